This is an optimization exercise on Yosys and OpenROAD, whose aim is small area and a short achievable clock period, not a production implementation.
Where RTL was checked, it was by simulation tests only, not by an equivalence proof against the original.
Order is by start time. A run may have started before the one above it ended, and the first run may already hold edits.
Some runs may be left out. An edit can pass the tests and still lose a function that they never use.
Only the layout flow was run in runs 3 to 6, 8 to 13, 15, 18, 19, 24 and 29; the RTL was not checked for function there.
Power is estimated from default activity; no workload was simulated.

[flow/config.mk]
export PLATFORM = sky130hd
export DESIGN_NAME = s_axi_template
export DESIGN_NICKNAME = s_axi_template
export VERILOG_FILES = /design/flow/design.v
export SDC_FILE = /design/flow/constraint.sdc
export NUM_CORES = 4
export LEC_CHECK = 0
export CAP_MARGIN = 20
export CORE_MARGIN = 2
export CORE_UTILIZATION = 40
export SLEW_MARGIN = 20
[flow/constraint.sdc]
create_clock -name core_clock -period 10.0 [get_ports {S_AXI_ACLK}]
set_input_delay 2.0000 -clock core_clock [delete_from_list [all_inputs] [get_ports {S_AXI_ACLK}]]
set_output_delay 2.0000 -clock core_clock [all_outputs]
set_load 0.01 [all_outputs]
[flow/run.sh]
#!/bin/bash
# synth_recipe.tcl (not shown) runs the flow's synth.tcl, then flattens the netlist and writes it again
# the make line also repeats each setting of config.mk as NAME=value (left out here)
make -C /OpenROAD-flow-scripts/flow DESIGN_CONFIG=/design/flow/config.mk WORK_HOME=/design/flow/orfs CLKGATE_MAP_FILE= SYNTH_SCRIPT=/design/flow/synth_recipe.tcl finish
[flow/design.v]
module xbip_multadd_0 (
  input  wire [15:0] A,
  input  wire [15:0] B,
  input  wire [15:0] C,
  input  wire        SUBTRACT,
  output wire [15:0] P,
  output wire [47:0] PCOUT
);
  wire [47:0] ab = A * B;
  wire [47:0] full = SUBTRACT ? (ab - {32'h0, C}) : (ab + {32'h0, C});
  assign P = full[15:0];
  assign PCOUT = full;
endmodule
`timescale 1ns / 1ps
module s_axi_template #(
		parameter integer C_S_AXI_ID_WIDTH	= 1,
		parameter integer C_S_AXI_DATA_WIDTH	= 64,
		parameter integer C_S_AXI_ADDR_WIDTH	= 32,
		parameter integer C_S_AXI_AWUSER_WIDTH	= 1,
		parameter integer C_S_AXI_ARUSER_WIDTH	= 1,
		parameter integer C_S_AXI_WUSER_WIDTH	= 1,
		parameter integer C_S_AXI_RUSER_WIDTH	= 1,
		parameter integer C_S_AXI_BUSER_WIDTH	= 1
	)
	(
		(* DONT_TOUCH = "TRUE" *) output wire [15:0] P_buf,  
		(* DONT_TOUCH = "TRUE" *) output wire [15:0] A_dbg,
		(* DONT_TOUCH = "TRUE" *) output wire [15:0] B_dbg,
		(* DONT_TOUCH = "TRUE" *) output wire [15:0] C_dbg,
		(* DONT_TOUCH = "TRUE" *) output wire [ 3:0] mode_sel_dbg,
		(* DONT_TOUCH = "TRUE" *) input wire  S_AXI_ACLK,
		(* DONT_TOUCH = "TRUE" *) input wire  S_AXI_ARESETN,
		(* DONT_TOUCH = "TRUE" *) input wire [C_S_AXI_ID_WIDTH-1 : 0] S_AXI_AWID,
		(* DONT_TOUCH = "TRUE" *) input wire [C_S_AXI_ADDR_WIDTH-1 : 0] S_AXI_AWADDR,
		(* DONT_TOUCH = "TRUE" *) input wire [7 : 0] S_AXI_AWLEN,
		(* DONT_TOUCH = "TRUE" *) input wire [2 : 0] S_AXI_AWSIZE,
		(* DONT_TOUCH = "TRUE" *) input wire [1 : 0] S_AXI_AWBURST,
		(* DONT_TOUCH = "TRUE" *) input wire  S_AXI_AWLOCK,
		(* DONT_TOUCH = "TRUE" *) input wire [3 : 0] S_AXI_AWCACHE,
		(* DONT_TOUCH = "TRUE" *) input wire [2 : 0] S_AXI_AWPROT,
		(* DONT_TOUCH = "TRUE" *) input wire [3 : 0] S_AXI_AWQOS,
		(* DONT_TOUCH = "TRUE" *) input wire [3 : 0] S_AXI_AWREGION,
		(* DONT_TOUCH = "TRUE" *) input wire [C_S_AXI_AWUSER_WIDTH-1 : 0] S_AXI_AWUSER,
		(* DONT_TOUCH = "TRUE" *) input wire  S_AXI_AWVALID,
		(* DONT_TOUCH = "TRUE" *) output wire  S_AXI_AWREADY,
		(* DONT_TOUCH = "TRUE" *) input wire [C_S_AXI_DATA_WIDTH-1 : 0] S_AXI_WDATA,
		(* DONT_TOUCH = "TRUE" *) input wire [(C_S_AXI_DATA_WIDTH/8)-1 : 0] S_AXI_WSTRB,
		(* DONT_TOUCH = "TRUE" *) input wire  S_AXI_WLAST,
		(* DONT_TOUCH = "TRUE" *) input wire [C_S_AXI_WUSER_WIDTH-1 : 0] S_AXI_WUSER,
		(* DONT_TOUCH = "TRUE" *) input wire  S_AXI_WVALID,
		(* DONT_TOUCH = "TRUE" *) output wire  S_AXI_WREADY,
		(* DONT_TOUCH = "TRUE" *) output wire [C_S_AXI_ID_WIDTH-1 : 0] S_AXI_BID,
		(* DONT_TOUCH = "TRUE" *) output wire [1 : 0] S_AXI_BRESP,
		(* DONT_TOUCH = "TRUE" *) output wire [C_S_AXI_BUSER_WIDTH-1 : 0] S_AXI_BUSER,
		(* DONT_TOUCH = "TRUE" *) output wire  S_AXI_BVALID,
		(* DONT_TOUCH = "TRUE" *) input wire  S_AXI_BREADY,
		(* DONT_TOUCH = "TRUE" *) input wire [C_S_AXI_ID_WIDTH-1 : 0] S_AXI_ARID,
		(* DONT_TOUCH = "TRUE" *) input wire [C_S_AXI_ADDR_WIDTH-1 : 0] S_AXI_ARADDR,
		(* DONT_TOUCH = "TRUE" *) input wire [7 : 0] S_AXI_ARLEN,
		(* DONT_TOUCH = "TRUE" *) input wire [2 : 0] S_AXI_ARSIZE,
		(* DONT_TOUCH = "TRUE" *) input wire [1 : 0] S_AXI_ARBURST,
		(* DONT_TOUCH = "TRUE" *) input wire  S_AXI_ARLOCK,
		(* DONT_TOUCH = "TRUE" *) input wire [3 : 0] S_AXI_ARCACHE,
		(* DONT_TOUCH = "TRUE" *) input wire [2 : 0] S_AXI_ARPROT,
		(* DONT_TOUCH = "TRUE" *) input wire [3 : 0] S_AXI_ARQOS,
		(* DONT_TOUCH = "TRUE" *) input wire [3 : 0] S_AXI_ARREGION,
		(* DONT_TOUCH = "TRUE" *) input wire [C_S_AXI_ARUSER_WIDTH-1 : 0] S_AXI_ARUSER,
		(* DONT_TOUCH = "TRUE" *) input wire  S_AXI_ARVALID,
		(* DONT_TOUCH = "TRUE" *) output wire  S_AXI_ARREADY,
		(* DONT_TOUCH = "TRUE" *) output wire [C_S_AXI_ID_WIDTH-1 : 0] S_AXI_RID,
		(* DONT_TOUCH = "TRUE" *) output wire [C_S_AXI_DATA_WIDTH-1 : 0] S_AXI_RDATA,
		(* DONT_TOUCH = "TRUE" *) output wire [1 : 0] S_AXI_RRESP,
		(* DONT_TOUCH = "TRUE" *) output wire  S_AXI_RLAST,
		(* DONT_TOUCH = "TRUE" *) output wire [C_S_AXI_RUSER_WIDTH-1 : 0] S_AXI_RUSER,
		(* DONT_TOUCH = "TRUE" *) output wire  S_AXI_RVALID,
		(* DONT_TOUCH = "TRUE" *) input wire  S_AXI_RREADY
	);
	(* DONT_TOUCH = "TRUE" *) reg [C_S_AXI_ADDR_WIDTH-1 : 0] 	axi_awaddr;
	reg  	axi_awready;
	reg  	axi_wready;
	reg [1 : 0] 	axi_bresp;
	reg [C_S_AXI_BUSER_WIDTH-1 : 0] 	axi_buser;
	reg  	axi_bvalid;
	(* DONT_TOUCH = "TRUE" *) reg [C_S_AXI_ADDR_WIDTH-1 : 0] 	axi_araddr;
	reg  	axi_arready;
	reg [C_S_AXI_DATA_WIDTH-1 : 0] 	axi_rdata;
	reg [1 : 0] 	axi_rresp;
	reg  	axi_rlast;
	reg [C_S_AXI_RUSER_WIDTH-1 : 0] 	axi_ruser;
	reg  	axi_rvalid;
	wire aw_wrap_en;
	wire ar_wrap_en;
	wire [31:0]  aw_wrap_size ; 
	wire [31:0]  ar_wrap_size ; 
	(* DONT_TOUCH = "TRUE" *) reg axi_awv_awr_flag;
	(* DONT_TOUCH = "TRUE" *) reg axi_arv_arr_flag; 
	reg [7:0] axi_awlen_cntr;
	reg [7:0] axi_arlen_cntr;
	reg [1:0] axi_arburst;
	reg [1:0] axi_awburst;
	reg [7:0] axi_arlen;
	reg [7:0] axi_awlen;
	localparam integer ADDR_LSB = (C_S_AXI_DATA_WIDTH/64)+ 1;
	localparam integer OPT_MEM_ADDR_BITS = 7;
	localparam integer USER_NUM_MEM = 1;
	(* DONT_TOUCH = "TRUE" *) wire [C_S_AXI_ADDR_WIDTH-1:0] mem_address;
	(* DONT_TOUCH = "TRUE" *) wire [USER_NUM_MEM-1:0] mem_select;
	(* DONT_TOUCH = "TRUE" *) wire [C_S_AXI_DATA_WIDTH-1:0] mem_data_out;
	(* DONT_TOUCH = "TRUE" *) wire [C_S_AXI_DATA_WIDTH-1:0] S_AXI_WDATA_mux;
	(* DONT_TOUCH = "TRUE" *) reg [15:0] A;
	(* DONT_TOUCH = "TRUE" *) reg [15:0] B;
	(* DONT_TOUCH = "TRUE" *) reg [15:0] C;
	(* DONT_TOUCH = "TRUE" *) reg [15:0] B_in;
	(* DONT_TOUCH = "TRUE" *) reg [15:0] C_in;
	(* DONT_TOUCH = "TRUE" *) wire [15:0] P_out; 
	(* DONT_TOUCH = "TRUE" *) reg SUBTRACT;
	(* DONT_TOUCH = "TRUE" *) reg [ 7:0] mode_sel;
	(* DONT_TOUCH = "TRUE" *) reg ABC_in_flag_n;
	(* DONT_TOUCH = "TRUE" *) reg [C_S_AXI_DATA_WIDTH-1:0] ABC_in_buf;
	(* DONT_TOUCH = "TRUE" *) reg [C_S_AXI_ADDR_WIDTH-1:0] mem_address_buf;
	(* DONT_TOUCH = "TRUE" *) reg [ 3:0] mem_wren_buf;
	assign S_AXI_AWREADY	= axi_awready;
	assign S_AXI_WREADY	= axi_wready;
	assign S_AXI_BRESP	= axi_bresp;
	assign S_AXI_BUSER	= axi_buser;
	assign S_AXI_BVALID	= axi_bvalid;
	assign S_AXI_ARREADY	= axi_arready;
	assign S_AXI_RDATA	= axi_rdata;
	assign S_AXI_RRESP	= axi_rresp;
	assign S_AXI_RLAST	= axi_rlast;
	assign S_AXI_RUSER	= axi_ruser;
	assign S_AXI_RVALID	= axi_rvalid;
	assign S_AXI_BID = S_AXI_AWID;
	assign S_AXI_RID = S_AXI_ARID;
	assign  aw_wrap_size = (C_S_AXI_DATA_WIDTH/8 * (axi_awlen)); 
	assign  ar_wrap_size = (C_S_AXI_DATA_WIDTH/8 * (axi_arlen)); 
	assign  aw_wrap_en = ((axi_awaddr & aw_wrap_size) == aw_wrap_size)? 1'b1: 1'b0;
	assign  ar_wrap_en = ((axi_araddr & ar_wrap_size) == ar_wrap_size)? 1'b1: 1'b0;
	always @( posedge S_AXI_ACLK )
	begin
	  if ( S_AXI_ARESETN == 1'b0 )
	    begin
	      axi_awready <= 1'b0;
	      axi_awv_awr_flag <= 1'b0;
	    end 
	  else
	    begin    
	      if (~axi_awready && S_AXI_AWVALID && ~axi_awv_awr_flag && ~axi_arv_arr_flag)
	        begin
	          axi_awready <= 1'b1;
	          axi_awv_awr_flag  <= 1'b1; 
	        end
	      else if (S_AXI_WLAST && axi_wready)          
	        begin
	          axi_awv_awr_flag  <= 1'b0;
	        end
	      else        
	        begin
	          axi_awready <= 1'b0;
	        end
	    end 
	end       
	always @( posedge S_AXI_ACLK )
	begin
	  if ( S_AXI_ARESETN == 1'b0 )
	    begin
	      axi_awaddr <= 0;
	      axi_awlen_cntr <= 0;
	      axi_awburst <= 0;
	      axi_awlen <= 0;
	    end 
	  else
	    begin    
	      if (~axi_awready && S_AXI_AWVALID && ~axi_awv_awr_flag)
	        begin
	          axi_awaddr <= S_AXI_AWADDR[C_S_AXI_ADDR_WIDTH - 1:0];  
	           axi_awburst <= S_AXI_AWBURST; 
	           axi_awlen <= S_AXI_AWLEN;     
	          axi_awlen_cntr <= 0;
	        end   
	      else if((axi_awlen_cntr <= axi_awlen) && axi_wready && S_AXI_WVALID)        
	        begin
	          axi_awlen_cntr <= axi_awlen_cntr + 1;
	          case (axi_awburst)
	            2'b00:  
	              begin
	                axi_awaddr <= axi_awaddr;          
	              end   
	            2'b01:  
	              begin
	                axi_awaddr[C_S_AXI_ADDR_WIDTH - 1:ADDR_LSB] <= axi_awaddr[C_S_AXI_ADDR_WIDTH - 1:ADDR_LSB] + 1;
	                axi_awaddr[ADDR_LSB-1:0]  <= {ADDR_LSB{1'b0}};   
	              end   
	            2'b10:  
	              if (aw_wrap_en)
	                begin
	                  axi_awaddr <= (axi_awaddr - aw_wrap_size); 
	                end
	              else 
	                begin
	                  axi_awaddr[C_S_AXI_ADDR_WIDTH - 1:ADDR_LSB] <= axi_awaddr[C_S_AXI_ADDR_WIDTH - 1:ADDR_LSB] + 1;
	                  axi_awaddr[ADDR_LSB-1:0]  <= {ADDR_LSB{1'b0}}; 
	                end                      
	            default:  
	              begin
	                axi_awaddr <= axi_awaddr[C_S_AXI_ADDR_WIDTH - 1:ADDR_LSB] + 1;
	              end
	          endcase              
	        end
	    end 
	end       
	always @( posedge S_AXI_ACLK )
	begin
	  if ( S_AXI_ARESETN == 1'b0 )
	    begin
	      axi_wready <= 1'b0;
	    end 
	  else
	    begin    
	      if ( ~axi_wready && S_AXI_WVALID && axi_awv_awr_flag)
	        begin
	          axi_wready <= 1'b1;
	        end
	      else if (S_AXI_WLAST && axi_wready)
	        begin
	          axi_wready <= 1'b0;
	        end
	    end 
	end       
	always @( posedge S_AXI_ACLK )
	begin
	  if ( S_AXI_ARESETN == 1'b0 )
	    begin
	      axi_bvalid <= 0;
	      axi_bresp <= 2'b0;
	      axi_buser <= 0;
	    end 
	  else
	    begin    
	      if (axi_awv_awr_flag && axi_wready && S_AXI_WVALID && ~axi_bvalid && S_AXI_WLAST )
	        begin
	          axi_bvalid <= 1'b1;
	          axi_bresp  <= 2'b0; 
	        end                   
	      else
	        begin
	          if (S_AXI_BREADY && axi_bvalid) 
	            begin
	              axi_bvalid <= 1'b0; 
	            end  
	        end
	    end
	 end   
	always @( posedge S_AXI_ACLK )
	begin
	  if ( S_AXI_ARESETN == 1'b0 )
	    begin
	      axi_arready <= 1'b0;
	      axi_arv_arr_flag <= 1'b0;
	    end 
	  else
	    begin    
	      if (~axi_arready && S_AXI_ARVALID && ~axi_awv_awr_flag && ~axi_arv_arr_flag)
	        begin
	          axi_arready <= 1'b1;
	          axi_arv_arr_flag <= 1'b1;
	        end
	      else if (axi_rvalid && S_AXI_RREADY && axi_arlen_cntr == axi_arlen)
	        begin
	          axi_arv_arr_flag  <= 1'b0;
	        end
	      else        
	        begin
	          axi_arready <= 1'b0;
	        end
	    end 
	end       
	always @( posedge S_AXI_ACLK )
	begin
	  if ( S_AXI_ARESETN == 1'b0 )
	    begin
	      axi_araddr <= 0;
	      axi_arlen_cntr <= 0;
	      axi_arburst <= 0;
	      axi_arlen <= 0;
	      axi_rlast <= 1'b0;
	      axi_ruser <= 0;
	    end 
	  else
	    begin    
	      if (~axi_arready && S_AXI_ARVALID && ~axi_arv_arr_flag)
	        begin
	          axi_araddr <= S_AXI_ARADDR[C_S_AXI_ADDR_WIDTH - 1:0]; 
	          axi_arburst <= S_AXI_ARBURST; 
	          axi_arlen <= S_AXI_ARLEN;     
	          axi_arlen_cntr <= 0;
	          axi_rlast <= 1'b0;
	        end   
	      else if((axi_arlen_cntr <= axi_arlen) && axi_rvalid && S_AXI_RREADY)        
	        begin
	          axi_arlen_cntr <= axi_arlen_cntr + 1;
	          axi_rlast <= 1'b0;
	          case (axi_arburst)
	            2'b00:  
	              begin
	                axi_araddr       <= axi_araddr;        
	              end   
	            2'b01:  
	              begin
	                axi_araddr[C_S_AXI_ADDR_WIDTH - 1:ADDR_LSB] <= axi_araddr[C_S_AXI_ADDR_WIDTH - 1:ADDR_LSB] + 1; 
	                axi_araddr[ADDR_LSB-1:0]  <= {ADDR_LSB{1'b0}};   
	              end   
	            2'b10:  
	              if (ar_wrap_en) 
	                begin
	                  axi_araddr <= (axi_araddr - ar_wrap_size); 
	                end
	              else 
	                begin
	                axi_araddr[C_S_AXI_ADDR_WIDTH - 1:ADDR_LSB] <= axi_araddr[C_S_AXI_ADDR_WIDTH - 1:ADDR_LSB] + 1; 
	                axi_araddr[ADDR_LSB-1:0]  <= {ADDR_LSB{1'b0}};   
	                end                      
	            default:  
	              begin
	                axi_araddr <= axi_araddr[C_S_AXI_ADDR_WIDTH - 1:ADDR_LSB]+1;
	              end
	          endcase              
	        end
	      else if((axi_arlen_cntr == axi_arlen) && ~axi_rlast && axi_arv_arr_flag )   
	        begin
	          axi_rlast <= 1'b1;
	        end          
	      else if (S_AXI_RREADY)   
	        begin
	          axi_rlast <= 1'b0;
	        end          
	    end 
	end       
	always @( posedge S_AXI_ACLK )
	begin
	  if ( S_AXI_ARESETN == 1'b0 )
	    begin
	      axi_rvalid <= 0;
	      axi_rresp  <= 0;
	    end 
	  else
	    begin    
	      if (axi_arv_arr_flag && ~axi_rvalid)
	        begin
	          axi_rvalid <= 1'b1;
	          axi_rresp  <= 2'b0; 
	        end   
	      else if (axi_rvalid && S_AXI_RREADY)
	        begin
	          axi_rvalid <= 1'b0;
	        end            
	    end
	end    
assign mem_address = (axi_arv_arr_flag? axi_araddr:(axi_awv_awr_flag? axi_awaddr:0));
wire [3:0] mem_rden;
wire [3:0] mem_wren;
assign mem_wren = (axi_wready && S_AXI_WVALID) ? 4'b1101 : 4'b0;
always @(posedge S_AXI_ACLK) begin
	if (S_AXI_ARESETN == 1'b0) begin
		A <= 'd0;
		B <= 'd0;
		C <= 'd0;
		mode_sel <= 'd0;
		ABC_in_flag_n <= 'b1;
		ABC_in_buf <= 'h0;
	end
	else if (mem_wren[0]) begin  
	case (mem_address[19:16])  
		4'h1 : begin 
			A <= S_AXI_WDATA[15:0];
			B <= B;
			C <= C;
			mode_sel <= mode_sel;
			ABC_in_flag_n <= 'b0;
			ABC_in_buf<= {32'h0, S_AXI_WDATA[31:0]};
		end
		4'h2 : begin 
			A <= A;
			B <= S_AXI_WDATA[15:0];
			C <= C;
			mode_sel <= mode_sel;
			ABC_in_flag_n <= 1'b0;
			ABC_in_buf <= {32'h0, S_AXI_WDATA[31:0]};
		end
		4'h3 : begin
			A <= A;
			B <= B;
			C <= S_AXI_WDATA[15:0];
			mode_sel <= mode_sel;
			ABC_in_flag_n <= 'b0;
			ABC_in_buf <= {32'h0, S_AXI_WDATA[31:0]};
		end
		4'h4 : begin
			A <= A;
			B <= B;
			C <= C;
			mode_sel <= S_AXI_WDATA[7:0];
			ABC_in_flag_n <= 'b0;
			ABC_in_buf <= ABC_in_buf;
		end
		4'h5 : begin
			A <= A;
			B <= B;
			C <= C;
			mode_sel <= mode_sel;
			ABC_in_flag_n <= 1'b1;
			ABC_in_buf <= ABC_in_buf;
		end
		default : begin
			A <= A;
			B <= B;
			C <= C;
			mode_sel <= mode_sel;
			ABC_in_flag_n <= 1'b1;
			ABC_in_buf <= ABC_in_buf;
		end
	endcase
	end
end
	always @( mem_data_out, axi_rvalid)
	begin
	  if (axi_rvalid) 
	    begin
	      axi_rdata <= mem_data_out;
		end
	   else 
	    begin
	      axi_rdata <= 64'h00000000;
	    end       
	end    
assign mode_sel_dbg = mode_sel;
assign A_dbg = A;
assign B_dbg = B_in;
assign C_dbg = C_in;
always @(posedge S_AXI_ACLK) begin
	if (S_AXI_ARESETN == 1'b0) begin 
		B_in		<= 'd0;
		C_in		<= 'd0;
	end
	else 	begin 
	case (mode_sel[2:0]) 
	3'b000 : begin
		B_in <= 'h0;
		C_in <= 'h0;
		SUBTRACT <= 1'b0;
	end
	3'b001 : begin
		B_in <= B;
		C_in <= 'd0;
		SUBTRACT <= 1'b1;
	end
	3'b010 : begin
		B_in <= B;
		C_in <= 'h0;
		SUBTRACT <= 1'b0;
	end
	3'b011 : begin
		B_in <= B;
		C_in <= C;
		SUBTRACT <= 1'b1;
	end
	3'b100 : begin
		B_in <= 'd1;
		C_in <= C;
		SUBTRACT <= 1'b0;
	end
	3'b101 : begin
		B_in <= 'd1;
		C_in <= C;
		SUBTRACT <= 1'b1;
	end
	3'b110 : begin
		B_in <= B;
		C_in <= C;
		SUBTRACT <= 1'b0;
	end
	3'b111 : begin
		B_in <= B;
		C_in <= C;
		SUBTRACT <= 1'b1;
	end
	endcase
	end
end
always @(posedge S_AXI_ACLK) begin
	if (S_AXI_ARESETN == 1'b0) begin
		mem_address_buf <=  'd0;
		mem_wren_buf <= 'b0;
	end
	else begin
		mem_address_buf <= mem_address;
		mem_wren_buf <= mem_wren;
	end
end
assign S_AXI_WDATA_mux = !ABC_in_flag_n ? ABC_in_buf : S_AXI_WDATA;
assign P_buf = (mode_sel[2:0] == 3'b000) ? P_out :           
               (mode_sel[2:0] == 3'b010) ? P_out :       
               (mode_sel[2:0] == 3'b011) ? P_out :       
               (mode_sel[2:0] == 3'b111) ? P_out :       
               16'b0;
wire [31:0] reg_data_out;
assign mem_data_out = {{(C_S_AXI_DATA_WIDTH-32){1'b0}}, reg_data_out};
registerx32  #(
	.C_REG_DATA_WIDTH(32),
	.C_ADDR_WIDTH(16)
)
registerx32_1(
    .clk(S_AXI_ACLK),
    .rstn(S_AXI_ARESETN),
    .address(mem_address[19:16]),  
    .data_in(S_AXI_WDATA),
    .write_enable(mem_wren[0]),
    .data_out(reg_data_out),
	.MultAdder_data_in(P_buf)
);
xbip_multadd_0 MultAdd (
  .A(A),                 
  .B(B_in),                 
  .C(C_in),                 
  .SUBTRACT(SUBTRACT),   
  .P(P_out),                 
  .PCOUT()         
);
endmodule
module registerx32
	#(
		parameter integer C_REG_DATA_WIDTH	= 32,
		parameter integer C_ADDR_WIDTH	= 16
	)
(
    input wire clk,
    input wire rstn,
    input wire [C_ADDR_WIDTH-1:0] address,
    input wire [C_REG_DATA_WIDTH-1:0] data_in,
    input wire write_enable,
	input wire [C_REG_DATA_WIDTH-1:0] MultAdder_data_in,
    output reg [C_REG_DATA_WIDTH-1:0] data_out
);
    reg [C_REG_DATA_WIDTH-1:0] mem [0:C_ADDR_WIDTH-1];
    localparam READ_ONLY_ADDR1 = 'h5;
    localparam READ_ONLY_ADDR2 = 'h6;
    reg [C_REG_DATA_WIDTH-1:0] MultAdder_only_reg1;
    reg [C_REG_DATA_WIDTH-1:0] MultAdder_only_reg2;
 	integer i;
    always @(posedge clk) begin
        if (!rstn) begin
            for (i = 0; i < C_ADDR_WIDTH; i = i + 1) begin
                mem[i] <= 'b0;
            end
            MultAdder_only_reg1 <= 'h0;  
            MultAdder_only_reg2 <= 'h0;  
            data_out <= 'h0;
        end 
		else if ((address != READ_ONLY_ADDR1) && (address != READ_ONLY_ADDR2)) 
		begin
			MultAdder_only_reg1 <= MultAdder_data_in;
			MultAdder_only_reg2 <= MultAdder_data_in;
        end 
		else if (write_enable && (address != READ_ONLY_ADDR1) && (address != READ_ONLY_ADDR2)) 
		begin
            mem[address] <= data_in;
			MultAdder_only_reg1 <= MultAdder_data_in;
			MultAdder_only_reg2 <= MultAdder_data_in;
        end 
		else
		begin
            if (address == READ_ONLY_ADDR1) 
			begin
                data_out <= MultAdder_only_reg1;
            end 
			else if (address == READ_ONLY_ADDR2) 
			begin
                data_out <= MultAdder_only_reg2;
            end 
			else 
			begin
                data_out <= mem[address];
            end
        end
    end
endmodule
==> metrics.yaml, run 1 <==
synth:
  synthCells: 2363
  yosys_warnings: 5
  synth-seq-area-share_pct: 25.4
  yosys.cell_types.count: 78
  syn_area_sq_um: 18700
  syn_avg_cell_area_sq_um: 7.93
  synth_edf_count: 1
  ys_ff_latch: 237
  synth-async-reset-ratio_pct: 0
  synth_ff_type: "dfxtp_1"
detailed_routing:
  via_count: 16869
  drt_wl_total_um: 57000
  vias_per_cell: 5.44
  dr.pass1.iters: 6
  drc: 0
  drt_iter0_drc: 1162
  wl_per_cell_um: 18.4
  ant_nets: 0
critical_path:
  rrSetupSlack_ns: 3.29
  crit_path_start_kind: "flip-flop"
  critPathArrivalTime_ns: 7.42
  crit_type: "reg -> out"
  crit_path_end_kind: "output pin"
  crit_required_ns: 8.00
  cp_max_fo: 15
clocking:
  ctsResizeCount: 0
  cts_made_buffers: 29
  cts.sink_count: 237
  clockRootBuffer: "clkbuf_16"
  htreeDepth: 1
  clock_path_buffers: 3
  cts.clk_slew.worst_paths_ns: 0.06
  cts_tree: "done"
  postCtsSetupBuffers: 0
  worstSkewPairLatency_ns: 0.58
  cts_hold_buf: 0
cells_and_area:
  drive_gt1_share_pct: 3.73
  final_nets: 2887
  fill_cells: 4626
  final_common_cell: "dfxtp_1"
  final_util_pct: 47.5
  antenna_cells: 0
  syn_to_final_growth_pct: 17.4
  mostFrequentLayoutCells: "dfxtp_1 (236), nand2_1 (234), clkdlybuf4s50_1 (208)"
sta:
  tightest_slew_ns: 1.08
  tns_ns: 0
  rsz0062_at_grt: "false"
  fmax_ghz: 0.106
  clock_skew_ns: 0.0257
  min_period_ns: 9.42
  setup_viol: 0
  min_period_over_period_pct: 94.2
  slew-limit-headroom_pct: 28.0
  slew_viol_final: 0
  hold_viol: 0
floorplan:
  core_sq_um: 46400
  fp.dieW_um: 220
  die-area_sq_um: 48600
  die_h_um: 220
  ioPinCount: 353
  fp-row-count: 79
  start_util_pct: 40.4
placed_design:
  hpwl_um: 41000
  place_congestion: 0.892
  io_buffers: 209
power:
  ir_drop_mv: 0.130
  power_per_cell_area_nw_per_um2: 121
  leakage_uw: 0.00860
run:
  cap_violations: 0
outcome:
  status: "complete, no violations"
worst_hold_path:
  hold_class: "reg -> reg"
global_routing:
  grt_usage_pct: 23.4
  grt_pass1_wl_um: 90900
  overflow: 0
  antenna_found_initial: 0
  grt_pass1_vias: 16795
  grt_max_degree: 86
kinds of logic (layout without fill, tap and decap cells):
| kind of cell | after synthesis | in the layout | synth area share (%) |
|---|---|---|---|
| compound gates | 456 | 456 | 15.5 |
| xor+xnor | 158 | 158 | 7.53 |
| fa+ha+maj | 206 | 206 | 17.1 |
| buf+inv | 373 | 468 | 8.37 |
| flops | 237 | 237 | 25.4 |
| mux | 62 | 62 | 3.32 |
| other cells | 1 | 38 | 0.0200 |
| simple gates | 870 | 870 | 22.8 |
state kept, by name (all words and copies together) (netlist names), 2 cells and up:
signal	cells
axi_awaddr	30
registerx32_1.data_out	32
axi_awlen	8
B_in	16
B	16
axi_awlen_cntr	8
registerx32_1.MultAdder_only_reg2	16
axi_awburst	2
axi_arburst	2
A	16
axi_araddr	30
mode_sel	4
axi_arlen	8
axi_arlen_cntr	8
C	16
C_in	16
path summary, 6_finish.rpt:
check                                                        endpoint  depth (start not counted)                        from
worst max-delay path                                        P_buf[15]                         21                     B_in[2]
worst min-delay path                       registerx32_1.data_out[13]                          2  registerx32_1.data_out[13]
worst max register to register  registerx32_1.MultAdder_only_reg2[15]                         21                     B_in[2]
worst min register to register             registerx32_1.data_out[13]                          2  registerx32_1.data_out[13]
area by class of cell:
type	instances	area, sq um	area share, %
Multi-Input combinational cell	1790	12600	57.2
Sequential cell	237	4750	21.6
Timing Repair Buffer	231	2260	10.3
Clock buffer	38	779	3.54
Tap cell	607	759	3.45
Inverter	185	697	3.17
Clock inverter	14	175	0.796
per-layer routing:
metal,vias to the layer above,part of all wire (%),GRT usage [%]
li1,8150,-,-
met1,8146,45,30.7
met2,479,47,39.6
met3,94,5.4,3.46
met4,0,2.9,7.20
met5,-,0,0
power by group:
part / total, uW / leakage, uW / switching (uW) / internal [uW]
clock network: 1060 / 0.000460 / 433 / 628
registers: 1050 / 0.00193 / 69.7 / 980
logic: 553 / 0.00621 / 337 / 216
cells in the mapped netlist, drive strengths merged, types with 4 or more instances:
cell type  instances  share of area, %
a2111oi            6              0.31
a211o              7              0.33
a211oi            23              0.92
a21o              16              0.64
a21oi            161               4.3
a221oi            17              0.79
a22oi              6              0.24
a2bb2oi            4              0.19
a311oi             7              0.33
a31oi             17              0.57
and2             162               5.4
and3              40               1.3
buf               54               2.0
clkbuf           134               2.7
dfxtp            236                25
fa                83               8.9
ha               123               8.2
inv              185               3.7
mux2i             60               3.2
nand2            234               4.7
nand2b            10              0.33
nand3             66               1.8
nand4             17              0.57
nor2             200               4.0
nor2b             16              0.53
nor3              57               1.6
nor4              18              0.60
o2111ai            4              0.19
o211ai            14              0.56
o21a              15              0.60
o21ai             85               2.3
o21bai             4              0.16
o221ai            12              0.56
o22ai             13              0.43
o31ai              9              0.36
o32ai              4              0.19
or2                7              0.25
or3               14              0.47
or4               18              0.76
xnor2            108               5.0
xor2              48               2.2
metrics by stage:
step,area [sq um],instances,hold WS (ns),total power [uW],setup WS (ns)
finish,22000,3102,0.453,2660,0.577
global route,22000,3102,0.464,2800,0.155
CTS,22000,3101,0.452,2680,0.546
detailed placement,21000,3049,0.438,1610,1.16
global placement,21000,3049,0.433,1610,1.18
floorplan,18900,2400,0.429,1450,2.18
worst max-delay path, cell delays in order (launching register included):
cell	delay, ns
dfxtp_1	0.79
nand2_1	0.17
fa_1	0.55
fa_1	0.44
fa_1	0.48
fa_1	0.49
inv_1	0.05
fa_1	0.54
inv_1	0.06
fa_1	0.53
inv_1	0.05
ha_1	0.37
o2111ai_1	0.18
nand4_1	0.12
o311ai_0	0.16
xnor2_1	0.17
ha_1	0.42
a21oi_1	0.17
o21ai_0	0.12
xnor2_1	0.43
nor2_1	0.07
clkdlybuf4s50_1	0.49
==> inputs of run 2 (changes only) <==
==> flow/design.v (replaced) <==
module xbip_multadd_0 (
  input  wire [15:0] A,
  input  wire [15:0] B,
  input  wire [15:0] X,
  input  wire        CI,
  output wire [15:0] S,
  output wire [15:0] Y
);
  wire one0 = B[0] ^ 1'b0;
  wire two0 = (B[1] & ~B[0] & ~1'b0) | (~B[1] & B[0] & 1'b0);
  wire neg0 = B[1];
  wire pp0_0 = (one0 & A[0]) ^ neg0;
  wire pp0_1 = ((one0 & A[1]) | (two0 & A[0])) ^ neg0;
  wire pp0_2 = ((one0 & A[2]) | (two0 & A[1])) ^ neg0;
  wire pp0_3 = ((one0 & A[3]) | (two0 & A[2])) ^ neg0;
  wire pp0_4 = ((one0 & A[4]) | (two0 & A[3])) ^ neg0;
  wire pp0_5 = ((one0 & A[5]) | (two0 & A[4])) ^ neg0;
  wire pp0_6 = ((one0 & A[6]) | (two0 & A[5])) ^ neg0;
  wire pp0_7 = ((one0 & A[7]) | (two0 & A[6])) ^ neg0;
  wire pp0_8 = ((one0 & A[8]) | (two0 & A[7])) ^ neg0;
  wire pp0_9 = ((one0 & A[9]) | (two0 & A[8])) ^ neg0;
  wire pp0_10 = ((one0 & A[10]) | (two0 & A[9])) ^ neg0;
  wire pp0_11 = ((one0 & A[11]) | (two0 & A[10])) ^ neg0;
  wire pp0_12 = ((one0 & A[12]) | (two0 & A[11])) ^ neg0;
  wire pp0_13 = ((one0 & A[13]) | (two0 & A[12])) ^ neg0;
  wire pp0_14 = ((one0 & A[14]) | (two0 & A[13])) ^ neg0;
  wire pp0_15 = ((one0 & A[15]) | (two0 & A[14])) ^ neg0;
  wire one1 = B[2] ^ B[1];
  wire two1 = (B[3] & ~B[2] & ~B[1]) | (~B[3] & B[2] & B[1]);
  wire neg1 = B[3];
  wire pp1_0 = (one1 & A[0]) ^ neg1;
  wire pp1_1 = ((one1 & A[1]) | (two1 & A[0])) ^ neg1;
  wire pp1_2 = ((one1 & A[2]) | (two1 & A[1])) ^ neg1;
  wire pp1_3 = ((one1 & A[3]) | (two1 & A[2])) ^ neg1;
  wire pp1_4 = ((one1 & A[4]) | (two1 & A[3])) ^ neg1;
  wire pp1_5 = ((one1 & A[5]) | (two1 & A[4])) ^ neg1;
  wire pp1_6 = ((one1 & A[6]) | (two1 & A[5])) ^ neg1;
  wire pp1_7 = ((one1 & A[7]) | (two1 & A[6])) ^ neg1;
  wire pp1_8 = ((one1 & A[8]) | (two1 & A[7])) ^ neg1;
  wire pp1_9 = ((one1 & A[9]) | (two1 & A[8])) ^ neg1;
  wire pp1_10 = ((one1 & A[10]) | (two1 & A[9])) ^ neg1;
  wire pp1_11 = ((one1 & A[11]) | (two1 & A[10])) ^ neg1;
  wire pp1_12 = ((one1 & A[12]) | (two1 & A[11])) ^ neg1;
  wire pp1_13 = ((one1 & A[13]) | (two1 & A[12])) ^ neg1;
  wire one2 = B[4] ^ B[3];
  wire two2 = (B[5] & ~B[4] & ~B[3]) | (~B[5] & B[4] & B[3]);
  wire neg2 = B[5];
  wire pp2_0 = (one2 & A[0]) ^ neg2;
  wire pp2_1 = ((one2 & A[1]) | (two2 & A[0])) ^ neg2;
  wire pp2_2 = ((one2 & A[2]) | (two2 & A[1])) ^ neg2;
  wire pp2_3 = ((one2 & A[3]) | (two2 & A[2])) ^ neg2;
  wire pp2_4 = ((one2 & A[4]) | (two2 & A[3])) ^ neg2;
  wire pp2_5 = ((one2 & A[5]) | (two2 & A[4])) ^ neg2;
  wire pp2_6 = ((one2 & A[6]) | (two2 & A[5])) ^ neg2;
  wire pp2_7 = ((one2 & A[7]) | (two2 & A[6])) ^ neg2;
  wire pp2_8 = ((one2 & A[8]) | (two2 & A[7])) ^ neg2;
  wire pp2_9 = ((one2 & A[9]) | (two2 & A[8])) ^ neg2;
  wire pp2_10 = ((one2 & A[10]) | (two2 & A[9])) ^ neg2;
  wire pp2_11 = ((one2 & A[11]) | (two2 & A[10])) ^ neg2;
  wire one3 = B[6] ^ B[5];
  wire two3 = (B[7] & ~B[6] & ~B[5]) | (~B[7] & B[6] & B[5]);
  wire neg3 = B[7];
  wire pp3_0 = (one3 & A[0]) ^ neg3;
  wire pp3_1 = ((one3 & A[1]) | (two3 & A[0])) ^ neg3;
  wire pp3_2 = ((one3 & A[2]) | (two3 & A[1])) ^ neg3;
  wire pp3_3 = ((one3 & A[3]) | (two3 & A[2])) ^ neg3;
  wire pp3_4 = ((one3 & A[4]) | (two3 & A[3])) ^ neg3;
  wire pp3_5 = ((one3 & A[5]) | (two3 & A[4])) ^ neg3;
  wire pp3_6 = ((one3 & A[6]) | (two3 & A[5])) ^ neg3;
  wire pp3_7 = ((one3 & A[7]) | (two3 & A[6])) ^ neg3;
  wire pp3_8 = ((one3 & A[8]) | (two3 & A[7])) ^ neg3;
  wire pp3_9 = ((one3 & A[9]) | (two3 & A[8])) ^ neg3;
  wire one4 = B[8] ^ B[7];
  wire two4 = (B[9] & ~B[8] & ~B[7]) | (~B[9] & B[8] & B[7]);
  wire neg4 = B[9];
  wire pp4_0 = (one4 & A[0]) ^ neg4;
  wire pp4_1 = ((one4 & A[1]) | (two4 & A[0])) ^ neg4;
  wire pp4_2 = ((one4 & A[2]) | (two4 & A[1])) ^ neg4;
  wire pp4_3 = ((one4 & A[3]) | (two4 & A[2])) ^ neg4;
  wire pp4_4 = ((one4 & A[4]) | (two4 & A[3])) ^ neg4;
  wire pp4_5 = ((one4 & A[5]) | (two4 & A[4])) ^ neg4;
  wire pp4_6 = ((one4 & A[6]) | (two4 & A[5])) ^ neg4;
  wire pp4_7 = ((one4 & A[7]) | (two4 & A[6])) ^ neg4;
  wire one5 = B[10] ^ B[9];
  wire two5 = (B[11] & ~B[10] & ~B[9]) | (~B[11] & B[10] & B[9]);
  wire neg5 = B[11];
  wire pp5_0 = (one5 & A[0]) ^ neg5;
  wire pp5_1 = ((one5 & A[1]) | (two5 & A[0])) ^ neg5;
  wire pp5_2 = ((one5 & A[2]) | (two5 & A[1])) ^ neg5;
  wire pp5_3 = ((one5 & A[3]) | (two5 & A[2])) ^ neg5;
  wire pp5_4 = ((one5 & A[4]) | (two5 & A[3])) ^ neg5;
  wire pp5_5 = ((one5 & A[5]) | (two5 & A[4])) ^ neg5;
  wire one6 = B[12] ^ B[11];
  wire two6 = (B[13] & ~B[12] & ~B[11]) | (~B[13] & B[12] & B[11]);
  wire neg6 = B[13];
  wire pp6_0 = (one6 & A[0]) ^ neg6;
  wire pp6_1 = ((one6 & A[1]) | (two6 & A[0])) ^ neg6;
  wire pp6_2 = ((one6 & A[2]) | (two6 & A[1])) ^ neg6;
  wire pp6_3 = ((one6 & A[3]) | (two6 & A[2])) ^ neg6;
  wire one7 = B[14] ^ B[13];
  wire two7 = (B[15] & ~B[14] & ~B[13]) | (~B[15] & B[14] & B[13]);
  wire neg7 = B[15];
  wire pp7_0 = (one7 & A[0]) ^ neg7;
  wire pp7_1 = ((one7 & A[1]) | (two7 & A[0])) ^ neg7;
  wire s0 = X[14] ^ neg7;
  wire c0 = X[14] & neg7;
  wire s1 = X[15] ^ pp0_15;
  wire s2 = X[8] ^ neg4;
  wire c2 = X[8] & neg4;
  wire s3 = X[9] ^ pp0_9;
  wire c3 = X[9] & pp0_9;
  wire s4 = X[10] ^ neg5 ^ pp0_10;
  wire c4 = (X[10] & neg5) | (X[10] & pp0_10) | (neg5 & pp0_10);
  wire s5 = pp1_8 ^ pp2_6;
  wire c5 = pp1_8 & pp2_6;
  wire s6 = X[11] ^ pp0_11 ^ pp1_9;
  wire c6 = (X[11] & pp0_11) | (X[11] & pp1_9) | (pp0_11 & pp1_9);
  wire s7 = pp2_7 ^ pp3_5;
  wire c7 = pp2_7 & pp3_5;
  wire s8 = X[12] ^ neg6 ^ pp0_12;
  wire c8 = (X[12] & neg6) | (X[12] & pp0_12) | (neg6 & pp0_12);
  wire s9 = pp1_10 ^ pp2_8 ^ pp3_6;
  wire c9 = (pp1_10 & pp2_8) | (pp1_10 & pp3_6) | (pp2_8 & pp3_6);
  wire s10 = pp4_4 ^ pp5_2;
  wire c10 = pp4_4 & pp5_2;
  wire s11 = X[13] ^ pp0_13 ^ pp1_11;
  wire c11 = (X[13] & pp0_13) | (X[13] & pp1_11) | (pp0_13 & pp1_11);
  wire s12 = pp2_9 ^ pp3_7 ^ pp4_5;
  wire c12 = (pp2_9 & pp3_7) | (pp2_9 & pp4_5) | (pp3_7 & pp4_5);
  wire s13 = pp5_3 ^ pp6_1;
  wire c13 = pp5_3 & pp6_1;
  wire s14 = pp0_14 ^ pp1_12 ^ pp2_10;
  wire c14 = (pp0_14 & pp1_12) | (pp0_14 & pp2_10) | (pp1_12 & pp2_10);
  wire s15 = pp3_8 ^ pp4_6 ^ pp5_4;
  wire c15 = (pp3_8 & pp4_6) | (pp3_8 & pp5_4) | (pp4_6 & pp5_4);
  wire s16 = pp6_2 ^ pp7_0 ^ s0;
  wire c16 = (pp6_2 & pp7_0) | (pp6_2 & s0) | (pp7_0 & s0);
  wire s17 = c0 ^ pp1_13 ^ pp2_11;
  wire s18 = pp3_9 ^ pp4_7 ^ pp5_5;
  wire s19 = pp6_3 ^ pp7_1 ^ s1;
  wire s20 = X[4] ^ neg2;
  wire c20 = X[4] & neg2;
  wire s21 = X[5] ^ pp0_5;
  wire c21 = X[5] & pp0_5;
  wire s22 = X[6] ^ neg3 ^ pp0_6;
  wire c22 = (X[6] & neg3) | (X[6] & pp0_6) | (neg3 & pp0_6);
  wire s23 = pp1_4 ^ pp2_2;
  wire c23 = pp1_4 & pp2_2;
  wire s24 = X[7] ^ pp0_7 ^ pp1_5;
  wire c24 = (X[7] & pp0_7) | (X[7] & pp1_5) | (pp0_7 & pp1_5);
  wire s25 = pp2_3 ^ pp3_1;
  wire c25 = pp2_3 & pp3_1;
  wire s26 = pp0_8 ^ pp1_6 ^ pp2_4;
  wire c26 = (pp0_8 & pp1_6) | (pp0_8 & pp2_4) | (pp1_6 & pp2_4);
  wire s27 = pp3_2 ^ pp4_0 ^ s2;
  wire c27 = (pp3_2 & pp4_0) | (pp3_2 & s2) | (pp4_0 & s2);
  wire s28 = c2 ^ pp1_7 ^ pp2_5;
  wire c28 = (c2 & pp1_7) | (c2 & pp2_5) | (pp1_7 & pp2_5);
  wire s29 = pp3_3 ^ pp4_1 ^ s3;
  wire c29 = (pp3_3 & pp4_1) | (pp3_3 & s3) | (pp4_1 & s3);
  wire s30 = pp3_4 ^ pp4_2 ^ pp5_0;
  wire c30 = (pp3_4 & pp4_2) | (pp3_4 & pp5_0) | (pp4_2 & pp5_0);
  wire s31 = c3 ^ s4 ^ s5;
  wire c31 = (c3 & s4) | (c3 & s5) | (s4 & s5);
  wire s32 = pp4_3 ^ pp5_1 ^ c4;
  wire c32 = (pp4_3 & pp5_1) | (pp4_3 & c4) | (pp5_1 & c4);
  wire s33 = c5 ^ s6 ^ s7;
  wire c33 = (c5 & s6) | (c5 & s7) | (s6 & s7);
  wire s34 = pp6_0 ^ c6 ^ c7;
  wire c34 = (pp6_0 & c6) | (pp6_0 & c7) | (c6 & c7);
  wire s35 = s10 ^ s8 ^ s9;
  wire c35 = (s10 & s8) | (s10 & s9) | (s8 & s9);
  wire s36 = c10 ^ c8 ^ c9;
  wire c36 = (c10 & c8) | (c10 & c9) | (c8 & c9);
  wire s37 = s11 ^ s12 ^ s13;
  wire c37 = (s11 & s12) | (s11 & s13) | (s12 & s13);
  wire s38 = c11 ^ c12 ^ c13;
  wire c38 = (c11 & c12) | (c11 & c13) | (c12 & c13);
  wire s39 = s14 ^ s15 ^ s16;
  wire c39 = (s14 & s15) | (s14 & s16) | (s15 & s16);
  wire s40 = c14 ^ c15 ^ c16;
  wire s41 = s17 ^ s18 ^ s19;
  wire s42 = CI ^ X[0];
  wire c42 = CI & X[0];
  wire s43 = X[2] ^ neg1;
  wire c43 = X[2] & neg1;
  wire s44 = X[3] ^ pp0_3;
  wire c44 = X[3] & pp0_3;
  wire s45 = pp0_4 ^ pp1_2 ^ pp2_0;
  wire c45 = (pp0_4 & pp1_2) | (pp0_4 & pp2_0) | (pp1_2 & pp2_0);
  wire s46 = c20 ^ pp1_3 ^ pp2_1;
  wire c46 = (c20 & pp1_3) | (c20 & pp2_1) | (pp1_3 & pp2_1);
  wire s47 = pp3_0 ^ c21 ^ s22;
  wire c47 = (pp3_0 & c21) | (pp3_0 & s22) | (c21 & s22);
  wire s48 = c22 ^ c23 ^ s24;
  wire c48 = (c22 & c23) | (c22 & s24) | (c23 & s24);
  wire s49 = c24 ^ c25 ^ s26;
  wire c49 = (c24 & c25) | (c24 & s26) | (c25 & s26);
  wire s50 = c26 ^ c27 ^ s28;
  wire c50 = (c26 & c27) | (c26 & s28) | (c27 & s28);
  wire s51 = c28 ^ s30 ^ c29;
  wire c51 = (c28 & s30) | (c28 & c29) | (s30 & c29);
  wire s52 = c30 ^ c31 ^ s32;
  wire c52 = (c30 & c31) | (c30 & s32) | (c31 & s32);
  wire s53 = c32 ^ c33 ^ s34;
  wire c53 = (c32 & c33) | (c32 & s34) | (c33 & s34);
  wire s54 = c34 ^ c35 ^ s36;
  wire c54 = (c34 & c35) | (c34 & s36) | (c35 & s36);
  wire s55 = c36 ^ c37 ^ s38;
  wire c55 = (c36 & c37) | (c36 & s38) | (c37 & s38);
  wire s56 = c38 ^ c39 ^ s40;
  wire s57 = neg0 ^ s42;
  wire c57 = neg0 & s42;
  wire s58 = X[1] ^ c42 ^ pp0_1;
  wire c58 = (X[1] & c42) | (X[1] & pp0_1) | (c42 & pp0_1);
  wire s59 = pp0_2 ^ pp1_0 ^ s43;
  wire c59 = (pp0_2 & pp1_0) | (pp0_2 & s43) | (pp1_0 & s43);
  wire s60 = c43 ^ pp1_1 ^ s44;
  wire c60 = (c43 & pp1_1) | (c43 & s44) | (pp1_1 & s44);
  wire s61 = s20 ^ c44 ^ s45;
  wire c61 = (s20 & c44) | (s20 & s45) | (c44 & s45);
  wire s62 = c45 ^ s21 ^ s46;
  wire c62 = (c45 & s21) | (c45 & s46) | (s21 & s46);
  wire s63 = c46 ^ s23 ^ s47;
  wire c63 = (c46 & s23) | (c46 & s47) | (s23 & s47);
  wire s64 = s25 ^ c47 ^ s48;
  wire c64 = (s25 & c47) | (s25 & s48) | (c47 & s48);
  wire s65 = s27 ^ c48 ^ s49;
  wire c65 = (s27 & c48) | (s27 & s49) | (c48 & s49);
  wire s66 = c49 ^ s29 ^ s50;
  wire c66 = (c49 & s29) | (c49 & s50) | (s29 & s50);
  wire s67 = c50 ^ s31 ^ s51;
  wire c67 = (c50 & s31) | (c50 & s51) | (s31 & s51);
  wire s68 = s33 ^ c51 ^ s52;
  wire c68 = (s33 & c51) | (s33 & s52) | (c51 & s52);
  wire s69 = s35 ^ c52 ^ s53;
  wire c69 = (s35 & c52) | (s35 & s53) | (c52 & s53);
  wire s70 = s37 ^ c53 ^ s54;
  wire c70 = (s37 & c53) | (s37 & s54) | (c53 & s54);
  wire s71 = s39 ^ c54 ^ s55;
  wire c71 = (s39 & c54) | (s39 & s55) | (c54 & s55);
  wire s72 = c55 ^ s56 ^ s41;
  assign S[0] = pp0_0;
  assign Y[0] = s57;
  assign S[1] = c57;
  assign Y[1] = s58;
  assign S[2] = c58;
  assign Y[2] = s59;
  assign S[3] = c59;
  assign Y[3] = s60;
  assign S[4] = c60;
  assign Y[4] = s61;
  assign S[5] = c61;
  assign Y[5] = s62;
  assign S[6] = c62;
  assign Y[6] = s63;
  assign S[7] = c63;
  assign Y[7] = s64;
  assign S[8] = c64;
  assign Y[8] = s65;
  assign S[9] = c65;
  assign Y[9] = s66;
  assign S[10] = c66;
  assign Y[10] = s67;
  assign S[11] = c67;
  assign Y[11] = s68;
  assign S[12] = c68;
  assign Y[12] = s69;
  assign S[13] = c69;
  assign Y[13] = s70;
  assign S[14] = c70;
  assign Y[14] = s71;
  assign S[15] = c71;
  assign Y[15] = s72;
endmodule
`timescale 1ns / 1ps
module s_axi_template #(
		parameter integer C_S_AXI_ID_WIDTH	= 1,
		parameter integer C_S_AXI_DATA_WIDTH	= 64,
		parameter integer C_S_AXI_ADDR_WIDTH	= 32,
		parameter integer C_S_AXI_AWUSER_WIDTH	= 1,
		parameter integer C_S_AXI_ARUSER_WIDTH	= 1,
		parameter integer C_S_AXI_WUSER_WIDTH	= 1,
		parameter integer C_S_AXI_RUSER_WIDTH	= 1,
		parameter integer C_S_AXI_BUSER_WIDTH	= 1
	)
	(
		output wire [15:0] P_buf,  
		output wire [15:0] A_dbg,
		output wire [15:0] B_dbg,
		output wire [15:0] C_dbg,
		output wire [ 3:0] mode_sel_dbg,
		input wire  S_AXI_ACLK,
		input wire  S_AXI_ARESETN,
		input wire [C_S_AXI_ID_WIDTH-1 : 0] S_AXI_AWID,
		input wire [C_S_AXI_ADDR_WIDTH-1 : 0] S_AXI_AWADDR,
		input wire [7 : 0] S_AXI_AWLEN,
		input wire [2 : 0] S_AXI_AWSIZE,
		input wire [1 : 0] S_AXI_AWBURST,
		input wire  S_AXI_AWLOCK,
		input wire [3 : 0] S_AXI_AWCACHE,
		input wire [2 : 0] S_AXI_AWPROT,
		input wire [3 : 0] S_AXI_AWQOS,
		input wire [3 : 0] S_AXI_AWREGION,
		input wire [C_S_AXI_AWUSER_WIDTH-1 : 0] S_AXI_AWUSER,
		input wire  S_AXI_AWVALID,
		output wire  S_AXI_AWREADY,
		input wire [C_S_AXI_DATA_WIDTH-1 : 0] S_AXI_WDATA,
		input wire [(C_S_AXI_DATA_WIDTH/8)-1 : 0] S_AXI_WSTRB,
		input wire  S_AXI_WLAST,
		input wire [C_S_AXI_WUSER_WIDTH-1 : 0] S_AXI_WUSER,
		input wire  S_AXI_WVALID,
		output wire  S_AXI_WREADY,
		output wire [C_S_AXI_ID_WIDTH-1 : 0] S_AXI_BID,
		output wire [1 : 0] S_AXI_BRESP,
		output wire [C_S_AXI_BUSER_WIDTH-1 : 0] S_AXI_BUSER,
		output wire  S_AXI_BVALID,
		input wire  S_AXI_BREADY,
		input wire [C_S_AXI_ID_WIDTH-1 : 0] S_AXI_ARID,
		input wire [C_S_AXI_ADDR_WIDTH-1 : 0] S_AXI_ARADDR,
		input wire [7 : 0] S_AXI_ARLEN,
		input wire [2 : 0] S_AXI_ARSIZE,
		input wire [1 : 0] S_AXI_ARBURST,
		input wire  S_AXI_ARLOCK,
		input wire [3 : 0] S_AXI_ARCACHE,
		input wire [2 : 0] S_AXI_ARPROT,
		input wire [3 : 0] S_AXI_ARQOS,
		input wire [3 : 0] S_AXI_ARREGION,
		input wire [C_S_AXI_ARUSER_WIDTH-1 : 0] S_AXI_ARUSER,
		input wire  S_AXI_ARVALID,
		output wire  S_AXI_ARREADY,
		output wire [C_S_AXI_ID_WIDTH-1 : 0] S_AXI_RID,
		output wire [C_S_AXI_DATA_WIDTH-1 : 0] S_AXI_RDATA,
		output wire [1 : 0] S_AXI_RRESP,
		output wire  S_AXI_RLAST,
		output wire [C_S_AXI_RUSER_WIDTH-1 : 0] S_AXI_RUSER,
		output wire  S_AXI_RVALID,
		input wire  S_AXI_RREADY
	);
	reg        axi_awready, axi_awv_awr_flag, axi_wready, axi_bvalid;
	reg        axi_arready, axi_arv_arr_flag, axi_rvalid, axi_rlast;
	reg  [7:0] axi_arlen_rem;      
	reg  [3:0] wsel;               
	wire idle   = ~axi_awv_awr_flag & ~axi_arv_arr_flag;
	wire aw_set = S_AXI_AWVALID & idle;
	wire ar_set = S_AXI_ARVALID & idle;
	wire wbeat  = axi_wready & S_AXI_WVALID;
	wire wdone  = S_AXI_WLAST & axi_wready;
	wire rhs    = axi_rvalid & S_AXI_RREADY;
	wire rzero  = (axi_arlen_rem == 8'd0);
	always @(posedge S_AXI_ACLK) begin
		if (S_AXI_ARESETN == 1'b0) begin
			axi_awready      <= 1'b0;
			axi_awv_awr_flag <= 1'b0;
			axi_wready       <= 1'b0;
			axi_bvalid       <= 1'b0;
			axi_arready      <= 1'b0;
			axi_arv_arr_flag <= 1'b0;
			axi_rvalid       <= 1'b0;
			axi_rlast        <= 1'b0;
			axi_arlen_rem    <= 8'd0;
		end else begin
			axi_awready <= aw_set;
			if (aw_set)
				axi_awv_awr_flag <= 1'b1;
			else if (wdone)
				axi_awv_awr_flag <= 1'b0;
			if (~axi_wready & S_AXI_WVALID & axi_awv_awr_flag)
				axi_wready <= 1'b1;
			else if (wdone)
				axi_wready <= 1'b0;
			if (wbeat & S_AXI_WLAST)
				axi_bvalid <= 1'b1;
			else if (S_AXI_BREADY & axi_bvalid)
				axi_bvalid <= 1'b0;
			axi_arready <= ar_set;
			if (ar_set)
				axi_arv_arr_flag <= 1'b1;
			else if (rhs & rzero)
				axi_arv_arr_flag <= 1'b0;
			if (axi_arv_arr_flag & ~axi_rvalid)
				axi_rvalid <= 1'b1;
			else if (rhs)
				axi_rvalid <= 1'b0;
			if (S_AXI_ARVALID & ~axi_arv_arr_flag) begin
				axi_arlen_rem <= S_AXI_ARLEN;
				axi_rlast     <= 1'b0;
			end else if (rhs) begin
				axi_arlen_rem <= axi_arlen_rem - 8'd1;
				axi_rlast     <= 1'b0;
			end else if (rzero & ~axi_rlast & axi_arv_arr_flag)
				axi_rlast <= 1'b1;
			else if (S_AXI_RREADY)
				axi_rlast <= 1'b0;
		end
	end
	always @(posedge S_AXI_ACLK)
		if (S_AXI_AWVALID & ~axi_awv_awr_flag)
			wsel <= {S_AXI_AWADDR[19:16] == 4'h4, S_AXI_AWADDR[19:16] == 4'h3,
			         S_AXI_AWADDR[19:16] == 4'h2, S_AXI_AWADDR[19:16] == 4'h1};
	assign S_AXI_AWREADY = axi_awready;
	assign S_AXI_WREADY  = axi_wready;
	assign S_AXI_BVALID  = axi_bvalid;
	assign S_AXI_BRESP   = 2'b00;
	assign S_AXI_BUSER   = {C_S_AXI_BUSER_WIDTH{1'b0}};
	assign S_AXI_BID     = S_AXI_AWID;
	assign S_AXI_ARREADY = axi_arready;
	assign S_AXI_RVALID  = axi_rvalid;
	assign S_AXI_RLAST   = axi_rlast;
	assign S_AXI_RRESP   = 2'b00;
	assign S_AXI_RUSER   = {C_S_AXI_RUSER_WIDTH{1'b0}};
	assign S_AXI_RID     = S_AXI_ARID;
	reg [15:0] A, B, C, B_in, C_in;
	reg [ 3:0] mode_sel;
	wire rst = ~S_AXI_ARESETN;
	wire [15:0] W = S_AXI_WDATA[15:0];
	wire [15:0] A_nx = rst ? 16'd0 : (wbeat & wsel[0]) ? W : A;
	wire [15:0] B_nx = rst ? 16'd0 : (wbeat & wsel[1]) ? W : B;
	wire [15:0] C_nx = rst ? 16'd0 : (wbeat & wsel[2]) ? W : C;
	wire [ 3:0] M_nx = rst ? 4'd0  : (wbeat & wsel[3]) ? W[3:0] : mode_sel;
	wire [15:0] Bi_nx = rst ? 16'd0 :
	                    (mode_sel[2:0] == 3'b000) ? 16'd0 :
	                    (mode_sel[2:1] == 2'b10)  ? 16'd1 : B;
	wire [15:0] Ci_nx = (~rst & (mode_sel[2] | (mode_sel[1] & mode_sel[0]))) ? C : 16'd0;
	wire        Sub_nx = mode_sel[0];
	always @(posedge S_AXI_ACLK) begin
		A        <= A_nx;
		B        <= B_nx;
		C        <= C_nx;
		mode_sel <= M_nx;
		B_in     <= Bi_nx;
		C_in     <= Ci_nx;
	end
	assign A_dbg        = A;
	assign B_dbg        = B_in;
	assign C_dbg        = C_in;
	assign mode_sel_dbg = mode_sel;
	wire [15:0] cs_s, cs_y;
	reg  [15:0] P_s, P_y;
	xbip_multadd_0 MultAdd (
		.A (A_nx),
		.B (Bi_nx),
		.X (Ci_nx ^ {16{Sub_nx}}),
		.CI(Sub_nx),
		.S (cs_s),
		.Y (cs_y)
	);
	always @(posedge S_AXI_ACLK) begin
		P_s <= cs_s;
		P_y <= cs_y;
	end
	wire P_en = (~mode_sel[2] & ~mode_sel[0]) | (mode_sel[1] & mode_sel[0]);
	assign P_buf = (P_s + P_y) & {16{P_en}};
	reg [15:0] rd_data;
	wire aw56 = (S_AXI_AWADDR[19:16] == 4'h5) | (S_AXI_AWADDR[19:16] == 4'h6);
	wire ar56 = (S_AXI_ARADDR[19:16] == 4'h5) | (S_AXI_ARADDR[19:16] == 4'h6);
	wire rd_load = (aw_set & aw56) | (ar_set & ar56);
	always @(posedge S_AXI_ACLK)
		if (rst)
			rd_data <= 16'd0;
		else if (rd_load)
			rd_data <= P_buf;
	assign S_AXI_RDATA = {{(C_S_AXI_DATA_WIDTH-16){1'b0}}, rd_data & {16{axi_rvalid}}};
endmodule
==> metrics.yaml, run 2 <==
detailed_routing:
  drt_iter0_drc: 846  # -27%
  wl_per_cell_um: 17.3  # -6.0%
  dr.pass1.iters: 5  # -1
  drt_wl_total_um: 29400  # -48%
  vias_per_cell: 5.28  # -3.0%
  drc: 0  # unchanged
  ant_nets: 0  # unchanged
  via_count: 8981  # -47%
synth:
  synth_ff_type: "dfxtp_1"
  synth_mux_area_share_pct: 2.63  # -0.69 points
  synth-async-reset-ratio_pct: 0  # unchanged
  yosys_warnings: 1  # -4
  yosys.cell_types.count: 67  # -14%
  syn_avg_cell_area_sq_um: 8.17  # +2.9%
  synth.area.top_cells: "dfxtp_1 (28%), fa_1 (9.6%), a21oi_1 (5.8%), nand2_1 (5.8%), xnor2_1 (4.4%)"
  synth_compound_area_share_pct: 17.6  # +2.1 points
  synth-seq-area-share_pct: 29.0  # +3.6 points
  syn_area_sq_um: 10600  # -43%
  ys_ff_latch: 152  # -36%
  synth_xor_area_share_pct: 6.95  # -0.58 points
  yosysMostFrequentCell: "nand2_1"
  yosysTopAreaCell: "dfxtp_1"
  synth-simple-area-share_pct: 17.8  # -5.0 points
  synth_common_cells: "nand2_1 (164), dfxtp_1 (148), a21oi_1 (123)"
  netlist.area_leader.share_pct: 27.8  # +2.6 points
  synthCells: 1303  # -45%
  yosys.area_share.adder_pct: 15.2  # -1.8 points
  synth_top_family_by_area: "simple AND/OR/NAND/NOR gates"
  synth_edf_count: 4  # +3
sta:
  fmax_ghz: 0.149  # +40%
  slew_viol_final: 0  # unchanged
  tightest_slew_ns: 0.966  # -0.114 ns
  hold_viol: 0  # unchanged
  setup_viol: 0  # unchanged
  tns_ns: 0  # unchanged
  min_period_ns: 6.72  # -2.70 ns
  rsz0062_at_grt: "false"
  clock_skew_ns: 0.0125  # -0.0132 ns
  min_period_over_period_pct: 67.2  # -27 points
  slew-limit-headroom_pct: 35.5  # +7.5 points
critical_path:
  rrSetupSlack_ns: 4.98  # +1.69 ns
  critPathArrivalTime_ns: 7.08  # -0.34 ns
  crit_chain: "clkdlybuf4s50_1 > nand3_4 > mux2i_1 > nand2b_1 > inv_1 > nand2_1 > o311ai_1 > a22oi_1 > nor2_1 > ha_1 > fa_1 > fa_1 > xnor2_1 > xnor2_1 > xnor2_1 > xnor2_1 > xnor2_1 > xnor2_1 > xnor2_1"
  crit_type: "in -> reg"
  crit_path_start_kind: "input pin"
  worst_path_max_delay_cell: "clkdlybuf4s50_1"
  crit_path_end_kind: "flip-flop"
  crit_top_cell: "xnor2_1"
  r2r_start: "axi_wready"
  critPathMaxStageDelay_ns: 0.73  # -0.06 ns
  crit_required_ns: 10.36  # +2.36 ns
  r2r_end: "P_y[15]"
  reg2regPathDepth: 18  # -14%
  cp_max_fo: 16  # +1
placed_design:
  io_buffers: 129  # -38%
  hpwl_um: 21100  # -49%
  place_congestion: 0.881  # -1.2%
outcome:
  status: "complete, no violations"
global_routing:
  grt_usage_pct: 20.8  # -2.6 points
  grt_max_degree: 62  # -28%
  overflow: 0  # unchanged
  grt_pass1_wl_um: 46000  # -49%
  grt_pass1_vias: 8293  # -51%
  antenna_found_initial: 0  # unchanged
clocking:
  clock_path_buffers: 2  # -1
  cts_made_buffers: 17  # -41%
  ctsResizeCount: 0  # unchanged
  htreeDepth: 4  # +3
  postCtsSetupBuffers: 0  # unchanged
  cts_tree: "done"
  cts.sink_count: 152  # -36%
  cts.clk_slew.worst_paths_ns: 0.07  # about the same
  clockRootBuffer: "clkbuf_16"
  cts_hold_buf: 0  # unchanged
  worstSkewPairLatency_ns: 0.44  # -0.14 ns
floorplan:
  ioPinCount: 353  # unchanged
  start_util_pct: 40.8  # +0.39 points
  fp-row-count: 59  # -25%
  core_sq_um: 26100  # -44%
  die-area_sq_um: 27900  # -43%
  fp.dieW_um: 167  # -24%
  die_h_um: 167  # -24%
power:
  leakage_uw: 0.00503  # -41%
  ir_drop_mv: 0.0884  # -32%
  power_per_cell_area_nw_per_um2: 114  # -5.6%
worst_hold_path:
  hold_end: "rd_data[9]"
  holdPathStages: 2  # unchanged
  worstHoldStart: "rd_data[9]"
  hold_class: "reg -> reg"
cells_and_area:
  drive_gt1_share_pct: 6.00  # +2.3 points
  multi_input_area_sq_um: 6620  # -47%
  final_util_pct: 47.7  # +0.23 points
  fill_cells: 2568  # -44%
  mostFrequentLayoutCells: "nand2_1 (164), dfxtp_1 (147), clkdlybuf4s50_1 (129)"
  final_nets: 1644  # -43%
  register_area_sq_um: 3080  # -35%
  antenna_cells: 0  # unchanged
  syn_to_final_growth_pct: 16.8
  final_common_cell: "nand2_1"
run:
  cap_violations: 0  # unchanged
## run 2: per-layer routing
metal,track usage (%),vias up,share of wire (%)
met2,33.5,331,46
met5,0,-,0
met3,3.31,32,6.2
met4,6.18,0,1.9
li1,-,4384,-
met1,28.7,4234,45
## run 2: area by class of cell
| class | instances | share of cell area [%] |
|---|---|---|
| Clock inverter | 14 | 1.45 |
| Inverter | 67 | 2.02 |
| Timing Repair Buffer | 147 | 11.5 |
| Sequential cell | 152 | 24.8 |
| Multi-Input combinational cell | 969 | 53.2 |
| Tap cell | 335 | 3.37 |
| Clock buffer | 18 | 3.62 |
## run 2: worst max-delay path by stage
stage                       from      end  slack [ns]  cells after the start
floorplan           S_AXI_WVALID  P_y[15]        3.96                     21
global placement    S_AXI_WVALID  P_y[15]        2.89                     21
detailed placement  S_AXI_WVALID  P_y[15]        2.80                     21
CTS                 S_AXI_WVALID  P_y[15]        3.23                     21
global route        S_AXI_WVALID  P_y[15]        3.02                     19
finish              S_AXI_WVALID  P_y[15]        3.28                     19
## run 2: cells by family after synthesis
logic type,count (synthesis)
and+or+nand+nor,412
AOI/OAI and AO/OA,294
buffers and inverters,235
DFF,152
adders and majority gates,103
xor gates and xnor gates,82
muxes,24
other,1
## run 2: critical path, delay by kind of cell
kind / cells / cell delay (ns)
adder cells (fa/ha/maj): 3 / 1.10
buffers and inverters: 2 / 1.11
multiplexers: 1 / 0.25
XOR/XNOR: 7 / 1.15
AND/OR/NAND/NOR: 4 / 1.16
AO/OA/AOI/OAI: 2 / 0.31
## run 2: stage by stage
step / setup slack (ns) / cell area, sq um / hold slack [ns] / cells / power (uW)
floorplan: 3.96 / 10800 / 0.427 / 1356 / 714
global placement: 2.89 / 11800 / 0.435 / 1670 / 736
detailed placement: 2.80 / 11800 / 0.441 / 1670 / 737
CTS: 3.23 / 12400 / 0.450 / 1702 / 1430
global route: 3.02 / 12400 / 0.458 / 1702 / 1470
finish: 3.28 / 12400 / 0.447 / 1702 / 1420
## run 2: report_power, final
part           switching [uW]  total (uW)  leakage (uW)  internal (uW)
combinational            59.0        97.7       0.00349           38.6
sequential               9.59         626       0.00124            617
clock                     302         696      0.000307            394
total                     371        1420       0.00503           1050
==> inputs of run 3 (changes only) <==
--- a/flow/design.v
+++ b/flow/design.v
@@ -414,7 +414,8 @@
 	reg [ 3:0] mode_sel;
 	wire rst = ~S_AXI_ARESETN;
 	wire [15:0] W = S_AXI_WDATA[15:0];
-	wire [15:0] A_nx = rst ? 16'd0 : (wbeat & wsel[0]) ? W : A;
+	wire [15:0] A_wr = (wbeat & wsel[0]) ? W : A;
+	wire [15:0] A_nx = rst ? 16'd0 : A_wr;
 	wire [15:0] B_nx = rst ? 16'd0 : (wbeat & wsel[1]) ? W : B;
 	wire [15:0] C_nx = rst ? 16'd0 : (wbeat & wsel[2]) ? W : C;
 	wire [ 3:0] M_nx = rst ? 4'd0  : (wbeat & wsel[3]) ? W[3:0] : mode_sel;
@@ -438,7 +439,7 @@
 	wire [15:0] cs_s, cs_y;
 	reg  [15:0] P_s, P_y;
 	xbip_multadd_0 MultAdd (
-		.A (A_nx),
+		.A (A_wr),
 		.B (Bi_nx),
 		.X (Ci_nx ^ {16{Sub_nx}}),
 		.CI(Sub_nx),
--- a/flow/config.mk
+++ b/flow/config.mk
@@ -5,7 +5,11 @@
 export SDC_FILE = /design/flow/constraint.sdc
 export NUM_CORES = 4
 export LEC_CHECK = 0
+export ABC_CLOCK_PERIOD_IN_PS = 4000
 export CAP_MARGIN = 20
 export CORE_MARGIN = 2
 export CORE_UTILIZATION = 40
+export CTS_BUF_LIST = sky130_fd_sc_hd__clkbuf_8
+export CTS_CLUSTER_SIZE = 30
+export SETUP_SLACK_MARGIN = 3.5
 export SLEW_MARGIN = 20
==> metrics.yaml, run 3 <==
global_routing:
  grt_usage_pct: 21.0  # +0.28 points
  antenna_found_initial: 0  # unchanged
  grt_max_degree: 57  # -8.1%
  overflow: 0  # unchanged
  grt_pass1_wl_um: 43500  # -5.4%
  grt_pass1_vias: 7811  # -5.8%
outcome:
  status: "complete, no violations"
critical_path:
  path_delay_family: "adder cells"
  crit_required_ns: 10.40  # +0.04 ns
  crit_type: "in -> reg"
  startpoint: "S_AXI_ARESETN"
  critPathArrivalTime_ns: 6.54  # -0.54 ns
  crit_top_cell: "xnor2_1"
  rrSetupSlack_ns: 5.04  # +0.06 ns
  cp_max_fo: 56  # +40
  crit_chain: "buf_2 > buf_4 > o21ai_1 > buf_4 > a21o_1 > o22ai_1 > xnor2_1 > fa_1 > fa_1 > fa_1 > xnor2_1 > xnor2_1 > xnor2_1 > xnor2_1 > xnor2_1 > xnor2_1"
  critPathMaxStageDelay_ns: 0.53  # -0.20 ns
  crit_path_start_kind: "input pin"
  crit_buf_inv: 3  # +1
  crit_path_end_kind: "flip-flop"
  r2r_start: "mode_sel[0]"
  worst_path_max_delay_cell: "buf_4"
power:
  pwr-share-clk_pct: 42.2  # -6.8 points
  power_per_cell_area_nw_per_um2: 104  # -8.8%
  power_switching_uw: 338  # -8.9%
  seqPwrFrac_pct: 49.9  # +5.8 points
  p_sw_share_pct: 26.9  # +0.82 points
  leakage_uw: 0.00482  # -4.3%
  comb_power_share_pct: 7.8  # +0.9 points
  ir_drop_mv: 0.0815  # -7.8%
  power.internal_uw: 917  # -13%
synth:
  syn_area_sq_um: 10200  # -4.0%
  netlist.area_leader.share_pct: 29.0  # +1.2 points
  synth_top_family_by_area: "compound AO/OA/AOI/OAI gates"
  yosysMostFrequentCell: "dfxtp_1"
  synth.area.top_cells: "dfxtp_1 (29%), fa_1 (10%), xnor2_1 (5.8%), nand2_1 (4.9%), buf_4 (4.2%)"
  ys_ff_latch: 152  # unchanged
  synth_mux_area_share_pct: 3.30  # +0.66 points
  synth-async-reset-ratio_pct: 0  # unchanged
  synth_xor_area_share_pct: 7.63  # +0.69 points
  yosys.area_share.adder_pct: 14.8  # -0.44 points
  yosysTopAreaCell: "dfxtp_1"
  yosys.cell_types.count: 68  # +1.5%
  yosys_warnings: 1  # unchanged
  synth-simple-area-share_pct: 16.6  # -1.2 points
  synth_common_cells: "dfxtp_1 (148), nand2_1 (134), clkbuf_1 (77)"
  synth_edf_count: 4  # unchanged
  synth_compound_area_share_pct: 17.6  # about the same
  syn_avg_cell_area_sq_um: 8.60  # +5.2%
  synth_ff_type: "dfxtp_1"
  synthCells: 1188  # -8.8%
  synth-seq-area-share_pct: 30.2  # +1.2 points
floorplan:
  ioPinCount: 353  # unchanged
  fp.dieW_um: 164  # -2.0%
  die_h_um: 164  # -2.0%
  core_sq_um: 25100  # -3.6%
  start_util_pct: 40.7  # -0.17 points
  fp-row-count: 58  # -1.7%
  die-area_sq_um: 26800  # -3.9%
cells_and_area:
  mostFrequentLayoutCells: "dfxtp_1 (148), nand2_1 (134), clkdlybuf4s50_1 (128)"
  final_nets: 1568  # -4.6%
  stdcell_area_sq_um: 12000  # -3.1%
  fill_cells: 2501  # -2.6%
  syn_to_final_growth_pct: 18.0
  final_common_cell: "dfxtp_1"
  antenna_cells: 0  # unchanged
  drive_gt1_share_pct: 6.43  # +0.43 points
clocking:
  clockRootBuffer: "clkbuf_8"
  worstSkewPairLatency_ns: 0.48  # +0.04 ns
  cts.sink_count: 152  # unchanged
  cts_tree: "done"
  cts_hold_buf: 0  # unchanged
  clock_path_buffers: 2  # unchanged
  htreeDepth: 4  # unchanged
  cts_made_buffers: 17  # unchanged
  cts.clk_slew.worst_paths_ns: 0.10  # +0.03 ns
detailed_routing:
  drc: 0  # unchanged
  vias_per_cell: 5.12  # -3.0%
  wl_per_cell_um: 17.1  # -1.0%
  drt_iter0_drc: 530  # -37%
  ant_nets: 0  # unchanged
  drt_wl_total_um: 27700  # -5.7%
  via_count: 8300  # -7.6%
  dr.pass1.iters: 6  # +1
worst_hold_path:
  worstHoldStart: "rd_data[12]"
  hold_class: "reg -> reg"
sta:
  min_period_ns: 6.14  # -0.583 ns
  slew_viol_final: 0  # unchanged
  clock_skew_ns: 0.0237  # +0.0112 ns
  slew-limit-headroom_pct: 37.7  # +2.2 points
  rsz0062_at_grt: "false"
  tns_ns: 0  # unchanged
  fmax_ghz: 0.163  # +9.5%
  tightest_slew_ns: 0.933  # -0.0324 ns
  hold_viol: 0  # unchanged
  min_period_over_period_pct: 61.4  # -5.8 points
  setup_viol: 0  # unchanged
placed_design:
  place_area_sq_um: 11500  # -2.6%
  hpwl_um: 20400  # -3.4%
  io_buffers: 129  # unchanged
  place_congestion: 0.839  # -4.8%
run:
  cap_violations: 0  # unchanged
## run 3: what timing repair did
action / in CTS / in global routing
pin swaps: 0 / 1
gates resized for setup: 2 / 2
hold endpoints to repair: 0 / 0
buffers inserted: 2 / 8
endpoints found under the setup margin: 2 / 1
cloned: 0 / 0
## run 3: final cells by class
class	count	area, sq um	area share, %
multi-input combinational	886	6350	52.7
sequential	152	3080	25.6
timing repair buffer	160	1530	12.7
tap	330	413	3.43
clock buffer	17	234	1.94
inverter	61	229	1.90
clock inverter	15	206	1.71
## run 3: cells by family (layout without fill, tap and decap cells)
group | after synthesis | in the layout
and+or+nand+nor | 350 | 350
AOI/OAI and AO/OA | 272 | 272
buffers and inverters | 203 | 253
DFF | 152 | 152
adders and majority gates | 92 | 92
xor gates and xnor gates | 89 | 89
muxes | 29 | 29
other | 1 | 54
## run 3: tightest hold or removal path, stage by stage, from the launching register on
cell     delay (ns)
dfxtp_1        0.32
nand3_1        0.06
nand2_1        0.04
## run 3: metrics by stage
stage               worst slack (ns)  std cells  power, uW  hold WS [ns]  util [%]
floorplan                       4.40       1241        712         0.425         -
global placement                2.57       1578        736         0.435      45.8
detailed placement              2.56       1579        737         0.441      45.8
CTS                             3.58       1613       1270         0.455      47.7
global route                    3.53       1621       1300         0.470      48.0
finish                          3.86       1621       1260         0.453      48.0
## run 3: metal layers
metal	part of all wire, %	vias up	global-route usage, %
li1	-	4089	-
met5	0	-	0
met3	5.9	29	3.48
met4	1.9	0	6.22
met2	47	269	34.5
met1	45	3913	28.6
## run 3: power by group through the flow
stage | Sequential [uW] | Clock, uW | Combinational, uW
3_5_place_dp | 641 | 0 | 96.2
5_1_grt | 629 | 567 | 108
6_report | 627 | 530 | 98.4
4_1_cts | 627 | 544 | 97.1
3_3_place_gp | 641 | 0 | 95.5
2_1_floorplan | 637 | 0 | 75.5
## run 3: worst paths after layout
check / cells past startpoint / end
min reg2reg: 2 / rd_data[12]
min: 2 / rd_data[12]
max reg2reg: 17 / P_y[15]
max: 16 / P_y[15]
==> inputs of run 4 (changes only) <==
--- a/flow/config.mk
+++ b/flow/config.mk
@@ -9,7 +9,5 @@
 export CAP_MARGIN = 20
 export CORE_MARGIN = 2
 export CORE_UTILIZATION = 40
-export CTS_BUF_LIST = sky130_fd_sc_hd__clkbuf_8
-export CTS_CLUSTER_SIZE = 30
 export SETUP_SLACK_MARGIN = 3.5
 export SLEW_MARGIN = 20
==> metrics.yaml, run 4 <==
floorplan:
  start_util_pct: 40.7  # unchanged
  fp-row-count: 58  # unchanged
  ioPinCount: 353  # unchanged
  core_sq_um: 25100  # unchanged
  die_h_um: 164  # unchanged
  fp.dieW_um: 164  # unchanged
  die-area_sq_um: 26800  # unchanged
sta:
  fmax_ghz: 0.165  # +1.2%
  tns_ns: 0  # unchanged
  slew-limit-headroom_pct: 36.3  # -1.4 points
  clock_skew_ns: 0.0146  # -0.00904 ns
  slew_viol_final: 0  # unchanged
  hold_viol: 0  # unchanged
  setup_viol: 0  # unchanged
  min_period_ns: 6.07  # -0.0717 ns
  rsz0062_at_grt: "false"
  min_period_over_period_pct: 60.7  # -0.72 points
  tightest_slew_ns: 0.954  # +0.0206 ns
synth:
  yosysMostFrequentCell: "dfxtp_1"
  synth_edf_count: 4  # unchanged
  yosys.cell_types.count: 68  # unchanged
  syn_avg_cell_area_sq_um: 8.60  # unchanged
  synth-seq-area-share_pct: 30.2  # unchanged
  synthCells: 1188  # unchanged
  synth-async-reset-ratio_pct: 0  # unchanged
  yosysTopAreaCell: "dfxtp_1"
  ys_ff_latch: 152  # unchanged
  synth_ff_type: "dfxtp_1"
  synth.area.top_cells: "dfxtp_1 (29%), fa_1 (10%), xnor2_1 (5.8%), nand2_1 (4.9%), buf_4 (4.2%)"
  syn_area_sq_um: 10200  # unchanged
  yosys_warnings: 1  # unchanged
  synth_common_cells: "dfxtp_1 (148), nand2_1 (134), clkbuf_1 (77)"
  netlist.area_leader.share_pct: 29.0  # unchanged
global_routing:
  antenna_found_initial: 0  # unchanged
  grt_max_degree: 57  # unchanged
  grt_pass1_vias: 7822  # +0.14%
  grt_pass1_wl_um: 43600  # +0.40%
  grt_usage_pct: 21.2  # +0.12 points
  overflow: 0  # unchanged
detailed_routing:
  drt_iter0_drc: 608  # +15%
  wl_met1_um: 12700  # +1.1%
  drt_wl_total_um: 27800  # +0.36%
  wl_met2_um: 13000  # +0.11%
  vias_per_cell: 5.12  # about the same
  wl_met3_um: 1640  # +0.43%
  drc: 0  # unchanged
  top_layer_used: "met4"
  ant_nets: 0  # unchanged
  wl_per_cell_um: 17.2  # +0.36%
  dr.pass1.iters: 6  # unchanged
  via_count: 8292  # -0.096%
outcome:
  status: "complete, no violations"
clocking:
  worstSkewPairLatency_ns: 0.43  # -0.05 ns
  clock_path_buffers: 2  # unchanged
  htreeDepth: 4  # unchanged
  cts_hold_buf: 0  # unchanged
  clockRootBuffer: "clkbuf_16"
  cts.sink_count: 152  # unchanged
  cts.clk_slew.worst_paths_ns: 0.07  # -0.03 ns
  cts_tree: "done"
  cts_made_buffers: 17  # unchanged
critical_path:
  crit_required_ns: 10.32  # -0.08 ns
  crit_path_start_kind: "input pin"
  crit_path_end_kind: "flip-flop"
  crit_type: "in -> reg"
  critPathArrivalTime_ns: 6.39  # -0.15 ns
  cp_max_fo: 19  # -66%
cells_and_area:
  multi_input_area_sq_um: 6350  # unchanged
  syn_to_final_growth_pct: 19.8
  fill_cells: 2477  # -0.96%
  final_nets: 1568  # unchanged
  stdcell_area_sq_um: 12200  # +1.6%
  final_common_cell: "dfxtp_1"
  register_area_sq_um: 3080  # unchanged
  final_util_pct: 48.7  # +0.75 points
  antenna_cells: 0  # unchanged
  drive_gt1_share_pct: 6.43  # unchanged
  mostFrequentLayoutCells: "dfxtp_1 (148), nand2_1 (134), clkdlybuf4s50_1 (128)"
power:
  leakage_uw: 0.00490  # +1.8%
  power_per_cell_area_nw_per_um2: 115  # +11%
  ir_drop_mv: 0.118  # +45%
placed_design:
  hpwl_um: 20400  # unchanged
  place_area_sq_um: 11500  # unchanged
  place_congestion: 0.839  # unchanged
  io_buffers: 129  # unchanged
worst_hold_path:
  hold_class: "reg -> reg"
run:
  cap_violations: 0  # unchanged
[run 4: cell counts after synthesis]
Identical to the previous run, type by type.
[run 4: per-stage QoR]
stage	hold WS, ns	power [uW]	instances	setup WS (ns)
after floorplan	0.425	712	1241	4.40
after CTS	0.451	1420	1613	3.53
after global routing	0.465	1460	1621	3.64
after detailed placement	0.441	737	1579	2.56
after global placement	0.435	736	1578	2.57
final	0.449	1410	1621	3.93
[run 4: final timing paths]
kind / startpoint / endpoint / slack [ns] / depth (start not counted)
setup / recovery: S_AXI_WVALID / P_y[15] / 3.93 / 16
setup reg to reg: mode_sel[0] / P_y[15] / 5.04 / 17
hold / removal: rd_data[12] / rd_data[12] / 0.45 / 2
hold reg to reg: rd_data[12] / rd_data[12] / 0.45 / 2
[run 4: area by class of cell]
class	count	share of cell area [%]
clock buffers	18	3.68
clock inverters	14	1.44
inverters	61	1.87
multi-input cells	886	51.9
flip-flops and latches	152	25.2
well taps	330	3.37
repair buffers	160	12.5
[run 4: critical path: stages]
cell and delay, ns:
clkdlybuf4s50_1 0.63, nand3_4 0.20, buf_12 0.20, buf_4 0.14, mux2i_1 0.51, o221ai_1 0.18, o31ai_1 0.15, fa_1 0.51
fa_1 0.46, fa_1 0.41, xnor2_1 0.16, xnor2_1 0.23, xnor2_1 0.16, xnor2_1 0.10, xnor2_1 0.22, xnor2_1 0.10
[run 4: repair_timing]
action                                  CTS  global route
pin swaps                                 0             1
gates cloned                              0             0
gates resized for setup                   2             3
setup buffers                             2             8
endpoints found under the setup margin    3             1
[run 4: kinds of logic after synthesis]
logic type                 Yosys count  share of synthesized area, %
muxes                               29                          3.30
DFF                                152                          30.2
other                                1                        0.0367
buffers and inverters              203                          9.84
adders and majority gates           92                          14.8
xor gates and xnor gates            89                          7.63
and+or+nand+nor                    350                          16.6
AOI/OAI and AO/OA                  272                          17.6
[run 4: routing by layer]
layer,vias to the layer above,global-route usage (%)
met5,-,0
met4,0,5.90
met3,27,3.99
met2,278,34.6
met1,3892,28.6
li1,4095,-
[run 4: power by group]
group	switching (uW)	internal (uW)
sequential	10.1	617
clock	291	394
combinational	55.7	42.7
==> inputs of run 5 (changes only) <==
--- a/flow/config.mk
+++ b/flow/config.mk
@@ -9,5 +9,7 @@
 export CAP_MARGIN = 20
 export CORE_MARGIN = 2
 export CORE_UTILIZATION = 40
-export SETUP_SLACK_MARGIN = 3.5
+export CTS_BUF_LIST = sky130_fd_sc_hd__clkbuf_8
+export CTS_CLUSTER_SIZE = 30
+export SETUP_SLACK_MARGIN = 5
 export SLEW_MARGIN = 20
==> metrics.yaml, run 5 <==
global_routing:
  grt_max_degree: 52  # -8.8%
  overflow: 0  # unchanged
  antenna_found_initial: 0  # unchanged
  grt_pass1_wl_um: 45600  # +4.4%
  grt_pass1_vias: 8184  # +4.6%
  grt_usage_pct: 22.2  # +1.0 points
clocking:
  cts.sink_count: 152  # unchanged
  htreeDepth: 4  # unchanged
  worstSkewPairLatency_ns: 0.48  # +0.05 ns
  cts_made_buffers: 17  # unchanged
  clock_path_buffers: 2  # unchanged
  cts.clk_slew.worst_paths_ns: 0.10  # +0.03 ns
  cts_hold_buf: 0  # unchanged
  clockRootBuffer: "clkbuf_8"
  cts_tree: "done"
synth:
  yosysMostFrequentCell: "dfxtp_1"
  syn_avg_cell_area_sq_um: 8.60  # unchanged
  yosys.cell_types.count: 68  # unchanged
  synthCells: 1188  # unchanged
  yosysTopAreaCell: "dfxtp_1"
  netlist.area_leader.share_pct: 29.0  # unchanged
  synth-seq-area-share_pct: 30.2  # unchanged
  yosys_warnings: 1  # unchanged
  synth.area.top_cells: "dfxtp_1 (29%), fa_1 (10%), xnor2_1 (5.8%), nand2_1 (4.9%), buf_4 (4.2%)"
  synth_common_cells: "dfxtp_1 (148), nand2_1 (134), clkbuf_1 (77)"
  syn_area_sq_um: 10200  # unchanged
  synth_edf_count: 4  # unchanged
  synth-async-reset-ratio_pct: 0  # unchanged
  synth_ff_type: "dfxtp_1"
  ys_ff_latch: 152  # unchanged
placed_design:
  hpwl_um: 20400  # +0.18%
  io_buffers: 129  # unchanged
  place_congestion: 0.852  # +1.5%
detailed_routing:
  top_layer_used: "met4"
  wl_per_cell_um: 18.1  # +5.6%
  dr.pass1.iters: 5  # -1
  drt_wl_total_um: 30000  # +7.7%
  via_count: 8728  # +5.3%
  drt_iter0_drc: 726  # +19%
  ant_nets: 0  # unchanged
  wl_met1_um: 13400  # +5.5%
  drc: 0  # unchanged
  wl_met3_um: 1970  # +20%
  vias_per_cell: 5.28  # +3.2%
  wl_met2_um: 13800  # +6.6%
sta:
  min_period_over_period_pct: 50.9  # -9.7 points
  min_period_ns: 5.09  # -0.974 ns
  setup_viol: 0  # unchanged
  tightest_slew_ns: 1.03  # +0.0792 ns
  fmax_ghz: 0.196  # +19%
  slew_viol_final: 0  # unchanged
  slew-limit-headroom_pct: 29.8  # -6.6 points
  clock_skew_ns: 0.0245  # +0.00986 ns
  rsz0062_at_grt: "true"
  hold_viol: 0  # unchanged
  tns_ns: 0  # unchanged
cells_and_area:
  final_common_cell: "dfxtp_1"
  drive_gt1_share_pct: 12.6  # +6.2 points
  final_nets: 1600  # +2.0%
  antenna_cells: 0  # unchanged
  syn_to_final_growth_pct: 25.1
  final_util_pct: 50.9  # +2.1 points
  mostFrequentLayoutCells: "dfxtp_1 (148), nand2_1 (131), clkdlybuf4s50_1 (109)"
power:
  p_sw_share_pct: 27.8  # +2.5 points
  comb_power_share_pct: 9.1  # +2.1 points
  power.internal_uw: 896  # -15%
  power_switching_uw: 345  # -3.3%
  pwr-share-clk_pct: 40.3  # -8.3 points
  power_per_cell_area_nw_per_um2: 97.1  # -16%
  seqPwrFrac_pct: 50.6  # +6.1 points
  leakage_uw: 0.00518  # +5.8%
  ir_drop_mv: 0.0663  # -44%
run:
  cap_violations: 0  # unchanged
critical_path:
  rrSetupSlack_ns: 5.54  # +0.50 ns
  crit_buf_inv: 4  # +1
  path_delay_family: "adder cells"
  crit_path_start_kind: "input pin"
  critPathMaxStageDelay_ns: 0.49  # -0.14 ns
  crit_chain: "buf_12 > nand3_4 > buf_12 > buf_16 > mux2i_4 > a21oi_1 > o211ai_1 > nand2_1 > fa_2 > fa_1 > inv_1 > fa_2 > xnor2_2 > xnor2_1 > xnor2_1 > xnor2_1 > xnor2_1 > xnor2_1"
  crit_required_ns: 10.41  # +0.09 ns
  crit_top_cell: "xnor2_1"
  crit_path_end_kind: "flip-flop"
  critPathArrivalTime_ns: 5.51  # -0.88 ns
  crit_type: "in -> reg"
  cp_max_fo: 5  # -14
  worst_path_max_delay_cell: "fa_1"
floorplan:
  core_sq_um: 25100  # unchanged
  ioPinCount: 353  # unchanged
  fp.dieW_um: 164  # unchanged
  die_h_um: 164  # unchanged
  start_util_pct: 40.7  # unchanged
  fp-row-count: 58  # unchanged
  die-area_sq_um: 26800  # unchanged
outcome:
  status: "complete, no violations"
worst_hold_path:
  hold_class: "reg -> reg"
[run 5: cell types whose count changed in the layout (fill, tap and decap cells not counted), moves of 8 or more]
cell             previous run  this run
clkdlybuf4s50_1           128       109
clkbuf_16                  18         0
clkbuf_8                    0        17
buf_4                      29        40
dlygate4sd2_1               0        10
buf_12                      1         9
buf_6                       0         8
[run 5: timing repair]
item                                    in CTS  in global routing
cloned                                       6                  0
resized for setup                           71                 36
setup buffers                               21                 20
endpoints found under the setup margin      30                 13
endpoints found under the hold margin        0                  0
pin swaps                                   18                 26
[run 5: per-layer routing]
metal | vias to the layer above | track usage [%]
met5 | - | 0
met4 | 0 | 7.02
met3 | 46 | 3.89
met2 | 342 | 36.4
met1 | 4178 | 29.8
li1 | 4162 | -
[run 5: power groups by stage]
stage	clock (uW)	sequential (uW)	combinational (uW)
after floorplan	0	637	76.7
after global placement	0	641	96.6
after detailed placement	0	641	97.8
after CTS	507	628	108
after global routing	529	630	123
final	499	628	113
[run 5: logic make-up after synthesis]
group / count (synthesis) / share of synthesized area [%]
buf+inv: 203 / 9.84
simple gates: 350 / 16.6
mux: 29 / 3.30
flops: 152 / 30.2
other cells: 1 / 0.0367
compound gates: 272 / 17.6
fa+ha+maj: 92 / 14.8
xor+xnor: 89 / 7.63
[run 5: path summary, 6_finish.rpt]
kind	from	to	cells after the start
max	S_AXI_WVALID	P_y[15]	18
min reg2reg	rd_data[10]	rd_data[10]	2
max reg2reg	mode_sel[0]	P_y[15]	18
min	rd_data[10]	rd_data[10]	2
[run 5: layout make-up]
| type | instances | area (sq um) |
|---|---|---|
| multi-input cells | 888 | 6650 |
| clock inverters | 15 | 163 |
| repair buffers | 190 | 1990 |
| fillers | 2403 | 12300 |
| clock buffers | 17 | 234 |
| inverters | 61 | 235 |
| flip-flops and latches | 152 | 3080 |
| well taps | 330 | 413 |
[run 5: worst reg2reg max path: stages, from the launching register on]
cell     delay (ns)
dfxtp_1        0.32
buf_4          0.36
nor2b_1        0.42
o21a_4         0.20
buf_12         0.19
o21ai_0        0.13
buf_4          0.20
o22ai_2        0.21
xnor2_2        0.10
fa_2           0.36
fa_1           0.49
inv_1          0.06
fa_2           0.37
xnor2_2        0.18
xnor2_1        0.16
xnor2_1        0.17
xnor2_1        0.11
xnor2_1        0.21
xnor2_1        0.15
[run 5: through the flow]
| step | total power (uW) | worst slack, ns | instance area [sq um] | instances | hold slack (ns) |
|---|---|---|---|---|---|
| floorplan | 714 | 4.72 | 10500 | 1241 | 0.425 |
| global placement | 737 | 3.02 | 11500 | 1574 | 0.432 |
| detailed placement | 739 | 2.97 | 11500 | 1574 | 0.440 |
| CTS | 1240 | 4.87 | 12400 | 1633 | 0.452 |
| global route | 1280 | 4.73 | 12800 | 1653 | 0.483 |
| finish | 1240 | 4.91 | 12800 | 1653 | 0.449 |
==> inputs of run 6 (changes only) <==
--- a/flow/config.mk
+++ b/flow/config.mk
@@ -8,7 +8,7 @@
 export ABC_CLOCK_PERIOD_IN_PS = 4000
 export CAP_MARGIN = 20
 export CORE_MARGIN = 2
-export CORE_UTILIZATION = 40
+export CORE_UTILIZATION = 60
 export CTS_BUF_LIST = sky130_fd_sc_hd__clkbuf_8
 export CTS_CLUSTER_SIZE = 30
 export SETUP_SLACK_MARGIN = 5
==> metrics.yaml, run 6 <==
outcome:
  status: "complete, no violations"
floorplan:
  start_util_pct: 61.6  # +21 points
  die-area_sq_um: 18100  # -33%
  fp.dieW_um: 134  # -18%
  core_sq_um: 16600  # -34%
  fp-row-count: 47  # -19%
  die_h_um: 134  # -18%
  ioPinCount: 353  # unchanged
power:
  leakage_uw: 0.00515  # -0.58%
  power_uw: 1240  # -0.37%
  power_per_cell_area_nw_per_um2: 98.2  # +1.1%
  ir_drop_mv: 0.0746  # +13%
detailed_routing:
  via_count: 8834  # +1.2%
  drc: 0  # unchanged
  dr.pass1.iters: 5  # unchanged
  wl_per_cell_um: 18.7  # +3.4%
  vias_per_cell: 5.74  # +8.8%
  drt_iter0_drc: 743  # +2.3%
  ant_nets: 0  # unchanged
  drt_wl_total_um: 28800  # -3.8%
global_routing:
  overflow: 0  # unchanged
  grt_use_met2_pct: 50.9  # +15 points
  antenna_found_initial: 0  # unchanged
  grtUsageMet3_pct: 7.09  # +3.2 points
  grt_usage_pct: 32.0  # +9.8 points
  grt_pass1_wl_um: 44700  # -1.8%
  busiest_layer: "met2"
  use_met1_pct: 41.4  # +12 points
  grt_pass1_vias: 8280  # +1.2%
  grt_max_degree: 52  # unchanged
placed_design:
  io_buffers: 129  # unchanged
  place_inst: 1465  # -6.9%
  place_congestion: 0.895  # +5.1%
  hpwl_um: 19400  # -5.2%
synth:
  synth_top_family_by_area: "compound AO/OA/AOI/OAI gates"
  synthCells: 1188  # unchanged
  synth_ff_type: "dfxtp_1"
  synth.area.top_cells: "dfxtp_1 (29%), fa_1 (10%), xnor2_1 (5.8%), nand2_1 (4.9%), buf_4 (4.2%)"
  synth_mux_area_share_pct: 3.30  # unchanged
  synth_xor_area_share_pct: 7.63  # unchanged
  synth-async-reset-ratio_pct: 0  # unchanged
  syn_avg_cell_area_sq_um: 8.60  # unchanged
  synth_edf_count: 4  # unchanged
  yosysMostFrequentCell: "dfxtp_1"
  synth-seq-area-share_pct: 30.2  # unchanged
  yosys.area_share.adder_pct: 14.8  # unchanged
  netlist.area_leader.share_pct: 29.0  # unchanged
  syn_area_sq_um: 10200  # unchanged
  yosysTopAreaCell: "dfxtp_1"
  synth_common_cells: "dfxtp_1 (148), nand2_1 (134), clkbuf_1 (77)"
  ys_ff_latch: 152  # unchanged
  yosys_warnings: 1  # unchanged
  synth_compound_area_share_pct: 17.6  # unchanged
  synth-simple-area-share_pct: 16.6  # unchanged
  yosys.cell_types.count: 68  # unchanged
cells_and_area:
  syn_to_final_growth_pct: 23.3
  fin_cells: 1538  # -7.0%
  mostFrequentLayoutCells: "dfxtp_1 (148), nand2_1 (130), clkdlybuf4s50_1 (110)"
  fill_cells: 1268  # -47%
  drive_gt1_share_pct: 13.1  # +0.43 points
  register_area_sq_um: 3080  # unchanged
  antenna_cells: 0  # unchanged
  final_common_cell: "dfxtp_1"
  multi_input_area_sq_um: 6690  # +0.51%
  final_nets: 1595  # -0.31%
clocking:
  clockRootBuffer: "clkbuf_8"
  clock_path_buffers: 2  # unchanged
  cts.clk_slew.worst_paths_ns: 0.08  # -0.02 ns
  worstSkewPairLatency_ns: 0.48  # about the same
  cts_tree: "done"
  cts.sink_count: 152  # unchanged
  htreeDepth: 4  # unchanged
  cts_made_buffers: 17  # unchanged
critical_path:
  crit_buf_inv: 3  # -1
  critPathArrivalTime_ns: 5.64  # +0.13 ns
  cp_max_fo: 6  # +1
  crit_chain: "buf_12 > nand3_4 > buf_12 > mux2i_4 > maj3_2 > nand2_1 > o211ai_1 > nand2_1 > fa_2 > inv_2 > fa_2 > fa_2 > xnor2_2 > xnor2_2 > xnor2_1 > xnor2_1 > xnor2_1 > xnor2_2"
  worst_path_max_delay_cell: "fa_2"
  crit_type: "in -> reg"
  crit_required_ns: 10.37  # -0.04 ns
  crit_path_end_kind: "flip-flop"
  path_delay_family: "adder cells"
  crit_path_start_kind: "input pin"
  critPathMaxStageDelay_ns: 0.55  # +0.06 ns
sta:
  setup_viol: 0  # unchanged
  fmax_ghz: 0.190  # -3.2%
  slew_viol_final: 0  # unchanged
  hold_viol: 0  # unchanged
  min_period_ns: 5.26  # +0.168 ns
  slew-limit-headroom_pct: 46.9  # +17 points
  tns_ns: 0  # unchanged
  clock_skew_ns: 0.0209  # -0.00360 ns
  min_period_over_period_pct: 52.6  # +1.7 points
  tightest_slew_ns: 0.795  # -0.238 ns
  rsz0062_at_grt: "true"
  fin_hold_ws_ns: 0.450  # +0.000840 ns
worst_hold_path:
  hold_class: "reg -> reg"
run:
  cap_violations: 0  # unchanged
-- run 6: final timing paths --
path | cells after the start | to | start | slack (ns)
max | 18 | P_y[15] | S_AXI_WVALID | 4.74
min | 2 | rd_data[12] | rd_data[12] | 0.45
max reg2reg | 15 | P_y[15] | B[8] | 5.51
min reg2reg | 2 | rd_data[12] | rd_data[12] | 0.45
-- run 6: final cells by class --
type / instances / area share, %
clock buffer: 20 / 2.19
clock inverter: 12 / 1.12
inverter: 61 / 1.86
multi-input combinational: 886 / 53.1
sequential: 152 / 24.5
tap: 220 / 2.19
timing repair buffer: 187 / 15.0
-- run 6: per-stage QoR --
step	utilization [%]	cell area (sq um)	setup slack, ns
after detailed placement	68.7	11400	2.96
after CTS	74.4	12300	4.75
after floorplan	-	10500	4.72
final	75.9	12600	4.74
after global placement	68.7	11400	2.99
after global routing	75.9	12600	4.66
-- run 6: what timing repair did --
item	4_1_cts	5_1_grt
hold buffers	0	0
pin swaps	18	19
setup buffers	27	9
gates cloned	5	0
setup endpoints to repair	30	16
resized for setup	68	44
-- run 6: layer usage --
layer | share of wire (%) | up-vias
met2 | 46 | 455
met3 | 8.4 | 90
li1 | - | 4152
met1 | 41 | 4137
met4 | 4.6 | 0
met5 | 0 | -
-- run 6: power breakdown --
| part | leakage (uW) | switching (uW) | internal, uW |
|---|---|---|---|
| combinational | 0.00371 | 61.6 | 50.5 |
| sequential | 0.00124 | 10.6 | 616 |
| clock | 0.000211 | 251 | 245 |
-- run 6: worst register-to-register path, cell delays in order (launching register included) --
cell	delay, ns
dfxtp_1	0.85
clkinv_1	0.52
nor3_1	0.28
a211oi_1	0.07
a21oi_1	0.14
o21ai_1	0.15
fa_2	0.57
inv_2	0.04
fa_2	0.34
fa_2	0.39
xnor2_2	0.20
xnor2_2	0.15
xnor2_1	0.16
xnor2_1	0.11
xnor2_1	0.26
xnor2_2	0.18
-- run 6: cells by family after synthesis --
group / after synthesis
adder cells (fa/ha/maj): 92
AO/OA/AOI/OAI: 272
flip-flops: 152
XOR/XNOR: 89
other: 1
AND/OR/NAND/NOR: 350
buffers and inverters: 203
multiplexers: 29
==> inputs of run 7 (changes only) <==
--- a/flow/design.v
+++ b/flow/design.v
@@ -4,7 +4,8 @@
   input  wire [15:0] X,
   input  wire        CI,
   output wire [15:0] S,
-  output wire [15:0] Y
+  output wire [15:0] Y,
+  output wire        Z
 );
   wire one0 = B[0] ^ 1'b0;
   wire two0 = (B[1] & ~B[0] & ~1'b0) | (~B[1] & B[0] & 1'b0);
@@ -104,174 +105,167 @@
   wire pp7_1 = ((one7 & A[1]) | (two7 & A[0])) ^ neg7;
   wire s0 = X[14] ^ neg7;
   wire c0 = X[14] & neg7;
-  wire s1 = X[15] ^ pp0_15;
-  wire s2 = X[8] ^ neg4;
-  wire c2 = X[8] & neg4;
-  wire s3 = X[9] ^ pp0_9;
-  wire c3 = X[9] & pp0_9;
-  wire s4 = X[10] ^ neg5 ^ pp0_10;
-  wire c4 = (X[10] & neg5) | (X[10] & pp0_10) | (neg5 & pp0_10);
-  wire s5 = pp1_8 ^ pp2_6;
-  wire c5 = pp1_8 & pp2_6;
-  wire s6 = X[11] ^ pp0_11 ^ pp1_9;
-  wire c6 = (X[11] & pp0_11) | (X[11] & pp1_9) | (pp0_11 & pp1_9);
-  wire s7 = pp2_7 ^ pp3_5;
-  wire c7 = pp2_7 & pp3_5;
-  wire s8 = X[12] ^ neg6 ^ pp0_12;
-  wire c8 = (X[12] & neg6) | (X[12] & pp0_12) | (neg6 & pp0_12);
-  wire s9 = pp1_10 ^ pp2_8 ^ pp3_6;
-  wire c9 = (pp1_10 & pp2_8) | (pp1_10 & pp3_6) | (pp2_8 & pp3_6);
-  wire s10 = pp4_4 ^ pp5_2;
-  wire c10 = pp4_4 & pp5_2;
-  wire s11 = X[13] ^ pp0_13 ^ pp1_11;
-  wire c11 = (X[13] & pp0_13) | (X[13] & pp1_11) | (pp0_13 & pp1_11);
-  wire s12 = pp2_9 ^ pp3_7 ^ pp4_5;
-  wire c12 = (pp2_9 & pp3_7) | (pp2_9 & pp4_5) | (pp3_7 & pp4_5);
-  wire s13 = pp5_3 ^ pp6_1;
-  wire c13 = pp5_3 & pp6_1;
-  wire s14 = pp0_14 ^ pp1_12 ^ pp2_10;
-  wire c14 = (pp0_14 & pp1_12) | (pp0_14 & pp2_10) | (pp1_12 & pp2_10);
-  wire s15 = pp3_8 ^ pp4_6 ^ pp5_4;
-  wire c15 = (pp3_8 & pp4_6) | (pp3_8 & pp5_4) | (pp4_6 & pp5_4);
-  wire s16 = pp6_2 ^ pp7_0 ^ s0;
-  wire c16 = (pp6_2 & pp7_0) | (pp6_2 & s0) | (pp7_0 & s0);
-  wire s17 = c0 ^ pp1_13 ^ pp2_11;
-  wire s18 = pp3_9 ^ pp4_7 ^ pp5_5;
-  wire s19 = pp6_3 ^ pp7_1 ^ s1;
-  wire s20 = X[4] ^ neg2;
-  wire c20 = X[4] & neg2;
-  wire s21 = X[5] ^ pp0_5;
-  wire c21 = X[5] & pp0_5;
-  wire s22 = X[6] ^ neg3 ^ pp0_6;
-  wire c22 = (X[6] & neg3) | (X[6] & pp0_6) | (neg3 & pp0_6);
-  wire s23 = pp1_4 ^ pp2_2;
-  wire c23 = pp1_4 & pp2_2;
-  wire s24 = X[7] ^ pp0_7 ^ pp1_5;
-  wire c24 = (X[7] & pp0_7) | (X[7] & pp1_5) | (pp0_7 & pp1_5);
-  wire s25 = pp2_3 ^ pp3_1;
-  wire c25 = pp2_3 & pp3_1;
-  wire s26 = pp0_8 ^ pp1_6 ^ pp2_4;
-  wire c26 = (pp0_8 & pp1_6) | (pp0_8 & pp2_4) | (pp1_6 & pp2_4);
-  wire s27 = pp3_2 ^ pp4_0 ^ s2;
-  wire c27 = (pp3_2 & pp4_0) | (pp3_2 & s2) | (pp4_0 & s2);
-  wire s28 = c2 ^ pp1_7 ^ pp2_5;
-  wire c28 = (c2 & pp1_7) | (c2 & pp2_5) | (pp1_7 & pp2_5);
-  wire s29 = pp3_3 ^ pp4_1 ^ s3;
-  wire c29 = (pp3_3 & pp4_1) | (pp3_3 & s3) | (pp4_1 & s3);
-  wire s30 = pp3_4 ^ pp4_2 ^ pp5_0;
-  wire c30 = (pp3_4 & pp4_2) | (pp3_4 & pp5_0) | (pp4_2 & pp5_0);
-  wire s31 = c3 ^ s4 ^ s5;
-  wire c31 = (c3 & s4) | (c3 & s5) | (s4 & s5);
-  wire s32 = pp4_3 ^ pp5_1 ^ c4;
-  wire c32 = (pp4_3 & pp5_1) | (pp4_3 & c4) | (pp5_1 & c4);
-  wire s33 = c5 ^ s6 ^ s7;
-  wire c33 = (c5 & s6) | (c5 & s7) | (s6 & s7);
-  wire s34 = pp6_0 ^ c6 ^ c7;
-  wire c34 = (pp6_0 & c6) | (pp6_0 & c7) | (c6 & c7);
-  wire s35 = s10 ^ s8 ^ s9;
-  wire c35 = (s10 & s8) | (s10 & s9) | (s8 & s9);
-  wire s36 = c10 ^ c8 ^ c9;
-  wire c36 = (c10 & c8) | (c10 & c9) | (c8 & c9);
-  wire s37 = s11 ^ s12 ^ s13;
-  wire c37 = (s11 & s12) | (s11 & s13) | (s12 & s13);
-  wire s38 = c11 ^ c12 ^ c13;
-  wire c38 = (c11 & c12) | (c11 & c13) | (c12 & c13);
-  wire s39 = s14 ^ s15 ^ s16;
-  wire c39 = (s14 & s15) | (s14 & s16) | (s15 & s16);
-  wire s40 = c14 ^ c15 ^ c16;
-  wire s41 = s17 ^ s18 ^ s19;
-  wire s42 = CI ^ X[0];
-  wire c42 = CI & X[0];
-  wire s43 = X[2] ^ neg1;
-  wire c43 = X[2] & neg1;
-  wire s44 = X[3] ^ pp0_3;
-  wire c44 = X[3] & pp0_3;
-  wire s45 = pp0_4 ^ pp1_2 ^ pp2_0;
-  wire c45 = (pp0_4 & pp1_2) | (pp0_4 & pp2_0) | (pp1_2 & pp2_0);
-  wire s46 = c20 ^ pp1_3 ^ pp2_1;
-  wire c46 = (c20 & pp1_3) | (c20 & pp2_1) | (pp1_3 & pp2_1);
-  wire s47 = pp3_0 ^ c21 ^ s22;
-  wire c47 = (pp3_0 & c21) | (pp3_0 & s22) | (c21 & s22);
-  wire s48 = c22 ^ c23 ^ s24;
-  wire c48 = (c22 & c23) | (c22 & s24) | (c23 & s24);
-  wire s49 = c24 ^ c25 ^ s26;
-  wire c49 = (c24 & c25) | (c24 & s26) | (c25 & s26);
-  wire s50 = c26 ^ c27 ^ s28;
-  wire c50 = (c26 & c27) | (c26 & s28) | (c27 & s28);
-  wire s51 = c28 ^ s30 ^ c29;
-  wire c51 = (c28 & s30) | (c28 & c29) | (s30 & c29);
-  wire s52 = c30 ^ c31 ^ s32;
-  wire c52 = (c30 & c31) | (c30 & s32) | (c31 & s32);
-  wire s53 = c32 ^ c33 ^ s34;
-  wire c53 = (c32 & c33) | (c32 & s34) | (c33 & s34);
-  wire s54 = c34 ^ c35 ^ s36;
-  wire c54 = (c34 & c35) | (c34 & s36) | (c35 & s36);
-  wire s55 = c36 ^ c37 ^ s38;
-  wire c55 = (c36 & c37) | (c36 & s38) | (c37 & s38);
-  wire s56 = c38 ^ c39 ^ s40;
-  wire s57 = neg0 ^ s42;
-  wire c57 = neg0 & s42;
-  wire s58 = X[1] ^ c42 ^ pp0_1;
-  wire c58 = (X[1] & c42) | (X[1] & pp0_1) | (c42 & pp0_1);
-  wire s59 = pp0_2 ^ pp1_0 ^ s43;
-  wire c59 = (pp0_2 & pp1_0) | (pp0_2 & s43) | (pp1_0 & s43);
-  wire s60 = c43 ^ pp1_1 ^ s44;
-  wire c60 = (c43 & pp1_1) | (c43 & s44) | (pp1_1 & s44);
-  wire s61 = s20 ^ c44 ^ s45;
-  wire c61 = (s20 & c44) | (s20 & s45) | (c44 & s45);
-  wire s62 = c45 ^ s21 ^ s46;
-  wire c62 = (c45 & s21) | (c45 & s46) | (s21 & s46);
-  wire s63 = c46 ^ s23 ^ s47;
-  wire c63 = (c46 & s23) | (c46 & s47) | (s23 & s47);
-  wire s64 = s25 ^ c47 ^ s48;
-  wire c64 = (s25 & c47) | (s25 & s48) | (c47 & s48);
-  wire s65 = s27 ^ c48 ^ s49;
-  wire c65 = (s27 & c48) | (s27 & s49) | (c48 & s49);
-  wire s66 = c49 ^ s29 ^ s50;
-  wire c66 = (c49 & s29) | (c49 & s50) | (s29 & s50);
-  wire s67 = c50 ^ s31 ^ s51;
-  wire c67 = (c50 & s31) | (c50 & s51) | (s31 & s51);
-  wire s68 = s33 ^ c51 ^ s52;
-  wire c68 = (s33 & c51) | (s33 & s52) | (c51 & s52);
-  wire s69 = s35 ^ c52 ^ s53;
-  wire c69 = (s35 & c52) | (s35 & s53) | (c52 & s53);
-  wire s70 = s37 ^ c53 ^ s54;
-  wire c70 = (s37 & c53) | (s37 & s54) | (c53 & s54);
-  wire s71 = s39 ^ c54 ^ s55;
-  wire c71 = (s39 & c54) | (s39 & s55) | (c54 & s55);
-  wire s72 = c55 ^ s56 ^ s41;
+  wire s1 = X[8] ^ neg4;
+  wire c1 = X[8] & neg4;
+  wire s2 = X[9] ^ pp0_9;
+  wire c2 = X[9] & pp0_9;
+  wire s3 = X[10] ^ neg5 ^ pp0_10;
+  wire c3 = (X[10] & neg5) | (X[10] & pp0_10) | (neg5 & pp0_10);
+  wire s4 = pp1_8 ^ pp2_6;
+  wire c4 = pp1_8 & pp2_6;
+  wire s5 = X[11] ^ pp0_11 ^ pp1_9;
+  wire c5 = (X[11] & pp0_11) | (X[11] & pp1_9) | (pp0_11 & pp1_9);
+  wire s6 = pp2_7 ^ pp3_5;
+  wire c6 = pp2_7 & pp3_5;
+  wire s7 = X[12] ^ neg6 ^ pp0_12;
+  wire c7 = (X[12] & neg6) | (X[12] & pp0_12) | (neg6 & pp0_12);
+  wire s8 = pp1_10 ^ pp2_8 ^ pp3_6;
+  wire c8 = (pp1_10 & pp2_8) | (pp1_10 & pp3_6) | (pp2_8 & pp3_6);
+  wire s9 = pp4_4 ^ pp5_2;
+  wire c9 = pp4_4 & pp5_2;
+  wire s10 = X[13] ^ pp0_13 ^ pp1_11;
+  wire c10 = (X[13] & pp0_13) | (X[13] & pp1_11) | (pp0_13 & pp1_11);
+  wire s11 = pp2_9 ^ pp3_7 ^ pp4_5;
+  wire c11 = (pp2_9 & pp3_7) | (pp2_9 & pp4_5) | (pp3_7 & pp4_5);
+  wire s12 = pp5_3 ^ pp6_1;
+  wire c12 = pp5_3 & pp6_1;
+  wire s13 = pp0_14 ^ pp1_12 ^ pp2_10;
+  wire c13 = (pp0_14 & pp1_12) | (pp0_14 & pp2_10) | (pp1_12 & pp2_10);
+  wire s14 = pp3_8 ^ pp4_6 ^ pp5_4;
+  wire c14 = (pp3_8 & pp4_6) | (pp3_8 & pp5_4) | (pp4_6 & pp5_4);
+  wire s15 = pp6_2 ^ pp7_0 ^ s0;
+  wire c15 = (pp6_2 & pp7_0) | (pp6_2 & s0) | (pp7_0 & s0);
+  wire s16 = X[4] ^ neg2;
+  wire c16 = X[4] & neg2;
+  wire s17 = X[5] ^ pp0_5;
+  wire c17 = X[5] & pp0_5;
+  wire s18 = X[6] ^ neg3 ^ pp0_6;
+  wire c18 = (X[6] & neg3) | (X[6] & pp0_6) | (neg3 & pp0_6);
+  wire s19 = pp1_4 ^ pp2_2;
+  wire c19 = pp1_4 & pp2_2;
+  wire s20 = X[7] ^ pp0_7 ^ pp1_5;
+  wire c20 = (X[7] & pp0_7) | (X[7] & pp1_5) | (pp0_7 & pp1_5);
+  wire s21 = pp2_3 ^ pp3_1;
+  wire c21 = pp2_3 & pp3_1;
+  wire s22 = pp0_8 ^ pp1_6 ^ pp2_4;
+  wire c22 = (pp0_8 & pp1_6) | (pp0_8 & pp2_4) | (pp1_6 & pp2_4);
+  wire s23 = pp3_2 ^ pp4_0 ^ s1;
+  wire c23 = (pp3_2 & pp4_0) | (pp3_2 & s1) | (pp4_0 & s1);
+  wire s24 = c1 ^ pp1_7 ^ pp2_5;
+  wire c24 = (c1 & pp1_7) | (c1 & pp2_5) | (pp1_7 & pp2_5);
+  wire s25 = pp3_3 ^ pp4_1 ^ s2;
+  wire c25 = (pp3_3 & pp4_1) | (pp3_3 & s2) | (pp4_1 & s2);
+  wire s26 = pp3_4 ^ pp4_2 ^ pp5_0;
+  wire c26 = (pp3_4 & pp4_2) | (pp3_4 & pp5_0) | (pp4_2 & pp5_0);
+  wire s27 = c2 ^ s3 ^ s4;
+  wire c27 = (c2 & s3) | (c2 & s4) | (s3 & s4);
+  wire s28 = pp4_3 ^ pp5_1 ^ c3;
+  wire c28 = (pp4_3 & pp5_1) | (pp4_3 & c3) | (pp5_1 & c3);
+  wire s29 = c4 ^ s5 ^ s6;
+  wire c29 = (c4 & s5) | (c4 & s6) | (s5 & s6);
+  wire s30 = pp6_0 ^ c5 ^ c6;
+  wire c30 = (pp6_0 & c5) | (pp6_0 & c6) | (c5 & c6);
+  wire s31 = s7 ^ s8 ^ s9;
+  wire c31 = (s7 & s8) | (s7 & s9) | (s8 & s9);
+  wire s32 = c7 ^ c8 ^ c9;
+  wire c32 = (c7 & c8) | (c7 & c9) | (c8 & c9);
+  wire s33 = s10 ^ s11 ^ s12;
+  wire c33 = (s10 & s11) | (s10 & s12) | (s11 & s12);
+  wire s34 = c10 ^ c11 ^ c12;
+  wire c34 = (c10 & c11) | (c10 & c12) | (c11 & c12);
+  wire s35 = s13 ^ s14 ^ s15;
+  wire c35 = (s13 & s14) | (s13 & s15) | (s14 & s15);
+  wire s36 = CI ^ X[0];
+  wire c36 = CI & X[0];
+  wire s37 = X[2] ^ neg1;
+  wire c37 = X[2] & neg1;
+  wire s38 = X[3] ^ pp0_3;
+  wire c38 = X[3] & pp0_3;
+  wire s39 = pp0_4 ^ pp1_2 ^ pp2_0;
+  wire c39 = (pp0_4 & pp1_2) | (pp0_4 & pp2_0) | (pp1_2 & pp2_0);
+  wire s40 = c16 ^ pp1_3 ^ pp2_1;
+  wire c40 = (c16 & pp1_3) | (c16 & pp2_1) | (pp1_3 & pp2_1);
+  wire s41 = pp3_0 ^ c17 ^ s18;
+  wire c41 = (pp3_0 & c17) | (pp3_0 & s18) | (c17 & s18);
+  wire s42 = c18 ^ c19 ^ s20;
+  wire c42 = (c18 & c19) | (c18 & s20) | (c19 & s20);
+  wire s43 = c20 ^ c21 ^ s22;
+  wire c43 = (c20 & c21) | (c20 & s22) | (c21 & s22);
+  wire s44 = c22 ^ c23 ^ s24;
+  wire c44 = (c22 & c23) | (c22 & s24) | (c23 & s24);
+  wire s45 = c24 ^ s26 ^ c25;
+  wire c45 = (c24 & s26) | (c24 & c25) | (s26 & c25);
+  wire s46 = c26 ^ c27 ^ s28;
+  wire c46 = (c26 & c27) | (c26 & s28) | (c27 & s28);
+  wire s47 = c28 ^ c29 ^ s30;
+  wire c47 = (c28 & c29) | (c28 & s30) | (c29 & s30);
+  wire s48 = c30 ^ c31 ^ s32;
+  wire c48 = (c30 & c31) | (c30 & s32) | (c31 & s32);
+  wire s49 = c32 ^ c33 ^ s34;
+  wire c49 = (c32 & c33) | (c32 & s34) | (c33 & s34);
+  wire s50 = neg0 ^ s36;
+  wire c50 = neg0 & s36;
+  wire s51 = X[1] ^ c36 ^ pp0_1;
+  wire c51 = (X[1] & c36) | (X[1] & pp0_1) | (c36 & pp0_1);
+  wire s52 = pp0_2 ^ pp1_0 ^ s37;
+  wire c52 = (pp0_2 & pp1_0) | (pp0_2 & s37) | (pp1_0 & s37);
+  wire s53 = c37 ^ pp1_1 ^ s38;
+  wire c53 = (c37 & pp1_1) | (c37 & s38) | (pp1_1 & s38);
+  wire s54 = s16 ^ c38 ^ s39;
+  wire c54 = (s16 & c38) | (s16 & s39) | (c38 & s39);
+  wire s55 = c39 ^ s17 ^ s40;
+  wire c55 = (c39 & s17) | (c39 & s40) | (s17 & s40);
+  wire s56 = c40 ^ s19 ^ s41;
+  wire c56 = (c40 & s19) | (c40 & s41) | (s19 & s41);
+  wire s57 = s21 ^ c41 ^ s42;
+  wire c57 = (s21 & c41) | (s21 & s42) | (c41 & s42);
+  wire s58 = s23 ^ c42 ^ s43;
+  wire c58 = (s23 & c42) | (s23 & s43) | (c42 & s43);
+  wire s59 = c43 ^ s25 ^ s44;
+  wire c59 = (c43 & s25) | (c43 & s44) | (s25 & s44);
+  wire s60 = c44 ^ s27 ^ s45;
+  wire c60 = (c44 & s27) | (c44 & s45) | (s27 & s45);
+  wire s61 = s29 ^ c45 ^ s46;
+  wire c61 = (s29 & c45) | (s29 & s46) | (c45 & s46);
+  wire s62 = s31 ^ c46 ^ s47;
+  wire c62 = (s31 & c46) | (s31 & s47) | (c46 & s47);
+  wire s63 = s33 ^ c47 ^ s48;
+  wire c63 = (s33 & c47) | (s33 & s48) | (c47 & s48);
+  wire s64 = s35 ^ c48 ^ s49;
+  wire c64 = (s35 & c48) | (s35 & s49) | (c48 & s49);
+  assign S[15] = X[15] ^ c0 ^ pp0_15 ^ pp1_13 ^ pp2_11 ^ pp3_9 ^ pp4_7 ^ pp5_5 ^ pp6_3 ^ pp7_1 ^ c13 ^ c14 ^ c15 ^ c34 ^ c35;
+  assign Y[15] = c64;
+  assign Z = c49;
   assign S[0] = pp0_0;
-  assign Y[0] = s57;
-  assign S[1] = c57;
-  assign Y[1] = s58;
-  assign S[2] = c58;
-  assign Y[2] = s59;
-  assign S[3] = c59;
-  assign Y[3] = s60;
-  assign S[4] = c60;
-  assign Y[4] = s61;
-  assign S[5] = c61;
-  assign Y[5] = s62;
-  assign S[6] = c62;
-  assign Y[6] = s63;
-  assign S[7] = c63;
-  assign Y[7] = s64;
-  assign S[8] = c64;
-  assign Y[8] = s65;
-  assign S[9] = c65;
-  assign Y[9] = s66;
-  assign S[10] = c66;
-  assign Y[10] = s67;
-  assign S[11] = c67;
-  assign Y[11] = s68;
-  assign S[12] = c68;
-  assign Y[12] = s69;
-  assign S[13] = c69;
-  assign Y[13] = s70;
-  assign S[14] = c70;
-  assign Y[14] = s71;
-  assign S[15] = c71;
-  assign Y[15] = s72;
+  assign Y[0] = s50;
+  assign S[1] = c50;
+  assign Y[1] = s51;
+  assign S[2] = c51;
+  assign Y[2] = s52;
+  assign S[3] = c52;
+  assign Y[3] = s53;
+  assign S[4] = c53;
+  assign Y[4] = s54;
+  assign S[5] = c54;
+  assign Y[5] = s55;
+  assign S[6] = c55;
+  assign Y[6] = s56;
+  assign S[7] = c56;
+  assign Y[7] = s57;
+  assign S[8] = c57;
+  assign Y[8] = s58;
+  assign S[9] = c58;
+  assign Y[9] = s59;
+  assign S[10] = c59;
+  assign Y[10] = s60;
+  assign S[11] = c60;
+  assign Y[11] = s61;
+  assign S[12] = c61;
+  assign Y[12] = s62;
+  assign S[13] = c62;
+  assign Y[13] = s63;
+  assign S[14] = c63;
+  assign Y[14] = s64;
 endmodule
 `timescale 1ns / 1ps
 module s_axi_template #(
@@ -437,21 +431,25 @@
 	assign C_dbg        = C_in;
 	assign mode_sel_dbg = mode_sel;
 	wire [15:0] cs_s, cs_y;
+	wire        cs_z;
 	reg  [15:0] P_s, P_y;
+	reg         P_z;
 	xbip_multadd_0 MultAdd (
 		.A (A_wr),
 		.B (Bi_nx),
 		.X (Ci_nx ^ {16{Sub_nx}}),
 		.CI(Sub_nx),
 		.S (cs_s),
-		.Y (cs_y)
+		.Y (cs_y),
+		.Z (cs_z)
 	);
 	always @(posedge S_AXI_ACLK) begin
 		P_s <= cs_s;
 		P_y <= cs_y;
+		P_z <= cs_z;
 	end
 	wire P_en = (~mode_sel[2] & ~mode_sel[0]) | (mode_sel[1] & mode_sel[0]);
-	assign P_buf = (P_s + P_y) & {16{P_en}};
+	assign P_buf = ((P_s + P_y) ^ {P_z, 15'd0}) & {16{P_en}};
 	reg [15:0] rd_data;
 	wire aw56 = (S_AXI_AWADDR[19:16] == 4'h5) | (S_AXI_AWADDR[19:16] == 4'h6);
 	wire ar56 = (S_AXI_ARADDR[19:16] == 4'h5) | (S_AXI_ARADDR[19:16] == 4'h6);
--- a/flow/config.mk
+++ b/flow/config.mk
@@ -8,7 +8,7 @@
 export ABC_CLOCK_PERIOD_IN_PS = 4000
 export CAP_MARGIN = 20
 export CORE_MARGIN = 2
-export CORE_UTILIZATION = 60
+export CORE_UTILIZATION = 40
 export CTS_BUF_LIST = sky130_fd_sc_hd__clkbuf_8
 export CTS_CLUSTER_SIZE = 30
 export SETUP_SLACK_MARGIN = 5
==> metrics.yaml, run 7 <==
floorplan:
  die_h_um: 162  # +21%
  fp.dieW_um: 162  # +21%
  core_sq_um: 24500  # +48%
  ioPinCount: 353  # unchanged
  start_util_pct: 41.0  # -21 points
  die-area_sq_um: 26400  # +46%
  fp-row-count: 57  # +21%
detailed_routing:
  wl_per_cell_um: 18.0  # -3.8%
  ant_nets: 0  # unchanged
  drt_wl_total_um: 30000  # +4.2%
  via_count: 8727  # -1.2%
  dr.pass1.iters: 5  # unchanged
  drt_iter0_drc: 705  # -5.1%
  vias_per_cell: 5.24  # -8.9%
  drc: 0  # unchanged
clocking:
  clock_path_buffers: 2  # unchanged
  cts_made_buffers: 17  # unchanged
  clockRootBuffer: "clkbuf_8"
  htreeDepth: 4  # unchanged
  cts.sink_count: 153  # +0.66%
  worstSkewPairLatency_ns: 0.48  # about the same
  cts.clk_slew.worst_paths_ns: 0.10  # +0.02 ns
  cts_hold_buf: 0  # unchanged
  cts_tree: "done"
sta:
  setup_slack_ns: 4.75  # +0.0139 ns
  setup_viol: 0  # unchanged
  min_period_over_period_pct: 52.5  # -0.14 points
  slew_viol_final: 0  # unchanged
  clock_skew_ns: 0.0259  # +0.00504 ns
  tightest_slew_ns: 0.926  # +0.131 ns
  tns_ns: 0  # unchanged
  slew-limit-headroom_pct: 37.0  # -9.9 points
  rsz0062_at_grt: "true"
  fmax_ghz: 0.191  # +0.26%
  hold_viol: 0  # unchanged
  min_period_ns: 5.25  # -0.0139 ns
synth:
  synth_compound_area_share_pct: 15.8  # -1.8 points
  syn_avg_cell_area_sq_um: 8.57  # -0.25%
  syn_area_sq_um: 10000  # -1.7%
  synthCells: 1171  # -1.4%
  yosysMostFrequentCell: "dfxtp_1"
  synth_common_cells: "dfxtp_1 (149), nand2_1 (130), a21oi_1 (89)"
  yosysTopAreaCell: "dfxtp_1"
  yosys_warnings: 1  # unchanged
  yosys.cell_types.count: 64  # -5.9%
  synth-seq-area-share_pct: 30.9  # +0.71 points
  synth_ff_type: "dfxtp_1"
  synth_xor_area_share_pct: 8.51  # +0.88 points
  synth.area.top_cells: "dfxtp_1 (30%), fa_1 (10%), xnor2_1 (5.8%), nand2_1 (4.9%), a21oi_1 (4.4%)"
  ys_ff_latch: 153  # +0.66%
  netlist.area_leader.share_pct: 29.7  # +0.69 points
  synth-simple-area-share_pct: 16.0  # -0.61 points
  synth_edf_count: 4  # unchanged
  yosys.area_share.adder_pct: 15.0  # +0.15 points
  synth_mux_area_share_pct: 3.83  # +0.53 points
  synth_top_family_by_area: "simple AND/OR/NAND/NOR gates"
  synth-async-reset-ratio_pct: 0  # unchanged
placed_design:
  io_buffers: 129  # unchanged
  pre_cts_ws_ns: 2.76  # -0.196 ns
  place_congestion: 0.898  # +0.29%
  hpwl_um: 20100  # +3.6%
cells_and_area:
  drive_gt1_share_pct: 18.1  # +5.0 points
  syn_to_final_growth_pct: 28.6
  register_area_sq_um: 3110  # +0.73%
  fill_cells: 2292  # +81%
  final_nets: 1620  # +1.6%
  mostFrequentLayoutCells: "dfxtp_1 (147), nand2_1 (123), clkdlybuf4s50_1 (109)"
  final_common_cell: "dfxtp_1"
  multi_input_area_sq_um: 6570  # -1.7%
  antenna_cells: 0  # unchanged
critical_path:
  rrSetupSlack_ns: 5.59  # +0.08 ns
  crit_path_start_kind: "input pin"
  reg2regPathDepth: 19  # +4
  critPathArrivalTime_ns: 5.65  # about the same
  crit_path_end_kind: "flip-flop"
  r2r_end: "P_s[15]"
  cp_max_fo: 20  # +14
  crit_required_ns: 10.40  # +0.03 ns
  r2r_start: "axi_wready"
  crit_type: "in -> reg"
global_routing:
  grt_max_degree: 44  # -15%
  antenna_found_initial: 0  # unchanged
  grt_pass1_wl_um: 46000  # +2.9%
  overflow: 0  # unchanged
  grt_usage_pct: 22.5  # -9.4 points
  grt_pass1_vias: 8220  # -0.72%
power:
  pwr-share-clk_pct: 39.5  # -0.7 points
  power_per_cell_area_nw_per_um2: 94.7  # -3.5%
  leakage_uw: 0.00530  # +2.9%
  power.internal_uw: 879  # -3.6%
  power_switching_uw: 344  # +6.2%
  seqPwrFrac_pct: 51.6  # +0.9 points
  ir_drop_mv: 0.0868  # +16%
  comb_power_share_pct: 8.9  # -0.2 points
  p_sw_share_pct: 28.1  # +1.9 points
run:
  cap_violations: 0  # unchanged
outcome:
  status: "complete, no violations"
worst_hold_path:
  hold_end: "rd_data[8]"
  hold_class: "reg -> reg"
  worstHoldStart: "rd_data[8]"
  holdPathStages: 2  # unchanged
[run 7: changes by cell type after synthesis, moves of 7 or more]
| cell | previous run | this run |
|---|---|---|
| o21ai_0 | 45 | 38 |
| mux2i_1 | 21 | 14 |
| o221ai_1 | 10 | 18 |
| a21boi_0 | 47 | 0 |
| a21oi_1 | 58 | 89 |
| buf_2 | 4 | 11 |
| inv_1 | 57 | 64 |
| o211a_1 | 8 | 1 |
| a211oi_1 | 7 | 16 |
| nor2b_1 | 27 | 7 |
| nor2_1 | 51 | 85 |
| xor2_1 | 21 | 29 |
| clkbuf_1 | 77 | 61 |
| o22ai_1 | 36 | 28 |
[run 7: cell families (layout without fill, tap and decap cells)]
group                      count (synthesis)  count (layout)
AOI/OAI and AO/OA                        250             250
and+or+nand+nor                          348             349
adders and majority gates                 91              91
muxes                                     29              30
other                                      1              54
buffers and inverters                    203             320
xor gates and xnor gates                  96              96
DFF                                      153             153
[run 7: repair_timing]
action | 4_1_cts | 5_1_grt
cloned | 4 | 3
pin swaps | 18 | 50
gates resized for setup | 75 | 105
setup endpoints to repair | 32 | 21
setup buffers | 46 | 25
[run 7: cell type report]
class | count | area share (%)
inverters | 66 | 1.94
flip-flops and latches | 153 | 24.1
multi-input cells | 870 | 50.9
clock buffers | 18 | 1.92
well taps | 324 | 3.14
clock inverters | 14 | 1.18
repair buffers | 222 | 16.9
[run 7: how the worst max path moves through the flow]
stage / startpoint / end / cells past startpoint
final: S_AXI_ARESETN / P_s[15] / 16
after floorplan: S_AXI_WVALID / P_s[15] / 19
after global routing: S_AXI_ARESETN / P_s[15] / 16
after global placement: S_AXI_ARESETN / P_s[15] / 18
after CTS: S_AXI_WVALID / P_s[15] / 20
after detailed placement: S_AXI_ARESETN / P_s[15] / 18
[run 7: worst max-delay path: stages]
cell and delay, ns:
buf_4 0.21, o21a_4 0.26, buf_6 0.25, nand2_1 0.22, o22ai_1 0.29, xnor2_1 0.15
fa_1 0.53, inv_2 0.05, fa_2 0.35, xor2_2 0.16, xnor2_1 0.18, xnor2_1 0.16
xnor2_1 0.11, xnor2_1 0.22, xnor3_1 0.29, xnor2_2 0.21
[run 7: through the flow]
| step | area [sq um] | std cells | hold WS [ns] | util (%) | total power, uW |
|---|---|---|---|---|---|
| floorplan | 10300 | 1224 | 0.427 | - | 712 |
| global placement | 11300 | 1557 | 0.434 | 46.4 | 736 |
| detailed placement | 11300 | 1557 | 0.440 | 46.4 | 737 |
| CTS | 12300 | 1639 | 0.451 | 50.5 | 1230 |
| global route | 12900 | 1667 | 0.469 | 52.8 | 1270 |
| finish | 12900 | 1667 | 0.450 | 52.8 | 1220 |
[run 7: routing by layer]
metal / share of wire [%] / vias up / global-route usage (%) / wire (um)
met5: 0 / - / 0 / 0
met4: 3.5 / 0 / 8.13 / 1040
met3: 6.5 / 66 / 3.64 / 1950
met2: 46 / 379 / 36.5 / 13800
met1: 44 / 4119 / 30.5 / 13300
li1: - / 4163 / - / -
[run 7: power by group through the flow]
stage | clock network (uW) | registers, uW | logic [uW]
after floorplan | 0 | 641 | 71.1
after detailed placement | 0 | 644 | 92.2
after global placement | 0 | 644 | 91.7
after global routing | 519 | 633 | 117
final | 483 | 631 | 109
after CTS | 493 | 631 | 101
==> inputs of run 8 (changes only) <==
--- a/flow/design.v
+++ b/flow/design.v
@@ -233,7 +233,21 @@
   wire c63 = (s33 & c47) | (s33 & s48) | (c47 & s48);
   wire s64 = s35 ^ c48 ^ s49;
   wire c64 = (s35 & c48) | (s35 & s49) | (c48 & s49);
-  assign S[15] = X[15] ^ c0 ^ pp0_15 ^ pp1_13 ^ pp2_11 ^ pp3_9 ^ pp4_7 ^ pp5_5 ^ pp6_3 ^ pp7_1 ^ c13 ^ c14 ^ c15 ^ c34 ^ c35;
+  wire x65 = X[15] ^ c0;
+  wire x66 = pp0_15 ^ pp1_13;
+  wire x67 = pp2_11 ^ pp3_9;
+  wire x68 = pp4_7 ^ pp5_5;
+  wire x69 = pp6_3 ^ pp7_1;
+  wire x70 = x65 ^ x66;
+  wire x71 = x67 ^ x68;
+  wire x72 = x69 ^ c13;
+  wire x73 = c14 ^ c15;
+  wire x74 = x70 ^ x71;
+  wire x75 = x72 ^ x73;
+  wire x76 = x74 ^ c34;
+  wire x77 = c35 ^ x75;
+  wire x78 = x76 ^ x77;
+  assign S[15] = x78;
   assign Y[15] = c64;
   assign Z = c49;
   assign S[0] = pp0_0;
@@ -408,7 +422,8 @@
 	reg [ 3:0] mode_sel;
 	wire rst = ~S_AXI_ARESETN;
 	wire [15:0] W = S_AXI_WDATA[15:0];
-	wire [15:0] A_wr = (wbeat & wsel[0]) ? W : A;
+	wire        armA = axi_wready & wsel[0];
+	wire [15:0] A_wr = S_AXI_WVALID ? (armA ? W : A) : A;
 	wire [15:0] A_nx = rst ? 16'd0 : A_wr;
 	wire [15:0] B_nx = rst ? 16'd0 : (wbeat & wsel[1]) ? W : B;
 	wire [15:0] C_nx = rst ? 16'd0 : (wbeat & wsel[2]) ? W : C;
==> flow/flow/run.sh (new file) <==
#!/bin/bash
# The standard layout (standard.sh), with the port buffers made from
# sky130_fd_sc_hd__buf_2 instead of the cell buffer_ports picks by itself.
set -euo pipefail
bash standard.sh BUFFER_PORTS_ARGS="-buffer_cell sky130_fd_sc_hd__buf_2" MATCH_CELL_FOOTPRINT=0 finish > standard.log 2>&1
==> flow/standard.sh (new file) <==
#!/bin/bash
# synth_recipe.tcl (not shown) runs the flow's synth.tcl, then flattens the netlist and writes it again
# the make line also repeats each setting of config.mk as NAME=value (left out here)
make -C /OpenROAD-flow-scripts/flow DESIGN_CONFIG=/design/flow/config.mk WORK_HOME=/design/flow/orfs CLKGATE_MAP_FILE= SYNTH_SCRIPT=/design/flow/synth_recipe.tcl "${@:-finish}"
removed: flow/run.sh
==> metrics.yaml, run 8 <==
detailed_routing:
  drt_wl_total_um: 30300  # +1.0%
  dr.pass1.iters: 5  # unchanged
  drc: 0  # unchanged
  drt_iter0_drc: 740  # +5.0%
  vias_per_cell: 5.28  # +0.89%
  via_count: 8789  # +0.71%
  wl_per_cell_um: 18.2  # +1.2%
  ant_nets: 0  # unchanged
power:
  ir_drop_mv: 0.0765  # -12%
  leakage_uw: 0.00555  # +4.6%
  power_per_cell_area_nw_per_um2: 101  # +6.6%
sta:
  setup_viol: 0  # unchanged
  fin_hold_ws_ns: 0.462  # +0.0125 ns
  rsz0062_at_grt: "true"
  slew-limit-headroom_pct: 49.9  # +13 points
  min_period_over_period_pct: 51.8  # -0.72 points
  clock_skew_ns: 0.0222  # -0.00379 ns
  tns_ns: 0  # unchanged
  fmax_ghz: 0.193  # +1.4%
  tightest_slew_ns: 0.749  # -0.177 ns
  min_period_ns: 5.18  # -0.0722 ns
  slew_viol_final: 0  # unchanged
  hold_viol: 0  # unchanged
clocking:
  cts.clk_slew.worst_paths_ns: 0.10  # about the same
  clockRootBuffer: "clkbuf_8"
  clock_path_buffers: 2  # unchanged
  cts.sink_count: 153  # unchanged
  cts_hold_buf: 0  # unchanged
  cts_tree: "done"
  htreeDepth: 4  # unchanged
  worstSkewPairLatency_ns: 0.47  # about the same
  cts_made_buffers: 17  # unchanged
placed_design:
  hpwl_um: 19800  # -1.5%
  io_buffers: 129  # unchanged
  place_congestion: 0.846  # -5.8%
  place_area_sq_um: 11000  # -2.7%
synth:
  synthCells: 1201  # +2.6%
  yosys.cell_types.count: 63  # -1.6%
  synth_ff_type: "dfxtp_1"
  yosys_warnings: 1  # unchanged
  ys_ff_latch: 153  # unchanged
  syn_area_sq_um: 10300  # +3.0%
  netlist.area_leader.share_pct: 28.8  # -0.87 points
  synth-seq-area-share_pct: 30.0  # -0.90 points
  synth_edf_count: 4  # unchanged
  synth.area.top_cells: "dfxtp_1 (29%), fa_1 (9.9%), xnor2_1 (5.2%), nand2_1 (4.2%), buf_4 (4.1%)"
  yosysTopAreaCell: "dfxtp_1"
  syn_avg_cell_area_sq_um: 8.61  # +0.44%
  yosysMostFrequentCell: "dfxtp_1"
  synth-async-reset-ratio_pct: 0  # unchanged
  synth_common_cells: "dfxtp_1 (149), nand2_1 (117), a21oi_1 (81)"
floorplan:
  fp-row-count: 58  # +1.8%
  die_h_um: 165  # +1.5%
  start_util_pct: 41.0  # -0.088 points
  die-area_sq_um: 27200  # +2.9%
  ioPinCount: 353  # unchanged
  fp.dieW_um: 165  # +1.5%
  core_sq_um: 25300  # +3.2%
global_routing:
  grt_pass1_vias: 8107  # -1.4%
  grt_max_degree: 62  # +41%
  overflow: 0  # unchanged
  grt_usage_pct: 22.0  # -0.50 points
  grt_pass1_wl_um: 45800  # -0.39%
  antenna_found_initial: 2  # +2
cells_and_area:
  mostFrequentLayoutCells: "dfxtp_1 (147), buf_2 (129), nand2_1 (111)"
  stdcell_area_sq_um: 12300  # -4.9%
  drive_gt1_share_pct: 22.7  # +4.6 points
  final_nets: 1610  # -0.62%
  fill_cells: 2428  # +5.9%
  syn_to_final_growth_pct: 18.8
  final_common_cell: "dfxtp_1"
critical_path:
  crit_type: "in -> reg"
  critPathArrivalTime_ns: 5.55  # -0.10 ns
  crit_path_start_kind: "input pin"
  crit_path_end_kind: "flip-flop"
  crit_required_ns: 10.37  # -0.03 ns
  cp_max_fo: 7  # -65%
outcome:
  status: "complete, no violations"
worst_hold_path:
  hold_class: "reg -> reg"
run:
  cap_violations: 0  # unchanged
## run 8: changes by cell type in the layout (fill, tap and decap cells not counted), sizes merged, moves of 19 or more
cell,delta
o22ai,+19
a21boi,+38
clkdlybuf4s50,-109
nor2b,+29
o221ai,-19
a221oi,+22
buf,+89
## run 8: power breakdown
group	internal (uW)	switching, uW	total, uW
clock network	232	272	504
registers	620	10.5	631
logic	42.6	64.1	107
## run 8: per-layer routing
layer	share of wire [%]	track usage [%]
met1	45	30.1
met3	7.1	3.79
met5	0	0
met4	1.9	6.17
met2	46	35.9
## run 8: stage by stage
stage / utilization, % / power, uW / cells / setup WS, ns
finish: 48.6 / 1240 / 1664 / 4.82
global route: 48.6 / 1290 / 1663 / 4.72
CTS: 47.2 / 1250 / 1646 / 4.90
detailed placement: 43.7 / 734 / 1588 / 3.14
global placement: 43.7 / 732 / 1588 / 3.24
floorplan: - / 720 / 1254 / 4.77
## run 8: timing repair
action	CTS	global route
cloned	6	1
endpoints found under the setup margin	27	19
pin swaps	7	25
hold endpoints to repair	0	0
buffers inserted	20	15
gates resized for setup	40	45
## run 8: final timing paths
path | start | endpoint | slack (ns) | depth (start not counted)
max reg2reg | B[0] | P_s[15] | 5.78 | 15
min reg2reg | C[12] | C[12] | 0.46 | 2
min | C[12] | C[12] | 0.46 | 2
max | S_AXI_WVALID | P_s[15] | 4.82 | 16
## run 8: cells by family after synthesis
kind of cell    share of synthesized area, %
compound gates                          16.6
xor+xnor                                7.50
fa+ha+maj                               15.3
buf+inv                                 9.65
flops                                   30.0
mux                                     4.00
other cells                           0.0363
simple gates                            16.9
## run 8: cell type report
class | instances | area, sq um | share of cell area [%]
Antenna cell | 1 | 2.50 | 0.0204
Clock buffer | 17 | 234 | 1.90
Clock inverter | 15 | 181 | 1.48
Inverter | 57 | 218 | 1.77
Multi-Input combinational cell | 901 | 6840 | 55.7
Sequential cell | 153 | 3110 | 25.3
Tap cell | 330 | 413 | 3.36
Timing Repair Buffer | 190 | 1290 | 10.5
## run 8: critical path, stage by stage
cell     delay [ns]
buf_12         0.12
nand3_4        0.08
buf_12         0.16
buf_4          0.14
mux2i_2        0.40
o22ai_1        0.16
o22a_1         0.25
fa_1           0.43
fa_1           0.51
xnor2_2        0.22
xnor2_2        0.14
xnor2_1        0.15
xnor2_1        0.16
xnor2_1        0.10
xnor2_1        0.28
xnor2_1        0.21
==> inputs of run 9 (changes only) <==
==> flow/flow/run.sh (replaced) <==
#!/bin/bash
# The standard layout (standard.sh), with the port buffers made from
# sky130_fd_sc_hd__buf_2 instead of the cell buffer_ports picks by itself.
set -euo pipefail
bash standard.sh BUFFER_PORTS_ARGS="-buffer_cell sky130_fd_sc_hd__buf_2" finish > standard.log 2>&1
==> metrics.yaml, run 9 <==
critical_path:
  critPathArrivalTime_ns: 5.63  # +0.08 ns
  worst_path_max_delay_cell: "fa_1"
  crit_chain: "buf_12 > nand3_4 > buf_12 > buf_12 > mux2i_4 > buf_6 > nor2_2 > a221oi_2 > a21oi_1 > a21oi_1 > nor2_1 > fa_2 > inv_2 > fa_1 > fa_1 > inv_1 > fa_2"
  crit_required_ns: 10.40  # +0.03 ns
  critPathMaxStageDelay_ns: 0.52  # about the same
  rrSetupSlack_ns: 5.62  # -0.16 ns
  cp_max_fo: 6  # -1
  crit_path_end_kind: "flip-flop"
  crit_type: "in -> reg"
  crit_top_cell: "buf_12"
  crit_path_start_kind: "input pin"
sta:
  clock_skew_ns: 0.0280  # +0.00588 ns
  hold_viol: 0  # unchanged
  fmax_ghz: 0.191  # -1.2%
  tns_ns: 0  # unchanged
  min_period_ns: 5.24  # +0.0604 ns
  slew-limit-headroom_pct: 29.1  # -21 points
  rsz0062_at_grt: "true"
  min_period_over_period_pct: 52.4  # +0.60 points
  slew_viol_final: 0  # unchanged
  tightest_slew_ns: 1.03  # +0.285 ns
  setup_viol: 0  # unchanged
global_routing:
  antenna_found_initial: 1  # -1
  grt_max_degree: 61  # -1.6%
  grt_usage_pct: 22.1  # +0.083 points
  grt_pass1_vias: 8048  # -0.73%
  overflow: 0  # unchanged
  grt_pass1_wl_um: 45700  # -0.18%
cells_and_area:
  syn_to_final_growth_pct: 18.1
  fin_cells: 1661  # -0.18%
  mostFrequentLayoutCells: "dfxtp_1 (146), buf_2 (129), nand2_1 (111)"
  final_nets: 1607  # -0.19%
  final_util_pct: 48.4  # -0.29 points
  final_common_cell: "dfxtp_1"
  drive_gt1_share_pct: 22.3  # -0.40 points
detailed_routing:
  via_count: 8782  # -0.080%
  drt_wl_total_um: 29900  # -1.5%
  drc: 0  # unchanged
  wl_met2_um: 13600  # -3.2%
  drt_iter0_drc: 818  # +11%
  top_layer_used: "met4"
  wl_met3_um: 2290  # +6.6%
  dr.pass1.iters: 5  # unchanged
  wl_per_cell_um: 18.0  # -1.3%
  vias_per_cell: 5.29  # +0.10%
  wl_met1_um: 13300  # -1.8%
  ant_nets: 0  # unchanged
placed_design:
  io_buffers: 129  # unchanged
  hpwl_um: 19700  # -0.28%
  place_congestion: 0.891  # +5.3%
  place_inst: 1587  # -0.063%
clocking:
  clock_path_buffers: 2  # unchanged
  cts.clk_slew.worst_paths_ns: 0.10  # about the same
  clockRootBuffer: "clkbuf_8"
  htreeDepth: 4  # unchanged
  cts_tree: "done"
  cts_made_buffers: 17  # unchanged
  cts_hold_buf: 0  # unchanged
  worstSkewPairLatency_ns: 0.47  # about the same
  cts.sink_count: 153  # unchanged
power:
  ir_drop_mv: 0.0707  # -7.5%
  leakage_uw: 0.00557  # +0.48%
  power_per_cell_area_nw_per_um2: 98.3  # -2.7%
run:
  cap_violations: 0  # unchanged
synth:
  synth.area.top_cells: "dfxtp_1 (29%), fa_1 (9.9%), xnor2_1 (5.2%), nand2_1 (4.2%), buf_4 (4.1%)"
  synthCells: 1201  # unchanged
  yosysTopAreaCell: "dfxtp_1"
  synth_ff_type: "dfxtp_1"
  syn_area_sq_um: 10300  # unchanged
  synth-seq-area-share_pct: 30.0  # unchanged
  yosys.cell_types.count: 63  # unchanged
  synth-async-reset-ratio_pct: 0  # unchanged
  yosys_warnings: 1  # unchanged
  yosysMostFrequentCell: "dfxtp_1"
  netlist.area_leader.share_pct: 28.8  # unchanged
  synth_edf_count: 4  # unchanged
  syn_avg_cell_area_sq_um: 8.61  # unchanged
  synth_common_cells: "dfxtp_1 (149), nand2_1 (117), a21oi_1 (81)"
  ys_ff_latch: 153  # unchanged
floorplan:
  die_h_um: 165  # unchanged
  fp.dieW_um: 165  # unchanged
  core_sq_um: 25300  # unchanged
  start_util_pct: 41.0  # unchanged
  ioPinCount: 353  # unchanged
  die-area_sq_um: 27200  # unchanged
  fp-row-count: 58  # unchanged
worst_hold_path:
  hold_class: "reg -> reg"
outcome:
  status: "complete, no violations"
run 9: cells by family after synthesis:
group	after synthesis	synth area share, %
simple gates	356	16.9
compound gates	268	16.6
buf+inv	202	9.65
flops	153	30.0
fa+ha+maj	99	15.3
xor+xnor	87	7.50
mux	35	4.00
other cells	1	0.0363
run 9: repair_timing:
action	CTS	global route
pin swaps	18	27
setup buffers	22	12
endpoints found under the setup margin	26	12
cloned	7	0
gates resized for setup	46	27
run 9: worst paths after layout:
check,startpoint,end,depth (start not counted)
hold reg to reg,rd_data[9],rd_data[9],2
hold / removal,rd_data[9],rd_data[9],2
setup / recovery,S_AXI_WVALID,P_y[14],17
setup reg to reg,axi_wready,P_y[14],16
run 9: worst max-delay path, delay by kind of cell:
family | cells | cell delay (ns)
compound gates | 3 | 0.47
buf+inv | 6 | 0.72
simple gates | 3 | 0.26
fa+ha+maj | 4 | 1.88
mux | 1 | 0.29
run 9: final cells by class:
cell class,count,area [sq um]
diodes,1,2.50
multi-input cells,900,6760
inverters,57,218
fillers,2430,13000
clock buffers,18,248
clock inverters,14,128
well taps,330,413
repair buffers,188,1340
flip-flops and latches,153,3110
run 9: metal layers:
metal  GRT usage, %  vias to the layer above
li1               -                     4194
met1           30.1                     4170
met2           35.2                      369
met3           4.42                       49
met4           7.27                        0
met5              0                        -
run 9: where the power goes:
part | switching [uW] | total (uW) | internal (uW)
sequential | 10.6 | 631 | 620
clock | 274 | 462 | 188
combinational | 63.3 | 108 | 44.7
run 9: stage by stage:
stage	power, uW	instance area, sq um	hold WS, ns	setup slack, ns
finish	1200	12200	0.458	4.76
global route	1250	12200	0.483	4.69
CTS	1210	12000	0.459	4.88
detailed placement	734	11000	0.444	3.18
global placement	733	11000	0.440	3.19
floorplan	720	10600	0.429	4.76
==> inputs of run 10 (changes only) <==
==> flow/design.v (replaced) <==
module mul_front (
  input  wire        WV,
  input  wire        ARM,
  input  wire [15:0] W,
  input  wire [15:0] AQ,
  input  wire [15:0] B,
  output wire [15:0] AW,
  output wire [71:0] PP,
  output wire [7:0]  NEG
);
  assign AW = WV ? (ARM ? W : AQ) : AQ;
  wire one0 = B[0] ^ 1'b0;
  wire two0 = (B[1] & ~B[0] & ~1'b0) | (~B[1] & B[0] & 1'b0);
  assign NEG[0] = B[1];
  assign PP[0] = (one0 & AW[0]) ^ B[1];
  assign PP[1] = ((one0 & AW[1]) | (two0 & AW[0])) ^ B[1];
  assign PP[2] = ((one0 & AW[2]) | (two0 & AW[1])) ^ B[1];
  assign PP[3] = ((one0 & AW[3]) | (two0 & AW[2])) ^ B[1];
  assign PP[4] = ((one0 & AW[4]) | (two0 & AW[3])) ^ B[1];
  assign PP[5] = ((one0 & AW[5]) | (two0 & AW[4])) ^ B[1];
  assign PP[6] = ((one0 & AW[6]) | (two0 & AW[5])) ^ B[1];
  assign PP[7] = ((one0 & AW[7]) | (two0 & AW[6])) ^ B[1];
  assign PP[8] = ((one0 & AW[8]) | (two0 & AW[7])) ^ B[1];
  assign PP[9] = ((one0 & AW[9]) | (two0 & AW[8])) ^ B[1];
  assign PP[10] = ((one0 & AW[10]) | (two0 & AW[9])) ^ B[1];
  assign PP[11] = ((one0 & AW[11]) | (two0 & AW[10])) ^ B[1];
  assign PP[12] = ((one0 & AW[12]) | (two0 & AW[11])) ^ B[1];
  assign PP[13] = ((one0 & AW[13]) | (two0 & AW[12])) ^ B[1];
  assign PP[14] = ((one0 & AW[14]) | (two0 & AW[13])) ^ B[1];
  assign PP[15] = ((one0 & AW[15]) | (two0 & AW[14])) ^ B[1];
  wire one1 = B[2] ^ B[1];
  wire two1 = (B[3] & ~B[2] & ~B[1]) | (~B[3] & B[2] & B[1]);
  assign NEG[1] = B[3];
  assign PP[16] = (one1 & AW[0]) ^ B[3];
  assign PP[17] = ((one1 & AW[1]) | (two1 & AW[0])) ^ B[3];
  assign PP[18] = ((one1 & AW[2]) | (two1 & AW[1])) ^ B[3];
  assign PP[19] = ((one1 & AW[3]) | (two1 & AW[2])) ^ B[3];
  assign PP[20] = ((one1 & AW[4]) | (two1 & AW[3])) ^ B[3];
  assign PP[21] = ((one1 & AW[5]) | (two1 & AW[4])) ^ B[3];
  assign PP[22] = ((one1 & AW[6]) | (two1 & AW[5])) ^ B[3];
  assign PP[23] = ((one1 & AW[7]) | (two1 & AW[6])) ^ B[3];
  assign PP[24] = ((one1 & AW[8]) | (two1 & AW[7])) ^ B[3];
  assign PP[25] = ((one1 & AW[9]) | (two1 & AW[8])) ^ B[3];
  assign PP[26] = ((one1 & AW[10]) | (two1 & AW[9])) ^ B[3];
  assign PP[27] = ((one1 & AW[11]) | (two1 & AW[10])) ^ B[3];
  assign PP[28] = ((one1 & AW[12]) | (two1 & AW[11])) ^ B[3];
  assign PP[29] = ((one1 & AW[13]) | (two1 & AW[12])) ^ B[3];
  wire one2 = B[4] ^ B[3];
  wire two2 = (B[5] & ~B[4] & ~B[3]) | (~B[5] & B[4] & B[3]);
  assign NEG[2] = B[5];
  assign PP[30] = (one2 & AW[0]) ^ B[5];
  assign PP[31] = ((one2 & AW[1]) | (two2 & AW[0])) ^ B[5];
  assign PP[32] = ((one2 & AW[2]) | (two2 & AW[1])) ^ B[5];
  assign PP[33] = ((one2 & AW[3]) | (two2 & AW[2])) ^ B[5];
  assign PP[34] = ((one2 & AW[4]) | (two2 & AW[3])) ^ B[5];
  assign PP[35] = ((one2 & AW[5]) | (two2 & AW[4])) ^ B[5];
  assign PP[36] = ((one2 & AW[6]) | (two2 & AW[5])) ^ B[5];
  assign PP[37] = ((one2 & AW[7]) | (two2 & AW[6])) ^ B[5];
  assign PP[38] = ((one2 & AW[8]) | (two2 & AW[7])) ^ B[5];
  assign PP[39] = ((one2 & AW[9]) | (two2 & AW[8])) ^ B[5];
  assign PP[40] = ((one2 & AW[10]) | (two2 & AW[9])) ^ B[5];
  assign PP[41] = ((one2 & AW[11]) | (two2 & AW[10])) ^ B[5];
  wire one3 = B[6] ^ B[5];
  wire two3 = (B[7] & ~B[6] & ~B[5]) | (~B[7] & B[6] & B[5]);
  assign NEG[3] = B[7];
  assign PP[42] = (one3 & AW[0]) ^ B[7];
  assign PP[43] = ((one3 & AW[1]) | (two3 & AW[0])) ^ B[7];
  assign PP[44] = ((one3 & AW[2]) | (two3 & AW[1])) ^ B[7];
  assign PP[45] = ((one3 & AW[3]) | (two3 & AW[2])) ^ B[7];
  assign PP[46] = ((one3 & AW[4]) | (two3 & AW[3])) ^ B[7];
  assign PP[47] = ((one3 & AW[5]) | (two3 & AW[4])) ^ B[7];
  assign PP[48] = ((one3 & AW[6]) | (two3 & AW[5])) ^ B[7];
  assign PP[49] = ((one3 & AW[7]) | (two3 & AW[6])) ^ B[7];
  assign PP[50] = ((one3 & AW[8]) | (two3 & AW[7])) ^ B[7];
  assign PP[51] = ((one3 & AW[9]) | (two3 & AW[8])) ^ B[7];
  wire one4 = B[8] ^ B[7];
  wire two4 = (B[9] & ~B[8] & ~B[7]) | (~B[9] & B[8] & B[7]);
  assign NEG[4] = B[9];
  assign PP[52] = (one4 & AW[0]) ^ B[9];
  assign PP[53] = ((one4 & AW[1]) | (two4 & AW[0])) ^ B[9];
  assign PP[54] = ((one4 & AW[2]) | (two4 & AW[1])) ^ B[9];
  assign PP[55] = ((one4 & AW[3]) | (two4 & AW[2])) ^ B[9];
  assign PP[56] = ((one4 & AW[4]) | (two4 & AW[3])) ^ B[9];
  assign PP[57] = ((one4 & AW[5]) | (two4 & AW[4])) ^ B[9];
  assign PP[58] = ((one4 & AW[6]) | (two4 & AW[5])) ^ B[9];
  assign PP[59] = ((one4 & AW[7]) | (two4 & AW[6])) ^ B[9];
  wire one5 = B[10] ^ B[9];
  wire two5 = (B[11] & ~B[10] & ~B[9]) | (~B[11] & B[10] & B[9]);
  assign NEG[5] = B[11];
  assign PP[60] = (one5 & AW[0]) ^ B[11];
  assign PP[61] = ((one5 & AW[1]) | (two5 & AW[0])) ^ B[11];
  assign PP[62] = ((one5 & AW[2]) | (two5 & AW[1])) ^ B[11];
  assign PP[63] = ((one5 & AW[3]) | (two5 & AW[2])) ^ B[11];
  assign PP[64] = ((one5 & AW[4]) | (two5 & AW[3])) ^ B[11];
  assign PP[65] = ((one5 & AW[5]) | (two5 & AW[4])) ^ B[11];
  wire one6 = B[12] ^ B[11];
  wire two6 = (B[13] & ~B[12] & ~B[11]) | (~B[13] & B[12] & B[11]);
  assign NEG[6] = B[13];
  assign PP[66] = (one6 & AW[0]) ^ B[13];
  assign PP[67] = ((one6 & AW[1]) | (two6 & AW[0])) ^ B[13];
  assign PP[68] = ((one6 & AW[2]) | (two6 & AW[1])) ^ B[13];
  assign PP[69] = ((one6 & AW[3]) | (two6 & AW[2])) ^ B[13];
  wire one7 = B[14] ^ B[13];
  wire two7 = (B[15] & ~B[14] & ~B[13]) | (~B[15] & B[14] & B[13]);
  assign NEG[7] = B[15];
  assign PP[70] = (one7 & AW[0]) ^ B[15];
  assign PP[71] = ((one7 & AW[1]) | (two7 & AW[0])) ^ B[15];
endmodule
module xbip_multadd_0 (
  input  wire        WV,
  input  wire        ARM,
  input  wire [15:0] W,
  input  wire [15:0] AQ,
  input  wire [15:0] B,
  input  wire [15:0] X,
  input  wire        CI,
  output wire [15:0] AW,
  output wire [15:0] S,
  output wire [15:0] Y,
  output wire [15:0] Z,
  output wire        E
);
  wire [71:0] PP;
  wire [7:0] NEG;
  mul_front front (.WV(WV), .ARM(ARM), .W(W), .AQ(AQ), .B(B), .AW(AW), .PP(PP), .NEG(NEG));
  wire s0 = NEG[0] ^ X[0];
  wire c0 = NEG[0] & X[0];
  wire s1 = NEG[1] ^ X[2];
  wire c1 = NEG[1] & X[2];
  wire s2 = NEG[2] ^ X[4];
  wire c2 = NEG[2] & X[4];
  wire s3 = NEG[3] ^ X[6];
  wire c3 = NEG[3] & X[6];
  wire s4 = NEG[4] ^ X[8];
  wire c4 = NEG[4] & X[8];
  wire s5 = NEG[5] ^ X[10];
  wire c5 = NEG[5] & X[10];
  wire s6 = NEG[6] ^ X[12];
  wire c6 = NEG[6] & X[12];
  wire s7 = NEG[7] ^ X[14];
  wire c7 = NEG[7] & X[14];
  wire s8 = X[9] ^ c4;
  wire c8 = X[9] & c4;
  wire s9 = PP[10] ^ PP[24] ^ PP[36];
  wire c9 = (PP[10] & PP[24]) | (PP[10] & PP[36]) | (PP[24] & PP[36]);
  wire s10 = X[11] ^ c5 ^ PP[11];
  wire c10 = (X[11] & c5) | (X[11] & PP[11]) | (c5 & PP[11]);
  wire s11 = PP[25] ^ PP[37];
  wire c11 = PP[25] & PP[37];
  wire s12 = PP[12] ^ PP[26] ^ PP[38];
  wire c12 = (PP[12] & PP[26]) | (PP[12] & PP[38]) | (PP[26] & PP[38]);
  wire s13 = PP[48] ^ PP[56] ^ PP[62];
  wire c13 = (PP[48] & PP[56]) | (PP[48] & PP[62]) | (PP[56] & PP[62]);
  wire s14 = X[13] ^ c6 ^ PP[13];
  wire c14 = (X[13] & c6) | (X[13] & PP[13]) | (c6 & PP[13]);
  wire s15 = PP[27] ^ PP[39] ^ PP[49];
  wire c15 = (PP[27] & PP[39]) | (PP[27] & PP[49]) | (PP[39] & PP[49]);
  wire s16 = PP[57] ^ PP[63];
  wire c16 = PP[57] & PP[63];
  wire s17 = PP[14] ^ PP[28] ^ PP[40];
  wire c17 = (PP[14] & PP[28]) | (PP[14] & PP[40]) | (PP[28] & PP[40]);
  wire s18 = PP[50] ^ PP[58] ^ PP[64];
  wire c18 = (PP[50] & PP[58]) | (PP[50] & PP[64]) | (PP[58] & PP[64]);
  wire s19 = PP[68] ^ PP[70] ^ s7;
  wire c19 = (PP[68] & PP[70]) | (PP[68] & s7) | (PP[70] & s7);
  wire s20 = X[5] ^ c2;
  wire c20 = X[5] & c2;
  wire s21 = PP[20] ^ PP[32] ^ PP[42];
  wire c21 = (PP[20] & PP[32]) | (PP[20] & PP[42]) | (PP[32] & PP[42]);
  wire s22 = X[7] ^ c3 ^ PP[21];
  wire c22 = (X[7] & c3) | (X[7] & PP[21]) | (c3 & PP[21]);
  wire s23 = PP[33] ^ PP[43];
  wire c23 = PP[33] & PP[43];
  wire s24 = PP[22] ^ PP[34] ^ PP[44];
  wire c24 = (PP[22] & PP[34]) | (PP[22] & PP[44]) | (PP[34] & PP[44]);
  wire s25 = PP[52] ^ PP[8] ^ s4;
  wire c25 = (PP[52] & PP[8]) | (PP[52] & s4) | (PP[8] & s4);
  wire s26 = PP[23] ^ PP[35] ^ PP[45];
  wire c26 = (PP[23] & PP[35]) | (PP[23] & PP[45]) | (PP[35] & PP[45]);
  wire s27 = PP[53] ^ PP[9] ^ s8;
  wire c27 = (PP[53] & PP[9]) | (PP[53] & s8) | (PP[9] & s8);
  wire s28 = PP[46] ^ PP[54] ^ PP[60];
  wire c28 = (PP[46] & PP[54]) | (PP[46] & PP[60]) | (PP[54] & PP[60]);
  wire s29 = s5 ^ c8 ^ s9;
  wire c29 = (s5 & c8) | (s5 & s9) | (c8 & s9);
  wire s30 = PP[47] ^ PP[55] ^ PP[61];
  wire c30 = (PP[47] & PP[55]) | (PP[47] & PP[61]) | (PP[55] & PP[61]);
  wire s31 = c9 ^ s10 ^ s11;
  wire c31 = (c9 & s10) | (c9 & s11) | (s10 & s11);
  wire s32 = PP[66] ^ s6 ^ c10;
  wire c32 = (PP[66] & s6) | (PP[66] & c10) | (s6 & c10);
  wire s33 = c11 ^ s12 ^ s13;
  wire c33 = (c11 & s12) | (c11 & s13) | (s12 & s13);
  wire s34 = PP[67] ^ c12 ^ c13;
  wire c34 = (PP[67] & c12) | (PP[67] & c13) | (c12 & c13);
  wire s35 = s14 ^ s15 ^ s16;
  wire c35 = (s14 & s15) | (s14 & s16) | (s15 & s16);
  wire s36 = c14 ^ c15 ^ c16;
  wire c36 = (c14 & c15) | (c14 & c16) | (c15 & c16);
  wire s37 = s17 ^ s18 ^ s19;
  wire c37 = (s17 & s18) | (s17 & s19) | (s18 & s19);
  wire s38 = X[3] ^ c1;
  wire c38 = X[3] & c1;
  wire s39 = PP[18] ^ PP[30] ^ PP[4];
  wire c39 = (PP[18] & PP[30]) | (PP[18] & PP[4]) | (PP[30] & PP[4]);
  wire s40 = PP[19] ^ PP[31] ^ PP[5];
  wire c40 = (PP[19] & PP[31]) | (PP[19] & PP[5]) | (PP[31] & PP[5]);
  wire s41 = PP[6] ^ s3 ^ c20;
  wire c41 = (PP[6] & s3) | (PP[6] & c20) | (s3 & c20);
  wire s42 = PP[7] ^ c21 ^ s22;
  wire c42 = (PP[7] & c21) | (PP[7] & s22) | (c21 & s22);
  wire s43 = c22 ^ c23 ^ s24;
  wire c43 = (c22 & c23) | (c22 & s24) | (c23 & s24);
  wire s44 = c24 ^ c25 ^ s26;
  wire c44 = (c24 & c25) | (c24 & s26) | (c25 & s26);
  wire s45 = c26 ^ s28 ^ c27;
  wire c45 = (c26 & s28) | (c26 & c27) | (s28 & c27);
  wire s46 = c28 ^ s30 ^ c29;
  wire c46 = (c28 & s30) | (c28 & c29) | (s30 & c29);
  wire s47 = c30 ^ c31 ^ s32;
  wire c47 = (c30 & c31) | (c30 & s32) | (c31 & s32);
  wire s48 = c32 ^ c33 ^ s34;
  wire c48 = (c32 & c33) | (c32 & s34) | (c33 & s34);
  wire s49 = c34 ^ c35 ^ s36;
  wire c49 = (c34 & c35) | (c34 & s36) | (c35 & s36);
  wire s50 = CI ^ PP[0];
  wire c50 = CI & PP[0];
  wire s51 = X[1] ^ c0 ^ PP[1];
  wire c51 = (X[1] & c0) | (X[1] & PP[1]) | (c0 & PP[1]);
  wire s52 = PP[16] ^ PP[2] ^ s1;
  wire c52 = (PP[16] & PP[2]) | (PP[16] & s1) | (PP[2] & s1);
  wire s53 = PP[17] ^ PP[3] ^ s38;
  wire c53 = (PP[17] & PP[3]) | (PP[17] & s38) | (PP[3] & s38);
  wire s54 = s2 ^ c38 ^ s39;
  wire c54 = (s2 & c38) | (s2 & s39) | (c38 & s39);
  wire s55 = c39 ^ s20 ^ s40;
  wire c55 = (c39 & s20) | (c39 & s40) | (s20 & s40);
  wire s56 = c40 ^ s21 ^ s41;
  wire c56 = (c40 & s21) | (c40 & s41) | (s21 & s41);
  wire s57 = s23 ^ c41 ^ s42;
  wire c57 = (s23 & c41) | (s23 & s42) | (c41 & s42);
  wire s58 = s25 ^ c42 ^ s43;
  wire c58 = (s25 & c42) | (s25 & s43) | (c42 & s43);
  wire s59 = c43 ^ s27 ^ s44;
  wire c59 = (c43 & s27) | (c43 & s44) | (s27 & s44);
  wire x60 = X[15] ^ c7;
  wire x61 = PP[15] ^ PP[29];
  wire x62 = PP[41] ^ PP[51];
  wire x63 = PP[59] ^ PP[65];
  wire x64 = PP[69] ^ PP[71];
  wire x65 = x60 ^ x61;
  wire x66 = x62 ^ x63;
  wire x67 = x64 ^ c17;
  wire x68 = c18 ^ c19;
  wire x69 = x65 ^ x66;
  wire x70 = x67 ^ x68;
  wire x71 = x69 ^ c36;
  wire x72 = x70 ^ x71;
  assign S[0] = s0;
  assign Y[0] = s50;
  assign Z[0] = 1'b0;
  assign S[1] = c50;
  assign Y[1] = s51;
  assign Z[1] = 1'b0;
  assign S[2] = c51;
  assign Y[2] = s52;
  assign Z[2] = 1'b0;
  assign S[3] = c52;
  assign Y[3] = s53;
  assign Z[3] = 1'b0;
  assign S[4] = c53;
  assign Y[4] = s54;
  assign Z[4] = 1'b0;
  assign S[5] = c54;
  assign Y[5] = s55;
  assign Z[5] = 1'b0;
  assign S[6] = c55;
  assign Y[6] = s56;
  assign Z[6] = 1'b0;
  assign S[7] = c56;
  assign Y[7] = s57;
  assign Z[7] = 1'b0;
  assign S[8] = c57;
  assign Y[8] = s58;
  assign Z[8] = 1'b0;
  assign S[9] = c58;
  assign Y[9] = s59;
  assign Z[9] = 1'b0;
  assign E = c59;
  assign S[10] = c44;
  assign Y[10] = s29;
  assign Z[10] = s45;
  assign S[11] = s31;
  assign Y[11] = c45;
  assign Z[11] = s46;
  assign S[12] = s33;
  assign Y[12] = c46;
  assign Z[12] = s47;
  assign S[13] = s35;
  assign Y[13] = c47;
  assign Z[13] = s48;
  assign S[14] = s37;
  assign Y[14] = c48;
  assign Z[14] = s49;
  assign S[15] = c37;
  assign Y[15] = c49;
  assign Z[15] = x72;
endmodule
module mul_final (
  input  wire [15:0] S,
  input  wire [15:0] Y,
  input  wire [15:0] Z,
  input  wire        E,
  input  wire        EN,
  output wire [15:0] P
);
  wire [15:0] r1, r2;
  assign r1[0] = S[0];
  assign r2[0] = Y[0];
  assign r1[1] = S[1];
  assign r2[1] = Y[1];
  assign r1[2] = S[2];
  assign r2[2] = Y[2];
  assign r1[3] = S[3];
  assign r2[3] = Y[3];
  assign r1[4] = S[4];
  assign r2[4] = Y[4];
  assign r1[5] = S[5];
  assign r2[5] = Y[5];
  assign r1[6] = S[6];
  assign r2[6] = Y[6];
  assign r1[7] = S[7];
  assign r2[7] = Y[7];
  assign r1[8] = S[8];
  assign r2[8] = Y[8];
  assign r1[9] = S[9];
  assign r2[9] = Y[9];
  assign r1[10] = S[10] ^ Y[10] ^ Z[10];
  assign r2[10] = E;
  assign r1[11] = S[11] ^ Y[11] ^ Z[11];
  assign r2[11] = (S[10] & Y[10]) | (S[10] & Z[10]) | (Y[10] & Z[10]);
  assign r1[12] = S[12] ^ Y[12] ^ Z[12];
  assign r2[12] = (S[11] & Y[11]) | (S[11] & Z[11]) | (Y[11] & Z[11]);
  assign r1[13] = S[13] ^ Y[13] ^ Z[13];
  assign r2[13] = (S[12] & Y[12]) | (S[12] & Z[12]) | (Y[12] & Z[12]);
  assign r1[14] = S[14] ^ Y[14] ^ Z[14];
  assign r2[14] = (S[13] & Y[13]) | (S[13] & Z[13]) | (Y[13] & Z[13]);
  assign r1[15] = S[15] ^ Y[15] ^ Z[15];
  assign r2[15] = (S[14] & Y[14]) | (S[14] & Z[14]) | (Y[14] & Z[14]);
  assign P = (r1 + r2) & {16{EN}};
endmodule
`timescale 1ns / 1ps
module s_axi_template #(
		parameter integer C_S_AXI_ID_WIDTH	= 1,
		parameter integer C_S_AXI_DATA_WIDTH	= 64,
		parameter integer C_S_AXI_ADDR_WIDTH	= 32,
		parameter integer C_S_AXI_AWUSER_WIDTH	= 1,
		parameter integer C_S_AXI_ARUSER_WIDTH	= 1,
		parameter integer C_S_AXI_WUSER_WIDTH	= 1,
		parameter integer C_S_AXI_RUSER_WIDTH	= 1,
		parameter integer C_S_AXI_BUSER_WIDTH	= 1
	)
	(
		output wire [15:0] P_buf,  
		output wire [15:0] A_dbg,
		output wire [15:0] B_dbg,
		output wire [15:0] C_dbg,
		output wire [ 3:0] mode_sel_dbg,
		input wire  S_AXI_ACLK,
		input wire  S_AXI_ARESETN,
		input wire [C_S_AXI_ID_WIDTH-1 : 0] S_AXI_AWID,
		input wire [C_S_AXI_ADDR_WIDTH-1 : 0] S_AXI_AWADDR,
		input wire [7 : 0] S_AXI_AWLEN,
		input wire [2 : 0] S_AXI_AWSIZE,
		input wire [1 : 0] S_AXI_AWBURST,
		input wire  S_AXI_AWLOCK,
		input wire [3 : 0] S_AXI_AWCACHE,
		input wire [2 : 0] S_AXI_AWPROT,
		input wire [3 : 0] S_AXI_AWQOS,
		input wire [3 : 0] S_AXI_AWREGION,
		input wire [C_S_AXI_AWUSER_WIDTH-1 : 0] S_AXI_AWUSER,
		input wire  S_AXI_AWVALID,
		output wire  S_AXI_AWREADY,
		input wire [C_S_AXI_DATA_WIDTH-1 : 0] S_AXI_WDATA,
		input wire [(C_S_AXI_DATA_WIDTH/8)-1 : 0] S_AXI_WSTRB,
		input wire  S_AXI_WLAST,
		input wire [C_S_AXI_WUSER_WIDTH-1 : 0] S_AXI_WUSER,
		input wire  S_AXI_WVALID,
		output wire  S_AXI_WREADY,
		output wire [C_S_AXI_ID_WIDTH-1 : 0] S_AXI_BID,
		output wire [1 : 0] S_AXI_BRESP,
		output wire [C_S_AXI_BUSER_WIDTH-1 : 0] S_AXI_BUSER,
		output wire  S_AXI_BVALID,
		input wire  S_AXI_BREADY,
		input wire [C_S_AXI_ID_WIDTH-1 : 0] S_AXI_ARID,
		input wire [C_S_AXI_ADDR_WIDTH-1 : 0] S_AXI_ARADDR,
		input wire [7 : 0] S_AXI_ARLEN,
		input wire [2 : 0] S_AXI_ARSIZE,
		input wire [1 : 0] S_AXI_ARBURST,
		input wire  S_AXI_ARLOCK,
		input wire [3 : 0] S_AXI_ARCACHE,
		input wire [2 : 0] S_AXI_ARPROT,
		input wire [3 : 0] S_AXI_ARQOS,
		input wire [3 : 0] S_AXI_ARREGION,
		input wire [C_S_AXI_ARUSER_WIDTH-1 : 0] S_AXI_ARUSER,
		input wire  S_AXI_ARVALID,
		output wire  S_AXI_ARREADY,
		output wire [C_S_AXI_ID_WIDTH-1 : 0] S_AXI_RID,
		output wire [C_S_AXI_DATA_WIDTH-1 : 0] S_AXI_RDATA,
		output wire [1 : 0] S_AXI_RRESP,
		output wire  S_AXI_RLAST,
		output wire [C_S_AXI_RUSER_WIDTH-1 : 0] S_AXI_RUSER,
		output wire  S_AXI_RVALID,
		input wire  S_AXI_RREADY
	);
	reg        axi_awready, axi_awv_awr_flag, axi_wready, axi_bvalid;
	reg        axi_arready, axi_arv_arr_flag, axi_rvalid, axi_rlast;
	reg  [7:0] axi_arlen_rem;      
	reg  [3:0] wsel;               
	wire idle   = ~axi_awv_awr_flag & ~axi_arv_arr_flag;
	wire aw_set = S_AXI_AWVALID & idle;
	wire ar_set = S_AXI_ARVALID & idle;
	wire wbeat  = axi_wready & S_AXI_WVALID;
	wire wdone  = S_AXI_WLAST & axi_wready;
	wire rhs    = axi_rvalid & S_AXI_RREADY;
	wire rzero  = (axi_arlen_rem == 8'd0);
	always @(posedge S_AXI_ACLK) begin
		if (S_AXI_ARESETN == 1'b0) begin
			axi_awready      <= 1'b0;
			axi_awv_awr_flag <= 1'b0;
			axi_wready       <= 1'b0;
			axi_bvalid       <= 1'b0;
			axi_arready      <= 1'b0;
			axi_arv_arr_flag <= 1'b0;
			axi_rvalid       <= 1'b0;
			axi_rlast        <= 1'b0;
			axi_arlen_rem    <= 8'd0;
		end else begin
			axi_awready <= aw_set;
			if (aw_set)
				axi_awv_awr_flag <= 1'b1;
			else if (wdone)
				axi_awv_awr_flag <= 1'b0;
			if (~axi_wready & S_AXI_WVALID & axi_awv_awr_flag)
				axi_wready <= 1'b1;
			else if (wdone)
				axi_wready <= 1'b0;
			if (wbeat & S_AXI_WLAST)
				axi_bvalid <= 1'b1;
			else if (S_AXI_BREADY & axi_bvalid)
				axi_bvalid <= 1'b0;
			axi_arready <= ar_set;
			if (ar_set)
				axi_arv_arr_flag <= 1'b1;
			else if (rhs & rzero)
				axi_arv_arr_flag <= 1'b0;
			if (axi_arv_arr_flag & ~axi_rvalid)
				axi_rvalid <= 1'b1;
			else if (rhs)
				axi_rvalid <= 1'b0;
			if (S_AXI_ARVALID & ~axi_arv_arr_flag) begin
				axi_arlen_rem <= S_AXI_ARLEN;
				axi_rlast     <= 1'b0;
			end else if (rhs) begin
				axi_arlen_rem <= axi_arlen_rem - 8'd1;
				axi_rlast     <= 1'b0;
			end else if (rzero & ~axi_rlast & axi_arv_arr_flag)
				axi_rlast <= 1'b1;
			else if (S_AXI_RREADY)
				axi_rlast <= 1'b0;
		end
	end
	always @(posedge S_AXI_ACLK)
		if (S_AXI_AWVALID & ~axi_awv_awr_flag)
			wsel <= {S_AXI_AWADDR[19:16] == 4'h4, S_AXI_AWADDR[19:16] == 4'h3,
			         S_AXI_AWADDR[19:16] == 4'h2, S_AXI_AWADDR[19:16] == 4'h1};
	assign S_AXI_AWREADY = axi_awready;
	assign S_AXI_WREADY  = axi_wready;
	assign S_AXI_BVALID  = axi_bvalid;
	assign S_AXI_BRESP   = 2'b00;
	assign S_AXI_BUSER   = {C_S_AXI_BUSER_WIDTH{1'b0}};
	assign S_AXI_BID     = S_AXI_AWID;
	assign S_AXI_ARREADY = axi_arready;
	assign S_AXI_RVALID  = axi_rvalid;
	assign S_AXI_RLAST   = axi_rlast;
	assign S_AXI_RRESP   = 2'b00;
	assign S_AXI_RUSER   = {C_S_AXI_RUSER_WIDTH{1'b0}};
	assign S_AXI_RID     = S_AXI_ARID;
	reg [15:0] A, B, C, B_in, C_in;
	reg [ 3:0] mode_sel;
	wire rst = ~S_AXI_ARESETN;
	wire [15:0] W = S_AXI_WDATA[15:0];
	wire [15:0] A_wr;
	wire [15:0] A_nx = rst ? 16'd0 : A_wr;
	wire [15:0] B_nx = rst ? 16'd0 : (wbeat & wsel[1]) ? W : B;
	wire [15:0] C_nx = rst ? 16'd0 : (wbeat & wsel[2]) ? W : C;
	wire [ 3:0] M_nx = rst ? 4'd0  : (wbeat & wsel[3]) ? W[3:0] : mode_sel;
	wire [15:0] Bi_nx = rst ? 16'd0 :
	                    (mode_sel[2:0] == 3'b000) ? 16'd0 :
	                    (mode_sel[2:1] == 2'b10)  ? 16'd1 : B;
	wire [15:0] Ci_nx = (~rst & (mode_sel[2] | (mode_sel[1] & mode_sel[0]))) ? C : 16'd0;
	wire        Sub_nx = mode_sel[0];
	always @(posedge S_AXI_ACLK) begin
		A        <= A_nx;
		B        <= B_nx;
		C        <= C_nx;
		mode_sel <= M_nx;
		B_in     <= Bi_nx;
		C_in     <= Ci_nx;
	end
	assign A_dbg        = A;
	assign B_dbg        = B_in;
	assign C_dbg        = C_in;
	assign mode_sel_dbg = mode_sel;
	wire [15:0] cs_s, cs_y, cs_z;
	wire        cs_e;
	reg  [15:0] P_s, P_y, P_z;
	reg         P_e;
	xbip_multadd_0 MultAdd (
		.WV (S_AXI_WVALID),
		.ARM(axi_wready & wsel[0]),
		.W  (W),
		.AQ (A),
		.B  (Bi_nx),
		.X  (Ci_nx ^ {16{Sub_nx}}),
		.CI (Sub_nx),
		.AW (A_wr),
		.S  (cs_s),
		.Y  (cs_y),
		.Z  (cs_z),
		.E  (cs_e)
	);
	always @(posedge S_AXI_ACLK) begin
		P_s <= cs_s;
		P_y <= cs_y;
		P_z <= cs_z;
		P_e <= cs_e;
	end
	wire P_en = (~mode_sel[2] & ~mode_sel[0]) | (mode_sel[1] & mode_sel[0]);
	mul_final MultFinal (
		.S (P_s),
		.Y (P_y),
		.Z (P_z),
		.E (P_e),
		.EN(P_en),
		.P (P_buf)
	);
	reg [15:0] rd_data;
	wire aw56 = (S_AXI_AWADDR[19:16] == 4'h5) | (S_AXI_AWADDR[19:16] == 4'h6);
	wire ar56 = (S_AXI_ARADDR[19:16] == 4'h5) | (S_AXI_ARADDR[19:16] == 4'h6);
	wire rd_load = (aw_set & aw56) | (ar_set & ar56);
	always @(posedge S_AXI_ACLK)
		if (rst)
			rd_data <= 16'd0;
		else if (rd_load)
			rd_data <= P_buf;
	assign S_AXI_RDATA = {{(C_S_AXI_DATA_WIDTH-16){1'b0}}, rd_data & {16{axi_rvalid}}};
endmodule
==> flow/flow/run.sh (replaced) <==
#!/bin/bash
# The standard layout (standard.sh), with the port buffers made from
# sky130_fd_sc_hd__buf_2 instead of the cell buffer_ports picks by itself.
set -euo pipefail
bash standard.sh BUFFER_PORTS_ARGS="-buffer_cell sky130_fd_sc_hd__buf_2" MATCH_CELL_FOOTPRINT=0 finish > standard.log 2>&1
==> metrics.yaml, run 10 <==
placed_design:
  io_buffers: 129  # unchanged
  place_congestion: 0.894  # +0.35%
  place_area_sq_um: 11400  # +3.4%
  hpwl_um: 21900  # +11%
sta:
  min_period_ns: 4.96  # -0.280 ns
  min_period_over_period_pct: 49.6  # -2.8 points
  slew-limit-headroom_pct: 20.0  # -9.1 points
  fmax_ghz: 0.202  # +5.6%
  slew_viol_final: 0  # unchanged
  setup_viol: 0  # unchanged
  hold_viol: 0  # unchanged
  fin_hold_ws_ns: 0.455  # -0.00270 ns
  tightest_slew_ns: 1.20  # +0.164 ns
  clock_skew_ns: 0.0218  # -0.00627 ns
  rsz0062_at_grt: "true"
  tns_ns: 0  # unchanged
cells_and_area:
  stdcell_area_sq_um: 12600  # +3.5%
  antenna_cells: 0  # -1
  register_area_sq_um: 3230  # +3.8%
  multi_input_area_sq_um: 6950  # +2.9%
  final_common_cell: "dfxtp_1"
  fill_cells: 2576  # +6.0%
  mostFrequentLayoutCells: "dfxtp_1 (153), a21oi_1 (137), buf_2 (128)"
  drive_gt1_share_pct: 20.6  # -1.6 points
  syn_to_final_growth_pct: 17.7
  final_nets: 1718  # +6.9%
detailed_routing:
  drc: 0  # unchanged
  ant_nets: 0  # unchanged
  vias_per_cell: 5.40  # +2.1%
  wl_per_cell_um: 18.8  # +4.5%
  drt_wl_total_um: 33400  # +12%
  via_count: 9582  # +9.1%
  drt_iter0_drc: 956  # +17%
  dr.pass1.iters: 5  # unchanged
synth:
  synth_ff_type: "dfxtp_1"
  syn_avg_cell_area_sq_um: 8.17  # -5.1%
  synth-seq-area-share_pct: 30.0  # +0.035 points
  yosys.cell_types.count: 59  # -6.3%
  syn_area_sq_um: 10700  # +3.8%
  yosysTopAreaCell: "dfxtp_1"
  yosys_warnings: 1  # unchanged
  yosysMostFrequentCell: "dfxtp_1"
  synth_edf_count: 4  # unchanged
  synthCells: 1313  # +9.3%
  ys_ff_latch: 159  # +3.9%
  synth_common_cells: "dfxtp_1 (155), a21oi_1 (140), nor2_1 (121)"
  netlist.area_leader.share_pct: 28.9  # +0.077 points
  synth.area.top_cells: "dfxtp_1 (29%), fa_1 (9.5%), a21oi_1 (6.5%), nor2_1 (4.2%), buf_4 (4.2%)"
  synth-async-reset-ratio_pct: 0  # unchanged
power:
  power_per_cell_area_nw_per_um2: 101  # +2.8%
  seqPwrFrac_pct: 51.3  # -1.2 points
  ir_drop_mv: 0.0782  # +11%
  power_uw: 1280  # +6.3%
  pwr-share-clk_pct: 40.2  # +1.7 points
  power_switching_uw: 363  # +4.4%
  power.internal_uw: 914  # +7.1%
  comb_power_share_pct: 8.5  # -0.5 points
  leakage_uw: 0.00558  # about the same
  p_sw_share_pct: 28.4  # -0.53 points
global_routing:
  grt_max_degree: 62  # +1.6%
  grt_usage_pct: 23.1  # +1.0 points
  overflow: 0  # unchanged
  grt_pass1_vias: 8861  # +10%
  antenna_found_initial: 0  # -1
  grt_pass1_wl_um: 50300  # +9.9%
worst_hold_path:
  holdPathStages: 2  # unchanged
  hold_end: "rd_data[9]"
  worstHoldStart: "rd_data[9]"
  hold_class: "reg -> reg"
clocking:
  htreeDepth: 4  # unchanged
  cts_tree: "done"
  clock_path_buffers: 2  # unchanged
  cts_hold_buf: 0  # unchanged
  cts_made_buffers: 17  # unchanged
  cts.sink_count: 159  # +3.9%
  worstSkewPairLatency_ns: 0.47  # about the same
  clockRootBuffer: "clkbuf_8"
  cts.clk_slew.worst_paths_ns: 0.09  # about the same
critical_path:
  rrSetupSlack_ns: 5.51  # -0.11 ns
  path_delay_family: "adder cells"
  crit_required_ns: 10.33  # -0.07 ns
  cp_max_fo: 9  # +3
  crit_chain: "buf_12 > nand3_4 > clkbuf_16 > mux2i_4 > buf_4 > nor2_1 > a221oi_1 > a21oi_1 > a21oi_1 > nor2_1 > fa_1 > inv_1 > fa_1 > inv_1 > fa_1"
  crit_top_cell: "fa_1"
  critPathMaxStageDelay_ns: 0.58  # +0.06 ns
  crit_buf_inv: 5  # -1
  critPathArrivalTime_ns: 5.29  # -0.34 ns
  r2r_end: "P_z[15]"
  reg2regPathDepth: 16  # unchanged
  crit_path_start_kind: "input pin"
  r2r_start: "B[5]"
  worst_path_max_delay_cell: "fa_1"
  crit_type: "in -> reg"
  crit_path_end_kind: "flip-flop"
floorplan:
  ioPinCount: 353  # unchanged
  die_h_um: 168  # +1.8%
  core_sq_um: 26200  # +3.8%
  die-area_sq_um: 28200  # +3.7%
  start_util_pct: 40.9  # about the same
  fp-row-count: 59  # +1.7%
  fp.dieW_um: 168  # +1.8%
outcome:
  status: "complete, no violations"
run:
  cap_violations: 0  # unchanged
## run 10: changes by cell type in the layout (fill, tap and decap cells not counted), moves of 21 or more
cell / change
a21boi_0: -33
a211oi_1: +24
nor3_1: +30
nor2_1: +53
nor2b_1: -25
a21oi_1: +63
buf_4: +21
## run 10: power groups by stage
stage,Sequential [uW],Clock [uW],Combinational [uW]
3_3_place_gp,668,0,91.5
6_report,655,513,109
3_5_place_dp,669,0,93.0
4_1_cts,655,519,102
2_1_floorplan,665,0,80.9
5_1_grt,657,547,118
## run 10: cell type report
class                           instances  share of cell area [%]
Clock buffer                           17                    1.85
Clock inverter                         14                    1.36
Inverter                               55                    1.73
Multi-Input combinational cell        990                    55.0
Sequential cell                       159                    25.5
Tap cell                              335                    3.32
Timing Repair Buffer                  204                    11.1
Timing Repair inverter                  1                  0.0693
## run 10: routing by layer
metal / vias to the layer above / wire, um / global-route usage [%]
met5: - / 0 / 0
met4: 0 / 773 / 6.88
met3: 52 / 2990 / 5.62
met2: 460 / 15000 / 36.3
met1: 4482 / 14600 / 31.6
li1: 4588 / - / -
## run 10: worst reg2reg max path, delay by kind of cell (launching register included)
kind,cells,cell delay [ns]
AND/OR/NAND/NOR,2,1.19
buffers and inverters,2,0.52
adder cells (fa/ha/maj),2,0.61
flip-flops,1,0.33
XOR/XNOR,7,1.24
AO/OA/AOI/OAI,3,0.49
## run 10: what timing repair did
item / in CTS / in global routing
gates resized for setup: 33 / 33
endpoints found under the hold margin: 0 / 0
setup buffers: 17 / 30
endpoints found under the setup margin: 32 / 12
pin swaps: 5 / 23
cloned: 5 / 2
## run 10: logic make-up after synthesis
family | count (synthesis) | synth area share (%)
XOR/XNOR | 78 | 6.62
AO/OA/AOI/OAI | 326 | 18.0
multiplexers | 42 | 4.22
AND/OR/NAND/NOR | 389 | 16.5
adder cells (fa/ha/maj) | 99 | 14.7
buffers and inverters | 219 | 9.83
other | 1 | 0.0349
flip-flops | 159 | 30.0
## run 10: how the worst max path moves through the flow
stage                  start  endpoint  slack (ns)  depth (start not counted)
6_report        S_AXI_WVALID    P_y[9]        5.04                         15
5_1_grt         S_AXI_WVALID   P_z[15]        4.90                         19
4_1_cts         S_AXI_WVALID   P_z[15]        4.95                         19
3_5_place_dp   S_AXI_ARESETN   P_z[15]        3.28                         17
3_3_place_gp   S_AXI_ARESETN   P_z[15]        3.30                         17
2_1_floorplan   S_AXI_WVALID   P_z[15]        4.84                         20
## run 10: per-stage QoR
| step | setup WS, ns | std cells | util (%) |
|---|---|---|---|
| finish | 5.04 | 1775 | 48.2 |
| global route | 4.90 | 1775 | 48.2 |
| CTS | 4.95 | 1743 | 46.6 |
| detailed placement | 3.28 | 1690 | 43.5 |
| global placement | 3.30 | 1690 | 43.5 |
| floorplan | 4.84 | 1366 | - |
==> inputs of run 11 (changes only) <==
--- a/flow/config.mk
+++ b/flow/config.mk
@@ -13,3 +13,5 @@
 export CTS_CLUSTER_SIZE = 30
 export SETUP_SLACK_MARGIN = 5
 export SLEW_MARGIN = 20
+export SYNTH_HIERARCHICAL = 1
+export SYNTH_MINIMUM_KEEP_SIZE = 0
==> metrics.yaml, run 11 <==
clocking:
  cts_hold_buf: 0  # unchanged
  clockRootBuffer: "clkbuf_8"
  cts_tree: "done"
  cts_made_buffers: 17  # unchanged
  worstSkewPairLatency_ns: 0.47  # about the same
  cts.sink_count: 159  # unchanged
  cts.clk_slew.worst_paths_ns: 0.09  # about the same
  htreeDepth: 4  # unchanged
  clock_path_buffers: 2  # unchanged
critical_path:
  crit_type: "in -> reg"
  cp_max_fo: 22  # +13
  crit_chain: "buf_6 > buf_12 > clkinv_16 > a21oi_4 > buf_6 > and2_4 > nor2_1 > nand2_2 > mux2i_1 > or3_4 > fa_1 > fa_1 > fa_1"
  r2r_start: "axi_wready"
  startpoint: "S_AXI_ARESETN"
  critPathArrivalTime_ns: 5.28  # about the same
  crit_path_end_kind: "flip-flop"
  endpoint: "P_y[9]"
  cp.depth: 13  # -2
  crit_buf_inv: 4  # -1
  r2r_end: "P_y[9]"
  reg2regPathDepth: 9  # -7
  path_delay_family: "adder cells"
  crit_top_cell: "fa_1"
  critPathMaxStageDelay_ns: 0.61  # +0.03 ns
  worst_path_max_delay_cell: "fa_1"
  rrSetupSlack_ns: 5.85  # +0.34 ns
  crit_path_start_kind: "input pin"
  crit_required_ns: 10.33  # about the same
synth:
  yosys_warnings: 7  # +6
  synthCells: 1384  # +5.4%
  syn_avg_cell_area_sq_um: 8.50  # +4.1%
  syn_area_sq_um: 11800  # +9.7%
global_routing:
  grt_max_degree: 45  # -27%
  grt_pass1_vias: 9022  # +1.8%
  grt_usage_pct: 21.8  # -1.3 points
  antenna_found_initial: 2  # +2
  grt_pass1_wl_um: 52400  # +4.2%
  overflow: 0  # unchanged
power:
  power_switching_uw: 352  # -2.9%
  power_per_cell_area_nw_per_um2: 95.9  # -5.1%
  p_sw_share_pct: 28.5  # +0.093 points
  ir_drop_mv: 0.0722  # -7.7%
  seqPwrFrac_pct: 53.1  # +1.8 points
  power.internal_uw: 883  # -3.4%
  comb_power_share_pct: 8.3  # -0.2 points
  pwr-share-clk_pct: 38.6  # -1.6 points
  leakage_uw: 0.00623  # +12%
floorplan:
  fp-row-count: 62  # +5.1%
  fp.dieW_um: 176  # +4.6%
  start_util_pct: 40.8  # -0.16 points
  core_sq_um: 28900  # +10%
  die_h_um: 176  # +4.6%
  ioPinCount: 353  # unchanged
  die-area_sq_um: 30800  # +9.5%
detailed_routing:
  ant_nets: 0  # unchanged
  via_count: 9861  # +2.9%
  drt_wl_total_um: 34500  # +3.2%
  wl_per_cell_um: 18.7  # -0.35%
  drc: 0  # unchanged
  dr.pass1.iters: 5  # unchanged
  drt_iter0_drc: 968  # +1.3%
  vias_per_cell: 5.36  # -0.67%
sta:
  hold_viol: 0  # unchanged
  tightest_slew_ns: 0.713  # -0.485 ns
  slew_viol_final: 0  # unchanged
  fmax_ghz: 0.202  # +0.15%
  clock_skew_ns: 0.0335  # +0.0118 ns
  rsz0062_at_grt: "true"
  slew-limit-headroom_pct: 52.4  # +32 points
  setup_viol: 0  # unchanged
  min_period_ns: 4.95  # -0.00747 ns
  min_period_over_period_pct: 49.5  # -0.075 points
  tns_ns: 0  # unchanged
outcome:
  status: "complete, no violations"
cells_and_area:
  final_common_cell: "dfxtp_1"
  mostFrequentLayoutCells: "dfxtp_1 (155), a21oi_1 (130), buf_2 (127)"
  final_nets: 1731  # +0.76%
  fill_cells: 2877  # +12%
  register_area_sq_um: 3220  # about the same
  syn_to_final_growth_pct: 9.43
  drive_gt1_share_pct: 21.3  # +0.63 points
  stdcell_area_sq_um: 12900  # +1.9%
  multi_input_area_sq_um: 7310  # +5.1%
placed_design:
  io_buffers: 129  # unchanged
  hpwl_um: 23300  # +6.5%
  place_congestion: 0.895  # about the same
  place_area_sq_um: 11900  # +4.5%
worst_hold_path:
  hold_class: "reg -> reg"
run:
  cap_violations: 0  # unchanged
==> run 11: power groups by stage <==
stage	Combinational, uW	Sequential (uW)	Clock (uW)
after floorplan	84.8	667	0
after global placement	91.3	670	0
after detailed placement	92.6	671	0
after CTS	98.5	656	488
after global routing	111	658	512
final	102	656	477
==> run 11: worst min path at each step <==
stage                    start    endpoint  depth (start not counted)
global placement         B[14]       B[14]                          2
global route        rd_data[4]  rd_data[4]                          2
floorplan           rd_data[0]  rd_data[0]                          2
CTS                      B[14]       B[14]                          2
detailed placement       B[14]       B[14]                          2
finish                   C[15]       C[15]                          2
==> run 11: final cells by class <==
cell class	count	area share, %
clock buffers	17	1.82
repair inverters	1	0.0874
diodes	1	0.0194
inverters	90	2.83
multi-input cells	993	56.7
clock inverters	15	1.05
well taps	384	3.73
flip-flops and latches	159	25.0
repair buffers	179	8.70
==> run 11: tightest hold or removal path, cell delays in order, from the launching register on <==
cell,delay [ns]
dfxtp_1,0.32
nand2_1,0.05
a21oi_1,0.05
==> run 11: repair_timing <==
item                                    in CTS  in global routing
endpoints found under the setup margin      33                 18
cloned                                      11                  2
buffers inserted                            29                  7
endpoints found under the hold margin        0                  0
pin swaps                                   10                  4
resized for setup                           31                 23
==> run 11: layer usage <==
metal	share of wire, %	GRT usage (%)	vias to the layer above
met3	7.8	3.79	40
met2	45	34.2	461
met1	45	31.2	4712
met4	1.2	5.06	2
met5	0.038	0	-
li1	-	-	4646
==> run 11: per-stage QoR <==
stage | total power, uW | utilization [%] | hold slack (ns) | std cells | worst slack (ns)
global placement | 762 | 41.3 | 0.437 | 1757 | 3.54
CTS | 1240 | 44.1 | 0.455 | 1829 | 5.01
finish | 1240 | 44.6 | 0.455 | 1839 | 5.05
floorplan | 752 | - | 0.430 | 1437 | 4.99
detailed placement | 763 | 41.3 | 0.442 | 1757 | 3.45
global route | 1280 | 44.6 | 0.471 | 1838 | 4.92
==> inputs of run 12 (changes only) <==
==> flow/flow/run.sh (replaced) <==
#!/bin/bash
# The standard layout (standard.sh), with the port buffers made from
# sky130_fd_sc_hd__buf_2 instead of the cell buffer_ports picks by itself,
# resizing free to change a cell's footprint, and timing repair aiming for
# 5.5 ns of setup slack.
set -euo pipefail
bash standard.sh BUFFER_PORTS_ARGS="-buffer_cell sky130_fd_sc_hd__buf_2" MATCH_CELL_FOOTPRINT=0 SETUP_SLACK_MARGIN=5.5 finish > standard.log 2>&1
--- a/flow/config.mk
+++ b/flow/config.mk
@@ -11,7 +11,4 @@
 export CORE_UTILIZATION = 40
 export CTS_BUF_LIST = sky130_fd_sc_hd__clkbuf_8
 export CTS_CLUSTER_SIZE = 30
-export SETUP_SLACK_MARGIN = 5
 export SLEW_MARGIN = 20
-export SYNTH_HIERARCHICAL = 1
-export SYNTH_MINIMUM_KEEP_SIZE = 0
==> metrics.yaml, run 12 <==
outcome:
  status: "complete, no violations"
critical_path:
  crit_type: "in -> reg"
  r2r_start: "B[2]"
  crit_path_start_kind: "input pin"
  r2r_end: "P_z[15]"
  crit_required_ns: 10.42  # +0.09 ns
  critPathArrivalTime_ns: 5.40  # +0.12 ns
  reg2regPathDepth: 17  # +8
  cp_max_fo: 8  # -64%
  crit_path_end_kind: "flip-flop"
  rrSetupSlack_ns: 5.62  # -0.23 ns
cells_and_area:
  drive_gt1_share_pct: 28.0  # +6.7 points
  final_nets: 1752  # +1.2%
  antenna_cells: 0  # -1
  mostFrequentLayoutCells: "dfxtp_1 (146), a21oi_1 (132), buf_2 (128)"
  final_common_cell: "dfxtp_1"
  syn_to_final_growth_pct: 24.5
  stdcell_area_sq_um: 13400  # +3.7%
global_routing:
  overflow: 0  # unchanged
  grt_usage_pct: 24.2  # +2.4 points
  grt_pass1_vias: 9352  # +3.7%
  grt_pass1_wl_um: 53000  # +1.1%
  grt_max_degree: 73  # +62%
  antenna_found_initial: 0  # -2
worst_hold_path:
  hold_end: "rd_data[9]"
  holdPathStages: 2  # unchanged
  worstHoldStart: "rd_data[9]"
  hold_class: "reg -> reg"
sta:
  rsz0062_at_grt: "true"
  fmax_ghz: 0.201  # -0.66%
  min_period_over_period_pct: 49.8  # +0.33 points
  tightest_slew_ns: 1.01  # +0.300 ns
  clock_skew_ns: 0.0282  # -0.00529 ns
  slew_viol_final: 0  # unchanged
  tns_ns: 0  # unchanged
  min_period_ns: 4.98  # +0.0327 ns
  setup_viol: 0  # unchanged
  hold_viol: 0  # unchanged
  slew-limit-headroom_pct: 32.3  # -20 points
floorplan:
  fp.dieW_um: 168  # -4.4%
  die_h_um: 168  # -4.4%
  start_util_pct: 40.9  # +0.16 points
  fp-row-count: 59  # -4.8%
  die-area_sq_um: 28200  # -8.6%
  core_sq_um: 26200  # -9.2%
  ioPinCount: 353  # unchanged
placed_design:
  place_area_sq_um: 11400  # -4.1%
  io_buffers: 129  # unchanged
  place_congestion: 0.895  # about the same
  hpwl_um: 21600  # -7.6%
clocking:
  htreeDepth: 4  # unchanged
  clockRootBuffer: "clkbuf_8"
  clock_path_buffers: 2  # unchanged
  cts_made_buffers: 17  # unchanged
  cts_tree: "done"
  cts.sink_count: 159  # unchanged
  cts.clk_slew.worst_paths_ns: 0.10  # about the same
  worstSkewPairLatency_ns: 0.48  # about the same
power:
  leakage_uw: 0.00580  # -6.9%
  ir_drop_mv: 0.0708  # -1.9%
  power_per_cell_area_nw_per_um2: 95.4  # -0.56%
synth:
  synth.area.top_cells: "dfxtp_1 (29%), fa_1 (9.5%), a21oi_1 (6.5%), nor2_1 (4.2%), buf_4 (4.2%)"
  syn_avg_cell_area_sq_um: 8.17  # -3.9%
  synth_ff_type: "dfxtp_1"
  synth-seq-area-share_pct: 30.0
  yosys.cell_types.count: 59
  netlist.area_leader.share_pct: 28.9
  syn_area_sq_um: 10700  # -8.8%
  yosysMostFrequentCell: "dfxtp_1"
  synth-async-reset-ratio_pct: 0
  ys_ff_latch: 159
  synth_common_cells: "dfxtp_1 (155), a21oi_1 (140), nor2_1 (121)"
  yosys_warnings: 1  # -6
  synthCells: 1313  # -5.1%
  yosysTopAreaCell: "dfxtp_1"
  synth_edf_count: 4
detailed_routing:
  via_count: 9998  # +1.4%
  drt_wl_total_um: 34700  # +0.79%
  drt_iter0_drc: 847  # -13%
  wl_per_cell_um: 19.2  # +2.4%
  dr.pass1.iters: 5  # unchanged
  ant_nets: 0  # unchanged
  drc: 0  # unchanged
  vias_per_cell: 5.52  # +3.0%
run:
  cap_violations: 0  # unchanged
## run 12: cell families after synthesis
family / count (synthesis) / synth area share [%]
other: 1 / 0.0349
XOR/XNOR: 78 / 6.62
multiplexers: 42 / 4.22
flip-flops: 159 / 30.0
adder cells (fa/ha/maj): 99 / 14.7
buffers and inverters: 219 / 9.83
AND/OR/NAND/NOR: 389 / 16.5
AO/OA/AOI/OAI: 326 / 18.0
## run 12: repair_timing
action                                  CTS  global route
pin swaps                                53            49
setup buffers                            60            22
gates resized for setup                  94            71
endpoints found under the setup margin   39            32
hold buffers                              0             0
gates cloned                              8             0
## run 12: worst max-delay path by stage
stage	start	end	slack [ns]
6_report	S_AXI_WVALID	P_y[7]	5.02
5_1_grt	S_AXI_WVALID	P_z[15]	4.92
4_1_cts	S_AXI_WVALID	P_z[15]	5.14
3_5_place_dp	S_AXI_WVALID	P_z[15]	3.77
3_3_place_gp	S_AXI_ARESETN	P_z[15]	3.84
2_1_floorplan	S_AXI_WVALID	P_z[15]	4.84
## run 12: per-stage QoR
step | setup WS (ns) | total power [uW] | hold slack, ns | cells | utilization, %
after floorplan | 4.84 | 747 | 0.417 | 1366 | -
after global placement | 3.84 | 760 | 0.430 | 1688 | 43.6
after detailed placement | 3.77 | 761 | 0.439 | 1688 | 43.6
after CTS | 5.14 | 1280 | 0.454 | 1788 | 49.2
after global routing | 4.92 | 1320 | 0.473 | 1810 | 51.0
final | 5.02 | 1270 | 0.450 | 1810 | 51.0
## run 12: final cells by class
class | count | area, sq um
clock inverters | 15 | 176
repair buffers | 238 | 1770
fillers | 2461 | 12800
clock buffers | 17 | 234
inverters | 55 | 216
well taps | 335 | 419
multi-input cells | 991 | 7310
flip-flops and latches | 159 | 3240
## run 12: routing by layer
layer | global-route usage, % | wire length (um) | up-vias
li1 | - | - | 4673
met1 | 33.0 | 15000 | 4825
met2 | 38.2 | 15900 | 434
met3 | 4.65 | 2740 | 66
met4 | 9.38 | 1090 | 0
met5 | 0 | 0 | -
## run 12: power by group
part           internal, uW  switching [uW]
registers               644            10.2
logic                  43.7            71.9
clock network           212             293
total                   899             375
## run 12: worst max-delay path, cell delays in order
cell and delay [ns]:
buf_12 0.11, nand3_4 0.12, clkbuf_16 0.19, mux2i_4 0.40, buf_6 0.15, buf_6 0.08
buf_6 0.12, nor3_4 0.05, a211oi_2 0.21, a21oi_1 0.05, a21oi_1 0.17, nor2_1 0.09
fa_1 0.54, inv_2 0.04, fa_1 0.51, inv_2 0.04, fa_2 0.52
==> inputs of run 13 (changes only) <==
==> flow/flow/run.sh (replaced) <==
#!/bin/bash
# The standard layout (standard.sh), with the port buffers made from
# sky130_fd_sc_hd__buf_2 instead of the cell buffer_ports picks by itself,
# resizing free to change a cell's footprint, and timing repair aiming for
# 6.0 ns of setup slack.
set -euo pipefail
bash standard.sh BUFFER_PORTS_ARGS="-buffer_cell sky130_fd_sc_hd__buf_2" MATCH_CELL_FOOTPRINT=0 SETUP_SLACK_MARGIN=6.0 finish > standard.log 2>&1
==> metrics.yaml, run 13 <==
sta:
  hold_viol: 0  # unchanged
  tns_ns: 0  # unchanged
  slew-limit-headroom_pct: 36.3  # +4.0 points
  setup_viol: 0  # unchanged
  setup_slack_ns: 5.04  # +0.0258 ns
  slew_viol_final: 0  # unchanged
  clock_skew_ns: 0.0246  # -0.00359 ns
  rsz0062_at_grt: "true"
  fmax_ghz: 0.202  # +0.52%
  min_period_over_period_pct: 49.6  # -0.26 points
  tightest_slew_ns: 0.953  # -0.0595 ns
  min_period_ns: 4.96  # -0.0258 ns
critical_path:
  crit_buf_inv: 4  # -3
  worst_path_max_delay_cell: "fa_2"
  cp_max_fo: 6  # -2
  crit_type: "in -> reg"
  rrSetupSlack_ns: 5.74  # +0.12 ns
  crit_top_cell: "xnor2_1"
  crit_path_start_kind: "input pin"
  critPathMaxStageDelay_ns: 0.43  # -0.11 ns
  critPathArrivalTime_ns: 5.32  # -0.08 ns
  path_delay_family: "XOR/XNOR gates"
  crit_path_end_kind: "flip-flop"
  crit_required_ns: 10.37  # -0.05 ns
  crit_chain: "buf_12 > nand3_4 > buf_12 > clkbuf_16 > buf_4 > mux2i_4 > o22ai_1 > o22a_1 > fa_2 > fa_2 > xnor2_2 > xnor2_1 > xnor2_1 > xnor2_1 > xnor2_1 > xnor2_1 > xnor3_1"
global_routing:
  grt_max_degree: 73  # unchanged
  grt_usage_pct: 24.4  # +0.18 points
  overflow: 0  # unchanged
  antenna_found_initial: 1  # +1
  grt_pass1_vias: 9202  # -1.6%
  grt_pass1_wl_um: 52800  # -0.30%
cells_and_area:
  syn_to_final_growth_pct: 25.7
  fill_cells: 2465  # +0.16%
  mostFrequentLayoutCells: "dfxtp_1 (146), a21oi_1 (128), buf_2 (127)"
  final_common_cell: "dfxtp_1"
  fin_cells: 1813  # +0.17%
  drive_gt1_share_pct: 28.9  # +0.89 points
  final_nets: 1755  # +0.17%
  stdcell_area_sq_um: 13500  # +0.94%
  antenna_cells: 0  # unchanged
synth:
  ys_ff_latch: 159  # unchanged
  synthCells: 1313  # unchanged
  yosysTopAreaCell: "dfxtp_1"
  synth_top_family_by_area: "compound AO/OA/AOI/OAI gates"
  synth_edf_count: 4  # unchanged
  synth_xor_area_share_pct: 6.62  # unchanged
  yosys.cell_types.count: 59  # unchanged
  synth_compound_area_share_pct: 18.0  # unchanged
  synth_ff_type: "dfxtp_1"
  synth.area.top_cells: "dfxtp_1 (29%), fa_1 (9.5%), a21oi_1 (6.5%), nor2_1 (4.2%), buf_4 (4.2%)"
  yosysMostFrequentCell: "dfxtp_1"
  synth_mux_area_share_pct: 4.22  # unchanged
  netlist.area_leader.share_pct: 28.9  # unchanged
  yosys.area_share.adder_pct: 14.7  # unchanged
  synth-simple-area-share_pct: 16.5  # unchanged
  synth-async-reset-ratio_pct: 0  # unchanged
  syn_avg_cell_area_sq_um: 8.17  # unchanged
  synth_common_cells: "dfxtp_1 (155), a21oi_1 (140), nor2_1 (121)"
  synth-seq-area-share_pct: 30.0  # unchanged
  yosys_warnings: 1  # unchanged
  syn_area_sq_um: 10700  # unchanged
detailed_routing:
  drc: 0  # unchanged
  via_count: 9957  # -0.41%
  drt_iter0_drc: 928  # +9.6%
  vias_per_cell: 5.49  # -0.57%
  ant_nets: 0  # unchanged
  drt_wl_total_um: 35200  # +1.3%
  dr.pass1.iters: 7  # +2
  wl_per_cell_um: 19.4  # +1.1%
power:
  leakage_uw: 0.00581  # +0.16%
  power_per_cell_area_nw_per_um2: 92.1  # -3.4%
  ir_drop_mv: 0.0580  # -18%
clocking:
  cts_tree: "done"
  clockRootBuffer: "clkbuf_8"
  cts.sink_count: 159  # unchanged
  cts_hold_buf: 0  # unchanged
  cts_made_buffers: 17  # unchanged
  clock_path_buffers: 2  # unchanged
  htreeDepth: 4  # unchanged
  cts.clk_slew.worst_paths_ns: 0.10  # about the same
  worstSkewPairLatency_ns: 0.48  # about the same
floorplan:
  start_util_pct: 40.9  # unchanged
  fp.dieW_um: 168  # unchanged
  die-area_sq_um: 28200  # unchanged
  ioPinCount: 353  # unchanged
  core_sq_um: 26200  # unchanged
  fp-row-count: 59  # unchanged
  die_h_um: 168  # unchanged
placed_design:
  pre_cts_ws_ns: 3.13  # -0.649 ns
  place_area_sq_um: 11500  # +0.49%
  place_inst: 1690  # +0.12%
  io_buffers: 129  # unchanged
  hpwl_um: 21700  # +0.68%
  place_congestion: 0.879  # -1.8%
outcome:
  status: "complete, no violations"
worst_hold_path:
  hold_class: "reg -> reg"
run:
  cap_violations: 0  # unchanged
[run 13: cell types whose count changed in the layout (fill, tap and decap cells not counted), sizes merged]
cell,previous run,this run
clkbuf,21,23
bufinv,1,0
buf,234,235
inv,61,60
clkinvlp,0,2
[run 13: metal layers]
layer	track usage (%)	wire, um	up-vias	share of wire (%)
met4	8.81	998	0	2.8
met1	33.0	15600	4756	44
li1	-	-	4667	-
met5	0	0	-	0
met3	4.68	2810	68	8.0
met2	39.1	15800	466	45
[run 13: area by class of cell]
| class | instances | area (sq um) | area share [%] |
|---|---|---|---|
| flip-flops and latches | 159 | 3240 | 24.0 |
| well taps | 335 | 419 | 3.11 |
| repair inverters | 1 | 8.76 | 0.0650 |
| repair buffers | 240 | 1850 | 13.7 |
| multi-input cells | 991 | 7370 | 54.7 |
| clock buffers | 18 | 248 | 1.84 |
| inverters | 55 | 219 | 1.62 |
| clock inverters | 14 | 125 | 0.928 |
[run 13: power by group]
group	leakage (uW)	switching, uW	internal [uW]
Sequential	0.00130	10.0	644
Combinational	0.00433	74.0	45.1
Clock	0.000187	282	187
Total	0.00581	366	876
[run 13: what timing repair did]
action,in CTS,in global routing
gates resized for setup,117,73
cloned,10,0
pin swaps,66,58
buffers inserted,64,17
hold endpoints to repair,0,0
endpoints found under the setup margin,56,48
[run 13: worst min-delay path: stages (launching register included)]
cell and delay (ns):
dfxtp_1 0.32, nand2_1 0.05, o21ai_1 0.05
[run 13: final timing paths]
path / start / endpoint / cells after the start
max: S_AXI_WVALID / P_z[15] / 17
min: rd_data[15] / rd_data[15] / 2
max reg2reg: B[2] / P_z[15] / 17
min reg2reg: rd_data[15] / rd_data[15] / 2
[run 13: through the flow]
| stage | total power (uW) | utilization (%) | hold WS [ns] |
|---|---|---|---|
| after global placement | 760 | 43.9 | 0.432 |
| after floorplan | 747 | - | 0.417 |
| after CTS | 1250 | 49.8 | 0.454 |
| final | 1240 | 51.4 | 0.456 |
| after global routing | 1290 | 51.4 | 0.473 |
| after detailed placement | 762 | 43.9 | 0.439 |
[run 13: cells by family (layout without fill, tap and decap cells)]
| group | Yosys count | after routing |
|---|---|---|
| and+or+nand+nor | 389 | 390 |
| AOI/OAI and AO/OA | 326 | 326 |
| DFF | 159 | 159 |
| adders and majority gates | 99 | 99 |
| buffers and inverters | 219 | 328 |
| muxes | 42 | 44 |
| other | 1 | 54 |
| xor gates and xnor gates | 78 | 78 |
==> inputs of run 14 (changes only) <==
==> flow/design.v: back to that of run 7 <==
==> flow/flow/run.sh (replaced) <==
#!/bin/bash
# The standard layout (standard.sh), with the port buffers made from
# sky130_fd_sc_hd__buf_2 instead of the cell buffer_ports picks by itself.
set -euo pipefail
bash standard.sh BUFFER_PORTS_ARGS="-buffer_cell sky130_fd_sc_hd__buf_2" finish > standard.log 2>&1
--- a/flow/config.mk
+++ b/flow/config.mk
@@ -11,4 +11,5 @@
 export CORE_UTILIZATION = 40
 export CTS_BUF_LIST = sky130_fd_sc_hd__clkbuf_8
 export CTS_CLUSTER_SIZE = 30
+export SETUP_SLACK_MARGIN = 5
 export SLEW_MARGIN = 20
==> metrics.yaml, run 14 <==
critical_path:
  r2r_end: "P_s[15]"
  r2r_start: "axi_wready"
  endpoint: "P_s[15]"
  worst_path_max_delay_cell: "fa_1"
  crit_type: "in -> reg"
  cp_max_fo: 8  # +2
  crit_top_cell: "xnor2_1"
  reg2regPathDepth: 17  # unchanged
  crit_path_end_kind: "flip-flop"
  crit_required_ns: 10.35  # -0.02 ns
  crit_chain: "buf_12 > nand3_4 > buf_4 > mux2_2 > o21ai_0 > a22oi_1 > o21ai_1 > nand2_1 > fa_1 > inv_1 > fa_2 > xor2_1 > xnor2_1 > xnor2_1 > xnor2_1 > xnor2_1 > xnor3_1 > xnor2_2"
  rrSetupSlack_ns: 5.53  # -0.21 ns
  critPathArrivalTime_ns: 5.63  # +0.31 ns
  critPathMaxStageDelay_ns: 0.50  # +0.07 ns
  crit_path_start_kind: "input pin"
  startpoint: "S_AXI_WVALID"
global_routing:
  grt_usage_pct: 21.7  # -2.8 points
  grt_pass1_vias: 7758  # -16%
  grt_pass1_wl_um: 43900  # -17%
  grt_max_degree: 78  # +6.8%
  antenna_found_initial: 0  # -1
  overflow: 0  # unchanged
cells_and_area:
  antenna_cells: 0  # unchanged
  mostFrequentLayoutCells: "dfxtp_1 (149), buf_2 (127), nand2_1 (123)"
  fill_cells: 2429  # -1.5%
  final_nets: 1592  # -9.3%
  syn_to_final_growth_pct: 16.8
  drive_gt1_share_pct: 22.5  # -6.4 points
  final_common_cell: "dfxtp_1"
clocking:
  cts.clk_slew.worst_paths_ns: 0.09  # about the same
  clock_path_buffers: 2  # unchanged
  cts_hold_buf: 0  # unchanged
  worstSkewPairLatency_ns: 0.48  # about the same
  clockRootBuffer: "clkbuf_8"
  cts.sink_count: 153  # -3.8%
  cts_tree: "done"
  htreeDepth: 4  # unchanged
  cts_made_buffers: 17  # unchanged
floorplan:
  die_h_um: 162  # -3.2%
  fp.dieW_um: 162  # -3.2%
  core_sq_um: 24500  # -6.7%
  ioPinCount: 353  # unchanged
  die-area_sq_um: 26400  # -6.3%
  start_util_pct: 41.0  # +0.096 points
  fp-row-count: 57  # -3.4%
detailed_routing:
  vias_per_cell: 5.26  # -4.2%
  dr.pass1.iters: 5  # -2
  wl_per_cell_um: 17.7  # -8.7%
  via_count: 8626  # -13%
  ant_nets: 0  # unchanged
  drt_iter0_drc: 808  # -13%
  drt_wl_total_um: 29000  # -17%
  drc: 0  # unchanged
synth:
  yosys_warnings: 1  # unchanged
  syn_area_sq_um: 10000  # -6.4%
  syn_avg_cell_area_sq_um: 8.57  # +4.9%
  synth_ff_type: "dfxtp_1"
  synth-async-reset-ratio_pct: 0  # unchanged
  synth.area.top_cells: "dfxtp_1 (30%), fa_1 (10%), xnor2_1 (5.8%), nand2_1 (4.9%), a21oi_1 (4.4%)"
  netlist.area_leader.share_pct: 29.7  # +0.79 points
  synth_common_cells: "dfxtp_1 (149), nand2_1 (130), a21oi_1 (89)"
  ys_ff_latch: 153  # -3.8%
  synth-seq-area-share_pct: 30.9  # +0.87 points
  yosysTopAreaCell: "dfxtp_1"
  synthCells: 1171  # -11%
  yosys.cell_types.count: 64  # +8.5%
  synth_edf_count: 4  # unchanged
  yosysMostFrequentCell: "dfxtp_1"
power:
  power_per_cell_area_nw_per_um2: 101  # +9.6%
  pwr-share-clk_pct: 38.9  # +1.1 points
  comb_power_share_pct: 7.8  # -1.8 points
  ir_drop_mv: 0.0702  # +21%
  leakage_uw: 0.00510  # -12%
  seqPwrFrac_pct: 53.3  # +0.6 points
  power.internal_uw: 846  # -3.5%
  power_switching_uw: 338  # -7.5%
  p_sw_share_pct: 28.6  # -0.89 points
sta:
  min_period_over_period_pct: 52.8  # +3.2 points
  clock_skew_ns: 0.0245  # -0.000166 ns
  setup_slack_ns: 4.72  # -0.324 ns
  fmax_ghz: 0.189  # -6.1%
  slew_viol_final: 0  # unchanged
  hold_viol: 0  # unchanged
  rsz0062_at_grt: "true"
  min_period_ns: 5.28  # +0.324 ns
  tns_ns: 0  # unchanged
  slew-limit-headroom_pct: 38.4  # +2.1 points
  setup_viol: 0  # unchanged
  tightest_slew_ns: 0.906  # -0.0476 ns
outcome:
  status: "complete, no violations"
placed_design:
  io_buffers: 129  # unchanged
  pre_cts_ws_ns: 3.46  # +0.333 ns
  hpwl_um: 19800  # -8.9%
  place_congestion: 0.887  # +0.89%
worst_hold_path:
  hold_class: "reg -> reg"
run:
  cap_violations: 0  # unchanged
==> run 14: changes by cell type after synthesis, sizes merged, moves of 10 or more <==
| cell | previous run | this run |
|---|---|---|
| a21oi | 140 | 89 |
| o31ai | 1 | 13 |
| nor3 | 57 | 35 |
| nor2 | 121 | 85 |
| nand2 | 118 | 130 |
| o221ai | 2 | 19 |
| inv | 53 | 65 |
| a211oi | 26 | 16 |
| o21ai | 71 | 43 |
| clkbuf | 89 | 61 |
| xnor2 | 47 | 66 |
| a221oi | 15 | 2 |
==> run 14: final cells by class <==
type / count / area, sq um / share of cell area (%)
clock buffers: 19 / 262 / 2.23
clock inverters: 13 / 110 / 0.939
inverters: 66 / 251 / 2.14
multi-input cells: 870 / 6400 / 54.5
flip-flops and latches: 153 / 3100 / 26.5
well taps: 324 / 405 / 3.46
repair buffers: 194 / 1200 / 10.2
==> run 14: per-stage QoR <==
stage	power (uW)	instance area, sq um	cells	hold WS, ns	utilization (%)
after floorplan	712	10300	1224	0.427	-
after global placement	725	10700	1557	0.433	43.8
after detailed placement	726	10700	1557	0.440	43.8
after CTS	1190	11400	1621	0.452	46.7
after global routing	1230	11700	1639	0.472	48.0
final	1180	11700	1639	0.450	48.0
==> run 14: cells by family (layout without fill, tap and decap cells) <==
logic type | Yosys count | in the layout | synth area share, %
buffers and inverters | 203 | 292 | 10.0
DFF | 153 | 153 | 30.9
muxes | 29 | 30 | 3.83
and+or+nand+nor | 348 | 349 | 16.0
adders and majority gates | 91 | 91 | 15.0
xor gates and xnor gates | 96 | 96 | 8.51
AOI/OAI and AO/OA | 250 | 250 | 15.8
other | 1 | 54 | 0.0374
==> run 14: metal layers <==
metal  wire (um)  vias to the layer above  global-route usage [%]
met5           0                        -                       0
met4        1010                        0                    8.45
met3        2190                       65                    3.90
met2       13000                      361                    33.8
met1       12800                     4087                    29.9
li1            -                     4113                       -
==> run 14: how the worst min path moves through the flow <==
stage                     slack, ns          end  cells past startpoint   startpoint
after global placement         0.43   rd_data[0]                      2   rd_data[0]
after CTS                      0.45   rd_data[0]                      2   rd_data[0]
after global routing           0.47   rd_data[0]                      2   rd_data[0]
final                          0.45   rd_data[3]                      2   rd_data[3]
after floorplan                0.43  rd_data[11]                      2  rd_data[11]
after detailed placement       0.44   rd_data[6]                      2   rd_data[6]
==> run 14: power groups by stage <==
| stage | clock, uW | combinational, uW | sequential [uW] |
|---|---|---|---|
| after global routing | 499 | 100 | 633 |
| after detailed placement | 0 | 81.6 | 644 |
| after floorplan | 0 | 71.1 | 641 |
| after CTS | 474 | 87.1 | 631 |
| final | 460 | 92.2 | 631 |
| after global placement | 0 | 81.1 | 644 |
==> run 14: what timing repair did <==
action,CTS,global route
setup buffers,30,17
cloned,2,1
endpoints found under the setup margin,19,9
gates resized for setup,28,47
pin swaps,10,17
==> run 14: worst max-delay path, delay by kind of cell <==
kind	cells	cell delay, ns
xor gates and xnor gates	7	1.26
AOI/OAI and AO/OA	3	0.48
muxes	1	0.33
buffers and inverters	3	0.40
and+or+nand+nor	2	0.28
adders and majority gates	2	0.86
==> inputs of run 15 (changes only) <==
==> flow/design.v: back to that of run 10 <==
==> flow/flow/run.sh (replaced) <==
#!/bin/bash
# The standard layout (standard.sh), with the port buffers made from
# sky130_fd_sc_hd__buf_1 instead of the cell buffer_ports picks by itself.
set -euo pipefail
bash standard.sh BUFFER_PORTS_ARGS="-buffer_cell sky130_fd_sc_hd__buf_1" MATCH_CELL_FOOTPRINT=0 finish > standard.log 2>&1
--- a/flow/config.mk
+++ b/flow/config.mk
@@ -9,7 +9,7 @@
 export CAP_MARGIN = 20
 export CORE_MARGIN = 2
 export CORE_UTILIZATION = 40
-export CTS_BUF_LIST = sky130_fd_sc_hd__clkbuf_8
-export CTS_CLUSTER_SIZE = 30
+export CTS_BUF_LIST = sky130_fd_sc_hd__clkbuf_4 sky130_fd_sc_hd__clkbuf_8
+export CTS_CLUSTER_SIZE = 40
 export SETUP_SLACK_MARGIN = 5
 export SLEW_MARGIN = 20
==> metrics.yaml, run 15 <==
sta:
  rsz0062_at_grt: "true"
  min_period_ns: 5.03  # -0.250 ns
  tightest_slew_ns: 1.30  # +0.390 ns
  clock_skew_ns: 0.0202  # -0.00422 ns
  min_period_over_period_pct: 50.3  # -2.5 points
  setup_viol: 0  # unchanged
  tns_ns: 0  # unchanged
  slew-limit-headroom_pct: 13.4  # -25 points
  hold_viol: 0  # unchanged
  slew_viol_final: 0  # unchanged
  fmax_ghz: 0.199  # +5.0%
synth:
  synth_common_cells: "dfxtp_1 (155), a21oi_1 (140), nor2_1 (121)"
  synth_ff_type: "dfxtp_1"
  synth_edf_count: 4  # unchanged
  netlist.area_leader.share_pct: 28.9  # -0.79 points
  synth-async-reset-ratio_pct: 0  # unchanged
  syn_avg_cell_area_sq_um: 8.17  # -4.7%
  ys_ff_latch: 159  # +3.9%
  synthCells: 1313  # +12%
  synth-seq-area-share_pct: 30.0  # -0.87 points
  yosysTopAreaCell: "dfxtp_1"
  synth.area.top_cells: "dfxtp_1 (29%), fa_1 (9.5%), a21oi_1 (6.5%), nor2_1 (4.2%), buf_4 (4.2%)"
  syn_area_sq_um: 10700  # +6.9%
  yosysMostFrequentCell: "dfxtp_1"
  yosys.cell_types.count: 59  # -7.8%
  yosys_warnings: 1  # unchanged
placed_design:
  hpwl_um: 21500  # +8.6%
  place_area_sq_um: 11200  # +4.9%
  place_congestion: 0.879  # -0.88%
  io_buffers: 129  # unchanged
clocking:
  htreeDepth: 4  # unchanged
  clock_path_buffers: 2  # unchanged
  cts.clk_slew.worst_paths_ns: 0.09  # about the same
  worstSkewPairLatency_ns: 0.47  # about the same
  clockRootBuffer: "clkbuf_8"
  cts_tree: "done"
  cts.sink_count: 159  # +3.9%
  cts_made_buffers: 17  # unchanged
critical_path:
  crit_top_cell: "xnor2_1"
  crit_chain: "buf_12 > nand3_4 > buf_12 > buf_4 > mux2i_2 > o22ai_1 > o22a_1 > fa_1 > fa_2 > xnor2_2 > xnor2_1 > xnor2_1 > xnor2_1 > xnor2_1 > xnor2_1 > xnor3_1"
  critPathMaxStageDelay_ns: 0.43  # -0.07 ns
  cp_max_fo: 8  # unchanged
  critPathArrivalTime_ns: 5.37  # -0.26 ns
  crit_path_start_kind: "input pin"
  crit_required_ns: 10.34  # about the same
  worst_path_max_delay_cell: "fa_2"
  crit_type: "in -> reg"
  crit_path_end_kind: "flip-flop"
  reg2regPathDepth: 16  # -1
global_routing:
  grt_max_degree: 73  # -6.4%
  antenna_found_initial: 1  # +1
  grt_usage_pct: 23.1  # +1.5 points
  grt_pass1_vias: 8736  # +13%
  overflow: 0  # unchanged
  grt_pass1_wl_um: 50400  # +15%
power:
  power_per_cell_area_nw_per_um2: 101  # +0.45%
  leakage_uw: 0.00504  # -1.2%
  ir_drop_mv: 0.0722  # +2.9%
  power_uw: 1260  # +6.2%
cells_and_area:
  final_common_cell: "dfxtp_1"
  antenna_cells: 0  # unchanged
  syn_to_final_growth_pct: 15.6
  mostFrequentLayoutCells: "dfxtp_1 (153), a21oi_1 (137), buf_1 (126)"
  multi_input_area_sq_um: 6990  # +9.3%
  fill_cells: 2558  # +5.3%
  drive_gt1_share_pct: 11.5  # -11 points
  final_nets: 1712  # +7.5%
  stdcell_area_sq_um: 12400  # +5.7%
  register_area_sq_um: 3230  # +4.0%
floorplan:
  core_sq_um: 26200  # +7.1%
  die_h_um: 168  # +3.3%
  fp.dieW_um: 168  # +3.3%
  start_util_pct: 40.9  # -0.096 points
  die-area_sq_um: 28200  # +6.7%
  ioPinCount: 353  # unchanged
  fp-row-count: 59  # +3.5%
detailed_routing:
  wl_per_cell_um: 18.9  # +6.6%
  drt_iter0_drc: 865  # +7.1%
  drc: 0  # unchanged
  drt_wl_total_um: 33400  # +15%
  via_count: 9705  # +13%
  vias_per_cell: 5.49  # +4.3%
  dr.pass1.iters: 6  # +1
  ant_nets: 0  # unchanged
outcome:
  status: "complete, no violations"
run:
  cap_violations: 0  # unchanged
worst_hold_path:
  hold_class: "reg -> reg"
  holdPathStages: 2  # unchanged
run 15: worst paths after layout:
kind | to | from | slack, ns
worst max register to register | P_z[15] | B[5] | 5.41
worst max-delay path | P_z[15] | S_AXI_WVALID | 4.97
worst min register to register | rd_data[12] | rd_data[12] | 0.45
worst min-delay path | rd_data[12] | rd_data[12] | 0.45
run 15: kinds of logic after synthesis:
| family | share of synthesized area [%] |
|---|---|
| flip-flops | 30.0 |
| other | 0.0349 |
| multiplexers | 4.22 |
| AND/OR/NAND/NOR | 16.5 |
| adder cells (fa/ha/maj) | 14.7 |
| XOR/XNOR | 6.62 |
| AO/OA/AOI/OAI | 18.0 |
| buffers and inverters | 9.83 |
run 15: what timing repair did:
item                                    4_1_cts  5_1_grt
setup buffers                                19       23
gates cloned                                  8        1
hold buffers                                  0        0
endpoints found under the setup margin       29        9
gates resized for setup                      43       26
pin swaps                                     5       25
run 15: final cells by class:
class,count,area share [%]
Multi-Input combinational cell,993,56.4
Sequential cell,159,26.0
Timing Repair Buffer,196,9.34
Tap cell,335,3.38
Clock buffer,17,1.89
Inverter,55,1.73
Clock inverter,13,1.26
run 15: per-stage QoR:
step	utilization, %	setup slack [ns]	std cells	hold WS (ns)
final	47.3	4.97	1768	0.451
after global placement	42.8	3.39	1687	0.429
after global routing	47.3	4.85	1768	0.473
after floorplan	-	4.84	1366	0.417
after detailed placement	42.8	3.26	1687	0.435
after CTS	46.1	4.92	1744	0.455
run 15: worst max-delay path, delay by kind of cell:
family | cells | cell delay [ns]
buf+inv | 3 | 0.38
compound gates | 2 | 0.37
xor+xnor | 7 | 1.26
simple gates | 1 | 0.08
mux | 1 | 0.40
fa+ha+maj | 2 | 0.84
run 15: power breakdown:
part           leakage, uW  internal, uW  switching (uW)
clock             0.000191           226             269
sequential         0.00129           644            10.5
combinational      0.00356          37.0            70.0
run 15: routing by layer:
metal / share of wire [%] / global-route usage, % / up-vias
met1: 45 / 32.9 / 4573
met5: 0.033 / 0 / -
met4: 3.1 / 8.54 / 2
li1: - / - / 4592
met2: 43 / 35.2 / 476
met3: 8.4 / 4.00 / 62
==> inputs of run 16 (changes only) <==
--- a/flow/design.v
+++ b/flow/design.v
@@ -118,7 +118,8 @@
   output wire [15:0] S,
   output wire [15:0] Y,
   output wire [15:0] Z,
-  output wire        E
+  output wire        E,
+  output wire [1:0]  F
 );
   wire [71:0] PP;
   wire [7:0] NEG;
@@ -243,19 +244,18 @@
   wire c58 = (s25 & c42) | (s25 & s43) | (c42 & s43);
   wire s59 = c43 ^ s27 ^ s44;
   wire c59 = (c43 & s27) | (c43 & s44) | (s27 & s44);
-  wire x60 = X[15] ^ c7;
-  wire x61 = PP[15] ^ PP[29];
-  wire x62 = PP[41] ^ PP[51];
-  wire x63 = PP[59] ^ PP[65];
-  wire x64 = PP[69] ^ PP[71];
-  wire x65 = x60 ^ x61;
-  wire x66 = x62 ^ x63;
-  wire x67 = x64 ^ c17;
-  wire x68 = c18 ^ c19;
-  wire x69 = x65 ^ x66;
-  wire x70 = x67 ^ x68;
-  wire x71 = x69 ^ c36;
-  wire x72 = x70 ^ x71;
+  wire x60 = c7 ^ c17;
+  wire x61 = c18 ^ c19;
+  wire x62 = x60 ^ x61;
+  wire x63 = X[15] ^ PP[15];
+  wire x64 = PP[29] ^ PP[41];
+  wire x65 = PP[51] ^ PP[59];
+  wire x66 = PP[65] ^ PP[69];
+  wire x67 = PP[71] ^ x63;
+  wire x68 = x64 ^ x65;
+  wire x69 = x66 ^ x67;
+  wire x70 = x68 ^ x69;
+  assign F = {x62, x70};
   assign S[0] = s0;
   assign Y[0] = s50;
   assign Z[0] = 1'b0;
@@ -302,15 +302,16 @@
   assign S[14] = s37;
   assign Y[14] = c48;
   assign Z[14] = s49;
-  assign S[15] = c37;
-  assign Y[15] = c49;
-  assign Z[15] = x72;
+  assign S[15] = c36;
+  assign Y[15] = c37;
+  assign Z[15] = c49;
 endmodule
 module mul_final (
   input  wire [15:0] S,
   input  wire [15:0] Y,
   input  wire [15:0] Z,
   input  wire        E,
+  input  wire [1:0]  F,
   input  wire        EN,
   output wire [15:0] P
 );
@@ -345,7 +346,7 @@
   assign r2[13] = (S[12] & Y[12]) | (S[12] & Z[12]) | (Y[12] & Z[12]);
   assign r1[14] = S[14] ^ Y[14] ^ Z[14];
   assign r2[14] = (S[13] & Y[13]) | (S[13] & Z[13]) | (Y[13] & Z[13]);
-  assign r1[15] = S[15] ^ Y[15] ^ Z[15];
+  assign r1[15] = S[15] ^ Y[15] ^ Z[15] ^ F[0] ^ F[1];
   assign r2[15] = (S[14] & Y[14]) | (S[14] & Z[14]) | (Y[14] & Z[14]);
   assign P = (r1 + r2) & {16{EN}};
 endmodule
@@ -514,8 +515,10 @@
 	assign mode_sel_dbg = mode_sel;
 	wire [15:0] cs_s, cs_y, cs_z;
 	wire        cs_e;
+	wire [ 1:0] cs_f;
 	reg  [15:0] P_s, P_y, P_z;
 	reg         P_e;
+	reg  [ 1:0] P_f;
 	xbip_multadd_0 MultAdd (
 		.WV (S_AXI_WVALID),
 		.ARM(axi_wready & wsel[0]),
@@ -528,13 +531,15 @@
 		.S  (cs_s),
 		.Y  (cs_y),
 		.Z  (cs_z),
-		.E  (cs_e)
+		.E  (cs_e),
+		.F  (cs_f)
 	);
 	always @(posedge S_AXI_ACLK) begin
 		P_s <= cs_s;
 		P_y <= cs_y;
 		P_z <= cs_z;
 		P_e <= cs_e;
+		P_f <= cs_f;
 	end
 	wire P_en = (~mode_sel[2] & ~mode_sel[0]) | (mode_sel[1] & mode_sel[0]);
 	mul_final MultFinal (
@@ -542,6 +547,7 @@
 		.Y (P_y),
 		.Z (P_z),
 		.E (P_e),
+		.F (P_f),
 		.EN(P_en),
 		.P (P_buf)
 	);
==> metrics.yaml, run 16 <==
synth:
  synth.area.top_cells: "dfxtp_1 (30%), fa_1 (9.9%), xnor2_1 (6.7%), nand2_1 (4.7%), buf_4 (4.2%)"
  synth_common_cells: "dfxtp_1 (157), nand2_1 (129), xnor2_1 (79)"
  synth-seq-area-share_pct: 31.7  # +1.6 points
  yosys_warnings: 1  # unchanged
  ys_ff_latch: 161  # +1.3%
  syn_avg_cell_area_sq_um: 8.75  # +7.1%
  synth-async-reset-ratio_pct: 0  # unchanged
  synth_edf_count: 4  # unchanged
  yosys.cell_types.count: 68  # +15%
  yosysTopAreaCell: "dfxtp_1"
  yosysMostFrequentCell: "dfxtp_1"
  netlist.area_leader.share_pct: 30.5  # +1.6 points
  syn_area_sq_um: 10300  # -3.9%
  synth_ff_type: "dfxtp_1"
  synthCells: 1178  # -10%
floorplan:
  fp.dieW_um: 165  # -1.9%
  die-area_sq_um: 27100  # -3.8%
  die_h_um: 165  # -1.9%
  start_util_pct: 40.8  # -0.12 points
  fp-row-count: 58  # -1.7%
  core_sq_um: 25300  # -3.6%
  ioPinCount: 353  # unchanged
clocking:
  cts_tree: "done"
  cts.sink_count: 161  # +1.3%
  cts_made_buffers: 17  # unchanged
  cts_hold_buf: 0  # unchanged
  clockRootBuffer: "clkbuf_8"
  worstSkewPairLatency_ns: 0.47  # about the same
  htreeDepth: 4  # unchanged
  clock_path_buffers: 2  # unchanged
  cts.clk_slew.worst_paths_ns: 0.10  # about the same
global_routing:
  grt_max_degree: 71  # -2.7%
  grt_pass1_wl_um: 42200  # -16%
  antenna_found_initial: 0  # -1
  overflow: 0  # unchanged
  grt_usage_pct: 20.3  # -2.9 points
  grt_pass1_vias: 7646  # -12%
placed_design:
  hpwl_um: 19900  # -7.2%
  io_buffers: 129  # unchanged
  place_area_sq_um: 10800  # -4.1%
  pre_cts_ws_ns: 3.77  # +0.516 ns
  place_congestion: 0.935  # +6.4%
detailed_routing:
  vias_per_cell: 5.26  # -4.2%
  drt_wl_total_um: 27200  # -18%
  drt_iter0_drc: 606  # -30%
  dr.pass1.iters: 5  # -1
  ant_nets: 0  # unchanged
  wl_per_cell_um: 16.9  # -10%
  drc: 0  # unchanged
  via_count: 8453  # -13%
sta:
  rsz0062_at_grt: "true"
  hold_viol: 0  # unchanged
  setup_slack_ns: 5.10  # +0.130 ns
  min_period_over_period_pct: 49.0  # -1.3 points
  min_period_ns: 4.90  # -0.130 ns
  slew_viol_final: 0  # unchanged
  clock_skew_ns: 0.0149  # -0.00530 ns
  setup_viol: 0  # unchanged
  tns_ns: 0  # unchanged
  tightest_slew_ns: 0.882  # -0.414 ns
  fmax_ghz: 0.204  # +2.7%
  fin_hold_ws_ns: 0.464  # +0.0127 ns
  slew-limit-headroom_pct: 41.1  # +28 points
cells_and_area:
  mostFrequentLayoutCells: "dfxtp_1 (157), nand2_1 (126), buf_1 (126)"
  drive_gt1_share_pct: 7.67  # -3.8 points
  final_nets: 1555  # -9.2%
  final_common_cell: "dfxtp_1"
  stdcell_area_sq_um: 11400  # -7.9%
  antenna_cells: 0  # unchanged
  syn_to_final_growth_pct: 10.8
critical_path:
  r2r_end: "P_y[7]"
  crit_required_ns: 8.00  # -2.34 ns
  cp_max_fo: 6  # -2
  crit_path_start_kind: "flip-flop"
  critPathArrivalTime_ns: 2.90  # -2.47 ns
  crit_path_end_kind: "output pin"
  r2r_start: "mode_sel[2]"
  rrSetupSlack_ns: 6.17  # +0.76 ns
  reg2regPathDepth: 11  # -5
  crit_type: "reg -> out"
worst_hold_path:
  holdPathStages: 2  # unchanged
  worstHoldStart: "C[0]"
  hold_class: "reg -> reg"
  hold_end: "C[0]"
power:
  ir_drop_mv: 0.0682  # -5.6%
  power_per_cell_area_nw_per_um2: 116  # +14%
  leakage_uw: 0.00460  # -8.7%
run:
  cap_violations: 0  # unchanged
outcome:
  status: "complete, no violations"
[run 16: cell count changes in the layout (fill, tap and decap cells not counted), sizes merged, moves of 16 or more]
cell | previous run | this run
o22ai | 33 | 55
a21oi | 140 | 64
nor2b | 11 | 27
a21boi | 5 | 46
xnor2 | 47 | 79
nor3 | 57 | 23
o21ai | 71 | 43
nor2 | 121 | 66
buf | 192 | 152
a211oi | 26 | 7
[run 16: what timing repair did]
action | CTS | global route
buffers inserted | 6 | 3
setup endpoints to repair | 29 | 21
pin swaps | 2 | 3
resized for setup | 13 | 15
[run 16: cells by family after synthesis]
family | count (synthesis) | synth area share (%)
compound gates | 271 | 17.0
xor+xnor | 95 | 8.35
fa+ha+maj | 88 | 14.3
buf+inv | 196 | 9.54
flops | 161 | 31.7
mux | 24 | 3.17
other cells | 1 | 0.0364
simple gates | 342 | 16.0
[run 16: how the worst max path moves through the flow]
stage,start,endpoint,slack (ns),depth (start not counted)
finish,P_z[10],P_buf[14],5.10,11
global route,mode_sel[0],P_buf[6],4.95,5
CTS,S_AXI_ARESETN,P_y[7],5.01,12
detailed placement,S_AXI_WVALID,P_z[11],3.77,13
global placement,S_AXI_WVALID,P_z[11],3.81,13
floorplan,S_AXI_WVALID,P_y[8],5.06,13
[run 16: power by group]
part,switching (uW),internal (uW),leakage [uW]
logic,61.2,33.8,0.00306
registers,11.6,653,0.00131
clock network,274,285,0.000231
total,347,972,0.00460
[run 16: cell type report]
class | instances | area [sq um]
clock buffer | 18 | 241
timing repair buffer | 155 | 706
multi-input combinational | 874 | 6360
sequential | 161 | 3260
fill | 2549 | 13800
clock inverter | 14 | 218
tap | 330 | 413
inverter | 56 | 214
[run 16: through the flow]
stage          util [%]  total power (uW)  std cells
5_1_grt            45.2              1370       1608
4_1_cts            44.9              1330       1605
2_1_floorplan         -               758       1231
6_report           45.2              1320       1608
3_5_place_dp       42.6               771       1567
3_3_place_gp       42.6               770       1567
[run 16: critical path, stage by stage (launching register included)]
cell      delay (ns)
dfxtp_1         0.32
fa_1            0.59
ha_4            0.24
inv_1           0.07
o21bai_1        0.09
a21o_1          0.21
a21o_1          0.19
a21oi_2         0.17
o31a_1          0.19
xor2_1          0.17
nor2_1          0.06
buf_1           0.15
[run 16: routing by layer]
metal | global-route usage [%] | part of all wire (%)
met1 | 29.1 | 46
met2 | 30.9 | 45
met3 | 3.19 | 6.9
met4 | 7.19 | 2.4
met5 | 0 | 0
==> inputs of run 17 (changes only) <==
==> flow/flow/run.sh (replaced) <==
#!/bin/bash
# The standard layout (standard.sh), with the port buffers made from
# sky130_fd_sc_hd__buf_1 instead of the cell buffer_ports picks by itself.
set -euo pipefail
bash standard.sh BUFFER_PORTS_ARGS="-buffer_cell sky130_fd_sc_hd__buf_1" MATCH_CELL_FOOTPRINT=0 SKIP_REPAIR_TIE_FANOUT=1 finish > standard.log 2>&1
==> metrics.yaml, run 17 <==
synth:
  synthCells: 1178  # unchanged
  ys_ff_latch: 161  # unchanged
  synth-async-reset-ratio_pct: 0  # unchanged
  synth.area.top_cells: "dfxtp_1 (30%), fa_1 (9.9%), xnor2_1 (6.7%), nand2_1 (4.7%), buf_4 (4.2%)"
  synth_common_cells: "dfxtp_1 (157), nand2_1 (129), xnor2_1 (79)"
  synth-seq-area-share_pct: 31.7  # unchanged
  yosysMostFrequentCell: "dfxtp_1"
  netlist.area_leader.share_pct: 30.5  # unchanged
  syn_avg_cell_area_sq_um: 8.75  # unchanged
  syn_area_sq_um: 10300  # unchanged
  yosysTopAreaCell: "dfxtp_1"
  yosys_warnings: 1  # unchanged
  synth_ff_type: "dfxtp_1"
  synth_edf_count: 4  # unchanged
  yosys.cell_types.count: 68  # unchanged
sta:
  tightest_slew_ns: 0.983  # +0.100 ns
  setup_viol: 0  # unchanged
  tns_ns: 0  # unchanged
  slew_viol_final: 0  # unchanged
  clock_skew_ns: 0.0284  # +0.0134 ns
  min_period_ns: 4.89  # -0.00552 ns
  min_period_over_period_pct: 48.9  # -0.055 points
  fmax_ghz: 0.204  # +0.11%
  hold_viol: 0  # unchanged
  rsz0062_at_grt: "true"
  slew-limit-headroom_pct: 34.0  # -7.0 points
global_routing:
  grt_max_degree: 63  # -11%
  grt_usage_pct: 20.0  # -0.21 points
  antenna_found_initial: 1  # +1
  overflow: 0  # unchanged
  grt_pass1_vias: 7596  # -0.65%
  grt_pass1_wl_um: 42100  # -0.21%
floorplan:
  ioPinCount: 353  # unchanged
  start_util_pct: 40.8  # unchanged
  die-area_sq_um: 27100  # unchanged
  die_h_um: 165  # unchanged
  fp-row-count: 58  # unchanged
  fp.dieW_um: 165  # unchanged
  core_sq_um: 25300  # unchanged
clocking:
  cts.sink_count: 161  # unchanged
  worstSkewPairLatency_ns: 0.47  # about the same
  clock_path_buffers: 2  # unchanged
  cts_hold_buf: 0  # unchanged
  clockRootBuffer: "clkbuf_8"
  cts.clk_slew.worst_paths_ns: 0.09  # about the same
  cts_tree: "done"
  cts_made_buffers: 17  # unchanged
  htreeDepth: 4  # unchanged
detailed_routing:
  drt_wl_total_um: 26600  # -2.1%
  drt_iter0_drc: 640  # +5.6%
  vias_per_cell: 5.23  # -0.42%
  wl_per_cell_um: 17.1  # +1.3%
  ant_nets: 0  # unchanged
  dr.pass1.iters: 5  # unchanged
  drc: 0  # unchanged
  via_count: 8135  # -3.8%
power:
  p_sw_share_pct: 26.6  # +0.23 points
  power_switching_uw: 331  # -4.6%
  power_per_cell_area_nw_per_um2: 112  # -3.3%
  ir_drop_mv: 0.0792  # +16%
  power_uw: 1250  # -5.4%
  seqPwrFrac_pct: 53.3  # +2.9 points
  comb_power_share_pct: 7.6  # +0.4 points
  power.internal_uw: 916  # -5.7%
  pwr-share-clk_pct: 39.1  # -3.3 points
  leakage_uw: 0.00439  # -4.5%
cells_and_area:
  drive_gt1_share_pct: 7.77  # +0.10 points
  mostFrequentLayoutCells: "dfxtp_1 (156), nand2_1 (128), buf_1 (126)"
  final_common_cell: "dfxtp_1"
  syn_to_final_growth_pct: 8.33
  final_nets: 1500  # -3.5%
  fin_cells: 1554  # -3.4%
critical_path:
  critPathArrivalTime_ns: 5.22  # +2.32 ns
  crit_chain: "clkbuf_4 > o21a_1 > nand2_1 > nand2_2 > o22a_1 > fa_1 > inv_1 > fa_1 > fa_1"
  crit_buf_inv: 2  # unchanged
  crit_path_end_kind: "flip-flop"
  crit_path_start_kind: "input pin"
  path_delay_family: "adder cells"
  crit_top_cell: "fa_1"
  critPathMaxStageDelay_ns: 0.56  # -0.03 ns
  worst_path_max_delay_cell: "fa_1"
  crit_required_ns: 10.33  # +2.33 ns
  cp_max_fo: 36  # +30
  crit_type: "in -> reg"
outcome:
  status: "complete, no violations"
placed_design:
  place_inst: 1512  # -3.5%
  io_buffers: 129  # unchanged
  hpwl_um: 19600  # -2.0%
  place_congestion: 0.910  # -2.7%
run:
  cap_violations: 0  # unchanged
worst_hold_path:
  hold_class: "reg -> reg"
==> run 17: cell counts after synthesis <==
Identical to the previous run, type by type.
==> run 17: what timing repair did <==
action	in CTS	in global routing
gates resized for setup	14	16
hold endpoints to repair	0	0
pin swaps	3	4
cloned	0	1
setup endpoints to repair	38	24
buffers inserted	5	3
==> run 17: layout make-up <==
| type | instances | area [sq um] |
|---|---|---|
| antenna | 1 | 2.50 |
| clock buffer | 21 | 289 |
| clock inverter | 11 | 115 |
| fill | 2567 | 14100 |
| inverter | 56 | 218 |
| multi-input combinational | 821 | 6160 |
| sequential | 161 | 3260 |
| tap | 330 | 413 |
| timing repair buffer | 152 | 701 |
| timing repair inverter | 1 | 5.00 |
==> run 17: worst reg2reg max path: stages (launching register included) <==
cell and delay, ns:
dfxtp_1 0.64, nand2b_4 0.18, and4b_1 0.22, o21ai_1 0.76, o22ai_1 0.24, xnor2_1 0.19
fa_1 0.55, inv_1 0.05, fa_1 0.47, inv_1 0.05, fa_1 0.42
==> run 17: layer usage <==
metal  up-vias  wire, um  track usage, %
li1       3976         -               -
met1      3807     12900            29.4
met2       319     11600            29.7
met3        33      1810            4.24
met4         0       368            5.53
met5         -         0               0
==> run 17: worst paths after layout <==
check                startpoint       to  slack, ns  cells past startpoint
setup / recovery  S_AXI_ARESETN  P_z[13]       5.11                      9
hold / removal            C[14]    C[14]       0.46                      2
setup reg to reg    mode_sel[2]   P_y[9]       6.11                     10
hold reg to reg           C[14]    C[14]       0.46                      2
==> run 17: power by group through the flow <==
stage          sequential [uW]  combinational [uW]  clock (uW)
3_5_place_dp               680                91.6           0
5_1_grt                    667                 106         533
3_3_place_gp               680                90.7           0
4_1_cts                    665                94.0         505
2_1_floorplan              676                82.2           0
6_report                   665                95.0         487
==> run 17: cells by family after synthesis <==
| family | synth area share (%) |
|---|---|
| xor+xnor | 8.35 |
| flops | 31.7 |
| other cells | 0.0364 |
| simple gates | 16.0 |
| buf+inv | 9.54 |
| compound gates | 17.0 |
| fa+ha+maj | 14.3 |
| mux | 3.17 |
==> run 17: metrics by stage <==
step           cell area (sq um)  hold slack (ns)  setup WS [ns]  utilization [%]
6_report                   11200            0.462           5.11             44.2
4_1_cts                    11100            0.466           5.01             43.9
2_1_floorplan              10300            0.436           5.06                -
5_1_grt                    11200            0.478           4.97             44.2
3_5_place_dp               10600            0.454           3.69             41.8
3_3_place_gp               10600            0.446           3.72             41.8
==> inputs of run 18 (changes only) <==
--- a/flow/design.v
+++ b/flow/design.v
@@ -496,11 +496,13 @@
 	wire [15:0] B_nx = rst ? 16'd0 : (wbeat & wsel[1]) ? W : B;
 	wire [15:0] C_nx = rst ? 16'd0 : (wbeat & wsel[2]) ? W : C;
 	wire [ 3:0] M_nx = rst ? 4'd0  : (wbeat & wsel[3]) ? W[3:0] : mode_sel;
-	wire [15:0] Bi_nx = rst ? 16'd0 :
-	                    (mode_sel[2:0] == 3'b000) ? 16'd0 :
+	wire [15:0] Bi_m  = (mode_sel[2:0] == 3'b000) ? 16'd0 :
 	                    (mode_sel[2:1] == 2'b10)  ? 16'd1 : B;
-	wire [15:0] Ci_nx = (~rst & (mode_sel[2] | (mode_sel[1] & mode_sel[0]))) ? C : 16'd0;
+	wire [15:0] Ci_m  = (mode_sel[2] | (mode_sel[1] & mode_sel[0])) ? C : 16'd0;
+	wire [15:0] Bi_nx = rst ? 16'd0 : Bi_m;
+	wire [15:0] Ci_nx = rst ? 16'd0 : Ci_m;
 	wire        Sub_nx = mode_sel[0];
+	reg         rst_d;
 	always @(posedge S_AXI_ACLK) begin
 		A        <= A_nx;
 		B        <= B_nx;
@@ -508,6 +510,7 @@
 		mode_sel <= M_nx;
 		B_in     <= Bi_nx;
 		C_in     <= Ci_nx;
+		rst_d    <= rst;
 	end
 	assign A_dbg        = A;
 	assign B_dbg        = B_in;
@@ -524,8 +527,8 @@
 		.ARM(axi_wready & wsel[0]),
 		.W  (W),
 		.AQ (A),
-		.B  (Bi_nx),
-		.X  (Ci_nx ^ {16{Sub_nx}}),
+		.B  (Bi_m),
+		.X  (Ci_m ^ {16{Sub_nx}}),
 		.CI (Sub_nx),
 		.AW (A_wr),
 		.S  (cs_s),
@@ -541,7 +544,7 @@
 		P_e <= cs_e;
 		P_f <= cs_f;
 	end
-	wire P_en = (~mode_sel[2] & ~mode_sel[0]) | (mode_sel[1] & mode_sel[0]);
+	wire P_en = ~rst_d & ((~mode_sel[2] & ~mode_sel[0]) | (mode_sel[1] & mode_sel[0]));
 	mul_final MultFinal (
 		.S (P_s),
 		.Y (P_y),
==> flow/flow/run.sh (replaced) <==
#!/bin/bash
# The standard layout (standard.sh), with the port buffers made from
# sky130_fd_sc_hd__buf_1 instead of the cell buffer_ports picks by itself.
set -euo pipefail
bash standard.sh BUFFER_PORTS_ARGS="-buffer_cell sky130_fd_sc_hd__buf_1" MATCH_CELL_FOOTPRINT=0 finish > standard.log 2>&1
==> metrics.yaml, run 18 <==
outcome:
  status: "complete, no violations"
cells_and_area:
  antenna_cells: 0  # -1
  drive_gt1_share_pct: 7.75  # -0.013 points
  final_nets: 1759  # +17%
  fill_cells: 2798  # +9.0%
  syn_to_final_growth_pct: 10.0
  register_area_sq_um: 3290  # +0.65%
  multi_input_area_sq_um: 7240  # +17%
  final_common_cell: "a21oi_1"
  fin_cells: 1861  # +20%
  stdcell_area_sq_um: 12400  # +11%
  mostFrequentLayoutCells: "a21oi_1 (170), dfxtp_1 (156), nand2_1 (140)"
global_routing:
  overflow: 0  # unchanged
  grt_usage_pct: 22.8  # +2.8 points
  antenna_found_initial: 0  # -1
  grt_pass1_vias: 9117  # +20%
  grt_pass1_wl_um: 51700  # +23%
  grt_max_degree: 77  # +22%
synth:
  yosys.cell_types.count: 59  # -13%
  synth-async-reset-ratio_pct: 0  # unchanged
  synth_compound_area_share_pct: 19.7  # +2.7 points
  ys_ff_latch: 162  # +0.62%
  yosysTopAreaCell: "dfxtp_1"
  synthCells: 1415  # +20%
  synth.area.top_cells: "dfxtp_1 (28%), fa_1 (9.1%), a21oi_1 (7.7%), nand2_1 (4.7%), nor2_1 (4.0%)"
  synth_mux_area_share_pct: 3.01  # -0.15 points
  synth_common_cells: "a21oi_1 (173), dfxtp_1 (158), nand2_1 (140)"
  synth_top_family_by_area: "compound AO/OA/AOI/OAI gates"
  yosys_warnings: 1  # unchanged
  synth-seq-area-share_pct: 29.2  # -2.5 points
  synth_ff_type: "dfxtp_1"
  synth-simple-area-share_pct: 18.4  # +2.4 points
  syn_area_sq_um: 11300  # +9.2%
  yosysMostFrequentCell: "a21oi_1"
  yosys.area_share.adder_pct: 14.1  # -0.15 points
  synth_xor_area_share_pct: 5.61  # -2.7 points
  netlist.area_leader.share_pct: 28.1  # -2.4 points
  synth_edf_count: 4  # unchanged
  syn_avg_cell_area_sq_um: 7.95  # -9.1%
critical_path:
  critPathArrivalTime_ns: 5.26  # +0.04 ns
  rrSetupSlack_ns: 5.62  # -0.49 ns
  crit_type: "in -> reg"
  cp_max_fo: 30  # -17%
  crit_path_start_kind: "input pin"
  crit_required_ns: 10.34  # about the same
  startpoint: "S_AXI_WVALID"
  crit_path_end_kind: "flip-flop"
  r2r_start: "mode_sel[0]"
floorplan:
  core_sq_um: 27700  # +9.7%
  start_util_pct: 40.6  # -0.21 points
  ioPinCount: 353  # unchanged
  fp-row-count: 61  # +5.2%
  die-area_sq_um: 29500  # +8.9%
  die_h_um: 172  # +4.4%
  fp.dieW_um: 172  # +4.4%
power:
  ir_drop_mv: 0.0607  # -23%
  leakage_uw: 0.00494  # +12%
  p_sw_share_pct: 28.9  # +2.4 points
  seqPwrFrac_pct: 52.7  # -0.6 points
  power.internal_uw: 900  # -1.8%
  comb_power_share_pct: 8.3  # +0.7 points
  pwr-share-clk_pct: 39.0  # about the same
  power_per_cell_area_nw_per_um2: 102  # -8.4%
  power_switching_uw: 366  # +10%
  power_uw: 1270  # +1.5%
clocking:
  clockRootBuffer: "clkbuf_8"
  clock_path_buffers: 2  # unchanged
  worstSkewPairLatency_ns: 0.49  # +0.02 ns
  cts.clk_slew.worst_paths_ns: 0.09  # about the same
  cts_tree: "done"
  cts.sink_count: 162  # +0.62%
  cts_made_buffers: 17  # unchanged
  htreeDepth: 4  # unchanged
sta:
  fmax_ghz: 0.204  # -0.34%
  min_period_over_period_pct: 49.1  # +0.17 points
  min_period_ns: 4.91  # +0.0166 ns
  hold_viol: 0  # unchanged
  tightest_slew_ns: 1.18  # +0.197 ns
  tns_ns: 0  # unchanged
  rsz0062_at_grt: "true"
  setup_viol: 0  # unchanged
  clock_skew_ns: 0.0276  # -0.000825 ns
  slew-limit-headroom_pct: 21.2  # -13 points
  slew_viol_final: 0  # unchanged
worst_hold_path:
  worstHoldStart: "rd_data[5]"
  hold_class: "reg -> reg"
detailed_routing:
  ant_nets: 0  # unchanged
  drt_iter0_drc: 1062  # +66%
  vias_per_cell: 5.44  # +3.9%
  dr.pass1.iters: 6  # +1
  via_count: 10124  # +24%
  drt_wl_total_um: 33900  # +27%
  wl_per_cell_um: 18.2  # +6.3%
  drc: 0  # unchanged
placed_design:
  place_congestion: 0.908  # -0.20%
  place_inst: 1809  # +20%
  place_area_sq_um: 11700  # +11%
  hpwl_um: 22400  # +15%
  io_buffers: 129  # unchanged
run:
  cap_violations: 0  # unchanged
[run 18: per-layer routing]
metal,part of all wire [%],track usage (%),up-vias
met5,0,0,-
met4,4.1,11.3,0
met3,7.6,3.18,73
li1,-,-,4851
met1,45,31.4,4787
met2,44,35.2,413
[run 18: what timing repair did]
action,CTS,global route
gates cloned,3,1
setup endpoints to repair,25,19
buffers inserted,5,11
pin swaps,3,7
gates resized for setup,11,22
endpoints found under the hold margin,0,0
hold buffers,0,0
[run 18: cells by family after synthesis]
family	after synthesis
buffers and inverters	235
AO/OA/AOI/OAI	372
adder cells (fa/ha/maj)	100
flip-flops	162
other	1
AND/OR/NAND/NOR	444
XOR/XNOR	69
multiplexers	32
[run 18: path summary, 6_finish.rpt]
kind / to / depth (start not counted)
max: P_y[8] / 13
min: rd_data[5] / 2
max reg2reg: P_z[14] / 8
min reg2reg: rd_data[5] / 2
[run 18: metrics by stage]
stage	utilization (%)	setup slack, ns	hold slack, ns
after floorplan	-	4.99	0.432
after global placement	42.1	3.95	0.438
after detailed placement	42.2	3.89	0.445
after CTS	44.0	5.01	0.458
after global routing	44.7	4.99	0.473
final	44.7	5.09	0.456
[run 18: final cells by class]
type | instances | area share (%)
clock buffers | 19 | 2.06
inverters | 46 | 1.39
clock inverters | 13 | 1.01
flip-flops and latches | 162 | 26.5
multi-input cells | 1074 | 58.4
repair buffers | 169 | 6.73
well taps | 378 | 3.82
[run 18: critical path, cell delays in order]
cell and delay [ns]:
clkbuf_4 0.20, nand3_4 0.12, buf_12 0.20, mux2i_2 0.34, buf_12 0.23, nor2_1 0.06
a221oi_1 0.26, a21oi_1 0.06, o21ai_0 0.25, fa_1 0.46, inv_1 0.12, fa_1 0.45
fa_1 0.44
[run 18: power by group through the flow]
stage	combinational, uW	clock (uW)	sequential [uW]
6_report	105	494	668
5_1_grt	115	529	669
4_1_cts	101	504	668
3_5_place_dp	97.6	0	682
3_3_place_gp	96.5	0	681
2_1_floorplan	87.5	0	678
==> inputs of run 19 (changes only) <==
--- a/flow/config.mk
+++ b/flow/config.mk
@@ -5,6 +5,7 @@
 export SDC_FILE = /design/flow/constraint.sdc
 export NUM_CORES = 4
 export LEC_CHECK = 0
+export ABC_AREA = 1
 export ABC_CLOCK_PERIOD_IN_PS = 4000
 export CAP_MARGIN = 20
 export CORE_MARGIN = 2
==> metrics.yaml, run 19 <==
synth:
  syn_avg_cell_area_sq_um: 7.84  # -1.4%
  synth_compound_area_share_pct: 12.1  # -7.6 points
  synthCells: 1300  # -8.1%
  synth_top_family_by_area: "simple AND/OR/NAND/NOR gates"
  synth-simple-area-share_pct: 21.0  # +2.6 points
  synth_xor_area_share_pct: 7.90  # +2.3 points
  synth_edf_count: 4  # unchanged
  syn_area_sq_um: 10200  # -9.4%
  yosys.cell_types.count: 49  # -17%
  netlist.area_leader.share_pct: 31.0  # +2.9 points
  yosysMostFrequentCell: "nand2_1"
  synth_mux_area_share_pct: 0  # -3.0 points
  synth_ff_type: "dfxtp_1"
  yosys_warnings: 1  # unchanged
  synth-async-reset-ratio_pct: 0  # unchanged
  synth-seq-area-share_pct: 32.2  # +3.0 points
  yosysTopAreaCell: "dfxtp_1"
  ys_ff_latch: 162  # unchanged
  synth.area.top_cells: "dfxtp_1 (31%), fa_1 (10%), nand2_1 (8.4%), xor2_1 (7.4%), inv_1 (5.4%)"
  synth_common_cells: "nand2_1 (229), dfxtp_1 (158), inv_1 (148)"
  yosys.area_share.adder_pct: 13.8  # -0.30 points
critical_path:
  crit_type: "in -> reg"
  critPathMaxStageDelay_ns: 0.86  # +0.40 ns
  crit_top_cell: "fa_1"
  critPathArrivalTime_ns: 5.30  # +0.04 ns
  crit_required_ns: 10.36  # +0.02 ns
  crit_chain: "buf_1 > nand3_1 > buf_4 > o21ai_0 > o22ai_1 > xor2_1 > fa_1 > inv_1 > fa_1 > fa_1"
  startpoint: "S_AXI_WVALID"
  crit_path_end_kind: "flip-flop"
  crit_buf_inv: 3  # -1
  cp_max_fo: 31  # +3.3%
  crit_path_start_kind: "input pin"
  r2r_start: "mode_sel[1]"
  worst_path_max_delay_cell: "o21ai_0"
  path_delay_family: "adder cells"
global_routing:
  grt_pass1_vias: 8084  # -11%
  antenna_found_initial: 0  # unchanged
  grt_max_degree: 79  # +2.6%
  overflow: 0  # unchanged
  grt_usage_pct: 20.9  # -1.9 points
  grt_pass1_wl_um: 43200  # -16%
placed_design:
  pre_cts_ws_ns: 4.66  # +0.766 ns
  io_buffers: 129  # unchanged
  hpwl_um: 21000  # -6.3%
  place_inst: 1707  # -5.6%
  place_area_sq_um: 10600  # -9.1%
  place_congestion: 0.888  # -2.2%
floorplan:
  core_sq_um: 25100  # -9.4%
  die-area_sq_um: 26800  # -9.2%
  ioPinCount: 353  # unchanged
  start_util_pct: 40.6  # about the same
  fp-row-count: 58  # -4.9%
  fp.dieW_um: 164  # -4.7%
  die_h_um: 164  # -4.7%
sta:
  hold_viol: 0  # unchanged
  slew_viol_final: 0  # unchanged
  tns_ns: 0  # unchanged
  tightest_slew_ns: 1.05  # -0.128 ns
  min_period_over_period_pct: 49.4  # +0.25 points
  clock_skew_ns: 0.0195  # -0.00810 ns
  rsz0062_at_grt: "false"
  min_period_ns: 4.94  # +0.0251 ns
  slew-limit-headroom_pct: 29.1  # +7.9 points
  fmax_ghz: 0.203  # -0.51%
  setup_slack_ns: 5.06  # -0.0251 ns
  setup_viol: 0  # unchanged
detailed_routing:
  ant_nets: 0  # unchanged
  vias_per_cell: 4.98  # -8.5%
  drt_wl_total_um: 27700  # -18%
  dr.pass1.iters: 5  # -1
  wl_per_cell_um: 15.9  # -12%
  drt_iter0_drc: 568  # -47%
  via_count: 8655  # -15%
  drc: 0  # unchanged
worst_hold_path:
  hold_class: "reg -> reg"
  worstHoldStart: "axi_bvalid"
power:
  power_switching_uw: 395  # +7.9%
  leakage_uw: 0.00519  # +5.2%
  seqPwrFrac_pct: 52.1  # -0.6 points
  p_sw_share_pct: 30.0  # +1.1 points
  power.internal_uw: 920  # +2.2%
  comb_power_share_pct: 11.3  # +3.0 points
  ir_drop_mv: 0.0604  # -0.54%
  power_per_cell_area_nw_per_um2: 119  # +17%
  pwr-share-clk_pct: 36.7  # -2.3 points
clocking:
  cts_tree: "done"
  worstSkewPairLatency_ns: 0.48  # about the same
  clockRootBuffer: "clkbuf_8"
  postCtsSetupBuffers: 0  # -5
  clock_path_buffers: 2  # unchanged
  cts_hold_buf: 0  # unchanged
  ctsResizeCount: 0  # -11
  cts.clk_slew.worst_paths_ns: 0.10  # about the same
  cts_made_buffers: 17  # unchanged
  htreeDepth: 4  # unchanged
  cts.sink_count: 162  # unchanged
run:
  cap_violations: 0  # unchanged
outcome:
  status: "complete, no violations"
cells_and_area:
  mostFrequentLayoutCells: "nand2_1 (229), dfxtp_1 (158), inv_1 (147)"
  syn_to_final_growth_pct: 8.15
  fill_cells: 2601  # -7.0%
  final_nets: 1685  # -4.2%
  final_common_cell: "nand2_1"
  drive_gt1_share_pct: 6.03  # -1.7 points
  stdcell_area_sq_um: 11000  # -11%
  fin_cells: 1739  # -6.6%
  antenna_cells: 0  # unchanged
run 19: stage by stage:
| stage | hold WS [ns] | utilization [%] | total power (uW) |
|---|---|---|---|
| 3_5_place_dp | 0.454 | 42.3 | 845 |
| 5_1_grt | 0.491 | 43.9 | 1370 |
| 2_1_floorplan | 0.441 | - | 815 |
| 3_3_place_gp | 0.449 | 42.3 | 845 |
| 4_1_cts | 0.466 | 43.8 | 1320 |
| 6_report | 0.466 | 43.9 | 1310 |
run 19: final cells by class:
cell class / count / area [sq um] / area share [%]
inverters: 166 / 626 / 5.67
multi-input cells: 916 / 5810 / 52.7
clock inverters: 12 / 121 / 1.10
flip-flops and latches: 162 / 3280 / 29.8
repair buffers: 133 / 514 / 4.66
well taps: 330 / 413 / 3.74
clock buffers: 20 / 263 / 2.38
run 19: power by group through the flow:
stage	Sequential (uW)	Combinational [uW]	Clock (uW)
after global routing	687	166	521
after detailed placement	699	146	0
after CTS	684	146	494
final	685	148	482
after floorplan	693	121	0
after global placement	699	145	0
run 19: final timing paths:
path	end	slack, ns	depth (start not counted)
max	P_z[13]	5.06	10
min	axi_bvalid	0.47	2
max reg2reg	P_y[9]	5.30	13
min reg2reg	axi_bvalid	0.47	2
run 19: cells by family (layout without fill, tap and decap cells):
| logic type | count (synthesis) | in the layout |
|---|---|---|
| AND/OR/NAND/NOR | 472 | 472 |
| adder cells (fa/ha/maj) | 82 | 82 |
| buffers and inverters | 275 | 331 |
| flip-flops | 162 | 162 |
| AO/OA/AOI/OAI | 216 | 216 |
| other | 1 | 54 |
| XOR/XNOR | 92 | 92 |
run 19: worst min-delay path, stage by stage, from the launching register on:
cell and delay [ns]:
dfxtp_1 0.32, nand2_1 0.06, a21oi_1 0.05
run 19: per-layer routing:
metal | routed length, um | global-route usage (%)
met1 | 13000 | 29.1
met2 | 12500 | 33.0
met3 | 1670 | 3.78
met4 | 492 | 6.50
met5 | 0 | 0
==> inputs of run 20 (changes only) <==
--- a/flow/design.v
+++ b/flow/design.v
@@ -496,13 +496,11 @@
 	wire [15:0] B_nx = rst ? 16'd0 : (wbeat & wsel[1]) ? W : B;
 	wire [15:0] C_nx = rst ? 16'd0 : (wbeat & wsel[2]) ? W : C;
 	wire [ 3:0] M_nx = rst ? 4'd0  : (wbeat & wsel[3]) ? W[3:0] : mode_sel;
-	wire [15:0] Bi_m  = (mode_sel[2:0] == 3'b000) ? 16'd0 :
+	wire [15:0] Bi_nx = rst ? 16'd0 :
+	                    (mode_sel[2:0] == 3'b000) ? 16'd0 :
 	                    (mode_sel[2:1] == 2'b10)  ? 16'd1 : B;
-	wire [15:0] Ci_m  = (mode_sel[2] | (mode_sel[1] & mode_sel[0])) ? C : 16'd0;
-	wire [15:0] Bi_nx = rst ? 16'd0 : Bi_m;
-	wire [15:0] Ci_nx = rst ? 16'd0 : Ci_m;
+	wire [15:0] Ci_nx = (~rst & (mode_sel[2] | (mode_sel[1] & mode_sel[0]))) ? C : 16'd0;
 	wire        Sub_nx = mode_sel[0];
-	reg         rst_d;
 	always @(posedge S_AXI_ACLK) begin
 		A        <= A_nx;
 		B        <= B_nx;
@@ -510,7 +508,6 @@
 		mode_sel <= M_nx;
 		B_in     <= Bi_nx;
 		C_in     <= Ci_nx;
-		rst_d    <= rst;
 	end
 	assign A_dbg        = A;
 	assign B_dbg        = B_in;
@@ -527,8 +524,8 @@
 		.ARM(axi_wready & wsel[0]),
 		.W  (W),
 		.AQ (A),
-		.B  (Bi_m),
-		.X  (Ci_m ^ {16{Sub_nx}}),
+		.B  (Bi_nx),
+		.X  (Ci_nx ^ {16{Sub_nx}}),
 		.CI (Sub_nx),
 		.AW (A_wr),
 		.S  (cs_s),
@@ -544,7 +541,7 @@
 		P_e <= cs_e;
 		P_f <= cs_f;
 	end
-	wire P_en = ~rst_d & ((~mode_sel[2] & ~mode_sel[0]) | (mode_sel[1] & mode_sel[0]));
+	wire P_en = (~mode_sel[2] & ~mode_sel[0]) | (mode_sel[1] & mode_sel[0]);
 	mul_final MultFinal (
 		.S (P_s),
 		.Y (P_y),
==> metrics.yaml, run 20 <==
outcome:
  status: "complete, no violations"
cells_and_area:
  final_nets: 1638  # -2.8%
  syn_to_final_growth_pct: 11.1
  fill_cells: 2529  # -2.8%
  antenna_cells: 0  # unchanged
  drive_gt1_share_pct: 7.57  # +1.5 points
  mostFrequentLayoutCells: "nand2_1 (210), inv_1 (158), dfxtp_1 (157)"
  final_common_cell: "nand2_1"
clocking:
  worstSkewPairLatency_ns: 0.49  # about the same
  clock_path_buffers: 2  # unchanged
  clockRootBuffer: "clkbuf_8"
  cts.clk_slew.worst_paths_ns: 0.09  # about the same
  cts.sink_count: 161  # -0.62%
  htreeDepth: 4  # unchanged
  cts_tree: "done"
  cts_made_buffers: 17  # unchanged
floorplan:
  fp.dieW_um: 160  # -2.1%
  ioPinCount: 353  # unchanged
  die-area_sq_um: 25700  # -4.2%
  start_util_pct: 40.5  # -0.11 points
  fp-row-count: 57  # -1.7%
  core_sq_um: 24100  # -4.0%
  die_h_um: 160  # -2.1%
detailed_routing:
  wl_per_cell_um: 15.9  # about the same
  via_count: 8267  # -4.5%
  dr.pass1.iters: 6  # +1
  drc: 0  # unchanged
  drt_wl_total_um: 26800  # -3.2%
  vias_per_cell: 4.91  # -1.4%
  ant_nets: 0  # unchanged
  drt_iter0_drc: 513  # -9.7%
power:
  pwr-share-clk_pct: 39.0  # +2.3 points
  comb_power_share_pct: 10.4  # -0.9 points
  power.internal_uw: 935  # +1.6%
  power_per_cell_area_nw_per_um2: 123  # +3.3%
  ir_drop_mv: 0.0789  # +31%
  power_switching_uw: 401  # +1.5%
  power_uw: 1340  # +1.6%
  leakage_uw: 0.00513  # -1.3%
  p_sw_share_pct: 30.0  # -0.039 points
  seqPwrFrac_pct: 50.6  # -1.5 points
sta:
  min_period_ns: 4.83  # -0.106 ns
  slew-limit-headroom_pct: 33.3  # +4.2 points
  rsz0062_at_grt: "false"
  fmax_ghz: 0.207  # +2.2%
  setup_viol: 0  # unchanged
  clock_skew_ns: 0.0208  # +0.00135 ns
  hold_viol: 0  # unchanged
  tns_ns: 0  # unchanged
  slew_viol_final: 0  # unchanged
  tightest_slew_ns: 0.998  # -0.0543 ns
  min_period_over_period_pct: 48.3  # -1.1 points
critical_path:
  path_delay_family: "adder cells"
  crit_type: "in -> reg"
  critPathArrivalTime_ns: 5.19  # -0.11 ns
  crit_path_end_kind: "flip-flop"
  crit_required_ns: 10.35  # about the same
  crit_buf_inv: 4  # +1
  crit_path_start_kind: "input pin"
  critPathMaxStageDelay_ns: 0.50  # -0.36 ns
  worst_path_max_delay_cell: "fa_1"
  cp_max_fo: 17  # -45%
  crit_chain: "buf_1 > nand2_1 > inv_2 > nand2_4 > nand2_1 > nand2_1 > inv_1 > o22ai_1 > xor2_1 > fa_1 > inv_1 > fa_1 > fa_1"
global_routing:
  grt_usage_pct: 21.1  # +0.18 points
  antenna_found_initial: 0  # unchanged
  grt_pass1_vias: 7869  # -2.7%
  grt_max_degree: 32  # -59%
  overflow: 0  # unchanged
  grt_pass1_wl_um: 42700  # -1.4%
synth:
  syn_area_sq_um: 9760  # -4.3%
  synthCells: 1234  # -5.1%
  ys_ff_latch: 161  # -0.62%
  synth-seq-area-share_pct: 33.4  # +1.2 points
  synth_ff_type: "dfxtp_1"
  synth_edf_count: 4  # unchanged
  synth.area.top_cells: "dfxtp_1 (32%), fa_1 (10%), nand2_1 (8.2%), xor2_1 (6.3%), inv_1 (6.1%)"
  netlist.area_leader.share_pct: 32.2  # +1.2 points
  yosys.cell_types.count: 45  # -8.2%
  synth-async-reset-ratio_pct: 0  # unchanged
  synth_common_cells: "nand2_1 (212), inv_1 (159), dfxtp_1 (157)"
  yosysMostFrequentCell: "nand2_1"
  syn_avg_cell_area_sq_um: 7.91  # +0.86%
  yosysTopAreaCell: "dfxtp_1"
  yosys_warnings: 1  # unchanged
placed_design:
  hpwl_um: 20500  # -2.2%
  place_congestion: 0.927  # +4.4%
  io_buffers: 129  # unchanged
worst_hold_path:
  hold_class: "reg -> reg"
run:
  cap_violations: 0  # unchanged
==> run 20: cell types whose count changed after synthesis, moves of 12 or more <==
cell and change:
xor2_1 -16, nor2_1 -17, nand2_1 -17, o211ai_1 +12, nand3_1 -21, o22ai_1 -15
o21ai_0 +28
==> run 20: kinds of logic (layout without fill, tap and decap cells) <==
| family | count (synthesis) | count (layout) | share of synthesized area (%) |
|---|---|---|---|
| adder cells (fa/ha/maj) | 83 | 83 | 14.6 |
| XOR/XNOR | 79 | 79 | 7.09 |
| AO/OA/AOI/OAI | 239 | 239 | 13.8 |
| flip-flops | 161 | 161 | 33.4 |
| other | 1 | 54 | 0.0384 |
| buffers and inverters | 273 | 347 | 13.1 |
| AND/OR/NAND/NOR | 398 | 398 | 18.0 |
==> run 20: worst min-delay path, cell delays in order (launching register included) <==
cell and delay, ns:
dfxtp_1 0.31, inv_1 0.06, a21oi_1 0.05
==> run 20: worst paths after layout <==
| kind | depth (start not counted) | end | from | slack (ns) |
|---|---|---|---|---|
| setup / recovery | 13 | P_y[8] | S_AXI_WVALID | 5.17 |
| hold / removal | 2 | C[7] | C[7] | 0.46 |
| setup reg to reg | 14 | P_y[8] | mode_sel[1] | 6.29 |
| hold reg to reg | 2 | C[7] | C[7] | 0.46 |
==> run 20: stage by stage <==
step / hold WS, ns / instance area, sq um / util (%) / instances / setup WS, ns
final: 0.456 / 10800 / 45.0 / 1685 / 5.17
after global routing: 0.479 / 10800 / 45.0 / 1685 / 5.00
after CTS: 0.456 / 10800 / 44.6 / 1681 / 5.02
after detailed placement: 0.444 / 10300 / 42.5 / 1644 / 3.90
after global placement: 0.440 / 10300 / 42.5 / 1644 / 3.95
after floorplan: 0.430 / 9960 / - / 1287 / 5.19
==> run 20: layer usage <==
metal | vias up | global-route usage (%) | share of wire, % | wire [um]
met2 | 310 | 33.0 | 44 | 11900
met1 | 3848 | 29.1 | 46 | 12300
met3 | 50 | 4.00 | 6.9 | 1860
li1 | 4059 | - | - | -
met5 | - | 0 | 0 | 0
met4 | 0 | 7.82 | 2.8 | 744
==> run 20: cell type report <==
type	count	area (sq um)	area share, %
clock buffer	18	241	2.23
clock inverter	14	173	1.59
inverter	172	649	5.99
multi-input combinational	853	5480	50.6
sequential	161	3260	30.1
tap	324	405	3.74
timing repair buffer	143	629	5.80
==> run 20: what timing repair did <==
action,4_1_cts,5_1_grt
pin swaps,1,1
setup endpoints to repair,26,16
buffers inserted,5,4
cloned,0,0
hold buffers,0,0
gates resized for setup,12,15
==> run 20: power groups by stage <==
| stage | combinational [uW] | sequential, uW | clock (uW) |
|---|---|---|---|
| 6_report | 139 | 676 | 520 |
| 5_1_grt | 155 | 680 | 549 |
| 4_1_cts | 136 | 677 | 526 |
| 3_5_place_dp | 133 | 691 | 0 |
| 3_3_place_gp | 132 | 691 | 0 |
| 2_1_floorplan | 110 | 687 | 0 |
==> inputs of run 21 (changes only) <==
==> flow/flow/run.sh (replaced) <==
#!/bin/bash
# The standard layout (standard.sh), with the port buffers made from
# sky130_fd_sc_hd__buf_1 instead of the cell buffer_ports picks by itself.
set -euo pipefail
bash standard.sh BUFFER_PORTS_ARGS="-buffer_cell sky130_fd_sc_hd__buf_1" MATCH_CELL_FOOTPRINT=0 SKIP_REPAIR_TIE_FANOUT=1 finish > standard.log 2>&1
--- a/flow/config.mk
+++ b/flow/config.mk
@@ -9,7 +9,7 @@
 export ABC_CLOCK_PERIOD_IN_PS = 4000
 export CAP_MARGIN = 20
 export CORE_MARGIN = 2
-export CORE_UTILIZATION = 40
+export CORE_UTILIZATION = 50
 export CTS_BUF_LIST = sky130_fd_sc_hd__clkbuf_4 sky130_fd_sc_hd__clkbuf_8
 export CTS_CLUSTER_SIZE = 40
 export SETUP_SLACK_MARGIN = 5
==> metrics.yaml, run 21 <==
clocking:
  clockRootBuffer: "clkbuf_8"
  cts_tree: "done"
  htreeDepth: 4  # unchanged
  cts.clk_slew.worst_paths_ns: 0.09  # about the same
  cts_hold_buf: 0  # unchanged
  worstSkewPairLatency_ns: 0.47  # -0.02 ns
  cts_made_buffers: 17  # unchanged
  cts.sink_count: 161  # unchanged
  clock_path_buffers: 2  # unchanged
detailed_routing:
  drc: 0  # unchanged
  dr.pass1.iters: 5  # -1
  drt_wl_total_um: 24900  # -7.4%
  drt_iter0_drc: 419  # -18%
  ant_nets: 0  # unchanged
  vias_per_cell: 5.14  # +4.7%
  wl_per_cell_um: 15.8  # -0.89%
  via_count: 8083  # -2.2%
sta:
  setup_slack_ns: 5.13  # -0.0373 ns
  fmax_ghz: 0.205  # -0.77%
  tns_ns: 0  # unchanged
  hold_viol: 0  # unchanged
  rsz0062_at_grt: "true"
  min_period_over_period_pct: 48.7  # +0.37 points
  slew-limit-headroom_pct: 43.1  # +9.8 points
  tightest_slew_ns: 0.851  # -0.147 ns
  clock_skew_ns: 0.0166  # -0.00425 ns
  slew_viol_final: 0  # unchanged
  min_period_ns: 4.87  # +0.0373 ns
  setup_viol: 0  # unchanged
floorplan:
  ioPinCount: 353  # unchanged
  core_sq_um: 19300  # -20%
  fp-row-count: 51  # -11%
  die-area_sq_um: 20700  # -20%
  fp.dieW_um: 144  # -10%
  start_util_pct: 50.5  # +10 points
  die_h_um: 144  # -10%
cells_and_area:
  final_nets: 1586  # -3.2%
  fill_cells: 1921  # -24%
  syn_to_final_growth_pct: 7.97
  final_common_cell: "nand2_1"
  antenna_cells: 0  # unchanged
  multi_input_area_sq_um: 5260  # -4.0%
  register_area_sq_um: 3260  # unchanged
  fin_cells: 1574  # -6.6%
  drive_gt1_share_pct: 7.94  # +0.38 points
  mostFrequentLayoutCells: "nand2_1 (211), dfxtp_1 (157), inv_1 (156)"
critical_path:
  worst_path_max_delay_cell: "xor2_1"
  crit_required_ns: 10.35  # about the same
  critPathArrivalTime_ns: 5.22  # +0.03 ns
  crit_top_cell: "fa_1"
  startpoint: "S_AXI_ARESETN"
  crit_path_end_kind: "flip-flop"
  path_delay_family: "adder cells"
  crit_type: "in -> reg"
  crit_buf_inv: 6  # +2
  cp_max_fo: 42  # +25
  crit_path_start_kind: "input pin"
  r2r_start: "mode_sel[1]"
  critPathMaxStageDelay_ns: 0.43  # -0.07 ns
  crit_chain: "buf_6 > inv_2 > buf_6 > a21oi_1 > inv_2 > nor2_1 > xor2_1 > ha_1 > fa_1 > inv_1 > fa_1 > inv_1 > fa_1"
global_routing:
  grt_usage_pct: 24.6  # +3.5 points
  grt_max_degree: 55  # +72%
  grt_pass1_wl_um: 39000  # -8.5%
  antenna_found_initial: 0  # unchanged
  busiest_layer: "met2"
  grt_pass1_vias: 7538  # -4.2%
  grt_use_met2_pct: 38.8  # +5.8 points
  use_met1_pct: 33.5  # +4.4 points
  overflow: 0  # unchanged
  grtUsageMet3_pct: 5.40  # +1.4 points
synth:
  synth_xor_area_share_pct: 7.09  # unchanged
  synth-simple-area-share_pct: 18.0  # unchanged
  synth_common_cells: "nand2_1 (212), inv_1 (159), dfxtp_1 (157)"
  synth-async-reset-ratio_pct: 0  # unchanged
  syn_area_sq_um: 9760  # unchanged
  synth-seq-area-share_pct: 33.4  # unchanged
  yosys_warnings: 1  # unchanged
  synth_compound_area_share_pct: 13.8  # unchanged
  synthCells: 1234  # unchanged
  netlist.area_leader.share_pct: 32.2  # unchanged
  synth.area.top_cells: "dfxtp_1 (32%), fa_1 (10%), nand2_1 (8.2%), xor2_1 (6.3%), inv_1 (6.1%)"
  syn_avg_cell_area_sq_um: 7.91  # unchanged
  synth_top_family_by_area: "simple AND/OR/NAND/NOR gates"
  synth_mux_area_share_pct: 0  # unchanged
  synth_ff_type: "dfxtp_1"
  ys_ff_latch: 161  # unchanged
  yosys.area_share.adder_pct: 14.6  # unchanged
  yosysTopAreaCell: "dfxtp_1"
  yosysMostFrequentCell: "nand2_1"
  yosys.cell_types.count: 45  # unchanged
  synth_edf_count: 4  # unchanged
placed_design:
  pre_cts_ws_ns: 3.74  # -0.164 ns
  hpwl_um: 18900  # -7.9%
  io_buffers: 129  # unchanged
  place_congestion: 0.894  # -3.5%
  place_inst: 1532  # -6.8%
power:
  power.internal_uw: 909  # -2.8%
  power_switching_uw: 376  # -6.1%
  seqPwrFrac_pct: 52.6  # +2.0 points
  comb_power_share_pct: 10.5  # about the same
  p_sw_share_pct: 29.3  # -0.73 points
  pwr-share-clk_pct: 36.9  # -2.1 points
  ir_drop_mv: 0.0919  # +16%
  power_per_cell_area_nw_per_um2: 122  # -1.0%
  leakage_uw: 0.00493  # -3.7%
outcome:
  status: "complete, no violations"
run:
  cap_violations: 0  # unchanged
worst_hold_path:
  worstHoldStart: "C[5]"
  hold_class: "reg -> reg"
-- run 21: final cells by class --
| type | count | share of cell area [%] |
|---|---|---|
| inverters | 172 | 6.23 |
| clock inverters | 13 | 1.21 |
| flip-flops and latches | 161 | 31.0 |
| well taps | 265 | 3.15 |
| multi-input cells | 800 | 49.9 |
| clock buffers | 19 | 2.36 |
| repair buffers | 144 | 6.15 |
-- run 21: logic make-up after synthesis --
logic type,after synthesis
AND/OR/NAND/NOR,398
buffers and inverters,273
AO/OA/AOI/OAI,239
flip-flops,161
adder cells (fa/ha/maj),83
XOR/XNOR,79
other,1
-- run 21: timing repair --
| item | CTS | global route |
|---|---|---|
| pin swaps | 2 | 1 |
| resized for setup | 7 | 19 |
| endpoints found under the setup margin | 29 | 16 |
| cloned | 0 | 1 |
| setup buffers | 5 | 4 |
-- run 21: per-layer routing --
metal  up-vias  routed length, um
li1       4019                  -
met1      3751              11500
met2       275              11200
met3        38               1620
met4         0                605
met5         -                  0
-- run 21: final timing paths --
path / to / slack [ns] / depth (start not counted)
min: C[5] / 0.45 / 2
min reg2reg: C[5] / 0.45 / 2
max: P_y[9] / 5.13 / 13
max reg2reg: P_y[9] / 6.27 / 16
-- run 21: through the flow --
stage	cell area, sq um	hold WS, ns	utilization, %	total power (uW)
after floorplan	9760	0.430	-	797
after global routing	10500	0.475	54.5	1340
after detailed placement	9980	0.444	51.6	821
after global placement	9980	0.439	51.6	820
after CTS	10400	0.458	53.9	1290
final	10500	0.453	54.5	1280
-- run 21: power groups by stage --
| stage | Clock, uW | Combinational [uW] | Sequential (uW) |
|---|---|---|---|
| 6_report | 474 | 135 | 676 |
| 5_1_grt | 512 | 152 | 679 |
| 4_1_cts | 485 | 131 | 676 |
| 3_5_place_dp | 0 | 130 | 691 |
| 3_3_place_gp | 0 | 129 | 691 |
| 2_1_floorplan | 0 | 110 | 687 |
-- run 21: worst reg2reg max path, delay by kind of cell, from the launching register on --
family | cells | cell delay [ns]
xor+xnor | 1 | 0.12
fa+ha+maj | 3 | 1.42
buf+inv | 6 | 0.71
flops | 1 | 0.44
compound gates | 1 | 0.15
simple gates | 5 | 0.77
==> inputs of run 22 (changes only) <==
--- a/flow/config.mk
+++ b/flow/config.mk
@@ -9,7 +9,7 @@
 export ABC_CLOCK_PERIOD_IN_PS = 4000
 export CAP_MARGIN = 20
 export CORE_MARGIN = 2
-export CORE_UTILIZATION = 50
+export CORE_UTILIZATION = 40
 export CTS_BUF_LIST = sky130_fd_sc_hd__clkbuf_4 sky130_fd_sc_hd__clkbuf_8
 export CTS_CLUSTER_SIZE = 40
 export SETUP_SLACK_MARGIN = 5
==> metrics.yaml, run 22 <==
power:
  leakage_uw: 0.00496  # +0.42%
  power_switching_uw: 365  # -2.8%
  comb_power_share_pct: 9.6  # -0.9 points
  power.internal_uw: 1010  # +11%
  pwr-share-clk_pct: 41.2  # +4.3 points
  seqPwrFrac_pct: 49.1  # -3.5 points
  ir_drop_mv: 0.0824  # -10%
  power_per_cell_area_nw_per_um2: 129  # +6.2%
  power_uw: 1380  # +7.2%
  p_sw_share_pct: 26.5  # -2.7 points
synth:
  ys_ff_latch: 161  # unchanged
  syn_avg_cell_area_sq_um: 7.91  # unchanged
  synth-seq-area-share_pct: 33.4  # unchanged
  synth_edf_count: 4  # unchanged
  yosys_warnings: 1  # unchanged
  yosys.area_share.adder_pct: 14.6  # unchanged
  netlist.area_leader.share_pct: 32.2  # unchanged
  yosys.cell_types.count: 45  # unchanged
  synth_compound_area_share_pct: 13.8  # unchanged
  synth-simple-area-share_pct: 18.0  # unchanged
  synth_xor_area_share_pct: 7.09  # unchanged
  yosysTopAreaCell: "dfxtp_1"
  synth.area.top_cells: "dfxtp_1 (32%), fa_1 (10%), nand2_1 (8.2%), xor2_1 (6.3%), inv_1 (6.1%)"
  yosysMostFrequentCell: "nand2_1"
  synth_mux_area_share_pct: 0  # unchanged
  synth_ff_type: "dfxtp_1"
  synth_common_cells: "nand2_1 (212), inv_1 (159), dfxtp_1 (157)"
  synth-async-reset-ratio_pct: 0  # unchanged
  synthCells: 1234  # unchanged
  synth_top_family_by_area: "simple AND/OR/NAND/NOR gates"
  syn_area_sq_um: 9760  # unchanged
sta:
  tns_ns: 0  # unchanged
  clock_skew_ns: 0.0189  # +0.00231 ns
  min_period_ns: 4.82  # -0.0442 ns
  setup_slack_ns: 5.18  # +0.0442 ns
  hold_viol: 0  # unchanged
  rsz0062_at_grt: "false"
  setup_viol: 0  # unchanged
  slew-limit-headroom_pct: 42.1  # -0.96 points
  min_period_over_period_pct: 48.2  # -0.44 points
  fmax_ghz: 0.207  # +0.92%
  tightest_slew_ns: 0.866  # +0.0144 ns
  slew_viol_final: 0  # unchanged
global_routing:
  grt_pass1_vias: 7672  # +1.8%
  overflow: 0  # unchanged
  antenna_found_initial: 0  # unchanged
  grt_usage_pct: 20.0  # -4.6 points
  use_met1_pct: 27.9  # -5.6 points
  grt_max_degree: 55  # unchanged
  busiest_layer: "met2"
  grt_pass1_wl_um: 40600  # +4.0%
  grtUsageMet3_pct: 3.84  # -1.6 points
  grt_use_met2_pct: 31.7  # -7.1 points
floorplan:
  core_sq_um: 24100  # +25%
  fp-row-count: 57  # +12%
  die-area_sq_um: 25700  # +24%
  die_h_um: 160  # +11%
  start_util_pct: 40.5  # -10 points
  fp.dieW_um: 160  # +11%
  ioPinCount: 353  # unchanged
critical_path:
  crit_required_ns: 10.32  # -0.03 ns
  critPathMaxStageDelay_ns: 0.54  # +0.11 ns
  worst_path_max_delay_cell: "fa_1"
  cp_max_fo: 15  # -64%
  crit_type: "in -> reg"
  path_delay_family: "adder cells"
  crit_path_end_kind: "flip-flop"
  crit_path_start_kind: "input pin"
  crit_top_cell: "fa_1"
  crit_buf_inv: 4  # -2
  crit_chain: "buf_1 > nand2_1 > nor2_1 > buf_4 > or2_2 > o21a_1 > inv_1 > o22ai_1 > xor2_1 > fa_1 > inv_1 > fa_1 > fa_1"
  critPathArrivalTime_ns: 5.15  # -0.07 ns
clocking:
  clockRootBuffer: "clkbuf_8"
  cts_made_buffers: 17  # unchanged
  cts.clk_slew.worst_paths_ns: 0.09  # about the same
  cts_tree: "done"
  worstSkewPairLatency_ns: 0.46  # about the same
  htreeDepth: 4  # unchanged
  cts.sink_count: 161  # unchanged
  clock_path_buffers: 2  # unchanged
  cts_hold_buf: 0  # unchanged
cells_and_area:
  drive_gt1_share_pct: 7.67  # -0.27 points
  final_nets: 1580  # -0.38%
  antenna_cells: 0  # unchanged
  final_common_cell: "nand2_1"
  mostFrequentLayoutCells: "nand2_1 (209), inv_1 (158), dfxtp_1 (157)"
  syn_to_final_growth_pct: 8.96
run:
  cap_violations: 0  # unchanged
worst_hold_path:
  hold_class: "reg -> reg"
detailed_routing:
  drt_iter0_drc: 597  # +42%
  wl_per_cell_um: 15.6  # -1.3%
  ant_nets: 0  # unchanged
  drc: 0  # unchanged
  drt_wl_total_um: 25400  # +2.0%
  vias_per_cell: 4.94  # -3.8%
  via_count: 8036  # -0.58%
  dr.pass1.iters: 5  # unchanged
outcome:
  status: "complete, no violations"
placed_design:
  io_buffers: 129  # unchanged
  hpwl_um: 19500  # +2.9%
  place_congestion: 0.910  # +1.8%
  pre_cts_ws_ns: 4.13  # +0.386 ns
-- run 22: worst paths after layout --
kind                            endpoint  slack, ns  depth (start not counted)          from
worst max-delay path              P_y[8]       5.18                         13  S_AXI_WVALID
worst min-delay path                C[1]       0.46                          2          C[1]
worst min register to register      C[1]       0.46                          2          C[1]
worst max register to register    P_y[8]       6.17                         14   mode_sel[1]
-- run 22: metrics by stage --
step                      cell area, sq um  hold slack [ns]  util [%]  cells
after floorplan                       9760            0.430         -   1234
after global placement               10100            0.439      41.7   1592
after detailed placement             10100            0.447      41.7   1592
after CTS                            10600            0.460      43.8   1625
after global routing                 10600            0.473      44.1   1627
final                                10600            0.456      44.1   1627
-- run 22: power groups by stage --
stage | clock (uW) | combinational (uW) | sequential, uW
final | 567 | 133 | 677
after global routing | 606 | 149 | 680
after CTS | 580 | 132 | 677
after detailed placement | 0 | 130 | 692
after global placement | 0 | 130 | 691
after floorplan | 0 | 110 | 687
-- run 22: layer usage --
layer / routed length [um] / part of all wire (%)
met1: 12100 / 48
met3: 1410 / 5.6
met4: 361 / 1.4
met2: 11500 / 45
met5: 0 / 0
-- run 22: final cells by class --
cell class | count | area [sq um]
fill | 2522 | 13500
multi-input combinational | 800 | 5280
sequential | 161 | 3260
inverter | 172 | 646
timing repair buffer | 138 | 576
tap | 324 | 405
clock buffer | 19 | 262
clock inverter | 13 | 208
-- run 22: what timing repair did --
item,in CTS,in global routing
setup buffers,1,2
endpoints found under the setup margin,16,14
pin swaps,1,1
resized for setup,8,18
-- run 22: kinds of logic after synthesis --
kind of cell | Yosys count
fa+ha+maj | 83
buf+inv | 273
simple gates | 398
other cells | 1
compound gates | 239
xor+xnor | 79
flops | 161
-- run 22: worst min-delay path: stages, from the launching register on --
cell and delay [ns]:
dfxtp_1 0.30, inv_1 0.06, a21oi_1 0.05
==> inputs of run 23 (changes only) <==
==> flow/flow/run.sh (replaced) <==
#!/bin/bash
# The standard layout (standard.sh) with these changes:
#  - the port buffers are sky130_fd_sc_hd__buf_1 instead of the cell that
#    buffer_ports picks by itself;
#  - resizing may change a cell's footprint (MATCH_CELL_FOOTPRINT=0);
#  - the constant outputs share one tie cell (SKIP_REPAIR_TIE_FANOUT=1).
# ORFS writes each step's log under orfs/logs; make's own output goes to standard.log.
set -euo pipefail
bash standard.sh BUFFER_PORTS_ARGS="-buffer_cell sky130_fd_sc_hd__buf_1" MATCH_CELL_FOOTPRINT=0 SKIP_REPAIR_TIE_FANOUT=1 finish > standard.log 2>&1
==> metrics.yaml, run 23 <==
outcome:
  status: "complete, no violations"
detailed_routing:
  vias_per_cell: 4.94  # unchanged
  ant_nets: 0  # unchanged
  dr.pass1.iters: 5  # unchanged
  via_count: 8036  # unchanged
  wl_per_cell_um: 15.6  # unchanged
  drc: 0  # unchanged
  drt_iter0_drc: 597  # unchanged
  drt_wl_total_um: 25400  # unchanged
sta:
  setup_slack_ns: 5.18  # unchanged
  hold_viol: 0  # unchanged
  tightest_slew_ns: 0.866  # unchanged
  tns_ns: 0  # unchanged
  fin_hold_ws_ns: 0.456  # unchanged
  clock_skew_ns: 0.0189  # unchanged
  min_period_ns: 4.82  # unchanged
  rsz0062_at_grt: "false"
  slew-limit-headroom_pct: 42.1  # unchanged
  fmax_ghz: 0.207  # unchanged
  min_period_over_period_pct: 48.2  # unchanged
  setup_viol: 0  # unchanged
  slew_viol_final: 0  # unchanged
clocking:
  cts_made_buffers: 17  # unchanged
  cts.sink_count: 161  # unchanged
  cts_tree: "done"
  worstSkewPairLatency_ns: 0.46  # about the same
  cts.clk_slew.worst_paths_ns: 0.09  # about the same
  clockRootBuffer: "clkbuf_8"
  cts_hold_buf: 0  # unchanged
  htreeDepth: 4  # unchanged
  clock_path_buffers: 2  # unchanged
synth:
  synth_xor_area_share_pct: 7.09  # unchanged
  synth_mux_area_share_pct: 0  # unchanged
  synth-async-reset-ratio_pct: 0  # unchanged
  yosys.area_share.adder_pct: 14.6  # unchanged
  ys_ff_latch: 161  # unchanged
  synth_ff_type: "dfxtp_1"
  yosysTopAreaCell: "dfxtp_1"
  synth_top_family_by_area: "simple AND/OR/NAND/NOR gates"
  syn_area_sq_um: 9760  # unchanged
  yosysMostFrequentCell: "nand2_1"
  yosys_warnings: 1  # unchanged
  synthCells: 1234  # unchanged
  syn_avg_cell_area_sq_um: 7.91  # unchanged
  netlist.area_leader.share_pct: 32.2  # unchanged
  synth_edf_count: 4  # unchanged
  synth-simple-area-share_pct: 18.0  # unchanged
  synth.area.top_cells: "dfxtp_1 (32%), fa_1 (10%), nand2_1 (8.2%), xor2_1 (6.3%), inv_1 (6.1%)"
  synth_common_cells: "nand2_1 (212), inv_1 (159), dfxtp_1 (157)"
  synth-seq-area-share_pct: 33.4  # unchanged
  yosys.cell_types.count: 45  # unchanged
  synth_compound_area_share_pct: 13.8  # unchanged
critical_path:
  crit_required_ns: 10.32  # about the same
  crit_path_end_kind: "flip-flop"
  cp_max_fo: 15  # unchanged
  crit_type: "in -> reg"
  crit_path_start_kind: "input pin"
  critPathArrivalTime_ns: 5.15  # about the same
placed_design:
  place_congestion: 0.910  # unchanged
  hpwl_um: 19500  # unchanged
  place_inst: 1592  # unchanged
  pre_cts_ws_ns: 4.13  # unchanged
  io_buffers: 129  # unchanged
cells_and_area:
  syn_to_final_growth_pct: 8.96  # unchanged
  mostFrequentLayoutCells: "nand2_1 (209), inv_1 (158), dfxtp_1 (157)"
  drive_gt1_share_pct: 7.67  # unchanged
  fin_cells: 1627  # unchanged
  antenna_cells: 0  # unchanged
  final_nets: 1580  # unchanged
  final_common_cell: "nand2_1"
floorplan:
  ioPinCount: 353  # unchanged
  start_util_pct: 40.5  # unchanged
  die_h_um: 160  # unchanged
  fp.dieW_um: 160  # unchanged
  core_sq_um: 24100  # unchanged
  die-area_sq_um: 25700  # unchanged
  fp-row-count: 57  # unchanged
global_routing:
  overflow: 0  # unchanged
  grt_pass1_vias: 7672  # unchanged
  grt_usage_pct: 20.0  # unchanged
  grt_pass1_wl_um: 40600  # unchanged
  antenna_found_initial: 0  # unchanged
  grt_max_degree: 55  # unchanged
run:
  cap_violations: 0  # unchanged
power:
  leakage_uw: 0.00496  # unchanged
  ir_drop_mv: 0.0824  # unchanged
  power_per_cell_area_nw_per_um2: 129  # unchanged
worst_hold_path:
  hold_class: "reg -> reg"
## run 23: cell type report
type	instances	area, sq um
Clock buffer	19	262
Clock inverter	13	208
Fill cell	2522	13500
Inverter	172	646
Multi-Input combinational cell	800	5280
Sequential cell	161	3260
Tap cell	324	405
Timing Repair Buffer	138	576
## run 23: cells by family (layout without fill, tap and decap cells)
kind of cell             Yosys count  in the layout
other                              1              1
AO/OA/AOI/OAI                    239            239
AND/OR/NAND/NOR                  398            398
adder cells (fa/ha/maj)           83             83
flip-flops                       161            161
buffers and inverters            273            342
XOR/XNOR                          79             79
## run 23: critical path, stage by stage
cell and delay, ns:
buf_1 0.10, nand2_1 0.10, nor2_1 0.05, buf_4 0.19, or2_2 0.28, o21a_1 0.16, inv_1 0.39, o22ai_1 0.18
xor2_1 0.18, fa_1 0.54, inv_1 0.06, fa_1 0.50, fa_1 0.41
## run 23: power breakdown
part           switching, uW  leakage [uW]  total, uW  internal [uW]
clock network            256      0.000236        567            311
registers               14.6       0.00131        677            662
logic                   94.9       0.00341        133           38.0
## run 23: worst paths after layout
check	depth (start not counted)	slack [ns]	start	end
setup / recovery	13	5.18	S_AXI_WVALID	P_y[8]
hold / removal	2	0.46	C[1]	C[1]
setup reg to reg	14	6.17	mode_sel[1]	P_y[8]
hold reg to reg	2	0.46	C[1]	C[1]
## run 23: per-stage QoR
stage	area, sq um	util (%)	total power (uW)
2_1_floorplan	9760	-	797
3_3_place_gp	10100	41.7	821
3_5_place_dp	10100	41.7	822
4_1_cts	10600	43.8	1390
5_1_grt	10600	44.1	1430
6_report	10600	44.1	1380
## run 23: layer usage
| metal | vias up | global-route usage (%) | share of wire [%] |
|---|---|---|---|
| met5 | - | 0 | 0 |
| met4 | 0 | 5.28 | 1.4 |
| met3 | 25 | 3.84 | 5.6 |
| met2 | 245 | 31.7 | 45 |
| met1 | 3760 | 27.9 | 48 |
| li1 | 4006 | - | - |
## run 23: timing repair
item | in CTS | in global routing
setup endpoints to repair | 16 | 14
gates resized for setup | 8 | 18
gates cloned | 0 | 0
setup buffers | 1 | 2
pin swaps | 1 | 1
==> inputs of run 24 (changes only) <==
--- a/flow/design.v
+++ b/flow/design.v
@@ -238,24 +238,18 @@
   wire c55 = (c39 & s20) | (c39 & s40) | (s20 & s40);
   wire s56 = c40 ^ s21 ^ s41;
   wire c56 = (c40 & s21) | (c40 & s41) | (s21 & s41);
-  wire s57 = s23 ^ c41 ^ s42;
-  wire c57 = (s23 & c41) | (s23 & s42) | (c41 & s42);
-  wire s58 = s25 ^ c42 ^ s43;
-  wire c58 = (s25 & c42) | (s25 & s43) | (c42 & s43);
-  wire s59 = c43 ^ s27 ^ s44;
-  wire c59 = (c43 & s27) | (c43 & s44) | (s27 & s44);
-  wire x60 = c7 ^ c17;
-  wire x61 = c18 ^ c19;
-  wire x62 = x60 ^ x61;
-  wire x63 = X[15] ^ PP[15];
-  wire x64 = PP[29] ^ PP[41];
-  wire x65 = PP[51] ^ PP[59];
-  wire x66 = PP[65] ^ PP[69];
-  wire x67 = PP[71] ^ x63;
-  wire x68 = x64 ^ x65;
-  wire x69 = x66 ^ x67;
-  wire x70 = x68 ^ x69;
-  assign F = {x62, x70};
+  wire x57 = c7 ^ c17;
+  wire x58 = c18 ^ c19;
+  wire x59 = x57 ^ x58;
+  wire x60 = X[15] ^ PP[15];
+  wire x61 = PP[29] ^ PP[41];
+  wire x62 = PP[51] ^ PP[59];
+  wire x63 = PP[65] ^ PP[69];
+  wire x64 = PP[71] ^ x60;
+  wire x65 = x61 ^ x62;
+  wire x66 = x63 ^ x64;
+  wire x67 = x65 ^ x66;
+  assign F = {x59, x67};
   assign S[0] = s0;
   assign Y[0] = s50;
   assign Z[0] = 1'b0;
@@ -277,16 +271,16 @@
   assign S[6] = c55;
   assign Y[6] = s56;
   assign Z[6] = 1'b0;
-  assign S[7] = c56;
-  assign Y[7] = s57;
-  assign Z[7] = 1'b0;
-  assign S[8] = c57;
-  assign Y[8] = s58;
-  assign Z[8] = 1'b0;
-  assign S[9] = c58;
-  assign Y[9] = s59;
-  assign Z[9] = 1'b0;
-  assign E = c59;
+  assign E = c56;
+  assign S[7] = s23;
+  assign Y[7] = c41;
+  assign Z[7] = s42;
+  assign S[8] = s25;
+  assign Y[8] = c42;
+  assign Z[8] = s43;
+  assign S[9] = c43;
+  assign Y[9] = s27;
+  assign Z[9] = s44;
   assign S[10] = c44;
   assign Y[10] = s29;
   assign Z[10] = s45;
@@ -330,14 +324,14 @@
   assign r2[5] = Y[5];
   assign r1[6] = S[6];
   assign r2[6] = Y[6];
-  assign r1[7] = S[7];
-  assign r2[7] = Y[7];
-  assign r1[8] = S[8];
-  assign r2[8] = Y[8];
-  assign r1[9] = S[9];
-  assign r2[9] = Y[9];
+  assign r1[7] = S[7] ^ Y[7] ^ Z[7];
+  assign r2[7] = E;
+  assign r1[8] = S[8] ^ Y[8] ^ Z[8];
+  assign r2[8] = (S[7] & Y[7]) | (S[7] & Z[7]) | (Y[7] & Z[7]);
+  assign r1[9] = S[9] ^ Y[9] ^ Z[9];
+  assign r2[9] = (S[8] & Y[8]) | (S[8] & Z[8]) | (Y[8] & Z[8]);
   assign r1[10] = S[10] ^ Y[10] ^ Z[10];
-  assign r2[10] = E;
+  assign r2[10] = (S[9] & Y[9]) | (S[9] & Z[9]) | (Y[9] & Z[9]);
   assign r1[11] = S[11] ^ Y[11] ^ Z[11];
   assign r2[11] = (S[10] & Y[10]) | (S[10] & Z[10]) | (Y[10] & Z[10]);
   assign r1[12] = S[12] ^ Y[12] ^ Z[12];
==> metrics.yaml, run 24 <==
critical_path:
  critPathArrivalTime_ns: 5.22  # +0.07 ns
  crit_type: "in -> reg"
  r2r_end: "P_z[13]"
  crit_required_ns: 10.36  # +0.04 ns
  r2r_start: "mode_sel[1]"
  crit_path_end_kind: "flip-flop"
  reg2regPathDepth: 12  # -2
  cp_max_fo: 43  # +28
  rrSetupSlack_ns: 5.96  # -0.21 ns
  crit_path_start_kind: "input pin"
power:
  power_per_cell_area_nw_per_um2: 126  # -2.7%
  leakage_uw: 0.00523  # +5.5%
  ir_drop_mv: 0.0761  # -7.7%
synth:
  synth_edf_count: 4  # unchanged
  syn_area_sq_um: 9920  # +1.6%
  synth-seq-area-share_pct: 33.5  # +0.066 points
  synth-async-reset-ratio_pct: 0  # unchanged
  yosys_warnings: 1  # unchanged
  synth_common_cells: "nand2_1 (184), dfxtp_1 (160), inv_1 (157)"
  netlist.area_leader.share_pct: 32.3  # +0.086 points
  synthCells: 1210  # -1.9%
  synth_ff_type: "dfxtp_1"
  yosys.cell_types.count: 53  # +18%
  synth.area.top_cells: "dfxtp_1 (32%), fa_1 (10%), nand2_1 (7.0%), xor2_1 (6.9%), inv_1 (5.9%)"
  yosysMostFrequentCell: "nand2_1"
  syn_avg_cell_area_sq_um: 8.20  # +3.7%
  ys_ff_latch: 164  # +1.9%
  yosysTopAreaCell: "dfxtp_1"
placed_design:
  io_buffers: 129  # unchanged
  place_congestion: 0.907  # -0.30%
  hpwl_um: 19400  # -0.31%
  place_inst: 1568  # -1.5%
  place_area_sq_um: 10200  # +1.6%
worst_hold_path:
  hold_class: "reg -> reg"
  worstHoldStart: "C[10]"
  holdPathStages: 2  # unchanged
  hold_end: "C[10]"
clocking:
  clockRootBuffer: "clkbuf_8"
  cts_made_buffers: 17  # unchanged
  cts.clk_slew.worst_paths_ns: 0.09  # about the same
  htreeDepth: 4  # unchanged
  worstSkewPairLatency_ns: 0.49  # +0.03 ns
  cts_tree: "done"
  clock_path_buffers: 2  # unchanged
  cts.sink_count: 164  # +1.9%
cells_and_area:
  stdcell_area_sq_um: 10800  # +1.7%
  antenna_cells: 0  # unchanged
  final_nets: 1560  # -1.3%
  final_common_cell: "nand2_1"
  fin_cells: 1607  # -1.2%
  mostFrequentLayoutCells: "nand2_1 (182), dfxtp_1 (160), inv_1 (155)"
  drive_gt1_share_pct: 9.12  # +1.4 points
  syn_to_final_growth_pct: 8.98  # about the same
global_routing:
  grt_usage_pct: 20.2  # +0.25 points
  overflow: 0  # unchanged
  grt_max_degree: 55  # unchanged
  grt_pass1_vias: 7582  # -1.2%
  antenna_found_initial: 0  # unchanged
  grt_pass1_wl_um: 40900  # +0.63%
sta:
  slew_viol_final: 0  # unchanged
  min_period_over_period_pct: 48.6  # +0.39 points
  hold_viol: 0  # unchanged
  slew-limit-headroom_pct: 44.6  # +2.5 points
  fmax_ghz: 0.206  # -0.80%
  setup_viol: 0  # unchanged
  tightest_slew_ns: 0.829  # -0.0367 ns
  rsz0062_at_grt: "false"
  tns_ns: 0  # unchanged
  clock_skew_ns: 0.0191  # +0.000216 ns
  min_period_ns: 4.86  # +0.0390 ns
detailed_routing:
  vias_per_cell: 5.00  # +1.3%
  drc: 0  # unchanged
  drt_wl_total_um: 26000  # +2.4%
  dr.pass1.iters: 6  # +1
  via_count: 8039  # +0.037%
  wl_per_cell_um: 16.2  # +3.7%
  ant_nets: 0  # unchanged
  drt_iter0_drc: 654  # +9.5%
floorplan:
  die-area_sq_um: 26100  # +1.6%
  fp-row-count: 57  # unchanged
  start_util_pct: 40.8  # +0.30 points
  core_sq_um: 24300  # +0.89%
  ioPinCount: 353  # unchanged
  die_h_um: 161  # +0.80%
  fp.dieW_um: 161  # +0.80%
run:
  cap_violations: 0  # unchanged
outcome:
  status: "complete, no violations"
[run 24: cell types whose count changed after synthesis, sizes merged, moves of 3 or more]
cell and change:
o211ai -11, xnor2 +4, o21ai -11, nand2 -20, dfxtp +3, xor2 +8, o21a -5, a21oi +3
nor2 -3, o22ai +15, nor3 -3, inv -8
[run 24: report_power, final]
part           switching, uW  leakage [uW]  total (uW)  internal, uW
clock network            267      0.000211         527           260
registers               15.1       0.00133         689           674
logic                    104       0.00368         145          41.8
[run 24: metrics by stage]
step / power [uW] / setup slack, ns / hold slack, ns / util (%)
2_1_floorplan: 814 / 5.15 / 0.430 / -
3_3_place_gp: 841 / 3.87 / 0.439 / 42.0
3_5_place_dp: 842 / 3.82 / 0.443 / 42.0
4_1_cts: 1360 / 5.01 / 0.459 / 44.0
5_1_grt: 1420 / 5.00 / 0.482 / 44.5
6_report: 1360 / 5.14 / 0.458 / 44.5
[run 24: repair_timing]
item | CTS | global route
pin swaps | 0 | 3
setup endpoints to repair | 29 | 10
gates resized for setup | 13 | 10
setup buffers | 1 | 5
gates cloned | 0 | 1
hold buffers | 0 | 0
[run 24: worst max-delay path, stage by stage]
cell and delay (ns):
buf_6 0.18, buf_12 0.16, inv_2 0.04, buf_6 0.20, a21oi_4 0.20, buf_4 0.17, nand2_1 0.12, o21ai_2 0.18
inv_2 0.13, o22ai_1 0.21, xor2_1 0.11, fa_1 0.52, inv_1 0.06, fa_1 0.42, fa_1 0.47
[run 24: kinds of logic after synthesis]
logic type                 synth area share (%)
other                                    0.0378
and+or+nand+nor                            17.9
buffers and inverters                      12.7
adders and majority gates                  14.3
muxes                                     0.202
xor gates and xnor gates                   8.11
DFF                                        33.5
AOI/OAI and AO/OA                          13.2
[run 24: cell type report]
type,count,area [sq um]
clock buffers,19,255
clock inverters,13,171
fillers,2469,13500
inverters,166,627
multi-input cells,779,5410
flip-flops and latches,164,3320
well taps,324,405
repair buffers,142,623
[run 24: layer usage]
| layer | vias up | GRT usage [%] | wire length (um) |
|---|---|---|---|
| met2 | 305 | 30.7 | 11200 |
| met3 | 51 | 3.44 | 1720 |
| met1 | 3718 | 28.4 | 12200 |
| met4 | 0 | 8.44 | 871 |
| met5 | - | 0 | 0 |
| li1 | 3965 | - | - |
[run 24: worst max path at each step]
stage          cells past startpoint      end     startpoint  slack (ns)
2_1_floorplan                     10  P_z[14]  S_AXI_ARESETN        5.15
3_5_place_dp                      14  P_z[13]  S_AXI_ARESETN        3.82
4_1_cts                           10  P_z[14]   S_AXI_WVALID        5.01
5_1_grt                           11  P_z[13]   S_AXI_WVALID        5.00
6_report                          15  P_z[13]  S_AXI_ARESETN        5.14
3_3_place_gp                      14  P_z[13]  S_AXI_ARESETN        3.87
==> inputs of run 25 (changes only) <==
==> flow/design.v: back to that of run 16 <==
--- a/flow/config.mk
+++ b/flow/config.mk
@@ -11,6 +11,7 @@
 export CORE_MARGIN = 2
 export CORE_UTILIZATION = 40
 export CTS_BUF_LIST = sky130_fd_sc_hd__clkbuf_4 sky130_fd_sc_hd__clkbuf_8
-export CTS_CLUSTER_SIZE = 40
+export CTS_CLUSTER_DIAMETER = 150
+export CTS_CLUSTER_SIZE = 60
 export SETUP_SLACK_MARGIN = 5
 export SLEW_MARGIN = 20
==> metrics.yaml, run 25 <==
critical_path:
  crit_path_end_kind: "flip-flop"
  worst_path_max_delay_cell: "fa_1"
  crit_chain: "buf_1 > nand2_1 > nor2_1 > buf_4 > or2_2 > o21a_1 > inv_1 > o22ai_1 > xor2_1 > fa_1 > inv_1 > fa_1 > fa_1"
  crit_top_cell: "fa_1"
  crit_path_start_kind: "input pin"
  cp_max_fo: 15  # -65%
  critPathArrivalTime_ns: 5.15  # -0.07 ns
  crit_required_ns: 10.32  # -0.04 ns
  critPathMaxStageDelay_ns: 0.54  # +0.02 ns
  crit_type: "in -> reg"
cells_and_area:
  final_util_pct: 44.1  # -0.34 points
  antenna_cells: 0  # unchanged
  drive_gt1_share_pct: 7.67  # -1.4 points
  fill_cells: 2522  # +2.1%
  final_nets: 1580  # +1.3%
  final_common_cell: "nand2_1"
  syn_to_final_growth_pct: 8.96  # about the same
  mostFrequentLayoutCells: "nand2_1 (209), inv_1 (158), dfxtp_1 (157)"
placed_design:
  hpwl_um: 19500  # +0.31%
  io_buffers: 129  # unchanged
  place_congestion: 0.910  # +0.30%
synth:
  syn_area_sq_um: 9760  # -1.6%
  yosys_warnings: 1  # unchanged
  yosys.cell_types.count: 45  # -15%
  synth-async-reset-ratio_pct: 0  # unchanged
  synth_ff_type: "dfxtp_1"
  netlist.area_leader.share_pct: 32.2  # -0.086 points
  syn_avg_cell_area_sq_um: 7.91  # -3.5%
  synth_common_cells: "nand2_1 (212), inv_1 (159), dfxtp_1 (157)"
  yosysMostFrequentCell: "nand2_1"
  synth-seq-area-share_pct: 33.4  # -0.066 points
  yosysTopAreaCell: "dfxtp_1"
  synthCells: 1234  # +2.0%
  ys_ff_latch: 161  # -1.8%
  synth_edf_count: 4  # unchanged
  synth.area.top_cells: "dfxtp_1 (32%), fa_1 (10%), nand2_1 (8.2%), xor2_1 (6.3%), inv_1 (6.1%)"
floorplan:
  core_sq_um: 24100  # -0.88%
  die_h_um: 160  # -0.79%
  start_util_pct: 40.5  # -0.30 points
  ioPinCount: 353  # unchanged
  fp-row-count: 57  # unchanged
  die-area_sq_um: 25700  # -1.6%
  fp.dieW_um: 160  # -0.79%
detailed_routing:
  via_count: 8036  # -0.037%
  wl_per_cell_um: 15.6  # -3.5%
  ant_nets: 0  # unchanged
  drt_wl_total_um: 25400  # -2.3%
  drt_iter0_drc: 597  # -8.7%
  vias_per_cell: 4.94  # -1.3%
  drc: 0  # unchanged
  dr.pass1.iters: 5  # -1
clocking:
  cts.clk_slew.worst_paths_ns: 0.09  # about the same
  cts_tree: "done"
  cts_made_buffers: 17  # unchanged
  clockRootBuffer: "clkbuf_8"
  htreeDepth: 4  # unchanged
  cts.sink_count: 161  # -1.8%
  clock_path_buffers: 2  # unchanged
  worstSkewPairLatency_ns: 0.46  # -0.03 ns
sta:
  tightest_slew_ns: 0.866  # +0.0367 ns
  min_period_over_period_pct: 48.2  # -0.39 points
  min_period_ns: 4.82  # -0.0390 ns
  rsz0062_at_grt: "false"
  hold_viol: 0  # unchanged
  clock_skew_ns: 0.0189  # -0.000216 ns
  tns_ns: 0  # unchanged
  fmax_ghz: 0.207  # +0.81%
  setup_viol: 0  # unchanged
  slew-limit-headroom_pct: 42.1  # -2.5 points
  slew_viol_final: 0  # unchanged
run:
  cap_violations: 0  # unchanged
global_routing:
  antenna_found_initial: 0  # unchanged
  grt_max_degree: 55  # unchanged
  grt_usage_pct: 20.0  # -0.25 points
  grt_pass1_wl_um: 40600  # -0.62%
  grt_pass1_vias: 7672  # +1.2%
  overflow: 0  # unchanged
power:
  leakage_uw: 0.00496  # -5.2%
  power_per_cell_area_nw_per_um2: 129  # +2.8%
  power_uw: 1380  # +1.1%
  ir_drop_mv: 0.0824  # +8.4%
outcome:
  status: "complete, no violations"
worst_hold_path:
  hold_class: "reg -> reg"
run 25: layout make-up:
type                       instances  area (sq um)  share of cell area (%)
timing repair buffer             138           576                    5.41
clock inverter                    13           208                    1.95
tap                              324           405                    3.81
inverter                         172           646                    6.07
clock buffer                      19           262                    2.46
multi-input combinational        800          5280                    49.6
sequential                       161          3260                    30.7
run 25: where the power goes:
part | leakage, uW | internal (uW) | switching (uW)
Sequential | 0.00131 | 662 | 14.6
Combinational | 0.00341 | 38.0 | 94.9
Clock | 0.000236 | 311 | 256
run 25: repair_timing:
action	4_1_cts	5_1_grt
hold buffers	0	0
endpoints found under the setup margin	16	14
resized for setup	8	18
pin swaps	1	1
setup buffers	1	2
run 25: worst paths after layout:
kind,slack [ns],end,start,cells past startpoint
max,5.18,P_y[8],S_AXI_WVALID,13
min,0.46,C[1],C[1],2
max reg2reg,6.17,P_y[8],mode_sel[1],14
min reg2reg,0.46,C[1],C[1],2
run 25: per-layer routing:
layer  routed length (um)  track usage, %
met3                 1410            3.84
met1                12100            27.9
met5                    0               0
met4                  361            5.28
met2                11500            31.7
run 25: kinds of logic (layout without fill, tap and decap cells):
group	count (synthesis)	after routing	synth area share (%)
xor+xnor	79	79	7.09
buf+inv	273	342	13.1
simple gates	398	398	18.0
fa+ha+maj	83	83	14.6
flops	161	161	33.4
compound gates	239	239	13.8
other cells	1	1	0.0384
run 25: critical path: cells and delay by family:
kind	cells	cell delay, ns
simple gates	3	0.43
xor+xnor	1	0.18
buf+inv	4	0.74
fa+ha+maj	3	1.45
compound gates	2	0.34
run 25: per-stage QoR:
step                cells  worst slack, ns  hold slack (ns)  instance area [sq um]
CTS                  1625             5.03            0.460                  10600
global route         1627             5.01            0.473                  10600
global placement     1592             4.17            0.439                  10100
detailed placement   1592             4.13            0.447                  10100
finish               1627             5.18            0.456                  10600
floorplan            1234             5.19            0.430                   9760
==> inputs of run 26 (changes only) <==
==> flow/flow/run.sh (replaced) <==
#!/bin/bash
# The standard layout (standard.sh) with these changes:
#  - the port buffers are sky130_fd_sc_hd__buf_1 instead of the cell that
#    buffer_ports picks by itself;
#  - resizing may change a cell's footprint (MATCH_CELL_FOOTPRINT=0);
#  - the constant outputs share one tie cell (SKIP_REPAIR_TIE_FANOUT=1);
#  - timing repair aims for 6.2 ns of setup slack (SETUP_SLACK_MARGIN=6.2).
# ORFS writes each step's log under orfs/logs; make's own output goes to standard.log.
set -euo pipefail
bash standard.sh BUFFER_PORTS_ARGS="-buffer_cell sky130_fd_sc_hd__buf_1" MATCH_CELL_FOOTPRINT=0 SKIP_REPAIR_TIE_FANOUT=1 SETUP_SLACK_MARGIN=6.2 finish > standard.log 2>&1
--- a/flow/config.mk
+++ b/flow/config.mk
@@ -11,7 +11,5 @@
 export CORE_MARGIN = 2
 export CORE_UTILIZATION = 40
 export CTS_BUF_LIST = sky130_fd_sc_hd__clkbuf_4 sky130_fd_sc_hd__clkbuf_8
-export CTS_CLUSTER_DIAMETER = 150
-export CTS_CLUSTER_SIZE = 60
-export SETUP_SLACK_MARGIN = 5
+export CTS_CLUSTER_SIZE = 40
 export SLEW_MARGIN = 20
==> metrics.yaml, run 26 <==
outcome:
  status: "complete, no violations"
critical_path:
  crit_path_start_kind: "flip-flop"
  crit_path_end_kind: "output pin"
  crit_type: "reg -> out"
  r2r_end: "P_z[14]"
  rrSetupSlack_ns: 6.31  # +0.14 ns
  crit_required_ns: 8.00  # -2.32 ns
  cp_max_fo: 3  # -12
  r2r_start: "mode_sel[2]"
  critPathArrivalTime_ns: 2.56  # -2.59 ns
  reg2regPathDepth: 10  # -4
detailed_routing:
  via_count: 8741  # +8.8%
  drt_iter0_drc: 673  # +13%
  drc: 0  # unchanged
  vias_per_cell: 5.04  # +2.0%
  dr.pass1.iters: 5  # unchanged
  wl_per_cell_um: 17.6  # +13%
  drt_wl_total_um: 30600  # +21%
  ant_nets: 0  # unchanged
clocking:
  cts_hold_buf: 0  # unchanged
  cts_made_buffers: 17  # unchanged
  cts_tree: "done"
  worstSkewPairLatency_ns: 0.48  # +0.02 ns
  clockRootBuffer: "clkbuf_8"
  clock_path_buffers: 2  # unchanged
  cts.clk_slew.worst_paths_ns: 0.09  # about the same
  cts.sink_count: 161  # unchanged
  htreeDepth: 4  # unchanged
worst_hold_path:
  hold_class: "reg -> reg"
  holdPathStages: 2  # unchanged
  hold_end: "C[2]"
  worstHoldStart: "C[2]"
sta:
  setup_viol: 0  # unchanged
  slew_viol_final: 0  # unchanged
  min_period_ns: 4.56  # -0.265 ns
  fmax_ghz: 0.219  # +5.8%
  clock_skew_ns: 0.0218  # +0.00290 ns
  rsz0062_at_grt: "true"
  tns_ns: 0  # unchanged
  slew-limit-headroom_pct: 37.7  # -4.4 points
  min_period_over_period_pct: 45.6  # -2.6 points
  tightest_slew_ns: 0.932  # +0.0665 ns
  hold_viol: 0  # unchanged
  setup_slack_ns: 5.44  # +0.265 ns
synth:
  synth-seq-area-share_pct: 33.4  # unchanged
  yosys.cell_types.count: 45  # unchanged
  yosysTopAreaCell: "dfxtp_1"
  synth-async-reset-ratio_pct: 0  # unchanged
  synthCells: 1234  # unchanged
  ys_ff_latch: 161  # unchanged
  synth_ff_type: "dfxtp_1"
  syn_avg_cell_area_sq_um: 7.91  # unchanged
  synth_edf_count: 4  # unchanged
  yosysMostFrequentCell: "nand2_1"
  synth.area.top_cells: "dfxtp_1 (32%), fa_1 (10%), nand2_1 (8.2%), xor2_1 (6.3%), inv_1 (6.1%)"
  yosys_warnings: 1  # unchanged
  netlist.area_leader.share_pct: 32.2  # unchanged
  syn_area_sq_um: 9760  # unchanged
  synth_common_cells: "nand2_1 (212), inv_1 (159), dfxtp_1 (157)"
placed_design:
  place_congestion: 0.960  # +5.5%
  hpwl_um: 20100  # +3.1%
  io_buffers: 129  # unchanged
  place_inst: 1590  # -0.13%
  place_area_sq_um: 10200  # +1.8%
  pre_cts_ws_ns: 3.89  # -0.232 ns
global_routing:
  antenna_found_initial: 1  # +1
  grt_usage_pct: 23.1  # +3.2 points
  grt_pass1_wl_um: 45900  # +13%
  grt_pass1_vias: 8432  # +9.9%
  overflow: 0  # unchanged
  grt_max_degree: 55  # unchanged
cells_and_area:
  drive_gt1_share_pct: 31.3  # +24 points
  final_util_pct: 53.6  # +9.5 points
  syn_to_final_growth_pct: 32.5
  fill_cells: 2213  # -12%
  final_nets: 1688  # +6.8%
  fin_cells: 1735  # +6.6%
  final_common_cell: "nand2_1"
  mostFrequentLayoutCells: "nand2_1 (181), dfxtp_1 (147), inv_1 (121)"
  stdcell_area_sq_um: 12900  # +22%
  antenna_cells: 0  # unchanged
power:
  leakage_uw: 0.00555  # +12%
  ir_drop_mv: 0.0863  # +4.7%
  power_per_cell_area_nw_per_um2: 105  # -19%
floorplan:
  ioPinCount: 353  # unchanged
  core_sq_um: 24100  # unchanged
  start_util_pct: 40.5  # unchanged
  die-area_sq_um: 25700  # unchanged
  fp-row-count: 57  # unchanged
  die_h_um: 160  # unchanged
  fp.dieW_um: 160  # unchanged
run:
  cap_violations: 0  # unchanged
run 26: timing repair:
| action | in CTS | in global routing |
|---|---|---|
| pin swaps | 73 | 72 |
| setup buffers | 80 | 28 |
| endpoints found under the setup margin | 56 | 65 |
| cloned | 5 | 0 |
| gates resized for setup | 232 | 129 |
run 26: critical path, cell delays in order (launching register included):
cell and delay (ns):
dfxtp_2 0.34, ha_4 0.16, fa_2 0.36, nand2_2 0.09
nand2_2 0.07, o21ai_4 0.09, inv_2 0.09, a21oi_4 0.20
o21ai_4 0.10, nand3_1 0.08, nand2_1 0.06, or2_4 0.23
nand3_2 0.07, inv_2 0.04, clkbuf_2 0.11
run 26: through the flow:
step	hold WS, ns	total power (uW)
5_1_grt	0.480	1420
3_3_place_gp	0.443	828
6_report	0.462	1360
2_1_floorplan	0.430	803
3_5_place_dp	0.447	828
4_1_cts	0.459	1350
run 26: cells by family after synthesis:
logic type | share of synthesized area, %
simple gates | 18.0
buf+inv | 13.1
compound gates | 13.8
flops | 33.4
fa+ha+maj | 14.6
xor+xnor | 7.09
other cells | 0.0384
run 26: layer usage:
| metal | global-route usage, % | wire length (um) | vias up | share of wire [%] |
|---|---|---|---|---|
| met1 | 30.1 | 13500 | 4166 | 44 |
| met3 | 4.73 | 1880 | 49 | 6.1 |
| li1 | - | - | 4221 | - |
| met4 | 9.58 | 924 | 2 | 3.0 |
| met5 | 0 | 17 | - | 0.056 |
| met2 | 37.7 | 14300 | 303 | 47 |
run 26: how the worst max path moves through the flow:
stage	start	end	depth (start not counted)
floorplan	S_AXI_WVALID	P_y[8]	13
global placement	S_AXI_ARESETN	P_y[9]	14
detailed placement	S_AXI_ARESETN	P_y[9]	14
CTS	P_z[10]	P_buf[15]	12
global route	P_y[10]	P_buf[15]	12
finish	P_s[0]	P_buf[12]	14
run 26: final cells by class:
type,count,area (sq um),area share (%)
multi-input cells,800,6430,49.7
flip-flops and latches,161,3280,25.4
repair buffers,245,1690,13.1
inverters,172,716,5.54
well taps,324,405,3.14
clock buffers,21,277,2.14
clock inverters,11,119,0.919
repair inverters,1,7.51,0.0581
run 26: power breakdown:
group          switching [uW]  internal, uW
combinational             120          64.2
sequential               16.4           662
clock                     274           224
total                     411           950
==> inputs of run 27 (changes only) <==
==> flow/flow/run.sh (replaced) <==
#!/bin/bash
# The standard layout (standard.sh) with these changes:
#  - the port buffers are sky130_fd_sc_hd__buf_1 instead of the cell that
#    buffer_ports picks by itself;
#  - resizing may change a cell's footprint (MATCH_CELL_FOOTPRINT=0);
#  - the constant outputs share one tie cell (SKIP_REPAIR_TIE_FANOUT=1);
#  - timing repair aims for 5.8 ns of setup slack (SETUP_SLACK_MARGIN=5.8).
# ORFS writes each step's log under orfs/logs; make's own output goes to standard.log.
set -euo pipefail
bash standard.sh BUFFER_PORTS_ARGS="-buffer_cell sky130_fd_sc_hd__buf_1" MATCH_CELL_FOOTPRINT=0 SKIP_REPAIR_TIE_FANOUT=1 SETUP_SLACK_MARGIN=5.8 finish > standard.log 2>&1
==> metrics.yaml, run 27 <==
power:
  power_uw: 1360  # -0.17%
  ir_drop_mv: 0.0742  # -14%
  power_per_cell_area_nw_per_um2: 108  # +2.8%
  leakage_uw: 0.00559  # +0.68%
synth:
  synth_ff_type: "dfxtp_1"
  synth-async-reset-ratio_pct: 0  # unchanged
  synth.area.top_cells: "dfxtp_1 (32%), fa_1 (10%), nand2_1 (8.2%), xor2_1 (6.3%), inv_1 (6.1%)"
  yosys_warnings: 1  # unchanged
  syn_avg_cell_area_sq_um: 7.91  # unchanged
  netlist.area_leader.share_pct: 32.2  # unchanged
  synth-seq-area-share_pct: 33.4  # unchanged
  yosysMostFrequentCell: "nand2_1"
  synth_edf_count: 4  # unchanged
  yosys.cell_types.count: 45  # unchanged
  yosysTopAreaCell: "dfxtp_1"
  synth_common_cells: "nand2_1 (212), inv_1 (159), dfxtp_1 (157)"
  syn_area_sq_um: 9760  # unchanged
  ys_ff_latch: 161  # unchanged
  synthCells: 1234  # unchanged
floorplan:
  die_h_um: 160  # unchanged
  start_util_pct: 40.5  # unchanged
  fp.dieW_um: 160  # unchanged
  ioPinCount: 353  # unchanged
  core_sq_um: 24100  # unchanged
  die-area_sq_um: 25700  # unchanged
  fp-row-count: 57  # unchanged
cells_and_area:
  multi_input_area_sq_um: 6060  # -5.7%
  fill_cells: 2270  # +2.6%
  fin_cells: 1743  # +0.46%
  final_common_cell: "nand2_1"
  antenna_cells: 0  # unchanged
  final_util_pct: 52.1  # -1.5 points
  register_area_sq_um: 3270  # -0.31%
  mostFrequentLayoutCells: "nand2_1 (184), dfxtp_1 (151), inv_1 (134)"
  syn_to_final_growth_pct: 28.6
  final_nets: 1696  # +0.47%
  drive_gt1_share_pct: 25.9  # -5.4 points
critical_path:
  critPathMaxStageDelay_ns: 0.59  # +0.23 ns
  crit_chain: "fa_1 > ha_4 > a21oi_4 > o21ai_2 > nand2_1 > o2111ai_2 > a31oi_1 > inv_1 > nand2_1 > nand3_2 > inv_1 > buf_2"
  rrSetupSlack_ns: 6.42  # +0.11 ns
  worst_path_max_delay_cell: "fa_1"
  r2r_end: "P_y[8]"
  crit_path_end_kind: "output pin"
  crit_type: "reg -> out"
  reg2regPathDepth: 14  # +4
  crit_path_start_kind: "flip-flop"
  cp_max_fo: 4  # +1
  startpoint: "P_z[10]"
  endpoint: "P_buf[15]"
  r2r_start: "mode_sel[1]"
  crit_required_ns: 8.00  # about the same
  critPathArrivalTime_ns: 2.61  # +0.05 ns
clocking:
  clockRootBuffer: "clkbuf_8"
  worstSkewPairLatency_ns: 0.49  # about the same
  cts_tree: "done"
  cts.clk_slew.worst_paths_ns: 0.10  # about the same
  clock_path_buffers: 2  # unchanged
  cts.sink_count: 161  # unchanged
  cts_made_buffers: 17  # unchanged
  htreeDepth: 4  # unchanged
sta:
  clock_skew_ns: 0.0235  # +0.00172 ns
  rsz0062_at_grt: "true"
  slew_viol_final: 0  # unchanged
  tns_ns: 0  # unchanged
  setup_viol: 0  # unchanged
  hold_viol: 0  # unchanged
  fmax_ghz: 0.217  # -1.2%
  tightest_slew_ns: 0.989  # +0.0570 ns
  slew-limit-headroom_pct: 33.9  # -3.8 points
  fin_hold_ws_ns: 0.462  # -0.000384 ns
  min_period_over_period_pct: 46.1  # +0.55 points
  min_period_ns: 4.61  # +0.0554 ns
global_routing:
  grt_max_degree: 55  # unchanged
  grt_usage_pct: 23.6  # +0.46 points
  overflow: 0  # unchanged
  grt_pass1_vias: 8305  # -1.5%
  grt_pass1_wl_um: 46400  # +1.0%
  antenna_found_initial: 1  # unchanged
detailed_routing:
  wl_per_cell_um: 17.8  # +0.89%
  dr.pass1.iters: 5  # unchanged
  vias_per_cell: 5.11  # +1.4%
  drt_iter0_drc: 672  # -0.15%
  via_count: 8901  # +1.8%
  ant_nets: 0  # unchanged
  drc: 0  # unchanged
  drt_wl_total_um: 31000  # +1.4%
placed_design:
  place_inst: 1591  # +0.063%
  hpwl_um: 20600  # +2.8%
  io_buffers: 129  # unchanged
  place_congestion: 0.931  # -3.0%
worst_hold_path:
  hold_class: "reg -> reg"
run:
  cap_violations: 0  # unchanged
outcome:
  status: "complete, no violations"
==> run 27: repair_timing <==
action                     CTS  global route
cloned                       7             0
setup buffers               86            27
setup endpoints to repair   48            34
hold buffers                 0             0
pin swaps                   44            49
resized for setup          191            81
==> run 27: worst min path at each step <==
stage,slack (ns),depth (start not counted),end,from
floorplan,0.43,2,C[0],C[0]
global placement,0.44,2,C[7],C[7]
detailed placement,0.45,2,C[0],C[0]
CTS,0.46,2,C[0],C[0]
global route,0.47,2,C[4],C[4]
finish,0.46,2,C[5],C[5]
==> run 27: layout make-up <==
class / instances / share of cell area (%)
Timing Repair Buffer: 251 / 13.2
Inverter: 172 / 5.80
Clock buffer: 17 / 1.86
Timing Repair inverter: 2 / 0.110
Sequential cell: 161 / 26.0
Clock inverter: 15 / 1.44
Tap cell: 324 / 3.23
Multi-Input combinational cell: 801 / 48.3
==> run 27: stage by stage <==
step / area, sq um / setup slack, ns
after floorplan: 9930 / 5.38
after global placement: 10200 / 3.92
after detailed placement: 10200 / 3.90
after CTS: 12000 / 5.36
after global routing: 12600 / 5.23
final: 12600 / 5.39
==> run 27: cells by family after synthesis <==
| group | synth area share (%) |
|---|---|
| fa+ha+maj | 14.6 |
| compound gates | 13.8 |
| simple gates | 18.0 |
| buf+inv | 13.1 |
| flops | 33.4 |
| other cells | 0.0384 |
| xor+xnor | 7.09 |
==> run 27: where the power goes <==
part | total [uW] | switching, uW | internal [uW] | leakage [uW]
clock | 499 | 305 | 193 | 0.000209
combinational | 181 | 118 | 63.1 | 0.00407
sequential | 679 | 16.3 | 662 | 0.00131
total | 1360 | 439 | 919 | 0.00559
==> run 27: per-layer routing <==
| layer | vias to the layer above | wire length, um | GRT usage, % |
|---|---|---|---|
| met5 | - | 19 | 0 |
| met4 | 2 | 1530 | 10.9 |
| met3 | 100 | 2690 | 6.16 |
| met2 | 420 | 13500 | 35.9 |
| met1 | 4132 | 13300 | 31.5 |
| li1 | 4247 | - | - |
==> run 27: worst max-delay path, delay by kind of cell (launching register included) <==
kind	cells	cell delay (ns)
AO/OA/AOI/OAI	4	0.51
AND/OR/NAND/NOR	3	0.23
flip-flops	1	0.33
adder cells (fa/ha/maj)	2	0.83
buffers and inverters	3	0.24
==> inputs of run 28 (changes only) <==
==> flow/flow/run.sh (replaced) <==
#!/bin/bash
# The standard layout (standard.sh) with these changes:
#  - the port buffers are sky130_fd_sc_hd__buf_1 instead of the cell that
#    buffer_ports picks by itself;
#  - resizing may change a cell's footprint (MATCH_CELL_FOOTPRINT=0);
#  - the constant outputs share one tie cell (SKIP_REPAIR_TIE_FANOUT=1);
#  - timing repair aims for 5.4 ns of setup slack (SETUP_SLACK_MARGIN=5.4).
# ORFS writes each step's log under orfs/logs; make's own output goes to standard.log.
set -euo pipefail
bash standard.sh BUFFER_PORTS_ARGS="-buffer_cell sky130_fd_sc_hd__buf_1" MATCH_CELL_FOOTPRINT=0 SKIP_REPAIR_TIE_FANOUT=1 SETUP_SLACK_MARGIN=5.4 finish > standard.log 2>&1
==> metrics.yaml, run 28 <==
outcome:
  status: "complete, no violations"
cells_and_area:
  fill_cells: 2494  # +9.9%
  mostFrequentLayoutCells: "nand2_1 (206), dfxtp_1 (155), inv_1 (149)"
  final_util_pct: 46.5  # -5.6 points
  final_common_cell: "nand2_1"
  syn_to_final_growth_pct: 14.8
  antenna_cells: 0  # unchanged
  final_nets: 1619  # -4.5%
  drive_gt1_share_pct: 13.4  # -13 points
global_routing:
  grt_usage_pct: 20.9  # -2.7 points
  use_met1_pct: 28.5  # -3.0 points
  grt_pass1_vias: 8112  # -2.3%
  busiest_layer: "met2"
  grtUsageMet3_pct: 4.00  # -2.2 points
  antenna_found_initial: 0  # -1
  grt_pass1_wl_um: 42600  # -8.2%
  grt_max_degree: 55  # unchanged
  overflow: 0  # unchanged
  grt_use_met2_pct: 33.9  # -2.0 points
synth:
  yosys.cell_types.count: 45  # unchanged
  syn_area_sq_um: 9760  # unchanged
  synthCells: 1234  # unchanged
  synth-async-reset-ratio_pct: 0  # unchanged
  ys_ff_latch: 161  # unchanged
  synth.area.top_cells: "dfxtp_1 (32%), fa_1 (10%), nand2_1 (8.2%), xor2_1 (6.3%), inv_1 (6.1%)"
  netlist.area_leader.share_pct: 32.2  # unchanged
  synth_common_cells: "nand2_1 (212), inv_1 (159), dfxtp_1 (157)"
  syn_avg_cell_area_sq_um: 7.91  # unchanged
  synth_ff_type: "dfxtp_1"
  yosysMostFrequentCell: "nand2_1"
  yosysTopAreaCell: "dfxtp_1"
  synth_edf_count: 4  # unchanged
  yosys_warnings: 1  # unchanged
  synth-seq-area-share_pct: 33.4  # unchanged
floorplan:
  die-area_sq_um: 25700  # unchanged
  start_util_pct: 40.5  # unchanged
  core_sq_um: 24100  # unchanged
  fp.dieW_um: 160  # unchanged
  die_h_um: 160  # unchanged
  ioPinCount: 353  # unchanged
  fp-row-count: 57  # unchanged
sta:
  min_period_over_period_pct: 45.8  # -0.37 points
  slew_viol_final: 0  # unchanged
  min_period_ns: 4.58  # -0.0368 ns
  slew-limit-headroom_pct: 38.0  # +4.1 points
  rsz0062_at_grt: "true"
  tns_ns: 0  # unchanged
  fmax_ghz: 0.218  # +0.81%
  clock_skew_ns: 0.0141  # -0.00943 ns
  setup_viol: 0  # unchanged
  tightest_slew_ns: 0.928  # -0.0617 ns
  hold_viol: 0  # unchanged
clocking:
  cts_tree: "done"
  htreeDepth: 4  # unchanged
  clockRootBuffer: "clkbuf_8"
  cts_made_buffers: 17  # unchanged
  worstSkewPairLatency_ns: 0.47  # -0.02 ns
  clock_path_buffers: 2  # unchanged
  cts.sink_count: 161  # unchanged
  cts.clk_slew.worst_paths_ns: 0.08  # -0.02 ns
detailed_routing:
  drc: 0  # unchanged
  via_count: 8284  # -6.9%
  ant_nets: 0  # unchanged
  wl_per_cell_um: 16.1  # -9.7%
  drt_iter0_drc: 700  # +4.2%
  drt_wl_total_um: 26800  # -14%
  dr.pass1.iters: 5  # unchanged
  vias_per_cell: 4.97  # -2.6%
power:
  power_per_cell_area_nw_per_um2: 122  # +13%
  ir_drop_mv: 0.0750  # +1.1%
  leakage_uw: 0.00514  # -8.0%
critical_path:
  critPathMaxStageDelay_ns: 0.47  # -0.12 ns
  crit_type: "reg -> out"
  crit_top_cell: "nand2_1"
  crit_buf_inv: 3  # unchanged
  crit_path_start_kind: "flip-flop"
  cp_max_fo: 5  # +1
  crit_chain: "fa_1 > ha_1 > nand2_1 > nor2_1 > nand2_1 > o2111ai_1 > a31oi_1 > inv_1 > nand2_1 > nand3_2 > inv_2 > buf_6"
  crit_required_ns: 8.00  # about the same
  path_delay_family: "adder cells"
  critPathArrivalTime_ns: 2.58  # -0.03 ns
  worst_path_max_delay_cell: "fa_1"
  crit_path_end_kind: "output pin"
placed_design:
  hpwl_um: 19600  # -4.9%
  place_congestion: 0.923  # -0.86%
  io_buffers: 129  # unchanged
run:
  cap_violations: 0  # unchanged
worst_hold_path:
  hold_class: "reg -> reg"
==> run 28: power by group <==
| part | leakage (uW) | internal, uW | switching (uW) | total (uW) |
|---|---|---|---|---|
| registers | 0.00131 | 662 | 14.8 | 677 |
| clock network | 0.000219 | 289 | 257 | 547 |
| logic | 0.00361 | 47.0 | 101 | 148 |
==> run 28: logic make-up (layout without fill, tap and decap cells) <==
logic type / count (synthesis) / count (layout) / share of synthesized area [%]
adders and majority gates: 83 / 83 / 14.6
buffers and inverters: 273 / 381 / 13.1
DFF: 161 / 161 / 33.4
and+or+nand+nor: 398 / 398 / 18.0
other: 1 / 1 / 0.0384
AOI/OAI and AO/OA: 239 / 239 / 13.8
xor gates and xnor gates: 79 / 79 / 7.09
==> run 28: timing repair <==
action                                  in CTS  in global routing
hold buffers                                 0                  0
resized for setup                           47                 41
buffers inserted                            29                 13
cloned                                       0                  1
endpoints found under the setup margin      33                 26
endpoints found under the hold margin        0                  0
pin swaps                                   11                 11
==> run 28: worst paths after layout <==
path	from	to	slack, ns	cells past startpoint
worst max-delay path	P_z[13]	P_buf[15]	5.42	12
worst min register to register	C[11]	C[11]	0.45	2
worst max register to register	mode_sel[1]	P_y[8]	6.21	14
worst min-delay path	C[11]	C[11]	0.45	2
==> run 28: routing by layer <==
metal  routed length [um]  vias up
li1                     -     4081
met1                11900     3855
met2                12500      297
met3                 1750       51
met4                  571        0
met5                    0        -
==> run 28: through the flow <==
stage | worst slack (ns) | area, sq um | cells | hold slack [ns] | power, uW
finish | 5.42 | 11200 | 1666 | 0.452 | 1370
global route | 5.23 | 11200 | 1666 | 0.480 | 1430
CTS | 5.33 | 10900 | 1652 | 0.454 | 1370
detailed placement | 4.09 | 10100 | 1591 | 0.442 | 823
global placement | 4.18 | 10100 | 1591 | 0.439 | 821
floorplan | 5.37 | 9810 | 1234 | 0.430 | 799
==> run 28: layout make-up <==
cell class,count,area [sq um],share of cell area [%]
Multi-Input combinational cell,800,5480,48.9
Sequential cell,161,3270,29.1
Timing Repair Buffer,177,926,8.26
Inverter,172,678,6.05
Tap cell,324,405,3.62
Clock buffer,20,269,2.40
Clock inverter,12,179,1.60
==> run 28: tightest hold or removal path, stage by stage, from the launching register on <==
cell	delay [ns]
dfxtp_1	0.30
inv_1	0.06
a21oi_1	0.05
==> inputs of run 29 (changes only) <==
--- a/flow/design.v
+++ b/flow/design.v
@@ -496,11 +496,13 @@
 	wire [15:0] B_nx = rst ? 16'd0 : (wbeat & wsel[1]) ? W : B;
 	wire [15:0] C_nx = rst ? 16'd0 : (wbeat & wsel[2]) ? W : C;
 	wire [ 3:0] M_nx = rst ? 4'd0  : (wbeat & wsel[3]) ? W[3:0] : mode_sel;
-	wire [15:0] Bi_nx = rst ? 16'd0 :
-	                    (mode_sel[2:0] == 3'b000) ? 16'd0 :
+	wire [15:0] Bi_m  = (mode_sel[2:0] == 3'b000) ? 16'd0 :
 	                    (mode_sel[2:1] == 2'b10)  ? 16'd1 : B;
-	wire [15:0] Ci_nx = (~rst & (mode_sel[2] | (mode_sel[1] & mode_sel[0]))) ? C : 16'd0;
+	wire [15:0] Ci_m  = (mode_sel[2] | (mode_sel[1] & mode_sel[0])) ? C : 16'd0;
+	wire [15:0] Bi_nx = rst ? 16'd0 : Bi_m;
+	wire [15:0] Ci_nx = rst ? 16'd0 : Ci_m;
 	wire        Sub_nx = mode_sel[0];
+	reg         rst_d;
 	always @(posedge S_AXI_ACLK) begin
 		A        <= A_nx;
 		B        <= B_nx;
@@ -508,6 +510,7 @@
 		mode_sel <= M_nx;
 		B_in     <= Bi_nx;
 		C_in     <= Ci_nx;
+		rst_d    <= rst;
 	end
 	assign A_dbg        = A;
 	assign B_dbg        = B_in;
@@ -524,8 +527,8 @@
 		.ARM(axi_wready & wsel[0]),
 		.W  (W),
 		.AQ (A),
-		.B  (Bi_nx),
-		.X  (Ci_nx ^ {16{Sub_nx}}),
+		.B  (Bi_m),
+		.X  (Ci_m ^ {16{Sub_nx}}),
 		.CI (Sub_nx),
 		.AW (A_wr),
 		.S  (cs_s),
@@ -541,7 +544,7 @@
 		P_e <= cs_e;
 		P_f <= cs_f;
 	end
-	wire P_en = (~mode_sel[2] & ~mode_sel[0]) | (mode_sel[1] & mode_sel[0]);
+	wire P_en = ~rst_d & ((~mode_sel[2] & ~mode_sel[0]) | (mode_sel[1] & mode_sel[0]));
 	mul_final MultFinal (
 		.S (P_s),
 		.Y (P_y),
==> metrics.yaml, run 29 <==
outcome:
  status: "complete, no violations"
power:
  power.internal_uw: 924  # -7.5%
  power_switching_uw: 409  # +9.8%
  comb_power_share_pct: 12.1  # +1.3 points
  ir_drop_mv: 0.0672  # -10%
  seqPwrFrac_pct: 51.4  # +2.0 points
  power_per_cell_area_nw_per_um2: 118  # -3.3%
  pwr-share-clk_pct: 36.5  # -3.4 points
  p_sw_share_pct: 30.7  # +3.5 points
  leakage_uw: 0.00520  # +1.2%
critical_path:
  worst_path_max_delay_cell: "fa_1"
  crit_path_end_kind: "output pin"
  critPathMaxStageDelay_ns: 0.58  # +0.11 ns
  startpoint: "P_z[12]"
  critPathArrivalTime_ns: 2.58  # about the same
  r2r_end: "P_y[9]"
  path_delay_family: "adder cells"
  reg2regPathDepth: 13  # -1
  crit_buf_inv: 3  # unchanged
  cp_max_fo: 4  # -1
  r2r_start: "mode_sel[0]"
  crit_type: "reg -> out"
  rrSetupSlack_ns: 5.73  # -0.48 ns
  crit_chain: "fa_1 > ha_4 > a21oi_4 > o21bai_1 > a21oi_1 > o21ai_1 > a21oi_1 > inv_1 > nand2_1 > nand3_2 > inv_1 > buf_2"
  crit_path_start_kind: "flip-flop"
  crit_required_ns: 8.00  # about the same
detailed_routing:
  drc: 0  # unchanged
  ant_nets: 0  # unchanged
  vias_per_cell: 5.09  # +2.4%
  drt_wl_total_um: 29200  # +9.2%
  wl_per_cell_um: 17.0  # +5.8%
  dr.pass1.iters: 5  # unchanged
  drt_iter0_drc: 582  # -17%
  via_count: 8751  # +5.6%
synth:
  synth_mux_area_share_pct: 0  # unchanged
  yosysMostFrequentCell: "nand2_1"
  synth_compound_area_share_pct: 12.1  # -1.7 points
  synth_top_family_by_area: "simple AND/OR/NAND/NOR gates"
  syn_area_sq_um: 10200  # +4.4%
  synth-async-reset-ratio_pct: 0  # unchanged
  synth.area.top_cells: "dfxtp_1 (31%), fa_1 (10%), nand2_1 (8.4%), xor2_1 (7.4%), inv_1 (5.4%)"
  synth_xor_area_share_pct: 7.90  # +0.81 points
  synth_edf_count: 4  # unchanged
  netlist.area_leader.share_pct: 31.0  # -1.2 points
  synth-seq-area-share_pct: 32.2  # -1.2 points
  yosysTopAreaCell: "dfxtp_1"
  synthCells: 1300  # +5.3%
  yosys.cell_types.count: 49  # +8.9%
  ys_ff_latch: 162  # +0.62%
  synth_common_cells: "nand2_1 (229), dfxtp_1 (158), inv_1 (148)"
  synth-simple-area-share_pct: 21.0  # +3.0 points
  yosys_warnings: 1  # unchanged
  syn_avg_cell_area_sq_um: 7.84  # -0.85%
  synth_ff_type: "dfxtp_1"
  yosys.area_share.adder_pct: 13.8  # -0.74 points
worst_hold_path:
  holdPathStages: 2  # unchanged
  hold_end: "C[9]"
  hold_class: "reg -> reg"
  worstHoldStart: "C[9]"
cells_and_area:
  final_nets: 1665  # +2.8%
  stdcell_area_sq_um: 11300  # +0.49%
  antenna_cells: 0  # unchanged
  register_area_sq_um: 3290  # +0.61%
  final_common_cell: "nand2_1"
  multi_input_area_sq_um: 5740  # +4.7%
  syn_to_final_growth_pct: 10.5
  fill_cells: 2612  # +4.7%
  drive_gt1_share_pct: 10.9  # -2.5 points
  mostFrequentLayoutCells: "nand2_1 (228), dfxtp_1 (156), inv_1 (140)"
sta:
  min_period_ns: 4.58  # +0.00580 ns
  fmax_ghz: 0.218  # -0.13%
  slew-limit-headroom_pct: 42.8  # +4.8 points
  slew_viol_final: 0  # unchanged
  setup_viol: 0  # unchanged
  fin_hold_ws_ns: 0.465  # +0.0130 ns
  tns_ns: 0  # unchanged
  clock_skew_ns: 0.0149  # +0.000868 ns
  tightest_slew_ns: 0.855  # -0.0721 ns
  rsz0062_at_grt: "true"
  hold_viol: 0  # unchanged
  min_period_over_period_pct: 45.8  # +0.058 points
placed_design:
  io_buffers: 129  # unchanged
  hpwl_um: 21500  # +9.7%
  place_area_sq_um: 10400  # +3.4%
  place_congestion: 0.965  # +4.6%
global_routing:
  antenna_found_initial: 0  # unchanged
  grt_pass1_vias: 8357  # +3.0%
  overflow: 0  # unchanged
  grt_max_degree: 76  # +38%
  grt_usage_pct: 21.9  # +0.93 points
  grt_pass1_wl_um: 45100  # +5.8%
run:
  cap_violations: 0  # unchanged
clocking:
  clockRootBuffer: "clkbuf_8"
  cts.sink_count: 162  # +0.62%
  cts_made_buffers: 17  # unchanged
  clock_path_buffers: 2  # unchanged
  htreeDepth: 4  # unchanged
  cts.clk_slew.worst_paths_ns: 0.09  # about the same
  worstSkewPairLatency_ns: 0.46  # about the same
  cts_tree: "done"
floorplan:
  fp.dieW_um: 164  # +2.1%
  core_sq_um: 25100  # +4.2%
  die_h_um: 164  # +2.1%
  start_util_pct: 40.6  # +0.11 points
  die-area_sq_um: 26800  # +4.3%
  fp-row-count: 58  # +1.8%
  ioPinCount: 353  # unchanged
[run 29: routing by layer]
metal / up-vias / GRT usage [%] / share of wire (%)
li1: 4297 / - / -
met1: 4052 / 29.6 / 46
met2: 339 / 33.9 / 44
met3: 63 / 4.09 / 6.2
met4: 0 / 9.73 / 3.5
met5: - / 0 / 0
[run 29: power by group through the flow]
stage,combinational [uW],sequential [uW],clock [uW]
2_1_floorplan,122,693,0
3_3_place_gp,145,699,0
3_5_place_dp,145,700,0
4_1_cts,154,685,499
5_1_grt,180,688,527
6_report,162,685,487
[run 29: worst max path at each step]
stage / end / cells past startpoint / slack (ns)
floorplan: P_y[9] / 12 / 5.40
global placement: P_z[13] / 10 / 4.53
detailed placement: P_z[13] / 10 / 4.56
CTS: P_buf[15] / 12 / 5.36
global route: P_buf[15] / 12 / 5.29
finish: P_buf[15] / 12 / 5.42
[run 29: final cells by class]
type | count | share of cell area [%]
repair buffers | 164 | 6.86
clock inverters | 14 | 1.27
inverters | 166 | 5.82
repair inverters | 2 | 0.0889
well taps | 330 | 3.67
flip-flops and latches | 162 | 29.2
multi-input cells | 863 | 51.0
clock buffers | 18 | 2.14
[run 29: timing repair]
action                                  CTS  global route
resized for setup                        28            30
gates cloned                              0             2
buffers inserted                         18            12
hold buffers                              0             0
pin swaps                                 4            12
endpoints found under the setup margin   18            18
[run 29: worst min-delay path: stages (launching register included)]
cell and delay (ns):
dfxtp_1 0.32, nand2_1 0.06, a21oi_1 0.05
[run 29: metrics by stage]
stage               setup slack, ns  total power [uW]  utilization [%]  cells
floorplan                      5.40               815                -   1300
global placement               4.53               844             41.5   1655
detailed placement             4.56               845             41.5   1655
CTS                            5.36              1340             44.1   1705
global route                   5.29              1390             44.8   1719
finish                         5.42              1330             44.8   1719
[run 29: kinds of logic (layout without fill, tap and decap cells)]
| kind of cell | count (synthesis) | count (layout) |
|---|---|---|
| DFF | 162 | 162 |
| buffers and inverters | 275 | 364 |
| adders and majority gates | 82 | 82 |
| and+or+nand+nor | 472 | 472 |
| AOI/OAI and AO/OA | 216 | 216 |
| other | 1 | 1 |
| xor gates and xnor gates | 92 | 92 |
==> inputs of run 30 (changes only) <==
--- a/flow/design.v
+++ b/flow/design.v
@@ -496,13 +496,11 @@
 	wire [15:0] B_nx = rst ? 16'd0 : (wbeat & wsel[1]) ? W : B;
 	wire [15:0] C_nx = rst ? 16'd0 : (wbeat & wsel[2]) ? W : C;
 	wire [ 3:0] M_nx = rst ? 4'd0  : (wbeat & wsel[3]) ? W[3:0] : mode_sel;
-	wire [15:0] Bi_m  = (mode_sel[2:0] == 3'b000) ? 16'd0 :
+	wire [15:0] Bi_nx = rst ? 16'd0 :
+	                    (mode_sel[2:0] == 3'b000) ? 16'd0 :
 	                    (mode_sel[2:1] == 2'b10)  ? 16'd1 : B;
-	wire [15:0] Ci_m  = (mode_sel[2] | (mode_sel[1] & mode_sel[0])) ? C : 16'd0;
-	wire [15:0] Bi_nx = rst ? 16'd0 : Bi_m;
-	wire [15:0] Ci_nx = rst ? 16'd0 : Ci_m;
+	wire [15:0] Ci_nx = (~rst & (mode_sel[2] | (mode_sel[1] & mode_sel[0]))) ? C : 16'd0;
 	wire        Sub_nx = mode_sel[0];
-	reg         rst_d;
 	always @(posedge S_AXI_ACLK) begin
 		A        <= A_nx;
 		B        <= B_nx;
@@ -510,7 +508,6 @@
 		mode_sel <= M_nx;
 		B_in     <= Bi_nx;
 		C_in     <= Ci_nx;
-		rst_d    <= rst;
 	end
 	assign A_dbg        = A;
 	assign B_dbg        = B_in;
@@ -527,8 +524,8 @@
 		.ARM(axi_wready & wsel[0]),
 		.W  (W),
 		.AQ (A),
-		.B  (Bi_m),
-		.X  (Ci_m ^ {16{Sub_nx}}),
+		.B  (Bi_nx),
+		.X  (Ci_nx ^ {16{Sub_nx}}),
 		.CI (Sub_nx),
 		.AW (A_wr),
 		.S  (cs_s),
@@ -544,7 +541,7 @@
 		P_e <= cs_e;
 		P_f <= cs_f;
 	end
-	wire P_en = ~rst_d & ((~mode_sel[2] & ~mode_sel[0]) | (mode_sel[1] & mode_sel[0]));
+	wire P_en = (~mode_sel[2] & ~mode_sel[0]) | (mode_sel[1] & mode_sel[0]);
 	mul_final MultFinal (
 		.S (P_s),
 		.Y (P_y),
--- a/flow/config.mk
+++ b/flow/config.mk
@@ -12,4 +12,5 @@
 export CORE_UTILIZATION = 40
 export CTS_BUF_LIST = sky130_fd_sc_hd__clkbuf_4 sky130_fd_sc_hd__clkbuf_8
 export CTS_CLUSTER_SIZE = 40
+export GPL_TIMING_DRIVEN = 0
 export SLEW_MARGIN = 20
==> metrics.yaml, run 30 <==
outcome:
  status: "complete, no violations"
sta:
  slew_viol_final: 0  # unchanged
  setup_slack_ns: 5.35  # -0.0668 ns
  tns_ns: 0  # unchanged
  tightest_slew_ns: 0.878  # +0.0228 ns
  fin_hold_ws_ns: 0.457  # -0.00794 ns
  fmax_ghz: 0.215  # -1.4%
  setup_viol: 0  # unchanged
  rsz0062_at_grt: "true"
  clock_skew_ns: 0.0256  # +0.0106 ns
  hold_viol: 0  # unchanged
  slew-limit-headroom_pct: 41.5  # -1.4 points
  min_period_over_period_pct: 46.5  # +0.67 points
  min_period_ns: 4.65  # +0.0668 ns
global_routing:
  overflow: 0  # unchanged
  grt_pass1_wl_um: 45100  # about the same
  grt_max_degree: 55  # -28%
  grt_usage_pct: 22.5  # +0.63 points
  antenna_found_initial: 0  # unchanged
  grt_pass1_vias: 8313  # -0.53%
synth:
  yosys_warnings: 1  # unchanged
  synth_edf_count: 4  # unchanged
  ys_ff_latch: 161  # -0.62%
  synth-async-reset-ratio_pct: 0  # unchanged
  synth-seq-area-share_pct: 33.4  # +1.2 points
  syn_avg_cell_area_sq_um: 7.91  # +0.86%
  yosys.cell_types.count: 45  # -8.2%
  synthCells: 1234  # -5.1%
  synth_ff_type: "dfxtp_1"
  synth_common_cells: "nand2_1 (212), inv_1 (159), dfxtp_1 (157)"
  yosysMostFrequentCell: "nand2_1"
  netlist.area_leader.share_pct: 32.2  # +1.2 points
  syn_area_sq_um: 9760  # -4.3%
  synth.area.top_cells: "dfxtp_1 (32%), fa_1 (10%), nand2_1 (8.2%), xor2_1 (6.3%), inv_1 (6.1%)"
  yosysTopAreaCell: "dfxtp_1"
clocking:
  cts_made_buffers: 17  # unchanged
  htreeDepth: 4  # unchanged
  cts.clk_slew.worst_paths_ns: 0.09  # about the same
  clockRootBuffer: "clkbuf_8"
  clock_path_buffers: 2  # unchanged
  cts.sink_count: 161  # -0.62%
  cts_tree: "done"
  worstSkewPairLatency_ns: 0.48  # +0.02 ns
placed_design:
  place_congestion: 0.929  # -3.8%
  io_buffers: 131  # +1.6%
  hpwl_um: 23000  # +6.8%
  pre_cts_ws_ns: 4.42  # -0.142 ns
worst_hold_path:
  hold_class: "reg -> reg"
cells_and_area:
  mostFrequentLayoutCells: "nand2_1 (204), dfxtp_1 (154), inv_1 (153)"
  syn_to_final_growth_pct: 18.6
  drive_gt1_share_pct: 16.5  # +5.6 points
  antenna_cells: 0  # unchanged
  final_nets: 1698  # +2.0%
  final_common_cell: "nand2_1"
  fill_cells: 2486  # -4.8%
critical_path:
  crit_type: "reg -> out"
  crit_required_ns: 8.00  # about the same
  crit_path_start_kind: "flip-flop"
  cp_max_fo: 3  # -1
  rrSetupSlack_ns: 6.24  # +0.51 ns
  critPathArrivalTime_ns: 2.65  # +0.07 ns
  crit_path_end_kind: "output pin"
detailed_routing:
  drc: 0  # unchanged
  wl_per_cell_um: 16.6  # -2.3%
  via_count: 8630  # -1.4%
  drt_wl_total_um: 29000  # -0.86%
  dr.pass1.iters: 5  # unchanged
  drt_iter0_drc: 579  # -0.52%
  vias_per_cell: 4.95  # -2.9%
  ant_nets: 0  # unchanged
power:
  power.internal_uw: 923  # about the same
  ir_drop_mv: 0.0767  # +14%
  p_sw_share_pct: 29.7  # -1.0 points
  pwr-share-clk_pct: 35.4  # -1.1 points
  leakage_uw: 0.00544  # +4.5%
  comb_power_share_pct: 13.1  # +1.0 points
  power_per_cell_area_nw_per_um2: 113  # -4.2%
  power_switching_uw: 389  # -4.9%
  seqPwrFrac_pct: 51.4  # about the same
floorplan:
  core_sq_um: 24100  # -4.0%
  fp-row-count: 57  # -1.7%
  die_h_um: 160  # -2.1%
  fp.dieW_um: 160  # -2.1%
  start_util_pct: 40.5  # -0.11 points
  ioPinCount: 353  # unchanged
  die-area_sq_um: 25700  # -4.2%
run:
  cap_violations: 0  # unchanged
-- run 30: power by group through the flow --
stage / Sequential, uW / Combinational (uW) / Clock, uW
floorplan: 688 / 111 / 0
global placement: 689 / 158 / 0
detailed placement: 689 / 159 / 0
CTS: 674 / 163 / 477
global route: 677 / 190 / 504
finish: 675 / 173 / 465
-- run 30: layer usage --
layer  track usage (%)  vias up  share of wire [%]
met5                 0        -                  0
met3              3.48       50                5.5
met4              6.80        0                2.3
met1              30.0     4028                 45
met2              37.8      310                 47
li1                  -     4242                  -
-- run 30: layout make-up --
type	instances	area, sq um	area share (%)
clock buffer	17	234	2.02
multi-input combinational	800	5480	47.4
clock inverter	15	130	1.12
sequential	161	3270	28.2
buffer	101	706	6.10
tap	324	405	3.50
inverter	172	659	5.70
timing repair buffer	155	688	5.95
-- run 30: what timing repair did --
item                                    in CTS  in global routing
gates resized for setup                     49                 60
endpoints found under the setup margin      24                 22
hold buffers                                 0                  0
pin swaps                                    9                 15
buffers inserted                             6                 18
-- run 30: cell families after synthesis --
logic type | Yosys count | share of synthesized area [%]
and+or+nand+nor | 398 | 18.0
adders and majority gates | 83 | 14.6
buffers and inverters | 273 | 13.1
AOI/OAI and AO/OA | 239 | 13.8
xor gates and xnor gates | 79 | 7.09
other | 1 | 0.0384
DFF | 161 | 33.4
-- run 30: through the flow --
stage / power, uW / instance area (sq um) / instances / utilization (%)
3_5_place_dp: 848 / 10700 / 1689 / 44.4
5_1_grt: 1370 / 11600 / 1745 / 48.0
4_1_cts: 1310 / 11300 / 1727 / 46.7
3_3_place_gp: 847 / 10700 / 1689 / 44.4
2_1_floorplan: 799 / 9810 / 1234 / -
6_report: 1310 / 11600 / 1745 / 48.0
-- run 30: worst max-delay path, stage by stage (launching register included) --
cell and delay, ns:
dfxtp_2 0.34, fa_2 0.60, ha_4 0.23, a21oi_4 0.16, o21ai_2 0.08, nand2_1 0.06
o2111ai_1 0.10, a31oi_1 0.21, inv_1 0.06, nand2_1 0.07, nand3_2 0.08, inv_2 0.09
buf_6 0.10
-- run 30: final timing paths --
kind          startpoint  depth (start not counted)         to
min reg2reg         C[9]                          2       C[9]
min                 C[9]                          2       C[9]
max reg2reg  mode_sel[0]                         16     P_y[8]
max              P_z[10]                         12  P_buf[15]
==> inputs of run 31 (changes only) <==
--- a/flow/config.mk
+++ b/flow/config.mk
@@ -9,8 +9,7 @@
 export ABC_CLOCK_PERIOD_IN_PS = 4000
 export CAP_MARGIN = 20
 export CORE_MARGIN = 2
-export CORE_UTILIZATION = 40
+export CORE_UTILIZATION = 50
 export CTS_BUF_LIST = sky130_fd_sc_hd__clkbuf_4 sky130_fd_sc_hd__clkbuf_8
 export CTS_CLUSTER_SIZE = 40
-export GPL_TIMING_DRIVEN = 0
 export SLEW_MARGIN = 20
==> metrics.yaml, run 31 <==
clocking:
  cts_made_buffers: 17  # unchanged
  cts.sink_count: 161  # unchanged
  cts_hold_buf: 0  # unchanged
  worstSkewPairLatency_ns: 0.47  # about the same
  cts.clk_slew.worst_paths_ns: 0.09  # about the same
  clockRootBuffer: "clkbuf_8"
  clock_path_buffers: 2  # unchanged
  cts_tree: "done"
  htreeDepth: 4  # unchanged
synth:
  synth_common_cells: "nand2_1 (212), inv_1 (159), dfxtp_1 (157)"
  synth_ff_type: "dfxtp_1"
  synth.area.top_cells: "dfxtp_1 (32%), fa_1 (10%), nand2_1 (8.2%), xor2_1 (6.3%), inv_1 (6.1%)"
  syn_avg_cell_area_sq_um: 7.91  # unchanged
  ys_ff_latch: 161  # unchanged
  yosysMostFrequentCell: "nand2_1"
  synth-async-reset-ratio_pct: 0  # unchanged
  synth-seq-area-share_pct: 33.4  # unchanged
  synthCells: 1234  # unchanged
  syn_area_sq_um: 9760  # unchanged
  yosys.cell_types.count: 45  # unchanged
  synth_edf_count: 4  # unchanged
  yosysTopAreaCell: "dfxtp_1"
  yosys_warnings: 1  # unchanged
  netlist.area_leader.share_pct: 32.2  # unchanged
floorplan:
  fp-row-count: 51  # -11%
  fp.dieW_um: 144  # -10%
  core_sq_um: 19300  # -20%
  start_util_pct: 50.5  # +10 points
  ioPinCount: 353  # unchanged
  die_h_um: 144  # -10%
  die-area_sq_um: 20700  # -20%
sta:
  slew-limit-headroom_pct: 41.7  # +0.28 points
  tightest_slew_ns: 0.872  # -0.00633 ns
  setup_viol: 0  # unchanged
  tns_ns: 0  # unchanged
  hold_viol: 0  # unchanged
  fmax_ghz: 0.219  # +1.8%
  slew_viol_final: 0  # unchanged
  clock_skew_ns: 0.0171  # -0.00848 ns
  rsz0062_at_grt: "true"
  min_period_ns: 4.57  # -0.0805 ns
  min_period_over_period_pct: 45.7  # -0.80 points
cells_and_area:
  drive_gt1_share_pct: 14.2  # -2.4 points
  final_util_pct: 57.2  # +9.2 points
  syn_to_final_growth_pct: 13.4
  mostFrequentLayoutCells: "nand2_1 (206), dfxtp_1 (153), inv_1 (146)"
  final_common_cell: "nand2_1"
  stdcell_area_sq_um: 11100  # -4.4%
  antenna_cells: 0  # unchanged
  final_nets: 1618  # -4.7%
detailed_routing:
  ant_nets: 0  # unchanged
  wl_met2_um: 12000  # -13%
  wl_met3_um: 1420  # -11%
  drt_iter0_drc: 554  # -4.3%
  wl_per_cell_um: 16.2  # -2.3%
  drc: 0  # unchanged
  vias_per_cell: 5.18  # +4.8%
  dr.pass1.iters: 5  # unchanged
  drt_wl_total_um: 26100  # -10%
  top_layer_used: "met4"
  via_count: 8324  # -3.5%
  wl_met1_um: 12000  # -7.5%
critical_path:
  crit_chain: "fa_1 > ha_4 > a21oi_4 > o21ai_2 > nand2_1 > o2111ai_1 > a31oi_1 > inv_1 > nand2_1 > nand3_2 > inv_2 > buf_6"
  worst_path_max_delay_cell: "fa_1"
  cp_max_fo: 3  # unchanged
  crit_top_cell: "nand2_1"
  crit_type: "reg -> out"
  critPathArrivalTime_ns: 2.57  # -0.08 ns
  crit_required_ns: 8.00  # about the same
  critPathMaxStageDelay_ns: 0.58  # -0.02 ns
  crit_path_end_kind: "output pin"
  crit_path_start_kind: "flip-flop"
global_routing:
  grt_pass1_vias: 7663  # -7.8%
  antenna_found_initial: 0  # unchanged
  grt_usage_pct: 25.4  # +2.9 points
  grt_pass1_wl_um: 40300  # -11%
  grt_max_degree: 55  # unchanged
  overflow: 0  # unchanged
power:
  leakage_uw: 0.00512  # -5.9%
  ir_drop_mv: 0.0840  # +9.5%
  power_per_cell_area_nw_per_um2: 117  # +3.5%
run:
  cap_violations: 0  # unchanged
placed_design:
  place_congestion: 0.919  # -1.1%
  io_buffers: 129  # -1.5%
  hpwl_um: 19000  # -18%
  place_area_sq_um: 10000  # -6.5%
outcome:
  status: "complete, no violations"
worst_hold_path:
  hold_class: "reg -> reg"
## run 31: cell types whose count changed in the layout (fill, tap and decap cells not counted), sizes merged
cell,previous run,this run
clkbuf,44,21
buf,229,173
clkinv,6,4
inv,176,172
clkinvlp,4,9
## run 31: layout make-up
cell class                      instances  area (sq um)
Fill cell                            1875          8270
Inverter                              172           681
Multi-Input combinational cell        800          5490
Sequential cell                       161          3270
Timing Repair Buffer                  175           905
Tap cell                              265           332
Clock inverter                         13           125
Timing Repair inverter                  1          7.51
Clock buffer                           19           255
## run 31: layer usage
| layer | vias up | track usage, % |
|---|---|---|
| met3 | 36 | 3.50 |
| li1 | 4085 | - |
| met5 | - | 0 |
| met1 | 3915 | 35.5 |
| met4 | 0 | 9.55 |
| met2 | 288 | 40.2 |
## run 31: cell families after synthesis
kind of cell,count (synthesis),share of synthesized area (%)
other,1,0.0384
AOI/OAI and AO/OA,239,13.8
buffers and inverters,273,13.1
adders and majority gates,83,14.6
xor gates and xnor gates,79,7.09
and+or+nand+nor,398,18.0
DFF,161,33.4
## run 31: worst max-delay path: cells and delay by family (launching register included)
family | cells | cell delay (ns)
adders and majority gates | 2 | 0.81
and+or+nand+nor | 3 | 0.22
DFF | 1 | 0.33
buffers and inverters | 3 | 0.24
AOI/OAI and AO/OA | 4 | 0.50
## run 31: power by group
group	internal [uW]	total, uW	switching, uW
clock	211	474	263
combinational	46.8	148	101
sequential	662	677	14.8
total	920	1300	379
## run 31: repair_timing
item                       4_1_cts  5_1_grt
setup endpoints to repair       34       24
pin swaps                       10       17
cloned                           0        1
gates resized for setup         40       66
buffers inserted                23       18
hold endpoints to repair         0        0
## run 31: through the flow
| step | hold slack [ns] | total power [uW] | cells | setup slack, ns |
|---|---|---|---|---|
| 2_1_floorplan | 0.430 | 799 | 1234 | 5.37 |
| 3_3_place_gp | 0.439 | 821 | 1532 | 4.19 |
| 3_5_place_dp | 0.442 | 823 | 1532 | 4.16 |
| 4_1_cts | 0.455 | 1300 | 1587 | 5.36 |
| 5_1_grt | 0.485 | 1360 | 1606 | 5.28 |
| 6_report | 0.454 | 1300 | 1606 | 5.43 |
## run 31: worst paths after layout
| kind | from | endpoint | slack [ns] | cells past startpoint |
|---|---|---|---|---|
| hold reg to reg | C[2] | C[2] | 0.45 | 2 |
| hold / removal | C[2] | C[2] | 0.45 | 2 |
| setup reg to reg | mode_sel[2] | P_z[13] | 6.14 | 11 |
| setup / recovery | P_z[10] | P_buf[15] | 5.43 | 12 |
==> inputs of run 32 (changes only) <==
==> flow/flow/run.sh (replaced) <==
#!/bin/bash
# The standard layout (standard.sh) with these changes:
#  - the port buffers are sky130_fd_sc_hd__buf_1 instead of the cell that
#    buffer_ports picks by itself;
#  - resizing may change a cell's footprint (MATCH_CELL_FOOTPRINT=0);
#  - the constant outputs share one tie cell (SKIP_REPAIR_TIE_FANOUT=1);
#  - timing repair aims for 5.2 ns of setup slack (SETUP_SLACK_MARGIN=5.2).
# ORFS writes each step's log under orfs/logs; make's own output goes to standard.log.
set -euo pipefail
bash standard.sh BUFFER_PORTS_ARGS="-buffer_cell sky130_fd_sc_hd__buf_1" MATCH_CELL_FOOTPRINT=0 SKIP_REPAIR_TIE_FANOUT=1 SETUP_SLACK_MARGIN=5.2 finish > standard.log 2>&1
==> metrics.yaml, run 32 <==
outcome:
  status: "complete, no violations"
cells_and_area:
  fin_cells: 1588  # -1.1%
  fill_cells: 1891  # +0.85%
  stdcell_area_sq_um: 10700  # -2.9%
  antenna_cells: 0  # unchanged
  mostFrequentLayoutCells: "nand2_1 (210), dfxtp_1 (157), inv_1 (153)"
  drive_gt1_share_pct: 10.5  # -3.7 points
  register_area_sq_um: 3260  # -0.15%
  multi_input_area_sq_um: 5380  # -2.0%
  final_common_cell: "nand2_1"
  final_nets: 1600  # -1.1%
  syn_to_final_growth_pct: 10.1
sta:
  clock_skew_ns: 0.0193  # +0.00221 ns
  fin_hold_ws_ns: 0.454  # -0.0000280 ns
  setup_viol: 0  # unchanged
  min_period_over_period_pct: 47.5  # +1.8 points
  fmax_ghz: 0.210  # -3.9%
  rsz0062_at_grt: "true"
  hold_viol: 0  # unchanged
  slew_viol_final: 0  # unchanged
  slew-limit-headroom_pct: 40.2  # -1.5 points
  tightest_slew_ns: 0.894  # +0.0225 ns
  tns_ns: 0  # unchanged
  min_period_ns: 4.75  # +0.185 ns
global_routing:
  overflow: 0  # unchanged
  grt_max_degree: 55  # unchanged
  grt_usage_pct: 24.7  # -0.75 points
  grt_pass1_vias: 7424  # -3.1%
  grt_pass1_wl_um: 39300  # -2.4%
  antenna_found_initial: 0  # unchanged
synth:
  synth_ff_type: "dfxtp_1"
  netlist.area_leader.share_pct: 32.2  # unchanged
  synth.area.top_cells: "dfxtp_1 (32%), fa_1 (10%), nand2_1 (8.2%), xor2_1 (6.3%), inv_1 (6.1%)"
  synthCells: 1234  # unchanged
  yosysTopAreaCell: "dfxtp_1"
  syn_area_sq_um: 9760  # unchanged
  yosysMostFrequentCell: "nand2_1"
  synth_edf_count: 4  # unchanged
  ys_ff_latch: 161  # unchanged
  synth-async-reset-ratio_pct: 0  # unchanged
  yosys_warnings: 1  # unchanged
  syn_avg_cell_area_sq_um: 7.91  # unchanged
  synth_common_cells: "nand2_1 (212), inv_1 (159), dfxtp_1 (157)"
  yosys.cell_types.count: 45  # unchanged
  synth-seq-area-share_pct: 33.4  # unchanged
placed_design:
  place_congestion: 0.902  # -1.8%
  hpwl_um: 18900  # about the same
  io_buffers: 129  # unchanged
  place_inst: 1532  # unchanged
  place_area_sq_um: 9980  # -0.24%
power:
  ir_drop_mv: 0.0778  # -7.3%
  leakage_uw: 0.00498  # -2.7%
  power_per_cell_area_nw_per_um2: 119  # +1.7%
clocking:
  cts.clk_slew.worst_paths_ns: 0.08  # about the same
  cts_made_buffers: 17  # unchanged
  cts_tree: "done"
  worstSkewPairLatency_ns: 0.46  # about the same
  clockRootBuffer: "clkbuf_8"
  clock_path_buffers: 2  # unchanged
  htreeDepth: 4  # unchanged
  cts.sink_count: 161  # unchanged
detailed_routing:
  drc: 0  # unchanged
  via_count: 8151  # -2.1%
  wl_per_cell_um: 16.0  # -1.6%
  vias_per_cell: 5.13  # -0.97%
  ant_nets: 0  # unchanged
  drt_iter0_drc: 563  # +1.6%
  dr.pass1.iters: 5  # unchanged
  drt_wl_total_um: 25400  # -2.7%
critical_path:
  cp_max_fo: 42  # +39
  crit_top_cell: "fa_1"
  reg2regPathDepth: 11  # unchanged
  path_delay_family: "adder cells"
  crit_type: "in -> reg"
  rrSetupSlack_ns: 6.24  # +0.10 ns
  crit_path_end_kind: "flip-flop"
  startpoint: "S_AXI_ARESETN"
  critPathArrivalTime_ns: 5.08  # +2.51 ns
  crit_chain: "buf_6 > buf_12 > inv_2 > buf_8 > a21oi_4 > inv_4 > nor2_2 > xor2_2 > ha_1 > fa_1 > inv_1 > fa_1 > inv_1 > fa_1"
  crit_path_start_kind: "input pin"
  crit_required_ns: 10.33  # +2.33 ns
  critPathMaxStageDelay_ns: 0.41  # -0.17 ns
  endpoint: "P_y[9]"
  r2r_end: "P_z[12]"
  crit_buf_inv: 7  # +4
  worst_path_max_delay_cell: "fa_1"
  r2r_start: "mode_sel[2]"
  cp.depth: 14  # +2
floorplan:
  ioPinCount: 353  # unchanged
  fp.dieW_um: 144  # unchanged
  start_util_pct: 50.5  # unchanged
  die-area_sq_um: 20700  # unchanged
  die_h_um: 144  # unchanged
  core_sq_um: 19300  # unchanged
  fp-row-count: 51  # unchanged
run:
  cap_violations: 0  # unchanged
worst_hold_path:
  hold_class: "reg -> reg"
[run 32: cell counts after synthesis]
Identical to the previous run, type by type.
[run 32: final cells by class]
class / count / share of cell area (%)
multi-input cells: 800 / 50.1
flip-flops and latches: 161 / 30.4
repair buffers: 155 / 6.59
repair inverters: 3 / 0.140
clock buffers: 18 / 2.25
inverters: 172 / 6.24
well taps: 265 / 3.09
clock inverters: 14 / 1.21
[run 32: cell families after synthesis]
logic type	share of synthesized area [%]
simple gates	18.0
buf+inv	13.1
compound gates	13.8
flops	33.4
fa+ha+maj	14.6
xor+xnor	7.09
other cells	0.0384
[run 32: power breakdown]
group | internal (uW) | switching [uW] | leakage, uW | total, uW
logic | 43.3 | 98.9 | 0.00349 | 142
registers | 662 | 14.3 | 0.00131 | 676
clock network | 203 | 260 | 0.000184 | 464
[run 32: worst min-delay path by stage]
stage	startpoint	endpoint	cells past startpoint
2_1_floorplan	C[0]	C[0]	2
3_3_place_gp	C[3]	C[3]	2
3_5_place_dp	C[3]	C[3]	2
4_1_cts	C[12]	C[12]	2
5_1_grt	C[1]	C[1]	2
6_report	C[3]	C[3]	2
[run 32: stage by stage]
stage	worst slack, ns	util, %	total power [uW]
2_1_floorplan	5.22	-	797
3_3_place_gp	3.94	51.6	820
3_5_place_dp	3.92	51.6	821
4_1_cts	5.22	54.4	1290
5_1_grt	5.18	55.6	1350
6_report	5.25	55.6	1280
[run 32: routing by layer]
metal  vias up  wire, um  global-route usage [%]
li1       4032         -                       -
met4         0       447                    6.66
met2       307     11600                    39.2
met3        33      1850                    4.53
met5         -         0                       0
met1      3779     11400                    34.6
[run 32: timing repair]
item,CTS,global route
endpoints found under the setup margin,32,11
cloned,0,3
hold buffers,0,0
pin swaps,3,2
gates resized for setup,34,20
buffers inserted,4,17
[run 32: worst min-delay path: cells and delay by family (launching register included)]
kind | cells | cell delay [ns]
AO/OA/AOI/OAI | 1 | 0.05
flip-flops | 1 | 0.30
buffers and inverters | 1 | 0.06

[port drivers added, routing unchanged]
No port has a modelled driver above. Below, the same layouts with a new extraction and two added sets of constraints. Step 1: set_driving_cell puts a clkbuf_16 on S_AXI_ACLK and a buf_2 on each other input, an assumption about the parent block. Step 2 also shifts input and output timing later by t, the mid clock arrival at the registers, as if the neighbouring blocks saw the same clock. a / b / c = ideal / step 1 / step 2; a / b = the first two.
run	t, ns	setup slack, ns	worst data-port slew with drivers (ns)	cell pins on the clock port's net
run 1	0.625	0.577 / 0.519 / 1.143	0.07	1
run 2	0.477	3.277 / 3.301 / 2.823	0.07	1
run 3	0.510	3.860 / 3.883 / 3.374	0.06	1
run 4	0.477	3.932 / 3.951 / 3.474	0.06	1
run 5	0.518	4.905 / 4.839 / 4.321	0.12	1
run 6	0.510	4.737 / 4.733 / 4.223	0.07	1
run 7	0.507	4.751 / 4.725 / 4.218	0.06	1
run 8	0.497	4.823 / 4.809 / 4.312	0.07	1
run 9	0.504	4.763 / 4.694 / 4.190	0.11	1
run 10	0.501	5.043 / 5.014 / 4.513	0.09	1
run 11	0.500	5.050 / 5.015 / 4.557	0.06	1
run 12	0.508	5.018 / 5.011 / 4.502	0.06	1
run 13	0.513	5.044 / 5.030 / 4.517	0.06	1
run 14	0.506	4.719 / 4.695 / 4.189	0.06	1
run 15	0.496	4.969 / 4.921 / 4.425	0.09	1
run 16	0.504	5.100 / 5.058 / 4.640	0.06	1
run 17	0.497	5.105 / 5.117 / 4.628	0.06	1
run 18	0.514	5.089 / 5.102 / 4.588	0.06	1
run 19	0.516	5.063 / 5.057 / 4.542	0.06	1
run 20	0.520	5.170 / 5.183 / 4.664	0.06	1
run 21	0.502	5.132 / 5.129 / 4.627	0.06	1
run 22	0.490	5.177 / 5.193 / 4.702	0.06	1
run 23	0.490	5.177 / 5.193 / 4.702	0.06	1
run 24	0.520	5.138 / 5.128 / 4.614	0.06	1
run 25	0.490	5.177 / 5.193 / 4.702	0.06	1
run 26	0.513	5.441 / 5.397 / 4.933	0.06	1
run 27	0.518	5.386 / 5.346 / 5.022	0.06	1
run 28	0.502	5.423 / 5.383 / 4.959	0.06	1
run 29	0.499	5.417 / 5.376 / 4.999	0.06	1
run 30	0.508	5.350 / 5.306 / 4.941	0.04	1
run 31	0.498	5.431 / 5.391 / 4.986	0.06	1
run 32	0.492	5.246 / 5.247 / 4.755	0.06	1
After both steps every run listed still meets setup and hold. For run 5, which loses most, drivers alone change the setup slack by -0.066 ns; drivers and shift together by -0.584 ns.
